Source: an optimization exercise on an open RTL-to-GDS flow (aim: small area, a short achievable clock period and few clock cycles per item). Production flows keep margins and buffers that such runs may drop. At most, simulation tests tie the RTL to the original design; equivalence was not proved. Runs are listed by start time; runs that overlapped did not see each other's results, and the first one shown may already differ from the original design. Some runs may be left out. An edit can pass the tests and still lose a function that they never use. Only the layout flow was run in runs 7 to 10, 14, 16, 20, 21, 23 and 24; the RTL was not checked for function there.

<file path="flow/design.v">
module rotation(A,rot,dir,C,clk);
input signed[35:0] A;
input dir,clk;
input [1:0] rot;
output reg signed[35:0] C;
always@(posedge clk)begin
		if(dir==0)begin
			case(rot)
			     0:C<=A;
				 1: begin C[35:32]<=A[27:24];
					 C[31:28]<=A[15:12];
					 C[27:24]<=A[3:0];
					 C[23:20]<=A[31:28];
					 C[19:16]<=A[19:16];
					 C[15:12]<=A[7:4];
					 C[11:8]<=A[35:32];
					 C[7:4]<=A[23:20];
					 C[3:0]<=A[11:8];
					 end
				 2:	begin C[3:0]<=A[35:32];
					 C[7:4]<=A[31:28];
					 C[11:8]<=A[27:24];
					 C[15:12]<=A[23:20];
					 C[19:16]<=A[19:16];
					 C[23:20]<=A[15:12];
					 C[27:24]<=A[11:8];
					 C[31:28]<=A[7:4];
					 C[35:32]<=A[3:0];
					 end
				 3: begin C[27:24]<=A[35:32];
					 C[15:12]<=A[31:28];
					 C[3:0]<=A[27:24];
					 C[31:28]<=A[23:20];
					 C[19:16]<=A[19:16];
					 C[7:4]<=A[15:12];
					 C[35:32]<=A[11:8];
					 C[23:20]<=A[7:4];
					 C[11:8]<=A[3:0];
					 end
			endcase	 
		end
		else begin
			case(rot)
			0:C<=A;
				 1: begin C[27:24]<=A[35:32];
					 C[15:12]<=A[31:28];
					 C[3:0]<=A[27:24];
					 C[31:28]<=A[23:20];
					 C[19:16]<=A[19:16];
					 C[7:4]<=A[15:12];
					 C[35:32]<=A[11:8];
					 C[23:20]<=A[7:4];
					 C[11:8]<=A[3:0];
					 end
				2:begin   C[35:32]<=A[3:0];
					 C[31:28]<=A[7:4];
					 C[27:24]<=A[11:8];
					 C[23:20]<=A[15:12];
					 C[19:16]<=A[19:16];
					 C[15:12]<=A[23:20];
					 C[11:8]<=A[27:24];
					 C[7:4]<=A[31:28];
					 C[3:0]<=A[35:32];
				end
				3:begin   C[35:32]<=A[27:24];
					 C[31:28]<=A[15:12];
					 C[27:24]<=A[3:0];
					 C[23:20]<=A[31:28];
					 C[19:16]<=A[19:16];
					 C[15:12]<=A[7:4];
					 C[11:8]<=A[35:32];
					 C[7:4]<=A[23:20];
					 C[3:0]<=A[11:8];
					 end
			endcase
		end
end
endmodule
module add(a,b,out);
input signed[35:0] a;
input signed[35:0] b;
output signed[143:0] out;
wire signed[143:0] out;
assign out[143:128]=$signed(a[35:32])+$signed(b[35:32]);
assign out[127:112]=$signed(a[31:28])+$signed(b[31:28]);
assign out[111:96]=$signed(a[27:24])+$signed(b[27:24]);
assign out[95:80]=$signed(a[23:20])+$signed(b[23:20]);
assign out[79:64]=$signed(a[19:16])+$signed(b[19:16]);
assign out[63:48]=$signed(a[15:12])+$signed(b[15:12]);
assign out[47:32]=$signed(a[11:8])+$signed(b[11:8]);
assign out[31:16]=$signed(a[7:4])+$signed(b[7:4]);
assign out[15:0]=$signed(a[3:0])+$signed(b[3:0]);
endmodule
module sub(a,b,out);
input signed[35:0] a;
input signed[35:0] b;
output signed[143:0] out;
wire signed[143:0] out;
assign out[143:128]=$signed(a[35:32])-$signed(b[35:32]);
assign out[127:112]=$signed(a[31:28])-$signed(b[31:28]);
assign out[111:96]=$signed(a[27:24])-$signed(b[27:24]);
assign out[95:80]=$signed(a[23:20])-$signed(b[23:20]);
assign out[79:64]=$signed(a[19:16])-$signed(b[19:16]);
assign out[63:48]=$signed(a[15:12])-$signed(b[15:12]);
assign out[47:32]=$signed(a[11:8])-$signed(b[11:8]);
assign out[31:16]=$signed(a[7:4])-$signed(b[7:4]);
assign out[15:0]=$signed(a[3:0])-$signed(b[3:0]);
endmodule
module mul(a,b,out);
input signed[35:0] a;
input signed[35:0] b;
output signed[143:0] out;
wire signed[143:0] out;
assign out[15:0]=$signed(a[11:8])*$signed(b[27:24])+$signed(a[7:4])*$signed(b[15:12])+$signed(a[3:0])*$signed(b[3:0]);
assign out[31:16]=$signed(a[11:8])*$signed(b[31:28])+$signed(a[7:4])*$signed(b[19:16])+$signed(a[3:0])*$signed(b[7:4]);
assign out[47:32]=$signed(a[11:8])*$signed(b[35:32])+$signed(a[7:4])*$signed(b[23:20])+$signed(a[3:0])*$signed(b[11:8]);
assign out[63:48]=$signed(a[23:20])*$signed(b[27:24])+$signed(a[19:16])*$signed(b[15:12])+$signed(a[15:12])*$signed(b[3:0]);
assign out[79:64]=$signed(a[23:20])*$signed(b[31:28])+$signed(a[19:16])*$signed(b[19:16])+$signed(a[15:12])*$signed(b[7:4]);
assign out[95:80]=$signed(a[23:20])*$signed(b[35:32])+$signed(a[19:16])*$signed(b[23:20])+$signed(a[15:12])*$signed(b[11:8]);
assign out[111:96]=$signed(a[35:32])*$signed(b[27:24])+$signed(a[31:28])*$signed(b[15:12])+$signed(a[27:24])*$signed(b[3:0]);
assign out[127:112]=$signed(a[35:32])*$signed(b[31:28])+$signed(a[31:28])*$signed(b[19:16])+$signed(a[27:24])*$signed(b[7:4]);
assign out[143:128]=$signed(a[35:32])*$signed(b[35:32])+$signed(a[31:28])*$signed(b[23:20])+$signed(a[27:24])*$signed(b[11:8]);
endmodule
module deter(a,out);
input signed[35:0] a;
output signed[15:0]out;
wire signed[15:0]out;
assign out=($signed(a[35:32])*$signed(a[19:16])*$signed(a[3:0]))+($signed(a[31:28])*$signed(a[15:12])*$signed(a[11:8]))+($signed(a[27:24])*$signed(a[23:20])*$signed(a[7:4]))-($signed(a[27:24])*$signed(a[19:16])*$signed(a[11:8]))-($signed(a[35:32])*$signed(a[15:12])*$signed(a[7:4]))-($signed(a[31:28])*$signed(a[23:20])*$signed(a[3:0]));
endmodule
module MATRIX(	
	CLK, 
	RESET, 
	IN_VALID, 
	IN, 
	OUT_VALID, 
	OUT
);
input           	  CLK;
input           	  RESET;
input           	  IN_VALID;
input 	signed[3:0]   IN;
output        reg  	  OUT_VALID;
output  signed[15:0]  OUT;
reg    signed[143:0] a_out2;
reg    signed[143:0] s_out2;
reg    signed[143:0] m_out2;
reg    signed[15:0] d_out2;
reg    signed[35:0] a;
wire   signed[35:0] a1;
reg    signed[35:0] b;
wire    signed[35:0] b1;
wire    signed[143:0] a_out;
wire    signed[143:0] s_out;
wire    signed[143:0] m_out;
wire    signed[15:0] d_out;
reg     [19:0] num;
reg    [4:0] count;
reg     [4:0] count2;
reg     signed[15:0]  OUT;
always @(posedge CLK) begin
if(RESET)begin
count<=0;
end
else if(IN_VALID && count<23)begin
if(count>=18)
    num <={num[15:0],IN};
else if(count>=9)
    b <={b[31:0],IN};
else
    a <= {a[31:0], IN};
count<=count+1;
end
else if(count2==14)
count<=0;
end
rotation rot_a(a,num[17:16],num[12],a1,CLK);
rotation rot_b(b,num[9:8],num[4],b1,CLK);
mul multi(a1,b1,m_out);
sub sub(a1,b1,s_out);
add add(a1,b1,a_out);
deter det1(a1,d_out);
always @(posedge CLK)begin
if(RESET)begin
OUT_VALID<=0;
count2<=0;
end
else if(count==23)begin
if(count2<4)
count2<=count2+1;
else if(count2==4)begin
a_out2<=a_out;
s_out2<=s_out;
m_out2<=m_out;
d_out2<=d_out;
count2<=count2+1;
end
else if(count2<14)begin
OUT_VALID<=1;
count2<=count2+1;
case(num[1:0])
2'b00:OUT<=a_out2[143:128];
2'b01:OUT<=s_out2[143:128];
2'b10:OUT<=m_out2[143:128];
2'b11:OUT<=d_out2[15:0];
endcase
a_out2<={a_out2[127:0],16'b0000000000000000};
s_out2<={s_out2[127:0],16'b0000000000000000};
m_out2<={m_out2[127:0],16'b0000000000000000};
end
else begin
OUT_VALID<=0;
count2<=0;
end
end
end
endmodule
</file>
<file path="flow/run.sh">
#!/bin/bash
# synth_recipe.tcl (not shown) runs the flow's synth.tcl, then flattens the netlist and writes it again
# the make line also repeats each setting of config.mk as NAME=value (left out here)
make -C /OpenROAD-flow-scripts/flow DESIGN_CONFIG=/design/flow/config.mk WORK_HOME=/design/flow/orfs CLKGATE_MAP_FILE= SYNTH_SCRIPT=/design/flow/synth_recipe.tcl finish
</file>
<file path="flow/config.mk">
export PLATFORM = sky130hd
export DESIGN_NAME = MATRIX
export DESIGN_NICKNAME = MATRIX
export VERILOG_FILES = /design/flow/design.v
export SDC_FILE = /design/flow/constraint.sdc
export NUM_CORES = 4
export LEC_CHECK = 0
export CAP_MARGIN = 20
export CORE_MARGIN = 2
export CORE_UTILIZATION = 40
export SLEW_MARGIN = 20
</file>
<file path="flow/constraint.sdc">
create_clock -name core_clock -period 10.0 [get_ports {CLK}]
set_input_delay 2.0000 -clock core_clock [delete_from_list [all_inputs] [get_ports {CLK}]]
set_output_delay 2.0000 -clock core_clock [all_outputs]
set_load 0.01 [all_outputs]
</file>
==> results.sh, run 1 <==
export IMPL_synthesis_instances=5093
export IMPL_post_synth_top_area_cell="fa_1"
export IMPL_grt_overflow_total=0
export IMPL_final_cell_count_no_fill=6728
export IMPL_clkSinkCount=422
export IMPL_worst_clock_skew_ps=55.2
export IMPL_busiest_layer="met2"
export IMPL_buffers_inserted_by_post_cts_timing_repair=0
export IMPL_worst_hold_path_num_cells=0
export IMPL_design_area_um2=53400
export IMPL_finalHoldViolations=0
export IMPL_async_reset_ff_frac=0
export IMPL_detail_route_first_pass_iterations=5
export IMPL_dpl_hpwl_um=107000
export IMPL_ys_ff_latch=422
export IMPL_timing_max_cap_violations=0
export IMPL_fill_cells=11728
export IMPL_critical_path_required_ps=10420
export IMPL_crit_path_start="rot_a.C[29]"
export IMPL_worstHoldEndpoint="rot_a.C[18]"
export IMPL_num_nets_final=6299
export IMPL_drcViolationCount=0
export IMPL_max_slew_margin=0.276
export IMPL_min_delay_path_class="reg -> reg"
export IMPL_post_route_min_period_ps=9440
export IMPL_rsz_0062_raised_after_global_routing="no"
export IMPL_mappedNetlistArea_um2=49400
export IMPL_master_cell_of_the_clock_root_buffer="clkbuf_16"
export IMPL_worst_setup_path_start_kind="flip-flop"
export IMPL_die_area_um2=126000
export IMPL_maxClockFrequency_mhz=106
export IMPL_yosysWarnings=2
export IMPL_wire_length_of_the_first_global_routing_pass_um=211000
export IMPL_area_growth_pct=8.08
export IMPL_met2_usage=0.353
export IMPL_synth_most_common_cell="inv_1"
export IMPL_most_common_library_cells_after_synthesis="inv_1, ha_1, nand2_1"
export IMPL_cts_hold_buffers_added=0
export IMPL_period_share=0.944
export IMPL_core_area_um2=122000
export IMPL_worst_hold_startpoint="a[18]"
export IMPL_gp_congestion=0.941
export IMPL_end_kind="flip-flop"
export IMPL_drt_iter0_drc=2580
export IMPL_cts_max_path_buffers=3
export IMPL_setup_total_negative_slack_ps=0
export IMPL_timing_hold_ws_ps=364
export IMPL_use_met3=0.0293
export IMPL_routed_wirelength_um=138000
export IMPL_fraction_of_layout_instances_using_a_drive_strength_above_1=0.0445
export IMPL_status="finished clean"
export IMPL_port_buffers=23
export IMPL_cts_htree_levels=2
export IMPL_worst_path_max_delay_cell="dfxtp_1"
export IMPL_clock_latency_ps=680
export IMPL_r2r_end="d_out2[14]"
export IMPL_netlist_area_leader_share=0.221
export IMPL_row_count=128
export IMPL_routing_usage_on_met1=0.313
export IMPL_placedInstanceArea_um2=51700
export IMPL_drt_vias_per_instance=5.22
export IMPL_gr_usage_all_layers=0.221
export IMPL_initial_utilization=0.405
export IMPL_seq_area_um2=11800
export IMPL_tightest_slew_ps=1080
export IMPL_timing_reg2reg_worst_path_depth=31
export IMPL_worst_ep_arrival_time_ps=9860
export IMPL_synth_area_per_cell_um2=9.71
export IMPL_grt_pass1_vias=35587
export IMPL_synth_nets=6331
export IMPL_multiInputGateArea_um2=34200
export IMPL_cts_tree="yes"
export IMPL_die_height_um=356
export IMPL_timing_reg2reg_setup_slack_ps=560
export IMPL_maximum_number_of_pins_on_one_net_before_global_route_repair=116
export IMPL_setup_violations=0
export IMPL_synth_top_cells_by_area="fa_1, edfxtp_1, ha_1, inv_1, nand2_1"
export IMPL_synthFlopType="edfxtp_1"
export IMPL_die_w_um=356
export IMPL_num_vias=35131
export IMPL_path_clk_slew_ps=70
export IMPL_yosysUniqueCellTypes=67
export IMPL_criticalPathCategory="reg -> reg"
export IMPL_numCtsBuffers=51
export IMPL_timing_critical_path_fanout_max=11
export IMPL_route_detailed_wl_per_inst_um=20.5
export IMPL_antenna_found_initial=5
export IMPL_place_inst=6633
export IMPL_seq_total_area_yosys=0.240
export IMPL_cp_common_cell="fa_1"
export IMPL_largest_stage_delay_on_the_critical_path_ps=720
export IMPL_ios=24
export IMPL_maxSlewViolCount=0
export IMPL_ant_nets=0
export IMPL_number_of_enable_type_register_cells_in_the_synthesized_netlist=339
export IMPL_timing_rr_start="rot_a.C[29]"
==> kinds of logic (layout without fill, tap and decap cells) <==
group / Yosys count / in the layout / share of synthesized area
fa+ha+maj: 1231 / 1231 / 0.394
simple gates: 1337 / 1337 / 0.123
flops: 422 / 422 / 0.240
compound gates: 783 / 783 / 0.0981
mux: 26 / 26 / 0.00633
other cells: 0 / 1 / 0
buf+inv: 928 / 937 / 0.0715
xor+xnor: 366 / 366 / 0.0671
==> layout by cell type, fill, tap and decap left out, types with 9 or more instances in the layout <==
master,synthesis,routed
a211oi_1,67,67
a21boi_0,16,16
a21o_1,101,101
a21oi_1,169,169
a31oi_1,68,68
and2_1,149,149
buf_4,2,89
clkbuf_1,166,10
clkbuf_16,0,53
clkdlybuf4s50_1,0,23
clkinv_2,0,10
dfxtp_1,83,80
edfxtp_1,339,339
fa_1,546,546
ha_1,685,685
inv_1,721,721
mux2_2,12,12
mux2i_1,11,11
nand2_1,657,657
nand2b_1,48,48
nand3_1,10,9
nor2_1,251,251
nor2b_1,108,108
nor3_1,41,41
nor4_1,13,10
o21a_1,50,50
o21ai_0,233,233
o21bai_1,16,16
o31ai_1,30,30
o41ai_1,10,10
or3_1,19,19
xnor2_1,265,263
xor2_1,93,91
==> sequential cells by signal, indices dropped and copies added (netlist names) <==
signal / flops
s_out2: 42
d_out2: 16
a_out2: 39
OUT: 16
a: 36
num: 10
count2: 5
b: 36
rot_a.C: 36
OUT_VALID: 1
m_out2: 144
count: 5
rot_b.C: 36
==> layout make-up <==
cell class,instances,area share
clock buffer,65,0.0260
timing repair buffer,114,0.0176
inverter,729,0.0512
antenna,1,0.0000468
tap,1625,0.0381
multi-input combinational,3743,0.639
clock inverter,29,0.00609
sequential,422,0.222
==> metrics by stage <==
stage	setup slack, ps	util
after floorplan	147	-
after global placement	554	0.423
after detailed placement	405	0.423
after CTS	371	0.437
after global routing	151	0.437
final	559	0.437
==> timing repair <==
item	CTS	global route
endpoints found under the hold margin	0	0
endpoints found under the setup margin	0	2
gates resized for setup	0	5
==> per-layer routing <==
metal / wire, um / share of wire
met1: 61600 / 0.45
met2: 62200 / 0.45
met3: 9790 / 0.071
met4: 4280 / 0.031
met5: 73 / 0.00053
==> how the worst max path moves through the flow <==
stage          cells past startpoint  slack [ps]          to
6_report                          31         560  d_out2[14]
5_1_grt                           32         150  d_out2[15]
4_1_cts                           29         370  d_out2[15]
3_5_place_dp                      29         400  d_out2[15]
3_3_place_gp                      30         550  d_out2[15]
2_1_floorplan                      2         150   a_out2[0]
==> worst max-delay path: cells and delay by family (launching register included) <==
kind	cells	cell delay [ps]
AOI/OAI and AO/OA	8	1740
adders and majority gates	13	5550
DFF	1	720
and+or+nand+nor	3	550
buffers and inverters	5	250
xor gates and xnor gates	2	350
Testbench counts, summed over its fixed seeds: cycles 60,800, items 1,600.
Power of run 1 is not shown: the default activity estimate is doubtful for this run.
==> run 2, diff against run 1 <==
==> flow/design.v (replaced) <==
module MATRIX(CLK, RESET, IN_VALID, IN, OUT_VALID, OUT);
input CLK;
input RESET;
input IN_VALID;
input [3:0] IN;
output reg OUT_VALID;
output [15:0] OUT;
reg [5:0] cnt;
reg [1:0] qa, qb, op;
reg [3:0] A0_0, A0_1, A0_2, A1_0, A1_1, A1_2, A2_0, A2_1, A2_2;
reg [3:0] B0_0, B0_1, B0_2, B1_0, B1_1, B1_2, B2_0, B2_1, B2_2;
reg [7:0] P;
reg [11:0] o;
assign OUT = {{4{o[11]}}, o};
wire [3:0] PH = P[7:4];
wire [3:0] PL = P[3:0];
wire [3:0] K1 = 4'b0001;
wire [3:0] KM1 = 4'b1111;
wire [5:0] ctl = {qa, qb, op};
wire ldA0 = cnt == 6'd0 || cnt == 6'd5 || cnt == 6'd7;
wire ldA1 = cnt == 6'd1 || cnt == 6'd3 || cnt == 6'd8;
wire ldA2 = cnt == 6'd2 || cnt == 6'd4 || cnt == 6'd6;
wire ldB0 = cnt == 6'd9 || cnt == 6'd14 || cnt == 6'd16;
wire ldB1 = cnt == 6'd10 || cnt == 6'd12 || cnt == 6'd17;
wire ldB2 = cnt == 6'd11 || cnt == 6'd13 || cnt == 6'd15;
always @(posedge CLK) begin
  A0_0 <= ldA0 ? IN : A0_2;
  A0_1 <= A0_0;
  A0_2 <= A0_1;
  A1_0 <= ldA1 ? IN : A1_2;
  A1_1 <= A1_0;
  A1_2 <= A1_1;
  A2_0 <= ldA2 ? IN : A2_2;
  A2_1 <= A2_0;
  A2_2 <= A2_1;
  B0_0 <= ldB0 ? IN : B0_2;
  B0_1 <= B0_0;
  B0_2 <= B0_1;
  B1_0 <= ldB1 ? IN : B1_2;
  B1_1 <= B1_0;
  B1_2 <= B1_1;
  B2_0 <= ldB2 ? IN : B2_2;
  B2_1 <= B2_0;
  B2_2 <= B2_1;
end
localparam [63:0] LUT_23_1111 = 64'h0000000000001111;
localparam [63:0] LUT_23_2222 = 64'h0000000000002222;
localparam [63:0] LUT_23_3333 = 64'h0000000000003333;
localparam [63:0] LUT_23_4444 = 64'h0000000000004444;
localparam [63:0] LUT_23_44440000 = 64'h0000000044440000;
localparam [63:0] LUT_23_77774444 = 64'h0000000077774444;
localparam [63:0] LUT_23_400040000 = 64'h0000000400040000;
localparam [63:0] LUT_23_400400003 = 64'h0000000400400003;
localparam [63:0] LUT_23_4000400000 = 64'h0000004000400000;
localparam [63:0] LUT_23_4004000030 = 64'h0000004004000030;
localparam [63:0] LUT_23_40004000000 = 64'h0000040004000000;
localparam [63:0] LUT_23_40040000300 = 64'h0000040040000300;
localparam [63:0] LUT_23_111100000000 = 64'h0000111100000000;
localparam [63:0] LUT_23_222200000000 = 64'h0000222200000000;
localparam [63:0] LUT_23_333300000000 = 64'h0000333300000000;
localparam [63:0] LUT_23_400000043000 = 64'h0000400000043000;
localparam [63:0] LUT_23_400040000000 = 64'h0000400040000000;
localparam [63:0] LUT_23_444400000000 = 64'h0000444400000000;
localparam [63:0] LUT_23_777744440000 = 64'h0000777744440000;
localparam [63:0] LUT_23_4000000000004 = 64'h0004000000000004;
localparam [63:0] LUT_23_4004300040040 = 64'h0004004300040040;
localparam [63:0] LUT_23_40000000000040 = 64'h0040000000000040;
localparam [63:0] LUT_23_40043000400400 = 64'h0040043000400400;
localparam [63:0] LUT_23_43000000030004 = 64'h0043000000030004;
localparam [63:0] LUT_23_400000000000400 = 64'h0400000000000400;
localparam [63:0] LUT_23_400430004004000 = 64'h0400430004004000;
localparam [63:0] LUT_23_430000000300040 = 64'h0430000000300040;
localparam [63:0] LUT_23_1111000011110000 = 64'h1111000011110000;
localparam [63:0] LUT_23_2222000022220000 = 64'h2222000022220000;
localparam [63:0] LUT_23_3004000030004000 = 64'h3004000030004000;
localparam [63:0] LUT_23_3333000033330000 = 64'h3333000033330000;
localparam [63:0] LUT_23_4000000000004000 = 64'h4000000000004000;
localparam [63:0] LUT_23_4000300440000004 = 64'h4000300440000004;
localparam [63:0] LUT_23_4300000003000400 = 64'h4300000003000400;
localparam [63:0] LUT_23_4444000000000000 = 64'h4444000000000000;
localparam [63:0] LUT_23_4444000000007777 = 64'h4444000000007777;
localparam [63:0] LUT_23_7777444400000000 = 64'h7777444400000000;
localparam [63:0] LUT_23_8888888888888888 = 64'h8888888888888888;
localparam [63:0] LUT_24_7777 = 64'h0000000000007777;
localparam [63:0] LUT_24_44444444 = 64'h0000000044444444;
localparam [63:0] LUT_24_77770000 = 64'h0000000077770000;
localparam [63:0] LUT_24_704030000 = 64'h0000000704030000;
localparam [63:0] LUT_24_7040300000 = 64'h0000007040300000;
localparam [63:0] LUT_24_70003040000 = 64'h0000070003040000;
localparam [63:0] LUT_24_111111110000 = 64'h0000111111110000;
localparam [63:0] LUT_24_222222220000 = 64'h0000222222220000;
localparam [63:0] LUT_24_333333330000 = 64'h0000333333330000;
localparam [63:0] LUT_24_444444440000 = 64'h0000444444440000;
localparam [63:0] LUT_24_700030400000 = 64'h0000700030400000;
localparam [63:0] LUT_24_777700000000 = 64'h0000777700000000;
localparam [63:0] LUT_24_4000000000400 = 64'h0004000000000400;
localparam [63:0] LUT_24_7040000040403 = 64'h0007040000040403;
localparam [63:0] LUT_24_40000000004000 = 64'h0040000000004000;
localparam [63:0] LUT_24_70400000404030 = 64'h0070400000404030;
localparam [63:0] LUT_24_400000000000004 = 64'h0400000000000004;
localparam [63:0] LUT_24_700000404000304 = 64'h0700000404000304;
localparam [63:0] LUT_24_1111000000001111 = 64'h1111000000001111;
localparam [63:0] LUT_24_2222000000002222 = 64'h2222000000002222;
localparam [63:0] LUT_24_3333000000003333 = 64'h3333000000003333;
localparam [63:0] LUT_24_4000000000000040 = 64'h4000000000000040;
localparam [63:0] LUT_24_4444000000004444 = 64'h4444000000004444;
localparam [63:0] LUT_24_4444444400000000 = 64'h4444444400000000;
localparam [63:0] LUT_24_7000004040003040 = 64'h7000004040003040;
localparam [63:0] LUT_24_7777000000000000 = 64'h7777000000000000;
localparam [63:0] LUT_24_8888888888888888 = 64'h8888888888888888;
localparam [63:0] LUT_25_4444 = 64'h0000000000004444;
localparam [63:0] LUT_25_11110000 = 64'h0000000011110000;
localparam [63:0] LUT_25_22220000 = 64'h0000000022220000;
localparam [63:0] LUT_25_33330000 = 64'h0000000033330000;
localparam [63:0] LUT_25_44440000 = 64'h0000000044440000;
localparam [63:0] LUT_25_44447777 = 64'h0000000044447777;
localparam [63:0] LUT_25_400040000 = 64'h0000000400040000;
localparam [63:0] LUT_25_4000400000 = 64'h0000004000400000;
localparam [63:0] LUT_25_40004000000 = 64'h0000040004000000;
localparam [63:0] LUT_25_111100001111 = 64'h0000111100001111;
localparam [63:0] LUT_25_222200002222 = 64'h0000222200002222;
localparam [63:0] LUT_25_333300003333 = 64'h0000333300003333;
localparam [63:0] LUT_25_400040000000 = 64'h0000400040000000;
localparam [63:0] LUT_25_444400000000 = 64'h0000444400000000;
localparam [63:0] LUT_25_444477770000 = 64'h0000444477770000;
localparam [63:0] LUT_25_3000440000000 = 64'h0003000440000000;
localparam [63:0] LUT_25_4000000000004 = 64'h0004000000000004;
localparam [63:0] LUT_25_4003000000070 = 64'h0004003000000070;
localparam [63:0] LUT_25_4400000074000 = 64'h0004400000074000;
localparam [63:0] LUT_25_30004000040000 = 64'h0030004000040000;
localparam [63:0] LUT_25_40000000000040 = 64'h0040000000000040;
localparam [63:0] LUT_25_40000400700004 = 64'h0040000400700004;
localparam [63:0] LUT_25_40030000000700 = 64'h0040030000000700;
localparam [63:0] LUT_25_300040000400000 = 64'h0300040000400000;
localparam [63:0] LUT_25_400000000000400 = 64'h0400000000000400;
localparam [63:0] LUT_25_400004007000040 = 64'h0400004007000040;
localparam [63:0] LUT_25_400300000007000 = 64'h0400300000007000;
localparam [63:0] LUT_25_1111000000000000 = 64'h1111000000000000;
localparam [63:0] LUT_25_2222000000000000 = 64'h2222000000000000;
localparam [63:0] LUT_25_3000400004000000 = 64'h3000400004000000;
localparam [63:0] LUT_25_3333000000000000 = 64'h3333000000000000;
localparam [63:0] LUT_25_4000000000004000 = 64'h4000000000004000;
localparam [63:0] LUT_25_4000000300000007 = 64'h4000000300000007;
localparam [63:0] LUT_25_4000040070000400 = 64'h4000040070000400;
localparam [63:0] LUT_25_4444000000000000 = 64'h4444000000000000;
localparam [63:0] LUT_25_4444777700000000 = 64'h4444777700000000;
localparam [63:0] LUT_25_7777000000004444 = 64'h7777000000004444;
localparam [63:0] LUT_26_11111111 = 64'h0000000011111111;
localparam [63:0] LUT_26_22222222 = 64'h0000000022222222;
localparam [63:0] LUT_26_33333333 = 64'h0000000033333333;
localparam [63:0] LUT_26_444400007777 = 64'h0000444400007777;
localparam [63:0] LUT_26_777700004444 = 64'h0000777700004444;
localparam [63:0] LUT_26_3000300000000 = 64'h0003000300000000;
localparam [63:0] LUT_26_4000400070007 = 64'h0004000400070007;
localparam [63:0] LUT_26_4000400400040 = 64'h0004000400400040;
localparam [63:0] LUT_26_4000440004000 = 64'h0004000440004000;
localparam [63:0] LUT_26_30003000000000 = 64'h0030003000000000;
localparam [63:0] LUT_26_40004000040004 = 64'h0040004000040004;
localparam [63:0] LUT_26_40004000700070 = 64'h0040004000700070;
localparam [63:0] LUT_26_40004004000400 = 64'h0040004004000400;
localparam [63:0] LUT_26_300030000000000 = 64'h0300030000000000;
localparam [63:0] LUT_26_400040000400040 = 64'h0400040000400040;
localparam [63:0] LUT_26_400040007000700 = 64'h0400040007000700;
localparam [63:0] LUT_26_400040040004000 = 64'h0400040040004000;
localparam [63:0] LUT_26_1111111100000000 = 64'h1111111100000000;
localparam [63:0] LUT_26_2222222200000000 = 64'h2222222200000000;
localparam [63:0] LUT_26_3000300000000000 = 64'h3000300000000000;
localparam [63:0] LUT_26_3333333300000000 = 64'h3333333300000000;
localparam [63:0] LUT_26_4000400000040004 = 64'h4000400000040004;
localparam [63:0] LUT_26_4000400004000400 = 64'h4000400004000400;
localparam [63:0] LUT_26_4000400070007000 = 64'h4000400070007000;
localparam [63:0] LUT_26_4444000077770000 = 64'h4444000077770000;
localparam [63:0] LUT_26_4444444444444444 = 64'h4444444444444444;
localparam [63:0] LUT_26_7777000044440000 = 64'h7777000044440000;
localparam [63:0] LUT_27_444400004444 = 64'h0000444400004444;
localparam [63:0] LUT_27_4000404000400 = 64'h0004000404000400;
localparam [63:0] LUT_27_40004040004000 = 64'h0040004040004000;
localparam [63:0] LUT_27_400040000040004 = 64'h0400040000040004;
localparam [63:0] LUT_27_1111111111111111 = 64'h1111111111111111;
localparam [63:0] LUT_27_2222222222222222 = 64'h2222222222222222;
localparam [63:0] LUT_27_3333333333333333 = 64'h3333333333333333;
localparam [63:0] LUT_27_4000400000400040 = 64'h4000400000400040;
localparam [63:0] LUT_27_4444000044440000 = 64'h4444000044440000;
localparam [63:0] LUT_27_4444444444444444 = 64'h4444444444444444;
localparam [63:0] LUT_27_7777777777777777 = 64'h7777777777777777;
localparam [63:0] LUT_28_30003 = 64'h0000000000030003;
localparam [63:0] LUT_28_300030 = 64'h0000000000300030;
localparam [63:0] LUT_28_3000300 = 64'h0000000003000300;
localparam [63:0] LUT_28_11111111 = 64'h0000000011111111;
localparam [63:0] LUT_28_22222222 = 64'h0000000022222222;
localparam [63:0] LUT_28_30003000 = 64'h0000000030003000;
localparam [63:0] LUT_28_33333333 = 64'h0000000033333333;
localparam [63:0] LUT_28_444400007777 = 64'h0000444400007777;
localparam [63:0] LUT_28_777700004444 = 64'h0000777700004444;
localparam [63:0] LUT_28_4000400400040 = 64'h0004000400400040;
localparam [63:0] LUT_28_4000440004000 = 64'h0004000440004000;
localparam [63:0] LUT_28_7000700040004 = 64'h0007000700040004;
localparam [63:0] LUT_28_40004000040004 = 64'h0040004000040004;
localparam [63:0] LUT_28_40004004000400 = 64'h0040004004000400;
localparam [63:0] LUT_28_70007000400040 = 64'h0070007000400040;
localparam [63:0] LUT_28_400040000400040 = 64'h0400040000400040;
localparam [63:0] LUT_28_400040040004000 = 64'h0400040040004000;
localparam [63:0] LUT_28_700070004000400 = 64'h0700070004000400;
localparam [63:0] LUT_28_1111111100000000 = 64'h1111111100000000;
localparam [63:0] LUT_28_2222222200000000 = 64'h2222222200000000;
localparam [63:0] LUT_28_3333333300000000 = 64'h3333333300000000;
localparam [63:0] LUT_28_4000400000040004 = 64'h4000400000040004;
localparam [63:0] LUT_28_4000400004000400 = 64'h4000400004000400;
localparam [63:0] LUT_28_4444000077770000 = 64'h4444000077770000;
localparam [63:0] LUT_28_4444444444444444 = 64'h4444444444444444;
localparam [63:0] LUT_28_7000700040004000 = 64'h7000700040004000;
localparam [63:0] LUT_28_7777000044440000 = 64'h7777000044440000;
localparam [63:0] LUT_29_4444 = 64'h0000000000004444;
localparam [63:0] LUT_29_11110000 = 64'h0000000011110000;
localparam [63:0] LUT_29_22220000 = 64'h0000000022220000;
localparam [63:0] LUT_29_33330000 = 64'h0000000033330000;
localparam [63:0] LUT_29_44440000 = 64'h0000000044440000;
localparam [63:0] LUT_29_44447777 = 64'h0000000044447777;
localparam [63:0] LUT_29_400040000 = 64'h0000000400040000;
localparam [63:0] LUT_29_740000003 = 64'h0000000740000003;
localparam [63:0] LUT_29_4000400000 = 64'h0000004000400000;
localparam [63:0] LUT_29_7000040030 = 64'h0000007000040030;
localparam [63:0] LUT_29_40004000000 = 64'h0000040004000000;
localparam [63:0] LUT_29_70000400300 = 64'h0000070000400300;
localparam [63:0] LUT_29_111100001111 = 64'h0000111100001111;
localparam [63:0] LUT_29_222200002222 = 64'h0000222200002222;
localparam [63:0] LUT_29_333300003333 = 64'h0000333300003333;
localparam [63:0] LUT_29_400040000000 = 64'h0000400040000000;
localparam [63:0] LUT_29_444400000000 = 64'h0000444400000000;
localparam [63:0] LUT_29_444477770000 = 64'h0000444477770000;
localparam [63:0] LUT_29_700004003000 = 64'h0000700004003000;
localparam [63:0] LUT_29_4000000000004 = 64'h0004000000000004;
localparam [63:0] LUT_29_4000000300040 = 64'h0004000000300040;
localparam [63:0] LUT_29_7400000044000 = 64'h0007400000044000;
localparam [63:0] LUT_29_40000000000040 = 64'h0040000000000040;
localparam [63:0] LUT_29_40000003000400 = 64'h0040000003000400;
localparam [63:0] LUT_29_70000400400004 = 64'h0070000400400004;
localparam [63:0] LUT_29_400000000000400 = 64'h0400000000000400;
localparam [63:0] LUT_29_400000030004000 = 64'h0400000030004000;
localparam [63:0] LUT_29_700004004000040 = 64'h0700004004000040;
localparam [63:0] LUT_29_1111000000000000 = 64'h1111000000000000;
localparam [63:0] LUT_29_2222000000000000 = 64'h2222000000000000;
localparam [63:0] LUT_29_3333000000000000 = 64'h3333000000000000;
localparam [63:0] LUT_29_4000000000004000 = 64'h4000000000004000;
localparam [63:0] LUT_29_4000000000030004 = 64'h4000000000030004;
localparam [63:0] LUT_29_4444000000000000 = 64'h4444000000000000;
localparam [63:0] LUT_29_4444777700000000 = 64'h4444777700000000;
localparam [63:0] LUT_29_7000040040000400 = 64'h7000040040000400;
localparam [63:0] LUT_29_7777000000004444 = 64'h7777000000004444;
localparam [63:0] LUT_30_7777 = 64'h0000000000007777;
localparam [63:0] LUT_30_44444444 = 64'h0000000044444444;
localparam [63:0] LUT_30_77770000 = 64'h0000000077770000;
localparam [63:0] LUT_30_404000000 = 64'h0000000404000000;
localparam [63:0] LUT_30_4040000000 = 64'h0000004040000000;
localparam [63:0] LUT_30_40000040000 = 64'h0000040000040000;
localparam [63:0] LUT_30_111111110000 = 64'h0000111111110000;
localparam [63:0] LUT_30_222222220000 = 64'h0000222222220000;
localparam [63:0] LUT_30_333333330000 = 64'h0000333333330000;
localparam [63:0] LUT_30_400000400000 = 64'h0000400000400000;
localparam [63:0] LUT_30_444444440000 = 64'h0000444444440000;
localparam [63:0] LUT_30_777700000000 = 64'h0000777700000000;
localparam [63:0] LUT_30_4040300070400 = 64'h0004040300070400;
localparam [63:0] LUT_30_40403000704000 = 64'h0040403000704000;
localparam [63:0] LUT_30_304000000000700 = 64'h0304000000000700;
localparam [63:0] LUT_30_400030407000004 = 64'h0400030407000004;
localparam [63:0] LUT_30_403000000000007 = 64'h0403000000000007;
localparam [63:0] LUT_30_1111000000001111 = 64'h1111000000001111;
localparam [63:0] LUT_30_2222000000002222 = 64'h2222000000002222;
localparam [63:0] LUT_30_3040000000007000 = 64'h3040000000007000;
localparam [63:0] LUT_30_3333000000003333 = 64'h3333000000003333;
localparam [63:0] LUT_30_4000304070000040 = 64'h4000304070000040;
localparam [63:0] LUT_30_4030000000000070 = 64'h4030000000000070;
localparam [63:0] LUT_30_4444000000004444 = 64'h4444000000004444;
localparam [63:0] LUT_30_4444444400000000 = 64'h4444444400000000;
localparam [63:0] LUT_30_7777000000000000 = 64'h7777000000000000;
localparam [63:0] LUT_31_1111 = 64'h0000000000001111;
localparam [63:0] LUT_31_2222 = 64'h0000000000002222;
localparam [63:0] LUT_31_3333 = 64'h0000000000003333;
localparam [63:0] LUT_31_4444 = 64'h0000000000004444;
localparam [63:0] LUT_31_44440000 = 64'h0000000044440000;
localparam [63:0] LUT_31_77774444 = 64'h0000000077774444;
localparam [63:0] LUT_31_400040000 = 64'h0000000400040000;
localparam [63:0] LUT_31_4000400000 = 64'h0000004000400000;
localparam [63:0] LUT_31_40004000000 = 64'h0000040004000000;
localparam [63:0] LUT_31_111100000000 = 64'h0000111100000000;
localparam [63:0] LUT_31_222200000000 = 64'h0000222200000000;
localparam [63:0] LUT_31_333300000000 = 64'h0000333300000000;
localparam [63:0] LUT_31_400040000000 = 64'h0000400040000000;
localparam [63:0] LUT_31_444400000000 = 64'h0000444400000000;
localparam [63:0] LUT_31_777744440000 = 64'h0000777744440000;
localparam [63:0] LUT_31_3000400430000 = 64'h0003000400430000;
localparam [63:0] LUT_31_4000000000004 = 64'h0004000000000004;
localparam [63:0] LUT_31_4004000040043 = 64'h0004004000040043;
localparam [63:0] LUT_31_4300000004000 = 64'h0004300000004000;
localparam [63:0] LUT_31_30004004300000 = 64'h0030004004300000;
localparam [63:0] LUT_31_40000000000040 = 64'h0040000000000040;
localparam [63:0] LUT_31_40000300000004 = 64'h0040000300000004;
localparam [63:0] LUT_31_40040000400430 = 64'h0040040000400430;
localparam [63:0] LUT_31_300040043000000 = 64'h0300040043000000;
localparam [63:0] LUT_31_400000000000400 = 64'h0400000000000400;
localparam [63:0] LUT_31_400003000000040 = 64'h0400003000000040;
localparam [63:0] LUT_31_400400004004300 = 64'h0400400004004300;
localparam [63:0] LUT_31_1111000011110000 = 64'h1111000011110000;
localparam [63:0] LUT_31_2222000022220000 = 64'h2222000022220000;
localparam [63:0] LUT_31_3000400030040000 = 64'h3000400030040000;
localparam [63:0] LUT_31_3333000033330000 = 64'h3333000033330000;
localparam [63:0] LUT_31_4000000000004000 = 64'h4000000000004000;
localparam [63:0] LUT_31_4000000440003004 = 64'h4000000440003004;
localparam [63:0] LUT_31_4000030000000400 = 64'h4000030000000400;
localparam [63:0] LUT_31_4444000000000000 = 64'h4444000000000000;
localparam [63:0] LUT_31_4444000000007777 = 64'h4444000000007777;
localparam [63:0] LUT_31_7777444400000000 = 64'h7777444400000000;
wire s_x0_A0_0 = ((cnt == 6'd23) && LUT_23_444400000000[ctl]) || ((cnt == 6'd24) && LUT_24_77770000[ctl]) || ((cnt == 6'd25) && LUT_25_7777000000004444[ctl]) || ((cnt == 6'd26) && LUT_26_7777000044440000[ctl]) || ((cnt == 6'd27) && LUT_27_444400004444[ctl]) || ((cnt == 6'd29) && LUT_29_4444[ctl]) || ((cnt == 6'd30) && LUT_30_7777000000000000[ctl]) || ((cnt == 6'd31) && LUT_31_777744440000[ctl]);
wire s_x0_A0_1 = (cnt == 6'd19) || (cnt == 6'd20) || (cnt == 6'd21) || ((cnt == 6'd23) && LUT_23_4444000000007777[ctl]) || ((cnt == 6'd24) && LUT_24_777700000000[ctl]) || ((cnt == 6'd25) && LUT_25_44440000[ctl]) || ((cnt == 6'd27) && LUT_27_4444000044440000[ctl]) || ((cnt == 6'd28) && LUT_28_444400007777[ctl]) || ((cnt == 6'd29) && LUT_29_444477770000[ctl]) || ((cnt == 6'd30) && LUT_30_7777[ctl]) || ((cnt == 6'd31) && LUT_31_4444000000000000[ctl]);
wire s_x0_A0_2 = (cnt == 6'd18) || ((cnt == 6'd23) && LUT_23_44440000[ctl]) || ((cnt == 6'd24) && LUT_24_4444000000004444[ctl]) || ((cnt == 6'd25) && LUT_25_444400000000[ctl]) || ((cnt == 6'd26) && LUT_26_777700004444[ctl]) || ((cnt == 6'd28) && LUT_28_4444000077770000[ctl]) || ((cnt == 6'd29) && LUT_29_4444000000000000[ctl]) || ((cnt == 6'd30) && LUT_30_444444440000[ctl]) || ((cnt == 6'd31) && LUT_31_4444[ctl]);
wire s_x0_A1_1 = (cnt == 6'd22);
wire s_x0_A2_2 = ((cnt == 6'd23) && LUT_23_8888888888888888[ctl]);
wire s_x0_K1 = ((cnt == 6'd23) && LUT_23_1111000011110000[ctl]) || ((cnt == 6'd25) && LUT_25_111100001111[ctl]) || ((cnt == 6'd27) && LUT_27_1111111111111111[ctl]) || ((cnt == 6'd29) && LUT_29_111100001111[ctl]) || ((cnt == 6'd31) && LUT_31_1111000011110000[ctl]);
wire s_x0_KM1 = ((cnt == 6'd23) && LUT_23_2222000022220000[ctl]) || ((cnt == 6'd25) && LUT_25_222200002222[ctl]) || ((cnt == 6'd27) && LUT_27_2222222222222222[ctl]) || ((cnt == 6'd29) && LUT_29_222200002222[ctl]) || ((cnt == 6'd31) && LUT_31_2222000022220000[ctl]);
wire [3:0] x0 = ({4{s_x0_A0_0}} & A0_0) | ({4{s_x0_A0_1}} & A0_1) | ({4{s_x0_A0_2}} & A0_2) | ({4{s_x0_A1_1}} & A1_1) | ({4{s_x0_A2_2}} & A2_2) | ({4{s_x0_K1}} & K1) | ({4{s_x0_KM1}} & KM1);
wire s_y0_A0_2 = (cnt == 6'd20);
wire s_y0_A1_2 = (cnt == 6'd19) || (cnt == 6'd21) || (cnt == 6'd22);
wire s_y0_A2_1 = (cnt == 6'd18) || ((cnt == 6'd23) && LUT_23_8888888888888888[ctl]);
wire s_y0_B0_0 = ((cnt == 6'd23) && LUT_23_400040000000[ctl]) || ((cnt == 6'd24) && LUT_24_4000000000000040[ctl]) || ((cnt == 6'd25) && LUT_25_400300000007000[ctl]) || ((cnt == 6'd27) && LUT_27_40004040004000[ctl]) || ((cnt == 6'd28) && LUT_28_4000400004000400[ctl]) || ((cnt == 6'd29) && LUT_29_4000000000004000[ctl]) || ((cnt == 6'd30) && LUT_30_400000400000[ctl]) || ((cnt == 6'd31) && LUT_31_300040043000000[ctl]);
wire s_y0_B0_1 = ((cnt == 6'd23) && LUT_23_43000000030004[ctl]) || ((cnt == 6'd24) && LUT_24_4000000000400[ctl]) || ((cnt == 6'd25) && LUT_25_400040000[ctl]) || ((cnt == 6'd26) && LUT_26_4000400400040[ctl]) || ((cnt == 6'd27) && LUT_27_400040000040004[ctl]) || ((cnt == 6'd29) && LUT_29_7000040030[ctl]) || ((cnt == 6'd30) && LUT_30_404000000[ctl]) || ((cnt == 6'd31) && LUT_31_4000000000004[ctl]);
wire s_y0_B0_2 = ((cnt == 6'd23) && LUT_23_40004000000[ctl]) || ((cnt == 6'd25) && LUT_25_4000400000[ctl]) || ((cnt == 6'd29) && LUT_29_400000000000400[ctl]) || ((cnt == 6'd31) && LUT_31_40000000000040[ctl]);
wire s_y0_B1_0 = ((cnt == 6'd23) && LUT_23_4000400000[ctl]) || ((cnt == 6'd25) && LUT_25_40004000000[ctl]) || ((cnt == 6'd29) && LUT_29_40000000000040[ctl]) || ((cnt == 6'd31) && LUT_31_400000000000400[ctl]);
wire s_y0_B1_1 = ((cnt == 6'd23) && LUT_23_400040000[ctl]) || ((cnt == 6'd24) && LUT_24_400000000000004[ctl]) || ((cnt == 6'd25) && LUT_25_4003000000070[ctl]) || ((cnt == 6'd27) && LUT_27_4000404000400[ctl]) || ((cnt == 6'd28) && LUT_28_40004000040004[ctl]) || ((cnt == 6'd29) && LUT_29_4000000000004[ctl]) || ((cnt == 6'd30) && LUT_30_40000040000[ctl]) || ((cnt == 6'd31) && LUT_31_3000400430000[ctl]);
wire s_y0_B1_2 = ((cnt == 6'd23) && LUT_23_4300000003000400[ctl]) || ((cnt == 6'd24) && LUT_24_40000000004000[ctl]) || ((cnt == 6'd25) && LUT_25_400040000000[ctl]) || ((cnt == 6'd26) && LUT_26_400040040004000[ctl]) || ((cnt == 6'd27) && LUT_27_4000400000400040[ctl]) || ((cnt == 6'd29) && LUT_29_700004003000[ctl]) || ((cnt == 6'd30) && LUT_30_4040000000[ctl]) || ((cnt == 6'd31) && LUT_31_4000000000004000[ctl]);
wire s_y0_B2_0 = ((cnt == 6'd25) && LUT_25_40030000000700[ctl]) || ((cnt == 6'd28) && LUT_28_400040000400040[ctl]) || ((cnt == 6'd31) && LUT_31_30004004300000[ctl]);
wire s_y0_B2_1 = ((cnt == 6'd23) && LUT_23_3004000030004000[ctl]) || ((cnt == 6'd24) && LUT_24_444444440000[ctl]) || ((cnt == 6'd25) && LUT_25_4000000300000007[ctl]) || ((cnt == 6'd26) && LUT_26_4000400000040004[ctl]) || ((cnt == 6'd27) && LUT_27_3333333333333333[ctl]) || ((cnt == 6'd28) && LUT_28_4000440004000[ctl]) || ((cnt == 6'd29) && LUT_29_740000003[ctl]) || ((cnt == 6'd30) && LUT_30_4444000000004444[ctl]) || ((cnt == 6'd31) && LUT_31_3000400030040000[ctl]);
wire s_y0_B2_2 = ((cnt == 6'd23) && LUT_23_430000000300040[ctl]) || ((cnt == 6'd26) && LUT_26_40004004000400[ctl]) || ((cnt == 6'd29) && LUT_29_70000400300[ctl]);
wire s_y0_K1 = ((cnt == 6'd23) && LUT_23_3333[ctl]) || ((cnt == 6'd24) && LUT_24_333333330000[ctl]) || ((cnt == 6'd25) && LUT_25_3333000000000000[ctl]) || ((cnt == 6'd26) && LUT_26_3333333300000000[ctl]) || ((cnt == 6'd28) && LUT_28_33333333[ctl]) || ((cnt == 6'd29) && LUT_29_33330000[ctl]) || ((cnt == 6'd30) && LUT_30_3333000000003333[ctl]) || ((cnt == 6'd31) && LUT_31_333300000000[ctl]);
wire [3:0] y0 = ({4{s_y0_A0_2}} & A0_2) | ({4{s_y0_A1_2}} & A1_2) | ({4{s_y0_A2_1}} & A2_1) | ({4{s_y0_B0_0}} & B0_0) | ({4{s_y0_B0_1}} & B0_1) | ({4{s_y0_B0_2}} & B0_2) | ({4{s_y0_B1_0}} & B1_0) | ({4{s_y0_B1_1}} & B1_1) | ({4{s_y0_B1_2}} & B1_2) | ({4{s_y0_B2_0}} & B2_0) | ({4{s_y0_B2_1}} & B2_1) | ({4{s_y0_B2_2}} & B2_2) | ({4{s_y0_K1}} & K1);
wire s_x1_A1_0 = ((cnt == 6'd23) && LUT_23_4444[ctl]) || ((cnt == 6'd24) && LUT_24_444444440000[ctl]) || ((cnt == 6'd25) && LUT_25_4444000000000000[ctl]) || ((cnt == 6'd26) && LUT_26_4444000077770000[ctl]) || ((cnt == 6'd28) && LUT_28_777700004444[ctl]) || ((cnt == 6'd29) && LUT_29_444400000000[ctl]) || ((cnt == 6'd30) && LUT_30_4444000000004444[ctl]) || ((cnt == 6'd31) && LUT_31_44440000[ctl]);
wire s_x1_A1_1 = ((cnt == 6'd23) && LUT_23_4444000000000000[ctl]) || ((cnt == 6'd24) && LUT_24_7777[ctl]) || ((cnt == 6'd25) && LUT_25_444477770000[ctl]) || ((cnt == 6'd26) && LUT_26_444400007777[ctl]) || ((cnt == 6'd27) && LUT_27_4444000044440000[ctl]) || ((cnt == 6'd29) && LUT_29_44440000[ctl]) || ((cnt == 6'd30) && LUT_30_777700000000[ctl]) || ((cnt == 6'd31) && LUT_31_4444000000007777[ctl]);
wire s_x1_A1_2 = ((cnt == 6'd23) && LUT_23_777744440000[ctl]) || ((cnt == 6'd24) && LUT_24_7777000000000000[ctl]) || ((cnt == 6'd25) && LUT_25_4444[ctl]) || ((cnt == 6'd27) && LUT_27_444400004444[ctl]) || ((cnt == 6'd28) && LUT_28_7777000044440000[ctl]) || ((cnt == 6'd29) && LUT_29_7777000000004444[ctl]) || ((cnt == 6'd30) && LUT_30_77770000[ctl]) || ((cnt == 6'd31) && LUT_31_444400000000[ctl]);
wire s_x1_K1 = ((cnt == 6'd23) && LUT_23_1111[ctl]) || ((cnt == 6'd24) && LUT_24_111111110000[ctl]) || ((cnt == 6'd25) && LUT_25_1111000000000000[ctl]) || ((cnt == 6'd26) && LUT_26_1111111100000000[ctl]) || ((cnt == 6'd28) && LUT_28_11111111[ctl]) || ((cnt == 6'd29) && LUT_29_11110000[ctl]) || ((cnt == 6'd30) && LUT_30_1111000000001111[ctl]) || ((cnt == 6'd31) && LUT_31_111100000000[ctl]);
wire s_x1_KM1 = ((cnt == 6'd23) && LUT_23_2222[ctl]) || ((cnt == 6'd24) && LUT_24_222222220000[ctl]) || ((cnt == 6'd25) && LUT_25_2222000000000000[ctl]) || ((cnt == 6'd26) && LUT_26_2222222200000000[ctl]) || ((cnt == 6'd28) && LUT_28_22222222[ctl]) || ((cnt == 6'd29) && LUT_29_22220000[ctl]) || ((cnt == 6'd30) && LUT_30_2222000000002222[ctl]) || ((cnt == 6'd31) && LUT_31_222200000000[ctl]);
wire s_x1_PH = (cnt == 6'd19) || (cnt == 6'd20) || (cnt == 6'd21) || (cnt == 6'd22) || ((cnt == 6'd23) && LUT_23_8888888888888888[ctl]) || ((cnt == 6'd24) && LUT_24_8888888888888888[ctl]);
wire [3:0] x1 = ({4{s_x1_A1_0}} & A1_0) | ({4{s_x1_A1_1}} & A1_1) | ({4{s_x1_A1_2}} & A1_2) | ({4{s_x1_K1}} & K1) | ({4{s_x1_KM1}} & KM1) | ({4{s_x1_PH}} & PH);
wire s_y1_A0_1 = (cnt == 6'd21);
wire s_y1_A1_1 = (cnt == 6'd19) || ((cnt == 6'd23) && LUT_23_8888888888888888[ctl]);
wire s_y1_A2_1 = (cnt == 6'd20) || (cnt == 6'd22) || ((cnt == 6'd24) && LUT_24_8888888888888888[ctl]);
wire s_y1_B0_0 = ((cnt == 6'd23) && LUT_23_4000000000004000[ctl]) || ((cnt == 6'd24) && LUT_24_7040300000[ctl]) || ((cnt == 6'd25) && LUT_25_3000400004000000[ctl]) || ((cnt == 6'd26) && LUT_26_3000300000000000[ctl]) || ((cnt == 6'd27) && LUT_27_4000400000400040[ctl]) || ((cnt == 6'd28) && LUT_28_400040040004000[ctl]) || ((cnt == 6'd29) && LUT_29_400040000000[ctl]) || ((cnt == 6'd30) && LUT_30_3040000000007000[ctl]) || ((cnt == 6'd31) && LUT_31_4000030000000400[ctl]);
wire s_y1_B0_1 = ((cnt == 6'd23) && LUT_23_400400003[ctl]) || ((cnt == 6'd24) && LUT_24_70003040000[ctl]) || ((cnt == 6'd25) && LUT_25_4000000000004[ctl]) || ((cnt == 6'd26) && LUT_26_40004000040004[ctl]) || ((cnt == 6'd27) && LUT_27_4000404000400[ctl]) || ((cnt == 6'd28) && LUT_28_30003[ctl]) || ((cnt == 6'd29) && LUT_29_4000000300040[ctl]) || ((cnt == 6'd30) && LUT_30_403000000000007[ctl]) || ((cnt == 6'd31) && LUT_31_400040000[ctl]);
wire s_y1_B0_2 = ((cnt == 6'd23) && LUT_23_400000000000400[ctl]) || ((cnt == 6'd25) && LUT_25_40000000000040[ctl]) || ((cnt == 6'd26) && LUT_26_300030000000000[ctl]) || ((cnt == 6'd28) && LUT_28_300030[ctl]) || ((cnt == 6'd29) && LUT_29_40004000000[ctl]) || ((cnt == 6'd31) && LUT_31_4000400000[ctl]);
wire s_y1_B1_0 = ((cnt == 6'd23) && LUT_23_40000000000040[ctl]) || ((cnt == 6'd25) && LUT_25_400000000000400[ctl]) || ((cnt == 6'd26) && LUT_26_30003000000000[ctl]) || ((cnt == 6'd28) && LUT_28_3000300[ctl]) || ((cnt == 6'd29) && LUT_29_4000400000[ctl]) || ((cnt == 6'd31) && LUT_31_40004000000[ctl]);
wire s_y1_B1_1 = ((cnt == 6'd23) && LUT_23_4000000000004[ctl]) || ((cnt == 6'd24) && LUT_24_704030000[ctl]) || ((cnt == 6'd25) && LUT_25_30004000040000[ctl]) || ((cnt == 6'd26) && LUT_26_3000300000000[ctl]) || ((cnt == 6'd27) && LUT_27_400040000040004[ctl]) || ((cnt == 6'd28) && LUT_28_4000400400040[ctl]) || ((cnt == 6'd29) && LUT_29_400040000[ctl]) || ((cnt == 6'd30) && LUT_30_304000000000700[ctl]) || ((cnt == 6'd31) && LUT_31_40000300000004[ctl]);
wire s_y1_B1_2 = ((cnt == 6'd23) && LUT_23_40040000300[ctl]) || ((cnt == 6'd24) && LUT_24_700030400000[ctl]) || ((cnt == 6'd25) && LUT_25_4000000000004000[ctl]) || ((cnt == 6'd26) && LUT_26_4000400004000400[ctl]) || ((cnt == 6'd27) && LUT_27_40004040004000[ctl]) || ((cnt == 6'd28) && LUT_28_30003000[ctl]) || ((cnt == 6'd29) && LUT_29_400000030004000[ctl]) || ((cnt == 6'd30) && LUT_30_4030000000000070[ctl]) || ((cnt == 6'd31) && LUT_31_400040000000[ctl]);
wire s_y1_B2_0 = ((cnt == 6'd25) && LUT_25_300040000400000[ctl]) || ((cnt == 6'd28) && LUT_28_40004004000400[ctl]) || ((cnt == 6'd31) && LUT_31_400003000000040[ctl]);
wire s_y1_B2_1 = ((cnt == 6'd23) && LUT_23_400000043000[ctl]) || ((cnt == 6'd24) && LUT_24_4444000000004444[ctl]) || ((cnt == 6'd25) && LUT_25_3000440000000[ctl]) || ((cnt == 6'd26) && LUT_26_4000440004000[ctl]) || ((cnt == 6'd28) && LUT_28_4000400000040004[ctl]) || ((cnt == 6'd29) && LUT_29_4000000000030004[ctl]) || ((cnt == 6'd30) && LUT_30_444444440000[ctl]) || ((cnt == 6'd31) && LUT_31_4300000004000[ctl]);
wire s_y1_B2_2 = ((cnt == 6'd23) && LUT_23_4004000030[ctl]) || ((cnt == 6'd26) && LUT_26_400040000400040[ctl]) || ((cnt == 6'd29) && LUT_29_40000003000400[ctl]);
wire s_y1_K1 = ((cnt == 6'd23) && LUT_23_333300000000[ctl]) || ((cnt == 6'd24) && LUT_24_3333000000003333[ctl]) || ((cnt == 6'd25) && LUT_25_33330000[ctl]) || ((cnt == 6'd26) && LUT_26_33333333[ctl]) || ((cnt == 6'd28) && LUT_28_3333333300000000[ctl]) || ((cnt == 6'd29) && LUT_29_3333000000000000[ctl]) || ((cnt == 6'd30) && LUT_30_333333330000[ctl]) || ((cnt == 6'd31) && LUT_31_3333[ctl]);
wire [3:0] y1 = ({4{s_y1_A0_1}} & A0_1) | ({4{s_y1_A1_1}} & A1_1) | ({4{s_y1_A2_1}} & A2_1) | ({4{s_y1_B0_0}} & B0_0) | ({4{s_y1_B0_1}} & B0_1) | ({4{s_y1_B0_2}} & B0_2) | ({4{s_y1_B1_0}} & B1_0) | ({4{s_y1_B1_1}} & B1_1) | ({4{s_y1_B1_2}} & B1_2) | ({4{s_y1_B2_0}} & B2_0) | ({4{s_y1_B2_1}} & B2_1) | ({4{s_y1_B2_2}} & B2_2) | ({4{s_y1_K1}} & K1);
wire s_x2_A2_0 = ((cnt == 6'd24) && LUT_24_44444444[ctl]) || ((cnt == 6'd25) && LUT_25_4444777700000000[ctl]) || ((cnt == 6'd26) && LUT_26_4444444444444444[ctl]) || ((cnt == 6'd30) && LUT_30_4444444400000000[ctl]) || ((cnt == 6'd31) && LUT_31_77774444[ctl]);
wire s_x2_A2_1 = ((cnt == 6'd23) && LUT_23_7777444400000000[ctl]) || ((cnt == 6'd25) && LUT_25_44447777[ctl]) || ((cnt == 6'd27) && LUT_27_7777777777777777[ctl]) || ((cnt == 6'd29) && LUT_29_44447777[ctl]) || ((cnt == 6'd31) && LUT_31_7777444400000000[ctl]);
wire s_x2_A2_2 = ((cnt == 6'd23) && LUT_23_77774444[ctl]) || ((cnt == 6'd24) && LUT_24_4444444400000000[ctl]) || ((cnt == 6'd28) && LUT_28_4444444444444444[ctl]) || ((cnt == 6'd29) && LUT_29_4444777700000000[ctl]) || ((cnt == 6'd30) && LUT_30_44444444[ctl]);
wire s_x2_K1 = ((cnt == 6'd23) && LUT_23_111100000000[ctl]) || ((cnt == 6'd24) && LUT_24_1111000000001111[ctl]) || ((cnt == 6'd25) && LUT_25_11110000[ctl]) || ((cnt == 6'd26) && LUT_26_11111111[ctl]) || ((cnt == 6'd28) && LUT_28_1111111100000000[ctl]) || ((cnt == 6'd29) && LUT_29_1111000000000000[ctl]) || ((cnt == 6'd30) && LUT_30_111111110000[ctl]) || ((cnt == 6'd31) && LUT_31_1111[ctl]);
wire s_x2_KM1 = ((cnt == 6'd23) && LUT_23_222200000000[ctl]) || ((cnt == 6'd24) && LUT_24_2222000000002222[ctl]) || ((cnt == 6'd25) && LUT_25_22220000[ctl]) || ((cnt == 6'd26) && LUT_26_22222222[ctl]) || ((cnt == 6'd28) && LUT_28_2222222200000000[ctl]) || ((cnt == 6'd29) && LUT_29_2222000000000000[ctl]) || ((cnt == 6'd30) && LUT_30_222222220000[ctl]) || ((cnt == 6'd31) && LUT_31_2222[ctl]);
wire s_x2_PL = (cnt == 6'd19) || (cnt == 6'd20) || (cnt == 6'd21) || (cnt == 6'd22) || ((cnt == 6'd23) && LUT_23_8888888888888888[ctl]) || ((cnt == 6'd24) && LUT_24_8888888888888888[ctl]);
wire [4:0] x2 = ({5{s_x2_A2_0}} & {A2_0[3], A2_0}) | ({5{s_x2_A2_1}} & {A2_1[3], A2_1}) | ({5{s_x2_A2_2}} & {A2_2[3], A2_2}) | ({5{s_x2_K1}} & {K1[3], K1}) | ({5{s_x2_KM1}} & {KM1[3], KM1}) | ({5{s_x2_PL}} & {1'b0, PL});
wire s_y2_A0_1 = (cnt == 6'd21);
wire s_y2_A1_1 = (cnt == 6'd19) || ((cnt == 6'd23) && LUT_23_8888888888888888[ctl]);
wire s_y2_A2_1 = (cnt == 6'd20) || (cnt == 6'd22) || ((cnt == 6'd24) && LUT_24_8888888888888888[ctl]);
wire s_y2_B0_0 = ((cnt == 6'd24) && LUT_24_70400000404030[ctl]) || ((cnt == 6'd25) && LUT_25_4000040070000400[ctl]) || ((cnt == 6'd26) && LUT_26_4000400070007000[ctl]) || ((cnt == 6'd30) && LUT_30_4000304070000040[ctl]) || ((cnt == 6'd31) && LUT_31_400400004004300[ctl]);
wire s_y2_B0_1 = ((cnt == 6'd23) && LUT_23_4004300040040[ctl]) || ((cnt == 6'd24) && LUT_24_700000404000304[ctl]) || ((cnt == 6'd28) && LUT_28_7000700040004[ctl]) || ((cnt == 6'd29) && LUT_29_70000400400004[ctl]) || ((cnt == 6'd30) && LUT_30_4040300070400[ctl]);
wire s_y2_B0_2 = ((cnt == 6'd26) && LUT_26_400040007000700[ctl]) || ((cnt == 6'd28) && LUT_28_70007000400040[ctl]);
wire s_y2_B1_0 = ((cnt == 6'd26) && LUT_26_40004000700070[ctl]) || ((cnt == 6'd28) && LUT_28_700070004000400[ctl]);
wire s_y2_B1_1 = ((cnt == 6'd24) && LUT_24_7040000040403[ctl]) || ((cnt == 6'd25) && LUT_25_40000400700004[ctl]) || ((cnt == 6'd26) && LUT_26_4000400070007[ctl]) || ((cnt == 6'd30) && LUT_30_400030407000004[ctl]) || ((cnt == 6'd31) && LUT_31_4004000040043[ctl]);
wire s_y2_B1_2 = ((cnt == 6'd23) && LUT_23_400430004004000[ctl]) || ((cnt == 6'd24) && LUT_24_7000004040003040[ctl]) || ((cnt == 6'd28) && LUT_28_7000700040004000[ctl]) || ((cnt == 6'd29) && LUT_29_7000040040000400[ctl]) || ((cnt == 6'd30) && LUT_30_40403000704000[ctl]);
wire s_y2_B2_0 = ((cnt == 6'd25) && LUT_25_400004007000040[ctl]) || ((cnt == 6'd31) && LUT_31_40040000400430[ctl]);
wire s_y2_B2_1 = ((cnt == 6'd23) && LUT_23_4000300440000004[ctl]) || ((cnt == 6'd25) && LUT_25_4400000074000[ctl]) || ((cnt == 6'd27) && LUT_27_4444444444444444[ctl]) || ((cnt == 6'd29) && LUT_29_7400000044000[ctl]) || ((cnt == 6'd31) && LUT_31_4000000440003004[ctl]);
wire s_y2_B2_2 = ((cnt == 6'd23) && LUT_23_40043000400400[ctl]) || ((cnt == 6'd29) && LUT_29_700004004000040[ctl]);
wire s_y2_K1 = ((cnt == 6'd23) && LUT_23_3333000033330000[ctl]) || ((cnt == 6'd25) && LUT_25_333300003333[ctl]) || ((cnt == 6'd27) && LUT_27_3333333333333333[ctl]) || ((cnt == 6'd29) && LUT_29_333300003333[ctl]) || ((cnt == 6'd31) && LUT_31_3333000033330000[ctl]);
wire [3:0] y2 = ({4{s_y2_A0_1}} & A0_1) | ({4{s_y2_A1_1}} & A1_1) | ({4{s_y2_A2_1}} & A2_1) | ({4{s_y2_B0_0}} & B0_0) | ({4{s_y2_B0_1}} & B0_1) | ({4{s_y2_B0_2}} & B0_2) | ({4{s_y2_B1_0}} & B1_0) | ({4{s_y2_B1_1}} & B1_1) | ({4{s_y2_B1_2}} & B1_2) | ({4{s_y2_B2_0}} & B2_0) | ({4{s_y2_B2_1}} & B2_1) | ({4{s_y2_B2_2}} & B2_2) | ({4{s_y2_K1}} & K1);
wire signed [7:0] m0 = $signed(x0) * $signed(y0);
wire signed [7:0] m1 = $signed(x1) * $signed(y1);
wire signed [8:0] m2 = $signed(x2) * $signed(y2);
wire dm = (cnt >= 6'd19 && cnt <= 6'd22) || (op == 2'd3 && (cnt == 6'd23 || cnt == 6'd24));
wire odd = cnt == 6'd21 || cnt == 6'd23 || cnt == 6'd24;
wire neg = dm && (odd ^ qa[0]);
wire keep = (dm && cnt != 6'd19) || (op == 2'd3 && cnt >= 6'd25);
wire signed [11:0] T = dm ? ({{4{m1[7]}}, m1, 4'b0000} + {{3{m2[8]}}, m2}) : ({{4{m0[7]}}, m0} + {{4{m1[7]}}, m1} + {{3{m2[8]}}, m2});
wire [11:0] onext = (keep ? o : 12'd0) + (T ^ {12{neg}}) + {11'd0, neg};
wire [5:0] cend = (op == 2'd3) ? 6'd33 : 6'd32;
always @(posedge CLK) begin
  P <= m0;
  o <= onext;
  if (cnt == 6'd18) qa <= IN[1:0];
  if (cnt == 6'd19) qa[1] <= qa[1] ^ (qa[0] & IN[0]);
  if (cnt == 6'd20) qb <= IN[1:0];
  if (cnt == 6'd21) qb[1] <= qb[1] ^ (qb[0] & IN[0]);
  if (cnt == 6'd22) op <= IN[1:0];
  if (RESET) begin
    cnt <= 6'd0;
    OUT_VALID <= 1'b0;
  end else begin
    if (cnt == 6'd0) cnt <= {5'd0, IN_VALID};
    else if (cnt == cend) cnt <= 6'd0;
    else cnt <= cnt + 6'd1;
    OUT_VALID <= (op != 2'd3) ? (cnt >= 6'd23 && cnt <= 6'd31) : (cnt >= 6'd24 && cnt <= 6'd32);
  end
end
endmodule
==> results.sh, run 2 <==
export IMPL_yosysWarnings=1
export IMPL_min_delay_path_class="reg -> reg"
export IMPL_dpl_hpwl_um=35100
export IMPL_setup_total_negative_slack_ps=0
export IMPL_cts_max_path_buffers=2
export IMPL_grt_pass1_vias=11131
export IMPL_cts_tree="yes"
export IMPL_mappedNetlistArea_um2=11200
export IMPL_netlist_area_leader_share=0.178
export IMPL_die_height_um=171
export IMPL_routed_wirelength_um=45800
export IMPL_area_growth_pct=9.69
export IMPL_master_cell_of_the_clock_root_buffer="clkbuf_16"
export IMPL_maxClockFrequency_mhz=106
export IMPL_initial_utilization=0.404
export IMPL_most_common_library_cells_after_synthesis="inv_1, a21oi_1, nand2_1"
export IMPL_path_clk_slew_ps=80
export IMPL_synth_area_per_cell_um2=7.82
export IMPL_reg_largest_list="o (12), P (8), cnt (6)"
export IMPL_finalHoldViolations=0
export IMPL_maxSlewViolCount=0
export IMPL_synth_nets=1542
export IMPL_worst_setup_path_start_kind="flip-flop"
export IMPL_regMostFlops="o"
export IMPL_numCtsBuffers=9
export IMPL_num_nets_final=1540
export IMPL_cp_common_cell="fa_1"
export IMPL_drt_iter0_drc=1697
export IMPL_number_of_flip_flops_under_the_largest_register_name=12
export IMPL_criticalPathCategory="reg -> reg"
export IMPL_cts_hold_buffers_added=0
export IMPL_crit_path_start="cnt[3]"
export IMPL_post_cts_resize_count=0
export IMPL_synth_most_common_cell="inv_1"
export IMPL_detail_route_first_pass_iterations=6
export IMPL_most_frequent_cells_in_the_layout="inv_1, a21oi_1, nand2_1, dfxtp_1, nor2_1"
export IMPL_status="finished clean"
export IMPL_worst_ep_arrival_time_ps=9710
export IMPL_largest_stage_delay_on_the_critical_path_ps=760
export IMPL_ys_ff_latch=105
export IMPL_grt_overflow_total=0
export IMPL_timing_rr_start="cnt[3]"
export IMPL_antenna_cells=0
export IMPL_post_route_min_period_ps=9470
export IMPL_die_w_um=171
export IMPL_timing_critical_path_fanout_max=16
export IMPL_core_area_um2=27600
export IMPL_async_reset_ff_frac=0
export IMPL_drt_vias_per_instance=6.47
export IMPL_synth_top_cells_by_area="dfxtp_1, ha_1, fa_1, a21oi_1, xnor2_1"
export IMPL_synthFlopType="dfxtp_1"
export IMPL_rsz_0062_raised_after_global_routing="no"
export IMPL_wire_length_of_the_first_global_routing_pass_um=69400
export IMPL_ant_nets=0
export IMPL_gr_usage_all_layers=0.315
export IMPL_worst_path_max_delay_cell="a211oi_1"
export IMPL_seq_total_area_yosys=0.194
export IMPL_route_detailed_wl_per_inst_um=25.4
export IMPL_antenna_found_initial=0
export IMPL_port_buffers=23
export IMPL_cts_htree_levels=3
export IMPL_clock_latency_ps=360
export IMPL_timing_max_cap_violations=0
export IMPL_gp_congestion=1.06
export IMPL_post_synth_top_area_cell="dfxtp_1"
export IMPL_worst_hold_startpoint="A1_0[3]"
export IMPL_mostFrequentLayoutCell="inv_1"
export IMPL_max_slew_margin=0.262
export IMPL_worst_clock_skew_ps=9.40
export IMPL_buffers_inserted_by_post_cts_timing_repair=0
export IMPL_number_of_enable_type_register_cells_in_the_synthesized_netlist=6
export IMPL_maximum_number_of_pins_on_one_net_before_global_route_repair=57
export IMPL_setup_violations=0
export IMPL_tightest_slew_ps=1100
export IMPL_fraction_of_layout_instances_using_a_drive_strength_above_1=0.103
export IMPL_row_count=61
export IMPL_synthesis_instances=1426
export IMPL_critical_path_required_ps=10240
export IMPL_period_share=0.947
export IMPL_num_vias=11700
export IMPL_end_kind="flip-flop"
export IMPL_yosysUniqueCellTypes=87
export IMPL_clkSinkCount=105
export IMPL_drcViolationCount=0
export IMPL_ios=24
export IMPL_die_area_um2=29200
## run 2: changes by cell type after synthesis, sizes merged, moves of 64 or more
cell and delta:
nor2b -81, fa -505, ha -617, clkbuf -121
inv -605, o21ai -160, nand2 -560, edfxtp -333
xnor2 -213, and2 -135, nor2 -165, a21oi -64
xor2 -78, a21o -83
## run 2: path summary, 6_finish.rpt
check	end	slack, ps	depth (start not counted)
worst max-delay path	o[11]	530	33
worst min-delay path	A1_1[3]	350	0
worst max register to register	o[11]	530	33
worst min register to register	A1_1[3]	350	0
## run 2: metrics by stage
stage                     instances  instance area (um2)   util  hold slack (ps)  worst slack (ps)
after floorplan                1426                11200      -              331              1830
after global placement         1791                11900  0.432              334               826
after detailed placement       1791                11900  0.432              339               789
after CTS                      1807                12200  0.443              355               709
after global routing           1807                12200  0.443              362               145
final                          1807                12200  0.443              351               528
## run 2: metal layers
layer	routed length (um)	up-vias	global-route usage
li1	-	5223	-
met4	1970	0	0.113
met1	19400	5592	0.444
met3	4960	152	0.0634
met5	0	-	0
met2	19600	733	0.475
## run 2: kinds of logic after synthesis
family          share of synthesized area
xor+xnor                           0.0586
compound gates                      0.289
simple gates                        0.200
fa+ha+maj                           0.150
flops                               0.194
buf+inv                            0.0822
mux                                0.0257
## run 2: layout make-up
| class | instances | area (um2) |
|---|---|---|
| sequential | 105 | 2160 |
| multi-input combinational | 1097 | 8090 |
| clock buffer | 9 | 225 |
| timing repair buffer | 92 | 773 |
| tap | 378 | 473 |
| inverter | 119 | 447 |
| clock inverter | 7 | 58.8 |
| fill | 2853 | 15400 |
## run 2: critical path, delay by kind of cell (launching register included)
| kind | cells | cell delay (ps) |
|---|---|---|
| XOR/XNOR | 4 | 900 |
| flip-flops | 1 | 620 |
| AO/OA/AOI/OAI | 10 | 2040 |
| adder cells (fa/ha/maj) | 8 | 3140 |
| AND/OR/NAND/NOR | 7 | 2360 |
| buffers and inverters | 4 | 270 |
Testbench counts for the RTL of run 2, summed over its fixed seeds: cycles 53,192, items 1,600.
Power of run 2 is not shown: the default activity estimate is doubtful for this run.
==> run 3, diff against run 2 <==
--- a/flow/config.mk
+++ b/flow/config.mk
@@ -8,4 +8,5 @@
 export CAP_MARGIN = 20
 export CORE_MARGIN = 2
 export CORE_UTILIZATION = 40
+export SETUP_SLACK_MARGIN = 5
 export SLEW_MARGIN = 20
==> results.sh, run 3 <==
export IMPL_mappedNetlistArea_um2=11200
export IMPL_drt_iter0_drc=2126
export IMPL_route_detailed_wl_per_inst_um=26.2
export IMPL_use_met3=0.107
export IMPL_antenna_found_initial=2
export IMPL_setup_violations=0
export IMPL_critical_path_required_ps=10310
export IMPL_synthFlopType="dfxtp_1"
export IMPL_busiest_layer="met2"
export IMPL_end_kind="flip-flop"
export IMPL_number_of_enable_type_register_cells_in_the_synthesized_netlist=6
export IMPL_timing_critical_path_fanout_max=7
export IMPL_synth_most_common_cell="inv_1"
export IMPL_die_height_um=171
export IMPL_largest_stage_delay_on_the_critical_path_ps=570
export IMPL_most_frequent_cells_in_the_layout="buf_4, dfxtp_1, inv_1, nand2_1, nor2_1"
export IMPL_routed_wirelength_um=51300
export IMPL_die_w_um=171
export IMPL_rsz_0062_raised_after_global_routing="yes"
export IMPL_post_synth_top_area_cell="dfxtp_1"
export IMPL_ys_ff_latch=105
export IMPL_min_delay_path_class="reg -> reg"
export IMPL_max_slew_margin=0.251
export IMPL_cp_common_cell="fa_1"
export IMPL_cts_htree_levels=3
export IMPL_num_nets_final=1693
export IMPL_synthesis_instances=1426
export IMPL_synth_top_cells_by_area="dfxtp_1, ha_1, fa_1, a21oi_1, xnor2_1"
export IMPL_drcViolationCount=0
export IMPL_worst_clock_skew_ps=15.2
export IMPL_mostFrequentLayoutCell="buf_4"
export IMPL_ant_nets=0
export IMPL_post_route_utilization=0.551
export IMPL_yosysWarnings=1
export IMPL_row_count=61
export IMPL_die_area_um2=29200
export IMPL_wire_length_of_the_first_global_routing_pass_um=75400
export IMPL_reg_largest_list="o (12), P (8), cnt (6)"
export IMPL_area_growth_pct=36.6
export IMPL_criticalPathCategory="reg -> reg"
export IMPL_post_route_min_period_ps=7980
export IMPL_core_area_um2=27600
export IMPL_maxClockFrequency_mhz=125
export IMPL_timing_max_cap_violations=0
export IMPL_gr_usage_all_layers=0.341
export IMPL_status="finished clean"
export IMPL_initial_utilization=0.404
export IMPL_grt_pass1_vias=12095
export IMPL_regMostFlops="o"
export IMPL_maximum_number_of_pins_on_one_net_before_global_route_repair=34
export IMPL_ios=24
export IMPL_fraction_of_layout_instances_using_a_drive_strength_above_1=0.339
export IMPL_cts_hold_buffers_added=0
export IMPL_maxSlewViolCount=0
export IMPL_routing_usage_on_met1=0.459
export IMPL_grt_overflow_total=0
export IMPL_num_vias=12964
export IMPL_seq_total_area_yosys=0.194
export IMPL_number_of_flip_flops_under_the_largest_register_name=12
export IMPL_tightest_slew_ps=1110
export IMPL_clock_latency_ps=370
export IMPL_gp_congestion=1.04
export IMPL_async_reset_ff_frac=0
export IMPL_clkSinkCount=105
export IMPL_numCtsBuffers=9
export IMPL_synth_area_per_cell_um2=7.82
export IMPL_yosysUniqueCellTypes=87
export IMPL_met2_usage=0.498
export IMPL_period_share=0.798
export IMPL_detail_route_first_pass_iterations=9
export IMPL_cts_tree="yes"
export IMPL_worst_setup_path_start_kind="flip-flop"
export IMPL_path_clk_slew_ps=80
export IMPL_dpl_hpwl_um=35500
export IMPL_cts_max_path_buffers=2
export IMPL_synth_nets=1542
export IMPL_drt_vias_per_instance=6.61
export IMPL_finalHoldViolations=0
export IMPL_worst_ep_arrival_time_ps=8290
export IMPL_master_cell_of_the_clock_root_buffer="clkbuf_16"
export IMPL_most_common_library_cells_after_synthesis="inv_1, a21oi_1, nand2_1"
export IMPL_port_buffers=23
export IMPL_setup_total_negative_slack_ps=0
export IMPL_netlist_area_leader_share=0.178
export IMPL_worst_path_max_delay_cell="fa_2"
run 3: what timing repair did:
action,CTS,global route
pin swaps,72,84
resized for setup,207,118
setup endpoints to repair,16,15
cloned,2,3
setup buffers,97,58
run 3: area by class of cell:
class | instances | area [um2]
diodes | 1 | 2.50
clock buffers | 10 | 229
clock inverters | 6 | 67.6
fillers | 2539 | 12400
inverters | 119 | 468
multi-input cells | 1098 | 9570
flip-flops and latches | 105 | 2180
well taps | 378 | 473
repair buffers | 244 | 2250
run 3: kinds of logic (layout without fill, tap and decap cells):
logic type / count (synthesis) / after routing / share of synthesized area
AO/OA/AOI/OAI: 459 / 459 / 0.289
XOR/XNOR: 70 / 70 / 0.0586
adder cells (fa/ha/maj): 109 / 109 / 0.150
buffers and inverters: 224 / 379 / 0.0822
flip-flops: 105 / 105 / 0.194
multiplexers: 26 / 26 / 0.0257
other: 0 / 1 / 0
AND/OR/NAND/NOR: 433 / 434 / 0.200
run 3: path summary, 6_finish.rpt:
check / end / slack [ps] / from / cells past startpoint
setup / recovery: o[11] / 2020 / qb[1] / 32
hold / removal: A0_1[2] / 350 / A0_0[2] / 0
setup reg to reg: o[11] / 2020 / qb[1] / 32
hold reg to reg: A0_1[2] / 350 / A0_0[2] / 0
run 3: layer usage:
| layer | up-vias | wire, um |
|---|---|---|
| met2 | 1010 | 20800 |
| li1 | 5558 | - |
| met3 | 284 | 6820 |
| met4 | 2 | 3210 |
| met1 | 6110 | 20500 |
| met5 | - | 11 |
run 3: worst max-delay path: cells and delay by family (launching register included):
kind,cells,cell delay [ps]
compound gates,9,1660
flops,1,530
buf+inv,7,880
simple gates,6,1290
fa+ha+maj,8,3180
xor+xnor,2,350
run 3: through the flow:
step	hold slack [ps]	cell area, um2	instances	setup WS [ps]
global route	356	15200	1960	1740
finish	353	15200	1961	2020
detailed placement	340	12200	1784	1060
floorplan	331	11600	1426	2430
CTS	354	14100	1899	2050
global placement	336	12200	1784	1030
Power of run 3 is not shown: the default activity estimate is doubtful for this run.
==> run 4, diff against run 3 <==
--- a/flow/config.mk
+++ b/flow/config.mk
@@ -5,6 +5,7 @@
 export SDC_FILE = /design/flow/constraint.sdc
 export NUM_CORES = 4
 export LEC_CHECK = 0
+export ABC_CLOCK_PERIOD_IN_PS = 4000
 export CAP_MARGIN = 20
 export CORE_MARGIN = 2
 export CORE_UTILIZATION = 40
==> results.sh, run 4 <==
export IMPL_period_share=0.798
export IMPL_dpl_hpwl_um=35500
export IMPL_cp_common_cell="fa_1"
export IMPL_critical_path_required_ps=10310
export IMPL_ys_ff_latch=105
export IMPL_most_common_library_cells_after_synthesis="inv_1, a21oi_1, nand2_1"
export IMPL_setup_total_negative_slack_ps=0
export IMPL_mostFrequentLayoutCell="buf_4"
export IMPL_num_vias=12964
export IMPL_port_buffers=23
export IMPL_drt_iter0_drc=2126
export IMPL_fill_cells=2539
export IMPL_worst_ep_arrival_time_ps=8290
export IMPL_timing_max_cap_violations=0
export IMPL_place_ws_ps=1060
export IMPL_cts_max_path_buffers=2
export IMPL_mappedNetlistArea_um2=11200
export IMPL_min_delay_path_class="reg -> reg"
export IMPL_maximum_number_of_pins_on_one_net_before_global_route_repair=34
export IMPL_yosysWarnings=1
export IMPL_numCtsBuffers=9
export IMPL_worst_setup_path_start_kind="flip-flop"
export IMPL_cts_hold_buffers_added=0
export IMPL_gr_usage_all_layers=0.341
export IMPL_worstHoldEndpoint="A0_1[2]"
export IMPL_synthesis_instances=1426
export IMPL_synthFlopType="dfxtp_1"
export IMPL_master_cell_of_the_clock_root_buffer="clkbuf_16"
export IMPL_drt_vias_per_instance=6.61
export IMPL_max_slew_margin=0.251
export IMPL_die_area_um2=29200
export IMPL_min_setup_slack_post_route_ps=2020
export IMPL_end_kind="flip-flop"
export IMPL_timing_critical_path_fanout_max=7
export IMPL_async_reset_ff_frac=0
export IMPL_area_growth_pct=36.6
export IMPL_synth_area_per_cell_um2=7.82
export IMPL_worst_hold_path_num_cells=0
export IMPL_initial_utilization=0.404
export IMPL_num_nets_final=1693
export IMPL_routed_wirelength_um=51300
export IMPL_finalHoldViolations=0
export IMPL_timing_reg2reg_worst_path_depth=32
export IMPL_maxSlewViolCount=0
export IMPL_most_frequent_cells_in_the_layout="buf_4, dfxtp_1, inv_1, nand2_1, nor2_1"
export IMPL_gp_congestion=1.04
export IMPL_yosysUniqueCellTypes=87
export IMPL_core_area_um2=27600
export IMPL_tightest_slew_ps=1110
export IMPL_wire_length_of_the_first_global_routing_pass_um=75400
export IMPL_worst_hold_startpoint="A0_0[2]"
export IMPL_reg_largest_list="o (12), P (8), cnt (6)"
export IMPL_netlist_area_leader_share=0.178
export IMPL_r2r_end="o[11]"
export IMPL_clock_latency_ps=370
export IMPL_regMostFlops="o"
export IMPL_setup_violations=0
export IMPL_timing_reg2reg_setup_slack_ps=2020
export IMPL_post_synth_top_area_cell="dfxtp_1"
export IMPL_synth_nets=1542
export IMPL_synth_top_cells_by_area="dfxtp_1, ha_1, fa_1, a21oi_1, xnor2_1"
export IMPL_number_of_enable_type_register_cells_in_the_synthesized_netlist=6
export IMPL_ios=24
export IMPL_worstPathBufferInverterCount=7
export IMPL_ant_nets=0
export IMPL_clkSinkCount=105
export IMPL_fraction_of_layout_instances_using_a_drive_strength_above_1=0.339
export IMPL_timing_rr_start="qb[1]"
export IMPL_detail_route_first_pass_iterations=9
export IMPL_row_count=61
export IMPL_post_route_min_period_ps=7980
export IMPL_die_height_um=171
export IMPL_grt_pass1_vias=12095
export IMPL_synth_most_common_cell="inv_1"
export IMPL_largest_stage_delay_on_the_critical_path_ps=570
export IMPL_status="finished clean"
export IMPL_drcViolationCount=0
export IMPL_timing_critical_path_max_delay_family="adder cells"
export IMPL_die_w_um=171
export IMPL_seq_total_area_yosys=0.194
export IMPL_cts_tree="yes"
export IMPL_rsz_0062_raised_after_global_routing="yes"
export IMPL_grt_overflow_total=0
export IMPL_worst_clock_skew_ps=15.2
export IMPL_cts_htree_levels=3
export IMPL_maxClockFrequency_mhz=125
export IMPL_worst_path_max_delay_cell="fa_2"
export IMPL_route_detailed_wl_per_inst_um=26.2
export IMPL_criticalPathCategory="reg -> reg"
export IMPL_number_of_flip_flops_under_the_largest_register_name=12
export IMPL_antenna_found_initial=2
export IMPL_path_clk_slew_ps=80
==> run 4: cell counts after synthesis <==
Identical to the previous run, type by type.
==> run 4: worst max path at each step <==
stage                      start  endpoint  slack (ps)  cells after the start
after global routing      cnt[0]     o[11]        1740                     36
after floorplan            qa[1]     o[11]        2430                     37
final                      qb[1]     o[11]        2020                     32
after detailed placement   qb[1]     o[11]        1060                     35
after global placement     qb[1]     o[11]        1030                     35
after CTS                  qb[0]     o[11]        2050                     33
==> run 4: area by class of cell <==
cell class | count | area (um2) | share of cell area
Multi-Input combinational cell | 1098 | 9570 | 0.628
Timing Repair Buffer | 244 | 2250 | 0.147
Sequential cell | 105 | 2180 | 0.143
Tap cell | 378 | 473 | 0.0311
Inverter | 119 | 468 | 0.0307
Clock buffer | 10 | 229 | 0.0150
Clock inverter | 6 | 67.6 | 0.00444
Antenna cell | 1 | 2.50 | 0.000164
==> run 4: through the flow <==
step                std cells  area, um2  hold slack, ps   util
finish                   1961      15200             353  0.551
global route             1960      15200             356  0.551
CTS                      1899      14100             354  0.512
detailed placement       1784      12200             340  0.440
global placement         1784      12200             336  0.440
floorplan                1426      11600             331      -
==> run 4: cells by family (layout without fill, tap and decap cells) <==
| family | Yosys count | after routing | share of synthesized area |
|---|---|---|---|
| AO/OA/AOI/OAI | 459 | 459 | 0.289 |
| AND/OR/NAND/NOR | 433 | 434 | 0.200 |
| buffers and inverters | 224 | 379 | 0.0822 |
| adder cells (fa/ha/maj) | 109 | 109 | 0.150 |
| flip-flops | 105 | 105 | 0.194 |
| XOR/XNOR | 70 | 70 | 0.0586 |
| multiplexers | 26 | 26 | 0.0257 |
| other | 0 | 1 | 0 |
==> run 4: what timing repair did <==
action                     4_1_cts  5_1_grt
setup endpoints to repair       16       15
gates cloned                     2        3
pin swaps                       72       84
setup buffers                   97       58
gates resized for setup        207      118
==> run 4: routing by layer <==
metal,share of wire,global-route usage,up-vias
li1,-,-,5558
met1,0.40,0.459,6110
met2,0.41,0.498,1010
met3,0.13,0.107,284
met4,0.063,0.153,2
met5,0.00021,0,-
Power of run 4 is not shown: the default activity estimate is doubtful for this run.
==> run 5, diff against run 4 <==
==> flow/design.v (replaced) <==
module MATRIX(CLK, RESET, IN_VALID, IN, OUT_VALID, OUT);
input CLK;
input RESET;
input IN_VALID;
input [3:0] IN;
output reg OUT_VALID;
output [15:0] OUT;
reg [5:0] cnt;
reg [1:0] qa, qb, op;     
reg [1:0] ci, cj;         
reg [3:0] a [0:8];
reg [3:0] b [0:8];
reg [11:0] o;
assign OUT = {{4{o[11]}}, o};
integer n, n1;
always @(posedge CLK) begin
  if (cnt <= 6'd8 && (cnt != 6'd0 || IN_VALID)) begin
    for (n1 = 0; n1 < 8; n1 = n1 + 1) a[n1] <= a[n1+1];
    a[8] <= IN;
  end
  if (cnt >= 6'd9 && cnt <= 6'd17) begin
    for (n1 = 0; n1 < 8; n1 = n1 + 1) b[n1] <= b[n1+1];
    b[8] <= IN;
  end
end
wire deta = cnt == 6'd9 || cnt == 6'd11 || cnt == 6'd13 || cnt == 6'd15 || cnt == 6'd17 || cnt == 6'd19;
wire detb = cnt == 6'd10 || cnt == 6'd12 || cnt == 6'd14 || cnt == 6'd16 || cnt == 6'd18 || cnt == 6'd20;
wire dodd = cnt >= 6'd16 && cnt <= 6'd20;
wire [1:0] opc = (cnt == 6'd22) ? IN[1:0] : op;    
wire outmm = opc == 2'd2 && cnt >= 6'd22 && cnt <= 6'd30;
wire outas = !opc[1] && cnt >= 6'd22 && cnt <= 6'd30;
function [1:0] m3;           
  input [2:0] x;
  m3 = (x >= 3'd3) ? x - 3'd3 : x[1:0];
endfunction
function [1:0] rv;           
  input [1:0] x;
  rv = 2'd2 - x;
endfunction
wire rowA = !qa[0];                        
wire revA = qa[1];                         
wire [1:0] idxA = (qa == 2'd0 || qa == 2'd3) ? ci : rv(ci);
wire rowB = qb[0];                         
wire revB = qb[0] ^ qb[1];
wire [1:0] idxB = (qb == 2'd0 || qb == 2'd1) ? cj : rv(cj);
reg [8:0] selA;
reg [8:0] selAR;
reg [8:0] selB0, selB1, selB2;
reg [1:0] kp [0:2];
reg [1:0] alB;
reg [1:0] alA;
integer r, c, k;
always @* begin
  selA = 9'd0;
  for (r = 0; r < 3; r = r + 1)
    for (c = 0; c < 3; c = c + 1)
      if (outmm && (rowA ? (idxA == r) : (idxA == c))) selA[3*r+c] = 1'b1;
  if (cnt == 6'd9 || cnt == 6'd15) selA[0] = 1'b1;
  if (cnt == 6'd11 || cnt == 6'd17) selA[1] = 1'b1;
  if (cnt == 6'd13 || cnt == 6'd19) selA[2] = 1'b1;
  for (k = 0; k < 3; k = k + 1) begin
    alA = m3(k + 3 - idxA);
    kp[k] = revA ? rv(alA) : alA;
  end
  selB0 = 9'd0; selB1 = 9'd0; selB2 = 9'd0;
  for (k = 0; k < 3; k = k + 1) begin
    alB = (outas && k == 1) ? ci : kp[k];
    if (revB) alB = rv(alB);
    for (r = 0; r < 3; r = r + 1)
      for (c = 0; c < 3; c = c + 1)
        if ((outmm || (outas && k == 1)) &&
            (rowB ? (idxB == r && alB == c) : (idxB == c && alB == r))) begin
          if (k == 0) selB0[3*r+c] = 1'b1;
          if (k == 1) selB1[3*r+c] = 1'b1;
          if (k == 2) selB2[3*r+c] = 1'b1;
        end
  end
  selAR = 9'd0;
  alA = revA ? rv(cj) : cj;
  for (r = 0; r < 3; r = r + 1)
    for (c = 0; c < 3; c = c + 1)
      if (outas && (rowA ? (idxA == r && alA == c) : (idxA == c && alA == r))) selAR[3*r+c] = 1'b1;
  case (cnt)
    6'd9:  selAR[4] = 1'b1;
    6'd10: selAR[8] = 1'b1;
    6'd11: selAR[5] = 1'b1;
    6'd12: selAR[6] = 1'b1;
    6'd13: selAR[3] = 1'b1;
    6'd14: selAR[7] = 1'b1;
    6'd15: selAR[5] = 1'b1;
    6'd16: selAR[7] = 1'b1;
    6'd17: selAR[3] = 1'b1;
    6'd18: selAR[8] = 1'b1;
    6'd19: selAR[4] = 1'b1;
    6'd20: selAR[6] = 1'b1;
    default: ;
  endcase
end
reg [3:0] At0, At1, At2, AR, Bt0, Bt1, Bt2;
always @* begin
  At0 = 4'd0; At1 = 4'd0; At2 = 4'd0; AR = 4'd0; Bt0 = 4'd0; Bt1 = 4'd0; Bt2 = 4'd0;
  for (n = 0; n < 9; n = n + 1) begin
    if ((n / 3 + n % 3) % 3 == 0) At0 = At0 | ({4{selA[n]}} & a[n]);
    if ((n / 3 + n % 3) % 3 == 1) At1 = At1 | ({4{selA[n]}} & a[n]);
    if ((n / 3 + n % 3) % 3 == 2) At2 = At2 | ({4{selA[n]}} & a[n]);
    AR = AR | ({4{selAR[n]}} & a[n]);
    Bt0 = Bt0 | ({4{selB0[n]}} & b[n]);
    Bt1 = Bt1 | ({4{selB1[n]}} & b[n]);
    Bt2 = Bt2 | ({4{selB2[n]}} & b[n]);
  end
end
reg [3:0] X0, Y0, X1, Y1, X1D, X2, Y2;
wire dP = cnt == 6'd10 || cnt == 6'd12 || cnt == 6'd14 || cnt == 6'd16 || cnt == 6'd18 || cnt == 6'd20;
wire dA = cnt == 6'd11 || cnt == 6'd13 || cnt == 6'd15 || cnt == 6'd17 || cnt == 6'd19 || cnt == 6'd21;
wire keep = (dA && cnt != 6'd11) || cnt == 6'd22;
wire negT = cnt == 6'd17 || cnt == 6'd19 || cnt == 6'd21;
wire invo = cnt == 6'd22;
wire [11:0] ob = (keep ? o : 12'd0) ^ {12{negT | invo}};
wire c_1 = (X0[0] & Y0[0]) ^ (X1[0] & Y1[0]) ^ (X2[0] & Y2[0]);
wire c_2 = ((X0[0] & Y0[0]) & (X1[0] & Y1[0])) | ((X0[0] & Y0[0]) & (X2[0] & Y2[0])) | ((X1[0] & Y1[0]) & (X2[0] & Y2[0]));
wire c_3 = ob[0] ^ invo;
wire c_4 = ob[0] & invo;
wire c_5 = (X0[0] & Y0[1]) ^ (X0[1] & Y0[0]) ^ (X1[0] & Y1[1]);
wire c_6 = ((X0[0] & Y0[1]) & (X0[1] & Y0[0])) | ((X0[0] & Y0[1]) & (X1[0] & Y1[1])) | ((X0[1] & Y0[0]) & (X1[0] & Y1[1]));
wire c_7 = (X1[1] & Y1[0]) ^ (X2[0] & Y2[1]) ^ (X2[1] & Y2[0]);
wire c_8 = ((X1[1] & Y1[0]) & (X2[0] & Y2[1])) | ((X1[1] & Y1[0]) & (X2[1] & Y2[0])) | ((X2[0] & Y2[1]) & (X2[1] & Y2[0]));
wire c_9 = (X0[0] & Y0[2]) ^ (X0[1] & Y0[1]) ^ (X0[2] & Y0[0]);
wire c_10 = ((X0[0] & Y0[2]) & (X0[1] & Y0[1])) | ((X0[0] & Y0[2]) & (X0[2] & Y0[0])) | ((X0[1] & Y0[1]) & (X0[2] & Y0[0]));
wire c_11 = (X1[0] & Y1[2]) ^ (X1[1] & Y1[1]) ^ (X1[2] & Y1[0]);
wire c_12 = ((X1[0] & Y1[2]) & (X1[1] & Y1[1])) | ((X1[0] & Y1[2]) & (X1[2] & Y1[0])) | ((X1[1] & Y1[1]) & (X1[2] & Y1[0]));
wire c_13 = (X2[0] & Y2[2]) ^ (X2[1] & Y2[1]) ^ (X2[2] & Y2[0]);
wire c_14 = ((X2[0] & Y2[2]) & (X2[1] & Y2[1])) | ((X2[0] & Y2[2]) & (X2[2] & Y2[0])) | ((X2[1] & Y2[1]) & (X2[2] & Y2[0]));
wire c_15 = ~(X0[0] & Y0[3]) ^ (X0[1] & Y0[2]) ^ (X0[2] & Y0[1]);
wire c_16 = (~(X0[0] & Y0[3]) & (X0[1] & Y0[2])) | (~(X0[0] & Y0[3]) & (X0[2] & Y0[1])) | ((X0[1] & Y0[2]) & (X0[2] & Y0[1]));
wire c_17 = ~(X0[3] & Y0[0]) ^ ~(X1[0] & Y1[3]) ^ (X1[1] & Y1[2]);
wire c_18 = (~(X0[3] & Y0[0]) & ~(X1[0] & Y1[3])) | (~(X0[3] & Y0[0]) & (X1[1] & Y1[2])) | (~(X1[0] & Y1[3]) & (X1[1] & Y1[2]));
wire c_19 = (X1[2] & Y1[1]) ^ ~(X1[3] & Y1[0]) ^ ~(X2[0] & Y2[3]);
wire c_20 = ((X1[2] & Y1[1]) & ~(X1[3] & Y1[0])) | ((X1[2] & Y1[1]) & ~(X2[0] & Y2[3])) | (~(X1[3] & Y1[0]) & ~(X2[0] & Y2[3]));
wire c_21 = (X2[1] & Y2[2]) ^ (X2[2] & Y2[1]) ^ ~(X2[3] & Y2[0]);
wire c_22 = ((X2[1] & Y2[2]) & (X2[2] & Y2[1])) | ((X2[1] & Y2[2]) & ~(X2[3] & Y2[0])) | ((X2[2] & Y2[1]) & ~(X2[3] & Y2[0]));
wire c_23 = ob[3] ^ dP;
wire c_24 = ob[3] & dP;
wire c_25 = ~(X0[1] & Y0[3]) ^ (X0[2] & Y0[2]) ^ ~(X0[3] & Y0[1]);
wire c_26 = (~(X0[1] & Y0[3]) & (X0[2] & Y0[2])) | (~(X0[1] & Y0[3]) & ~(X0[3] & Y0[1])) | ((X0[2] & Y0[2]) & ~(X0[3] & Y0[1]));
wire c_27 = ~(X1[1] & Y1[3]) ^ (X1[2] & Y1[2]) ^ ~(X1[3] & Y1[1]);
wire c_28 = (~(X1[1] & Y1[3]) & (X1[2] & Y1[2])) | (~(X1[1] & Y1[3]) & ~(X1[3] & Y1[1])) | ((X1[2] & Y1[2]) & ~(X1[3] & Y1[1]));
wire c_29 = (X1D[0] & Y1[0]) ^ ~(X2[1] & Y2[3]) ^ (X2[2] & Y2[2]);
wire c_30 = ((X1D[0] & Y1[0]) & ~(X2[1] & Y2[3])) | ((X1D[0] & Y1[0]) & (X2[2] & Y2[2])) | (~(X2[1] & Y2[3]) & (X2[2] & Y2[2]));
wire c_31 = ~(X2[3] & Y2[1]) ^ ob[4] ^ 1'b1;
wire c_32 = (~(X2[3] & Y2[1]) & ob[4]) | (~(X2[3] & Y2[1]) & 1'b1) | (ob[4] & 1'b1);
wire c_33 = ~(X0[2] & Y0[3]) ^ ~(X0[3] & Y0[2]) ^ ~(X1[2] & Y1[3]);
wire c_34 = (~(X0[2] & Y0[3]) & ~(X0[3] & Y0[2])) | (~(X0[2] & Y0[3]) & ~(X1[2] & Y1[3])) | (~(X0[3] & Y0[2]) & ~(X1[2] & Y1[3]));
wire c_35 = ~(X1[3] & Y1[2]) ^ (X1D[0] & Y1[1]) ^ (X1D[1] & Y1[0]);
wire c_36 = (~(X1[3] & Y1[2]) & (X1D[0] & Y1[1])) | (~(X1[3] & Y1[2]) & (X1D[1] & Y1[0])) | ((X1D[0] & Y1[1]) & (X1D[1] & Y1[0]));
wire c_37 = ~(X2[2] & Y2[3]) ^ ~(X2[3] & Y2[2]) ^ ob[5];
wire c_38 = (~(X2[2] & Y2[3]) & ~(X2[3] & Y2[2])) | (~(X2[2] & Y2[3]) & ob[5]) | (~(X2[3] & Y2[2]) & ob[5]);
wire c_39 = (X0[3] & Y0[3]) ^ (X1[3] & Y1[3]) ^ (X1D[0] & Y1[2]);
wire c_40 = ((X0[3] & Y0[3]) & (X1[3] & Y1[3])) | ((X0[3] & Y0[3]) & (X1D[0] & Y1[2])) | ((X1[3] & Y1[3]) & (X1D[0] & Y1[2]));
wire c_41 = (X1D[1] & Y1[1]) ^ (X1D[2] & Y1[0]) ^ (X2[3] & Y2[3]);
wire c_42 = ((X1D[1] & Y1[1]) & (X1D[2] & Y1[0])) | ((X1D[1] & Y1[1]) & (X2[3] & Y2[3])) | ((X1D[2] & Y1[0]) & (X2[3] & Y2[3]));
wire c_43 = ~(X1D[0] & Y1[3]) ^ (X1D[1] & Y1[2]) ^ (X1D[2] & Y1[1]);
wire c_44 = (~(X1D[0] & Y1[3]) & (X1D[1] & Y1[2])) | (~(X1D[0] & Y1[3]) & (X1D[2] & Y1[1])) | ((X1D[1] & Y1[2]) & (X1D[2] & Y1[1]));
wire c_45 = ~(X1D[3] & Y1[0]) ^ ob[7] ^ 1'b1;
wire c_46 = (~(X1D[3] & Y1[0]) & ob[7]) | (~(X1D[3] & Y1[0]) & 1'b1) | (ob[7] & 1'b1);
wire c_47 = ~(X1D[1] & Y1[3]) ^ (X1D[2] & Y1[2]) ^ ~(X1D[3] & Y1[1]);
wire c_48 = (~(X1D[1] & Y1[3]) & (X1D[2] & Y1[2])) | (~(X1D[1] & Y1[3]) & ~(X1D[3] & Y1[1])) | ((X1D[2] & Y1[2]) & ~(X1D[3] & Y1[1]));
wire c_49 = ob[8] ^ 1'b1;
wire c_50 = ob[8] & 1'b1;
wire c_51 = ~(X1D[2] & Y1[3]) ^ ~(X1D[3] & Y1[2]) ^ ob[9];
wire c_52 = (~(X1D[2] & Y1[3]) & ~(X1D[3] & Y1[2])) | (~(X1D[2] & Y1[3]) & ob[9]) | (~(X1D[3] & Y1[2]) & ob[9]);
wire c_53 = (X1D[3] & Y1[3]) ^ ob[10] ^ 1'b1;
wire c_54 = ((X1D[3] & Y1[3]) & ob[10]) | ((X1D[3] & Y1[3]) & 1'b1) | (ob[10] & 1'b1);
wire c_55 = c_2 ^ c_4 ^ c_5;
wire c_56 = (c_2 & c_4) | (c_2 & c_5) | (c_4 & c_5);
wire c_57 = c_7 ^ ob[1];
wire c_58 = c_7 & ob[1];
wire c_59 = c_6 ^ c_8 ^ c_9;
wire c_60 = (c_6 & c_8) | (c_6 & c_9) | (c_8 & c_9);
wire c_61 = c_11 ^ c_13 ^ ob[2];
wire c_62 = (c_11 & c_13) | (c_11 & ob[2]) | (c_13 & ob[2]);
wire c_63 = c_10 ^ c_12 ^ c_14;
wire c_64 = (c_10 & c_12) | (c_10 & c_14) | (c_12 & c_14);
wire c_65 = c_15 ^ c_17 ^ c_19;
wire c_66 = (c_15 & c_17) | (c_15 & c_19) | (c_17 & c_19);
wire c_67 = c_21 ^ c_23;
wire c_68 = c_21 & c_23;
wire c_69 = c_16 ^ c_18 ^ c_20;
wire c_70 = (c_16 & c_18) | (c_16 & c_20) | (c_18 & c_20);
wire c_71 = c_22 ^ c_24 ^ c_25;
wire c_72 = (c_22 & c_24) | (c_22 & c_25) | (c_24 & c_25);
wire c_73 = c_27 ^ c_29 ^ c_31;
wire c_74 = (c_27 & c_29) | (c_27 & c_31) | (c_29 & c_31);
wire c_75 = c_26 ^ c_28 ^ c_30;
wire c_76 = (c_26 & c_28) | (c_26 & c_30) | (c_28 & c_30);
wire c_77 = c_32 ^ c_33 ^ c_35;
wire c_78 = (c_32 & c_33) | (c_32 & c_35) | (c_33 & c_35);
wire c_79 = c_37 ^ 1'b1;
wire c_80 = c_37 & 1'b1;
wire c_81 = c_34 ^ c_36 ^ c_38;
wire c_82 = (c_34 & c_36) | (c_34 & c_38) | (c_36 & c_38);
wire c_83 = c_39 ^ c_41 ^ ob[6];
wire c_84 = (c_39 & c_41) | (c_39 & ob[6]) | (c_41 & ob[6]);
wire c_85 = c_40 ^ c_42 ^ c_43;
wire c_86 = (c_40 & c_42) | (c_40 & c_43) | (c_42 & c_43);
wire c_87 = c_44 ^ c_46 ^ c_47;
wire c_88 = (c_44 & c_46) | (c_44 & c_47) | (c_46 & c_47);
wire c_89 = c_48 ^ c_50 ^ c_51;
wire c_90 = (c_48 & c_50) | (c_48 & c_51) | (c_50 & c_51);
wire c_91 = c_56 ^ c_58 ^ c_59;
wire c_92 = (c_56 & c_58) | (c_56 & c_59) | (c_58 & c_59);
wire c_93 = c_60 ^ c_62 ^ c_63;
wire c_94 = (c_60 & c_62) | (c_60 & c_63) | (c_62 & c_63);
wire c_95 = c_65 ^ c_67;
wire c_96 = c_65 & c_67;
wire c_97 = c_64 ^ c_66 ^ c_68;
wire c_98 = (c_64 & c_66) | (c_64 & c_68) | (c_66 & c_68);
wire c_99 = c_69 ^ c_71 ^ c_73;
wire c_100 = (c_69 & c_71) | (c_69 & c_73) | (c_71 & c_73);
wire c_101 = c_70 ^ c_72 ^ c_74;
wire c_102 = (c_70 & c_72) | (c_70 & c_74) | (c_72 & c_74);
wire c_103 = c_75 ^ c_77 ^ c_79;
wire c_104 = (c_75 & c_77) | (c_75 & c_79) | (c_77 & c_79);
wire c_105 = c_76 ^ c_78 ^ c_80;
wire c_106 = (c_76 & c_78) | (c_76 & c_80) | (c_78 & c_80);
wire c_107 = c_81 ^ c_83;
wire c_108 = c_81 & c_83;
wire c_109 = c_82 ^ c_84 ^ c_85;
wire c_110 = (c_82 & c_84) | (c_82 & c_85) | (c_84 & c_85);
wire c_111 = c_86 ^ c_87 ^ c_49;
wire c_112 = (c_86 & c_87) | (c_86 & c_49) | (c_87 & c_49);
wire c_113 = c_88 ^ c_89 ^ 1'b1;
wire c_114 = (c_88 & c_89) | (c_88 & 1'b1) | (c_89 & 1'b1);
wire c_115 = c_90 ^ c_52 ^ c_53;
wire c_116 = (c_90 & c_52) | (c_90 & c_53) | (c_52 & c_53);
wire c_117 = c_92 ^ c_93 ^ c_95;
wire c_118 = (c_92 & c_93) | (c_92 & c_95) | (c_93 & c_95);
wire c_119 = c_94 ^ c_96 ^ c_97;
wire c_120 = (c_94 & c_96) | (c_94 & c_97) | (c_96 & c_97);
wire c_121 = c_98 ^ c_100 ^ c_101;
wire c_122 = (c_98 & c_100) | (c_98 & c_101) | (c_100 & c_101);
wire c_123 = c_102 ^ c_104 ^ c_105;
wire c_124 = (c_102 & c_104) | (c_102 & c_105) | (c_104 & c_105);
wire c_125 = c_106 ^ c_108 ^ c_109;
wire c_126 = (c_106 & c_108) | (c_106 & c_109) | (c_108 & c_109);
wire c_127 = c_116 ^ c_54 ^ ob[11];
wire c_128 = (c_116 & c_54) | (c_116 & ob[11]) | (c_54 & ob[11]);
wire c_129 = c_118 ^ c_119 ^ c_99;
wire c_130 = (c_118 & c_119) | (c_118 & c_99) | (c_119 & c_99);
wire c_131 = c_120 ^ c_121 ^ c_103;
wire c_132 = (c_120 & c_121) | (c_120 & c_103) | (c_121 & c_103);
wire c_133 = c_122 ^ c_123 ^ c_107;
wire c_134 = (c_122 & c_123) | (c_122 & c_107) | (c_123 & c_107);
wire c_135 = c_124 ^ c_125 ^ c_45;
wire c_136 = (c_124 & c_125) | (c_124 & c_45) | (c_125 & c_45);
wire c_137 = c_126 ^ c_110 ^ c_111;
wire c_138 = (c_126 & c_110) | (c_126 & c_111) | (c_110 & c_111);
wire c_139 = c_138 ^ c_112 ^ c_113;
wire c_140 = (c_138 & c_112) | (c_138 & c_113) | (c_112 & c_113);
wire c_141 = c_140 ^ c_114 ^ c_115;
wire c_142 = (c_140 & c_114) | (c_140 & c_115) | (c_114 & c_115);
wire [11:0] S = {c_142,c_141,c_139,c_136,c_134,c_132,c_130,c_129,c_117,c_91,c_55,c_1} + {c_127,1'b0,1'b0,c_137,c_135,c_133,c_131,1'b0,1'b0,c_61,c_57,c_3};
wire [11:0] onext = S ^ {12{negT}};
wire oen = dA || (invo && qa[0]) || (cnt >= 6'd23 && cnt <= 6'd31 && op != 2'd3);
always @(posedge CLK) begin
  X0 <= outas ? 4'd1 : At0;
  Y0 <= (outas || deta) ? AR : Bt0;
  X1 <= outas ? {{3{opc[0]}}, 1'b1} : At1;
  X1D <= {4{detb}} & S[7:4];
  X2 <= detb ? {~S[3], S[2:0]} : At2;
  Y1 <= (deta || detb) ? AR : Bt1;
  Y2 <= (deta || detb) ? AR : Bt2;
  if (oen) o <= onext;
  if (cnt == 6'd18) qa <= IN[1:0];
  if (cnt == 6'd19) qa[1] <= qa[1] ^ (qa[0] & IN[0]);
  if (cnt == 6'd20) qb <= IN[1:0];
  if (cnt == 6'd21) qb[1] <= qb[1] ^ (qb[0] & IN[0]);
  if (cnt == 6'd22) op <= IN[1:0];
  if (cnt <= 6'd21) begin
    ci <= 2'd0; cj <= 2'd0;
  end else if (cj == 2'd2) begin
    cj <= 2'd0; ci <= ci + 2'd1;
  end else
    cj <= cj + 2'd1;
  if (RESET) begin
    cnt <= 6'd0;
    OUT_VALID <= 1'b0;
  end else begin
    if (cnt == 6'd0) cnt <= {5'd0, IN_VALID};
    else if (cnt == ((op == 2'd3) ? 6'd31 : 6'd32)) cnt <= 6'd0;
    else cnt <= cnt + 6'd1;
    OUT_VALID <= (cnt == 6'd22 && IN[1:0] == 2'd3) || (op == 2'd3 && cnt >= 6'd23 && cnt <= 6'd30) ||
                 (op != 2'd3 && cnt >= 6'd23 && cnt <= 6'd31);
  end
end
endmodule
==> flow/config.mk (replaced) <==
export PLATFORM = sky130hd
export DESIGN_NAME = MATRIX
export DESIGN_NICKNAME = MATRIX
export VERILOG_FILES = /design/flow/design.v
export SDC_FILE = /design/flow/constraint.sdc
export NUM_CORES = 4
export LEC_CHECK = 0
export CAP_MARGIN = 20
export CORE_MARGIN = 2
export CORE_UTILIZATION = 40
export SLEW_MARGIN = 20
==> results.sh, run 5 <==
export IMPL_worst_setup_path_start_kind="flip-flop"
export IMPL_seq_total_area_yosys=0.371
export IMPL_synthesis_instances=942
export IMPL_clkSinkCount=129
export IMPL_drt_vias_per_instance=5.82
export IMPL_synth_compound_area_frac=0.145
export IMPL_criticalPathCategory="reg -> reg"
export IMPL_async_reset_ff_frac=0
export IMPL_core_area_um2=22800
export IMPL_wire_length_of_the_first_global_routing_pass_um=42000
export IMPL_reg_largest_list="a (36), b (36), o (12)"
export IMPL_cts_max_path_buffers=2
export IMPL_timing_critical_path_fanout_max=16
export IMPL_maxSlewViolCount=0
export IMPL_clock_latency_ps=440
export IMPL_detail_route_first_pass_iterations=5
export IMPL_worst_clock_skew_ps=17.8
export IMPL_initial_utilization=0.410
export IMPL_synth_nets=1038
export IMPL_antenna_cells=0
export IMPL_die_area_um2=24600
export IMPL_synth_top_cells_by_area="edfxtp_1, fa_1, dfxtp_1, inv_1, nand2_1"
export IMPL_worst_ep_arrival_time_ps=6360
export IMPL_most_frequent_cells_in_the_layout="inv_1, nand2_1, edfxtp_1, fa_1, nor2_1"
export IMPL_timing_max_cap_violations=0
export IMPL_port_buffers=23
export IMPL_mappedNetlistArea_um2=9330
export IMPL_main_combinational_cell_family_by_area_after_synthesis="simple AND/OR/NAND/NOR gates"
export IMPL_numCtsBuffers=17
export IMPL_status="finished clean"
export IMPL_fraction_of_layout_instances_using_a_drive_strength_above_1=0.0621
export IMPL_yosysWarnings=4
export IMPL_post_synth_mux_area_share=0.0244
export IMPL_route_detailed_wl_per_inst_um=21.0
export IMPL_min_setup_slack_post_route_ps=3810
export IMPL_die_w_um=157
export IMPL_place_ws_ps=3890
export IMPL_dpl_hpwl_um=20500
export IMPL_end_kind="flip-flop"
export IMPL_most_common_library_cells_after_synthesis="inv_1, nand2_1, edfxtp_1"
export IMPL_max_slew_margin=0.314
export IMPL_synth_area_per_cell_um2=9.91
export IMPL_routed_wirelength_um=26900
export IMPL_post_synthesis_share_of_cell_area_spent_on_and_or_nand_and_nor_gates=0.188
export IMPL_finalHoldViolations=0
export IMPL_synth_most_common_cell="inv_1"
export IMPL_num_nets_final=1049
export IMPL_period_share=0.619
export IMPL_setup_violations=0
export IMPL_setup_total_negative_slack_ps=0
export IMPL_row_count=55
export IMPL_netlist_area_leader_share=0.283
export IMPL_grt_pass1_vias=7340
export IMPL_synth_xor_area_share=0.0441
export IMPL_min_delay_path_class="reg -> reg"
export IMPL_post_route_min_period_ps=6190
export IMPL_drcViolationCount=0
export IMPL_yosysUniqueCellTypes=76
export IMPL_yosys_area_share_adder=0.167
export IMPL_mostFrequentLayoutCell="inv_1"
export IMPL_post_cts_resize_count=0
export IMPL_cts_htree_levels=4
export IMPL_rsz_0062_raised_after_global_routing="no"
export IMPL_die_height_um=157
export IMPL_post_synth_top_area_cell="edfxtp_1"
export IMPL_maxClockFrequency_mhz=162
export IMPL_ys_ff_latch=129
export IMPL_num_vias=7438
export IMPL_ant_nets=0
export IMPL_gr_usage_all_layers=0.228
export IMPL_synthFlopType="edfxtp_1"
export IMPL_antenna_found_initial=0
export IMPL_maximum_number_of_pins_on_one_net_before_global_route_repair=39
export IMPL_critical_path_required_ps=10180
export IMPL_area_growth_pct=12.1
export IMPL_timing_reg2reg_setup_slack_ps=3810
export IMPL_drt_iter0_drc=701
export IMPL_buffers_inserted_by_post_cts_timing_repair=0
export IMPL_ios=24
export IMPL_cts_tree="yes"
export IMPL_tightest_slew_ps=1020
export IMPL_number_of_enable_type_register_cells_in_the_synthesized_netlist=88
export IMPL_grt_overflow_total=0
export IMPL_cts_hold_buffers_added=0
export IMPL_master_cell_of_the_clock_root_buffer="clkbuf_16"
export IMPL_path_clk_slew_ps=60
export IMPL_gp_congestion=0.959
==> run 5: changes by cell type after synthesis, sizes merged, moves of 38 or more <==
cell	before	now
a21oi	106	35
buf	59	14
dfxtp	99	41
edfxtp	6	88
ha	68	30
o21ai	73	26
==> run 5: per-layer routing <==
metal / track usage / share of wire
met5: 0 / 0
met1: 0.310 / 0.44
met3: 0.0482 / 0.070
met2: 0.359 / 0.46
met4: 0.0821 / 0.027
==> run 5: path summary, 6_finish.rpt <==
path,startpoint,endpoint,depth (start not counted)
hold reg to reg,a[8][2],a[7][2],0
hold / removal,a[8][2],a[7][2],0
setup / recovery,cnt[4],o[11],19
setup reg to reg,cnt[4],o[11],19
==> run 5: cell families (layout without fill, tap and decap cells) <==
kind of cell	count (synthesis)	in the layout
AND/OR/NAND/NOR	330	330
flip-flops	129	129
XOR/XNOR	47	47
adder cells (fa/ha/maj)	89	89
AO/OA/AOI/OAI	186	186
multiplexers	19	19
buffers and inverters	142	166
==> run 5: worst max-delay path, stage by stage (launching register included) <==
cell	delay, ps
dfxtp_1	650
nand2b_1	280
nor2_1	420
o21ai_1	150
buf_4	240
nand2_1	400
xnor2_1	160
fa_1	390
fa_1	400
fa_1	570
fa_1	160
inv_1	50
fa_1	440
fa_1	460
fa_1	440
xor2_1	180
xnor2_1	150
xnor2_1	150
xnor2_1	150
xnor2_1	80
==> run 5: per-stage QoR <==
| step | instance area, um2 | hold WS (ps) | instances | utilization |
|---|---|---|---|---|
| floorplan | 9330 | 441 | 942 | - |
| global placement | 9840 | 459 | 1247 | 0.432 |
| detailed placement | 9840 | 477 | 1247 | 0.432 |
| CTS | 10500 | 492 | 1279 | 0.459 |
| global route | 10500 | 514 | 1279 | 0.459 |
| finish | 10500 | 491 | 1279 | 0.459 |
==> run 5: final cells by class <==
cell class,instances,area (um2)
Multi-Input combinational cell,671,5320
Inverter,105,394
Sequential cell,129,3460
Clock inverter,9,128
Timing Repair Buffer,29,275
Tap cell,313,392
Fill cell,2188,12300
Clock buffer,23,489
Testbench counts for the RTL of run 5, summed over its fixed seeds: cycles 52,408, items 1,600.
Power of run 5 is not shown: the default activity estimate is doubtful for this run.
==> run 6, diff against run 5 <==
--- a/flow/config.mk
+++ b/flow/config.mk
@@ -8,4 +8,5 @@
 export CAP_MARGIN = 20
 export CORE_MARGIN = 2
 export CORE_UTILIZATION = 40
+export SETUP_SLACK_MARGIN = 4
 export SLEW_MARGIN = 20
==> results.sh, run 6 <==
export IMPL_status="finished clean"
export IMPL_detail_route_first_pass_iterations=7
export IMPL_ys_ff_latch=129
export IMPL_route_detailed_wl_per_inst_um=20.9
export IMPL_grt_pass1_vias=7265
export IMPL_worst_ep_arrival_time_ps=5810
export IMPL_finalHoldViolations=0
export IMPL_cts_tree="yes"
export IMPL_critical_path_required_ps=10170
export IMPL_fraction_of_layout_instances_using_a_drive_strength_above_1=0.0776
export IMPL_die_area_um2=24600
export IMPL_drt_iter0_drc=1030
export IMPL_mostFrequentLayoutCell="inv_1"
export IMPL_synthFlopType="edfxtp_1"
export IMPL_end_kind="flip-flop"
export IMPL_setup_worst_path_end="o[11]"
export IMPL_yosysWarnings=4
export IMPL_wire_length_of_the_first_global_routing_pass_um=41400
export IMPL_crit_path_start="cnt[3]"
export IMPL_ios=24
export IMPL_grt_overflow_total=0
export IMPL_gr_usage_all_layers=0.224
export IMPL_worst_clock_skew_ps=12.9
export IMPL_timing_rr_start="cnt[3]"
export IMPL_num_nets_final=1049
export IMPL_most_common_library_cells_after_synthesis="inv_1, nand2_1, edfxtp_1"
export IMPL_setup_total_negative_slack_ps=0
export IMPL_post_route_min_period_ps=5630
export IMPL_criticalPathCategory="reg -> reg"
export IMPL_maximum_number_of_pins_on_one_net_before_global_route_repair=39
export IMPL_number_of_enable_type_register_cells_in_the_synthesized_netlist=88
export IMPL_tightest_slew_ps=1020
export IMPL_initial_utilization=0.410
export IMPL_num_vias=7593
export IMPL_final_cell_count_no_fill=1279
export IMPL_maxSlewViolCount=0
export IMPL_master_cell_of_the_clock_root_buffer="clkbuf_16"
export IMPL_mappedNetlistArea_um2=9330
export IMPL_numCtsBuffers=17
export IMPL_place_inst=1247
export IMPL_synth_top_cells_by_area="edfxtp_1, fa_1, dfxtp_1, inv_1, nand2_1"
export IMPL_period_share=0.563
export IMPL_max_slew_margin=0.313
export IMPL_die_height_um=157
export IMPL_min_delay_path_class="reg -> reg"
export IMPL_maxClockFrequency_mhz=178
export IMPL_timing_reg2reg_setup_slack_ps=4370
export IMPL_synth_nets=1038
export IMPL_drt_vias_per_instance=5.94
export IMPL_seq_total_area_yosys=0.371
export IMPL_port_buffers=23
export IMPL_post_synth_top_area_cell="edfxtp_1"
export IMPL_clkSinkCount=129
export IMPL_ant_nets=0
export IMPL_synthesis_instances=942
export IMPL_synth_area_per_cell_um2=9.91
export IMPL_dpl_hpwl_um=20300
export IMPL_drcViolationCount=0
export IMPL_cts_hold_buffers_added=0
export IMPL_cts_htree_levels=4
export IMPL_timing_max_cap_violations=0
export IMPL_reg_largest_list="a (36), b (36), o (12)"
export IMPL_async_reset_ff_frac=0
export IMPL_clock_latency_ps=430
export IMPL_core_area_um2=22800
export IMPL_area_growth_pct=13.1
export IMPL_timing_critical_path_fanout_max=25
export IMPL_design_area_um2=10600
export IMPL_most_frequent_cells_in_the_layout="inv_1, nand2_1, edfxtp_1, fa_1, nor2_1"
export IMPL_cts_max_path_buffers=2
export IMPL_gp_congestion=0.972
export IMPL_post_route_utilization=0.463
export IMPL_synth_most_common_cell="inv_1"
export IMPL_antenna_found_initial=0
export IMPL_yosysUniqueCellTypes=76
export IMPL_rsz_0062_raised_after_global_routing="no"
export IMPL_path_clk_slew_ps=60
export IMPL_routed_wirelength_um=26700
export IMPL_antenna_cells=0
export IMPL_die_w_um=157
export IMPL_placedInstanceArea_um2=9850
export IMPL_row_count=55
export IMPL_timing_reg2reg_worst_path_depth=20
export IMPL_worst_setup_path_start_kind="flip-flop"
export IMPL_setup_violations=0
export IMPL_r2r_end="o[11]"
export IMPL_netlist_area_leader_share=0.283
run 6: cell counts after synthesis:
Identical to the previous run, type by type.
run 6: worst min-delay path by stage:
| stage | endpoint | cells past startpoint | start | slack (ps) |
|---|---|---|---|---|
| finish | a[7][2] | 0 | a[8][2] | 490 |
| global route | a[3][1] | 0 | a[4][1] | 490 |
| CTS | a[3][1] | 0 | a[4][1] | 480 |
| detailed placement | a[3][1] | 0 | a[4][1] | 470 |
| global placement | a[7][2] | 0 | a[8][2] | 470 |
| floorplan | X0[0] | 2 | a[0][0] | 440 |
run 6: layer usage:
| layer | vias up | wire length [um] | track usage |
|---|---|---|---|
| met2 | 406 | 12300 | 0.352 |
| met3 | 74 | 2050 | 0.0410 |
| met1 | 3712 | 11500 | 0.307 |
| met5 | - | 0 | 0 |
| li1 | 3401 | - | - |
| met4 | 0 | 890 | 0.0874 |
run 6: cells by family after synthesis:
| logic type | count (synthesis) | share of synthesized area |
|---|---|---|
| AO/OA/AOI/OAI | 186 | 0.145 |
| XOR/XNOR | 47 | 0.0441 |
| adder cells (fa/ha/maj) | 89 | 0.167 |
| buffers and inverters | 142 | 0.0610 |
| flip-flops | 129 | 0.371 |
| multiplexers | 19 | 0.0244 |
| AND/OR/NAND/NOR | 330 | 0.188 |
run 6: repair_timing:
action | in CTS | in global routing
setup buffers | 0 | 0
setup endpoints to repair | 2 | 4
gates resized for setup | 5 | 15
run 6: worst max-delay path: stages (launching register included):
cell	delay, ps
dfxtp_4	520
nor2b_2	250
o21ai_0	110
a21o_1	190
o21ai_1	190
buf_4	220
nand2_1	80
xnor2_1	140
fa_1	400
fa_1	410
fa_1	570
fa_1	160
inv_1	50
fa_1	440
fa_1	470
fa_1	440
xor2_1	160
xnor2_1	180
xnor2_1	150
xnor2_1	150
xnor2_1	80
run 6: metrics by stage:
step           hold slack (ps)  worst slack [ps]
4_1_cts                    485              4050
6_report                   486              4370
3_5_place_dp               471              3840
5_1_grt                    489              4040
3_3_place_gp               468              3970
2_1_floorplan              441              4190
run 6: final cells by class:
| cell class | instances | area, um2 |
|---|---|---|
| Timing Repair Buffer | 29 | 275 |
| Inverter | 105 | 394 |
| Multi-Input combinational cell | 671 | 5380 |
| Sequential cell | 129 | 3480 |
| Fill cell | 2160 | 12200 |
| Clock inverter | 8 | 83.8 |
| Clock buffer | 24 | 547 |
| Tap cell | 313 | 392 |
Power of run 6 is not shown: the default activity estimate is doubtful for this run.
==> run 7, diff against run 6 <==
--- a/flow/design.v
+++ b/flow/design.v
@@ -110,11 +110,15 @@
   end
 end
 reg [3:0] X0, Y0, X1, Y1, X1D, X2, Y2;
-wire dP = cnt == 6'd10 || cnt == 6'd12 || cnt == 6'd14 || cnt == 6'd16 || cnt == 6'd18 || cnt == 6'd20;
-wire dA = cnt == 6'd11 || cnt == 6'd13 || cnt == 6'd15 || cnt == 6'd17 || cnt == 6'd19 || cnt == 6'd21;
-wire keep = (dA && cnt != 6'd11) || cnt == 6'd22;
-wire negT = cnt == 6'd17 || cnt == 6'd19 || cnt == 6'd21;
-wire invo = cnt == 6'd22;
+reg dP, dA, keep, negT, invo, oen;
+always @(posedge CLK) begin
+  dP <= deta;
+  dA <= detb;
+  keep <= (detb && cnt != 6'd10) || cnt == 6'd21;
+  negT <= cnt == 6'd16 || cnt == 6'd18 || cnt == 6'd20;
+  invo <= cnt == 6'd21;
+  oen <= detb || (cnt == 6'd21 && qa[0]) || (cnt >= 6'd22 && cnt <= 6'd30 && opc != 2'd3);
+end
 wire [11:0] ob = (keep ? o : 12'd0) ^ {12{negT | invo}};
 wire c_1 = (X0[0] & Y0[0]) ^ (X1[0] & Y1[0]) ^ (X2[0] & Y2[0]);
 wire c_2 = ((X0[0] & Y0[0]) & (X1[0] & Y1[0])) | ((X0[0] & Y0[0]) & (X2[0] & Y2[0])) | ((X1[0] & Y1[0]) & (X2[0] & Y2[0]));
@@ -260,7 +264,6 @@
 wire c_142 = (c_140 & c_114) | (c_140 & c_115) | (c_114 & c_115);
 wire [11:0] S = {c_142,c_141,c_139,c_136,c_134,c_132,c_130,c_129,c_117,c_91,c_55,c_1} + {c_127,1'b0,1'b0,c_137,c_135,c_133,c_131,1'b0,1'b0,c_61,c_57,c_3};
 wire [11:0] onext = S ^ {12{negT}};
-wire oen = dA || (invo && qa[0]) || (cnt >= 6'd23 && cnt <= 6'd31 && op != 2'd3);
 always @(posedge CLK) begin
   X0 <= outas ? 4'd1 : At0;
   Y0 <= (outas || deta) ? AR : Bt0;
--- a/flow/config.mk
+++ b/flow/config.mk
@@ -8,5 +8,5 @@
 export CAP_MARGIN = 20
 export CORE_MARGIN = 2
 export CORE_UTILIZATION = 40
-export SETUP_SLACK_MARGIN = 4
+export SETUP_SLACK_MARGIN = 5
 export SLEW_MARGIN = 20
==> results.sh, run 7 <==
export IMPL_critical_path_required_ps=10170
export IMPL_maxClockFrequency_mhz=207
export IMPL_path_clk_slew_ps=60
export IMPL_end_kind="flip-flop"
export IMPL_wire_length_of_the_first_global_routing_pass_um=43600
export IMPL_number_of_enable_type_register_cells_in_the_synthesized_netlist=88
export IMPL_clock_latency_ps=430
export IMPL_max_slew_margin=0.253
export IMPL_worst_clock_skew_ps=17.1
export IMPL_worstHoldEndpoint="a[2][2]"
export IMPL_synth_most_common_cell="inv_1"
export IMPL_gp_congestion=1.01
export IMPL_synth_top_cells_by_area="edfxtp_1, fa_1, dfxtp_1, ha_1, inv_1"
export IMPL_fraction_of_layout_instances_using_a_drive_strength_above_1=0.0881
export IMPL_grt_overflow_total=0
export IMPL_route_detailed_wl_per_inst_um=21.8
export IMPL_drcViolationCount=0
export IMPL_cts_htree_levels=4
export IMPL_grt_pass1_vias=7510
export IMPL_design_area_um2=10600
export IMPL_largest_stage_delay_on_the_critical_path_ps=550
export IMPL_area_growth_pct=13.0
export IMPL_row_count=55
export IMPL_timing_max_cap_violations=0
export IMPL_async_reset_ff_frac=0
export IMPL_status="finished clean"
export IMPL_setup_total_negative_slack_ps=0
export IMPL_port_buffers=23
export IMPL_worst_ep_arrival_time_ps=5010
export IMPL_core_area_um2=22800
export IMPL_cts_max_path_buffers=2
export IMPL_placedInstanceArea_um2=9860
export IMPL_routed_wirelength_um=27400
export IMPL_gr_usage_all_layers=0.234
export IMPL_reg_largest_list="a (36), b (36), o (12)"
export IMPL_min_delay_path_class="reg -> reg"
export IMPL_ios=24
export IMPL_synth_nets=1017
export IMPL_initial_utilization=0.411
export IMPL_cp_common_cell="fa_1"
export IMPL_most_common_library_cells_after_synthesis="inv_1, edfxtp_1, nand2_1"
export IMPL_crit_chain="and2_1, fa_1, fa_1, fa_1, fa_1, inv_1, fa_1, inv_1, ha_4, inv_1, o41ai_2, a21o_1, a211oi_1, or4_1, xnor2_1"
export IMPL_tightest_slew_ps=1110
export IMPL_r2r_end="o[11]"
export IMPL_cts_tree="yes"
export IMPL_die_height_um=157
export IMPL_master_cell_of_the_clock_root_buffer="clkbuf_16"
export IMPL_most_frequent_cells_in_the_layout="inv_1, edfxtp_1, nand2_1, fa_1, nor2_1"
export IMPL_timing_critical_path_fanout_max=4
export IMPL_mappedNetlistArea_um2=9370
export IMPL_synthFlopType="edfxtp_1"
export IMPL_netlist_area_leader_share=0.282
export IMPL_post_synth_top_area_cell="edfxtp_1"
export IMPL_die_w_um=157
export IMPL_die_area_um2=24700
export IMPL_num_nets_final=1025
export IMPL_fill_cells=2138
export IMPL_drt_iter0_drc=876
export IMPL_criticalPathCategory="reg -> reg"
export IMPL_worst_setup_path_start_kind="flip-flop"
export IMPL_setup_violations=0
export IMPL_maximum_number_of_pins_on_one_net_before_global_route_repair=37
export IMPL_synth_area_per_cell_um2=10.2
export IMPL_antenna_cells=0
export IMPL_timing_reg2reg_setup_slack_ps=5160
export IMPL_rsz_0062_raised_after_global_routing="no"
export IMPL_seq_total_area_yosys=0.380
export IMPL_ys_ff_latch=134
export IMPL_ant_nets=0
export IMPL_yosysWarnings=4
export IMPL_worst_hold_startpoint="a[3][2]"
export IMPL_detail_route_first_pass_iterations=5
export IMPL_dpl_hpwl_um=20400
export IMPL_synthesis_instances=921
export IMPL_drt_vias_per_instance=5.92
export IMPL_worst_hold_path_num_cells=0
export IMPL_timing_rr_start="X0[0]"
export IMPL_finalHoldViolations=0
export IMPL_maxSlewViolCount=0
export IMPL_mostFrequentLayoutCell="inv_1"
export IMPL_yosysUniqueCellTypes=76
export IMPL_period_share=0.484
export IMPL_clkSinkCount=134
export IMPL_cts_hold_buffers_added=0
export IMPL_timing_reg2reg_worst_path_depth=15
export IMPL_worst_path_max_delay_cell="fa_1"
export IMPL_num_vias=7435
export IMPL_antenna_found_initial=0
export IMPL_numCtsBuffers=17
export IMPL_post_route_min_period_ps=4840
## run 7: changes by cell type after synthesis, moves of 10 or more
| cell | change |
|---|---|
| inv_1 | -10 |
| nor3_1 | -12 |
| a22oi_1 | +19 |
| o21ai_0 | -12 |
| a222oi_1 | -15 |
| nand2_1 | -21 |
| a22o_1 | +10 |
| nand3_1 | +10 |
| nand4_1 | +14 |
## run 7: stage by stage
stage	hold WS (ps)	worst slack [ps]	cells	util
3_5_place_dp	486	4610	1218	0.433
4_1_cts	509	5010	1253	0.461
5_1_grt	515	5000	1255	0.465
6_report	497	5160	1255	0.465
2_1_floorplan	441	5190	921	-
3_3_place_gp	489	4730	1218	0.433
## run 7: worst max-delay path by stage
stage	startpoint	end	slack [ps]	depth (start not counted)
2_1_floorplan	negT	o[11]	5190	19
3_3_place_gp	negT	o[11]	4730	19
3_5_place_dp	negT	o[11]	4610	19
4_1_cts	negT	o[11]	5010	19
5_1_grt	Y0[2]	o[11]	5000	17
6_report	X0[0]	o[11]	5160	15
## run 7: timing repair
action / in CTS / in global routing
endpoints found under the setup margin: 4 / 6
buffers inserted: 3 / 2
gates cloned: 0 / 0
resized for setup: 6 / 17
pin swaps: 1 / 1
## run 7: cells by family (layout without fill, tap and decap cells)
logic type / count (synthesis) / count (layout) / synth area share
AOI/OAI and AO/OA: 199 / 199 / 0.166
DFF: 134 / 134 / 0.380
xor gates and xnor gates: 48 / 48 / 0.0449
adders and majority gates: 89 / 89 / 0.166
buffers and inverters: 139 / 160 / 0.0597
and+or+nand+nor: 304 / 304 / 0.173
muxes: 8 / 8 / 0.00908
## run 7: final cells by class
type / instances / area [um2] / share of cell area
sequential: 134 / 3580 / 0.338
inverter: 94 / 353 / 0.0333
tap: 313 / 392 / 0.0370
clock buffer: 17 / 425 / 0.0402
clock inverter: 15 / 176 / 0.0167
timing repair buffer: 34 / 317 / 0.0299
multi-input combinational: 648 / 5340 / 0.504
## run 7: critical path, delay by kind of cell, from the launching register on
family	cells	cell delay, ps
buffers and inverters	3	160
adders and majority gates	6	2760
AOI/OAI and AO/OA	3	530
and+or+nand+nor	2	670
xor gates and xnor gates	1	140
DFF	1	330
## run 7: metal layers
layer  global-route usage  vias up  routed length [um]
met5                    0        -                   0
met4               0.0991        0                 980
met3               0.0396       77                2120
met2                0.375      393               12700
met1                0.314     3596               11600
li1                     -     3369                   -
Power of run 7 is not shown: the default activity estimate is doubtful for this run.
==> run 8, diff against run 7 <==
--- a/flow/config.mk
+++ b/flow/config.mk
@@ -8,5 +8,5 @@
 export CAP_MARGIN = 20
 export CORE_MARGIN = 2
 export CORE_UTILIZATION = 40
-export SETUP_SLACK_MARGIN = 5
+export SETUP_SLACK_MARGIN = 3
 export SLEW_MARGIN = 20
==> results.sh, run 8 <==
export IMPL_fill_cells=2168
export IMPL_reg_largest_list="a (36), b (36), o (12)"
export IMPL_tightest_slew_ps=963
export IMPL_ant_nets=0
export IMPL_cts_hold_buffers_added=0
export IMPL_dpl_hpwl_um=19700
export IMPL_row_count=55
export IMPL_gr_usage_all_layers=0.221
export IMPL_seq_total_area_yosys=0.380
export IMPL_area_growth_pct=11.1
export IMPL_core_area_um2=22800
export IMPL_num_nets_final=1021
export IMPL_post_synth_top_area_cell="edfxtp_1"
export IMPL_mostFrequentLayoutCell="inv_1"
export IMPL_die_height_um=157
export IMPL_maxClockFrequency_mhz=188
export IMPL_critical_path_required_ps=10180
export IMPL_setup_violations=0
export IMPL_gp_congestion=0.957
export IMPL_status="finished clean"
export IMPL_numCtsBuffers=17
export IMPL_die_area_um2=24700
export IMPL_most_common_library_cells_after_synthesis="inv_1, edfxtp_1, nand2_1"
export IMPL_netlist_area_leader_share=0.282
export IMPL_most_frequent_cells_in_the_layout="inv_1, edfxtp_1, nand2_1, fa_1, nor2_1"
export IMPL_async_reset_ff_frac=0
export IMPL_grt_pass1_vias=7143
export IMPL_cts_tree="yes"
export IMPL_min_delay_path_class="reg -> reg"
export IMPL_path_clk_slew_ps=60
export IMPL_fraction_of_layout_instances_using_a_drive_strength_above_1=0.0640
export IMPL_timing_max_cap_violations=0
export IMPL_num_vias=7353
export IMPL_post_route_min_period_ps=5310
export IMPL_post_cts_resize_count=0
export IMPL_max_slew_margin=0.357
export IMPL_mappedNetlistArea_um2=9370
export IMPL_end_kind="flip-flop"
export IMPL_antenna_found_initial=0
export IMPL_worst_ep_arrival_time_ps=5490
export IMPL_finalHoldViolations=0
export IMPL_number_of_enable_type_register_cells_in_the_synthesized_netlist=88
export IMPL_detail_route_first_pass_iterations=6
export IMPL_timing_critical_path_fanout_max=13
export IMPL_ios=24
export IMPL_cts_htree_levels=4
export IMPL_grt_overflow_total=0
export IMPL_yosysWarnings=4
export IMPL_r2r_end="o[11]"
export IMPL_wire_length_of_the_first_global_routing_pass_um=41500
export IMPL_timing_reg2reg_worst_path_depth=19
export IMPL_place_ws_ps=4650
export IMPL_worst_hold_path_num_cells=0
export IMPL_synthFlopType="edfxtp_1"
export IMPL_period_share=0.531
export IMPL_rsz_0062_raised_after_global_routing="no"
export IMPL_timing_rr_start="negT"
export IMPL_port_buffers=23
export IMPL_worst_setup_path_start_kind="flip-flop"
export IMPL_worstHoldEndpoint="a[1][3]"
export IMPL_master_cell_of_the_clock_root_buffer="clkbuf_16"
export IMPL_initial_utilization=0.411
export IMPL_synthesis_instances=921
export IMPL_clock_latency_ps=440
export IMPL_synth_top_cells_by_area="edfxtp_1, fa_1, dfxtp_1, ha_1, inv_1"
export IMPL_die_w_um=157
export IMPL_ys_ff_latch=134
export IMPL_antenna_cells=0
export IMPL_maximum_number_of_pins_on_one_net_before_global_route_repair=37
export IMPL_worst_clock_skew_ps=16.2
export IMPL_routed_wirelength_um=26300
export IMPL_synth_most_common_cell="inv_1"
export IMPL_clkSinkCount=134
export IMPL_cts_max_path_buffers=2
export IMPL_drt_vias_per_instance=5.88
export IMPL_setup_total_negative_slack_ps=0
export IMPL_synth_area_per_cell_um2=10.2
export IMPL_drt_iter0_drc=986
export IMPL_synth_nets=1017
export IMPL_yosysUniqueCellTypes=76
export IMPL_maxSlewViolCount=0
export IMPL_drcViolationCount=0
export IMPL_worst_hold_startpoint="a[2][3]"
export IMPL_timing_reg2reg_setup_slack_ps=4690
export IMPL_buffers_inserted_by_post_cts_timing_repair=0
export IMPL_route_detailed_wl_per_inst_um=21.0
export IMPL_criticalPathCategory="reg -> reg"
export IMPL_min_setup_slack_post_route_ps=4690
[run 8: cell count changes in the layout (fill, tap and decap cells not counted), sizes merged]
cell / change
buf: -4
clkinvlp: -2
clkinv: -4
clkbuf: +8
bufinv: -2
[run 8: layout make-up]
| type | instances | area (um2) | area share |
|---|---|---|---|
| clock buffers | 25 | 495 | 0.0476 |
| inverters | 94 | 353 | 0.0339 |
| flip-flops and latches | 134 | 3560 | 0.342 |
| repair buffers | 30 | 283 | 0.0272 |
| multi-input cells | 648 | 5260 | 0.505 |
| well taps | 313 | 392 | 0.0376 |
| clock inverters | 7 | 67.6 | 0.00649 |
[run 8: how the worst max path moves through the flow]
stage	startpoint	endpoint	slack, ps	cells after the start
2_1_floorplan	IN_VALID	a[0][0]	3950	2
3_3_place_gp	negT	o[11]	4740	19
3_5_place_dp	negT	o[11]	4650	19
4_1_cts	negT	o[11]	4630	19
5_1_grt	negT	o[11]	4290	19
6_report	negT	o[11]	4690	19
[run 8: worst max-delay path: stages (launching register included)]
cell and delay (ps):
dfxtp_1 720, nor2_1 80, buf_4 220, xor2_1 190, ha_1 160, inv_1 50, fa_1 410, fa_1 510
inv_1 50, fa_1 470, inv_1 50, fa_1 490, inv_1 40, ha_1 290, inv_1 60, o41ai_1 330
a21o_1 220, a211oi_1 80, or4_1 490, xnor2_1 150
[run 8: logic make-up after synthesis]
family / after synthesis / synth area share
xor gates and xnor gates: 48 / 0.0449
buffers and inverters: 139 / 0.0597
DFF: 134 / 0.380
AOI/OAI and AO/OA: 199 / 0.166
muxes: 8 / 0.00908
and+or+nand+nor: 304 / 0.173
adders and majority gates: 89 / 0.166
[run 8: routing by layer]
metal  global-route usage  part of all wire  up-vias
li1                     -                 -     3368
met1                0.307              0.43     3535
met2                0.347              0.46      373
met3               0.0350             0.072       77
met4               0.0887             0.033        0
met5                    0                 0        -
[run 8: stage by stage]
stage | utilization | hold WS (ps) | std cells | area (um2)
floorplan | - | 441 | 921 | 9370
global placement | 0.432 | 476 | 1219 | 9850
detailed placement | 0.432 | 482 | 1219 | 9850
CTS | 0.457 | 496 | 1251 | 10400
global route | 0.457 | 508 | 1251 | 10400
finish | 0.457 | 497 | 1251 | 10400
Power of run 8 is not shown: the default activity estimate is doubtful for this run.
==> run 9, diff against run 8 <==
--- a/flow/design.v
+++ b/flow/design.v
@@ -27,8 +27,11 @@
 wire detb = cnt == 6'd10 || cnt == 6'd12 || cnt == 6'd14 || cnt == 6'd16 || cnt == 6'd18 || cnt == 6'd20;
 wire dodd = cnt >= 6'd16 && cnt <= 6'd20;
 wire [1:0] opc = (cnt == 6'd22) ? IN[1:0] : op;    
-wire outmm = opc == 2'd2 && cnt >= 6'd22 && cnt <= 6'd30;
-wire outas = !opc[1] && cnt >= 6'd22 && cnt <= 6'd30;
+wire outmm = cnt == 6'd22 || (op == 2'd2 && cnt >= 6'd23 && cnt <= 6'd30);    
+wire outas = !op[1] && cnt >= 6'd23 && cnt <= 6'd30;                         
+wire outar = cnt >= 6'd22 && cnt <= 6'd30;                                   
+wire isas = (cnt == 6'd22) ? !IN[1] : outas;                                 
+wire [3:0] Bc = (qb == 2'd0) ? b[0] : (qb == 2'd1) ? b[2] : (qb == 2'd2) ? b[8] : b[6];
 function [1:0] m3;           
   input [2:0] x;
   m3 = (x >= 3'd3) ? x - 3'd3 : x[1:0];
@@ -45,7 +48,8 @@
 wire [1:0] idxB = (qb == 2'd0 || qb == 2'd1) ? cj : rv(cj);
 reg [8:0] selA;
 reg [8:0] selAR;
-reg [8:0] selB0, selB1, selB2;
+reg [8:0] selBL;
+reg [1:0] tau [0:2];
 reg [1:0] kp [0:2];
 reg [1:0] alB;
 reg [1:0] alA;
@@ -62,24 +66,20 @@
     alA = m3(k + 3 - idxA);
     kp[k] = revA ? rv(alA) : alA;
   end
-  selB0 = 9'd0; selB1 = 9'd0; selB2 = 9'd0;
+  selBL = 9'd0;
+  for (r = 0; r < 3; r = r + 1)
+    for (c = 0; c < 3; c = c + 1)
+      if (rowB ? (idxB == r) : (idxB == c)) selBL[3*r+c] = 1'b1;
   for (k = 0; k < 3; k = k + 1) begin
     alB = (outas && k == 1) ? ci : kp[k];
     if (revB) alB = rv(alB);
-    for (r = 0; r < 3; r = r + 1)
-      for (c = 0; c < 3; c = c + 1)
-        if ((outmm || (outas && k == 1)) &&
-            (rowB ? (idxB == r && alB == c) : (idxB == c && alB == r))) begin
-          if (k == 0) selB0[3*r+c] = 1'b1;
-          if (k == 1) selB1[3*r+c] = 1'b1;
-          if (k == 2) selB2[3*r+c] = 1'b1;
-        end
+    tau[k] = m3(idxB + alB);
   end
   selAR = 9'd0;
   alA = revA ? rv(cj) : cj;
   for (r = 0; r < 3; r = r + 1)
     for (c = 0; c < 3; c = c + 1)
-      if (outas && (rowA ? (idxA == r && alA == c) : (idxA == c && alA == r))) selAR[3*r+c] = 1'b1;
+      if (outar && (rowA ? (idxA == r && alA == c) : (idxA == c && alA == r))) selAR[3*r+c] = 1'b1;
   case (cnt)
     6'd9:  selAR[4] = 1'b1;
     6'd10: selAR[8] = 1'b1;
@@ -96,19 +96,27 @@
     default: ;
   endcase
 end
-reg [3:0] At0, At1, At2, AR, Bt0, Bt1, Bt2;
+reg [3:0] At0, At1, At2, AR, Bl0, Bl1, Bl2;
 always @* begin
-  At0 = 4'd0; At1 = 4'd0; At2 = 4'd0; AR = 4'd0; Bt0 = 4'd0; Bt1 = 4'd0; Bt2 = 4'd0;
+  At0 = 4'd0; At1 = 4'd0; At2 = 4'd0; AR = 4'd0; Bl0 = 4'd0; Bl1 = 4'd0; Bl2 = 4'd0;
   for (n = 0; n < 9; n = n + 1) begin
     if ((n / 3 + n % 3) % 3 == 0) At0 = At0 | ({4{selA[n]}} & a[n]);
     if ((n / 3 + n % 3) % 3 == 1) At1 = At1 | ({4{selA[n]}} & a[n]);
     if ((n / 3 + n % 3) % 3 == 2) At2 = At2 | ({4{selA[n]}} & a[n]);
     AR = AR | ({4{selAR[n]}} & a[n]);
-    Bt0 = Bt0 | ({4{selB0[n]}} & b[n]);
-    Bt1 = Bt1 | ({4{selB1[n]}} & b[n]);
-    Bt2 = Bt2 | ({4{selB2[n]}} & b[n]);
+    if ((n / 3 + n % 3) % 3 == 0) Bl0 = Bl0 | ({4{selBL[n]}} & b[n]);
+    if ((n / 3 + n % 3) % 3 == 1) Bl1 = Bl1 | ({4{selBL[n]}} & b[n]);
+    if ((n / 3 + n % 3) % 3 == 2) Bl2 = Bl2 | ({4{selBL[n]}} & b[n]);
   end
 end
+function [3:0] pick;
+  input [1:0] t;
+  input [3:0] v0, v1, v2;
+  pick = (t == 2'd0) ? v0 : (t == 2'd1) ? v1 : v2;
+endfunction
+wire [3:0] Bt0 = pick(tau[0], Bl0, Bl1, Bl2);
+wire [3:0] Bt1 = pick(tau[1], Bl0, Bl1, Bl2);
+wire [3:0] Bt2 = pick(tau[2], Bl0, Bl1, Bl2);
 reg [3:0] X0, Y0, X1, Y1, X1D, X2, Y2;
 reg dP, dA, keep, negT, invo, oen;
 always @(posedge CLK) begin
@@ -265,12 +273,12 @@
 wire [11:0] S = {c_142,c_141,c_139,c_136,c_134,c_132,c_130,c_129,c_117,c_91,c_55,c_1} + {c_127,1'b0,1'b0,c_137,c_135,c_133,c_131,1'b0,1'b0,c_61,c_57,c_3};
 wire [11:0] onext = S ^ {12{negT}};
 always @(posedge CLK) begin
-  X0 <= outas ? 4'd1 : At0;
-  Y0 <= (outas || deta) ? AR : Bt0;
-  X1 <= outas ? {{3{opc[0]}}, 1'b1} : At1;
+  X0 <= isas ? 4'd1 : At0;
+  Y0 <= (isas || deta) ? AR : Bt0;
+  X1 <= isas ? {{3{opc[0]}}, 1'b1} : At1;
   X1D <= {4{detb}} & S[7:4];
-  X2 <= detb ? {~S[3], S[2:0]} : At2;
-  Y1 <= (deta || detb) ? AR : Bt1;
+  X2 <= detb ? {~S[3], S[2:0]} : (isas ? 4'd0 : At2);
+  Y1 <= (deta || detb) ? AR : ((cnt == 6'd22 && !IN[1]) ? Bc : Bt1);
   Y2 <= (deta || detb) ? AR : Bt2;
   if (oen) o <= onext;
   if (cnt == 6'd18) qa <= IN[1:0];
--- a/flow/config.mk
+++ b/flow/config.mk
@@ -8,5 +8,5 @@
 export CAP_MARGIN = 20
 export CORE_MARGIN = 2
 export CORE_UTILIZATION = 40
-export SETUP_SLACK_MARGIN = 3
+export SETUP_SLACK_MARGIN = 5
 export SLEW_MARGIN = 20
==> results.sh, run 9 <==
export IMPL_status="finished clean"
export IMPL_worst_setup_path_start_kind="flip-flop"
export IMPL_synth_top_cells_by_area="edfxtp_1, fa_1, dfxtp_1, ha_1, inv_1"
export IMPL_initial_utilization=0.405
export IMPL_min_delay_path_class="reg -> reg"
export IMPL_post_synthesis_share_of_cell_area_spent_on_and_or_nand_and_nor_gates=0.155
export IMPL_timing_rr_start="Y1[3]"
export IMPL_row_count=57
export IMPL_drt_iter0_drc=794
export IMPL_timing_reg2reg_setup_slack_ps=5250
export IMPL_numCtsBuffers=17
export IMPL_critical_path_required_ps=10190
export IMPL_routing_usage_on_met1=0.278
export IMPL_gr_usage_all_layers=0.195
export IMPL_post_synth_mux_area_share=0.0460
export IMPL_timing_max_cap_violations=0
export IMPL_synth_nets=1052
export IMPL_end_kind="flip-flop"
export IMPL_ant_nets=0
export IMPL_drt_vias_per_instance=5.48
export IMPL_die_height_um=160
export IMPL_post_route_min_period_ps=4750
export IMPL_busiest_layer="met2"
export IMPL_max_slew_margin=0.356
export IMPL_place_ws_ps=4940
export IMPL_worstHoldEndpoint="b[3][2]"
export IMPL_met2_usage=0.307
export IMPL_r2r_end="o[11]"
export IMPL_post_route_utilization=0.448
export IMPL_antenna_cells=0
export IMPL_die_area_um2=25700
export IMPL_clock_latency_ps=440
export IMPL_tightest_slew_ps=956
export IMPL_ios=24
export IMPL_worst_hold_startpoint="b[4][2]"
export IMPL_num_nets_final=1060
export IMPL_mappedNetlistArea_um2=9790
export IMPL_post_synth_top_area_cell="edfxtp_1"
export IMPL_criticalPathCategory="reg -> reg"
export IMPL_fraction_of_layout_instances_using_a_drive_strength_above_1=0.0909
export IMPL_synthesis_instances=947
export IMPL_core_area_um2=24200
export IMPL_maxClockFrequency_mhz=210
export IMPL_timing_reg2reg_worst_path_depth=16
export IMPL_netlist_area_leader_share=0.270
export IMPL_main_combinational_cell_family_by_area_after_synthesis="adder cells"
export IMPL_use_met3=0.0302
export IMPL_synth_compound_area_frac=0.153
export IMPL_yosysWarnings=5
export IMPL_detail_route_first_pass_iterations=7
export IMPL_finalHoldViolations=0
export IMPL_yosys_area_share_adder=0.173
export IMPL_drcViolationCount=0
export IMPL_timing_critical_path_fanout_max=8
export IMPL_reg_largest_list="a (36), b (36), o (12)"
export IMPL_dpl_hpwl_um=18300
export IMPL_route_detailed_wl_per_inst_um=18.7
export IMPL_mostFrequentLayoutCell="inv_1"
export IMPL_most_frequent_cells_in_the_layout="inv_1, nand2_1, edfxtp_1, fa_1, nor2_1"
export IMPL_grt_overflow_total=0
export IMPL_rsz_0062_raised_after_global_routing="yes"
export IMPL_most_common_library_cells_after_synthesis="inv_1, nand2_1, edfxtp_1"
export IMPL_buffers_inserted_by_post_cts_timing_repair=0
export IMPL_setup_violations=0
export IMPL_cts_tree="yes"
export IMPL_cts_htree_levels=4
export IMPL_die_w_um=160
export IMPL_timing_hold_ws_ps=452
export IMPL_yosysUniqueCellTypes=93
export IMPL_master_cell_of_the_clock_root_buffer="clkbuf_16"
export IMPL_port_buffers=23
export IMPL_num_vias=7074
export IMPL_gp_congestion=0.899
export IMPL_setup_total_negative_slack_ps=0
export IMPL_antenna_found_initial=0
export IMPL_number_of_enable_type_register_cells_in_the_synthesized_netlist=88
export IMPL_wire_length_of_the_first_global_routing_pass_um=39400
export IMPL_path_clk_slew_ps=60
export IMPL_synth_most_common_cell="inv_1"
export IMPL_maximum_number_of_pins_on_one_net_before_global_route_repair=38
export IMPL_ys_ff_latch=134
export IMPL_period_share=0.475
export IMPL_area_growth_pct=10.7
export IMPL_worst_hold_path_num_cells=0
export IMPL_synthFlopType="edfxtp_1"
export IMPL_routed_wirelength_um=24100
export IMPL_cts_max_path_buffers=2
export IMPL_seq_total_area_yosys=0.364
export IMPL_worst_clock_skew_ps=8.10
export IMPL_clkSinkCount=134
export IMPL_grt_pass1_vias=7071
export IMPL_worst_ep_arrival_time_ps=4940
export IMPL_maxSlewViolCount=0
export IMPL_synth_xor_area_share=0.0437
export IMPL_async_reset_ff_frac=0
export IMPL_min_setup_slack_post_route_ps=5250
export IMPL_synth_area_per_cell_um2=10.3
[run 9: logic make-up after synthesis]
logic type / count (synthesis)
simple gates: 286
fa+ha+maj: 98
mux: 42
buf+inv: 145
compound gates: 194
flops: 134
xor+xnor: 48
[run 9: timing repair]
action,CTS,global route
resized for setup,1,2
setup endpoints to repair,1,6
hold buffers,0,0
endpoints found under the hold margin,0,0
[run 9: worst max-delay path, stage by stage (launching register included)]
cell and delay [ps]:
dfxtp_1 460, nand2_1 120, fa_1 540, inv_1 50, fa_1 470, inv_1 50
fa_1 450, fa_1 490, inv_1 50, fa_1 490, inv_1 40, ha_1 370
nand4_1 120, o311ai_0 320, a21oi_1 160, nor3b_1 240, xnor2_1 90
[run 9: worst max-delay path by stage]
stage                 end  startpoint  slack (ps)  cells past startpoint
CTS                 o[11]        negT        5160                     17
global route        o[11]       Y1[3]        4860                     16
global placement    o[11]        negT        5050                     17
detailed placement  o[11]        negT        4940                     17
floorplan           o[11]        negT        5340                     17
finish              o[11]       Y1[3]        5250                     16
[run 9: layout make-up]
type	count	area (um2)
repair buffers	30	283
fillers	2246	13300
clock buffers	18	429
multi-input cells	668	5620
flip-flops and latches	134	3570
clock inverters	14	134
inverters	104	390
well taps	324	405
[run 9: stage by stage]
step                      instance area, um2  std cells
final                                  10800       1292
after global routing                   10800       1292
after CTS                              10800       1292
after detailed placement               10300       1260
after global placement                 10300       1260
after floorplan                         9800        947
[run 9: layer usage]
| layer | wire [um] | part of all wire |
|---|---|---|
| met5 | 0 | 0 |
| met4 | 496 | 0.021 |
| met3 | 1100 | 0.045 |
| met2 | 10800 | 0.45 |
| met1 | 11700 | 0.49 |
Power of run 9 is not shown: the default activity estimate is doubtful for this run.
==> run 10, diff against run 9 <==
--- a/flow/design.v
+++ b/flow/design.v
@@ -48,8 +48,7 @@
 wire [1:0] idxB = (qb == 2'd0 || qb == 2'd1) ? cj : rv(cj);
 reg [8:0] selA;
 reg [8:0] selAR;
-reg [8:0] selBL;
-reg [1:0] tau [0:2];
+reg [8:0] selB0, selB1, selB2;
 reg [1:0] kp [0:2];
 reg [1:0] alB;
 reg [1:0] alA;
@@ -66,14 +65,18 @@
     alA = m3(k + 3 - idxA);
     kp[k] = revA ? rv(alA) : alA;
   end
-  selBL = 9'd0;
-  for (r = 0; r < 3; r = r + 1)
-    for (c = 0; c < 3; c = c + 1)
-      if (rowB ? (idxB == r) : (idxB == c)) selBL[3*r+c] = 1'b1;
+  selB0 = 9'd0; selB1 = 9'd0; selB2 = 9'd0;
   for (k = 0; k < 3; k = k + 1) begin
     alB = (outas && k == 1) ? ci : kp[k];
     if (revB) alB = rv(alB);
-    tau[k] = m3(idxB + alB);
+    for (r = 0; r < 3; r = r + 1)
+      for (c = 0; c < 3; c = c + 1)
+        if ((outmm || (outas && k == 1)) &&
+            (rowB ? (idxB == r && alB == c) : (idxB == c && alB == r))) begin
+          if (k == 0) selB0[3*r+c] = 1'b1;
+          if (k == 1) selB1[3*r+c] = 1'b1;
+          if (k == 2) selB2[3*r+c] = 1'b1;
+        end
   end
   selAR = 9'd0;
   alA = revA ? rv(cj) : cj;
@@ -96,27 +99,19 @@
     default: ;
   endcase
 end
-reg [3:0] At0, At1, At2, AR, Bl0, Bl1, Bl2;
+reg [3:0] At0, At1, At2, AR, Bt0, Bt1, Bt2;
 always @* begin
-  At0 = 4'd0; At1 = 4'd0; At2 = 4'd0; AR = 4'd0; Bl0 = 4'd0; Bl1 = 4'd0; Bl2 = 4'd0;
+  At0 = 4'd0; At1 = 4'd0; At2 = 4'd0; AR = 4'd0; Bt0 = 4'd0; Bt1 = 4'd0; Bt2 = 4'd0;
   for (n = 0; n < 9; n = n + 1) begin
     if ((n / 3 + n % 3) % 3 == 0) At0 = At0 | ({4{selA[n]}} & a[n]);
     if ((n / 3 + n % 3) % 3 == 1) At1 = At1 | ({4{selA[n]}} & a[n]);
     if ((n / 3 + n % 3) % 3 == 2) At2 = At2 | ({4{selA[n]}} & a[n]);
     AR = AR | ({4{selAR[n]}} & a[n]);
-    if ((n / 3 + n % 3) % 3 == 0) Bl0 = Bl0 | ({4{selBL[n]}} & b[n]);
-    if ((n / 3 + n % 3) % 3 == 1) Bl1 = Bl1 | ({4{selBL[n]}} & b[n]);
-    if ((n / 3 + n % 3) % 3 == 2) Bl2 = Bl2 | ({4{selBL[n]}} & b[n]);
+    Bt0 = Bt0 | ({4{selB0[n]}} & b[n]);
+    Bt1 = Bt1 | ({4{selB1[n]}} & b[n]);
+    Bt2 = Bt2 | ({4{selB2[n]}} & b[n]);
   end
 end
-function [3:0] pick;
-  input [1:0] t;
-  input [3:0] v0, v1, v2;
-  pick = (t == 2'd0) ? v0 : (t == 2'd1) ? v1 : v2;
-endfunction
-wire [3:0] Bt0 = pick(tau[0], Bl0, Bl1, Bl2);
-wire [3:0] Bt1 = pick(tau[1], Bl0, Bl1, Bl2);
-wire [3:0] Bt2 = pick(tau[2], Bl0, Bl1, Bl2);
 reg [3:0] X0, Y0, X1, Y1, X1D, X2, Y2;
 reg dP, dA, keep, negT, invo, oen;
 always @(posedge CLK) begin
==> results.sh, run 10 <==
export IMPL_num_nets_final=1023
export IMPL_maxClockFrequency_mhz=210
export IMPL_worst_ep_arrival_time_ps=5050
export IMPL_synth_area_per_cell_um2=10.2
export IMPL_min_delay_path_class="reg -> reg"
export IMPL_drcViolationCount=0
export IMPL_finalHoldViolations=0
export IMPL_master_cell_of_the_clock_root_buffer="clkbuf_16"
export IMPL_setup_total_negative_slack_ps=0
export IMPL_die_area_um2=24900
export IMPL_drt_vias_per_instance=5.89
export IMPL_worst_hold_startpoint="a[8][0]"
export IMPL_number_of_enable_type_register_cells_in_the_synthesized_netlist=88
export IMPL_mostFrequentLayoutCell="nand2_1"
export IMPL_reg_largest_list="a (36), b (36), o (12)"
export IMPL_netlist_area_leader_share=0.280
export IMPL_worstHoldEndpoint="a[7][0]"
export IMPL_clkSinkCount=134
export IMPL_setup_violations=0
export IMPL_drt_iter0_drc=1073
export IMPL_gp_congestion=0.976
export IMPL_criticalPathCategory="reg -> reg"
export IMPL_worst_clock_skew_ps=11.3
export IMPL_yosysWarnings=4
export IMPL_end_kind="flip-flop"
export IMPL_worst_setup_path_start_kind="flip-flop"
export IMPL_timing_critical_path_max_delay_family="multiplexers"
export IMPL_worstPathBufferInverterCount=0
export IMPL_status="finished clean"
export IMPL_seq_total_area_yosys=0.377
export IMPL_rsz_0062_raised_after_global_routing="no"
export IMPL_synthFlopType="edfxtp_1"
export IMPL_detail_route_first_pass_iterations=7
export IMPL_maxSlewViolCount=0
export IMPL_cts_tree="yes"
export IMPL_yosysUniqueCellTypes=67
export IMPL_antenna_cells=0
export IMPL_gr_usage_all_layers=0.216
export IMPL_die_w_um=158
export IMPL_timing_rr_start="qa[0]"
export IMPL_r2r_end="Y1[3]"
export IMPL_multiInputGateArea_um2=5380
export IMPL_most_frequent_cells_in_the_layout="nand2_1, edfxtp_1, inv_1, fa_1, nor2_1"
export IMPL_max_slew_margin=0.259
export IMPL_synth_most_common_cell="nand2_1"
export IMPL_antenna_found_initial=1
export IMPL_fraction_of_layout_instances_using_a_drive_strength_above_1=0.0714
export IMPL_port_buffers=23
export IMPL_route_detailed_wl_per_inst_um=20.7
export IMPL_tightest_slew_ps=1110
export IMPL_period_share=0.477
export IMPL_most_common_library_cells_after_synthesis="nand2_1, edfxtp_1, inv_1"
export IMPL_grt_overflow_total=0
export IMPL_area_growth_pct=11.8
export IMPL_synthesis_instances=925
export IMPL_ant_nets=0
export IMPL_row_count=56
export IMPL_seq_area_um2=3560
export IMPL_ys_ff_latch=134
export IMPL_core_area_um2=23300
export IMPL_die_height_um=158
export IMPL_async_reset_ff_frac=0
export IMPL_dpl_hpwl_um=19100
export IMPL_worst_path_max_delay_cell="edfxtp_1"
export IMPL_post_route_min_period_ps=4770
export IMPL_fill_cells=2247
export IMPL_synth_nets=1022
export IMPL_numCtsBuffers=17
export IMPL_cts_hold_buffers_added=0
export IMPL_timing_reg2reg_setup_slack_ps=5230
export IMPL_num_vias=7414
export IMPL_post_synth_top_area_cell="edfxtp_1"
export IMPL_cts_htree_levels=4
export IMPL_clock_latency_ps=440
export IMPL_largest_stage_delay_on_the_critical_path_ps=840
export IMPL_cts_max_path_buffers=2
export IMPL_mappedNetlistArea_um2=9440
export IMPL_maximum_number_of_pins_on_one_net_before_global_route_repair=37
export IMPL_routed_wirelength_um=26000
export IMPL_timing_critical_path_fanout_max=23
export IMPL_critical_path_required_ps=10280
export IMPL_cp_common_cell="mux2i_1"
export IMPL_worst_hold_path_num_cells=0
export IMPL_initial_utilization=0.405
export IMPL_timing_max_cap_violations=0
export IMPL_crit_chain="xor2_1, nor2_1, a21o_1, ha_1, mux2_2, o21ai_0, ha_1, mux2i_1, mux2i_1, mux2i_1, o22ai_1, nor3_1, a211oi_2"
export IMPL_wire_length_of_the_first_global_routing_pass_um=40600
export IMPL_timing_reg2reg_worst_path_depth=13
export IMPL_ios=24
export IMPL_grt_pass1_vias=7141
export IMPL_synth_top_cells_by_area="edfxtp_1, fa_1, dfxtp_1, ha_1, nand2_1"
export IMPL_path_clk_slew_ps=60
run 10: cell count changes in the layout (fill, tap and decap cells not counted), moves of 5 or more:
cell	previous run	this run
a32oi_1	7	12
nand3b_1	8	1
and4_1	0	6
mux2i_1	25	18
a22o_1	9	15
a31oi_1	16	10
inv_1	102	83
a22oi_1	13	32
a222oi_1	4	14
nand3_1	11	17
nand2b_1	14	6
ha_1	36	31
mux2_2	14	9
run 10: area by class of cell:
class | instances | share of cell area
Timing Repair Buffer | 29 | 0.0261
Clock buffer | 24 | 0.0517
Sequential cell | 134 | 0.338
Inverter | 83 | 0.0295
Clock inverter | 8 | 0.00747
Tap cell | 319 | 0.0378
Multi-Input combinational cell | 661 | 0.510
run 10: routing by layer:
| layer | wire, um | track usage | up-vias |
|---|---|---|---|
| li1 | - | - | 3350 |
| met1 | 11100 | 0.293 | 3584 |
| met2 | 11800 | 0.342 | 417 |
| met3 | 2340 | 0.0495 | 63 |
| met5 | 0 | 0 | - |
| met4 | 700 | 0.0727 | 0 |
run 10: kinds of logic (layout without fill, tap and decap cells):
logic type,Yosys count,in the layout,share of synthesized area
AO/OA/AOI/OAI,212,212,0.171
XOR/XNOR,49,49,0.0454
adder cells (fa/ha/maj),90,90,0.166
buffers and inverters,130,144,0.0568
flip-flops,134,134,0.377
multiplexers,28,28,0.0314
AND/OR/NAND/NOR,282,282,0.152
run 10: timing repair:
item,CTS,global route
resized for setup,2,3
endpoints found under the setup margin,3,2
buffers inserted,0,0
run 10: through the flow:
step	setup slack (ps)	hold slack, ps	instances	util	area (um2)
global placement	4940	477	1226	0.425	9920
global route	5020	507	1258	0.452	10600
floorplan	5140	449	925	-	9450
finish	5230	493	1258	0.452	10600
detailed placement	4810	476	1226	0.425	9920
CTS	5080	490	1258	0.452	10500
run 10: worst max-delay path by stage:
stage / start / end / cells past startpoint
after floorplan: IN_VALID / a[0][0] / 2
after global placement: negT / o[10] / 20
after detailed placement: negT / o[10] / 20
after CTS: negT / o[10] / 20
after global routing: qa[0] / Y1[3] / 13
final: qa[0] / Y1[3] / 13
Power of run 10 is not shown: the default activity estimate is doubtful for this run.
==> run 11, diff against run 10 <==
==> flow/design.v (replaced) <==
module MATRIX(CLK, RESET, IN_VALID, IN, OUT_VALID, OUT);
input CLK;
input RESET;
input IN_VALID;
input [3:0] IN;
output reg OUT_VALID;
output [15:0] OUT;
reg [5:0] cnt;
reg [1:0] qa, qb, op;     
reg [2:0] ci, cj;         
reg [3:0] a [0:8];
reg [3:0] b [0:8];
reg [11:0] o;
assign OUT = {{4{o[11]}}, o};
integer n, n1;
always @(posedge CLK) begin
  if (cnt <= 6'd8 && (cnt != 6'd0 || IN_VALID)) begin
    for (n1 = 0; n1 < 8; n1 = n1 + 1) a[n1] <= a[n1+1];
    a[8] <= IN;
  end
  if (cnt >= 6'd9 && cnt <= 6'd17) begin
    for (n1 = 0; n1 < 8; n1 = n1 + 1) b[n1] <= b[n1+1];
    b[8] <= IN;
  end
end
reg f22, outmm, outas, outar, deta, detb;
always @(posedge CLK) begin
  f22 <= cnt == 6'd21;
  outmm <= cnt == 6'd21 || (cnt >= 6'd22 && cnt <= 6'd29 && opc == 2'd2);    
  outas <= cnt >= 6'd22 && cnt <= 6'd29 && !opc[1];                         
  outar <= cnt >= 6'd21 && cnt <= 6'd29;                                    
  deta <= cnt == 6'd8 || cnt == 6'd10 || cnt == 6'd12 || cnt == 6'd14 || cnt == 6'd16 || cnt == 6'd18;
  detb <= cnt == 6'd9 || cnt == 6'd11 || cnt == 6'd13 || cnt == 6'd15 || cnt == 6'd17 || cnt == 6'd19;
end
wire [1:0] opc = (cnt == 6'd22) ? IN[1:0] : op;    
wire isas = f22 ? !IN[1] : outas;                   
wire [3:0] Bc = (qb == 2'd0) ? b[0] : (qb == 2'd1) ? b[2] : (qb == 2'd2) ? b[8] : b[6];
function [2:0] rv;           
  input [2:0] x;
  rv = {x[0], x[1], x[2]};
endfunction
wire rowA = !qa[0];                        
wire revA = qa[1];                         
wire [2:0] idxA = (qa == 2'd0 || qa == 2'd3) ? ci : rv(ci);
wire rowB = qb[0];                         
wire revB = qb[0] ^ qb[1];
wire [2:0] idxB = (qb == 2'd0 || qb == 2'd1) ? cj : rv(cj);
reg [8:0] selA, selAR, selBL;
reg [2:0] alA, alB, alR;
reg [2:0] tau [0:2];
integer r, c, k, p;
always @* begin
  selA = 9'd0;
  for (r = 0; r < 3; r = r + 1)
    for (c = 0; c < 3; c = c + 1)
      selA[3*r+c] = outmm && (rowA ? idxA[r] : idxA[c]);
  if (cnt == 6'd9 || cnt == 6'd15) selA[0] = 1'b1;
  if (cnt == 6'd11 || cnt == 6'd17) selA[1] = 1'b1;
  if (cnt == 6'd13 || cnt == 6'd19) selA[2] = 1'b1;
  for (r = 0; r < 3; r = r + 1)
    for (c = 0; c < 3; c = c + 1)
      selBL[3*r+c] = rowB ? idxB[r] : idxB[c];
  for (k = 0; k < 3; k = k + 1) begin
    for (p = 0; p < 3; p = p + 1) alA[p] = idxA[(k - p + 3) % 3];    
    alB = (revA ^ revB) ? rv(alA) : alA;
    if (outas && k == 1) alB = revB ? rv(ci) : ci;
    for (p = 0; p < 3; p = p + 1)
      tau[k][p] = (idxB[0] & alB[p]) | (idxB[1] & alB[(p + 2) % 3]) | (idxB[2] & alB[(p + 1) % 3]);
  end
  alR = revA ? rv(cj) : cj;
  for (r = 0; r < 3; r = r + 1)
    for (c = 0; c < 3; c = c + 1)
      selAR[3*r+c] = outar && (rowA ? (idxA[r] && alR[c]) : (idxA[c] && alR[r]));
  case (cnt)
    6'd9:  selAR[4] = 1'b1;
    6'd10: selAR[8] = 1'b1;
    6'd11: selAR[5] = 1'b1;
    6'd12: selAR[6] = 1'b1;
    6'd13: selAR[3] = 1'b1;
    6'd14: selAR[7] = 1'b1;
    6'd15: selAR[5] = 1'b1;
    6'd16: selAR[7] = 1'b1;
    6'd17: selAR[3] = 1'b1;
    6'd18: selAR[8] = 1'b1;
    6'd19: selAR[4] = 1'b1;
    6'd20: selAR[6] = 1'b1;
    default: ;
  endcase
end
reg [3:0] At0, At1, At2, AR, Bl0, Bl1, Bl2;
always @* begin
  At0 = 4'd0; At1 = 4'd0; At2 = 4'd0; AR = 4'd0; Bl0 = 4'd0; Bl1 = 4'd0; Bl2 = 4'd0;
  for (n = 0; n < 9; n = n + 1) begin
    if ((n / 3 + n % 3) % 3 == 0) At0 = At0 | ({4{selA[n]}} & a[n]);
    if ((n / 3 + n % 3) % 3 == 1) At1 = At1 | ({4{selA[n]}} & a[n]);
    if ((n / 3 + n % 3) % 3 == 2) At2 = At2 | ({4{selA[n]}} & a[n]);
    AR = AR | ({4{selAR[n]}} & a[n]);
    if ((n / 3 + n % 3) % 3 == 0) Bl0 = Bl0 | ({4{selBL[n]}} & b[n]);
    if ((n / 3 + n % 3) % 3 == 1) Bl1 = Bl1 | ({4{selBL[n]}} & b[n]);
    if ((n / 3 + n % 3) % 3 == 2) Bl2 = Bl2 | ({4{selBL[n]}} & b[n]);
  end
end
wire [3:0] Bt0 = ({4{tau[0][0]}} & Bl0) | ({4{tau[0][1]}} & Bl1) | ({4{tau[0][2]}} & Bl2);
wire [3:0] Bt1 = ({4{tau[1][0]}} & Bl0) | ({4{tau[1][1]}} & Bl1) | ({4{tau[1][2]}} & Bl2);
wire [3:0] Bt2 = ({4{tau[2][0]}} & Bl0) | ({4{tau[2][1]}} & Bl1) | ({4{tau[2][2]}} & Bl2);
wire nx0 = cnt == 6'd15, nx1 = cnt == 6'd17, nx2 = cnt == 6'd19;
reg [3:0] X0, Y0, X1, Y1, X1D, X2, Y2;
reg dP, keep, invo, oen;
always @(posedge CLK) begin
  dP <= deta;
  keep <= (detb && cnt != 6'd10) || cnt == 6'd21;
  invo <= cnt == 6'd21;
  oen <= detb || (cnt == 6'd21 && qa[0]) || (cnt >= 6'd22 && cnt <= 6'd30 && opc != 2'd3);
end
wire [11:0] ob = ((keep ? o : 12'd0) ^ {12{invo}}) | {8'd0, dP, 3'd0};
wire c_1 = (X0[0] & Y0[0]) ^ (X1[0] & Y1[0]) ^ (X2[0] & Y2[0]);
wire c_2 = ((X0[0] & Y0[0]) & (X1[0] & Y1[0])) | ((X0[0] & Y0[0]) & (X2[0] & Y2[0])) | ((X1[0] & Y1[0]) & (X2[0] & Y2[0]));
wire c_3 = ob[0] ^ invo;
wire c_4 = ob[0] & invo;
wire c_5 = (X0[0] & Y0[1]) ^ (X0[1] & Y0[0]) ^ (X1[0] & Y1[1]);
wire c_6 = ((X0[0] & Y0[1]) & (X0[1] & Y0[0])) | ((X0[0] & Y0[1]) & (X1[0] & Y1[1])) | ((X0[1] & Y0[0]) & (X1[0] & Y1[1]));
wire c_7 = (X1[1] & Y1[0]) ^ (X2[0] & Y2[1]) ^ (X2[1] & Y2[0]);
wire c_8 = ((X1[1] & Y1[0]) & (X2[0] & Y2[1])) | ((X1[1] & Y1[0]) & (X2[1] & Y2[0])) | ((X2[0] & Y2[1]) & (X2[1] & Y2[0]));
wire c_9 = (X0[0] & Y0[2]) ^ (X0[1] & Y0[1]) ^ (X0[2] & Y0[0]);
wire c_10 = ((X0[0] & Y0[2]) & (X0[1] & Y0[1])) | ((X0[0] & Y0[2]) & (X0[2] & Y0[0])) | ((X0[1] & Y0[1]) & (X0[2] & Y0[0]));
wire c_11 = (X1[0] & Y1[2]) ^ (X1[1] & Y1[1]) ^ (X1[2] & Y1[0]);
wire c_12 = ((X1[0] & Y1[2]) & (X1[1] & Y1[1])) | ((X1[0] & Y1[2]) & (X1[2] & Y1[0])) | ((X1[1] & Y1[1]) & (X1[2] & Y1[0]));
wire c_13 = (X2[0] & Y2[2]) ^ (X2[1] & Y2[1]) ^ (X2[2] & Y2[0]);
wire c_14 = ((X2[0] & Y2[2]) & (X2[1] & Y2[1])) | ((X2[0] & Y2[2]) & (X2[2] & Y2[0])) | ((X2[1] & Y2[1]) & (X2[2] & Y2[0]));
wire c_15 = ~(X0[0] & Y0[3]) ^ (X0[1] & Y0[2]) ^ (X0[2] & Y0[1]);
wire c_16 = (~(X0[0] & Y0[3]) & (X0[1] & Y0[2])) | (~(X0[0] & Y0[3]) & (X0[2] & Y0[1])) | ((X0[1] & Y0[2]) & (X0[2] & Y0[1]));
wire c_17 = ~(X0[3] & Y0[0]) ^ ~(X1[0] & Y1[3]) ^ (X1[1] & Y1[2]);
wire c_18 = (~(X0[3] & Y0[0]) & ~(X1[0] & Y1[3])) | (~(X0[3] & Y0[0]) & (X1[1] & Y1[2])) | (~(X1[0] & Y1[3]) & (X1[1] & Y1[2]));
wire c_19 = (X1[2] & Y1[1]) ^ ~(X1[3] & Y1[0]) ^ ~(X2[0] & Y2[3]);
wire c_20 = ((X1[2] & Y1[1]) & ~(X1[3] & Y1[0])) | ((X1[2] & Y1[1]) & ~(X2[0] & Y2[3])) | (~(X1[3] & Y1[0]) & ~(X2[0] & Y2[3]));
wire c_21 = (X2[1] & Y2[2]) ^ (X2[2] & Y2[1]) ^ ~(X2[3] & Y2[0]);
wire c_22 = ((X2[1] & Y2[2]) & (X2[2] & Y2[1])) | ((X2[1] & Y2[2]) & ~(X2[3] & Y2[0])) | ((X2[2] & Y2[1]) & ~(X2[3] & Y2[0]));
wire c_23 = ~(X0[1] & Y0[3]) ^ (X0[2] & Y0[2]) ^ ~(X0[3] & Y0[1]);
wire c_24 = (~(X0[1] & Y0[3]) & (X0[2] & Y0[2])) | (~(X0[1] & Y0[3]) & ~(X0[3] & Y0[1])) | ((X0[2] & Y0[2]) & ~(X0[3] & Y0[1]));
wire c_25 = ~(X1[1] & Y1[3]) ^ (X1[2] & Y1[2]) ^ ~(X1[3] & Y1[1]);
wire c_26 = (~(X1[1] & Y1[3]) & (X1[2] & Y1[2])) | (~(X1[1] & Y1[3]) & ~(X1[3] & Y1[1])) | ((X1[2] & Y1[2]) & ~(X1[3] & Y1[1]));
wire c_27 = (X1D[0] & Y1[0]) ^ ~(X2[1] & Y2[3]) ^ (X2[2] & Y2[2]);
wire c_28 = ((X1D[0] & Y1[0]) & ~(X2[1] & Y2[3])) | ((X1D[0] & Y1[0]) & (X2[2] & Y2[2])) | (~(X2[1] & Y2[3]) & (X2[2] & Y2[2]));
wire c_29 = ~(X2[3] & Y2[1]) ^ ob[4] ^ 1'b1;
wire c_30 = (~(X2[3] & Y2[1]) & ob[4]) | (~(X2[3] & Y2[1]) & 1'b1) | (ob[4] & 1'b1);
wire c_31 = ~(X0[2] & Y0[3]) ^ ~(X0[3] & Y0[2]) ^ ~(X1[2] & Y1[3]);
wire c_32 = (~(X0[2] & Y0[3]) & ~(X0[3] & Y0[2])) | (~(X0[2] & Y0[3]) & ~(X1[2] & Y1[3])) | (~(X0[3] & Y0[2]) & ~(X1[2] & Y1[3]));
wire c_33 = ~(X1[3] & Y1[2]) ^ (X1D[0] & Y1[1]) ^ (X1D[1] & Y1[0]);
wire c_34 = (~(X1[3] & Y1[2]) & (X1D[0] & Y1[1])) | (~(X1[3] & Y1[2]) & (X1D[1] & Y1[0])) | ((X1D[0] & Y1[1]) & (X1D[1] & Y1[0]));
wire c_35 = ~(X2[2] & Y2[3]) ^ ~(X2[3] & Y2[2]) ^ ob[5];
wire c_36 = (~(X2[2] & Y2[3]) & ~(X2[3] & Y2[2])) | (~(X2[2] & Y2[3]) & ob[5]) | (~(X2[3] & Y2[2]) & ob[5]);
wire c_37 = (X0[3] & Y0[3]) ^ (X1[3] & Y1[3]) ^ (X1D[0] & Y1[2]);
wire c_38 = ((X0[3] & Y0[3]) & (X1[3] & Y1[3])) | ((X0[3] & Y0[3]) & (X1D[0] & Y1[2])) | ((X1[3] & Y1[3]) & (X1D[0] & Y1[2]));
wire c_39 = (X1D[1] & Y1[1]) ^ (X1D[2] & Y1[0]) ^ (X2[3] & Y2[3]);
wire c_40 = ((X1D[1] & Y1[1]) & (X1D[2] & Y1[0])) | ((X1D[1] & Y1[1]) & (X2[3] & Y2[3])) | ((X1D[2] & Y1[0]) & (X2[3] & Y2[3]));
wire c_41 = ~(X1D[0] & Y1[3]) ^ (X1D[1] & Y1[2]) ^ (X1D[2] & Y1[1]);
wire c_42 = (~(X1D[0] & Y1[3]) & (X1D[1] & Y1[2])) | (~(X1D[0] & Y1[3]) & (X1D[2] & Y1[1])) | ((X1D[1] & Y1[2]) & (X1D[2] & Y1[1]));
wire c_43 = ~(X1D[3] & Y1[0]) ^ ob[7] ^ 1'b1;
wire c_44 = (~(X1D[3] & Y1[0]) & ob[7]) | (~(X1D[3] & Y1[0]) & 1'b1) | (ob[7] & 1'b1);
wire c_45 = ~(X1D[1] & Y1[3]) ^ (X1D[2] & Y1[2]) ^ ~(X1D[3] & Y1[1]);
wire c_46 = (~(X1D[1] & Y1[3]) & (X1D[2] & Y1[2])) | (~(X1D[1] & Y1[3]) & ~(X1D[3] & Y1[1])) | ((X1D[2] & Y1[2]) & ~(X1D[3] & Y1[1]));
wire c_47 = ob[8] ^ 1'b1;
wire c_48 = ob[8] & 1'b1;
wire c_49 = ~(X1D[2] & Y1[3]) ^ ~(X1D[3] & Y1[2]) ^ ob[9];
wire c_50 = (~(X1D[2] & Y1[3]) & ~(X1D[3] & Y1[2])) | (~(X1D[2] & Y1[3]) & ob[9]) | (~(X1D[3] & Y1[2]) & ob[9]);
wire c_51 = (X1D[3] & Y1[3]) ^ ob[10] ^ 1'b1;
wire c_52 = ((X1D[3] & Y1[3]) & ob[10]) | ((X1D[3] & Y1[3]) & 1'b1) | (ob[10] & 1'b1);
wire c_53 = c_2 ^ c_4 ^ c_5;
wire c_54 = (c_2 & c_4) | (c_2 & c_5) | (c_4 & c_5);
wire c_55 = c_7 ^ ob[1];
wire c_56 = c_7 & ob[1];
wire c_57 = c_6 ^ c_8 ^ c_9;
wire c_58 = (c_6 & c_8) | (c_6 & c_9) | (c_8 & c_9);
wire c_59 = c_11 ^ c_13 ^ ob[2];
wire c_60 = (c_11 & c_13) | (c_11 & ob[2]) | (c_13 & ob[2]);
wire c_61 = c_10 ^ c_12 ^ c_14;
wire c_62 = (c_10 & c_12) | (c_10 & c_14) | (c_12 & c_14);
wire c_63 = c_15 ^ c_17 ^ c_19;
wire c_64 = (c_15 & c_17) | (c_15 & c_19) | (c_17 & c_19);
wire c_65 = c_21 ^ ob[3];
wire c_66 = c_21 & ob[3];
wire c_67 = c_16 ^ c_18 ^ c_20;
wire c_68 = (c_16 & c_18) | (c_16 & c_20) | (c_18 & c_20);
wire c_69 = c_22 ^ c_23 ^ c_25;
wire c_70 = (c_22 & c_23) | (c_22 & c_25) | (c_23 & c_25);
wire c_71 = c_27 ^ c_29;
wire c_72 = c_27 & c_29;
wire c_73 = c_24 ^ c_26 ^ c_28;
wire c_74 = (c_24 & c_26) | (c_24 & c_28) | (c_26 & c_28);
wire c_75 = c_30 ^ c_31 ^ c_33;
wire c_76 = (c_30 & c_31) | (c_30 & c_33) | (c_31 & c_33);
wire c_77 = c_35 ^ 1'b1;
wire c_78 = c_35 & 1'b1;
wire c_79 = c_32 ^ c_34 ^ c_36;
wire c_80 = (c_32 & c_34) | (c_32 & c_36) | (c_34 & c_36);
wire c_81 = c_37 ^ c_39 ^ ob[6];
wire c_82 = (c_37 & c_39) | (c_37 & ob[6]) | (c_39 & ob[6]);
wire c_83 = c_38 ^ c_40 ^ c_41;
wire c_84 = (c_38 & c_40) | (c_38 & c_41) | (c_40 & c_41);
wire c_85 = c_42 ^ c_44 ^ c_45;
wire c_86 = (c_42 & c_44) | (c_42 & c_45) | (c_44 & c_45);
wire c_87 = c_46 ^ c_48 ^ c_49;
wire c_88 = (c_46 & c_48) | (c_46 & c_49) | (c_48 & c_49);
wire c_89 = c_54 ^ c_56 ^ c_57;
wire c_90 = (c_54 & c_56) | (c_54 & c_57) | (c_56 & c_57);
wire c_91 = c_58 ^ c_60 ^ c_61;
wire c_92 = (c_58 & c_60) | (c_58 & c_61) | (c_60 & c_61);
wire c_93 = c_63 ^ c_65;
wire c_94 = c_63 & c_65;
wire c_95 = c_62 ^ c_64 ^ c_66;
wire c_96 = (c_62 & c_64) | (c_62 & c_66) | (c_64 & c_66);
wire c_97 = c_67 ^ c_69 ^ c_71;
wire c_98 = (c_67 & c_69) | (c_67 & c_71) | (c_69 & c_71);
wire c_99 = c_68 ^ c_70 ^ c_72;
wire c_100 = (c_68 & c_70) | (c_68 & c_72) | (c_70 & c_72);
wire c_101 = c_73 ^ c_75 ^ c_77;
wire c_102 = (c_73 & c_75) | (c_73 & c_77) | (c_75 & c_77);
wire c_103 = c_74 ^ c_76 ^ c_78;
wire c_104 = (c_74 & c_76) | (c_74 & c_78) | (c_76 & c_78);
wire c_105 = c_79 ^ c_81;
wire c_106 = c_79 & c_81;
wire c_107 = c_80 ^ c_82 ^ c_83;
wire c_108 = (c_80 & c_82) | (c_80 & c_83) | (c_82 & c_83);
wire c_109 = c_84 ^ c_85 ^ c_47;
wire c_110 = (c_84 & c_85) | (c_84 & c_47) | (c_85 & c_47);
wire c_111 = c_86 ^ c_87 ^ 1'b1;
wire c_112 = (c_86 & c_87) | (c_86 & 1'b1) | (c_87 & 1'b1);
wire c_113 = c_88 ^ c_50 ^ c_51;
wire c_114 = (c_88 & c_50) | (c_88 & c_51) | (c_50 & c_51);
wire c_115 = c_90 ^ c_91 ^ c_93;
wire c_116 = (c_90 & c_91) | (c_90 & c_93) | (c_91 & c_93);
wire c_117 = c_92 ^ c_94 ^ c_95;
wire c_118 = (c_92 & c_94) | (c_92 & c_95) | (c_94 & c_95);
wire c_119 = c_96 ^ c_98 ^ c_99;
wire c_120 = (c_96 & c_98) | (c_96 & c_99) | (c_98 & c_99);
wire c_121 = c_100 ^ c_102 ^ c_103;
wire c_122 = (c_100 & c_102) | (c_100 & c_103) | (c_102 & c_103);
wire c_123 = c_104 ^ c_106 ^ c_107;
wire c_124 = (c_104 & c_106) | (c_104 & c_107) | (c_106 & c_107);
wire c_125 = c_114 ^ c_52 ^ ob[11];
wire c_126 = (c_114 & c_52) | (c_114 & ob[11]) | (c_52 & ob[11]);
wire c_127 = c_116 ^ c_117 ^ c_97;
wire c_128 = (c_116 & c_117) | (c_116 & c_97) | (c_117 & c_97);
wire c_129 = c_118 ^ c_119 ^ c_101;
wire c_130 = (c_118 & c_119) | (c_118 & c_101) | (c_119 & c_101);
wire c_131 = c_120 ^ c_121 ^ c_105;
wire c_132 = (c_120 & c_121) | (c_120 & c_105) | (c_121 & c_105);
wire c_133 = c_122 ^ c_123 ^ c_43;
wire c_134 = (c_122 & c_123) | (c_122 & c_43) | (c_123 & c_43);
wire c_135 = c_124 ^ c_108 ^ c_109;
wire c_136 = (c_124 & c_108) | (c_124 & c_109) | (c_108 & c_109);
wire c_137 = c_136 ^ c_110 ^ c_111;
wire c_138 = (c_136 & c_110) | (c_136 & c_111) | (c_110 & c_111);
wire c_139 = c_138 ^ c_112 ^ c_113;
wire c_140 = (c_138 & c_112) | (c_138 & c_113) | (c_112 & c_113);
wire [11:0] S = {c_140,c_139,c_137,c_134,c_132,c_130,c_128,c_127,c_115,c_89,c_53,c_1} + {c_125,1'b0,1'b0,c_135,c_133,c_131,c_129,1'b0,1'b0,c_59,c_55,c_3};
always @(posedge CLK) begin
  X0 <= isas ? 4'd1 : ((At0 ^ {4{nx0}}) | {3'd0, nx2});
  Y0 <= (isas || deta) ? AR : Bt0;
  X1 <= isas ? {{3{opc[0]}}, 1'b1} : ((At1 ^ {4{nx1}}) | {3'd0, nx0});
  X1D <= {4{detb}} & S[7:4];
  X2 <= detb ? {~S[3], S[2:0]} : (isas ? 4'd0 : ((At2 ^ {4{nx2}}) | {3'd0, nx1}));
  Y1 <= (deta || detb) ? AR : ((f22 && !IN[1]) ? Bc : Bt1);
  Y2 <= (deta || detb) ? AR : Bt2;
  if (oen) o <= S;
  if (cnt == 6'd18) qa <= IN[1:0];
  if (cnt == 6'd19) qa[1] <= qa[1] ^ (qa[0] & IN[0]);
  if (cnt == 6'd20) qb <= IN[1:0];
  if (cnt == 6'd21) qb[1] <= qb[1] ^ (qb[0] & IN[0]);
  if (cnt == 6'd22) op <= IN[1:0];
  if (cnt <= 6'd21) begin
    ci <= 3'b001; cj <= 3'b001;
  end else begin
    cj <= {cj[1:0], cj[2]};
    if (cj[2]) ci <= {ci[1:0], ci[2]};
  end
  if (RESET) begin
    cnt <= 6'd0;
    OUT_VALID <= 1'b0;
  end else begin
    if (cnt == 6'd0) cnt <= {5'd0, IN_VALID};
    else if (cnt == ((op == 2'd3) ? 6'd31 : 6'd32)) cnt <= 6'd0;
    else cnt <= cnt + 6'd1;
    OUT_VALID <= (cnt == 6'd22 && IN[1:0] == 2'd3) || (op == 2'd3 && cnt >= 6'd23 && cnt <= 6'd30) ||
                 (op != 2'd3 && cnt >= 6'd23 && cnt <= 6'd31);
  end
end
endmodule
==> results.sh, run 11 <==
export IMPL_post_synth_top_area_cell="edfxtp_1"
export IMPL_synth_nets=1012
export IMPL_yosysWarnings=4
export IMPL_antenna_found_initial=0
export IMPL_path_clk_slew_ps=70
export IMPL_cts_hold_buffers_added=0
export IMPL_seq_total_area_yosys=0.396
export IMPL_synth_area_per_cell_um2=10.1
export IMPL_crit_path_start="f22"
export IMPL_synth_top_cells_by_area="edfxtp_1, fa_1, dfxtp_1, nand2_1, inv_1"
export IMPL_buffers_inserted_by_post_cts_timing_repair=0
export IMPL_port_buffers=23
export IMPL_gr_usage_all_layers=0.201
export IMPL_criticalPathCategory="reg -> reg"
export IMPL_post_route_min_period_ps=4520
export IMPL_cts_max_path_buffers=2
export IMPL_finalHoldViolations=0
export IMPL_synth_xor_area_share=0.0458
export IMPL_maxClockFrequency_mhz=221
export IMPL_reg_largest_list="a (36), b (36), o (12)"
export IMPL_mostFrequentLayoutCell="nand2_1"
export IMPL_grt_pass1_vias=6638
export IMPL_min_delay_path_class="reg -> reg"
export IMPL_final_cell_count_no_fill=1246
export IMPL_antenna_cells=0
export IMPL_drt_iter0_drc=790
export IMPL_die_height_um=157
export IMPL_row_count=55
export IMPL_fraction_of_layout_instances_using_a_drive_strength_above_1=0.0697
export IMPL_main_combinational_cell_family_by_area_after_synthesis="adder cells"
export IMPL_number_of_enable_type_register_cells_in_the_synthesized_netlist=88
export IMPL_gp_congestion=0.939
export IMPL_num_nets_final=1010
export IMPL_timing_critical_path_fanout_max=16
export IMPL_maximum_number_of_pins_on_one_net_before_global_route_repair=37
export IMPL_period_share=0.452
export IMPL_num_vias=6834
export IMPL_ys_ff_latch=140
export IMPL_area_growth_pct=11.6
export IMPL_die_area_um2=24500
export IMPL_synth_most_common_cell="nand2_1"
export IMPL_post_synthesis_share_of_cell_area_spent_on_and_or_nand_and_nor_gates=0.155
export IMPL_post_synth_mux_area_share=0.0425
export IMPL_ios=24
export IMPL_drt_vias_per_instance=5.48
export IMPL_worst_clock_skew_ps=10.4
export IMPL_most_frequent_cells_in_the_layout="nand2_1, inv_1, edfxtp_1, fa_1, dfxtp_1"
export IMPL_async_reset_ff_frac=0
export IMPL_dpl_hpwl_um=17500
export IMPL_timing_max_cap_violations=0
export IMPL_critical_path_required_ps=10180
export IMPL_detail_route_first_pass_iterations=8
export IMPL_drcViolationCount=0
export IMPL_rsz_0062_raised_after_global_routing="no"
export IMPL_synthesis_instances=922
export IMPL_maxSlewViolCount=0
export IMPL_worst_ep_arrival_time_ps=4710
export IMPL_core_area_um2=22800
export IMPL_cts_htree_levels=4
export IMPL_clkSinkCount=140
export IMPL_die_w_um=157
export IMPL_timing_rr_start="f22"
export IMPL_initial_utilization=0.409
export IMPL_status="finished clean"
export IMPL_synthFlopType="edfxtp_1"
export IMPL_synth_compound_area_frac=0.141
export IMPL_yosys_area_share_adder=0.158
export IMPL_master_cell_of_the_clock_root_buffer="clkbuf_16"
export IMPL_route_detailed_wl_per_inst_um=18.8
export IMPL_numCtsBuffers=17
export IMPL_most_common_library_cells_after_synthesis="nand2_1, inv_1, edfxtp_1"
export IMPL_post_route_utilization=0.456
export IMPL_worst_setup_path_start_kind="flip-flop"
export IMPL_routed_wirelength_um=23400
export IMPL_mappedNetlistArea_um2=9310
export IMPL_end_kind="flip-flop"
export IMPL_tightest_slew_ps=1000
export IMPL_wire_length_of_the_first_global_routing_pass_um=37300
export IMPL_max_slew_margin=0.330
export IMPL_cts_tree="yes"
export IMPL_setup_violations=0
export IMPL_post_cts_resize_count=0
export IMPL_ant_nets=0
export IMPL_netlist_area_leader_share=0.284
export IMPL_fill_cells=2148
export IMPL_worst_hold_startpoint="deta"
export IMPL_place_inst=1213
export IMPL_yosysUniqueCellTypes=66
export IMPL_grt_overflow_total=0
export IMPL_setup_total_negative_slack_ps=0
export IMPL_clock_latency_ps=430
run 11: worst max-delay path: stages (launching register included):
cell     delay [ps]
dfxtp_1         890
xor2_1          240
fa_1            200
inv_1            50
fa_1            400
fa_1            560
fa_1            160
inv_1            50
fa_1            400
inv_1            80
fa_1            170
inv_1            60
fa_1            420
xnor2_1         200
xnor2_1         150
xnor2_1         150
xnor2_1          90
run 11: layer usage:
metal  routed length, um  GRT usage  part of all wire  up-vias
met3                1300     0.0363             0.055       33
li1                    -          -                 -     3238
met2               11000      0.316              0.47      255
met5                   0          0                 0        -
met1               10600      0.279              0.45     3308
met4                 561     0.0686             0.024        0
run 11: cell type report:
class / count / area, um2 / share of cell area
clock inverters: 15 / 178 / 0.0171
clock buffers: 17 / 425 / 0.0410
well taps: 313 / 392 / 0.0377
multi-input cells: 641 / 5080 / 0.489
repair buffers: 27 / 280 / 0.0270
inverters: 93 / 349 / 0.0336
flip-flops and latches: 140 / 3680 / 0.355
run 11: final timing paths:
check                           endpoint  slack, ps  depth (start not counted)
worst min register to register        dP        380                          0
worst min-delay path                  dP        380                          0
worst max-delay path               o[11]       5480                         16
worst max register to register     o[11]       5480                         16
run 11: kinds of logic after synthesis:
| family | Yosys count |
|---|---|
| AOI/OAI and AO/OA | 190 |
| and+or+nand+nor | 284 |
| DFF | 140 |
| buffers and inverters | 141 |
| muxes | 37 |
| adders and majority gates | 83 |
| xor gates and xnor gates | 47 |
run 11: stage by stage:
stage | hold slack (ps) | area [um2] | worst slack, ps
2_1_floorplan | 352 | 9320 | 5140
3_3_place_gp | 364 | 9760 | 5450
3_5_place_dp | 363 | 9760 | 5430
4_1_cts | 376 | 10400 | 5440
5_1_grt | 388 | 10400 | 5140
6_report | 378 | 10400 | 5480
Testbench counts for the RTL of run 11, summed over its fixed seeds: cycles 52,408, items 1,600.
Power of run 11 is not shown: the default activity estimate is doubtful for this run.
==> run 12, diff against run 11 <==
==> flow/flow/run.sh (new file) <==
#!/bin/bash
set -euo pipefail
bash standard.sh SETUP_SLACK_MARGIN=7 finish > standard.log 2>&1
==> flow/standard.sh (new file) <==
#!/bin/bash
# synth_recipe.tcl (not shown) runs the flow's synth.tcl, then flattens the netlist and writes it again
# the make line also repeats each setting of config.mk as NAME=value (left out here)
make -C /OpenROAD-flow-scripts/flow DESIGN_CONFIG=/design/flow/config.mk WORK_HOME=/design/flow/orfs CLKGATE_MAP_FILE= SYNTH_SCRIPT=/design/flow/synth_recipe.tcl "${@:-finish}"
removed: flow/run.sh
==> results.sh, run 12 <==
export IMPL_status="finished clean"
export IMPL_synthFlopType="edfxtp_1"
export IMPL_route_detailed_wl_per_inst_um=19.5
export IMPL_yosysUniqueCellTypes=66
export IMPL_cts_max_path_buffers=2
export IMPL_cts_tree="yes"
export IMPL_criticalPathCategory="reg -> reg"
export IMPL_rsz_0062_raised_after_global_routing="yes"
export IMPL_maxSlewViolCount=0
export IMPL_synthesis_instances=922
export IMPL_worst_clock_skew_ps=13.1
export IMPL_worst_ep_arrival_time_ps=4540
export IMPL_critical_path_required_ps=10320
export IMPL_post_synth_top_area_cell="edfxtp_1"
export IMPL_die_area_um2=24500
export IMPL_finalHoldViolations=0
export IMPL_number_of_enable_type_register_cells_in_the_synthesized_netlist=88
export IMPL_yosysWarnings=4
export IMPL_antenna_cells=0
export IMPL_tightest_slew_ps=1010
export IMPL_worst_path_max_delay_cell="fa_1"
export IMPL_dpl_hpwl_um=17700
export IMPL_ys_ff_latch=140
export IMPL_max_slew_margin=0.325
export IMPL_row_count=55
export IMPL_ant_nets=0
export IMPL_largest_stage_delay_on_the_critical_path_ps=520
export IMPL_seq_total_area_yosys=0.396
export IMPL_drt_iter0_drc=822
export IMPL_maxClockFrequency_mhz=237
export IMPL_core_area_um2=22800
export IMPL_clock_latency_ps=430
export IMPL_num_nets_final=1038
export IMPL_setup_violations=0
export IMPL_path_clk_slew_ps=70
export IMPL_period_share=0.422
export IMPL_cts_htree_levels=4
export IMPL_wire_length_of_the_first_global_routing_pass_um=39100
export IMPL_end_kind="flip-flop"
export IMPL_port_buffers=23
export IMPL_mostFrequentLayoutCell="nand2_1"
export IMPL_async_reset_ff_frac=0
export IMPL_die_height_um=157
export IMPL_synth_nets=1012
export IMPL_crit_chain="and2_4, fa_1, fa_2, inv_2, fa_1, fa_1, inv_1, fa_1, ha_4, nor4bb_4, o21a_1, buf_4, buf_6, nor2_4, xnor2_2, and2_1"
export IMPL_gr_usage_all_layers=0.210
export IMPL_synth_top_cells_by_area="edfxtp_1, fa_1, dfxtp_1, nand2_1, inv_1"
export IMPL_netlist_area_leader_share=0.284
export IMPL_ios=24
export IMPL_grt_overflow_total=0
export IMPL_timing_critical_path_fanout_max=4
export IMPL_reg_largest_list="a (36), b (36), o (12)"
export IMPL_most_common_library_cells_after_synthesis="nand2_1, inv_1, edfxtp_1"
export IMPL_die_w_um=157
export IMPL_maximum_number_of_pins_on_one_net_before_global_route_repair=37
export IMPL_grt_pass1_vias=7069
export IMPL_clkSinkCount=140
export IMPL_post_route_min_period_ps=4220
export IMPL_most_frequent_cells_in_the_layout="nand2_1, edfxtp_1, inv_1, o21ai_0, fa_1"
export IMPL_gp_congestion=0.935
export IMPL_routed_wirelength_um=24800
export IMPL_synth_most_common_cell="nand2_1"
export IMPL_initial_utilization=0.409
export IMPL_numCtsBuffers=17
export IMPL_area_growth_pct=17.4
export IMPL_timing_critical_path_max_delay_family="adder cells"
export IMPL_detail_route_first_pass_iterations=8
export IMPL_fraction_of_layout_instances_using_a_drive_strength_above_1=0.191
export IMPL_timing_max_cap_violations=0
export IMPL_worst_setup_path_start_kind="flip-flop"
export IMPL_mappedNetlistArea_um2=9310
export IMPL_num_vias=7085
export IMPL_drcViolationCount=0
export IMPL_synth_area_per_cell_um2=10.1
export IMPL_cp_common_cell="fa_1"
export IMPL_drt_vias_per_instance=5.56
export IMPL_master_cell_of_the_clock_root_buffer="clkbuf_16"
export IMPL_worstPathBufferInverterCount=4
export IMPL_antenna_found_initial=0
export IMPL_min_delay_path_class="reg -> reg"
export IMPL_setup_total_negative_slack_ps=0
run 12: kinds of logic (layout without fill, tap and decap cells):
group | count (synthesis) | after routing | synth area share
AOI/OAI and AO/OA | 190 | 190 | 0.141
xor gates and xnor gates | 47 | 47 | 0.0458
adders and majority gates | 83 | 83 | 0.158
buffers and inverters | 141 | 180 | 0.0621
DFF | 140 | 140 | 0.396
muxes | 37 | 37 | 0.0425
and+or+nand+nor | 284 | 284 | 0.155
run 12: final cells by class:
cell class / instances / area [um2]
Clock buffer: 17 / 425
Clock inverter: 15 / 189
Fill cell: 2134 / 11800
Inverter: 93 / 349
Multi-Input combinational cell: 641 / 5330
Sequential cell: 140 / 3730
Tap cell: 313 / 392
Timing Repair Buffer: 55 / 514
run 12: through the flow:
stage                     area, um2   util  worst slack, ps  instances  hold WS, ps
after detailed placement       9890  0.434             5550       1215          363
after global routing          10900  0.480             5620       1274          425
after global placement         9890  0.434             5610       1215          366
final                         10900  0.480             5780       1274          418
after floorplan                9470      -             5970        922          352
after CTS                     10700  0.471             5840       1266          407
run 12: worst paths after layout:
path / from / to / slack [ps] / cells after the start
setup reg to reg: X0[2] / X1D[3] / 5780 / 16
hold reg to reg: deta / dP / 420 / 0
setup / recovery: X0[2] / X1D[3] / 5780 / 16
hold / removal: deta / dP / 420 / 0
run 12: repair_timing:
item | 4_1_cts | 5_1_grt
hold buffers | 0 | 0
buffers inserted | 18 | 7
gates resized for setup | 119 | 34
pin swaps | 12 | 19
cloned | 1 | 0
endpoints found under the hold margin | 0 | 0
endpoints found under the setup margin | 87 | 46
run 12: per-layer routing:
| layer | wire length [um] | track usage | part of all wire | vias up |
|---|---|---|---|---|
| met5 | 0 | 0 | 0 | - |
| met4 | 542 | 0.0620 | 0.022 | 0 |
| met3 | 1400 | 0.0393 | 0.056 | 41 |
| met2 | 11800 | 0.344 | 0.48 | 267 |
| met1 | 11100 | 0.283 | 0.45 | 3476 |
| li1 | - | - | - | 3301 |
Power of run 12 is not shown: the default activity estimate is doubtful for this run.
==> run 13, diff against run 12 <==
==> flow/flow/run.sh (replaced) <==
#!/bin/bash
set -euo pipefail
bash standard.sh SETUP_SLACK_MARGIN=6 finish > standard.log 2>&1
--- a/flow/config.mk
+++ b/flow/config.mk
@@ -5,6 +5,7 @@
 export SDC_FILE = /design/flow/constraint.sdc
 export NUM_CORES = 4
 export LEC_CHECK = 0
+export ABC_AREA = 1
 export CAP_MARGIN = 20
 export CORE_MARGIN = 2
 export CORE_UTILIZATION = 40
==> results.sh, run 13 <==
export IMPL_tightest_slew_ps=1030
export IMPL_grt_overflow_total=0
export IMPL_synth_most_common_cell="nand2_1"
export IMPL_design_area_um2=10700
export IMPL_largest_stage_delay_on_the_critical_path_ps=530
export IMPL_maxClockFrequency_mhz=232
export IMPL_dpl_hpwl_um=18600
export IMPL_worst_setup_path_start_kind="flip-flop"
export IMPL_end_kind="flip-flop"
export IMPL_row_count=55
export IMPL_die_area_um2=24200
export IMPL_worst_clock_skew_ps=13.0
export IMPL_area_growth_pct=16.2
export IMPL_netlist_area_leader_share=0.288
export IMPL_most_frequent_cells_in_the_layout="nand2_1, inv_1, edfxtp_1, nand3_1, fa_1"
export IMPL_mappedNetlistArea_um2=9190
export IMPL_post_synth_top_area_cell="edfxtp_1"
export IMPL_most_common_library_cells_after_synthesis="nand2_1, inv_1, edfxtp_1"
export IMPL_status="finished clean"
export IMPL_timing_critical_path_fanout_max=5
export IMPL_clock_latency_ps=430
export IMPL_placedInstanceArea_um2=9750
export IMPL_cts_tree="yes"
export IMPL_maximum_number_of_pins_on_one_net_before_global_route_repair=37
export IMPL_seq_total_area_yosys=0.401
export IMPL_synthesis_instances=1108
export IMPL_yosysUniqueCellTypes=45
export IMPL_seq_area_um2=3730
export IMPL_ios=24
export IMPL_drt_vias_per_instance=5.01
export IMPL_cts_max_path_buffers=2
export IMPL_crit_chain="nand2_1, fa_1, inv_1, fa_2, inv_1, fa_1, inv_1, fa_1, fa_1, inv_1, ha_4, a21oi_4, o21ai_2, a21oi_2, o31ai_4, buf_4, xor2_1"
export IMPL_synth_area_per_cell_um2=8.29
export IMPL_mostFrequentLayoutCell="nand2_1"
export IMPL_rsz_0062_raised_after_global_routing="yes"
export IMPL_max_slew_margin=0.309
export IMPL_die_height_um=156
export IMPL_finalHoldViolations=0
export IMPL_drcViolationCount=0
export IMPL_reg_largest_list="a (36), b (36), o (12)"
export IMPL_setup_violations=0
export IMPL_cts_htree_levels=4
export IMPL_gr_usage_all_layers=0.206
export IMPL_antenna_cells=0
export IMPL_post_route_min_period_ps=4310
export IMPL_gp_congestion=0.939
export IMPL_setup_total_negative_slack_ps=0
export IMPL_port_buffers=23
export IMPL_initial_utilization=0.407
export IMPL_drt_iter0_drc=571
export IMPL_cts_hold_buffers_added=0
export IMPL_die_w_um=156
export IMPL_number_of_enable_type_register_cells_in_the_synthesized_netlist=88
export IMPL_worst_ep_arrival_time_ps=4490
export IMPL_timing_max_cap_violations=0
export IMPL_synthFlopType="edfxtp_1"
export IMPL_final_cell_count_no_fill=1445
export IMPL_worst_path_max_delay_cell="fa_1"
export IMPL_ys_ff_latch=140
export IMPL_period_share=0.431
export IMPL_criticalPathCategory="reg -> reg"
export IMPL_route_detailed_wl_per_inst_um=16.6
export IMPL_synth_nets=1198
export IMPL_path_clk_slew_ps=70
export IMPL_num_vias=7237
export IMPL_wire_length_of_the_first_global_routing_pass_um=38500
export IMPL_detail_route_first_pass_iterations=5
export IMPL_maxSlewViolCount=0
export IMPL_async_reset_ff_frac=0
export IMPL_fill_cells=2189
export IMPL_master_cell_of_the_clock_root_buffer="clkbuf_16"
export IMPL_min_delay_path_class="reg -> reg"
export IMPL_routed_wirelength_um=24000
export IMPL_grt_pass1_vias=7302
export IMPL_multiInputGateArea_um2=4890
export IMPL_core_area_um2=22600
export IMPL_synth_top_cells_by_area="edfxtp_1, nand2_1, fa_1, dfxtp_1, inv_1"
export IMPL_ant_nets=0
export IMPL_fraction_of_layout_instances_using_a_drive_strength_above_1=0.138
export IMPL_antenna_found_initial=0
export IMPL_clkSinkCount=140
export IMPL_yosysWarnings=4
export IMPL_critical_path_required_ps=10180
export IMPL_place_inst=1396
export IMPL_numCtsBuffers=17
export IMPL_num_nets_final=1237
==> run 13: changes by cell type after synthesis, moves of 12 or more <==
cell / delta
nand2b_1: -12
nand3_1: +50
o21ai_0: -19
mux2i_1: -15
nand2_1: +280
xnor2_1: -25
mux2_2: -17
clkbuf_1: -17
inv_1: +83
a222oi_1: -15
and2_1: -44
==> run 13: per-stage QoR <==
stage	setup slack [ps]	hold WS (ps)	utilization
final	5690	397	0.473
after global routing	5530	400	0.473
after CTS	5710	392	0.464
after detailed placement	5220	372	0.432
after global placement	5330	358	0.432
after floorplan	5820	352	-
==> run 13: timing repair <==
action,CTS,global route
setup buffers,8,8
gates resized for setup,35,33
endpoints found under the setup margin,10,10
endpoints found under the hold margin,0,0
pin swaps,11,15
==> run 13: cell families (layout without fill, tap and decap cells) <==
kind of cell,Yosys count,after routing,synth area share
AOI/OAI and AO/OA,102,102,0.0627
DFF,140,140,0.401
muxes,4,4,0.00436
adders and majority gates,83,83,0.160
buffers and inverters,210,262,0.0899
xor gates and xnor gates,28,28,0.0267
and+or+nand+nor,541,541,0.255
==> run 13: worst max-delay path, delay by kind of cell (launching register included) <==
kind	cells	cell delay, ps
flip-flops	1	370
AND/OR/NAND/NOR	1	90
buffers and inverters	5	390
AO/OA/AOI/OAI	4	510
adder cells (fa/ha/maj)	6	2560
XOR/XNOR	1	140
==> run 13: path summary, 6_finish.rpt <==
| path | startpoint | end | slack, ps | depth (start not counted) |
|---|---|---|---|---|
| setup reg to reg | X1[3] | o[9] | 5690 | 17 |
| hold / removal | deta | dP | 400 | 0 |
| hold reg to reg | deta | dP | 400 | 0 |
| setup / recovery | X1[3] | o[9] | 5690 | 17 |
==> run 13: cell type report <==
class	instances	share of cell area
Multi-Input combinational cell	758	0.458
Sequential cell	140	0.349
Inverter	188	0.0666
Clock buffer	17	0.0399
Timing Repair Buffer	42	0.0372
Tap cell	285	0.0334
Clock inverter	15	0.0161
==> run 13: per-layer routing <==
metal / vias up / global-route usage / part of all wire
li1: 3573 / - / -
met3: 49 / 0.0381 / 0.042
met5: - / 0 / 0
met4: 0 / 0.0773 / 0.034
met2: 170 / 0.338 / 0.47
met1: 3445 / 0.272 / 0.46
Power of run 13 is not shown: the default activity estimate is doubtful for this run.
==> run 14, diff against run 13 <==
==> flow/design.v (replaced) <==
module MATRIX(CLK, RESET, IN_VALID, IN, OUT_VALID, OUT);
input CLK;
input RESET;
input IN_VALID;
input [3:0] IN;
output reg OUT_VALID;
output [15:0] OUT;
reg [5:0] cnt;
reg [1:0] qa, qb, op;     
reg [2:0] ci, cj;         
reg [3:0] a [0:8];
reg [3:0] b [0:8];
reg [11:0] o;
assign OUT = {{4{o[11]}}, o};
integer n, n1;
always @(posedge CLK) begin
  if (cnt <= 6'd8 && (cnt != 6'd0 || IN_VALID)) begin
    for (n1 = 0; n1 < 8; n1 = n1 + 1) a[n1] <= a[n1+1];
    a[8] <= IN;
  end
  if (cnt >= 6'd9 && cnt <= 6'd17) begin
    for (n1 = 0; n1 < 8; n1 = n1 + 1) b[n1] <= b[n1+1];
    b[8] <= IN;
  end
end
reg f22, outmm, outas, outar, deta, detb;
always @(posedge CLK) begin
  f22 <= cnt == 6'd21;
  outmm <= cnt == 6'd21 || (cnt >= 6'd22 && cnt <= 6'd29 && opc == 2'd2);    
  outas <= cnt >= 6'd22 && cnt <= 6'd29 && !opc[1];                         
  outar <= cnt >= 6'd21 && cnt <= 6'd29;                                    
  deta <= cnt == 6'd8 || cnt == 6'd10 || cnt == 6'd12 || cnt == 6'd14 || cnt == 6'd16 || cnt == 6'd18;
  detb <= cnt == 6'd9 || cnt == 6'd11 || cnt == 6'd13 || cnt == 6'd15 || cnt == 6'd17 || cnt == 6'd19;
end
wire [1:0] opc = (cnt == 6'd22) ? IN[1:0] : op;    
wire isas = f22 ? !IN[1] : outas;                   
wire [3:0] Bc = (qb == 2'd0) ? b[0] : (qb == 2'd1) ? b[2] : (qb == 2'd2) ? b[8] : b[6];
function [2:0] rv;           
  input [2:0] x;
  rv = {x[0], x[1], x[2]};
endfunction
wire rowA = !qa[0];                        
wire revA = qa[1];                         
wire [2:0] idxA = (qa == 2'd0 || qa == 2'd3) ? ci : rv(ci);
wire rowB = qb[0];                         
wire revB = qb[0] ^ qb[1];
wire [2:0] idxB = (qb == 2'd0 || qb == 2'd1) ? cj : rv(cj);
reg [8:0] selA, selAR, selBL;
reg [2:0] alA, alB, alR;
reg [2:0] tau [0:2];
integer r, c, k, p;
always @* begin
  selA = 9'd0;
  for (r = 0; r < 3; r = r + 1)
    for (c = 0; c < 3; c = c + 1)
      selA[3*r+c] = outmm && (rowA ? idxA[r] : idxA[c]);
  if (cnt == 6'd9 || cnt == 6'd15) selA[0] = 1'b1;
  if (cnt == 6'd11 || cnt == 6'd17) selA[1] = 1'b1;
  if (cnt == 6'd13 || cnt == 6'd19) selA[2] = 1'b1;
  for (r = 0; r < 3; r = r + 1)
    for (c = 0; c < 3; c = c + 1)
      selBL[3*r+c] = rowB ? idxB[r] : idxB[c];
  for (k = 0; k < 3; k = k + 1) begin
    for (p = 0; p < 3; p = p + 1) alA[p] = idxA[(k - p + 3) % 3];    
    alB = (revA ^ revB) ? rv(alA) : alA;
    if (outas && k == 1) alB = revB ? rv(ci) : ci;
    for (p = 0; p < 3; p = p + 1)
      tau[k][p] = (idxB[0] & alB[p]) | (idxB[1] & alB[(p + 2) % 3]) | (idxB[2] & alB[(p + 1) % 3]);
  end
  alR = revA ? rv(cj) : cj;
  for (r = 0; r < 3; r = r + 1)
    for (c = 0; c < 3; c = c + 1)
      selAR[3*r+c] = outar && (rowA ? (idxA[r] && alR[c]) : (idxA[c] && alR[r]));
  case (cnt)
    6'd9:  selAR[4] = 1'b1;
    6'd10: selAR[8] = 1'b1;
    6'd11: selAR[5] = 1'b1;
    6'd12: selAR[6] = 1'b1;
    6'd13: selAR[3] = 1'b1;
    6'd14: selAR[7] = 1'b1;
    6'd15: selAR[5] = 1'b1;
    6'd16: selAR[7] = 1'b1;
    6'd17: selAR[3] = 1'b1;
    6'd18: selAR[8] = 1'b1;
    6'd19: selAR[4] = 1'b1;
    6'd20: selAR[6] = 1'b1;
    default: ;
  endcase
end
reg [3:0] At0, At1, At2, AR, Bl0, Bl1, Bl2;
always @* begin
  At0 = 4'd0; At1 = 4'd0; At2 = 4'd0; AR = 4'd0; Bl0 = 4'd0; Bl1 = 4'd0; Bl2 = 4'd0;
  for (n = 0; n < 9; n = n + 1) begin
    if ((n / 3 + n % 3) % 3 == 0) At0 = At0 | ({4{selA[n]}} & a[n]);
    if ((n / 3 + n % 3) % 3 == 1) At1 = At1 | ({4{selA[n]}} & a[n]);
    if ((n / 3 + n % 3) % 3 == 2) At2 = At2 | ({4{selA[n]}} & a[n]);
    AR = AR | ({4{selAR[n]}} & a[n]);
    if ((n / 3 + n % 3) % 3 == 0) Bl0 = Bl0 | ({4{selBL[n]}} & b[n]);
    if ((n / 3 + n % 3) % 3 == 1) Bl1 = Bl1 | ({4{selBL[n]}} & b[n]);
    if ((n / 3 + n % 3) % 3 == 2) Bl2 = Bl2 | ({4{selBL[n]}} & b[n]);
  end
end
wire [3:0] Bt0 = ({4{tau[0][0]}} & Bl0) | ({4{tau[0][1]}} & Bl1) | ({4{tau[0][2]}} & Bl2);
wire [3:0] Bt1 = ({4{tau[1][0]}} & Bl0) | ({4{tau[1][1]}} & Bl1) | ({4{tau[1][2]}} & Bl2);
wire [3:0] Bt2 = ({4{tau[2][0]}} & Bl0) | ({4{tau[2][1]}} & Bl1) | ({4{tau[2][2]}} & Bl2);
wire nx0 = cnt == 6'd15, nx1 = cnt == 6'd17, nx2 = cnt == 6'd19;
reg [3:0] X0, Y0, X1, Y1, X1D, X2, Y2;
reg dP, keep, invo, oen;
always @(posedge CLK) begin
  dP <= deta;
  keep <= (detb && cnt != 6'd10) || cnt == 6'd21;
  invo <= cnt == 6'd21;
  oen <= detb || (cnt == 6'd21 && qa[0]) || (cnt >= 6'd22 && cnt <= 6'd30 && opc != 2'd3);
end
wire [11:0] ob = ((keep ? o : 12'd0) ^ {12{invo}}) | {8'd0, dP, 3'd0};
wire c_1 = (X0[0] & Y0[2]) ^ (X0[1] & Y0[1]);
wire c_2 = (X0[0] & Y0[2]) & (X0[1] & Y0[1]);
wire c_3 = ~(X0[0] & Y0[3]) ^ (X0[1] & Y0[2]) ^ (X0[2] & Y0[1]);
wire c_4 = (~(X0[0] & Y0[3]) & (X0[1] & Y0[2])) | (~(X0[0] & Y0[3]) & (X0[2] & Y0[1])) | ((X0[1] & Y0[2]) & (X0[2] & Y0[1]));
wire c_5 = ~(X0[3] & Y0[0]) ^ ~(X1[0] & Y1[3]) ^ (X1[1] & Y1[2]);
wire c_6 = (~(X0[3] & Y0[0]) & ~(X1[0] & Y1[3])) | (~(X0[3] & Y0[0]) & (X1[1] & Y1[2])) | (~(X1[0] & Y1[3]) & (X1[1] & Y1[2]));
wire c_7 = (X1[2] & Y1[1]) ^ ~(X1[3] & Y1[0]);
wire c_8 = (X1[2] & Y1[1]) & ~(X1[3] & Y1[0]);
wire c_9 = ~(X0[1] & Y0[3]) ^ (X0[2] & Y0[2]) ^ ~(X0[3] & Y0[1]);
wire c_10 = (~(X0[1] & Y0[3]) & (X0[2] & Y0[2])) | (~(X0[1] & Y0[3]) & ~(X0[3] & Y0[1])) | ((X0[2] & Y0[2]) & ~(X0[3] & Y0[1]));
wire c_11 = ~(X1[1] & Y1[3]) ^ (X1[2] & Y1[2]) ^ ~(X1[3] & Y1[1]);
wire c_12 = (~(X1[1] & Y1[3]) & (X1[2] & Y1[2])) | (~(X1[1] & Y1[3]) & ~(X1[3] & Y1[1])) | ((X1[2] & Y1[2]) & ~(X1[3] & Y1[1]));
wire c_13 = (X1D[0] & Y1[0]) ^ ~(X2[1] & Y2[3]) ^ (X2[2] & Y2[2]);
wire c_14 = ((X1D[0] & Y1[0]) & ~(X2[1] & Y2[3])) | ((X1D[0] & Y1[0]) & (X2[2] & Y2[2])) | (~(X2[1] & Y2[3]) & (X2[2] & Y2[2]));
wire c_15 = ~(X0[2] & Y0[3]) ^ ~(X0[3] & Y0[2]) ^ ~(X1[2] & Y1[3]);
wire c_16 = (~(X0[2] & Y0[3]) & ~(X0[3] & Y0[2])) | (~(X0[2] & Y0[3]) & ~(X1[2] & Y1[3])) | (~(X0[3] & Y0[2]) & ~(X1[2] & Y1[3]));
wire c_17 = ~(X1[3] & Y1[2]) ^ (X1D[0] & Y1[1]) ^ (X1D[1] & Y1[0]);
wire c_18 = (~(X1[3] & Y1[2]) & (X1D[0] & Y1[1])) | (~(X1[3] & Y1[2]) & (X1D[1] & Y1[0])) | ((X1D[0] & Y1[1]) & (X1D[1] & Y1[0]));
wire c_19 = (X0[0] & Y0[1]) ^ (X0[1] & Y0[0]);
wire c_20 = (X0[0] & Y0[1]) & (X0[1] & Y0[0]);
wire c_21 = (X0[2] & Y0[0]) ^ (X1[0] & Y1[2]) ^ (X1[1] & Y1[1]);
wire c_22 = ((X0[2] & Y0[0]) & (X1[0] & Y1[2])) | ((X0[2] & Y0[0]) & (X1[1] & Y1[1])) | ((X1[0] & Y1[2]) & (X1[1] & Y1[1]));
wire c_23 = (X1[2] & Y1[0]) ^ (X2[0] & Y2[2]) ^ (X2[1] & Y2[1]);
wire c_24 = ((X1[2] & Y1[0]) & (X2[0] & Y2[2])) | ((X1[2] & Y1[0]) & (X2[1] & Y2[1])) | ((X2[0] & Y2[2]) & (X2[1] & Y2[1]));
wire c_25 = ~(X2[0] & Y2[3]) ^ (X2[1] & Y2[2]) ^ (X2[2] & Y2[1]);
wire c_26 = (~(X2[0] & Y2[3]) & (X2[1] & Y2[2])) | (~(X2[0] & Y2[3]) & (X2[2] & Y2[1])) | ((X2[1] & Y2[2]) & (X2[2] & Y2[1]));
wire c_27 = ~(X2[3] & Y2[0]) ^ ob[3] ^ c_2;
wire c_28 = (~(X2[3] & Y2[0]) & ob[3]) | (~(X2[3] & Y2[0]) & c_2) | (ob[3] & c_2);
wire c_29 = c_3 ^ c_5;
wire c_30 = c_3 & c_5;
wire c_31 = ~(X2[3] & Y2[1]) ^ ob[4] ^ 1'b1;
wire c_32 = (~(X2[3] & Y2[1]) & ob[4]) | (~(X2[3] & Y2[1]) & 1'b1) | (ob[4] & 1'b1);
wire c_33 = c_4 ^ c_6 ^ c_8;
wire c_34 = (c_4 & c_6) | (c_4 & c_8) | (c_6 & c_8);
wire c_35 = c_9 ^ c_11 ^ c_13;
wire c_36 = (c_9 & c_11) | (c_9 & c_13) | (c_11 & c_13);
wire c_37 = ~(X2[2] & Y2[3]) ^ ~(X2[3] & Y2[2]) ^ ob[5];
wire c_38 = (~(X2[2] & Y2[3]) & ~(X2[3] & Y2[2])) | (~(X2[2] & Y2[3]) & ob[5]) | (~(X2[3] & Y2[2]) & ob[5]);
wire c_39 = 1'b1 ^ c_10 ^ c_12;
wire c_40 = (1'b1 & c_10) | (1'b1 & c_12) | (c_10 & c_12);
wire c_41 = c_14 ^ c_15 ^ c_17;
wire c_42 = (c_14 & c_15) | (c_14 & c_17) | (c_15 & c_17);
wire c_43 = (X0[3] & Y0[3]) ^ (X1[3] & Y1[3]) ^ (X1D[0] & Y1[2]);
wire c_44 = ((X0[3] & Y0[3]) & (X1[3] & Y1[3])) | ((X0[3] & Y0[3]) & (X1D[0] & Y1[2])) | ((X1[3] & Y1[3]) & (X1D[0] & Y1[2]));
wire c_45 = (X1D[1] & Y1[1]) ^ (X1D[2] & Y1[0]) ^ (X2[3] & Y2[3]);
wire c_46 = ((X1D[1] & Y1[1]) & (X1D[2] & Y1[0])) | ((X1D[1] & Y1[1]) & (X2[3] & Y2[3])) | ((X1D[2] & Y1[0]) & (X2[3] & Y2[3]));
wire c_47 = ob[6] ^ c_16 ^ c_18;
wire c_48 = (ob[6] & c_16) | (ob[6] & c_18) | (c_16 & c_18);
wire c_49 = ~(X1D[0] & Y1[3]) ^ (X1D[1] & Y1[2]) ^ (X1D[2] & Y1[1]);
wire c_50 = (~(X1D[0] & Y1[3]) & (X1D[1] & Y1[2])) | (~(X1D[0] & Y1[3]) & (X1D[2] & Y1[1])) | ((X1D[1] & Y1[2]) & (X1D[2] & Y1[1]));
wire c_51 = ~(X1D[3] & Y1[0]) ^ ob[7];
wire c_52 = ~(X1D[3] & Y1[0]) & ob[7];
wire c_53 = ~(X1D[1] & Y1[3]) ^ (X1D[2] & Y1[2]);
wire c_54 = ~(X1D[1] & Y1[3]) & (X1D[2] & Y1[2]);
wire c_55 = (X0[0] & Y0[0]) ^ (X1[0] & Y1[0]);
wire c_56 = (X0[0] & Y0[0]) & (X1[0] & Y1[0]);
wire c_57 = (X1[0] & Y1[1]) ^ (X1[1] & Y1[0]) ^ (X2[0] & Y2[1]);
wire c_58 = ((X1[0] & Y1[1]) & (X1[1] & Y1[0])) | ((X1[0] & Y1[1]) & (X2[0] & Y2[1])) | ((X1[1] & Y1[0]) & (X2[0] & Y2[1]));
wire c_59 = (X2[1] & Y2[0]) ^ ob[1];
wire c_60 = (X2[1] & Y2[0]) & ob[1];
wire c_61 = (X2[2] & Y2[0]) ^ ob[2] ^ c_1;
wire c_62 = ((X2[2] & Y2[0]) & ob[2]) | ((X2[2] & Y2[0]) & c_1) | (ob[2] & c_1);
wire c_63 = c_20 ^ c_21 ^ c_23;
wire c_64 = (c_20 & c_21) | (c_20 & c_23) | (c_21 & c_23);
wire c_65 = c_7 ^ c_22 ^ c_24;
wire c_66 = (c_7 & c_22) | (c_7 & c_24) | (c_22 & c_24);
wire c_67 = c_25 ^ c_27 ^ c_29;
wire c_68 = (c_25 & c_27) | (c_25 & c_29) | (c_27 & c_29);
wire c_69 = c_26 ^ c_28 ^ c_30;
wire c_70 = (c_26 & c_28) | (c_26 & c_30) | (c_28 & c_30);
wire c_71 = c_31 ^ c_33 ^ c_35;
wire c_72 = (c_31 & c_33) | (c_31 & c_35) | (c_33 & c_35);
wire c_73 = c_32 ^ c_34 ^ c_36;
wire c_74 = (c_32 & c_34) | (c_32 & c_36) | (c_34 & c_36);
wire c_75 = c_37 ^ c_39 ^ c_41;
wire c_76 = (c_37 & c_39) | (c_37 & c_41) | (c_39 & c_41);
wire c_77 = c_38 ^ c_40 ^ c_42;
wire c_78 = (c_38 & c_40) | (c_38 & c_42) | (c_40 & c_42);
wire c_79 = c_43 ^ c_45 ^ c_47;
wire c_80 = (c_43 & c_45) | (c_43 & c_47) | (c_45 & c_47);
wire c_81 = 1'b1 ^ c_44 ^ c_46;
wire c_82 = (1'b1 & c_44) | (1'b1 & c_46) | (c_44 & c_46);
wire c_83 = c_48 ^ c_49 ^ c_51;
wire c_84 = (c_48 & c_49) | (c_48 & c_51) | (c_49 & c_51);
wire c_85 = ~(X1D[3] & Y1[1]) ^ ob[8] ^ 1'b1;
wire c_86 = (~(X1D[3] & Y1[1]) & ob[8]) | (~(X1D[3] & Y1[1]) & 1'b1) | (ob[8] & 1'b1);
wire c_87 = c_50 ^ c_52 ^ c_53;
wire c_88 = (c_50 & c_52) | (c_50 & c_53) | (c_52 & c_53);
wire c_89 = ~(X1D[2] & Y1[3]) ^ ~(X1D[3] & Y1[2]) ^ ob[9];
wire c_90 = (~(X1D[2] & Y1[3]) & ~(X1D[3] & Y1[2])) | (~(X1D[2] & Y1[3]) & ob[9]) | (~(X1D[3] & Y1[2]) & ob[9]);
wire c_91 = 1'b1 ^ c_54;
wire c_92 = 1'b1 & c_54;
wire c_93 = (X1D[3] & Y1[3]) ^ ob[10];
wire c_94 = (X1D[3] & Y1[3]) & ob[10];
wire c_95 = (X2[0] & Y2[0]) ^ ob[0];
wire c_96 = (X2[0] & Y2[0]) & ob[0];
wire c_97 = c_19 ^ c_56 ^ c_57;
wire c_98 = (c_19 & c_56) | (c_19 & c_57) | (c_56 & c_57);
wire c_99 = c_58 ^ c_60 ^ c_61;
wire c_100 = (c_58 & c_60) | (c_58 & c_61) | (c_60 & c_61);
wire c_101 = c_62 ^ c_64 ^ c_65;
wire c_102 = (c_62 & c_64) | (c_62 & c_65) | (c_64 & c_65);
wire c_103 = c_66 ^ c_68 ^ c_69;
wire c_104 = (c_66 & c_68) | (c_66 & c_69) | (c_68 & c_69);
wire c_105 = c_70 ^ c_72 ^ c_73;
wire c_106 = (c_70 & c_72) | (c_70 & c_73) | (c_72 & c_73);
wire c_107 = c_74 ^ c_76 ^ c_77;
wire c_108 = (c_74 & c_76) | (c_74 & c_77) | (c_76 & c_77);
wire c_109 = c_78 ^ c_80 ^ c_81;
wire c_110 = (c_78 & c_80) | (c_78 & c_81) | (c_80 & c_81);
wire c_111 = c_82 ^ c_84 ^ c_85;
wire c_112 = (c_82 & c_84) | (c_82 & c_85) | (c_84 & c_85);
wire c_113 = c_86 ^ c_88 ^ c_89;
wire c_114 = (c_86 & c_88) | (c_86 & c_89) | (c_88 & c_89);
wire c_115 = 1'b1 ^ c_90 ^ c_92;
wire c_116 = (1'b1 & c_90) | (1'b1 & c_92) | (c_90 & c_92);
wire c_117 = invo ^ c_55;
wire c_118 = invo & c_55;
wire c_119 = c_59 ^ c_96 ^ c_97;
wire c_120 = (c_59 & c_96) | (c_59 & c_97) | (c_96 & c_97);
wire c_121 = c_63 ^ c_98 ^ c_99;
wire c_122 = (c_63 & c_98) | (c_63 & c_99) | (c_98 & c_99);
wire c_123 = c_67 ^ c_100 ^ c_101;
wire c_124 = (c_67 & c_100) | (c_67 & c_101) | (c_100 & c_101);
wire c_125 = c_71 ^ c_102 ^ c_103;
wire c_126 = (c_71 & c_102) | (c_71 & c_103) | (c_102 & c_103);
wire c_127 = c_75 ^ c_104 ^ c_105;
wire c_128 = (c_75 & c_104) | (c_75 & c_105) | (c_104 & c_105);
wire c_129 = c_79 ^ c_106 ^ c_107;
wire c_130 = (c_79 & c_106) | (c_79 & c_107) | (c_106 & c_107);
wire c_131 = c_83 ^ c_108 ^ c_109;
wire c_132 = (c_83 & c_108) | (c_83 & c_109) | (c_108 & c_109);
wire c_133 = c_87 ^ c_110 ^ c_111;
wire c_134 = (c_87 & c_110) | (c_87 & c_111) | (c_110 & c_111);
wire c_135 = c_91 ^ c_112 ^ c_113;
wire c_136 = (c_91 & c_112) | (c_91 & c_113) | (c_112 & c_113);
wire c_137 = c_93 ^ c_114 ^ c_115;
wire c_138 = (c_93 & c_114) | (c_93 & c_115) | (c_114 & c_115);
wire c_139 = ob[11] ^ c_94 ^ c_116;
wire c_140 = (ob[11] & c_94) | (ob[11] & c_116) | (c_94 & c_116);
wire [11:0] S = {c_138,c_136,c_134,c_132,c_130,c_128,c_126,c_124,c_122,c_120,c_118,c_95} + {c_139,c_137,c_135,c_133,c_131,c_129,c_127,c_125,c_123,c_121,c_119,c_117};
always @(posedge CLK) begin
  X0 <= isas ? 4'd1 : ((At0 ^ {4{nx0}}) | {3'd0, nx2});
  Y0 <= (isas || deta) ? AR : Bt0;
  X1 <= isas ? {{3{opc[0]}}, 1'b1} : ((At1 ^ {4{nx1}}) | {3'd0, nx0});
  X1D <= {4{detb}} & S[7:4];
  X2 <= detb ? {~S[3], S[2:0]} : (isas ? 4'd0 : ((At2 ^ {4{nx2}}) | {3'd0, nx1}));
  Y1 <= (deta || detb) ? AR : ((f22 && !IN[1]) ? Bc : Bt1);
  Y2 <= (deta || detb) ? AR : Bt2;
  if (oen) o <= S;
  if (cnt == 6'd18) qa <= IN[1:0];
  if (cnt == 6'd19) qa[1] <= qa[1] ^ (qa[0] & IN[0]);
  if (cnt == 6'd20) qb <= IN[1:0];
  if (cnt == 6'd21) qb[1] <= qb[1] ^ (qb[0] & IN[0]);
  if (cnt == 6'd22) op <= IN[1:0];
  if (cnt <= 6'd21) begin
    ci <= 3'b001; cj <= 3'b001;
  end else begin
    cj <= {cj[1:0], cj[2]};
    if (cj[2]) ci <= {ci[1:0], ci[2]};
  end
  if (RESET) begin
    cnt <= 6'd0;
    OUT_VALID <= 1'b0;
  end else begin
    if (cnt == 6'd0) cnt <= {5'd0, IN_VALID};
    else if (cnt == ((op == 2'd3) ? 6'd31 : 6'd32)) cnt <= 6'd0;
    else cnt <= cnt + 6'd1;
    OUT_VALID <= (cnt == 6'd22 && IN[1:0] == 2'd3) || (op == 2'd3 && cnt >= 6'd23 && cnt <= 6'd30) ||
                 (op != 2'd3 && cnt >= 6'd23 && cnt <= 6'd31);
  end
end
endmodule
--- a/flow/config.mk
+++ b/flow/config.mk
@@ -5,7 +5,6 @@
 export SDC_FILE = /design/flow/constraint.sdc
 export NUM_CORES = 4
 export LEC_CHECK = 0
-export ABC_AREA = 1
 export CAP_MARGIN = 20
 export CORE_MARGIN = 2
 export CORE_UTILIZATION = 40
==> results.sh, run 14 <==
export IMPL_antenna_found_initial=0
export IMPL_mappedNetlistArea_um2=9480
export IMPL_fill_cells=2247
export IMPL_worst_ep_arrival_time_ps=4420
export IMPL_cts_htree_levels=4
export IMPL_reg_largest_list="a (36), b (36), o (12)"
export IMPL_critical_path_required_ps=10190
export IMPL_most_frequent_cells_in_the_layout="edfxtp_1, nand2_1, inv_1, and2_1, nor2_1"
export IMPL_die_w_um=158
export IMPL_master_cell_of_the_clock_root_buffer="clkbuf_16"
export IMPL_multiInputGateArea_um2=5460
export IMPL_yosysUniqueCellTypes=81
export IMPL_area_growth_pct=13.8
export IMPL_max_slew_margin=0.266
export IMPL_row_count=56
export IMPL_path_clk_slew_ps=70
export IMPL_synth_most_common_cell="edfxtp_1"
export IMPL_worst_setup_path_start_kind="flip-flop"
export IMPL_ios=24
export IMPL_maxClockFrequency_mhz=236
export IMPL_post_synth_top_area_cell="edfxtp_1"
export IMPL_antenna_cells=0
export IMPL_netlist_area_leader_share=0.279
export IMPL_worstPathBufferInverterCount=1
export IMPL_clock_latency_ps=430
export IMPL_end_kind="flip-flop"
export IMPL_timing_critical_path_max_delay_family="adder cells"
export IMPL_worst_hold_path_num_cells=0
export IMPL_min_delay_path_class="reg -> reg"
export IMPL_maxSlewViolCount=0
export IMPL_initial_utilization=0.405
export IMPL_tightest_slew_ps=1070
export IMPL_gr_usage_all_layers=0.208
export IMPL_maximum_number_of_pins_on_one_net_before_global_route_repair=37
export IMPL_rsz_0062_raised_after_global_routing="yes"
export IMPL_cts_hold_buffers_added=0
export IMPL_worst_path_max_delay_cell="fa_2"
export IMPL_drcViolationCount=0
export IMPL_ys_ff_latch=140
export IMPL_drt_vias_per_instance=5.57
export IMPL_cts_tree="yes"
export IMPL_routed_wirelength_um=24800
export IMPL_mostFrequentLayoutCell="edfxtp_1"
export IMPL_detail_route_first_pass_iterations=5
export IMPL_number_of_enable_type_register_cells_in_the_synthesized_netlist=88
export IMPL_worst_clock_skew_ps=13.4
export IMPL_status="finished clean"
export IMPL_synth_nets=1009
export IMPL_timing_critical_path_fanout_max=4
export IMPL_synth_area_per_cell_um2=10.4
export IMPL_largest_stage_delay_on_the_critical_path_ps=540
export IMPL_num_nets_final=1022
export IMPL_synthFlopType="edfxtp_1"
export IMPL_most_common_library_cells_after_synthesis="edfxtp_1, inv_1, nand2_1"
export IMPL_timing_max_cap_violations=0
export IMPL_setup_violations=0
export IMPL_yosysWarnings=4
export IMPL_async_reset_ff_frac=0
export IMPL_numCtsBuffers=17
export IMPL_seq_total_area_yosys=0.388
export IMPL_criticalPathCategory="reg -> reg"
export IMPL_wire_length_of_the_first_global_routing_pass_um=39200
export IMPL_num_vias=7010
export IMPL_setup_total_negative_slack_ps=0
export IMPL_finalHoldViolations=0
export IMPL_grt_overflow_total=0
export IMPL_period_share=0.423
export IMPL_cts_max_path_buffers=2
export IMPL_clkSinkCount=140
export IMPL_die_area_um2=25000
export IMPL_post_route_min_period_ps=4230
export IMPL_timing_critical_path_depth=13
export IMPL_seq_area_um2=3730
export IMPL_cp_common_cell="fa_2"
export IMPL_drt_iter0_drc=583
export IMPL_crit_chain="and2_4, fa_1, fa_2, fa_2, inv_2, fa_2, fa_1, ha_4, a2111oi_4, o21ai_2, a41oi_2, o21ai_1, xnor2_1"
export IMPL_synth_top_cells_by_area="edfxtp_1, fa_1, dfxtp_1, ha_1, mux2i_1"
export IMPL_synthesis_instances=914
export IMPL_port_buffers=23
export IMPL_dpl_hpwl_um=18700
export IMPL_ant_nets=0
export IMPL_core_area_um2=23400
export IMPL_gp_congestion=0.965
export IMPL_route_detailed_wl_per_inst_um=19.7
export IMPL_grt_pass1_vias=7023
export IMPL_die_height_um=158
export IMPL_timing_reg2reg_worst_path_depth=13
export IMPL_fraction_of_layout_instances_using_a_drive_strength_above_1=0.128
[run 14: changes by cell type in the layout (fill, tap and decap cells not counted), moves of 17 or more]
| cell | change |
|---|---|
| inv_1 | -92 |
| mux2i_1 | +32 |
| nand2_1 | -297 |
| xnor2_1 | +22 |
| and2_1 | +50 |
| nand3_1 | -49 |
| inv_2 | -17 |
[run 14: cell families (layout without fill, tap and decap cells)]
family,after synthesis,after routing,share of synthesized area
xor gates and xnor gates,41,41,0.0387
DFF,140,140,0.388
AOI/OAI and AO/OA,195,195,0.152
muxes,45,45,0.0503
buffers and inverters,119,145,0.0538
adders and majority gates,88,88,0.158
and+or+nand+nor,286,286,0.159
[run 14: area by class of cell]
class,count,share of cell area
multi-input combinational,655,0.506
sequential,140,0.345
clock buffer,17,0.0394
tap,319,0.0370
timing repair buffer,36,0.0307
inverter,77,0.0268
clock inverter,15,0.0151
[run 14: final timing paths]
path | start | endpoint | slack [ps]
worst max register to register | X0[3] | o[11] | 5770
worst max-delay path | X0[3] | o[11] | 5770
worst min-delay path | deta | dP | 410
worst min register to register | deta | dP | 410
[run 14: metrics by stage]
| step | utilization | cell area, um2 | setup WS, ps | cells | hold slack, ps |
|---|---|---|---|---|---|
| final | 0.461 | 10800 | 5770 | 1259 | 410 |
| after floorplan | - | 9590 | 5860 | 914 | 365 |
| after CTS | 0.459 | 10800 | 5700 | 1257 | 415 |
| after global placement | 0.428 | 10000 | 5520 | 1218 | 385 |
| after global routing | 0.461 | 10800 | 5610 | 1259 | 423 |
| after detailed placement | 0.428 | 10000 | 5510 | 1218 | 396 |
[run 14: metal layers]
layer	global-route usage	routed length [um]	vias up
met5	0	0	-
met3	0.0339	1140	54
met2	0.336	11800	207
li1	-	-	3313
met1	0.274	11000	3436
met4	0.0978	906	0
[run 14: timing repair]
| item | 4_1_cts | 5_1_grt |
|---|---|---|
| endpoints found under the setup margin | 8 | 8 |
| pin swaps | 18 | 9 |
| gates resized for setup | 27 | 12 |
| buffers inserted | 7 | 2 |
Power of run 14 is not shown: the default activity estimate is doubtful for this run.
==> run 15, diff against run 14 <==
==> flow/design.v: back to that of run 11 <==
==> results.sh, run 15 <==
export IMPL_period_share=0.419
export IMPL_synth_nets=1012
export IMPL_timing_critical_path_fanout_max=8
export IMPL_wire_length_of_the_first_global_routing_pass_um=38500
export IMPL_synthFlopType="edfxtp_1"
export IMPL_grt_overflow_total=0
export IMPL_detail_route_first_pass_iterations=8
export IMPL_timing_max_cap_violations=0
export IMPL_seq_total_area_yosys=0.396
export IMPL_num_vias=6935
export IMPL_largest_stage_delay_on_the_critical_path_ps=540
export IMPL_finalHoldViolations=0
export IMPL_status="finished clean"
export IMPL_numCtsBuffers=17
export IMPL_top_signal_layer_used="met4"
export IMPL_grt_pass1_vias=6936
export IMPL_area_growth_pct=14.7
export IMPL_async_reset_ff_frac=0
export IMPL_setup_violations=0
export IMPL_timing_hold_ws_ps=373
export IMPL_netlist_area_leader_share=0.284
export IMPL_critical_path_required_ps=10170
export IMPL_yosysWarnings=4
export IMPL_port_buffers=23
export IMPL_drt_iter0_drc=698
export IMPL_maxSlewViolCount=0
export IMPL_end_kind="flip-flop"
export IMPL_crit_chain="and2_4, fa_1, inv_1, fa_1, inv_1, fa_1, fa_2, inv_2, fa_1, inv_2, ha_4, nand4_1, nand4b_1, a21oi_2, xnor2_2"
export IMPL_drcViolationCount=0
export IMPL_worst_path_max_delay_cell="fa_2"
export IMPL_routed_wirelength_um=24300
export IMPL_worst_ep_arrival_time_ps=4360
export IMPL_reg_largest_list="a (36), b (36), o (12)"
export IMPL_drt_vias_per_instance=5.53
export IMPL_max_slew_margin=0.315
export IMPL_worst_setup_path_start_kind="flip-flop"
export IMPL_final_cell_count_no_fill=1253
export IMPL_antenna_cells=0
export IMPL_maximum_number_of_pins_on_one_net_before_global_route_repair=37
export IMPL_maxClockFrequency_mhz=239
export IMPL_fraction_of_layout_instances_using_a_drive_strength_above_1=0.143
export IMPL_ant_nets=0
export IMPL_die_w_um=157
export IMPL_setup_total_negative_slack_ps=0
export IMPL_antenna_found_initial=0
export IMPL_synth_top_cells_by_area="edfxtp_1, fa_1, dfxtp_1, nand2_1, inv_1"
export IMPL_synth_area_per_cell_um2=10.1
export IMPL_met2_wirelength_um=11500
export IMPL_cp_common_cell="fa_1"
export IMPL_most_common_library_cells_after_synthesis="nand2_1, inv_1, edfxtp_1"
export IMPL_clock_latency_ps=440
export IMPL_mostFrequentLayoutCell="nand2_1"
export IMPL_num_nets_final=1017
export IMPL_cts_tree="yes"
export IMPL_most_frequent_cells_in_the_layout="nand2_1, edfxtp_1, inv_1, fa_1, o21ai_0"
export IMPL_synth_most_common_cell="nand2_1"
export IMPL_initial_utilization=0.409
export IMPL_drt_met1_wl_um=11000
export IMPL_route_detailed_wl_per_inst_um=19.4
export IMPL_ys_ff_latch=140
export IMPL_synthesis_instances=922
export IMPL_cts_max_path_buffers=2
export IMPL_criticalPathCategory="reg -> reg"
export IMPL_row_count=55
export IMPL_tightest_slew_ps=1030
export IMPL_clkSinkCount=140
export IMPL_post_route_min_period_ps=4190
export IMPL_fill_cells=2138
export IMPL_gp_congestion=0.915
export IMPL_mappedNetlistArea_um2=9310
export IMPL_yosysUniqueCellTypes=66
export IMPL_die_area_um2=24500
export IMPL_place_inst=1214
export IMPL_gr_usage_all_layers=0.206
export IMPL_path_clk_slew_ps=70
export IMPL_min_delay_path_class="reg -> reg"
export IMPL_number_of_enable_type_register_cells_in_the_synthesized_netlist=88
export IMPL_cts_htree_levels=4
export IMPL_ios=24
export IMPL_worst_clock_skew_ps=12.0
export IMPL_post_synth_top_area_cell="edfxtp_1"
export IMPL_core_area_um2=22800
export IMPL_routed_wl_met3_um=1290
export IMPL_rsz_0062_raised_after_global_routing="yes"
export IMPL_die_height_um=157
export IMPL_master_cell_of_the_clock_root_buffer="clkbuf_16"
export IMPL_dpl_hpwl_um=17700
==> run 15: cell count changes after synthesis, moves of 10 or more <==
cell      before  now
inv_1         77   92
nand2_1       77   98
clkbuf_1      15   26
o22ai_1       16    6
mux2i_1       36   19
ha_1          35   25
mux2_2         7   17
o21ai_0       28   49
==> run 15: cell families (layout without fill, tap and decap cells) <==
group                      count (synthesis)  after routing  synth area share
DFF                                      140            140             0.396
adders and majority gates                 83             83             0.158
buffers and inverters                    141            159            0.0621
xor gates and xnor gates                  47             47            0.0458
muxes                                     37             37            0.0425
and+or+nand+nor                          284            284             0.155
AOI/OAI and AO/OA                        190            190             0.141
==> run 15: final timing paths <==
path                             from  endpoint  slack [ps]  depth (start not counted)
worst max register to register  Y1[2]      o[9]        5810                         15
worst min-delay path             deta        dP         370                          0
worst max-delay path            Y1[2]      o[9]        5810                         15
worst min register to register   deta        dP         370                          0
==> run 15: what timing repair did <==
action | in CTS | in global routing
buffers inserted | 4 | 2
gates resized for setup | 26 | 25
hold buffers | 0 | 0
pin swaps | 16 | 8
setup endpoints to repair | 8 | 9
hold endpoints to repair | 0 | 0
==> run 15: critical path: cells and delay by family, from the launching register on <==
kind            cells  cell delay, ps
buf+inv             4             180
xor+xnor            1             160
flops               1             370
simple gates        3             410
compound gates      1              90
fa+ha+maj           6            2710
==> run 15: through the flow <==
step	instance area (um2)	setup slack (ps)	utilization
floorplan	9420	5970	-
global placement	9840	5600	0.432
detailed placement	9840	5510	0.432
CTS	10600	5790	0.465
global route	10700	5680	0.469
finish	10700	5810	0.469
==> run 15: final cells by class <==
class / instances / area [um2] / area share
Sequential cell: 140 / 3720 / 0.348
Tap cell: 313 / 392 / 0.0367
Clock inverter: 15 / 199 / 0.0186
Clock buffer: 17 / 425 / 0.0398
Multi-Input combinational cell: 641 / 5260 / 0.492
Inverter: 93 / 349 / 0.0327
Timing Repair Buffer: 34 / 340 / 0.0319
==> run 15: routing by layer <==
metal  track usage  vias to the layer above
li1              -                     3252
met1         0.283                     3401
met2         0.327                      241
met3        0.0371                       41
met4        0.0725                        0
met5             0                        -
Testbench counts for the RTL of run 15, summed over its fixed seeds: cycles 52,408, items 1,600.
Power of run 15 is not shown: the default activity estimate is doubtful for this run.
==> run 16, diff against run 15 <==
==> flow/design.v: back to that of run 14 <==
==> flow/flow/run.sh (replaced) <==
#!/bin/bash
set -euo pipefail
bash standard.sh SETUP_SLACK_MARGIN=6 "BUFFER_PORTS_ARGS=-buffer_cell sky130_fd_sc_hd__buf_2" finish > standard.log 2>&1
--- a/flow/config.mk
+++ b/flow/config.mk
@@ -7,6 +7,7 @@
 export LEC_CHECK = 0
 export CAP_MARGIN = 20
 export CORE_MARGIN = 2
-export CORE_UTILIZATION = 40
+export CORE_UTILIZATION = 60
+export CTS_BUF_LIST = sky130_fd_sc_hd__clkbuf_4 sky130_fd_sc_hd__clkbuf_8
 export SETUP_SLACK_MARGIN = 5
 export SLEW_MARGIN = 20
==> results.sh, run 16 <==
export IMPL_status="finished clean"
export IMPL_wire_length_of_the_first_global_routing_pass_um=39500
export IMPL_criticalPathCategory="reg -> reg"
export IMPL_setup_total_negative_slack_ps=0
export IMPL_async_reset_ff_frac=0
export IMPL_number_of_enable_type_register_cells_in_the_synthesized_netlist=88
export IMPL_min_delay_path_class="reg -> reg"
export IMPL_final_cell_count_no_fill=1156
export IMPL_dpl_hpwl_um=18900
export IMPL_numCtsBuffers=17
export IMPL_detail_route_first_pass_iterations=6
export IMPL_die_area_um2=16800
export IMPL_routed_wirelength_um=25300
export IMPL_num_vias=7295
export IMPL_gp_congestion=0.981
export IMPL_ant_nets=0
export IMPL_cts_hold_buffers_added=0
export IMPL_cp_common_cell="fa_2"
export IMPL_seq_total_area_yosys=0.388
export IMPL_most_common_library_cells_after_synthesis="edfxtp_1, inv_1, nand2_1"
export IMPL_tightest_slew_ps=1040
export IMPL_synth_top_cells_by_area="edfxtp_1, fa_1, dfxtp_1, ha_1, mux2i_1"
export IMPL_row_count=45
export IMPL_finalHoldViolations=0
export IMPL_drt_vias_per_instance=6.31
export IMPL_yosysWarnings=4
export IMPL_core_area_um2=15300
export IMPL_num_nets_final=1027
export IMPL_yosysUniqueCellTypes=81
export IMPL_place_ws_ps=5420
export IMPL_synth_area_per_cell_um2=10.4
export IMPL_synth_most_common_cell="edfxtp_1"
export IMPL_cts_htree_levels=4
export IMPL_period_share=0.432
export IMPL_die_height_um=130
export IMPL_crit_chain="and2_4, fa_1, fa_2, fa_2, inv_2, fa_2, fa_2, ha_4, o21a_1, o21ai_1, nand2b_1, a41oi_2, o21ai_2, xnor2_1"
export IMPL_largest_stage_delay_on_the_critical_path_ps=540
export IMPL_synthFlopType="edfxtp_1"
export IMPL_clkSinkCount=140
export IMPL_ys_ff_latch=140
export IMPL_clock_latency_ps=460
export IMPL_ios=24
export IMPL_fraction_of_layout_instances_using_a_drive_strength_above_1=0.164
export IMPL_timing_reg2reg_setup_slack_ps=5680
export IMPL_min_setup_slack_post_route_ps=5680
export IMPL_worstPathBufferInverterCount=1
export IMPL_design_area_um2=10400
export IMPL_maxSlewViolCount=0
export IMPL_placedInstanceArea_um2=9770
export IMPL_master_cell_of_the_clock_root_buffer="clkbuf_8"
export IMPL_maximum_number_of_pins_on_one_net_before_global_route_repair=37
export IMPL_maxClockFrequency_mhz=232
export IMPL_worst_setup_path_start_kind="flip-flop"
export IMPL_grt_overflow_total=0
export IMPL_timing_max_cap_violations=0
export IMPL_max_slew_margin=0.290
export IMPL_cts_tree="yes"
export IMPL_place_inst=1109
export IMPL_cts_max_path_buffers=2
export IMPL_antenna_found_initial=0
export IMPL_antenna_cells=0
export IMPL_post_route_min_period_ps=4320
export IMPL_area_growth_pct=9.28
export IMPL_worst_path_max_delay_cell="fa_2"
export IMPL_port_buffers=23
export IMPL_drt_iter0_drc=814
export IMPL_netlist_area_leader_share=0.279
export IMPL_most_frequent_cells_in_the_layout="edfxtp_1, nand2_1, inv_1, and2_1, nor2_1"
export IMPL_drcViolationCount=0
export IMPL_mostFrequentLayoutCell="edfxtp_1"
export IMPL_synthesis_instances=914
export IMPL_timing_critical_path_fanout_max=6
export IMPL_rsz_0062_raised_after_global_routing="yes"
export IMPL_post_synth_top_area_cell="edfxtp_1"
export IMPL_die_w_um=130
export IMPL_path_clk_slew_ps=80
export IMPL_synth_nets=1009
export IMPL_reg_largest_list="a (36), b (36), o (12)"
export IMPL_grt_pass1_vias=7192
export IMPL_end_kind="flip-flop"
export IMPL_worst_ep_arrival_time_ps=4530
export IMPL_critical_path_required_ps=10210
export IMPL_mappedNetlistArea_um2=9480
export IMPL_initial_utilization=0.619
export IMPL_worst_clock_skew_ps=12.2
export IMPL_setup_violations=0
export IMPL_gr_usage_all_layers=0.310
export IMPL_route_detailed_wl_per_inst_um=21.9
export IMPL_timing_critical_path_max_delay_family="adder cells"
run 16: cell types whose count changed in the layout (fill, tap and decap cells not counted), sizes merged, moves of 17 or more:
| cell | change |
|---|---|
| o21ai | -27 |
| inv | -19 |
| nand2 | -21 |
| buf | +30 |
| mux2i | +17 |
| clkdlybuf4s50 | -23 |
run 16: stage by stage:
stage	util	hold WS (ps)
2_1_floorplan	-	365
3_3_place_gp	0.638	433
3_5_place_dp	0.638	430
4_1_cts	0.671	447
5_1_grt	0.677	453
6_report	0.677	452
run 16: path summary, 6_finish.rpt:
check | start | end | depth (start not counted)
setup / recovery | Y1[3] | o[11] | 14
hold / removal | deta | dP | 0
setup reg to reg | Y1[3] | o[11] | 14
hold reg to reg | deta | dP | 0
run 16: cell type report:
class / count / area (um2)
well taps: 211 / 264
clock inverters: 14 / 135
repair buffers: 41 / 250
multi-input cells: 655 / 5460
clock buffers: 18 / 241
fillers: 1204 / 4950
inverters: 77 / 289
flip-flops and latches: 140 / 3720
run 16: worst register-to-register path, cell delays in order (launching register included):
cell and delay [ps]:
dfxtp_4 380, and2_4 150, fa_1 500, fa_2 380, fa_2 540, inv_2 40, fa_2 540, fa_2 470
ha_4 240, o21a_1 110, o21ai_1 140, nand2b_1 120, a41oi_2 260, o21ai_2 90, xnor2_1 130
run 16: what timing repair did:
| item | 4_1_cts | 5_1_grt |
|---|---|---|
| resized for setup | 26 | 15 |
| buffers inserted | 11 | 4 |
| gates cloned | 0 | 0 |
| setup endpoints to repair | 8 | 7 |
| pin swaps | 17 | 8 |
run 16: metal layers:
layer  track usage  up-vias  wire [um]
li1              -     3309          -
met1         0.410     3607      10600
met2         0.517      315      12300
met3        0.0554       64       1580
met4         0.110        0        791
met5             0        -          0
run 16: cells by family after synthesis:
logic type / Yosys count / share of synthesized area
XOR/XNOR: 41 / 0.0387
buffers and inverters: 119 / 0.0538
AO/OA/AOI/OAI: 195 / 0.152
adder cells (fa/ha/maj): 88 / 0.158
flip-flops: 140 / 0.388
multiplexers: 45 / 0.0503
AND/OR/NAND/NOR: 286 / 0.159
Power of run 16 is not shown: the default activity estimate is doubtful for this run.
==> run 17, diff against run 16 <==
==> flow/design.v (replaced) <==
module MATRIX(CLK, RESET, IN_VALID, IN, OUT_VALID, OUT);
input CLK;
input RESET;
input IN_VALID;
input [3:0] IN;
output reg OUT_VALID;
output [15:0] OUT;
reg [5:0] cnt;
reg [1:0] qa, qb, op;     
reg [2:0] ci, cj;         
reg [3:0] a [0:8];
reg [3:0] b [0:8];
reg [11:0] o;
assign OUT = {{4{o[11]}}, o};
integer n, n1;
always @(posedge CLK) begin
  if (cnt <= 6'd8 && (cnt != 6'd0 || IN_VALID)) begin
    for (n1 = 0; n1 < 8; n1 = n1 + 1) a[n1] <= a[n1+1];
    a[8] <= IN;
  end
  if (cnt >= 6'd9 && cnt <= 6'd17) begin
    for (n1 = 0; n1 < 8; n1 = n1 + 1) b[n1] <= b[n1+1];
    b[8] <= IN;
  end
end
reg f22, outmm, outas, outar, deta, detb;
always @(posedge CLK) begin
  f22 <= cnt == 6'd21;
  outmm <= cnt == 6'd21 || (cnt >= 6'd22 && cnt <= 6'd29 && opc == 2'd2);    
  outas <= cnt >= 6'd22 && cnt <= 6'd29 && !opc[1];                         
  outar <= cnt >= 6'd21 && cnt <= 6'd29;                                    
  deta <= cnt == 6'd8 || cnt == 6'd9 || cnt == 6'd12 || cnt == 6'd13 || cnt == 6'd16 || cnt == 6'd17;
  detb <= cnt == 6'd10 || cnt == 6'd11 || cnt == 6'd14 || cnt == 6'd15 || cnt == 6'd18 || cnt == 6'd19;
end
wire [1:0] opc = (cnt == 6'd22) ? IN[1:0] : op;    
wire isas = f22 ? !IN[1] : outas;                   
wire [3:0] Bc = (qb == 2'd0) ? b[0] : (qb == 2'd1) ? b[2] : (qb == 2'd2) ? b[8] : b[6];
function [2:0] rv;           
  input [2:0] x;
  rv = {x[0], x[1], x[2]};
endfunction
wire rowA = !qa[0];                        
wire revA = qa[1];                         
wire [2:0] idxA = (qa == 2'd0 || qa == 2'd3) ? ci : rv(ci);
wire rowB = qb[0];                         
wire revB = qb[0] ^ qb[1];
wire [2:0] idxB = (qb == 2'd0 || qb == 2'd1) ? cj : rv(cj);
reg [8:0] selA, selAR, selBL;
reg [2:0] alA, alB, alR;
reg [2:0] tau [0:2];
integer r, c, k, p;
always @* begin
  selA = 9'd0;
  for (r = 0; r < 3; r = r + 1)
    for (c = 0; c < 3; c = c + 1)
      selA[3*r+c] = outmm && (rowA ? idxA[r] : idxA[c]);
  if (cnt == 6'd9 || cnt == 6'd14) selA[0] = 1'b1;
  if (cnt == 6'd10 || cnt == 6'd17) selA[1] = 1'b1;
  if (cnt == 6'd13 || cnt == 6'd18) selA[2] = 1'b1;
  for (r = 0; r < 3; r = r + 1)
    for (c = 0; c < 3; c = c + 1)
      selBL[3*r+c] = rowB ? idxB[r] : idxB[c];
  for (k = 0; k < 3; k = k + 1) begin
    for (p = 0; p < 3; p = p + 1) alA[p] = idxA[(k - p + 3) % 3];    
    alB = (revA ^ revB) ? rv(alA) : alA;
    if (outas && k == 1) alB = revB ? rv(ci) : ci;
    for (p = 0; p < 3; p = p + 1)
      tau[k][p] = (idxB[0] & alB[p]) | (idxB[1] & alB[(p + 2) % 3]) | (idxB[2] & alB[(p + 1) % 3]);
  end
  alR = revA ? rv(cj) : cj;
  for (r = 0; r < 3; r = r + 1)
    for (c = 0; c < 3; c = c + 1)
      selAR[3*r+c] = outar && (rowA ? (idxA[r] && alR[c]) : (idxA[c] && alR[r]));
  case (cnt)
    6'd9:  selAR[4] = 1'b1;
    6'd10: selAR[5] = 1'b1;
    6'd11: selAR[8] = 1'b1;
    6'd12: selAR[6] = 1'b1;
    6'd13: selAR[3] = 1'b1;
    6'd14: selAR[5] = 1'b1;
    6'd15: selAR[7] = 1'b1;
    6'd16: selAR[7] = 1'b1;
    6'd17: selAR[3] = 1'b1;
    6'd18: selAR[4] = 1'b1;
    6'd19: selAR[8] = 1'b1;
    6'd20: selAR[6] = 1'b1;
    default: ;
  endcase
end
reg [3:0] At0, At1, At2, AR, Bl0, Bl1, Bl2;
always @* begin
  At0 = 4'd0; At1 = 4'd0; At2 = 4'd0; AR = 4'd0; Bl0 = 4'd0; Bl1 = 4'd0; Bl2 = 4'd0;
  for (n = 0; n < 9; n = n + 1) begin
    if ((n / 3 + n % 3) % 3 == 0) At0 = At0 | ({4{selA[n]}} & a[n]);
    if ((n / 3 + n % 3) % 3 == 1) At1 = At1 | ({4{selA[n]}} & a[n]);
    if ((n / 3 + n % 3) % 3 == 2) At2 = At2 | ({4{selA[n]}} & a[n]);
    AR = AR | ({4{selAR[n]}} & a[n]);
    if ((n / 3 + n % 3) % 3 == 0) Bl0 = Bl0 | ({4{selBL[n]}} & b[n]);
    if ((n / 3 + n % 3) % 3 == 1) Bl1 = Bl1 | ({4{selBL[n]}} & b[n]);
    if ((n / 3 + n % 3) % 3 == 2) Bl2 = Bl2 | ({4{selBL[n]}} & b[n]);
  end
end
wire [3:0] Bt0 = ({4{tau[0][0]}} & Bl0) | ({4{tau[0][1]}} & Bl1) | ({4{tau[0][2]}} & Bl2);
wire [3:0] Bt1 = ({4{tau[1][0]}} & Bl0) | ({4{tau[1][1]}} & Bl1) | ({4{tau[1][2]}} & Bl2);
wire [3:0] Bt2 = ({4{tau[2][0]}} & Bl0) | ({4{tau[2][1]}} & Bl1) | ({4{tau[2][2]}} & Bl2);
wire nx0 = cnt == 6'd14, nx1 = cnt == 6'd17, nx2 = cnt == 6'd18;
reg [3:0] X0, Y0, X1, Y1, X1D, X2, Y2;
wire c_1 = ~(X0[0] & Y0[3]) ^ (X0[1] & Y0[2]) ^ (X0[2] & Y0[1]);
wire c_2 = (~(X0[0] & Y0[3]) & (X0[1] & Y0[2])) | (~(X0[0] & Y0[3]) & (X0[2] & Y0[1])) | ((X0[1] & Y0[2]) & (X0[2] & Y0[1]));
wire c_3 = ~(X0[3] & Y0[0]) ^ ~(X1[0] & Y1[3]);
wire c_4 = ~(X0[3] & Y0[0]) & ~(X1[0] & Y1[3]);
wire c_5 = ~(X0[1] & Y0[3]) ^ (X0[2] & Y0[2]) ^ ~(X0[3] & Y0[1]);
wire c_6 = (~(X0[1] & Y0[3]) & (X0[2] & Y0[2])) | (~(X0[1] & Y0[3]) & ~(X0[3] & Y0[1])) | ((X0[2] & Y0[2]) & ~(X0[3] & Y0[1]));
wire c_7 = ~(X1[1] & Y1[3]) ^ (X1[2] & Y1[2]) ^ ~(X1[3] & Y1[1]);
wire c_8 = (~(X1[1] & Y1[3]) & (X1[2] & Y1[2])) | (~(X1[1] & Y1[3]) & ~(X1[3] & Y1[1])) | ((X1[2] & Y1[2]) & ~(X1[3] & Y1[1]));
wire c_9 = ~(X0[2] & Y0[3]) ^ ~(X0[3] & Y0[2]) ^ ~(X1[2] & Y1[3]);
wire c_10 = (~(X0[2] & Y0[3]) & ~(X0[3] & Y0[2])) | (~(X0[2] & Y0[3]) & ~(X1[2] & Y1[3])) | (~(X0[3] & Y0[2]) & ~(X1[2] & Y1[3]));
wire c_11 = (X0[0] & Y0[2]) ^ (X0[1] & Y0[1]) ^ (X0[2] & Y0[0]);
wire c_12 = ((X0[0] & Y0[2]) & (X0[1] & Y0[1])) | ((X0[0] & Y0[2]) & (X0[2] & Y0[0])) | ((X0[1] & Y0[1]) & (X0[2] & Y0[0]));
wire c_13 = (X1[0] & Y1[2]) ^ (X1[1] & Y1[1]);
wire c_14 = (X1[0] & Y1[2]) & (X1[1] & Y1[1]);
wire c_15 = (X1[1] & Y1[2]) ^ (X1[2] & Y1[1]) ^ ~(X1[3] & Y1[0]);
wire c_16 = ((X1[1] & Y1[2]) & (X1[2] & Y1[1])) | ((X1[1] & Y1[2]) & ~(X1[3] & Y1[0])) | ((X1[2] & Y1[1]) & ~(X1[3] & Y1[0]));
wire c_17 = ~(X2[0] & Y2[3]) ^ (X2[1] & Y2[2]) ^ (X2[2] & Y2[1]);
wire c_18 = (~(X2[0] & Y2[3]) & (X2[1] & Y2[2])) | (~(X2[0] & Y2[3]) & (X2[2] & Y2[1])) | ((X2[1] & Y2[2]) & (X2[2] & Y2[1]));
wire c_19 = ~(X2[3] & Y2[0]) ^ c_1;
wire c_20 = ~(X2[3] & Y2[0]) & c_1;
wire c_21 = (X1D[0] & Y1[0]) ^ ~(X2[1] & Y2[3]) ^ (X2[2] & Y2[2]);
wire c_22 = ((X1D[0] & Y1[0]) & ~(X2[1] & Y2[3])) | ((X1D[0] & Y1[0]) & (X2[2] & Y2[2])) | (~(X2[1] & Y2[3]) & (X2[2] & Y2[2]));
wire c_23 = ~(X2[3] & Y2[1]) ^ 1'b1 ^ c_2;
wire c_24 = (~(X2[3] & Y2[1]) & 1'b1) | (~(X2[3] & Y2[1]) & c_2) | (1'b1 & c_2);
wire c_25 = c_4 ^ c_5 ^ c_7;
wire c_26 = (c_4 & c_5) | (c_4 & c_7) | (c_5 & c_7);
wire c_27 = ~(X1[3] & Y1[2]) ^ (X1D[0] & Y1[1]) ^ (X1D[1] & Y1[0]);
wire c_28 = (~(X1[3] & Y1[2]) & (X1D[0] & Y1[1])) | (~(X1[3] & Y1[2]) & (X1D[1] & Y1[0])) | ((X1D[0] & Y1[1]) & (X1D[1] & Y1[0]));
wire c_29 = ~(X2[2] & Y2[3]) ^ ~(X2[3] & Y2[2]) ^ 1'b1;
wire c_30 = (~(X2[2] & Y2[3]) & ~(X2[3] & Y2[2])) | (~(X2[2] & Y2[3]) & 1'b1) | (~(X2[3] & Y2[2]) & 1'b1);
wire c_31 = c_6 ^ c_8 ^ c_9;
wire c_32 = (c_6 & c_8) | (c_6 & c_9) | (c_8 & c_9);
wire c_33 = (X0[3] & Y0[3]) ^ (X1[3] & Y1[3]) ^ (X1D[0] & Y1[2]);
wire c_34 = ((X0[3] & Y0[3]) & (X1[3] & Y1[3])) | ((X0[3] & Y0[3]) & (X1D[0] & Y1[2])) | ((X1[3] & Y1[3]) & (X1D[0] & Y1[2]));
wire c_35 = (X1D[1] & Y1[1]) ^ (X1D[2] & Y1[0]) ^ (X2[3] & Y2[3]);
wire c_36 = ((X1D[1] & Y1[1]) & (X1D[2] & Y1[0])) | ((X1D[1] & Y1[1]) & (X2[3] & Y2[3])) | ((X1D[2] & Y1[0]) & (X2[3] & Y2[3]));
wire c_37 = ~(X1D[0] & Y1[3]) ^ (X1D[1] & Y1[2]);
wire c_38 = ~(X1D[0] & Y1[3]) & (X1D[1] & Y1[2]);
wire c_39 = (X0[0] & Y0[1]) ^ (X0[1] & Y0[0]) ^ (X1[0] & Y1[1]);
wire c_40 = ((X0[0] & Y0[1]) & (X0[1] & Y0[0])) | ((X0[0] & Y0[1]) & (X1[0] & Y1[1])) | ((X0[1] & Y0[0]) & (X1[0] & Y1[1]));
wire c_41 = (X1[2] & Y1[0]) ^ (X2[0] & Y2[2]) ^ (X2[1] & Y2[1]);
wire c_42 = ((X1[2] & Y1[0]) & (X2[0] & Y2[2])) | ((X1[2] & Y1[0]) & (X2[1] & Y2[1])) | ((X2[0] & Y2[2]) & (X2[1] & Y2[1]));
wire c_43 = (X2[2] & Y2[0]) ^ c_11;
wire c_44 = (X2[2] & Y2[0]) & c_11;
wire c_45 = c_3 ^ c_12 ^ c_14;
wire c_46 = (c_3 & c_12) | (c_3 & c_14) | (c_12 & c_14);
wire c_47 = c_15 ^ c_17 ^ c_19;
wire c_48 = (c_15 & c_17) | (c_15 & c_19) | (c_17 & c_19);
wire c_49 = c_16 ^ c_18 ^ c_20;
wire c_50 = (c_16 & c_18) | (c_16 & c_20) | (c_18 & c_20);
wire c_51 = c_21 ^ c_23 ^ c_25;
wire c_52 = (c_21 & c_23) | (c_21 & c_25) | (c_23 & c_25);
wire c_53 = c_22 ^ c_24 ^ c_26;
wire c_54 = (c_22 & c_24) | (c_22 & c_26) | (c_24 & c_26);
wire c_55 = c_27 ^ c_29 ^ c_31;
wire c_56 = (c_27 & c_29) | (c_27 & c_31) | (c_29 & c_31);
wire c_57 = c_10 ^ c_28 ^ c_30;
wire c_58 = (c_10 & c_28) | (c_10 & c_30) | (c_28 & c_30);
wire c_59 = c_32 ^ c_33 ^ c_35;
wire c_60 = (c_32 & c_33) | (c_32 & c_35) | (c_33 & c_35);
wire c_61 = (X1D[2] & Y1[1]) ^ ~(X1D[3] & Y1[0]) ^ 1'b1;
wire c_62 = ((X1D[2] & Y1[1]) & ~(X1D[3] & Y1[0])) | ((X1D[2] & Y1[1]) & 1'b1) | (~(X1D[3] & Y1[0]) & 1'b1);
wire c_63 = c_34 ^ c_36 ^ c_37;
wire c_64 = (c_34 & c_36) | (c_34 & c_37) | (c_36 & c_37);
wire c_65 = ~(X1D[1] & Y1[3]) ^ (X1D[2] & Y1[2]) ^ ~(X1D[3] & Y1[1]);
wire c_66 = (~(X1D[1] & Y1[3]) & (X1D[2] & Y1[2])) | (~(X1D[1] & Y1[3]) & ~(X1D[3] & Y1[1])) | ((X1D[2] & Y1[2]) & ~(X1D[3] & Y1[1]));
wire c_67 = 1'b1 ^ c_38;
wire c_68 = 1'b1 & c_38;
wire c_69 = ~(X1D[2] & Y1[3]) ^ ~(X1D[3] & Y1[2]);
wire c_70 = ~(X1D[2] & Y1[3]) & ~(X1D[3] & Y1[2]);
wire c_71 = (X1[1] & Y1[0]) ^ (X2[0] & Y2[1]);
wire c_72 = (X1[1] & Y1[0]) & (X2[0] & Y2[1]);
wire c_73 = c_13 ^ c_40 ^ c_41;
wire c_74 = (c_13 & c_40) | (c_13 & c_41) | (c_40 & c_41);
wire c_75 = c_42 ^ c_44 ^ c_45;
wire c_76 = (c_42 & c_44) | (c_42 & c_45) | (c_44 & c_45);
wire c_77 = c_46 ^ c_48 ^ c_49;
wire c_78 = (c_46 & c_48) | (c_46 & c_49) | (c_48 & c_49);
wire c_79 = c_50 ^ c_52 ^ c_53;
wire c_80 = (c_50 & c_52) | (c_50 & c_53) | (c_52 & c_53);
wire c_81 = c_54 ^ c_56 ^ c_57;
wire c_82 = (c_54 & c_56) | (c_54 & c_57) | (c_56 & c_57);
wire c_83 = c_58 ^ c_60 ^ c_61;
wire c_84 = (c_58 & c_60) | (c_58 & c_61) | (c_60 & c_61);
wire c_85 = c_62 ^ c_64 ^ c_65;
wire c_86 = (c_62 & c_64) | (c_62 & c_65) | (c_64 & c_65);
wire c_87 = 1'b1 ^ c_66 ^ c_68;
wire c_88 = (1'b1 & c_66) | (1'b1 & c_68) | (c_66 & c_68);
wire c_89 = (X1D[3] & Y1[3]) ^ 1'b1;
wire c_90 = (X1D[3] & Y1[3]) & 1'b1;
wire c_91 = (X0[0] & Y0[0]) ^ (X1[0] & Y1[0]);
wire c_92 = (X0[0] & Y0[0]) & (X1[0] & Y1[0]);
wire c_93 = (X2[1] & Y2[0]) ^ c_39 ^ c_71;
wire c_94 = ((X2[1] & Y2[0]) & c_39) | ((X2[1] & Y2[0]) & c_71) | (c_39 & c_71);
wire c_95 = c_43 ^ c_72 ^ c_73;
wire c_96 = (c_43 & c_72) | (c_43 & c_73) | (c_72 & c_73);
wire c_97 = c_47 ^ c_74 ^ c_75;
wire c_98 = (c_47 & c_74) | (c_47 & c_75) | (c_74 & c_75);
wire c_99 = c_51 ^ c_76 ^ c_77;
wire c_100 = (c_51 & c_76) | (c_51 & c_77) | (c_76 & c_77);
wire c_101 = c_55 ^ c_78 ^ c_79;
wire c_102 = (c_55 & c_78) | (c_55 & c_79) | (c_78 & c_79);
wire c_103 = c_59 ^ c_80 ^ c_81;
wire c_104 = (c_59 & c_80) | (c_59 & c_81) | (c_80 & c_81);
wire c_105 = c_63 ^ c_82 ^ c_83;
wire c_106 = (c_63 & c_82) | (c_63 & c_83) | (c_82 & c_83);
wire c_107 = c_67 ^ c_84 ^ c_85;
wire c_108 = (c_67 & c_84) | (c_67 & c_85) | (c_84 & c_85);
wire c_109 = c_69 ^ c_86 ^ c_87;
wire c_110 = (c_69 & c_86) | (c_69 & c_87) | (c_86 & c_87);
wire c_111 = c_70 ^ c_88 ^ c_89;
wire c_112 = (c_70 & c_88) | (c_70 & c_89) | (c_88 & c_89);
wire [11:0] R0 = {c_90,c_110,c_108,c_106,c_104,c_102,c_100,c_98,c_96,c_94,c_92,(X2[0] & Y2[0])};
wire [11:0] R1 = {c_112,c_111,c_109,c_107,c_105,c_103,c_101,c_99,c_97,c_95,c_93,c_91};
reg [11:0] R0r, R1r;
reg dP, keep, invo, oen;
always @(posedge CLK) begin
  dP <= cnt == 6'd10 || cnt == 6'd11 || cnt == 6'd14 || cnt == 6'd15 || cnt == 6'd18 || cnt == 6'd19;
  keep <= cnt == 6'd13 || cnt == 6'd16 || cnt == 6'd17 || cnt == 6'd20 || cnt == 6'd21 || cnt == 6'd22;
  invo <= cnt == 6'd22;
  oen <= cnt == 6'd12 || cnt == 6'd13 || cnt == 6'd16 || cnt == 6'd17 || cnt == 6'd20 || cnt == 6'd21 ||
         (cnt == 6'd22 && qa[0]) || (cnt >= 6'd23 && cnt <= 6'd31 && op != 2'd3);
end
wire [11:0] ob = ((keep ? o : 12'd0) ^ {12{invo}}) | {8'd0, dP, 3'd0};
wire [11:0] sa = R0r ^ R1r ^ ob;
wire [11:0] sb = (R0r & R1r) | (R0r & ob) | (R1r & ob);
wire [11:0] S = sa + {sb[10:0], invo};
always @(posedge CLK) begin
  X0 <= isas ? 4'd1 : ((At0 ^ {4{nx0}}) | {3'd0, nx2});
  Y0 <= (isas || deta) ? AR : Bt0;
  X1 <= isas ? {{3{opc[0]}}, 1'b1} : ((At1 ^ {4{nx1}}) | {3'd0, nx0});
  X1D <= {4{detb}} & S[7:4];
  X2 <= detb ? {~S[3], S[2:0]} : (isas ? 4'd0 : ((At2 ^ {4{nx2}}) | {3'd0, nx1}));
  Y1 <= (deta || detb) ? AR : ((f22 && !IN[1]) ? Bc : Bt1);
  Y2 <= (deta || detb) ? AR : Bt2;
  if (oen) o <= S;
  if (cnt == 6'd18) qa <= IN[1:0];
  if (cnt == 6'd19) qa[1] <= qa[1] ^ (qa[0] & IN[0]);
  if (cnt == 6'd20) qb <= IN[1:0];
  if (cnt == 6'd21) qb[1] <= qb[1] ^ (qb[0] & IN[0]);
  if (cnt == 6'd22) op <= IN[1:0];
  if (cnt <= 6'd21) begin
    ci <= 3'b001; cj <= 3'b001;
  end else begin
    cj <= {cj[1:0], cj[2]};
    if (cj[2]) ci <= {ci[1:0], ci[2]};
  end
  R0r <= R0;
  R1r <= R1;
  if (RESET) begin
    cnt <= 6'd0;
    OUT_VALID <= 1'b0;
  end else begin
    if (cnt == 6'd0) cnt <= {5'd0, IN_VALID};
    else if (cnt == ((op == 2'd3) ? 6'd32 : 6'd33)) cnt <= 6'd0;
    else cnt <= cnt + 6'd1;
    OUT_VALID <= (op == 2'd3 && cnt >= 6'd23 && cnt <= 6'd31) ||
                 (op != 2'd3 && cnt >= 6'd24 && cnt <= 6'd32);
  end
end
endmodule
==> flow/flow/run.sh (replaced) <==
#!/bin/bash
set -euo pipefail
bash standard.sh SETUP_SLACK_MARGIN=6.5 "BUFFER_PORTS_ARGS=-buffer_cell sky130_fd_sc_hd__buf_2" finish > standard.log 2>&1
==> results.sh, run 17 <==
export IMPL_status="finished clean"
export IMPL_synth_area_per_cell_um2=10.3
export IMPL_timing_max_cap_violations=0
export IMPL_seq_area_um2=4170
export IMPL_post_route_utilization=0.651
export IMPL_synth_nets=1032
export IMPL_async_reset_ff_frac=0
export IMPL_max_slew_margin=0.389
export IMPL_most_common_library_cells_after_synthesis="nand2_1, inv_1, edfxtp_1"
export IMPL_grt_overflow_total=0
export IMPL_end_kind="flip-flop"
export IMPL_criticalPathCategory="reg -> reg"
export IMPL_most_frequent_cells_in_the_layout="nand2_1, inv_1, edfxtp_1, dfxtp_1, fa_1"
export IMPL_drt_vias_per_instance=6.01
export IMPL_die_w_um=131
export IMPL_dpl_hpwl_um=17400
export IMPL_maxSlewViolCount=0
export IMPL_cts_max_path_buffers=2
export IMPL_synthesis_instances=941
export IMPL_port_buffers=23
export IMPL_die_area_um2=17100
export IMPL_drt_met1_wl_um=9560
export IMPL_synth_most_common_cell="nand2_1"
export IMPL_min_delay_path_class="reg -> reg"
export IMPL_drcViolationCount=0
export IMPL_numCtsBuffers=17
export IMPL_ys_ff_latch=164
export IMPL_num_nets_final=1033
export IMPL_cts_tree="yes"
export IMPL_cts_hold_buffers_added=0
export IMPL_master_cell_of_the_clock_root_buffer="clkbuf_8"
export IMPL_setup_violations=0
export IMPL_rsz_0062_raised_after_global_routing="yes"
export IMPL_wire_length_of_the_first_global_routing_pass_um=35800
export IMPL_met2_wirelength_um=11600
export IMPL_post_synthesis_share_of_cell_area_spent_on_and_or_nand_and_nor_gates=0.140
export IMPL_fraction_of_layout_instances_using_a_drive_strength_above_1=0.0901
export IMPL_post_synth_top_area_cell="edfxtp_1"
export IMPL_mappedNetlistArea_um2=9670
export IMPL_critical_path_required_ps=10320
export IMPL_main_combinational_cell_family_by_area_after_synthesis="adder cells"
export IMPL_synth_xor_area_share=0.0435
export IMPL_seq_total_area_yosys=0.431
export IMPL_period_share=0.336
export IMPL_netlist_area_leader_share=0.273
export IMPL_timing_critical_path_fanout_max=17
export IMPL_area_growth_pct=6.61
export IMPL_multiInputGateArea_um2=4970
export IMPL_detail_route_first_pass_iterations=9
export IMPL_num_vias=7034
export IMPL_fill_cells=1251
export IMPL_worst_setup_path_start_kind="flip-flop"
export IMPL_synth_top_cells_by_area="edfxtp_1, dfxtp_1, fa_1, nand2_1, ha_1"
export IMPL_maximum_number_of_pins_on_one_net_before_global_route_repair=37
export IMPL_worst_hold_path_num_cells=0
export IMPL_die_height_um=131
export IMPL_ant_nets=0
export IMPL_yosysUniqueCellTypes=67
export IMPL_worst_clock_skew_ps=12.0
export IMPL_ios=24
export IMPL_path_clk_slew_ps=90
export IMPL_route_detailed_wl_per_inst_um=19.9
export IMPL_worst_ep_arrival_time_ps=3690
export IMPL_post_synth_mux_area_share=0.0452
export IMPL_tightest_slew_ps=915
export IMPL_finalHoldViolations=0
export IMPL_post_route_min_period_ps=3360
export IMPL_antenna_found_initial=0
export IMPL_yosysWarnings=4
export IMPL_timing_reg2reg_worst_path_depth=8
export IMPL_mostFrequentLayoutCell="nand2_1"
export IMPL_clock_latency_ps=470
export IMPL_yosys_area_share_adder=0.151
export IMPL_timing_hold_ws_ps=454
export IMPL_clkSinkCount=164
export IMPL_routed_wl_met3_um=1460
export IMPL_row_count=46
export IMPL_synth_compound_area_frac=0.129
export IMPL_antenna_cells=0
export IMPL_synthFlopType="edfxtp_1"
export IMPL_initial_utilization=0.611
export IMPL_maxClockFrequency_mhz=297
export IMPL_top_signal_layer_used="met4"
export IMPL_grt_pass1_vias=6914
export IMPL_gr_usage_all_layers=0.278
export IMPL_gp_congestion=0.917
export IMPL_core_area_um2=15800
export IMPL_drt_iter0_drc=797
export IMPL_cts_htree_levels=4
export IMPL_setup_total_negative_slack_ps=0
export IMPL_number_of_enable_type_register_cells_in_the_synthesized_netlist=88
export IMPL_reg_largest_list="a (36), b (36)"
export IMPL_routed_wirelength_um=23300
run 17: changes by cell type in the layout (fill, tap and decap cells not counted), sizes merged, moves of 15 or more:
cell	delta
nand2	+38
inv	+26
dfxtp	+24
buf	-15
run 17: metrics by stage:
step	instance area, um2	cells	setup slack, ps
after floorplan	9700	941	6270
after global placement	9910	1138	6510
after detailed placement	9910	1138	6420
after CTS	10300	1170	6610
after global routing	10300	1171	6490
final	10300	1171	6640
run 17: path summary, 6_finish.rpt:
path / from / end / slack [ps]
max: qb[0] / Y2[3] / 6640
min: b[1][3] / b[0][3] / 450
max reg2reg: qb[0] / Y2[3] / 6640
min reg2reg: b[1][3] / b[0][3] / 450
run 17: critical path, cell delays in order, from the launching register on:
cell	delay, ps
edfxtp_1	740
inv_1	210
ha_2	570
xor2_1	250
mux2_2	400
a22oi_1	190
o21ai_0	270
a222oi_1	480
a21oi_1	120
run 17: repair_timing:
action	in CTS	in global routing
pin swaps	0	0
endpoints found under the setup margin	2	12
cloned	0	0
gates resized for setup	2	5
buffers inserted	0	0
run 17: area by class of cell:
cell class,count,area share
inverter,102,0.0371
timing repair buffer,26,0.0153
sequential,164,0.405
tap,216,0.0262
clock buffer,17,0.0227
multi-input combinational,631,0.482
clock inverter,15,0.0117
run 17: kinds of logic after synthesis:
family          Yosys count
mux                      41
compound gates          177
flops                   164
simple gates            281
fa+ha+maj                84
buf+inv                 146
xor+xnor                 48
run 17: routing by layer:
| layer | track usage | up-vias |
|---|---|---|
| met2 | 0.476 | 304 |
| met5 | 0 | - |
| met3 | 0.0493 | 51 |
| li1 | - | 3270 |
| met1 | 0.350 | 3409 |
| met4 | 0.118 | 0 |
Testbench counts for the RTL of run 17, summed over its fixed seeds: cycles 54,008, items 1,600.
Power of run 17 is not shown: the default activity estimate is doubtful for this run.
==> run 18, diff against run 17 <==
==> flow/flow/run.sh (replaced) <==
#!/bin/bash
set -euo pipefail
bash standard.sh SETUP_SLACK_MARGIN=7 "BUFFER_PORTS_ARGS=-buffer_cell sky130_fd_sc_hd__buf_2" finish > standard.log 2>&1
==> results.sh, run 18 <==
export IMPL_status="finished clean"
export IMPL_min_delay_path_class="reg -> reg"
export IMPL_synthesis_instances=941
export IMPL_mappedNetlistArea_um2=9670
export IMPL_row_count=46
export IMPL_ant_nets=0
export IMPL_timing_hold_ws_ps=453
export IMPL_port_buffers=23
export IMPL_drcViolationCount=0
export IMPL_master_cell_of_the_clock_root_buffer="clkbuf_8"
export IMPL_clkSinkCount=164
export IMPL_die_area_um2=17100
export IMPL_area_growth_pct=11.5
export IMPL_synth_nets=1032
export IMPL_dpl_hpwl_um=17000
export IMPL_number_of_enable_type_register_cells_in_the_synthesized_netlist=88
export IMPL_post_synthesis_share_of_cell_area_spent_on_and_or_nand_and_nor_gates=0.140
export IMPL_gp_congestion=0.928
export IMPL_yosysUniqueCellTypes=67
export IMPL_setup_violations=0
export IMPL_die_height_um=131
export IMPL_netlist_area_leader_share=0.273
export IMPL_worst_path_max_delay_cell="edfxtp_1"
export IMPL_post_route_min_period_ps=3080
export IMPL_reg_largest_list="a (36), b (36)"
export IMPL_gr_usage_all_layers=0.277
export IMPL_core_area_um2=15800
export IMPL_grt_overflow_total=0
export IMPL_fraction_of_layout_instances_using_a_drive_strength_above_1=0.158
export IMPL_path_clk_slew_ps=90
export IMPL_worst_ep_arrival_time_ps=1080
export IMPL_rsz_0062_raised_after_global_routing="yes"
export IMPL_routed_wirelength_um=23400
export IMPL_most_common_library_cells_after_synthesis="nand2_1, inv_1, edfxtp_1"
export IMPL_timing_max_cap_violations=0
export IMPL_cts_max_path_buffers=2
export IMPL_crit_chain="buf_2"
export IMPL_mostFrequentLayoutCell="nand2_1"
export IMPL_critical_path_required_ps=8000
export IMPL_seq_total_area_yosys=0.431
export IMPL_yosys_area_share_adder=0.151
export IMPL_maxSlewViolCount=0
export IMPL_worst_clock_skew_ps=13.7
export IMPL_largest_stage_delay_on_the_critical_path_ps=450
export IMPL_clock_latency_ps=450
export IMPL_synthFlopType="edfxtp_1"
export IMPL_post_synth_top_area_cell="edfxtp_1"
export IMPL_antenna_found_initial=0
export IMPL_post_synth_mux_area_share=0.0452
export IMPL_final_cell_count_no_fill=1202
export IMPL_route_detailed_wl_per_inst_um=19.5
export IMPL_numCtsBuffers=17
export IMPL_finalHoldViolations=0
export IMPL_criticalPathCategory="reg -> out"
export IMPL_cts_htree_levels=4
export IMPL_synth_area_per_cell_um2=10.3
export IMPL_ys_ff_latch=164
export IMPL_seq_area_um2=4200
export IMPL_synth_compound_area_frac=0.129
export IMPL_maximum_number_of_pins_on_one_net_before_global_route_repair=37
export IMPL_num_vias=7148
export IMPL_antenna_cells=0
export IMPL_timing_critical_path_max_delay_family="flip-flops"
export IMPL_detail_route_first_pass_iterations=7
export IMPL_end_kind="primary output"
export IMPL_synth_most_common_cell="nand2_1"
export IMPL_timing_critical_path_fanout_max=6
export IMPL_async_reset_ff_frac=0
export IMPL_multiInputGateArea_um2=5110
export IMPL_ios=24
export IMPL_most_frequent_cells_in_the_layout="nand2_1, inv_1, edfxtp_1, dfxtp_1, nor2_1"
export IMPL_main_combinational_cell_family_by_area_after_synthesis="adder cells"
export IMPL_cts_tree="yes"
export IMPL_place_inst=1139
export IMPL_setup_total_negative_slack_ps=0
export IMPL_max_slew_margin=0.388
export IMPL_period_share=0.308
export IMPL_yosysWarnings=4
export IMPL_num_nets_final=1064
export IMPL_wire_length_of_the_first_global_routing_pass_um=35800
export IMPL_initial_utilization=0.611
export IMPL_synth_top_cells_by_area="edfxtp_1, dfxtp_1, fa_1, nand2_1, ha_1"
export IMPL_tightest_slew_ps=917
export IMPL_fill_cells=1219
export IMPL_drt_vias_per_instance=5.95
export IMPL_worstPathBufferInverterCount=1
export IMPL_grt_pass1_vias=6968
export IMPL_worst_setup_path_start_kind="flip-flop"
export IMPL_die_w_um=131
export IMPL_drt_iter0_drc=879
export IMPL_synth_xor_area_share=0.0435
export IMPL_maxClockFrequency_mhz=325
[run 18: through the flow]
stage | area [um2] | utilization | worst slack (ps)
after detailed placement | 9920 | 0.627 | 6480
after floorplan | 9720 | - | 6270
after global placement | 9920 | 0.627 | 6640
final | 10800 | 0.682 | 6920
after global routing | 10800 | 0.682 | 6870
after CTS | 10500 | 0.662 | 6900
[run 18: final timing paths]
kind	endpoint	cells past startpoint	startpoint	slack, ps
hold reg to reg	b[0][3]	0	b[1][3]	450
setup reg to reg	o[10]	12	o[0]	6990
setup / recovery	OUT[12]	1	o[11]	6920
hold / removal	b[0][3]	0	b[1][3]	450
[run 18: final cells by class]
cell class	instances	area share
Inverter	102	0.0355
Sequential cell	164	0.389
Clock buffer	17	0.0217
Multi-Input combinational cell	631	0.473
Tap cell	216	0.0251
Clock inverter	15	0.0175
Timing Repair Buffer	57	0.0377
[run 18: repair_timing]
| action | 4_1_cts | 5_1_grt |
|---|---|---|
| pin swaps | 0 | 20 |
| hold buffers | 0 | 0 |
| setup endpoints to repair | 43 | 36 |
| gates resized for setup | 21 | 34 |
| buffers inserted | 10 | 20 |
[run 18: per-layer routing]
| layer | wire, um | track usage | part of all wire | vias up |
|---|---|---|---|---|
| met5 | 0 | 0 | 0 | - |
| met4 | 562 | 0.0932 | 0.024 | 0 |
| met3 | 1480 | 0.0489 | 0.063 | 51 |
| met2 | 11800 | 0.478 | 0.50 | 290 |
| met1 | 9560 | 0.355 | 0.41 | 3468 |
| li1 | - | - | - | 3339 |
[run 18: cell families (layout without fill, tap and decap cells)]
group | count (synthesis) | in the layout
multiplexers | 41 | 41
adder cells (fa/ha/maj) | 84 | 84
buffers and inverters | 146 | 191
flip-flops | 164 | 164
XOR/XNOR | 48 | 48
AND/OR/NAND/NOR | 281 | 281
AO/OA/AOI/OAI | 177 | 177
Power of run 18 is not shown: the default activity estimate is doubtful for this run.
==> run 19, diff against run 18 <==
--- a/flow/config.mk
+++ b/flow/config.mk
@@ -7,7 +7,8 @@
 export LEC_CHECK = 0
 export CAP_MARGIN = 20
 export CORE_MARGIN = 2
-export CORE_UTILIZATION = 60
+export CORE_UTILIZATION = 75
 export CTS_BUF_LIST = sky130_fd_sc_hd__clkbuf_4 sky130_fd_sc_hd__clkbuf_8
+export PLACE_DENSITY = 0.8
 export SETUP_SLACK_MARGIN = 5
 export SLEW_MARGIN = 20
==> results.sh, run 19 <==
export IMPL_status="finished clean"
export IMPL_post_synth_top_area_cell="edfxtp_1"
export IMPL_seq_area_um2=4200
export IMPL_dpl_hpwl_um=17500
export IMPL_routed_wirelength_um=26300
export IMPL_mostFrequentLayoutCell="nand2_1"
export IMPL_gp_congestion=0.963
export IMPL_ios=24
export IMPL_crit_chain="buf_2"
export IMPL_ys_ff_latch=164
export IMPL_largest_stage_delay_on_the_critical_path_ps=470
export IMPL_min_delay_path_class="reg -> reg"
export IMPL_setup_violations=0
export IMPL_drt_vias_per_instance=6.66
export IMPL_drcViolationCount=0
export IMPL_rsz_0062_raised_after_global_routing="yes"
export IMPL_numCtsBuffers=17
export IMPL_gr_usage_all_layers=0.369
export IMPL_ant_nets=0
export IMPL_critical_path_required_ps=8000
export IMPL_num_vias=7696
export IMPL_num_nets_final=1062
export IMPL_worst_path_max_delay_cell="edfxtp_1"
export IMPL_maximum_number_of_pins_on_one_net_before_global_route_repair=37
export IMPL_netlist_area_leader_share=0.273
export IMPL_maxSlewViolCount=0
export IMPL_timing_rr_start="Y0[2]"
export IMPL_most_common_library_cells_after_synthesis="nand2_1, inv_1, edfxtp_1"
export IMPL_synthFlopType="edfxtp_1"
export IMPL_seq_total_area_yosys=0.431
export IMPL_cts_tree="yes"
export IMPL_worst_clock_skew_ps=26.4
export IMPL_area_growth_pct=10.2
export IMPL_async_reset_ff_frac=0
export IMPL_port_buffers=23
export IMPL_wire_length_of_the_first_global_routing_pass_um=39500
export IMPL_synth_nets=1032
export IMPL_timing_critical_path_max_delay_family="flip-flops"
export IMPL_finalHoldViolations=0
export IMPL_grt_pass1_vias=7565
export IMPL_timing_critical_path_fanout_max=6
export IMPL_worst_hold_startpoint="b[3][2]"
export IMPL_criticalPathCategory="reg -> out"
export IMPL_synth_top_cells_by_area="edfxtp_1, dfxtp_1, fa_1, nand2_1, ha_1"
export IMPL_yosysUniqueCellTypes=67
export IMPL_row_count=41
export IMPL_core_area_um2=12600
export IMPL_route_detailed_wl_per_inst_um=22.8
export IMPL_detail_route_first_pass_iterations=10
export IMPL_die_w_um=118
export IMPL_reg_largest_list="a (36), b (36)"
export IMPL_antenna_found_initial=0
export IMPL_worst_hold_path_num_cells=0
export IMPL_die_height_um=118
export IMPL_synth_most_common_cell="nand2_1"
export IMPL_drt_iter0_drc=1076
export IMPL_worst_setup_path_start_kind="flip-flop"
export IMPL_number_of_enable_type_register_cells_in_the_synthesized_netlist=88
export IMPL_initial_utilization=0.766
export IMPL_max_slew_margin=0.363
export IMPL_timing_max_cap_violations=0
export IMPL_tightest_slew_ps=955
export IMPL_worst_ep_arrival_time_ps=1130
export IMPL_period_share=0.313
export IMPL_post_route_min_period_ps=3130
export IMPL_synthesis_instances=941
export IMPL_antenna_cells=0
export IMPL_maxClockFrequency_mhz=319
export IMPL_mappedNetlistArea_um2=9670
export IMPL_cts_htree_levels=4
export IMPL_master_cell_of_the_clock_root_buffer="clkbuf_8"
export IMPL_synth_area_per_cell_um2=10.3
export IMPL_grt_overflow_total=0
export IMPL_cts_max_path_buffers=2
export IMPL_timing_critical_path_depth=1
export IMPL_clock_latency_ps=490
export IMPL_timing_reg2reg_worst_path_depth=8
export IMPL_fill_cells=667
export IMPL_path_clk_slew_ps=90
export IMPL_clkSinkCount=164
export IMPL_worstPathBufferInverterCount=1
export IMPL_most_frequent_cells_in_the_layout="nand2_1, inv_1, edfxtp_1, dfxtp_1, nor2_1"
export IMPL_end_kind="primary output"
export IMPL_fraction_of_layout_instances_using_a_drive_strength_above_1=0.155
export IMPL_crit_path_start="o[11]"
export IMPL_die_area_um2=13800
export IMPL_yosysWarnings=4
export IMPL_setup_total_negative_slack_ps=0
export IMPL_multiInputGateArea_um2=5080
[run 19: kinds of logic after synthesis]
group                      count (synthesis)  share of synthesized area
muxes                                     41                     0.0452
buffers and inverters                    146                     0.0606
adders and majority gates                 84                      0.151
AOI/OAI and AO/OA                        177                      0.129
and+or+nand+nor                          281                      0.140
xor gates and xnor gates                  48                     0.0435
DFF                                      164                      0.431
[run 19: final cells by class]
cell class	instances	area share
inverters	102	0.0359
clock inverters	13	0.0148
flip-flops and latches	164	0.394
multi-input cells	631	0.476
repair buffers	55	0.0352
clock buffers	19	0.0234
well taps	172	0.0202
[run 19: layer usage]
layer / vias to the layer above / wire length, um / track usage
li1: 3332 / - / -
met1: 3666 / 9520 / 0.456
met2: 578 / 13000 / 0.627
met3: 120 / 2370 / 0.0625
met4: 0 / 1390 / 0.190
met5: - / 0 / 0
[run 19: final timing paths]
path / end / slack [ps]
worst max-delay path: OUT[15] / 6870
worst min-delay path: b[2][2] / 460
worst max register to register: R1r[5] / 6870
worst min register to register: b[2][2] / 460
[run 19: through the flow]
| stage | hold WS, ps | cell area [um2] | setup slack [ps] | util | cells |
|---|---|---|---|---|---|
| 6_report | 461 | 10700 | 6870 | 0.844 | 1156 |
| 2_1_floorplan | 426 | 9720 | 6270 | - | 941 |
| 3_5_place_dp | 433 | 9860 | 6530 | 0.781 | 1094 |
| 3_3_place_gp | 432 | 9860 | 6650 | 0.781 | 1094 |
| 4_1_cts | 456 | 10400 | 6880 | 0.827 | 1140 |
| 5_1_grt | 476 | 10700 | 6780 | 0.844 | 1156 |
[run 19: what timing repair did]
action	CTS	global route
hold buffers	0	0
pin swaps	6	13
endpoints found under the setup margin	44	41
setup buffers	14	15
resized for setup	27	24
hold endpoints to repair	0	0
Power of run 19 is not shown: the default activity estimate is doubtful for this run.
==> run 20, diff against run 19 <==
--- a/flow/design.v
+++ b/flow/design.v
@@ -103,7 +103,7 @@
 wire [3:0] Bt0 = ({4{tau[0][0]}} & Bl0) | ({4{tau[0][1]}} & Bl1) | ({4{tau[0][2]}} & Bl2);
 wire [3:0] Bt1 = ({4{tau[1][0]}} & Bl0) | ({4{tau[1][1]}} & Bl1) | ({4{tau[1][2]}} & Bl2);
 wire [3:0] Bt2 = ({4{tau[2][0]}} & Bl0) | ({4{tau[2][1]}} & Bl1) | ({4{tau[2][2]}} & Bl2);
-wire nx0 = cnt == 6'd14, nx1 = cnt == 6'd17, nx2 = cnt == 6'd18;
+wire nx0 = cnt == 6'd14, nx1 = cnt == 6'd17, nx2 = cnt == 6'd18 && !IN[0];
 reg [3:0] X0, Y0, X1, Y1, X1D, X2, Y2;
 wire c_1 = ~(X0[0] & Y0[3]) ^ (X0[1] & Y0[2]) ^ (X0[2] & Y0[1]);
 wire c_2 = (~(X0[0] & Y0[3]) & (X0[1] & Y0[2])) | (~(X0[0] & Y0[3]) & (X0[2] & Y0[1])) | ((X0[1] & Y0[2]) & (X0[2] & Y0[1]));
@@ -223,10 +223,10 @@
 reg dP, keep, invo, oen;
 always @(posedge CLK) begin
   dP <= cnt == 6'd10 || cnt == 6'd11 || cnt == 6'd14 || cnt == 6'd15 || cnt == 6'd18 || cnt == 6'd19;
-  keep <= cnt == 6'd13 || cnt == 6'd16 || cnt == 6'd17 || cnt == 6'd20 || cnt == 6'd21 || cnt == 6'd22;
-  invo <= cnt == 6'd22;
+  keep <= cnt == 6'd13 || cnt == 6'd16 || cnt == 6'd17 || cnt == 6'd20 || cnt == 6'd21;
+  invo <= cnt == 6'd21 && qa[0];
   oen <= cnt == 6'd12 || cnt == 6'd13 || cnt == 6'd16 || cnt == 6'd17 || cnt == 6'd20 || cnt == 6'd21 ||
-         (cnt == 6'd22 && qa[0]) || (cnt >= 6'd23 && cnt <= 6'd31 && op != 2'd3);
+         (cnt >= 6'd23 && cnt <= 6'd31 && op != 2'd3);
 end
 wire [11:0] ob = ((keep ? o : 12'd0) ^ {12{invo}}) | {8'd0, dP, 3'd0};
 wire [11:0] sa = R0r ^ R1r ^ ob;
@@ -259,9 +259,9 @@
     OUT_VALID <= 1'b0;
   end else begin
     if (cnt == 6'd0) cnt <= {5'd0, IN_VALID};
-    else if (cnt == ((op == 2'd3) ? 6'd32 : 6'd33)) cnt <= 6'd0;
+    else if (cnt == ((op == 2'd3) ? 6'd31 : 6'd33)) cnt <= 6'd0;
     else cnt <= cnt + 6'd1;
-    OUT_VALID <= (op == 2'd3 && cnt >= 6'd23 && cnt <= 6'd31) ||
+    OUT_VALID <= (cnt == 6'd22 && IN[1:0] == 2'd3) || (op == 2'd3 && cnt >= 6'd23 && cnt <= 6'd30) ||
                  (op != 2'd3 && cnt >= 6'd24 && cnt <= 6'd32);
   end
 end
==> flow/flow/run.sh (replaced) <==
#!/bin/bash
set -euo pipefail
bash standard.sh SETUP_SLACK_MARGIN=6.9 "BUFFER_PORTS_ARGS=-buffer_cell sky130_fd_sc_hd__buf_2" finish > standard.log 2>&1
--- a/flow/config.mk
+++ b/flow/config.mk
@@ -7,8 +7,7 @@
 export LEC_CHECK = 0
 export CAP_MARGIN = 20
 export CORE_MARGIN = 2
-export CORE_UTILIZATION = 75
+export CORE_UTILIZATION = 60
 export CTS_BUF_LIST = sky130_fd_sc_hd__clkbuf_4 sky130_fd_sc_hd__clkbuf_8
-export PLACE_DENSITY = 0.8
 export SETUP_SLACK_MARGIN = 5
 export SLEW_MARGIN = 20
==> results.sh, run 20 <==
export IMPL_synth_most_common_cell="inv_1"
export IMPL_most_frequent_cells_in_the_layout="inv_1, nand2_1, edfxtp_1, dfxtp_1, nor2_1"
export IMPL_synth_nets=1018
export IMPL_grt_overflow_total=0
export IMPL_synthFlopType="edfxtp_1"
export IMPL_cts_htree_levels=4
export IMPL_worst_hold_startpoint="b[1][2]"
export IMPL_min_setup_slack_post_route_ps=6820
export IMPL_reg_largest_list="a (36), b (36)"
export IMPL_drt_iter0_drc=782
export IMPL_dpl_hpwl_um=17800
export IMPL_setup_violations=0
export IMPL_fill_cells=1261
export IMPL_clock_latency_ps=450
export IMPL_timing_critical_path_max_delay_family="compound AO/OA/AOI/OAI gates"
export IMPL_clkSinkCount=164
export IMPL_numCtsBuffers=17
export IMPL_min_delay_path_class="reg -> reg"
export IMPL_die_w_um=131
export IMPL_cts_tree="yes"
export IMPL_maxClockFrequency_mhz=314
export IMPL_rsz_0062_raised_after_global_routing="yes"
export IMPL_netlist_area_leader_share=0.271
export IMPL_routed_wirelength_um=23700
export IMPL_yosysUniqueCellTypes=71
export IMPL_area_growth_pct=9.95
export IMPL_maxSlewViolCount=0
export IMPL_gr_usage_all_layers=0.275
export IMPL_master_cell_of_the_clock_root_buffer="clkbuf_8"
export IMPL_drcViolationCount=0
export IMPL_worst_clock_skew_ps=14.9
export IMPL_finalHoldViolations=0
export IMPL_worst_setup_path_start_kind="flip-flop"
export IMPL_largest_stage_delay_on_the_critical_path_ps=500
export IMPL_cp_common_cell="a21oi_2"
export IMPL_die_area_um2=17300
export IMPL_number_of_enable_type_register_cells_in_the_synthesized_netlist=88
export IMPL_period_share=0.318
export IMPL_path_clk_slew_ps=100
export IMPL_crit_chain="nand2_2, xor2_1, fa_1, inv_2, ha_4, fa_2, a21o_1, a21oi_2, o21bai_1, a2111o_1, a31o_2, a21oi_2, xnor2_1"
export IMPL_post_route_min_period_ps=3180
export IMPL_mappedNetlistArea_um2=9740
export IMPL_initial_utilization=0.613
export IMPL_synth_top_cells_by_area="edfxtp_1, dfxtp_1, fa_1, ha_1, inv_1"
export IMPL_maximum_number_of_pins_on_one_net_before_global_route_repair=37
export IMPL_detail_route_first_pass_iterations=8
export IMPL_synth_area_per_cell_um2=10.5
export IMPL_ios=24
export IMPL_tightest_slew_ps=793
export IMPL_grt_pass1_vias=7225
export IMPL_max_slew_margin=0.464
export IMPL_drt_vias_per_instance=6.03
export IMPL_num_nets_final=1042
export IMPL_setup_total_negative_slack_ps=0
export IMPL_seq_total_area_yosys=0.428
export IMPL_core_area_um2=15900
export IMPL_route_detailed_wl_per_inst_um=20.1
export IMPL_critical_path_required_ps=10220
export IMPL_mostFrequentLayoutCell="inv_1"
export IMPL_post_synth_top_area_cell="edfxtp_1"
export IMPL_place_ws_ps=6360
export IMPL_antenna_cells=0
export IMPL_antenna_found_initial=0
export IMPL_row_count=46
export IMPL_ant_nets=0
export IMPL_worst_path_max_delay_cell="fa_1"
export IMPL_port_buffers=23
export IMPL_end_kind="flip-flop"
export IMPL_post_route_utilization=0.674
export IMPL_crit_path_start="keep"
export IMPL_async_reset_ff_frac=0
export IMPL_gp_congestion=0.956
export IMPL_timing_max_cap_violations=0
export IMPL_num_vias=7107
export IMPL_status="finished clean"
export IMPL_yosysWarnings=4
export IMPL_most_common_library_cells_after_synthesis="inv_1, nand2_1, edfxtp_1"
export IMPL_fraction_of_layout_instances_using_a_drive_strength_above_1=0.140
export IMPL_criticalPathCategory="reg -> reg"
export IMPL_cts_max_path_buffers=2
export IMPL_timing_rr_start="keep"
export IMPL_die_height_um=131
export IMPL_worst_ep_arrival_time_ps=3400
export IMPL_worstPathBufferInverterCount=1
export IMPL_timing_critical_path_fanout_max=4
export IMPL_wire_length_of_the_first_global_routing_pass_um=37300
export IMPL_ys_ff_latch=164
export IMPL_synthesis_instances=926
## run 20: changes by cell type after synthesis, moves of 7 or more
cell / previous run / this run
nand2_1: 115 / 96
o22ai_1: 13 / 27
a21oi_1: 50 / 39
mux2i_1: 25 / 35
a211oi_1: 4 / 13
o21ai_0: 9 / 16
## run 20: layout make-up
type | instances | area [um2] | area share
Multi-Input combinational cell | 620 | 5150 | 0.481
Inverter | 103 | 387 | 0.0361
Clock inverter | 14 | 155 | 0.0145
Timing Repair Buffer | 44 | 319 | 0.0298
Sequential cell | 164 | 4180 | 0.391
Tap cell | 216 | 270 | 0.0252
Clock buffer | 18 | 241 | 0.0226
## run 20: repair_timing
action | CTS | global route
buffers inserted | 13 | 5
hold buffers | 0 | 0
pin swaps | 8 | 8
gates resized for setup | 12 | 23
setup endpoints to repair | 27 | 25
## run 20: final timing paths
check / end / slack [ps] / cells past startpoint
worst min-delay path: b[0][2] / 460 / 0
worst min register to register: b[0][2] / 460 / 0
worst max-delay path: o[10] / 6820 / 13
worst max register to register: o[10] / 6820 / 13
## run 20: cell families (layout without fill, tap and decap cells)
logic type	after synthesis	after routing	share of synthesized area
buffers and inverters	142	179	0.0599
xor gates and xnor gates	45	45	0.0432
DFF	164	164	0.428
and+or+nand+nor	258	258	0.130
AOI/OAI and AO/OA	185	185	0.137
muxes	47	47	0.0517
adders and majority gates	85	85	0.151
## run 20: metrics by stage
step,hold WS (ps),area (um2),instances
2_1_floorplan,426,9800,926
3_3_place_gp,432,10000,1128
3_5_place_dp,439,10000,1128
4_1_cts,461,10500,1173
5_1_grt,479,10700,1179
6_report,462,10700,1179
## run 20: routing by layer
| layer | up-vias | GRT usage | routed length [um] |
|---|---|---|---|
| li1 | 3307 | - | - |
| met1 | 3454 | 0.333 | 9360 |
| met2 | 282 | 0.494 | 12300 |
| met3 | 64 | 0.0498 | 1360 |
| met4 | 0 | 0.0978 | 691 |
| met5 | - | 0 | 0 |
Power of run 20 is not shown: the default activity estimate is doubtful for this run.
==> run 21, diff against run 20 <==
--- a/flow/config.mk
+++ b/flow/config.mk
@@ -9,5 +9,7 @@
 export CORE_MARGIN = 2
 export CORE_UTILIZATION = 60
 export CTS_BUF_LIST = sky130_fd_sc_hd__clkbuf_4 sky130_fd_sc_hd__clkbuf_8
+export CTS_CLUSTER_DIAMETER = 100
+export CTS_CLUSTER_SIZE = 30
 export SETUP_SLACK_MARGIN = 5
 export SLEW_MARGIN = 20
==> results.sh, run 21 <==
export IMPL_status="finished clean"
export IMPL_drcViolationCount=0
export IMPL_synth_top_cells_by_area="edfxtp_1, dfxtp_1, fa_1, ha_1, inv_1"
export IMPL_seq_total_area_yosys=0.428
export IMPL_tightest_slew_ps=793
export IMPL_ant_nets=0
export IMPL_num_vias=7107
export IMPL_netlist_area_leader_share=0.271
export IMPL_worst_path_max_delay_cell="fa_1"
export IMPL_drt_vias_per_instance=6.03
export IMPL_antenna_found_initial=0
export IMPL_met2_wirelength_um=12300
export IMPL_grt_pass1_vias=7225
export IMPL_mappedNetlistArea_um2=9740
export IMPL_die_height_um=131
export IMPL_worst_ep_arrival_time_ps=3400
export IMPL_yosysUniqueCellTypes=71
export IMPL_mostFrequentLayoutCell="inv_1"
export IMPL_reg_largest_list="a (36), b (36)"
export IMPL_numCtsBuffers=17
export IMPL_criticalPathCategory="reg -> reg"
export IMPL_max_slew_margin=0.464
export IMPL_critical_path_required_ps=10220
export IMPL_most_common_library_cells_after_synthesis="inv_1, nand2_1, edfxtp_1"
export IMPL_antenna_cells=0
export IMPL_rsz_0062_raised_after_global_routing="yes"
export IMPL_ios=24
export IMPL_place_ws_ps=6360
export IMPL_synthesis_instances=926
export IMPL_period_share=0.318
export IMPL_dpl_hpwl_um=17800
export IMPL_detail_route_first_pass_iterations=8
export IMPL_worst_clock_skew_ps=14.9
export IMPL_master_cell_of_the_clock_root_buffer="clkbuf_8"
export IMPL_initial_utilization=0.613
export IMPL_maxSlewViolCount=0
export IMPL_drt_iter0_drc=782
export IMPL_cp_common_cell="a21oi_2"
export IMPL_cts_max_path_buffers=2
export IMPL_synth_nets=1018
export IMPL_yosysWarnings=4
export IMPL_core_area_um2=15900
export IMPL_place_inst=1128
export IMPL_number_of_enable_type_register_cells_in_the_synthesized_netlist=88
export IMPL_most_frequent_cells_in_the_layout="inv_1, nand2_1, edfxtp_1, dfxtp_1, nor2_1"
export IMPL_die_area_um2=17300
export IMPL_ys_ff_latch=164
export IMPL_setup_total_negative_slack_ps=0
export IMPL_grt_overflow_total=0
export IMPL_timing_reg2reg_setup_slack_ps=6820
export IMPL_maximum_number_of_pins_on_one_net_before_global_route_repair=37
export IMPL_async_reset_ff_frac=0
export IMPL_num_nets_final=1042
export IMPL_design_area_um2=10700
export IMPL_top_signal_layer_used="met4"
export IMPL_wire_length_of_the_first_global_routing_pass_um=37300
export IMPL_fraction_of_layout_instances_using_a_drive_strength_above_1=0.140
export IMPL_synth_area_per_cell_um2=10.5
export IMPL_drt_met1_wl_um=9360
export IMPL_worst_setup_path_start_kind="flip-flop"
export IMPL_port_buffers=23
export IMPL_routed_wirelength_um=23700
export IMPL_path_clk_slew_ps=100
export IMPL_cts_htree_levels=4
export IMPL_timing_max_cap_violations=0
export IMPL_gr_usage_all_layers=0.275
export IMPL_placedInstanceArea_um2=10000
export IMPL_route_detailed_wl_per_inst_um=20.1
export IMPL_cts_tree="yes"
export IMPL_crit_chain="nand2_2, xor2_1, fa_1, inv_2, ha_4, fa_2, a21o_1, a21oi_2, o21bai_1, a2111o_1, a31o_2, a21oi_2, xnor2_1"
export IMPL_end_kind="flip-flop"
export IMPL_maxClockFrequency_mhz=314
export IMPL_finalHoldViolations=0
export IMPL_area_growth_pct=9.95
export IMPL_die_w_um=131
export IMPL_final_cell_count_no_fill=1179
export IMPL_row_count=46
export IMPL_timing_critical_path_fanout_max=4
export IMPL_setup_violations=0
export IMPL_min_delay_path_class="reg -> reg"
export IMPL_post_synth_top_area_cell="edfxtp_1"
export IMPL_cts_hold_buffers_added=0
export IMPL_clkSinkCount=164
export IMPL_post_route_min_period_ps=3180
export IMPL_synthFlopType="edfxtp_1"
export IMPL_synth_most_common_cell="inv_1"
export IMPL_largest_stage_delay_on_the_critical_path_ps=500
export IMPL_clock_latency_ps=450
export IMPL_routed_wl_met3_um=1360
export IMPL_min_setup_slack_post_route_ps=6820
export IMPL_gp_congestion=0.956
run 21: worst paths after layout:
| kind | from | to | cells after the start |
|---|---|---|---|
| hold reg to reg | b[1][2] | b[0][2] | 0 |
| setup / recovery | keep | o[10] | 13 |
| hold / removal | b[1][2] | b[0][2] | 0 |
| setup reg to reg | keep | o[10] | 13 |
run 21: final cells by class:
class,instances,area (um2)
Inverter,103,387
Multi-Input combinational cell,620,5150
Fill cell,1261,5180
Timing Repair Buffer,44,319
Clock buffer,18,241
Tap cell,216,270
Sequential cell,164,4180
Clock inverter,14,155
run 21: metal layers:
metal / track usage / up-vias
met2: 0.494 / 282
met5: 0 / -
met3: 0.0498 / 64
met1: 0.333 / 3454
met4: 0.0978 / 0
li1: - / 3307
run 21: worst max-delay path: cells and delay by family (launching register included):
kind	cells	cell delay, ps
compound gates	6	1200
xor+xnor	2	220
fa+ha+maj	3	1020
buf+inv	1	50
flops	1	410
simple gates	1	60
run 21: kinds of logic after synthesis:
kind of cell / after synthesis / share of synthesized area
mux: 47 / 0.0517
xor+xnor: 45 / 0.0432
fa+ha+maj: 85 / 0.151
buf+inv: 142 / 0.0599
flops: 164 / 0.428
simple gates: 258 / 0.130
compound gates: 185 / 0.137
run 21: metrics by stage:
stage          hold slack [ps]  utilization
2_1_floorplan              426            -
3_5_place_dp               439        0.629
3_3_place_gp               432        0.629
4_1_cts                    461        0.662
6_report                   462        0.674
5_1_grt                    479        0.674
run 21: timing repair:
| action | in CTS | in global routing |
|---|---|---|
| setup endpoints to repair | 27 | 25 |
| pin swaps | 8 | 8 |
| gates resized for setup | 12 | 23 |
| buffers inserted | 13 | 5 |
| gates cloned | 0 | 0 |
Power of run 21 is not shown: the default activity estimate is doubtful for this run.
==> run 22, diff against run 21 <==
--- a/flow/design.v
+++ b/flow/design.v
@@ -103,7 +103,7 @@
 wire [3:0] Bt0 = ({4{tau[0][0]}} & Bl0) | ({4{tau[0][1]}} & Bl1) | ({4{tau[0][2]}} & Bl2);
 wire [3:0] Bt1 = ({4{tau[1][0]}} & Bl0) | ({4{tau[1][1]}} & Bl1) | ({4{tau[1][2]}} & Bl2);
 wire [3:0] Bt2 = ({4{tau[2][0]}} & Bl0) | ({4{tau[2][1]}} & Bl1) | ({4{tau[2][2]}} & Bl2);
-wire nx0 = cnt == 6'd14, nx1 = cnt == 6'd17, nx2 = cnt == 6'd18 && !IN[0];
+wire nx0 = cnt == 6'd14, nx1 = cnt == 6'd17, nx2 = cnt == 6'd18;
 reg [3:0] X0, Y0, X1, Y1, X1D, X2, Y2;
 wire c_1 = ~(X0[0] & Y0[3]) ^ (X0[1] & Y0[2]) ^ (X0[2] & Y0[1]);
 wire c_2 = (~(X0[0] & Y0[3]) & (X0[1] & Y0[2])) | (~(X0[0] & Y0[3]) & (X0[2] & Y0[1])) | ((X0[1] & Y0[2]) & (X0[2] & Y0[1]));
@@ -223,10 +223,10 @@
 reg dP, keep, invo, oen;
 always @(posedge CLK) begin
   dP <= cnt == 6'd10 || cnt == 6'd11 || cnt == 6'd14 || cnt == 6'd15 || cnt == 6'd18 || cnt == 6'd19;
-  keep <= cnt == 6'd13 || cnt == 6'd16 || cnt == 6'd17 || cnt == 6'd20 || cnt == 6'd21;
-  invo <= cnt == 6'd21 && qa[0];
+  keep <= cnt == 6'd13 || cnt == 6'd16 || cnt == 6'd17 || cnt == 6'd20 || cnt == 6'd21 || cnt == 6'd22;
+  invo <= cnt == 6'd22;
   oen <= cnt == 6'd12 || cnt == 6'd13 || cnt == 6'd16 || cnt == 6'd17 || cnt == 6'd20 || cnt == 6'd21 ||
-         (cnt >= 6'd23 && cnt <= 6'd31 && op != 2'd3);
+         (cnt == 6'd22 && qa[0]) || (cnt >= 6'd23 && cnt <= 6'd31 && op != 2'd3);
 end
 wire [11:0] ob = ((keep ? o : 12'd0) ^ {12{invo}}) | {8'd0, dP, 3'd0};
 wire [11:0] sa = R0r ^ R1r ^ ob;
@@ -259,9 +259,9 @@
     OUT_VALID <= 1'b0;
   end else begin
     if (cnt == 6'd0) cnt <= {5'd0, IN_VALID};
-    else if (cnt == ((op == 2'd3) ? 6'd31 : 6'd33)) cnt <= 6'd0;
+    else if (cnt == ((op == 2'd3) ? 6'd32 : 6'd33)) cnt <= 6'd0;
     else cnt <= cnt + 6'd1;
-    OUT_VALID <= (cnt == 6'd22 && IN[1:0] == 2'd3) || (op == 2'd3 && cnt >= 6'd23 && cnt <= 6'd30) ||
+    OUT_VALID <= (op == 2'd3 && cnt >= 6'd23 && cnt <= 6'd31) ||
                  (op != 2'd3 && cnt >= 6'd24 && cnt <= 6'd32);
   end
 end
--- a/flow/config.mk
+++ b/flow/config.mk
@@ -9,7 +9,5 @@
 export CORE_MARGIN = 2
 export CORE_UTILIZATION = 60
 export CTS_BUF_LIST = sky130_fd_sc_hd__clkbuf_4 sky130_fd_sc_hd__clkbuf_8
-export CTS_CLUSTER_DIAMETER = 100
-export CTS_CLUSTER_SIZE = 30
 export SETUP_SLACK_MARGIN = 5
 export SLEW_MARGIN = 20
==> results.sh, run 22 <==
export IMPL_die_height_um=131
export IMPL_mappedNetlistArea_um2=9670
export IMPL_clkSinkCount=164
export IMPL_ios=24
export IMPL_yosys_area_share_adder=0.151
export IMPL_synth_area_per_cell_um2=10.3
export IMPL_drt_vias_per_instance=6.10
export IMPL_antenna_cells=0
export IMPL_worst_hold_startpoint="b[1][3]"
export IMPL_cts_tree="yes"
export IMPL_timing_reg2reg_setup_slack_ps=6930
export IMPL_period_share=0.310
export IMPL_post_synthesis_share_of_cell_area_spent_on_and_or_nand_and_nor_gates=0.140
export IMPL_row_count=46
export IMPL_worst_setup_path_start_kind="flip-flop"
export IMPL_min_delay_path_class="reg -> reg"
export IMPL_timing_critical_path_fanout_max=6
export IMPL_die_area_um2=17100
export IMPL_reg_largest_list="a (36), b (36)"
export IMPL_seq_area_um2=4190
export IMPL_area_growth_pct=8.75
export IMPL_most_frequent_cells_in_the_layout="nand2_1, inv_1, edfxtp_1, dfxtp_1, nor2_1"
export IMPL_post_synth_mux_area_share=0.0452
export IMPL_maxClockFrequency_mhz=323
export IMPL_gp_congestion=0.945
export IMPL_drt_iter0_drc=787
export IMPL_main_combinational_cell_family_by_area_after_synthesis="adder cells"
export IMPL_number_of_enable_type_register_cells_in_the_synthesized_netlist=88
export IMPL_synth_xor_area_share=0.0435
export IMPL_finalHoldViolations=0
export IMPL_place_inst=1138
export IMPL_maximum_number_of_pins_on_one_net_before_global_route_repair=37
export IMPL_grt_pass1_vias=7082
export IMPL_timing_max_cap_violations=0
export IMPL_cts_hold_buffers_added=0
export IMPL_synthFlopType="edfxtp_1"
export IMPL_setup_total_negative_slack_ps=0
export IMPL_cts_htree_levels=4
export IMPL_num_nets_final=1038
export IMPL_timing_reg2reg_worst_path_depth=12
export IMPL_ys_ff_latch=164
export IMPL_synth_compound_area_frac=0.129
export IMPL_yosysUniqueCellTypes=67
export IMPL_antenna_found_initial=0
export IMPL_port_buffers=23
export IMPL_crit_chain="buf_2"
export IMPL_detail_route_first_pass_iterations=6
export IMPL_maxSlewViolCount=0
export IMPL_mostFrequentLayoutCell="nand2_1"
export IMPL_synthesis_instances=941
export IMPL_core_area_um2=15800
export IMPL_timing_hold_ws_ps=454
export IMPL_synth_top_cells_by_area="edfxtp_1, dfxtp_1, fa_1, nand2_1, ha_1"
export IMPL_synth_nets=1032
export IMPL_worst_hold_path_num_cells=0
export IMPL_ant_nets=0
export IMPL_num_vias=7179
export IMPL_placedInstanceArea_um2=9910
export IMPL_async_reset_ff_frac=0
export IMPL_worst_clock_skew_ps=14.9
export IMPL_crit_path_start="o[11]"
export IMPL_post_synth_top_area_cell="edfxtp_1"
export IMPL_route_detailed_wl_per_inst_um=19.9
export IMPL_die_w_um=131
export IMPL_criticalPathCategory="reg -> out"
export IMPL_grt_overflow_total=0
export IMPL_numCtsBuffers=17
export IMPL_drcViolationCount=0
export IMPL_wire_length_of_the_first_global_routing_pass_um=36400
export IMPL_worst_path_max_delay_cell="edfxtp_1"
export IMPL_master_cell_of_the_clock_root_buffer="clkbuf_8"
export IMPL_worstPathBufferInverterCount=1
export IMPL_final_cell_count_no_fill=1176
export IMPL_timing_rr_start="invo"
export IMPL_setup_violations=0
export IMPL_initial_utilization=0.611
export IMPL_clock_latency_ps=470
export IMPL_timing_critical_path_max_delay_family="flip-flops"
export IMPL_fraction_of_layout_instances_using_a_drive_strength_above_1=0.118
export IMPL_seq_total_area_yosys=0.431
export IMPL_max_slew_margin=0.335
export IMPL_gr_usage_all_layers=0.284
export IMPL_multiInputGateArea_um2=5030
export IMPL_rsz_0062_raised_after_global_routing="yes"
export IMPL_fill_cells=1229
export IMPL_synth_most_common_cell="nand2_1"
export IMPL_worst_ep_arrival_time_ps=1100
export IMPL_dpl_hpwl_um=17400
export IMPL_cts_max_path_buffers=2
export IMPL_most_common_library_cells_after_synthesis="nand2_1, inv_1, edfxtp_1"
export IMPL_routed_wirelength_um=23500
export IMPL_status="finished clean"
export IMPL_path_clk_slew_ps=100
export IMPL_worstHoldEndpoint="b[0][3]"
export IMPL_tightest_slew_ps=996
export IMPL_post_route_min_period_ps=3100
export IMPL_design_area_um2=10500
export IMPL_yosysWarnings=4
export IMPL_end_kind="primary output"
export IMPL_critical_path_required_ps=8000
export IMPL_largest_stage_delay_on_the_critical_path_ps=450
export IMPL_netlist_area_leader_share=0.273
export IMPL_r2r_end="o[10]"
-- run 22: cell type report --
type,instances,share of cell area
flip-flops and latches,164,0.398
clock inverters,13,0.0183
well taps,216,0.0257
clock buffers,19,0.0243
repair buffers,31,0.0186
multi-input cells,631,0.479
inverters,102,0.0364
-- run 22: worst max-delay path by stage --
stage	cells past startpoint	endpoint	slack [ps]
final	1	OUT[13]	6900
after global routing	13	o[10]	6800
after CTS	12	o[10]	6850
after detailed placement	12	o[10]	6320
after global placement	11	o[10]	6530
after floorplan	2	a[0][0]	6270
-- run 22: stage by stage --
stage                util  setup slack, ps
floorplan               -             6270
global placement    0.626             6530
detailed placement  0.626             6320
CTS                 0.658             6850
global route        0.664             6800
finish              0.664             6900
-- run 22: logic make-up after synthesis --
kind of cell             count (synthesis)
XOR/XNOR                                48
flip-flops                             164
AND/OR/NAND/NOR                        281
buffers and inverters                  146
adder cells (fa/ha/maj)                 84
multiplexers                            41
AO/OA/AOI/OAI                          177
-- run 22: what timing repair did --
action	CTS	global route
resized for setup	14	17
pin swaps	0	1
endpoints found under the setup margin	29	25
buffers inserted	3	2
-- run 22: per-layer routing --
metal  track usage  vias up  part of all wire
met1         0.356     3531              0.41
met4         0.131        0             0.033
met5             0        -                 0
met2         0.482      294              0.51
met3        0.0476       71             0.054
li1              -     3283                 -
Testbench counts for the RTL of run 22, summed over its fixed seeds: cycles 54,008, items 1,600.
Power of run 22 is not shown: the default activity estimate is doubtful for this run.
==> run 23, diff against run 22 <==
--- a/flow/design.v
+++ b/flow/design.v
@@ -103,7 +103,7 @@
 wire [3:0] Bt0 = ({4{tau[0][0]}} & Bl0) | ({4{tau[0][1]}} & Bl1) | ({4{tau[0][2]}} & Bl2);
 wire [3:0] Bt1 = ({4{tau[1][0]}} & Bl0) | ({4{tau[1][1]}} & Bl1) | ({4{tau[1][2]}} & Bl2);
 wire [3:0] Bt2 = ({4{tau[2][0]}} & Bl0) | ({4{tau[2][1]}} & Bl1) | ({4{tau[2][2]}} & Bl2);
-wire nx0 = cnt == 6'd14, nx1 = cnt == 6'd17, nx2 = cnt == 6'd18;
+wire nx0 = cnt == 6'd14, nx1 = cnt == 6'd17, nx2 = cnt == 6'd18 && !IN[0];
 reg [3:0] X0, Y0, X1, Y1, X1D, X2, Y2;
 wire c_1 = ~(X0[0] & Y0[3]) ^ (X0[1] & Y0[2]) ^ (X0[2] & Y0[1]);
 wire c_2 = (~(X0[0] & Y0[3]) & (X0[1] & Y0[2])) | (~(X0[0] & Y0[3]) & (X0[2] & Y0[1])) | ((X0[1] & Y0[2]) & (X0[2] & Y0[1]));
@@ -223,10 +223,10 @@
 reg dP, keep, invo, oen;
 always @(posedge CLK) begin
   dP <= cnt == 6'd10 || cnt == 6'd11 || cnt == 6'd14 || cnt == 6'd15 || cnt == 6'd18 || cnt == 6'd19;
-  keep <= cnt == 6'd13 || cnt == 6'd16 || cnt == 6'd17 || cnt == 6'd20 || cnt == 6'd21 || cnt == 6'd22;
-  invo <= cnt == 6'd22;
+  keep <= cnt == 6'd13 || cnt == 6'd16 || cnt == 6'd17 || cnt == 6'd20 || cnt == 6'd21;
+  invo <= cnt == 6'd21 && qa[0];
   oen <= cnt == 6'd12 || cnt == 6'd13 || cnt == 6'd16 || cnt == 6'd17 || cnt == 6'd20 || cnt == 6'd21 ||
-         (cnt == 6'd22 && qa[0]) || (cnt >= 6'd23 && cnt <= 6'd31 && op != 2'd3);
+         (cnt >= 6'd23 && cnt <= 6'd31 && op != 2'd3);
 end
 wire [11:0] ob = ((keep ? o : 12'd0) ^ {12{invo}}) | {8'd0, dP, 3'd0};
 wire [11:0] sa = R0r ^ R1r ^ ob;
@@ -259,9 +259,9 @@
     OUT_VALID <= 1'b0;
   end else begin
     if (cnt == 6'd0) cnt <= {5'd0, IN_VALID};
-    else if (cnt == ((op == 2'd3) ? 6'd32 : 6'd33)) cnt <= 6'd0;
+    else if (cnt == ((op == 2'd3) ? 6'd31 : 6'd33)) cnt <= 6'd0;
     else cnt <= cnt + 6'd1;
-    OUT_VALID <= (op == 2'd3 && cnt >= 6'd23 && cnt <= 6'd31) ||
+    OUT_VALID <= (cnt == 6'd22 && IN[1:0] == 2'd3) || (op == 2'd3 && cnt >= 6'd23 && cnt <= 6'd30) ||
                  (op != 2'd3 && cnt >= 6'd24 && cnt <= 6'd32);
   end
 end
==> flow/flow/run.sh (replaced) <==
#!/bin/bash
set -euo pipefail
bash standard.sh SETUP_SLACK_MARGIN=7 "BUFFER_PORTS_ARGS=-buffer_cell sky130_fd_sc_hd__buf_2" finish > standard.log 2>&1
==> results.sh, run 23 <==
export IMPL_grt_overflow_total=0
export IMPL_seq_total_area_yosys=0.428
export IMPL_most_frequent_cells_in_the_layout="inv_1, nand2_1, edfxtp_1, dfxtp_1, nor2_1"
export IMPL_maxSlewViolCount=0
export IMPL_path_clk_slew_ps=100
export IMPL_min_setup_slack_post_route_ps=6830
export IMPL_reg_largest_list="a (36), b (36)"
export IMPL_max_slew_margin=0.457
export IMPL_drcViolationCount=0
export IMPL_timing_reg2reg_worst_path_depth=13
export IMPL_period_share=0.317
export IMPL_drt_iter0_drc=682
export IMPL_dpl_hpwl_um=17500
export IMPL_numCtsBuffers=17
export IMPL_criticalPathCategory="reg -> reg"
export IMPL_drt_vias_per_instance=5.95
export IMPL_cts_tree="yes"
export IMPL_synth_area_per_cell_um2=10.5
export IMPL_number_of_enable_type_register_cells_in_the_synthesized_netlist=88
export IMPL_post_synth_top_area_cell="edfxtp_1"
export IMPL_master_cell_of_the_clock_root_buffer="clkbuf_8"
export IMPL_cts_htree_levels=4
export IMPL_maximum_number_of_pins_on_one_net_before_global_route_repair=37
export IMPL_wire_length_of_the_first_global_routing_pass_um=37700
export IMPL_r2r_end="o[10]"
export IMPL_netlist_area_leader_share=0.271
export IMPL_timing_reg2reg_setup_slack_ps=6830
export IMPL_gp_congestion=0.956
export IMPL_timing_rr_start="keep"
export IMPL_antenna_cells=0
export IMPL_antenna_found_initial=0
export IMPL_place_ws_ps=6380
export IMPL_yosysWarnings=4
export IMPL_timing_max_cap_violations=0
export IMPL_port_buffers=23
export IMPL_num_nets_final=1062
export IMPL_rsz_0062_raised_after_global_routing="yes"
export IMPL_cts_hold_buffers_added=0
export IMPL_setup_worst_path_end="o[10]"
export IMPL_row_count=46
export IMPL_mappedNetlistArea_um2=9740
export IMPL_grt_pass1_vias=7201
export IMPL_tightest_slew_ps=813
export IMPL_route_detailed_wl_per_inst_um=19.8
export IMPL_routed_wirelength_um=23800
export IMPL_cts_max_path_buffers=2
export IMPL_worst_hold_path_num_cells=0
export IMPL_timing_critical_path_fanout_max=3
export IMPL_die_area_um2=17300
export IMPL_critical_path_required_ps=10220
export IMPL_ant_nets=0
export IMPL_worst_clock_skew_ps=9.98
export IMPL_ios=24
export IMPL_setup_total_negative_slack_ps=0
export IMPL_detail_route_first_pass_iterations=9
export IMPL_post_route_min_period_ps=3170
export IMPL_initial_utilization=0.613
export IMPL_async_reset_ff_frac=0
export IMPL_maxClockFrequency_mhz=316
export IMPL_mostFrequentLayoutCell="inv_1"
export IMPL_worst_ep_arrival_time_ps=3380
export IMPL_setup_violations=0
export IMPL_crit_path_start="keep"
export IMPL_ys_ff_latch=164
export IMPL_die_w_um=131
export IMPL_yosysUniqueCellTypes=71
export IMPL_synth_most_common_cell="inv_1"
export IMPL_clkSinkCount=164
export IMPL_synthesis_instances=926
export IMPL_die_height_um=131
export IMPL_core_area_um2=15900
export IMPL_num_vias=7139
export IMPL_fraction_of_layout_instances_using_a_drive_strength_above_1=0.174
export IMPL_synth_top_cells_by_area="edfxtp_1, dfxtp_1, fa_1, ha_1, inv_1"
export IMPL_end_kind="flip-flop"
export IMPL_most_common_library_cells_after_synthesis="inv_1, nand2_1, edfxtp_1"
export IMPL_timing_hold_ws_ps=448
export IMPL_post_route_utilization=0.687
export IMPL_worst_setup_path_start_kind="flip-flop"
export IMPL_synthFlopType="edfxtp_1"
export IMPL_synth_nets=1018
export IMPL_clock_latency_ps=460
export IMPL_min_delay_path_class="reg -> reg"
export IMPL_finalHoldViolations=0
export IMPL_area_growth_pct=12.1
export IMPL_gr_usage_all_layers=0.281
export IMPL_status="finished clean"
## run 23: cell count changes in the layout (fill, tap and decap cells not counted), sizes merged, moves of 4 or more
cell	delta
o22ai	+14
a21oi	-11
buf	+33
and3	+6
a211oi	+9
mux2i	+11
mux2	-5
a222oi	-4
nand2	-19
a221oi	+7
nor2b	-5
nand3	-5
## run 23: kinds of logic after synthesis
kind of cell | count (synthesis) | synth area share
multiplexers | 47 | 0.0517
flip-flops | 164 | 0.428
buffers and inverters | 142 | 0.0599
AND/OR/NAND/NOR | 258 | 0.130
adder cells (fa/ha/maj) | 85 | 0.151
XOR/XNOR | 45 | 0.0432
AO/OA/AOI/OAI | 185 | 0.137
## run 23: area by class of cell
cell class	count	area, um2
multi-input cells	620	5210
fillers	1209	4970
flip-flops and latches	164	4190
repair buffers	64	470
inverters	103	387
well taps	216	270
clock buffers	18	241
clock inverters	14	145
## run 23: worst max-delay path, cell delays in order (launching register included)
cell	delay, ps
dfxtp_4	400
nand2_2	60
xor2_1	150
fa_1	480
inv_1	40
ha_2	180
fa_2	340
a21o_1	200
a21oi_2	160
o21bai_2	90
a2111o_1	420
a31o_2	230
a21oi_2	130
xnor2_1	70
## run 23: worst min-delay path by stage
stage                 start      end
floorplan           b[4][0]  b[3][0]
global placement    b[1][1]  b[0][1]
detailed placement  b[4][0]  b[3][0]
CTS                 b[3][1]  b[2][1]
global route        b[3][1]  b[2][1]
finish              b[3][1]  b[2][1]
## run 23: layer usage
layer,vias to the layer above,wire length [um],GRT usage
li1,3337,-,-
met1,3487,9850,0.358
met2,259,11900,0.485
met3,56,1270,0.0451
met4,0,733,0.105
met5,-,0,0
## run 23: per-stage QoR
stage	std cells	instance area [um2]
after floorplan	926	9810
after global placement	1128	10000
after detailed placement	1128	10000
after CTS	1182	10700
after global routing	1199	10900
final	1199	10900
## run 23: what timing repair did
item / CTS / global route
buffers inserted: 22 / 16
resized for setup: 37 / 18
endpoints found under the hold margin: 0 / 0
endpoints found under the setup margin: 43 / 37
pin swaps: 18 / 4
Power of run 23 is not shown: the default activity estimate is doubtful for this run.
==> run 24, diff against run 23 <==
==> flow/flow/run.sh (replaced) <==
#!/bin/bash
set -euo pipefail
bash standard.sh SETUP_SLACK_MARGIN=6.9 "BUFFER_PORTS_ARGS=-buffer_cell sky130_fd_sc_hd__buf_2" finish > standard.log 2>&1
--- a/flow/config.mk
+++ b/flow/config.mk
@@ -5,6 +5,7 @@
 export SDC_FILE = /design/flow/constraint.sdc
 export NUM_CORES = 4
 export LEC_CHECK = 0
+export ABC_CLOCK_PERIOD_IN_PS = 2500
 export CAP_MARGIN = 20
 export CORE_MARGIN = 2
 export CORE_UTILIZATION = 60
==> results.sh, run 24 <==
export IMPL_status="finished clean"
export IMPL_ant_nets=0
export IMPL_netlist_area_leader_share=0.271
export IMPL_yosysWarnings=4
export IMPL_wire_length_of_the_first_global_routing_pass_um=37300
export IMPL_mappedNetlistArea_um2=9740
export IMPL_drt_vias_per_instance=6.03
export IMPL_timing_hold_ws_ps=462
export IMPL_fill_cells=1261
export IMPL_period_share=0.318
export IMPL_tightest_slew_ps=793
export IMPL_post_route_min_period_ps=3180
export IMPL_antenna_found_initial=0
export IMPL_synthesis_instances=926
export IMPL_timing_critical_path_fanout_max=4
export IMPL_initial_utilization=0.613
export IMPL_die_w_um=131
export IMPL_reg_largest_list="a (36), b (36)"
export IMPL_maxClockFrequency_mhz=314
export IMPL_num_nets_final=1042
export IMPL_numCtsBuffers=17
export IMPL_setup_total_negative_slack_ps=0
export IMPL_clock_latency_ps=450
export IMPL_min_delay_path_class="reg -> reg"
export IMPL_synth_area_per_cell_um2=10.5
export IMPL_die_area_um2=17300
export IMPL_timing_max_cap_violations=0
export IMPL_clkSinkCount=164
export IMPL_most_frequent_cells_in_the_layout="inv_1, nand2_1, edfxtp_1, dfxtp_1, nor2_1"
export IMPL_area_growth_pct=9.95
export IMPL_end_kind="flip-flop"
export IMPL_ys_ff_latch=164
export IMPL_mostFrequentLayoutCell="inv_1"
export IMPL_drcViolationCount=0
export IMPL_number_of_enable_type_register_cells_in_the_synthesized_netlist=88
export IMPL_cts_htree_levels=4
export IMPL_grt_overflow_total=0
export IMPL_max_slew_margin=0.464
export IMPL_seq_total_area_yosys=0.428
export IMPL_worst_setup_path_start_kind="flip-flop"
export IMPL_setup_worst_path_end="o[10]"
export IMPL_synth_most_common_cell="inv_1"
export IMPL_synth_top_cells_by_area="edfxtp_1, dfxtp_1, fa_1, ha_1, inv_1"
export IMPL_num_vias=7107
export IMPL_timing_reg2reg_setup_slack_ps=6820
export IMPL_routed_wirelength_um=23700
export IMPL_maxSlewViolCount=0
export IMPL_row_count=46
export IMPL_r2r_end="o[10]"
export IMPL_async_reset_ff_frac=0
export IMPL_synthFlopType="edfxtp_1"
export IMPL_yosysUniqueCellTypes=71
export IMPL_timing_rr_start="keep"
export IMPL_critical_path_required_ps=10220
export IMPL_post_synth_top_area_cell="edfxtp_1"
export IMPL_worst_ep_arrival_time_ps=3400
export IMPL_maximum_number_of_pins_on_one_net_before_global_route_repair=37
export IMPL_cts_max_path_buffers=2
export IMPL_synth_nets=1018
export IMPL_worst_clock_skew_ps=14.9
export IMPL_gp_congestion=0.956
export IMPL_path_clk_slew_ps=100
export IMPL_antenna_cells=0
export IMPL_gr_usage_all_layers=0.275
export IMPL_detail_route_first_pass_iterations=8
export IMPL_dpl_hpwl_um=17800
export IMPL_port_buffers=23
export IMPL_fraction_of_layout_instances_using_a_drive_strength_above_1=0.140
export IMPL_crit_path_start="keep"
export IMPL_master_cell_of_the_clock_root_buffer="clkbuf_8"
export IMPL_rsz_0062_raised_after_global_routing="yes"
export IMPL_die_height_um=131
export IMPL_drt_iter0_drc=782
export IMPL_most_common_library_cells_after_synthesis="inv_1, nand2_1, edfxtp_1"
export IMPL_route_detailed_wl_per_inst_um=20.1
export IMPL_grt_pass1_vias=7225
export IMPL_cts_tree="yes"
export IMPL_criticalPathCategory="reg -> reg"
export IMPL_setup_violations=0
export IMPL_timing_reg2reg_worst_path_depth=13
export IMPL_finalHoldViolations=0
export IMPL_core_area_um2=15900
export IMPL_ios=24
## run 24: cell count changes in the layout (fill, tap and decap cells not counted), sizes merged
cell and change:
buf -20, clkinv -3, inv +3
## run 24: cells by family after synthesis
group                    after synthesis  share of synthesized area
AND/OR/NAND/NOR                      258                      0.130
buffers and inverters                142                     0.0599
XOR/XNOR                              45                     0.0432
multiplexers                          47                     0.0517
flip-flops                           164                      0.428
adder cells (fa/ha/maj)               85                      0.151
AO/OA/AOI/OAI                        185                      0.137
## run 24: critical path, stage by stage (launching register included)
cell      delay, ps
dfxtp_4         410
nand2_2          60
xor2_1          150
fa_1            500
inv_2            50
ha_4            160
fa_2            360
a21o_1          170
a21oi_2         160
o21bai_1        120
a2111o_1        400
a31o_2          220
a21oi_2         130
xnor2_1          70
## run 24: cell type report
type	count	area, um2	area share
multi-input cells	620	5150	0.481
flip-flops and latches	164	4180	0.391
inverters	103	387	0.0361
repair buffers	44	319	0.0298
well taps	216	270	0.0252
clock buffers	18	241	0.0226
clock inverters	14	155	0.0145
## run 24: timing repair
| item | in CTS | in global routing |
|---|---|---|
| endpoints found under the setup margin | 27 | 25 |
| hold buffers | 0 | 0 |
| pin swaps | 8 | 8 |
| gates resized for setup | 12 | 23 |
| gates cloned | 0 | 0 |
| setup buffers | 13 | 5 |
## run 24: through the flow
step | area, um2 | setup slack, ps | cells | util
6_report | 10700 | 6820 | 1179 | 0.674
3_5_place_dp | 10000 | 6360 | 1128 | 0.629
5_1_grt | 10700 | 6750 | 1179 | 0.674
3_3_place_gp | 10000 | 6470 | 1128 | 0.629
2_1_floorplan | 9800 | 6270 | 926 | -
4_1_cts | 10500 | 6830 | 1173 | 0.662
## run 24: per-layer routing
layer,GRT usage,routed length (um),share of wire
met5,0,0,0
met4,0.0978,691,0.029
met3,0.0498,1360,0.057
met2,0.494,12300,0.52
met1,0.333,9360,0.39
## run 24: worst min path at each step
| stage | from | end | slack (ps) | cells after the start |
|---|---|---|---|---|
| 2_1_floorplan | b[4][0] | b[3][0] | 430 | 0 |
| 3_3_place_gp | b[3][1] | b[2][1] | 430 | 0 |
| 3_5_place_dp | b[1][2] | b[0][2] | 440 | 0 |
| 4_1_cts | b[1][2] | b[0][2] | 460 | 0 |
| 5_1_grt | b[1][2] | b[0][2] | 480 | 0 |
| 6_report | b[1][2] | b[0][2] | 460 | 0 |
Power of run 24 is not shown: the default activity estimate is doubtful for this run.
==> run 25, diff against run 24 <==
--- a/flow/design.v
+++ b/flow/design.v
@@ -103,7 +103,7 @@
 wire [3:0] Bt0 = ({4{tau[0][0]}} & Bl0) | ({4{tau[0][1]}} & Bl1) | ({4{tau[0][2]}} & Bl2);
 wire [3:0] Bt1 = ({4{tau[1][0]}} & Bl0) | ({4{tau[1][1]}} & Bl1) | ({4{tau[1][2]}} & Bl2);
 wire [3:0] Bt2 = ({4{tau[2][0]}} & Bl0) | ({4{tau[2][1]}} & Bl1) | ({4{tau[2][2]}} & Bl2);
-wire nx0 = cnt == 6'd14, nx1 = cnt == 6'd17, nx2 = cnt == 6'd18 && !IN[0];
+wire nx0 = cnt == 6'd14, nx1 = cnt == 6'd17, nx2 = cnt == 6'd18;
 reg [3:0] X0, Y0, X1, Y1, X1D, X2, Y2;
 wire c_1 = ~(X0[0] & Y0[3]) ^ (X0[1] & Y0[2]) ^ (X0[2] & Y0[1]);
 wire c_2 = (~(X0[0] & Y0[3]) & (X0[1] & Y0[2])) | (~(X0[0] & Y0[3]) & (X0[2] & Y0[1])) | ((X0[1] & Y0[2]) & (X0[2] & Y0[1]));
@@ -223,10 +223,10 @@
 reg dP, keep, invo, oen;
 always @(posedge CLK) begin
   dP <= cnt == 6'd10 || cnt == 6'd11 || cnt == 6'd14 || cnt == 6'd15 || cnt == 6'd18 || cnt == 6'd19;
-  keep <= cnt == 6'd13 || cnt == 6'd16 || cnt == 6'd17 || cnt == 6'd20 || cnt == 6'd21;
-  invo <= cnt == 6'd21 && qa[0];
+  keep <= cnt == 6'd13 || cnt == 6'd16 || cnt == 6'd17 || cnt == 6'd20 || cnt == 6'd21 || cnt == 6'd22;
+  invo <= cnt == 6'd22;
   oen <= cnt == 6'd12 || cnt == 6'd13 || cnt == 6'd16 || cnt == 6'd17 || cnt == 6'd20 || cnt == 6'd21 ||
-         (cnt >= 6'd23 && cnt <= 6'd31 && op != 2'd3);
+         (cnt == 6'd22 && qa[0]) || (cnt >= 6'd23 && cnt <= 6'd31 && op != 2'd3);
 end
 wire [11:0] ob = ((keep ? o : 12'd0) ^ {12{invo}}) | {8'd0, dP, 3'd0};
 wire [11:0] sa = R0r ^ R1r ^ ob;
@@ -259,9 +259,9 @@
     OUT_VALID <= 1'b0;
   end else begin
     if (cnt == 6'd0) cnt <= {5'd0, IN_VALID};
-    else if (cnt == ((op == 2'd3) ? 6'd31 : 6'd33)) cnt <= 6'd0;
+    else if (cnt == ((op == 2'd3) ? 6'd32 : 6'd33)) cnt <= 6'd0;
     else cnt <= cnt + 6'd1;
-    OUT_VALID <= (cnt == 6'd22 && IN[1:0] == 2'd3) || (op == 2'd3 && cnt >= 6'd23 && cnt <= 6'd30) ||
+    OUT_VALID <= (op == 2'd3 && cnt >= 6'd23 && cnt <= 6'd31) ||
                  (op != 2'd3 && cnt >= 6'd24 && cnt <= 6'd32);
   end
 end
==> flow/flow/run.sh (replaced) <==
#!/bin/bash
set -euo pipefail
bash standard.sh SETUP_SLACK_MARGIN=6.9 "BUFFER_PORTS_ARGS=-buffer_cell sky130_fd_sc_hd__buf_2" \
  "CTS_ARGS=-buf_list {sky130_fd_sc_hd__clkbuf_4 sky130_fd_sc_hd__clkbuf_8} -sink_clustering_enable -sink_clustering_size 30 -sink_clustering_max_diameter 120" \
  finish > standard.log 2>&1
--- a/flow/config.mk
+++ b/flow/config.mk
@@ -5,7 +5,6 @@
 export SDC_FILE = /design/flow/constraint.sdc
 export NUM_CORES = 4
 export LEC_CHECK = 0
-export ABC_CLOCK_PERIOD_IN_PS = 2500
 export CAP_MARGIN = 20
 export CORE_MARGIN = 2
 export CORE_UTILIZATION = 60
==> results.sh, run 25 <==
export IMPL_status="finished clean"
export IMPL_gr_usage_all_layers=0.284
export IMPL_worst_ep_arrival_time_ps=1100
export IMPL_multiInputGateArea_um2=5030
export IMPL_master_cell_of_the_clock_root_buffer="clkbuf_8"
export IMPL_synth_area_per_cell_um2=10.3
export IMPL_largest_stage_delay_on_the_critical_path_ps=450
export IMPL_end_kind="primary output"
export IMPL_netlist_area_leader_share=0.273
export IMPL_ant_nets=0
export IMPL_synth_top_cells_by_area="edfxtp_1, dfxtp_1, fa_1, nand2_1, ha_1"
export IMPL_criticalPathCategory="reg -> out"
export IMPL_clkSinkCount=164
export IMPL_yosysWarnings=4
export IMPL_drt_vias_per_instance=6.10
export IMPL_num_vias=7179
export IMPL_timing_reg2reg_setup_slack_ps=6930
export IMPL_die_height_um=131
export IMPL_path_clk_slew_ps=100
export IMPL_most_common_library_cells_after_synthesis="nand2_1, inv_1, edfxtp_1"
export IMPL_timing_max_cap_violations=0
export IMPL_period_share=0.310
export IMPL_seq_total_area_yosys=0.431
export IMPL_number_of_enable_type_register_cells_in_the_synthesized_netlist=88
export IMPL_worstPathBufferInverterCount=1
export IMPL_die_area_um2=17100
export IMPL_yosysUniqueCellTypes=67
export IMPL_port_buffers=23
export IMPL_setup_total_negative_slack_ps=0
export IMPL_clock_latency_ps=470
export IMPL_cts_max_path_buffers=2
export IMPL_tightest_slew_ps=996
export IMPL_min_delay_path_class="reg -> reg"
export IMPL_maxSlewViolCount=0
export IMPL_crit_chain="buf_2"
export IMPL_die_w_um=131
export IMPL_synth_most_common_cell="nand2_1"
export IMPL_ys_ff_latch=164
export IMPL_timing_hold_ws_ps=454
export IMPL_cts_tree="yes"
export IMPL_maximum_number_of_pins_on_one_net_before_global_route_repair=37
export IMPL_crit_path_start="o[11]"
export IMPL_worst_hold_startpoint="b[1][3]"
export IMPL_worst_path_max_delay_cell="edfxtp_1"
export IMPL_core_area_um2=15800
export IMPL_timing_critical_path_max_delay_family="flip-flops"
export IMPL_mostFrequentLayoutCell="nand2_1"
export IMPL_max_slew_margin=0.335
export IMPL_drt_iter0_drc=787
export IMPL_setup_violations=0
export IMPL_maxClockFrequency_mhz=323
export IMPL_wire_length_of_the_first_global_routing_pass_um=36400
export IMPL_fill_cells=1229
export IMPL_grt_pass1_vias=7082
export IMPL_worst_clock_skew_ps=14.9
export IMPL_worst_setup_path_start_kind="flip-flop"
export IMPL_mappedNetlistArea_um2=9670
export IMPL_drcViolationCount=0
export IMPL_finalHoldViolations=0
export IMPL_reg_largest_list="a (36), b (36)"
export IMPL_synthesis_instances=941
export IMPL_numCtsBuffers=17
export IMPL_cts_htree_levels=4
export IMPL_antenna_cells=0
export IMPL_area_growth_pct=8.75
export IMPL_dpl_hpwl_um=17400
export IMPL_row_count=46
export IMPL_seq_area_um2=4190
export IMPL_synthFlopType="edfxtp_1"
export IMPL_rsz_0062_raised_after_global_routing="yes"
export IMPL_fraction_of_layout_instances_using_a_drive_strength_above_1=0.118
export IMPL_antenna_found_initial=0
export IMPL_timing_critical_path_fanout_max=6
export IMPL_async_reset_ff_frac=0
export IMPL_post_route_min_period_ps=3100
export IMPL_detail_route_first_pass_iterations=6
export IMPL_ios=24
export IMPL_num_nets_final=1038
export IMPL_initial_utilization=0.611
export IMPL_critical_path_required_ps=8000
export IMPL_routed_wirelength_um=23500
export IMPL_gp_congestion=0.945
export IMPL_most_frequent_cells_in_the_layout="nand2_1, inv_1, edfxtp_1, dfxtp_1, nor2_1"
export IMPL_grt_overflow_total=0
export IMPL_cts_hold_buffers_added=0
export IMPL_route_detailed_wl_per_inst_um=19.9
export IMPL_synth_nets=1032
export IMPL_timing_rr_start="invo"
export IMPL_post_synth_top_area_cell="edfxtp_1"
run 25: cell types whose count changed in the layout (fill, tap and decap cells not counted), sizes merged, moves of 4 or more:
cell,change
and3,-6
nor2b,+5
a222oi,+4
mux2,+5
o22ai,-14
a211oi,-9
nand3,+5
nand2,+19
mux2i,-11
buf,-13
a21oi,+11
inv,-6
a221oi,-7
run 25: repair_timing:
action,4_1_cts,5_1_grt
pin swaps,0,1
cloned,0,0
gates resized for setup,14,17
buffers inserted,3,2
hold endpoints to repair,0,0
endpoints found under the setup margin,29,25
run 25: per-stage QoR:
stage	area, um2	std cells	worst slack, ps	util
final	10500	1176	6900	0.664
after detailed placement	9910	1138	6320	0.626
after global routing	10500	1176	6800	0.664
after floorplan	9710	941	6270	-
after global placement	9910	1138	6530	0.626
after CTS	10400	1173	6850	0.658
run 25: cells by family after synthesis:
| group | after synthesis | share of synthesized area |
|---|---|---|
| compound gates | 177 | 0.129 |
| xor+xnor | 48 | 0.0435 |
| fa+ha+maj | 84 | 0.151 |
| buf+inv | 146 | 0.0606 |
| flops | 164 | 0.431 |
| mux | 41 | 0.0452 |
| simple gates | 281 | 0.140 |
run 25: path summary, 6_finish.rpt:
path         endpoint  cells after the start
min           b[0][3]                      0
max           OUT[13]                      1
min reg2reg   b[0][3]                      0
max reg2reg     o[10]                     12
run 25: final cells by class:
| class | count | share of cell area |
|---|---|---|
| multi-input cells | 631 | 0.479 |
| flip-flops and latches | 164 | 0.398 |
| inverters | 102 | 0.0364 |
| well taps | 216 | 0.0257 |
| clock buffers | 19 | 0.0243 |
| repair buffers | 31 | 0.0186 |
| clock inverters | 13 | 0.0183 |
run 25: layer usage:
metal / routed length, um / vias to the layer above / track usage / part of all wire
met4: 780 / 0 / 0.131 / 0.033
met2: 11900 / 294 / 0.482 / 0.51
met1: 9520 / 3531 / 0.356 / 0.41
li1: - / 3283 / - / -
met5: 0 / - / 0 / 0
met3: 1270 / 71 / 0.0476 / 0.054
Testbench counts for the RTL of run 25, summed over its fixed seeds: cycles 54,008, items 1,600.
Power of run 25 is not shown: the default activity estimate is doubtful for this run.

afterwards: timing with drivers on the ports:
Ports are ideal in the flow. The routed layouts listed here were re-timed in OpenROAD. Step 1 (the two cells are an assumption about what drives the block):
set clk [get_ports {CLK}]
set_driving_cell -lib_cell sky130_fd_sc_hd__clkbuf_16 $clk
set_driving_cell -lib_cell sky130_fd_sc_hd__buf_2 [delete_from_list [all_inputs] $clk]
Step 2 times the ports against the registers' clock, not the clock port: input delays grow and output delays shrink by t, the midpoint of the rising clock arrivals with the driver on. Slacks: no drivers / after step 1 / after step 2; pairs: no drivers / after step 1.
run	t, ns	setup slack, ns	hold WS [ns]	worst setup path after step 2	worst register clock-pin slew, ns
run 1	0.720	0.559 / 0.559 / 0.559	0.364 / 0.364 / 0.364	register to register	0.07 / 0.07
run 2	0.407	0.528 / 0.528 / 0.528	0.351 / 0.351 / 0.351	register to register	0.08 / 0.08
run 3	0.411	2.020 / 2.020 / 2.020	0.353 / 0.353 / 0.353	register to register	0.08 / 0.08
run 4	0.411	2.020 / 2.020 / 2.020	0.353 / 0.353 / 0.353	register to register	0.08 / 0.08
run 5	0.474	3.815 / 3.815 / 3.815	0.491 / 0.491 / 0.491	register to register	0.06 / 0.06
run 6	0.471	4.368 / 4.368 / 4.368	0.486 / 0.486 / 0.486	register to register	0.07 / 0.07
run 7	0.470	5.162 / 5.162 / 4.727	0.497 / 0.497 / 0.497	input to register	0.07 / 0.07
run 8	0.475	4.686 / 4.686 / 4.550	0.497 / 0.497 / 0.497	input to register	0.06 / 0.06
run 9	0.476	5.247 / 5.247 / 5.247	0.452 / 0.452 / 0.452	register to register	0.06 / 0.06
run 10	0.477	5.230 / 5.230 / 5.230	0.493 / 0.493 / 0.493	register to register	0.06 / 0.06
run 11	0.474	5.475 / 5.475 / 5.475	0.378 / 0.378 / 0.378	register to register	0.07 / 0.07
run 12	0.469	5.780 / 5.780 / 5.780	0.418 / 0.418 / 0.418	register to register	0.07 / 0.07
run 13	0.471	5.692 / 5.692 / 5.692	0.397 / 0.397 / 0.397	register to register	0.07 / 0.07
run 14	0.475	5.767 / 5.767 / 5.767	0.410 / 0.410 / 0.410	register to register	0.07 / 0.07
run 15	0.471	5.813 / 5.813 / 5.734	0.373 / 0.373 / 0.373	input to register	0.07 / 0.07
run 16	0.495	5.684 / 5.684 / 5.684	0.452 / 0.452 / 0.452	register to register	0.09 / 0.09
run 17	0.504	6.637 / 6.637 / 6.562	0.454 / 0.454 / 0.454	input to register	0.10 / 0.10
run 18	0.486	6.921 / 6.882 / 6.713	0.453 / 0.453 / 0.453	input to register	0.10 / 0.10
run 19	0.514	6.869 / 6.832 / 6.758	0.461 / 0.461 / 0.461	input to register	0.11 / 0.11
run 20	0.486	6.820 / 6.820 / 6.628	0.462 / 0.462 / 0.462	input to register	0.10 / 0.10
run 21	0.486	6.820 / 6.820 / 6.628	0.462 / 0.462 / 0.462	input to register	0.10 / 0.10
run 22	0.507	6.903 / 6.862 / 6.600	0.454 / 0.454 / 0.454	input to register	0.10 / 0.10
run 23	0.496	6.834 / 6.834 / 6.643	0.448 / 0.448 / 0.448	input to register	0.10 / 0.10
run 24	0.486	6.820 / 6.820 / 6.628	0.462 / 0.462 / 0.462	input to register	0.10 / 0.10
run 25	0.507	6.903 / 6.862 / 6.600	0.454 / 0.454 / 0.454	input to register	0.10 / 0.10
After both steps setup and hold are still met in every run listed. For run 7, which loses most, drivers alone change the setup slack by 0.000 ns; drivers and shift together by -0.435 ns.
